This is an optimization exercise on Yosys and OpenROAD, whose aim is small area and a short achievable clock period, not a production implementation.
RTL that was checked went through simulation tests only; none was proved equivalent to the original.
Order is by start time. A run may have started before the one above it ended, and the first run may already hold edits.
The series may have gaps, and a smaller design here may also do less where the tests do not look.
The RTL of runs 1 to 6, 8, 12, 15, 16, 20 to 23, 28 and 35 was laid out without a check of its function.

==> design/flow/design.v <==
module FullAdder(A,B,C,sum, carry);
	input A,B,C;
	output sum,carry;
	assign sum = A^B^C;
	assign carry = (A&B) | (B&C) | (C&A);
endmodule
module	FA4(A,B,Cin, sum,carry);
	input [3:0] A,B;
	input Cin;
	output [3:0] sum;
	output carry;
	wire C1,C2,C3;
	FullAdder FA_0(A[0],B[0],Cin,sum[0],C1);
	FullAdder FA_1(A[1],B[1],C1, sum[1], C2);
	FullAdder FA_2(A[2],B[2],C2, sum[2], C3);
	FullAdder FA_3(A[3],B[3], C3, sum[3], carry);
endmodule
module FA8(A,B,Cin,Sum,Carry);
	input [7:0] A,B;
	input Cin;
	output [7:0] Sum;
	output Carry;
	wire C1;
	FA4 f1(A[3:0],B[3:0], Cin, Sum[3:0], C1);
	FA4 f2(A[7:4],B[7:4], C1, Sum[7:4], Carry);
endmodule
module FA16(A,B,Cin,Sum,Cout);
	input [15:0] A,B;
	input Cin;
	output [15:0] Sum;
	output Cout;
	wire C1;
	FA8 f1(A[7:0],B[7:0], Cin, Sum[7:0], C1);
	FA8 f2(A[15:8],B[15:8], C1, Sum[15:8], Cout);
endmodule
module FA36(A,B,Sum,Carry);
	input [35:0] A,B;
	output [35:0] Sum;
	output Carry;
	wire C0,C1;
	FA16 f1(A[15:0],B[15:0],1'b0,Sum[15:0],C0);
	FA16 f2(A[31:16],B[31:16],C0,Sum[31:16],C1);
	FA4 f3(A[35:32],B[35:32],C1,Sum[35:32],Carry);
endmodule
module FA(A,B,C,sum, carry);
	input A,B,C;
	output sum,carry;
	assign sum = A^B^C;
	assign carry = (A&B) | (B&C) | (C&A);
endmodule
module HA(A,B,sum, carry);
	input A,B;
	output sum,carry;
	assign sum = A^B;
	assign carry = A&B;
endmodule
module step1(A,B,P1,P2,P3,P4,P5,P6,P7,P8);
	input [7:0] A,B;
	output [7:0] P1,P2,P3,P4,P5,P6,P7,P8;
	assign P1[0] = A[0] & B[0];
	assign P1[1] = A[1] & B[0];
	assign P1[2] = A[2] & B[0];
	assign P1[3] = A[3] & B[0];
	assign P1[4] = A[4] & B[0];
	assign P1[5] = A[5] & B[0];
	assign P1[6] = A[6] & B[0];
	assign P1[7] = A[7] & B[0];
	assign P2[0] = A[0] & B[1];
	assign P2[1] = A[1] & B[1];
	assign P2[2] = A[2] & B[1];
	assign P2[3] = A[3] & B[1];
	assign P2[4] = A[4] & B[1];
	assign P2[5] = A[5] & B[1];
	assign P2[6] = A[6] & B[1];
	assign P2[7] = A[7] & B[1];
	assign P3[0] = A[0] & B[2];
	assign P3[1] = A[1] & B[2];
	assign P3[2] = A[2] & B[2];
	assign P3[3] = A[3] & B[2];
	assign P3[4] = A[4] & B[2];
	assign P3[5] = A[5] & B[2];
	assign P3[6] = A[6] & B[2];
	assign P3[7] = A[7] & B[2];
	assign P4[0] = A[0] & B[3];
	assign P4[1] = A[1] & B[3];
	assign P4[2] = A[2] & B[3];
	assign P4[3] = A[3] & B[3];
	assign P4[4] = A[4] & B[3];
	assign P4[5] = A[5] & B[3];
	assign P4[6] = A[6] & B[3];
	assign P4[7] = A[7] & B[3];
	assign P5[0] = A[0] & B[4];
	assign P5[1] = A[1] & B[4];
	assign P5[2] = A[2] & B[4];
	assign P5[3] = A[3] & B[4];
	assign P5[4] = A[4] & B[4];
	assign P5[5] = A[5] & B[4];
	assign P5[6] = A[6] & B[4];
	assign P5[7] = A[7] & B[4];
	assign P6[0] = A[0] & B[5];
	assign P6[1] = A[1] & B[5];
	assign P6[2] = A[2] & B[5];
	assign P6[3] = A[3] & B[5];
	assign P6[4] = A[4] & B[5];
	assign P6[5] = A[5] & B[5];
	assign P6[6] = A[6] & B[5];
	assign P6[7] = A[7] & B[5];
	assign P7[0] = A[0] & B[6];
	assign P7[1] = A[1] & B[6];
	assign P7[2] = A[2] & B[6];
	assign P7[3] = A[3] & B[6];
	assign P7[4] = A[4] & B[6];
	assign P7[5] = A[5] & B[6];
	assign P7[6] = A[6] & B[6];
	assign P7[7] = A[7] & B[6];
	assign P8[0] = A[0] & B[7];
	assign P8[1] = A[1] & B[7];
	assign P8[2] = A[2] & B[7];
	assign P8[3] = A[3] & B[7];
	assign P8[4] = A[4] & B[7];
	assign P8[5] = A[5] & B[7];
	assign P8[6] = A[6] & B[7];
	assign P8[7] = A[7] & B[7];
endmodule
module it(P1,P2,P3,P4,P5,P6,P7,P8,S,C);
	input [7:0] P1,P2,P3,P4,P5,P6,P7,P8;
	output [14:0] S;
	output [10:0] C;	 
	wire [9:0] S1,S2;	
	wire [7:0] C1,C2;	 
	assign S1[0] = P1[0];  
	HA h1(P1[1],P2[0],S1[1],C1[0]);
	FA f1(P1[2],P2[1],P3[0],S1[2],C1[1]);
	FA f2(P1[3],P2[2],P3[1],S1[3],C1[2]);
	FA f3(P1[4],P2[3],P3[2],S1[4],C1[3]);
	FA f4(P1[5],P2[4],P3[3],S1[5],C1[4]);
	FA f5(P1[6],P2[5],P3[4],S1[6],C1[5]);
	FA f6(P1[7],P2[6],P3[5],S1[7],C1[6]);
	HA h2(P2[7],P3[6],S1[8],C1[7]);
	assign S1[9] = P3[7];
	assign S2[0] = P4[0];  
	HA i1h1(P4[1],P5[0],S2[1],C2[0]);
	FA i1f1(P4[2],P5[1],P6[0],S2[2],C2[1]);
	FA i1f2(P4[3],P5[2],P6[1],S2[3],C2[2]);
	FA i1f3(P4[4],P5[3],P6[2],S2[4],C2[3]);
	FA i1f4(P4[5],P5[4],P6[3],S2[5],C2[4]);
	FA i1f5(P4[6],P5[5],P6[4],S2[6],C2[5]);
	FA i1f6(P4[7],P5[6],P6[5],S2[7],C2[6]);
	HA i1h2(P5[7],P6[6],S2[8],C2[7]);
	assign S2[9] = P6[7];
	wire [10:0] S3;
	wire [9:0] C3;
	assign S3[0] = S1[0];
	assign S3[1] = S1[1];
	HA i2h1(S1[2],C1[0],S3[2],C3[0]);
	FA i2f1(S1[3],C1[1],S2[0],S3[3],C3[1]);
	FA i2f2(S1[4],C1[2],S2[1],S3[4],C3[2]);
	FA i2f3(S1[5],C1[3],S2[2],S3[5],C3[3]);
	FA i2f4(S1[6],C1[4],S2[3],S3[6],C3[4]);
	FA i2f5(S1[7],C1[5],S2[4],S3[7],C3[5]);
	FA i2f6(S1[8],C1[6],S2[5],S3[8],C3[6]);
	FA i2f7(S1[9],C1[7],S2[6],S3[9],C3[7]);
	assign S3[10] = S2[7];
	assign C3[8] = S2[8];
	assign C3[9] = S2[9];
	wire [9:0] S4;
	wire [7:0] C4;
	assign S4[0] = C2[0];  
	HA it2h1(C2[1],P7[0],S4[1],C4[0]);
	FA it2f1(C2[2],P7[1],P8[0],S4[2],C4[1]);
	FA it2f2(C2[3],P7[2],P8[1],S4[3],C4[2]);
	FA it2f3(C2[4],P7[3],P8[2],S4[4],C4[3]);
	FA it2f4(C2[5],P7[4],P8[3],S4[5],C4[4]);
	FA it2f5(C2[6],P7[5],P8[4],S4[6],C4[5]);
	FA it2f6(C2[7],P7[6],P8[5],S4[7],C4[6]);
	HA it2h2(P7[7],P8[6],S4[8],C4[7]);
	assign S4[9] = P8[7];
	wire [13:0] S5;
	wire [10:0] C5;
	assign S5[0] = S3[0];
	assign S5[1] = S3[1];
	assign S5[2] = S3[2];
	HA i3h1(S3[3],C3[0],S5[3],C5[0]);
	HA i3h2(S3[4],C3[1],S5[4],C5[1]);
	FA i3f1(S3[5],C3[2],S4[0],S5[5],C5[2]);
	FA i3f2(S3[6],C3[3],S4[1],S5[6],C5[3]);
	FA i3f3(S3[7],C3[4],S4[2],S5[7],C5[4]);
	FA i3f4(S3[8],C3[5],S4[3],S5[8],C5[5]);
	FA i3f5(S3[9],C3[6],S4[4],S5[9],C5[6]);
	FA i3f6(S3[10],C3[7],S4[5],S5[10],C5[7]);
	HA i3h3(C3[8],S4[6],S5[11],C5[8]);
	HA i3h4(C3[9],S4[7],S5[12],C5[9]);
	assign S5[13] = S4[8];
	assign C5[10] = S4[9];
	assign S[0] = S5[0];
	assign S[1] = S5[1];
	assign S[2] = S5[2];
	assign S[3] = S5[3];
	HA i4h1(S5[4],C5[0],S[4],C[0]);
	HA i4h2(S5[5],C5[1],S[5],C[1]);
	HA i4h3(S5[6],C5[2],S[6],C[2]);
	FA i4f1(S5[7],C5[3],C4[0],S[7],C[3]);
	FA i4f2(S5[8],C5[4],C4[1],S[8],C[4]);
	FA i4f3(S5[9],C5[5],C4[2],S[9],C[5]);
	FA i4f4(S5[10],C5[6],C4[3],S[10],C[6]);
	FA i4f5(S5[11],C5[7],C4[4],S[11],C[7]);
	FA i4f6(S5[12],C5[8],C4[5],S[12],C[8]);
	FA i4f7(S5[13],C5[9],C4[6],S[13],C[9]);
	HA i4h4(C5[10],C4[7],S[14],C[10]);
endmodule
module wm(A,B,Sum,Cout);
input [7:0] A,B;	 
output [15:0] Sum;		 
output Cout;
wire [7:0] P1,P2,P3,P4,P5,P6,P7,P8;
step1 s(A,B,P1,P2,P3,P4,P5,P6,P7,P8);
wire [14:0] S;
wire [10:0] C;
it i(P1,P2,P3,P4,P5,P6,P7,P8,S,C);
wire [15:0] a,b;	 
assign a[14:0] = S[14:0];
assign a[15] = 1'b0;
assign b[4:0] = 5'b00000;
assign b[15:5] = C[10:0];
FA16 add(a,b,1'b0,Sum,Cout);
endmodule
module Wallace16bit(A,B,out);
	input [15:0] A,B;
	output [35:0] out;
	wire cout1,cout2,cout3,cout4;
	wire [15:0] pp1,pp2,pp3,pp4;
	wm w1(A[7:0],B[7:0],pp1,cout1); 
	wm w2(A[15:8],B[7:0],pp2,cout2);
	wm w3(A[7:0],B[15:8],pp3,cout3);
	wm w4(A[15:8],B[15:8],pp4,cout4);
	assign out[7:0] = pp1[7:0];
	wire c1,c2,c3,c4,c5;
	wire [7:0] t1,t2;
	FA8 a(pp1[15:8],pp2[7:0],1'b0,t1,c1);
	FA8 b(t1,pp3[7:0],1'b0,out[15:8],c2);
	FA8 c(pp2[15:8],pp3[15:8],c1,t2,c3);
	FA8 d(t2,pp4[7:0],c2,out[23:16],c4);
	wire [7:0] ca1;
	assign ca1[0] = c3;
	assign ca1[7:1] = 7'd0;
	FA8 e(pp4[15:8],ca1,c4,out[31:24],c5);
	assign out[35:32] = 4'd0;
endmodule
module dff(d,clk,reset,q);
	input [35:0] d;
	input clk, reset;
	output reg [35:0] q;
	always @(posedge clk or posedge reset)
	begin
		if(reset)
 			q <= 36'd0;
		else
			q <= d;
	end
endmodule
module MAC(A,B,out,clk,reset);
	input [15:0] A,B;
	input clk,reset;
	output [35:0] out;
	wire [35:0] out1,temp;
	Wallace16bit w(A,B,out1);
	dff d1 (out1,clk,reset,temp);
	wire [35:0] sumt,outff;
	wire c;
	FA36 fa (temp,outff,out,c);
	dff d2 (out,clk,reset,outff);
endmodule
==> design/flow/constraint.sdc <==
create_clock -name core_clock -period 19.0 [get_ports {clk}]
set_input_delay 3.8000 -clock core_clock [delete_from_list [all_inputs] [get_ports {clk}]]
set_output_delay 3.8000 -clock core_clock [all_outputs]
set_load 0.01 [all_outputs]
==> design/flow/run.sh <==
#!/bin/bash
# synth_recipe.tcl (not shown) runs the flow's synth.tcl, then flattens the netlist and writes it again
# the make line also repeats each setting of config.mk as NAME=value (left out here)
make -C /OpenROAD-flow-scripts/flow DESIGN_CONFIG=/design/flow/config.mk WORK_HOME=/design/flow/orfs CLKGATE_MAP_FILE= SYNTH_SCRIPT=/design/flow/synth_recipe.tcl finish
==> design/flow/config.mk <==
export PLATFORM = sky130hd
export DESIGN_NAME = MAC
export DESIGN_NICKNAME = MAC
export VERILOG_FILES = /design/flow/design.v
export SDC_FILE = /design/flow/constraint.sdc
export NUM_CORES = 4
export LEC_CHECK = 0
export CAP_MARGIN = 20
export CORE_MARGIN = 2
export CORE_UTILIZATION = 40
export SLEW_MARGIN = 20
==> results.txt, run 1 <==
status finished clean; die area 27740 um2; Yosys reg bits 68; Post-CTS Setup Inserts 0; CTS Sinks 68; Worst Hold Class reg2reg; IO Port Bufs 69; Final Cycle Share 0.9707; DRC 0; Worst setup SP type flip-flop; H-tree depth 3; area growth from synthesis to layout 8.774%; Initial Util 0.4067; skew final 0.01108 ns; worst-skew pair later-pin latency approximately 0.34 ns; Ports 70; antenna diode count 0; post-synthesis cell type count 11; Rel. slew slack 0.4341; vias post-DR 5929; most used cell, CP fa_2; DRT Pass-1 Iters 4; critical path class reg2out; Routed Antenna Nets 0; unrepaired setup endpoints after global routing false; fmax 54.22 MHz; RD Place Congestion 0.7485; minimum clock period approximately 18 ns; Die X 166.5 um; Finished Layout Cells 1310; CTS tree done; measured slew at the worst slew-check pin 0.8489 ns; CTS Root Buffer Type clkbuf_16; mapped cell area 10570 um2; final hold violation count 0; cts bufs inserted 9; pin count of the biggest net entering global routing 69; Final Max Tran Viols 0; CORE AREA 25980 um2; max_cap viols 0; average wire per cell in the routed design 14.70 um; # hold bufs at CTS 0; die height 166.5 um; Mapped Cells 955; final wirelength 19260 um; GRT Overall Usage 0.1516; synthesized area per cell 11.07 um2; CP endpoint kind output port; CP peak stage delay 0.46 ns; WHS approximately 0.46 ns; CP delay by family, top adder cells; initial antenna violation count 0; arrival time at the worst endpoint 14.64 ns; DP Cell Count 1294; via/cell ratio 4.526; sequential area share after synthesis 0.1610; layout cell share with drive strength beyond 1 0.05949; Clock Path Buffers 2; first-pass GRT wire length roughly 34000 um; Detailed Route Iter0 Violations about 190; Rows 59; DP HPWL 14920 um; crit-path max FO 2; slowest CP cell fa_1; total congestion overflow 0; Syn. warnings 1; vias in the first global route 6472; clock-pin transition on the worst setup and hold timing paths ~0.06 ns; WP data required 15.20 ns; final setup fails 0; Buf+Inv Stages, Crit Path 1; nets@finish 1330
-- cell usage in the layout (no fill, tap or decap) --
master,netlist,layout
nand2_1,89,89
clkinvlp_4,0,2
dlygate4sd2_1,0,1
inv_2,0,1
fa_1,250,222
xor3_1,1,1
clkbuf_1,0,1
fa_2,0,28
and2_1,157,157
inv_1,232,231
clkinv_4,0,1
dfrtp_1,68,68
ha_1,76,76
and2_2,10,10
clkinv_2,0,1
buf_4,47,3
clkdlybuf4s50_1,0,66
dlymetal6s2s_1,0,1
clkbuf_16,0,9
clkbuf_2,0,1
bufinv_16,0,2
xor2_1,4,4
-- Yosys cell counts --
master / count / area share
and2_1: 157 / 0.093
and2_2: 10 / 0.0071
buf_4: 47 / 0.033
buf_6: 21 / 0.022
dfrtp_1: 68 / 0.16
fa_1: 250 / 0.47
ha_1: 76 / 0.090
inv_1: 232 / 0.082
nand2_1: 89 / 0.032
xor2_1: 4 / 0.0033
xor3_1: 1 / 0.0022
-- layout make-up --
| cell class | count | area, um2 |
|---|---|---|
| Clock buffer | 10 | 229.0 |
| Inverter | 232 | 870.8 |
| Clock inverter | 6 | 88.84 |
| Multi-Input combinational cell | 587 | 7476 |
| Sequential cell | 68 | 1702 |
| Timing Repair Buffer | 72 | 709.4 |
| Fill cell | 2436 | 14490 |
| Tap cell | 335 | 419.2 |
-- worst reg2reg max path: cells and delay by family (launching register included) --
family | cells | cell delay [ns]
XOR/XNOR | 1 | 0.17
adder cells (fa/ha/maj) | 35 | 13.56
flip-flops | 1 | 0.36
-- per-layer routing --
metal | vias to the layer above | wire, um | GRT usage
met3 | 12 | 631 | 0.02186
met1 | 3143 | 9248 | 0.2242
met2 | 85 | 9206 | 0.2404
li1 | 2689 | - | -
met4 | 0 | 177 | 0.03036
met5 | - | 0 | 0
-- flip-flops by register name, summed over array words and instances, names as in the netlist --
register	cells
d2.q	36
d1.q	32
-- cells by family (layout without fill, tap and decap cells) --
family                   count (synthesis)  count (layout)  synth area share
buffers and inverters                  300             320            0.1382
XOR/XNOR                                 5               5          0.005564
AND/OR/NAND/NOR                        256             256            0.1317
flip-flops                              68              68            0.1610
adder cells (fa/ha/maj)                326             326            0.5636
-- what timing repair did --
action / 4_1_cts / 5_1_grt
hold endpoints to repair: 0 / 0
setup endpoints to repair: 6 / 4
resized for setup: 20 / 8
-- stage by stage --
stage	area (um2)	TNS, ns	utilization	setup slack (ns)
4_1_cts	11480	0	0.4419	0.04319
3_3_place_gp	11120	-2.551	0.4281	-0.8332
3_5_place_dp	11120	-2.970	0.4281	-0.9317
2_1_floorplan	10580	0	-	0.007246
6_report	11490	0	0.4424	0.5570
5_1_grt	11490	0	0.4424	0.04231
-- final timing paths --
check / from / end / slack [ns] / depth (start not counted)
max in group asynchronous: reset / d1.q[4]$_DFF_PP0_ / 14.41 / 3
worst max-delay path: d2.q[0]$_DFF_PP0_ / out[34] / 0.56 / 36
worst max register to register: d2.q[0]$_DFF_PP0_ / d2.q[35]$_DFF_PP0_ / 4.79 / 36
min in group asynchronous: reset / d2.q[20]$_DFF_PP0_ / 4.04 / 3
worst min register to register: d2.q[35]$_DFF_PP0_ / d2.q[35]$_DFF_PP0_ / 0.46 / 1
worst min-delay path: d2.q[35]$_DFF_PP0_ / d2.q[35]$_DFF_PP0_ / 0.46 / 1
Power of run 1 is not shown: the default activity estimate is doubtful for this run.
==> run 2: changes to the inputs <==
==> design/flow/design.v (replaced) <==
module MAC(A,B,out,clk,reset);
	input [15:0] A,B;
	input clk,reset;
	output [35:0] out;
	reg [35:0] acc;
	wire [35:0] nxt;
	always @(posedge clk or posedge reset)
	begin
		if(reset)
			acc <= 36'd0;
		else
			acc <= nxt;
	end
	assign out = acc;
	wire [255:0] pp;
	genvar gi;
	generate for (gi = 0; gi < 16; gi = gi + 1) begin : ppg
		assign pp[16*gi+15:16*gi] = A & {16{B[gi]}};
	end endgenerate
	wire hs1;
	wire hc2;
	wire fs3;
	wire fc4;
	wire hs5;
	wire hc6;
	wire fs7;
	wire fc8;
	wire fs9;
	wire fc10;
	wire hs11;
	wire hc12;
	wire fs13;
	wire fc14;
	wire fs15;
	wire fc16;
	wire fs17;
	wire fc18;
	wire hs19;
	wire hc20;
	wire fs21;
	wire fc22;
	wire fs23;
	wire fc24;
	wire fs25;
	wire fc26;
	wire fs27;
	wire fc28;
	wire hs29;
	wire hc30;
	wire fs31;
	wire fc32;
	wire fs33;
	wire fc34;
	wire fs35;
	wire fc36;
	wire fs37;
	wire fc38;
	wire fs39;
	wire fc40;
	wire hs41;
	wire hc42;
	wire fs43;
	wire fc44;
	wire fs45;
	wire fc46;
	wire fs47;
	wire fc48;
	wire fs49;
	wire fc50;
	wire fs51;
	wire fc52;
	wire fs53;
	wire fc54;
	wire hs55;
	wire hc56;
	wire fs57;
	wire fc58;
	wire fs59;
	wire fc60;
	wire fs61;
	wire fc62;
	wire fs63;
	wire fc64;
	wire fs65;
	wire fc66;
	wire fs67;
	wire fc68;
	wire fs69;
	wire fc70;
	wire hs71;
	wire hc72;
	wire fs73;
	wire fc74;
	wire fs75;
	wire fc76;
	wire fs77;
	wire fc78;
	wire fs79;
	wire fc80;
	wire fs81;
	wire fc82;
	wire fs83;
	wire fc84;
	wire fs85;
	wire fc86;
	wire fs87;
	wire fc88;
	wire hs89;
	wire hc90;
	wire fs91;
	wire fc92;
	wire fs93;
	wire fc94;
	wire fs95;
	wire fc96;
	wire fs97;
	wire fc98;
	wire fs99;
	wire fc100;
	wire fs101;
	wire fc102;
	wire fs103;
	wire fc104;
	wire fs105;
	wire fc106;
	wire fs107;
	wire fc108;
	wire hs109;
	wire hc110;
	wire fs111;
	wire fc112;
	wire fs113;
	wire fc114;
	wire fs115;
	wire fc116;
	wire fs117;
	wire fc118;
	wire fs119;
	wire fc120;
	wire fs121;
	wire fc122;
	wire fs123;
	wire fc124;
	wire fs125;
	wire fc126;
	wire fs127;
	wire fc128;
	wire fs129;
	wire fc130;
	wire hs131;
	wire hc132;
	wire fs133;
	wire fc134;
	wire fs135;
	wire fc136;
	wire fs137;
	wire fc138;
	wire fs139;
	wire fc140;
	wire fs141;
	wire fc142;
	wire fs143;
	wire fc144;
	wire fs145;
	wire fc146;
	wire fs147;
	wire fc148;
	wire fs149;
	wire fc150;
	wire fs151;
	wire fc152;
	wire fs153;
	wire fc154;
	wire hs155;
	wire hc156;
	wire fs157;
	wire fc158;
	wire fs159;
	wire fc160;
	wire fs161;
	wire fc162;
	wire fs163;
	wire fc164;
	wire fs165;
	wire fc166;
	wire fs167;
	wire fc168;
	wire fs169;
	wire fc170;
	wire fs171;
	wire fc172;
	wire fs173;
	wire fc174;
	wire fs175;
	wire fc176;
	wire fs177;
	wire fc178;
	wire fs179;
	wire fc180;
	wire hs181;
	wire hc182;
	wire fs183;
	wire fc184;
	wire fs185;
	wire fc186;
	wire fs187;
	wire fc188;
	wire fs189;
	wire fc190;
	wire fs191;
	wire fc192;
	wire fs193;
	wire fc194;
	wire fs195;
	wire fc196;
	wire fs197;
	wire fc198;
	wire fs199;
	wire fc200;
	wire fs201;
	wire fc202;
	wire fs203;
	wire fc204;
	wire fs205;
	wire fc206;
	wire fs207;
	wire fc208;
	wire hs209;
	wire hc210;
	wire fs211;
	wire fc212;
	wire fs213;
	wire fc214;
	wire fs215;
	wire fc216;
	wire fs217;
	wire fc218;
	wire fs219;
	wire fc220;
	wire fs221;
	wire fc222;
	wire fs223;
	wire fc224;
	wire fs225;
	wire fc226;
	wire fs227;
	wire fc228;
	wire fs229;
	wire fc230;
	wire fs231;
	wire fc232;
	wire fs233;
	wire fc234;
	wire fs235;
	wire fc236;
	wire fs237;
	wire fc238;
	wire hs239;
	wire hc240;
	wire fs241;
	wire fc242;
	wire fs243;
	wire fc244;
	wire fs245;
	wire fc246;
	wire fs247;
	wire fc248;
	wire fs249;
	wire fc250;
	wire fs251;
	wire fc252;
	wire fs253;
	wire fc254;
	wire fs255;
	wire fc256;
	wire fs257;
	wire fc258;
	wire fs259;
	wire fc260;
	wire fs261;
	wire fc262;
	wire fs263;
	wire fc264;
	wire fs265;
	wire fc266;
	wire fs267;
	wire fc268;
	wire hs269;
	wire hc270;
	wire fs271;
	wire fc272;
	wire fs273;
	wire fc274;
	wire fs275;
	wire fc276;
	wire fs277;
	wire fc278;
	wire fs279;
	wire fc280;
	wire fs281;
	wire fc282;
	wire fs283;
	wire fc284;
	wire fs285;
	wire fc286;
	wire fs287;
	wire fc288;
	wire fs289;
	wire fc290;
	wire fs291;
	wire fc292;
	wire fs293;
	wire fc294;
	wire fs295;
	wire fc296;
	wire fs297;
	wire fc298;
	wire fs299;
	wire fc300;
	wire fs301;
	wire fc302;
	wire fs303;
	wire fc304;
	wire fs305;
	wire fc306;
	wire fs307;
	wire fc308;
	wire fs309;
	wire fc310;
	wire fs311;
	wire fc312;
	wire fs313;
	wire fc314;
	wire fs315;
	wire fc316;
	wire fs317;
	wire fc318;
	wire fs319;
	wire fc320;
	wire fs321;
	wire fc322;
	wire fs323;
	wire fc324;
	wire fs325;
	wire fc326;
	wire fs327;
	wire fc328;
	wire fs329;
	wire fc330;
	wire fs331;
	wire fc332;
	wire fs333;
	wire fc334;
	wire fs335;
	wire fc336;
	wire fs337;
	wire fc338;
	wire fs339;
	wire fc340;
	wire fs341;
	wire fc342;
	wire fs343;
	wire fc344;
	wire fs345;
	wire fc346;
	wire fs347;
	wire fc348;
	wire fs349;
	wire fc350;
	wire fs351;
	wire fc352;
	wire fs353;
	wire fc354;
	wire fs355;
	wire fc356;
	wire fs357;
	wire fc358;
	wire fs359;
	wire fc360;
	wire fs361;
	wire fc362;
	wire fs363;
	wire fc364;
	wire fs365;
	wire fc366;
	wire fs367;
	wire fc368;
	wire fs369;
	wire fc370;
	wire fs371;
	wire fc372;
	wire fs373;
	wire fc374;
	wire fs375;
	wire fc376;
	wire fs377;
	wire fc378;
	wire fs379;
	wire fc380;
	wire fs381;
	wire fc382;
	wire fs383;
	wire fc384;
	wire fs385;
	wire fc386;
	wire fs387;
	wire fc388;
	wire fs389;
	wire fc390;
	wire fs391;
	wire fc392;
	wire fs393;
	wire fc394;
	wire fs395;
	wire fc396;
	wire fs397;
	wire fc398;
	wire fs399;
	wire fc400;
	wire fs401;
	wire fc402;
	wire fs403;
	wire fc404;
	wire fs405;
	wire fc406;
	wire fs407;
	wire fc408;
	wire fs409;
	wire fc410;
	wire fs411;
	wire fc412;
	wire fs413;
	wire fc414;
	wire fs415;
	wire fc416;
	wire fs417;
	wire fc418;
	wire fs419;
	wire fc420;
	wire fs421;
	wire fc422;
	wire fs423;
	wire fc424;
	wire fs425;
	wire fc426;
	wire fs427;
	wire fc428;
	wire fs429;
	wire fc430;
	wire fs431;
	wire fc432;
	wire fs433;
	wire fc434;
	wire fs435;
	wire fc436;
	wire fs437;
	wire fc438;
	wire fs439;
	wire fc440;
	wire fs441;
	wire fc442;
	wire fs443;
	wire fc444;
	wire fs445;
	wire fc446;
	wire fs447;
	wire fc448;
	wire fs449;
	wire fc450;
	wire fs451;
	wire fc452;
	wire fs453;
	wire fc454;
	wire fs455;
	wire fc456;
	wire fs457;
	wire fc458;
	wire fs459;
	wire fc460;
	wire fs461;
	wire fc462;
	wire fs463;
	wire fc464;
	wire fs465;
	wire fc466;
	wire fs467;
	wire fc468;
	wire fs469;
	wire fc470;
	wire fs471;
	wire fc472;
	wire fs473;
	wire fc474;
	wire fs475;
	wire fc476;
	wire fs477;
	wire fc478;
	wire fs479;
	wire fc480;
	wire g0_0;
	wire p0_0;
	wire g0_1;
	wire p0_1;
	wire g0_2;
	wire p0_2;
	wire g0_3;
	wire p0_3;
	wire g0_4;
	wire p0_4;
	wire g0_5;
	wire p0_5;
	wire g0_6;
	wire p0_6;
	wire g0_7;
	wire p0_7;
	wire g0_8;
	wire p0_8;
	wire g0_9;
	wire p0_9;
	wire g0_10;
	wire p0_10;
	wire g0_11;
	wire p0_11;
	wire g0_12;
	wire p0_12;
	wire g0_13;
	wire p0_13;
	wire g0_14;
	wire p0_14;
	wire g0_15;
	wire p0_15;
	wire g0_16;
	wire p0_16;
	wire g0_17;
	wire p0_17;
	wire g0_18;
	wire p0_18;
	wire g0_19;
	wire p0_19;
	wire g0_20;
	wire p0_20;
	wire g0_21;
	wire p0_21;
	wire g0_22;
	wire p0_22;
	wire g0_23;
	wire p0_23;
	wire g0_24;
	wire p0_24;
	wire g0_25;
	wire p0_25;
	wire g0_26;
	wire p0_26;
	wire g0_27;
	wire p0_27;
	wire g0_28;
	wire p0_28;
	wire g0_29;
	wire p0_29;
	wire g0_30;
	wire p0_30;
	wire g0_31;
	wire p0_31;
	wire g0_32;
	wire p0_32;
	wire g0_33;
	wire p0_33;
	wire g0_34;
	wire p0_34;
	wire g0_35;
	wire p0_35;
	wire pg481;
	wire pp_482;
	wire pg483;
	wire pp_484;
	wire pg485;
	wire pp_486;
	wire pg487;
	wire pp_488;
	wire pg489;
	wire pp_490;
	wire pg491;
	wire pp_492;
	wire pg493;
	wire pp_494;
	wire pg495;
	wire pp_496;
	wire pg497;
	wire pp_498;
	wire pg499;
	wire pp_500;
	wire pg501;
	wire pp_502;
	wire pg503;
	wire pp_504;
	wire pg505;
	wire pp_506;
	wire pg507;
	wire pp_508;
	wire pg509;
	wire pp_510;
	wire pg511;
	wire pp_512;
	wire pg513;
	wire pp_514;
	wire pg515;
	wire pp_516;
	wire pg517;
	wire pp_518;
	wire pg519;
	wire pp_520;
	wire pg521;
	wire pp_522;
	wire pg523;
	wire pp_524;
	wire pg525;
	wire pp_526;
	wire pg527;
	wire pp_528;
	wire pg529;
	wire pp_530;
	wire pg531;
	wire pp_532;
	wire pg533;
	wire pp_534;
	wire pg535;
	wire pp_536;
	wire pg537;
	wire pp_538;
	wire pg539;
	wire pp_540;
	wire pg541;
	wire pp_542;
	wire pg543;
	wire pp_544;
	wire pg545;
	wire pp_546;
	wire pg547;
	wire pp_548;
	wire pg549;
	wire pp_550;
	wire pg551;
	wire pp_552;
	wire pg553;
	wire pp_554;
	wire pg555;
	wire pp_556;
	wire pg557;
	wire pp_558;
	wire pg559;
	wire pp_560;
	wire pg561;
	wire pp_562;
	wire pg563;
	wire pp_564;
	wire pg565;
	wire pp_566;
	wire pg567;
	wire pp_568;
	wire pg569;
	wire pp_570;
	wire pg571;
	wire pp_572;
	wire pg573;
	wire pp_574;
	wire pg575;
	wire pp_576;
	wire pg577;
	wire pp_578;
	wire pg579;
	wire pp_580;
	wire pg581;
	wire pp_582;
	wire pg583;
	wire pp_584;
	wire pg585;
	wire pp_586;
	wire pg587;
	wire pp_588;
	wire pg589;
	wire pp_590;
	wire pg591;
	wire pp_592;
	wire pg593;
	wire pp_594;
	wire pg595;
	wire pp_596;
	wire pg597;
	wire pp_598;
	wire pg599;
	wire pp_600;
	wire pg601;
	wire pp_602;
	wire pg603;
	wire pp_604;
	wire pg605;
	wire pp_606;
	wire pg607;
	wire pp_608;
	wire pg609;
	wire pp_610;
	wire pg611;
	wire pp_612;
	wire pg613;
	wire pp_614;
	wire pg615;
	wire pp_616;
	wire pg617;
	wire pp_618;
	wire pg619;
	wire pp_620;
	wire pg621;
	wire pp_622;
	wire pg623;
	wire pp_624;
	wire pg625;
	wire pp_626;
	wire pg627;
	wire pp_628;
	wire pg629;
	wire pp_630;
	wire pg631;
	wire pp_632;
	wire pg633;
	wire pp_634;
	wire pg635;
	wire pp_636;
	wire pg637;
	wire pp_638;
	wire pg639;
	wire pp_640;
	wire pg641;
	wire pp_642;
	wire pg643;
	wire pp_644;
	wire pg645;
	wire pp_646;
	wire pg647;
	wire pp_648;
	wire pg649;
	wire pp_650;
	wire pg651;
	wire pp_652;
	wire pg653;
	wire pp_654;
	wire pg655;
	wire pp_656;
	wire [35:0] x, y;
	assign hs1 = acc[1] ^ pp[1];
	assign hc2 = acc[1] & pp[1];
	assign fs3 = acc[2] ^ pp[2] ^ pp[17];
	assign fc4 = (acc[2] & pp[2]) | (acc[2] & pp[17]) | (pp[2] & pp[17]);
	assign hs5 = pp[32] ^ hc2;
	assign hc6 = pp[32] & hc2;
	assign fs7 = acc[3] ^ pp[3] ^ pp[18];
	assign fc8 = (acc[3] & pp[3]) | (acc[3] & pp[18]) | (pp[3] & pp[18]);
	assign fs9 = pp[33] ^ pp[48] ^ fc4;
	assign fc10 = (pp[33] & pp[48]) | (pp[33] & fc4) | (pp[48] & fc4);
	assign hs11 = fs7 ^ hc6;
	assign hc12 = fs7 & hc6;
	assign fs13 = acc[4] ^ pp[4] ^ pp[19];
	assign fc14 = (acc[4] & pp[4]) | (acc[4] & pp[19]) | (pp[4] & pp[19]);
	assign fs15 = pp[34] ^ pp[49] ^ pp[64];
	assign fc16 = (pp[34] & pp[49]) | (pp[34] & pp[64]) | (pp[49] & pp[64]);
	assign fs17 = fc8 ^ fs15 ^ fs13;
	assign fc18 = (fc8 & fs15) | (fc8 & fs13) | (fs15 & fs13);
	assign hs19 = fc10 ^ hc12;
	assign hc20 = fc10 & hc12;
	assign fs21 = acc[5] ^ pp[5] ^ pp[20];
	assign fc22 = (acc[5] & pp[5]) | (acc[5] & pp[20]) | (pp[5] & pp[20]);
	assign fs23 = pp[35] ^ pp[50] ^ pp[65];
	assign fc24 = (pp[35] & pp[50]) | (pp[35] & pp[65]) | (pp[50] & pp[65]);
	assign fs25 = pp[80] ^ fc14 ^ fc16;
	assign fc26 = (pp[80] & fc14) | (pp[80] & fc16) | (fc14 & fc16);
	assign fs27 = fs23 ^ fs21 ^ fs25;
	assign fc28 = (fs23 & fs21) | (fs23 & fs25) | (fs21 & fs25);
	assign hs29 = fc18 ^ hc20;
	assign hc30 = fc18 & hc20;
	assign fs31 = acc[6] ^ pp[6] ^ pp[21];
	assign fc32 = (acc[6] & pp[6]) | (acc[6] & pp[21]) | (pp[6] & pp[21]);
	assign fs33 = pp[36] ^ pp[51] ^ pp[66];
	assign fc34 = (pp[36] & pp[51]) | (pp[36] & pp[66]) | (pp[51] & pp[66]);
	assign fs35 = pp[81] ^ pp[96] ^ fc22;
	assign fc36 = (pp[81] & pp[96]) | (pp[81] & fc22) | (pp[96] & fc22);
	assign fs37 = fc24 ^ fs33 ^ fs31;
	assign fc38 = (fc24 & fs33) | (fc24 & fs31) | (fs33 & fs31);
	assign fs39 = fc26 ^ fs35 ^ fs37;
	assign fc40 = (fc26 & fs35) | (fc26 & fs37) | (fs35 & fs37);
	assign hs41 = fc28 ^ fs39;
	assign hc42 = fc28 & fs39;
	assign fs43 = acc[7] ^ pp[7] ^ pp[22];
	assign fc44 = (acc[7] & pp[7]) | (acc[7] & pp[22]) | (pp[7] & pp[22]);
	assign fs45 = pp[37] ^ pp[52] ^ pp[67];
	assign fc46 = (pp[37] & pp[52]) | (pp[37] & pp[67]) | (pp[52] & pp[67]);
	assign fs47 = pp[82] ^ pp[97] ^ pp[112];
	assign fc48 = (pp[82] & pp[97]) | (pp[82] & pp[112]) | (pp[97] & pp[112]);
	assign fs49 = fc32 ^ fc34 ^ fs47;
	assign fc50 = (fc32 & fc34) | (fc32 & fs47) | (fc34 & fs47);
	assign fs51 = fs45 ^ fs43 ^ fc36;
	assign fc52 = (fs45 & fs43) | (fs45 & fc36) | (fs43 & fc36);
	assign fs53 = fc38 ^ fs49 ^ fs51;
	assign fc54 = (fc38 & fs49) | (fc38 & fs51) | (fs49 & fs51);
	assign hs55 = fc40 ^ hc42;
	assign hc56 = fc40 & hc42;
	assign fs57 = acc[8] ^ pp[8] ^ pp[23];
	assign fc58 = (acc[8] & pp[8]) | (acc[8] & pp[23]) | (pp[8] & pp[23]);
	assign fs59 = pp[38] ^ pp[53] ^ pp[68];
	assign fc60 = (pp[38] & pp[53]) | (pp[38] & pp[68]) | (pp[53] & pp[68]);
	assign fs61 = pp[83] ^ pp[98] ^ pp[113];
	assign fc62 = (pp[83] & pp[98]) | (pp[83] & pp[113]) | (pp[98] & pp[113]);
	assign fs63 = pp[128] ^ fc44 ^ fc46;
	assign fc64 = (pp[128] & fc44) | (pp[128] & fc46) | (fc44 & fc46);
	assign fs65 = fc48 ^ fs61 ^ fs59;
	assign fc66 = (fc48 & fs61) | (fc48 & fs59) | (fs61 & fs59);
	assign fs67 = fs57 ^ fs63 ^ fc50;
	assign fc68 = (fs57 & fs63) | (fs57 & fc50) | (fs63 & fc50);
	assign fs69 = fs65 ^ fc52 ^ fs67;
	assign fc70 = (fs65 & fc52) | (fs65 & fs67) | (fc52 & fs67);
	assign hs71 = fc54 ^ fs69;
	assign hc72 = fc54 & fs69;
	assign fs73 = acc[9] ^ pp[9] ^ pp[24];
	assign fc74 = (acc[9] & pp[9]) | (acc[9] & pp[24]) | (pp[9] & pp[24]);
	assign fs75 = pp[39] ^ pp[54] ^ pp[69];
	assign fc76 = (pp[39] & pp[54]) | (pp[39] & pp[69]) | (pp[54] & pp[69]);
	assign fs77 = pp[84] ^ pp[99] ^ pp[114];
	assign fc78 = (pp[84] & pp[99]) | (pp[84] & pp[114]) | (pp[99] & pp[114]);
	assign fs79 = pp[129] ^ pp[144] ^ fc58;
	assign fc80 = (pp[129] & pp[144]) | (pp[129] & fc58) | (pp[144] & fc58);
	assign fs81 = fc60 ^ fc62 ^ fs77;
	assign fc82 = (fc60 & fc62) | (fc60 & fs77) | (fc62 & fs77);
	assign fs83 = fs75 ^ fs73 ^ fc64;
	assign fc84 = (fs75 & fs73) | (fs75 & fc64) | (fs73 & fc64);
	assign fs85 = fs79 ^ fc66 ^ fs81;
	assign fc86 = (fs79 & fc66) | (fs79 & fs81) | (fc66 & fs81);
	assign fs87 = fs83 ^ fc68 ^ fs85;
	assign fc88 = (fs83 & fc68) | (fs83 & fs85) | (fc68 & fs85);
	assign hs89 = fc70 ^ fs87;
	assign hc90 = fc70 & fs87;
	assign fs91 = acc[10] ^ pp[10] ^ pp[25];
	assign fc92 = (acc[10] & pp[10]) | (acc[10] & pp[25]) | (pp[10] & pp[25]);
	assign fs93 = pp[40] ^ pp[55] ^ pp[70];
	assign fc94 = (pp[40] & pp[55]) | (pp[40] & pp[70]) | (pp[55] & pp[70]);
	assign fs95 = pp[85] ^ pp[100] ^ pp[115];
	assign fc96 = (pp[85] & pp[100]) | (pp[85] & pp[115]) | (pp[100] & pp[115]);
	assign fs97 = pp[130] ^ pp[145] ^ pp[160];
	assign fc98 = (pp[130] & pp[145]) | (pp[130] & pp[160]) | (pp[145] & pp[160]);
	assign fs99 = fc74 ^ fc76 ^ fc78;
	assign fc100 = (fc74 & fc76) | (fc74 & fc78) | (fc76 & fc78);
	assign fs101 = fs97 ^ fs95 ^ fs93;
	assign fc102 = (fs97 & fs95) | (fs97 & fs93) | (fs95 & fs93);
	assign fs103 = fs91 ^ fc80 ^ fs99;
	assign fc104 = (fs91 & fc80) | (fs91 & fs99) | (fc80 & fs99);
	assign fs105 = fc82 ^ fs101 ^ fc84;
	assign fc106 = (fc82 & fs101) | (fc82 & fc84) | (fs101 & fc84);
	assign fs107 = fs103 ^ fc86 ^ fs105;
	assign fc108 = (fs103 & fc86) | (fs103 & fs105) | (fc86 & fs105);
	assign hs109 = fc88 ^ hc90;
	assign hc110 = fc88 & hc90;
	assign fs111 = acc[11] ^ pp[11] ^ pp[26];
	assign fc112 = (acc[11] & pp[11]) | (acc[11] & pp[26]) | (pp[11] & pp[26]);
	assign fs113 = pp[41] ^ pp[56] ^ pp[71];
	assign fc114 = (pp[41] & pp[56]) | (pp[41] & pp[71]) | (pp[56] & pp[71]);
	assign fs115 = pp[86] ^ pp[101] ^ pp[116];
	assign fc116 = (pp[86] & pp[101]) | (pp[86] & pp[116]) | (pp[101] & pp[116]);
	assign fs117 = pp[131] ^ pp[146] ^ pp[161];
	assign fc118 = (pp[131] & pp[146]) | (pp[131] & pp[161]) | (pp[146] & pp[161]);
	assign fs119 = pp[176] ^ fc92 ^ fc94;
	assign fc120 = (pp[176] & fc92) | (pp[176] & fc94) | (fc92 & fc94);
	assign fs121 = fc96 ^ fc98 ^ fs117;
	assign fc122 = (fc96 & fc98) | (fc96 & fs117) | (fc98 & fs117);
	assign fs123 = fs115 ^ fs113 ^ fs111;
	assign fc124 = (fs115 & fs113) | (fs115 & fs111) | (fs113 & fs111);
	assign fs125 = fc100 ^ fs119 ^ fc102;
	assign fc126 = (fc100 & fs119) | (fc100 & fc102) | (fs119 & fc102);
	assign fs127 = fs123 ^ fs121 ^ fc104;
	assign fc128 = (fs123 & fs121) | (fs123 & fc104) | (fs121 & fc104);
	assign fs129 = fs125 ^ fc106 ^ fs127;
	assign fc130 = (fs125 & fc106) | (fs125 & fs127) | (fc106 & fs127);
	assign hs131 = fc108 ^ fs129;
	assign hc132 = fc108 & fs129;
	assign fs133 = acc[12] ^ pp[12] ^ pp[27];
	assign fc134 = (acc[12] & pp[12]) | (acc[12] & pp[27]) | (pp[12] & pp[27]);
	assign fs135 = pp[42] ^ pp[57] ^ pp[72];
	assign fc136 = (pp[42] & pp[57]) | (pp[42] & pp[72]) | (pp[57] & pp[72]);
	assign fs137 = pp[87] ^ pp[102] ^ pp[117];
	assign fc138 = (pp[87] & pp[102]) | (pp[87] & pp[117]) | (pp[102] & pp[117]);
	assign fs139 = pp[132] ^ pp[147] ^ pp[162];
	assign fc140 = (pp[132] & pp[147]) | (pp[132] & pp[162]) | (pp[147] & pp[162]);
	assign fs141 = pp[177] ^ pp[192] ^ fc112;
	assign fc142 = (pp[177] & pp[192]) | (pp[177] & fc112) | (pp[192] & fc112);
	assign fs143 = fc114 ^ fc116 ^ fc118;
	assign fc144 = (fc114 & fc116) | (fc114 & fc118) | (fc116 & fc118);
	assign fs145 = fs139 ^ fs137 ^ fs135;
	assign fc146 = (fs139 & fs137) | (fs139 & fs135) | (fs137 & fs135);
	assign fs147 = fs133 ^ fc120 ^ fs143;
	assign fc148 = (fs133 & fc120) | (fs133 & fs143) | (fc120 & fs143);
	assign fs149 = fs141 ^ fc122 ^ fc124;
	assign fc150 = (fs141 & fc122) | (fs141 & fc124) | (fc122 & fc124);
	assign fs151 = fs145 ^ fc126 ^ fs149;
	assign fc152 = (fs145 & fc126) | (fs145 & fs149) | (fc126 & fs149);
	assign fs153 = fs147 ^ fc128 ^ fs151;
	assign fc154 = (fs147 & fc128) | (fs147 & fs151) | (fc128 & fs151);
	assign hs155 = fc130 ^ fs153;
	assign hc156 = fc130 & fs153;
	assign fs157 = acc[13] ^ pp[13] ^ pp[28];
	assign fc158 = (acc[13] & pp[13]) | (acc[13] & pp[28]) | (pp[13] & pp[28]);
	assign fs159 = pp[43] ^ pp[58] ^ pp[73];
	assign fc160 = (pp[43] & pp[58]) | (pp[43] & pp[73]) | (pp[58] & pp[73]);
	assign fs161 = pp[88] ^ pp[103] ^ pp[118];
	assign fc162 = (pp[88] & pp[103]) | (pp[88] & pp[118]) | (pp[103] & pp[118]);
	assign fs163 = pp[133] ^ pp[148] ^ pp[163];
	assign fc164 = (pp[133] & pp[148]) | (pp[133] & pp[163]) | (pp[148] & pp[163]);
	assign fs165 = pp[178] ^ pp[193] ^ pp[208];
	assign fc166 = (pp[178] & pp[193]) | (pp[178] & pp[208]) | (pp[193] & pp[208]);
	assign fs167 = fc134 ^ fc136 ^ fc138;
	assign fc168 = (fc134 & fc136) | (fc134 & fc138) | (fc136 & fc138);
	assign fs169 = fc140 ^ fs165 ^ fs163;
	assign fc170 = (fc140 & fs165) | (fc140 & fs163) | (fs165 & fs163);
	assign fs171 = fs161 ^ fs159 ^ fs157;
	assign fc172 = (fs161 & fs159) | (fs161 & fs157) | (fs159 & fs157);
	assign fs173 = fc142 ^ fc144 ^ fs167;
	assign fc174 = (fc142 & fc144) | (fc142 & fs167) | (fc144 & fs167);
	assign fs175 = fc146 ^ fs171 ^ fs169;
	assign fc176 = (fc146 & fs171) | (fc146 & fs169) | (fs171 & fs169);
	assign fs177 = fc148 ^ fc150 ^ fs173;
	assign fc178 = (fc148 & fc150) | (fc148 & fs173) | (fc150 & fs173);
	assign fs179 = fs175 ^ fc152 ^ fs177;
	assign fc180 = (fs175 & fc152) | (fs175 & fs177) | (fc152 & fs177);
	assign hs181 = fc154 ^ fs179;
	assign hc182 = fc154 & fs179;
	assign fs183 = acc[14] ^ pp[14] ^ pp[29];
	assign fc184 = (acc[14] & pp[14]) | (acc[14] & pp[29]) | (pp[14] & pp[29]);
	assign fs185 = pp[44] ^ pp[59] ^ pp[74];
	assign fc186 = (pp[44] & pp[59]) | (pp[44] & pp[74]) | (pp[59] & pp[74]);
	assign fs187 = pp[89] ^ pp[104] ^ pp[119];
	assign fc188 = (pp[89] & pp[104]) | (pp[89] & pp[119]) | (pp[104] & pp[119]);
	assign fs189 = pp[134] ^ pp[149] ^ pp[164];
	assign fc190 = (pp[134] & pp[149]) | (pp[134] & pp[164]) | (pp[149] & pp[164]);
	assign fs191 = pp[179] ^ pp[194] ^ pp[209];
	assign fc192 = (pp[179] & pp[194]) | (pp[179] & pp[209]) | (pp[194] & pp[209]);
	assign fs193 = pp[224] ^ fc158 ^ fc160;
	assign fc194 = (pp[224] & fc158) | (pp[224] & fc160) | (fc158 & fc160);
	assign fs195 = fc162 ^ fc164 ^ fc166;
	assign fc196 = (fc162 & fc164) | (fc162 & fc166) | (fc164 & fc166);
	assign fs197 = fs191 ^ fs189 ^ fs187;
	assign fc198 = (fs191 & fs189) | (fs191 & fs187) | (fs189 & fs187);
	assign fs199 = fs185 ^ fs183 ^ fc168;
	assign fc200 = (fs185 & fs183) | (fs185 & fc168) | (fs183 & fc168);
	assign fs201 = fs195 ^ fs193 ^ fc170;
	assign fc202 = (fs195 & fs193) | (fs195 & fc170) | (fs193 & fc170);
	assign fs203 = fc172 ^ fs197 ^ fs199;
	assign fc204 = (fc172 & fs197) | (fc172 & fs199) | (fs197 & fs199);
	assign fs205 = fc174 ^ fs201 ^ fc176;
	assign fc206 = (fc174 & fs201) | (fc174 & fc176) | (fs201 & fc176);
	assign fs207 = fs203 ^ fc178 ^ fs205;
	assign fc208 = (fs203 & fc178) | (fs203 & fs205) | (fc178 & fs205);
	assign hs209 = fc180 ^ fs207;
	assign hc210 = fc180 & fs207;
	assign fs211 = acc[15] ^ pp[15] ^ pp[30];
	assign fc212 = (acc[15] & pp[15]) | (acc[15] & pp[30]) | (pp[15] & pp[30]);
	assign fs213 = pp[45] ^ pp[60] ^ pp[75];
	assign fc214 = (pp[45] & pp[60]) | (pp[45] & pp[75]) | (pp[60] & pp[75]);
	assign fs215 = pp[90] ^ pp[105] ^ pp[120];
	assign fc216 = (pp[90] & pp[105]) | (pp[90] & pp[120]) | (pp[105] & pp[120]);
	assign fs217 = pp[135] ^ pp[150] ^ pp[165];
	assign fc218 = (pp[135] & pp[150]) | (pp[135] & pp[165]) | (pp[150] & pp[165]);
	assign fs219 = pp[180] ^ pp[195] ^ pp[210];
	assign fc220 = (pp[180] & pp[195]) | (pp[180] & pp[210]) | (pp[195] & pp[210]);
	assign fs221 = pp[225] ^ pp[240] ^ fc184;
	assign fc222 = (pp[225] & pp[240]) | (pp[225] & fc184) | (pp[240] & fc184);
	assign fs223 = fc186 ^ fc188 ^ fc190;
	assign fc224 = (fc186 & fc188) | (fc186 & fc190) | (fc188 & fc190);
	assign fs225 = fc192 ^ fs219 ^ fs217;
	assign fc226 = (fc192 & fs219) | (fc192 & fs217) | (fs219 & fs217);
	assign fs227 = fs215 ^ fs213 ^ fs211;
	assign fc228 = (fs215 & fs213) | (fs215 & fs211) | (fs213 & fs211);
	assign fs229 = fc194 ^ fc196 ^ fs223;
	assign fc230 = (fc194 & fc196) | (fc194 & fs223) | (fc196 & fs223);
	assign fs231 = fs221 ^ fc198 ^ fs227;
	assign fc232 = (fs221 & fc198) | (fs221 & fs227) | (fc198 & fs227);
	assign fs233 = fs225 ^ fc200 ^ fc202;
	assign fc234 = (fs225 & fc200) | (fs225 & fc202) | (fc200 & fc202);
	assign fs235 = fs229 ^ fs231 ^ fc204;
	assign fc236 = (fs229 & fs231) | (fs229 & fc204) | (fs231 & fc204);
	assign fs237 = fs233 ^ fc206 ^ fs235;
	assign fc238 = (fs233 & fc206) | (fs233 & fs235) | (fc206 & fs235);
	assign hs239 = fc208 ^ hc210;
	assign hc240 = fc208 & hc210;
	assign fs241 = acc[16] ^ pp[31] ^ pp[46];
	assign fc242 = (acc[16] & pp[31]) | (acc[16] & pp[46]) | (pp[31] & pp[46]);
	assign fs243 = pp[61] ^ pp[76] ^ pp[91];
	assign fc244 = (pp[61] & pp[76]) | (pp[61] & pp[91]) | (pp[76] & pp[91]);
	assign fs245 = pp[106] ^ pp[121] ^ pp[136];
	assign fc246 = (pp[106] & pp[121]) | (pp[106] & pp[136]) | (pp[121] & pp[136]);
	assign fs247 = pp[151] ^ pp[166] ^ pp[181];
	assign fc248 = (pp[151] & pp[166]) | (pp[151] & pp[181]) | (pp[166] & pp[181]);
	assign fs249 = pp[196] ^ pp[211] ^ pp[226];
	assign fc250 = (pp[196] & pp[211]) | (pp[196] & pp[226]) | (pp[211] & pp[226]);
	assign fs251 = pp[241] ^ fc212 ^ fc214;
	assign fc252 = (pp[241] & fc212) | (pp[241] & fc214) | (fc212 & fc214);
	assign fs253 = fc216 ^ fc218 ^ fc220;
	assign fc254 = (fc216 & fc218) | (fc216 & fc220) | (fc218 & fc220);
	assign fs255 = fs249 ^ fs247 ^ fs245;
	assign fc256 = (fs249 & fs247) | (fs249 & fs245) | (fs247 & fs245);
	assign fs257 = fs243 ^ fs241 ^ fc222;
	assign fc258 = (fs243 & fs241) | (fs243 & fc222) | (fs241 & fc222);
	assign fs259 = fc224 ^ fs253 ^ fs251;
	assign fc260 = (fc224 & fs253) | (fc224 & fs251) | (fs253 & fs251);
	assign fs261 = fc226 ^ fc228 ^ fs255;
	assign fc262 = (fc226 & fc228) | (fc226 & fs255) | (fc228 & fs255);
	assign fs263 = fs257 ^ fc230 ^ fs259;
	assign fc264 = (fs257 & fc230) | (fs257 & fs259) | (fc230 & fs259);
	assign fs265 = fc232 ^ fs261 ^ fc234;
	assign fc266 = (fc232 & fs261) | (fc232 & fc234) | (fs261 & fc234);
	assign fs267 = fs263 ^ fc236 ^ fs265;
	assign fc268 = (fs263 & fc236) | (fs263 & fs265) | (fc236 & fs265);
	assign hs269 = fc238 ^ fs267;
	assign hc270 = fc238 & fs267;
	assign fs271 = acc[17] ^ pp[47] ^ pp[62];
	assign fc272 = (acc[17] & pp[47]) | (acc[17] & pp[62]) | (pp[47] & pp[62]);
	assign fs273 = pp[77] ^ pp[92] ^ pp[107];
	assign fc274 = (pp[77] & pp[92]) | (pp[77] & pp[107]) | (pp[92] & pp[107]);
	assign fs275 = pp[122] ^ pp[137] ^ pp[152];
	assign fc276 = (pp[122] & pp[137]) | (pp[122] & pp[152]) | (pp[137] & pp[152]);
	assign fs277 = pp[167] ^ pp[182] ^ pp[197];
	assign fc278 = (pp[167] & pp[182]) | (pp[167] & pp[197]) | (pp[182] & pp[197]);
	assign fs279 = pp[212] ^ pp[227] ^ pp[242];
	assign fc280 = (pp[212] & pp[227]) | (pp[212] & pp[242]) | (pp[227] & pp[242]);
	assign fs281 = fc242 ^ fc244 ^ fc246;
	assign fc282 = (fc242 & fc244) | (fc242 & fc246) | (fc244 & fc246);
	assign fs283 = fc248 ^ fc250 ^ fs279;
	assign fc284 = (fc248 & fc250) | (fc248 & fs279) | (fc250 & fs279);
	assign fs285 = fs277 ^ fs275 ^ fs273;
	assign fc286 = (fs277 & fs275) | (fs277 & fs273) | (fs275 & fs273);
	assign fs287 = fs271 ^ fc252 ^ fc254;
	assign fc288 = (fs271 & fc252) | (fs271 & fc254) | (fc252 & fc254);
	assign fs289 = fs281 ^ fc256 ^ fs285;
	assign fc290 = (fs281 & fc256) | (fs281 & fs285) | (fc256 & fs285);
	assign fs291 = fs283 ^ fc258 ^ fs287;
	assign fc292 = (fs283 & fc258) | (fs283 & fs287) | (fc258 & fs287);
	assign fs293 = fc260 ^ fc262 ^ fs289;
	assign fc294 = (fc260 & fc262) | (fc260 & fs289) | (fc262 & fs289);
	assign fs295 = fs291 ^ fc264 ^ fs293;
	assign fc296 = (fs291 & fc264) | (fs291 & fs293) | (fc264 & fs293);
	assign fs297 = fc266 ^ fs295 ^ fc268;
	assign fc298 = (fc266 & fs295) | (fc266 & fc268) | (fs295 & fc268);
	assign fs299 = acc[18] ^ pp[63] ^ pp[78];
	assign fc300 = (acc[18] & pp[63]) | (acc[18] & pp[78]) | (pp[63] & pp[78]);
	assign fs301 = pp[93] ^ pp[108] ^ pp[123];
	assign fc302 = (pp[93] & pp[108]) | (pp[93] & pp[123]) | (pp[108] & pp[123]);
	assign fs303 = pp[138] ^ pp[153] ^ pp[168];
	assign fc304 = (pp[138] & pp[153]) | (pp[138] & pp[168]) | (pp[153] & pp[168]);
	assign fs305 = pp[183] ^ pp[198] ^ pp[213];
	assign fc306 = (pp[183] & pp[198]) | (pp[183] & pp[213]) | (pp[198] & pp[213]);
	assign fs307 = pp[228] ^ pp[243] ^ fc272;
	assign fc308 = (pp[228] & pp[243]) | (pp[228] & fc272) | (pp[243] & fc272);
	assign fs309 = fc274 ^ fc276 ^ fc278;
	assign fc310 = (fc274 & fc276) | (fc274 & fc278) | (fc276 & fc278);
	assign fs311 = fc280 ^ fs305 ^ fs303;
	assign fc312 = (fc280 & fs305) | (fc280 & fs303) | (fs305 & fs303);
	assign fs313 = fs301 ^ fs299 ^ fc282;
	assign fc314 = (fs301 & fs299) | (fs301 & fc282) | (fs299 & fc282);
	assign fs315 = fs309 ^ fs307 ^ fc284;
	assign fc316 = (fs309 & fs307) | (fs309 & fc284) | (fs307 & fc284);
	assign fs317 = fc286 ^ fs311 ^ fc288;
	assign fc318 = (fc286 & fs311) | (fc286 & fc288) | (fs311 & fc288);
	assign fs319 = fs313 ^ fs315 ^ fc290;
	assign fc320 = (fs313 & fs315) | (fs313 & fc290) | (fs315 & fc290);
	assign fs321 = fc292 ^ fs317 ^ fs319;
	assign fc322 = (fc292 & fs317) | (fc292 & fs319) | (fs317 & fs319);
	assign fs323 = fc294 ^ fs321 ^ fc296;
	assign fc324 = (fc294 & fs321) | (fc294 & fc296) | (fs321 & fc296);
	assign fs325 = acc[19] ^ pp[79] ^ pp[94];
	assign fc326 = (acc[19] & pp[79]) | (acc[19] & pp[94]) | (pp[79] & pp[94]);
	assign fs327 = pp[109] ^ pp[124] ^ pp[139];
	assign fc328 = (pp[109] & pp[124]) | (pp[109] & pp[139]) | (pp[124] & pp[139]);
	assign fs329 = pp[154] ^ pp[169] ^ pp[184];
	assign fc330 = (pp[154] & pp[169]) | (pp[154] & pp[184]) | (pp[169] & pp[184]);
	assign fs331 = pp[199] ^ pp[214] ^ pp[229];
	assign fc332 = (pp[199] & pp[214]) | (pp[199] & pp[229]) | (pp[214] & pp[229]);
	assign fs333 = pp[244] ^ fc300 ^ fc302;
	assign fc334 = (pp[244] & fc300) | (pp[244] & fc302) | (fc300 & fc302);
	assign fs335 = fc304 ^ fc306 ^ fs331;
	assign fc336 = (fc304 & fc306) | (fc304 & fs331) | (fc306 & fs331);
	assign fs337 = fs329 ^ fs327 ^ fs325;
	assign fc338 = (fs329 & fs327) | (fs329 & fs325) | (fs327 & fs325);
	assign fs339 = fc308 ^ fc310 ^ fs333;
	assign fc340 = (fc308 & fc310) | (fc308 & fs333) | (fc310 & fs333);
	assign fs341 = fc312 ^ fs337 ^ fs335;
	assign fc342 = (fc312 & fs337) | (fc312 & fs335) | (fs337 & fs335);
	assign fs343 = fc314 ^ fc316 ^ fs339;
	assign fc344 = (fc314 & fc316) | (fc314 & fs339) | (fc316 & fs339);
	assign fs345 = fs341 ^ fc318 ^ fc320;
	assign fc346 = (fs341 & fc318) | (fs341 & fc320) | (fc318 & fc320);
	assign fs347 = fs343 ^ fs345 ^ fc322;
	assign fc348 = (fs343 & fs345) | (fs343 & fc322) | (fs345 & fc322);
	assign fs349 = acc[20] ^ pp[95] ^ pp[110];
	assign fc350 = (acc[20] & pp[95]) | (acc[20] & pp[110]) | (pp[95] & pp[110]);
	assign fs351 = pp[125] ^ pp[140] ^ pp[155];
	assign fc352 = (pp[125] & pp[140]) | (pp[125] & pp[155]) | (pp[140] & pp[155]);
	assign fs353 = pp[170] ^ pp[185] ^ pp[200];
	assign fc354 = (pp[170] & pp[185]) | (pp[170] & pp[200]) | (pp[185] & pp[200]);
	assign fs355 = pp[215] ^ pp[230] ^ pp[245];
	assign fc356 = (pp[215] & pp[230]) | (pp[215] & pp[245]) | (pp[230] & pp[245]);
	assign fs357 = fc326 ^ fc328 ^ fc330;
	assign fc358 = (fc326 & fc328) | (fc326 & fc330) | (fc328 & fc330);
	assign fs359 = fc332 ^ fs355 ^ fs353;
	assign fc360 = (fc332 & fs355) | (fc332 & fs353) | (fs355 & fs353);
	assign fs361 = fs351 ^ fs349 ^ fc334;
	assign fc362 = (fs351 & fs349) | (fs351 & fc334) | (fs349 & fc334);
	assign fs363 = fs357 ^ fc336 ^ fc338;
	assign fc364 = (fs357 & fc336) | (fs357 & fc338) | (fc336 & fc338);
	assign fs365 = fs359 ^ fs361 ^ fc340;
	assign fc366 = (fs359 & fs361) | (fs359 & fc340) | (fs361 & fc340);
	assign fs367 = fs363 ^ fc342 ^ fs365;
	assign fc368 = (fs363 & fc342) | (fs363 & fs365) | (fc342 & fs365);
	assign fs369 = fc344 ^ fc346 ^ fs367;
	assign fc370 = (fc344 & fc346) | (fc344 & fs367) | (fc346 & fs367);
	assign fs371 = acc[21] ^ pp[111] ^ pp[126];
	assign fc372 = (acc[21] & pp[111]) | (acc[21] & pp[126]) | (pp[111] & pp[126]);
	assign fs373 = pp[141] ^ pp[156] ^ pp[171];
	assign fc374 = (pp[141] & pp[156]) | (pp[141] & pp[171]) | (pp[156] & pp[171]);
	assign fs375 = pp[186] ^ pp[201] ^ pp[216];
	assign fc376 = (pp[186] & pp[201]) | (pp[186] & pp[216]) | (pp[201] & pp[216]);
	assign fs377 = pp[231] ^ pp[246] ^ fc350;
	assign fc378 = (pp[231] & pp[246]) | (pp[231] & fc350) | (pp[246] & fc350);
	assign fs379 = fc352 ^ fc354 ^ fc356;
	assign fc380 = (fc352 & fc354) | (fc352 & fc356) | (fc354 & fc356);
	assign fs381 = fs375 ^ fs373 ^ fs371;
	assign fc382 = (fs375 & fs373) | (fs375 & fs371) | (fs373 & fs371);
	assign fs383 = fc358 ^ fs379 ^ fs377;
	assign fc384 = (fc358 & fs379) | (fc358 & fs377) | (fs379 & fs377);
	assign fs385 = fc360 ^ fs381 ^ fc362;
	assign fc386 = (fc360 & fs381) | (fc360 & fc362) | (fs381 & fc362);
	assign fs387 = fc364 ^ fs383 ^ fc366;
	assign fc388 = (fc364 & fs383) | (fc364 & fc366) | (fs383 & fc366);
	assign fs389 = fs385 ^ fs387 ^ fc368;
	assign fc390 = (fs385 & fs387) | (fs385 & fc368) | (fs387 & fc368);
	assign fs391 = acc[22] ^ pp[127] ^ pp[142];
	assign fc392 = (acc[22] & pp[127]) | (acc[22] & pp[142]) | (pp[127] & pp[142]);
	assign fs393 = pp[157] ^ pp[172] ^ pp[187];
	assign fc394 = (pp[157] & pp[172]) | (pp[157] & pp[187]) | (pp[172] & pp[187]);
	assign fs395 = pp[202] ^ pp[217] ^ pp[232];
	assign fc396 = (pp[202] & pp[217]) | (pp[202] & pp[232]) | (pp[217] & pp[232]);
	assign fs397 = pp[247] ^ fc372 ^ fc374;
	assign fc398 = (pp[247] & fc372) | (pp[247] & fc374) | (fc372 & fc374);
	assign fs399 = fc376 ^ fs395 ^ fs393;
	assign fc400 = (fc376 & fs395) | (fc376 & fs393) | (fs395 & fs393);
	assign fs401 = fs391 ^ fc378 ^ fc380;
	assign fc402 = (fs391 & fc378) | (fs391 & fc380) | (fc378 & fc380);
	assign fs403 = fs397 ^ fc382 ^ fs399;
	assign fc404 = (fs397 & fc382) | (fs397 & fs399) | (fc382 & fs399);
	assign fs405 = fs401 ^ fc384 ^ fs403;
	assign fc406 = (fs401 & fc384) | (fs401 & fs403) | (fc384 & fs403);
	assign fs407 = fc386 ^ fs405 ^ fc388;
	assign fc408 = (fc386 & fs405) | (fc386 & fc388) | (fs405 & fc388);
	assign fs409 = acc[23] ^ pp[143] ^ pp[158];
	assign fc410 = (acc[23] & pp[143]) | (acc[23] & pp[158]) | (pp[143] & pp[158]);
	assign fs411 = pp[173] ^ pp[188] ^ pp[203];
	assign fc412 = (pp[173] & pp[188]) | (pp[173] & pp[203]) | (pp[188] & pp[203]);
	assign fs413 = pp[218] ^ pp[233] ^ pp[248];
	assign fc414 = (pp[218] & pp[233]) | (pp[218] & pp[248]) | (pp[233] & pp[248]);
	assign fs415 = fc392 ^ fc394 ^ fc396;
	assign fc416 = (fc392 & fc394) | (fc392 & fc396) | (fc394 & fc396);
	assign fs417 = fs413 ^ fs411 ^ fs409;
	assign fc418 = (fs413 & fs411) | (fs413 & fs409) | (fs411 & fs409);
	assign fs419 = fc398 ^ fs415 ^ fc400;
	assign fc420 = (fc398 & fs415) | (fc398 & fc400) | (fs415 & fc400);
	assign fs421 = fs417 ^ fc402 ^ fs419;
	assign fc422 = (fs417 & fc402) | (fs417 & fs419) | (fc402 & fs419);
	assign fs423 = fc404 ^ fs421 ^ fc406;
	assign fc424 = (fc404 & fs421) | (fc404 & fc406) | (fs421 & fc406);
	assign fs425 = acc[24] ^ pp[159] ^ pp[174];
	assign fc426 = (acc[24] & pp[159]) | (acc[24] & pp[174]) | (pp[159] & pp[174]);
	assign fs427 = pp[189] ^ pp[204] ^ pp[219];
	assign fc428 = (pp[189] & pp[204]) | (pp[189] & pp[219]) | (pp[204] & pp[219]);
	assign fs429 = pp[234] ^ pp[249] ^ fc410;
	assign fc430 = (pp[234] & pp[249]) | (pp[234] & fc410) | (pp[249] & fc410);
	assign fs431 = fc412 ^ fc414 ^ fs427;
	assign fc432 = (fc412 & fc414) | (fc412 & fs427) | (fc414 & fs427);
	assign fs433 = fs425 ^ fc416 ^ fs429;
	assign fc434 = (fs425 & fc416) | (fs425 & fs429) | (fc416 & fs429);
	assign fs435 = fc418 ^ fs431 ^ fc420;
	assign fc436 = (fc418 & fs431) | (fc418 & fc420) | (fs431 & fc420);
	assign fs437 = fs433 ^ fs435 ^ fc422;
	assign fc438 = (fs433 & fs435) | (fs433 & fc422) | (fs435 & fc422);
	assign fs439 = acc[25] ^ pp[175] ^ pp[190];
	assign fc440 = (acc[25] & pp[175]) | (acc[25] & pp[190]) | (pp[175] & pp[190]);
	assign fs441 = pp[205] ^ pp[220] ^ pp[235];
	assign fc442 = (pp[205] & pp[220]) | (pp[205] & pp[235]) | (pp[220] & pp[235]);
	assign fs443 = pp[250] ^ fc426 ^ fc428;
	assign fc444 = (pp[250] & fc426) | (pp[250] & fc428) | (fc426 & fc428);
	assign fs445 = fs441 ^ fs439 ^ fc430;
	assign fc446 = (fs441 & fs439) | (fs441 & fc430) | (fs439 & fc430);
	assign fs447 = fs443 ^ fc432 ^ fs445;
	assign fc448 = (fs443 & fc432) | (fs443 & fs445) | (fc432 & fs445);
	assign fs449 = fc434 ^ fc436 ^ fs447;
	assign fc450 = (fc434 & fc436) | (fc434 & fs447) | (fc436 & fs447);
	assign fs451 = acc[26] ^ pp[191] ^ pp[206];
	assign fc452 = (acc[26] & pp[191]) | (acc[26] & pp[206]) | (pp[191] & pp[206]);
	assign fs453 = pp[221] ^ pp[236] ^ pp[251];
	assign fc454 = (pp[221] & pp[236]) | (pp[221] & pp[251]) | (pp[236] & pp[251]);
	assign fs455 = fc440 ^ fc442 ^ fs453;
	assign fc456 = (fc440 & fc442) | (fc440 & fs453) | (fc442 & fs453);
	assign fs457 = fs451 ^ fc444 ^ fs455;
	assign fc458 = (fs451 & fc444) | (fs451 & fs455) | (fc444 & fs455);
	assign fs459 = fc446 ^ fs457 ^ fc448;
	assign fc460 = (fc446 & fs457) | (fc446 & fc448) | (fs457 & fc448);
	assign fs461 = acc[27] ^ pp[207] ^ pp[222];
	assign fc462 = (acc[27] & pp[207]) | (acc[27] & pp[222]) | (pp[207] & pp[222]);
	assign fs463 = pp[237] ^ pp[252] ^ fc452;
	assign fc464 = (pp[237] & pp[252]) | (pp[237] & fc452) | (pp[252] & fc452);
	assign fs465 = fc454 ^ fs461 ^ fs463;
	assign fc466 = (fc454 & fs461) | (fc454 & fs463) | (fs461 & fs463);
	assign fs467 = fc456 ^ fs465 ^ fc458;
	assign fc468 = (fc456 & fs465) | (fc456 & fc458) | (fs465 & fc458);
	assign fs469 = acc[28] ^ pp[223] ^ pp[238];
	assign fc470 = (acc[28] & pp[223]) | (acc[28] & pp[238]) | (pp[223] & pp[238]);
	assign fs471 = pp[253] ^ fc462 ^ fs469;
	assign fc472 = (pp[253] & fc462) | (pp[253] & fs469) | (fc462 & fs469);
	assign fs473 = fc464 ^ fs471 ^ fc466;
	assign fc474 = (fc464 & fs471) | (fc464 & fc466) | (fs471 & fc466);
	assign fs475 = acc[29] ^ pp[239] ^ pp[254];
	assign fc476 = (acc[29] & pp[239]) | (acc[29] & pp[254]) | (pp[239] & pp[254]);
	assign fs477 = fc470 ^ fs475 ^ fc472;
	assign fc478 = (fc470 & fs475) | (fc470 & fc472) | (fs475 & fc472);
	assign fs479 = acc[30] ^ pp[255] ^ fc476;
	assign fc480 = (acc[30] & pp[255]) | (acc[30] & fc476) | (pp[255] & fc476);
	assign x[0] = acc[0];
	assign y[0] = pp[0];
	assign x[1] = pp[16];
	assign y[1] = hs1;
	assign x[2] = fs3;
	assign y[2] = hs5;
	assign x[3] = fs9;
	assign y[3] = hs11;
	assign x[4] = fs17;
	assign y[4] = hs19;
	assign x[5] = fs27;
	assign y[5] = hs29;
	assign x[6] = hc30;
	assign y[6] = hs41;
	assign x[7] = fs53;
	assign y[7] = hs55;
	assign x[8] = hc56;
	assign y[8] = hs71;
	assign x[9] = hc72;
	assign y[9] = hs89;
	assign x[10] = fs107;
	assign y[10] = hs109;
	assign x[11] = hc110;
	assign y[11] = hs131;
	assign x[12] = hc132;
	assign y[12] = hs155;
	assign x[13] = hc156;
	assign y[13] = hs181;
	assign x[14] = hc182;
	assign y[14] = hs209;
	assign x[15] = fs237;
	assign y[15] = hs239;
	assign x[16] = hc240;
	assign y[16] = hs269;
	assign x[17] = hc270;
	assign y[17] = fs297;
	assign x[18] = fs323;
	assign y[18] = fc298;
	assign x[19] = fs347;
	assign y[19] = fc324;
	assign x[20] = fc348;
	assign y[20] = fs369;
	assign x[21] = fs389;
	assign y[21] = fc370;
	assign x[22] = fs407;
	assign y[22] = fc390;
	assign x[23] = fs423;
	assign y[23] = fc408;
	assign x[24] = fs437;
	assign y[24] = fc424;
	assign x[25] = fc438;
	assign y[25] = fs449;
	assign x[26] = fs459;
	assign y[26] = fc450;
	assign x[27] = fs467;
	assign y[27] = fc460;
	assign x[28] = fs473;
	assign y[28] = fc468;
	assign x[29] = fs477;
	assign y[29] = fc474;
	assign x[30] = fs479;
	assign y[30] = fc478;
	assign x[31] = acc[31];
	assign y[31] = fc480;
	assign x[32] = acc[32];
	assign y[32] = 1'b0;
	assign x[33] = acc[33];
	assign y[33] = 1'b0;
	assign x[34] = acc[34];
	assign y[34] = 1'b0;
	assign x[35] = acc[35];
	assign y[35] = 1'b0;
	assign g0_0 = x[0] & y[0];
	assign p0_0 = x[0] ^ y[0];
	assign g0_1 = x[1] & y[1];
	assign p0_1 = x[1] ^ y[1];
	assign g0_2 = x[2] & y[2];
	assign p0_2 = x[2] ^ y[2];
	assign g0_3 = x[3] & y[3];
	assign p0_3 = x[3] ^ y[3];
	assign g0_4 = x[4] & y[4];
	assign p0_4 = x[4] ^ y[4];
	assign g0_5 = x[5] & y[5];
	assign p0_5 = x[5] ^ y[5];
	assign g0_6 = x[6] & y[6];
	assign p0_6 = x[6] ^ y[6];
	assign g0_7 = x[7] & y[7];
	assign p0_7 = x[7] ^ y[7];
	assign g0_8 = x[8] & y[8];
	assign p0_8 = x[8] ^ y[8];
	assign g0_9 = x[9] & y[9];
	assign p0_9 = x[9] ^ y[9];
	assign g0_10 = x[10] & y[10];
	assign p0_10 = x[10] ^ y[10];
	assign g0_11 = x[11] & y[11];
	assign p0_11 = x[11] ^ y[11];
	assign g0_12 = x[12] & y[12];
	assign p0_12 = x[12] ^ y[12];
	assign g0_13 = x[13] & y[13];
	assign p0_13 = x[13] ^ y[13];
	assign g0_14 = x[14] & y[14];
	assign p0_14 = x[14] ^ y[14];
	assign g0_15 = x[15] & y[15];
	assign p0_15 = x[15] ^ y[15];
	assign g0_16 = x[16] & y[16];
	assign p0_16 = x[16] ^ y[16];
	assign g0_17 = x[17] & y[17];
	assign p0_17 = x[17] ^ y[17];
	assign g0_18 = x[18] & y[18];
	assign p0_18 = x[18] ^ y[18];
	assign g0_19 = x[19] & y[19];
	assign p0_19 = x[19] ^ y[19];
	assign g0_20 = x[20] & y[20];
	assign p0_20 = x[20] ^ y[20];
	assign g0_21 = x[21] & y[21];
	assign p0_21 = x[21] ^ y[21];
	assign g0_22 = x[22] & y[22];
	assign p0_22 = x[22] ^ y[22];
	assign g0_23 = x[23] & y[23];
	assign p0_23 = x[23] ^ y[23];
	assign g0_24 = x[24] & y[24];
	assign p0_24 = x[24] ^ y[24];
	assign g0_25 = x[25] & y[25];
	assign p0_25 = x[25] ^ y[25];
	assign g0_26 = x[26] & y[26];
	assign p0_26 = x[26] ^ y[26];
	assign g0_27 = x[27] & y[27];
	assign p0_27 = x[27] ^ y[27];
	assign g0_28 = x[28] & y[28];
	assign p0_28 = x[28] ^ y[28];
	assign g0_29 = x[29] & y[29];
	assign p0_29 = x[29] ^ y[29];
	assign g0_30 = x[30] & y[30];
	assign p0_30 = x[30] ^ y[30];
	assign g0_31 = x[31] & y[31];
	assign p0_31 = x[31] ^ y[31];
	assign g0_32 = x[32] & y[32];
	assign p0_32 = x[32] ^ y[32];
	assign g0_33 = x[33] & y[33];
	assign p0_33 = x[33] ^ y[33];
	assign g0_34 = x[34] & y[34];
	assign p0_34 = x[34] ^ y[34];
	assign g0_35 = x[35] & y[35];
	assign p0_35 = x[35] ^ y[35];
	assign pg481 = g0_1 | (p0_1 & g0_0);
	assign pp_482 = p0_1 & p0_0;
	assign pg483 = g0_3 | (p0_3 & g0_2);
	assign pp_484 = p0_3 & p0_2;
	assign pg485 = g0_5 | (p0_5 & g0_4);
	assign pp_486 = p0_5 & p0_4;
	assign pg487 = g0_7 | (p0_7 & g0_6);
	assign pp_488 = p0_7 & p0_6;
	assign pg489 = g0_9 | (p0_9 & g0_8);
	assign pp_490 = p0_9 & p0_8;
	assign pg491 = g0_11 | (p0_11 & g0_10);
	assign pp_492 = p0_11 & p0_10;
	assign pg493 = g0_13 | (p0_13 & g0_12);
	assign pp_494 = p0_13 & p0_12;
	assign pg495 = g0_15 | (p0_15 & g0_14);
	assign pp_496 = p0_15 & p0_14;
	assign pg497 = g0_17 | (p0_17 & g0_16);
	assign pp_498 = p0_17 & p0_16;
	assign pg499 = g0_19 | (p0_19 & g0_18);
	assign pp_500 = p0_19 & p0_18;
	assign pg501 = g0_21 | (p0_21 & g0_20);
	assign pp_502 = p0_21 & p0_20;
	assign pg503 = g0_23 | (p0_23 & g0_22);
	assign pp_504 = p0_23 & p0_22;
	assign pg505 = g0_25 | (p0_25 & g0_24);
	assign pp_506 = p0_25 & p0_24;
	assign pg507 = g0_27 | (p0_27 & g0_26);
	assign pp_508 = p0_27 & p0_26;
	assign pg509 = g0_29 | (p0_29 & g0_28);
	assign pp_510 = p0_29 & p0_28;
	assign pg511 = g0_31 | (p0_31 & g0_30);
	assign pp_512 = p0_31 & p0_30;
	assign pg513 = g0_33 | (p0_33 & g0_32);
	assign pp_514 = p0_33 & p0_32;
	assign pg515 = g0_35 | (p0_35 & g0_34);
	assign pp_516 = p0_35 & p0_34;
	assign pg517 = g0_2 | (p0_2 & pg481);
	assign pp_518 = p0_2 & pp_482;
	assign pg519 = pg483 | (pp_484 & pg481);
	assign pp_520 = pp_484 & pp_482;
	assign pg521 = g0_6 | (p0_6 & pg485);
	assign pp_522 = p0_6 & pp_486;
	assign pg523 = pg487 | (pp_488 & pg485);
	assign pp_524 = pp_488 & pp_486;
	assign pg525 = g0_10 | (p0_10 & pg489);
	assign pp_526 = p0_10 & pp_490;
	assign pg527 = pg491 | (pp_492 & pg489);
	assign pp_528 = pp_492 & pp_490;
	assign pg529 = g0_14 | (p0_14 & pg493);
	assign pp_530 = p0_14 & pp_494;
	assign pg531 = pg495 | (pp_496 & pg493);
	assign pp_532 = pp_496 & pp_494;
	assign pg533 = g0_18 | (p0_18 & pg497);
	assign pp_534 = p0_18 & pp_498;
	assign pg535 = pg499 | (pp_500 & pg497);
	assign pp_536 = pp_500 & pp_498;
	assign pg537 = g0_22 | (p0_22 & pg501);
	assign pp_538 = p0_22 & pp_502;
	assign pg539 = pg503 | (pp_504 & pg501);
	assign pp_540 = pp_504 & pp_502;
	assign pg541 = g0_26 | (p0_26 & pg505);
	assign pp_542 = p0_26 & pp_506;
	assign pg543 = pg507 | (pp_508 & pg505);
	assign pp_544 = pp_508 & pp_506;
	assign pg545 = g0_30 | (p0_30 & pg509);
	assign pp_546 = p0_30 & pp_510;
	assign pg547 = pg511 | (pp_512 & pg509);
	assign pp_548 = pp_512 & pp_510;
	assign pg549 = g0_34 | (p0_34 & pg513);
	assign pp_550 = p0_34 & pp_514;
	assign pg551 = pg515 | (pp_516 & pg513);
	assign pp_552 = pp_516 & pp_514;
	assign pg553 = g0_4 | (p0_4 & pg519);
	assign pp_554 = p0_4 & pp_520;
	assign pg555 = pg485 | (pp_486 & pg519);
	assign pp_556 = pp_486 & pp_520;
	assign pg557 = pg521 | (pp_522 & pg519);
	assign pp_558 = pp_522 & pp_520;
	assign pg559 = pg523 | (pp_524 & pg519);
	assign pp_560 = pp_524 & pp_520;
	assign pg561 = g0_12 | (p0_12 & pg527);
	assign pp_562 = p0_12 & pp_528;
	assign pg563 = pg493 | (pp_494 & pg527);
	assign pp_564 = pp_494 & pp_528;
	assign pg565 = pg529 | (pp_530 & pg527);
	assign pp_566 = pp_530 & pp_528;
	assign pg567 = pg531 | (pp_532 & pg527);
	assign pp_568 = pp_532 & pp_528;
	assign pg569 = g0_20 | (p0_20 & pg535);
	assign pp_570 = p0_20 & pp_536;
	assign pg571 = pg501 | (pp_502 & pg535);
	assign pp_572 = pp_502 & pp_536;
	assign pg573 = pg537 | (pp_538 & pg535);
	assign pp_574 = pp_538 & pp_536;
	assign pg575 = pg539 | (pp_540 & pg535);
	assign pp_576 = pp_540 & pp_536;
	assign pg577 = g0_28 | (p0_28 & pg543);
	assign pp_578 = p0_28 & pp_544;
	assign pg579 = pg509 | (pp_510 & pg543);
	assign pp_580 = pp_510 & pp_544;
	assign pg581 = pg545 | (pp_546 & pg543);
	assign pp_582 = pp_546 & pp_544;
	assign pg583 = pg547 | (pp_548 & pg543);
	assign pp_584 = pp_548 & pp_544;
	assign pg585 = g0_8 | (p0_8 & pg559);
	assign pp_586 = p0_8 & pp_560;
	assign pg587 = pg489 | (pp_490 & pg559);
	assign pp_588 = pp_490 & pp_560;
	assign pg589 = pg525 | (pp_526 & pg559);
	assign pp_590 = pp_526 & pp_560;
	assign pg591 = pg527 | (pp_528 & pg559);
	assign pp_592 = pp_528 & pp_560;
	assign pg593 = pg561 | (pp_562 & pg559);
	assign pp_594 = pp_562 & pp_560;
	assign pg595 = pg563 | (pp_564 & pg559);
	assign pp_596 = pp_564 & pp_560;
	assign pg597 = pg565 | (pp_566 & pg559);
	assign pp_598 = pp_566 & pp_560;
	assign pg599 = pg567 | (pp_568 & pg559);
	assign pp_600 = pp_568 & pp_560;
	assign pg601 = g0_24 | (p0_24 & pg575);
	assign pp_602 = p0_24 & pp_576;
	assign pg603 = pg505 | (pp_506 & pg575);
	assign pp_604 = pp_506 & pp_576;
	assign pg605 = pg541 | (pp_542 & pg575);
	assign pp_606 = pp_542 & pp_576;
	assign pg607 = pg543 | (pp_544 & pg575);
	assign pp_608 = pp_544 & pp_576;
	assign pg609 = pg577 | (pp_578 & pg575);
	assign pp_610 = pp_578 & pp_576;
	assign pg611 = pg579 | (pp_580 & pg575);
	assign pp_612 = pp_580 & pp_576;
	assign pg613 = pg581 | (pp_582 & pg575);
	assign pp_614 = pp_582 & pp_576;
	assign pg615 = pg583 | (pp_584 & pg575);
	assign pp_616 = pp_584 & pp_576;
	assign pg617 = g0_16 | (p0_16 & pg599);
	assign pp_618 = p0_16 & pp_600;
	assign pg619 = pg497 | (pp_498 & pg599);
	assign pp_620 = pp_498 & pp_600;
	assign pg621 = pg533 | (pp_534 & pg599);
	assign pp_622 = pp_534 & pp_600;
	assign pg623 = pg535 | (pp_536 & pg599);
	assign pp_624 = pp_536 & pp_600;
	assign pg625 = pg569 | (pp_570 & pg599);
	assign pp_626 = pp_570 & pp_600;
	assign pg627 = pg571 | (pp_572 & pg599);
	assign pp_628 = pp_572 & pp_600;
	assign pg629 = pg573 | (pp_574 & pg599);
	assign pp_630 = pp_574 & pp_600;
	assign pg631 = pg575 | (pp_576 & pg599);
	assign pp_632 = pp_576 & pp_600;
	assign pg633 = pg601 | (pp_602 & pg599);
	assign pp_634 = pp_602 & pp_600;
	assign pg635 = pg603 | (pp_604 & pg599);
	assign pp_636 = pp_604 & pp_600;
	assign pg637 = pg605 | (pp_606 & pg599);
	assign pp_638 = pp_606 & pp_600;
	assign pg639 = pg607 | (pp_608 & pg599);
	assign pp_640 = pp_608 & pp_600;
	assign pg641 = pg609 | (pp_610 & pg599);
	assign pp_642 = pp_610 & pp_600;
	assign pg643 = pg611 | (pp_612 & pg599);
	assign pp_644 = pp_612 & pp_600;
	assign pg645 = pg613 | (pp_614 & pg599);
	assign pp_646 = pp_614 & pp_600;
	assign pg647 = pg615 | (pp_616 & pg599);
	assign pp_648 = pp_616 & pp_600;
	assign pg649 = g0_32 | (p0_32 & pg647);
	assign pp_650 = p0_32 & pp_648;
	assign pg651 = pg513 | (pp_514 & pg647);
	assign pp_652 = pp_514 & pp_648;
	assign pg653 = pg549 | (pp_550 & pg647);
	assign pp_654 = pp_550 & pp_648;
	assign pg655 = pg551 | (pp_552 & pg647);
	assign pp_656 = pp_552 & pp_648;
	assign nxt[0] = p0_0;
	assign nxt[1] = p0_1 ^ g0_0;
	assign nxt[2] = p0_2 ^ pg481;
	assign nxt[3] = p0_3 ^ pg517;
	assign nxt[4] = p0_4 ^ pg519;
	assign nxt[5] = p0_5 ^ pg553;
	assign nxt[6] = p0_6 ^ pg555;
	assign nxt[7] = p0_7 ^ pg557;
	assign nxt[8] = p0_8 ^ pg559;
	assign nxt[9] = p0_9 ^ pg585;
	assign nxt[10] = p0_10 ^ pg587;
	assign nxt[11] = p0_11 ^ pg589;
	assign nxt[12] = p0_12 ^ pg591;
	assign nxt[13] = p0_13 ^ pg593;
	assign nxt[14] = p0_14 ^ pg595;
	assign nxt[15] = p0_15 ^ pg597;
	assign nxt[16] = p0_16 ^ pg599;
	assign nxt[17] = p0_17 ^ pg617;
	assign nxt[18] = p0_18 ^ pg619;
	assign nxt[19] = p0_19 ^ pg621;
	assign nxt[20] = p0_20 ^ pg623;
	assign nxt[21] = p0_21 ^ pg625;
	assign nxt[22] = p0_22 ^ pg627;
	assign nxt[23] = p0_23 ^ pg629;
	assign nxt[24] = p0_24 ^ pg631;
	assign nxt[25] = p0_25 ^ pg633;
	assign nxt[26] = p0_26 ^ pg635;
	assign nxt[27] = p0_27 ^ pg637;
	assign nxt[28] = p0_28 ^ pg639;
	assign nxt[29] = p0_29 ^ pg641;
	assign nxt[30] = p0_30 ^ pg643;
	assign nxt[31] = p0_31 ^ pg645;
	assign nxt[32] = p0_32 ^ pg647;
	assign nxt[33] = p0_33 ^ pg649;
	assign nxt[34] = p0_34 ^ pg651;
	assign nxt[35] = p0_35 ^ pg653;
endmodule
==> results.txt, run 2 <==
status finished clean; average wire per cell in the routed design 16.83 um (+14%); Initial Util 0.4060 (-0.0006345); DRT Pass-1 Iters 5 (+1); Core Util, Final 0.4529 (+0.01050); nets@finish 1356 (+2.0%); max FFs per register 36 (unchanged); DRC 0 (unchanged); final setup fails 0 (unchanged); antenna diode count 0 (unchanged); Commonest cells post-synth 253 x inv_1, 229 x fa_1, 151 x and2_1; CTS tree done; final worst slack 8.490 ns (+7.933 ns); Final Max Tran Viols 0 (unchanged); measured slew at the worst slew-check pin 0.7624 ns (-0.08644 ns); top post-synthesis cells by area fa_1 48%, inv_1 10%, and2_1 10%; clock-pin transition on the worst setup and hold timing paths 0.07 ns (about the same); Synth Flop Type dfrtp_1; top cell type's share of synthesized area 0.4839 (+0.01029); Final Cycle Share 0.5532 (-0.4175); minimum clock period 10.51 ns (-7.933 ns); Mapped Cells 1005 (+5.2%); fillers 2278 (-6.5%); arrival time at the worst endpoint 10.71 ns (-3.93 ns); total congestion overflow 0 (unchanged); Yosys reg bits 36 (-47%); unrepaired setup endpoints after global routing false; Detailed Route Iter0 Violations 358 (+92%); critical path class in2reg; post-synthesis cell type count 49 (+38); Routed Antenna Nets 0 (unchanged); CP endpoint kind flip-flop; DP HPWL 19250 um (+29%); max_cap viols 0 (unchanged); die height 157.9 um (-5.2%); GRT Overall Usage 0.2066 (+0.05504); CTS Sinks 36 (-47%); vias in the first global route 7314 (+13%); synthesized area per cell 9.427 um2 (-15%); skew final 0.01542 ns (+0.004340 ns); Syn. warnings 1 (unchanged); Rows 56 (-5.1%); most frequent cells in the layout 252 x inv_1, 229 x fa_1, 151 x and2_1, 126 x nand2_1, 69 x clkdlybuf4s50_1; die area 24930 um2 (-10%); # hold bufs at CTS 0 (unchanged); Clock Path Buffers 2 (unchanged); final hold violation count 0 (unchanged); layout cell share with drive strength beyond 1 0.01530 (-0.04419); Finished Layout Cells 1365 (+4.2%); WP data required 19.19 ns (+3.99 ns); pre-CTS WS 8.159 ns (+9.091 ns); Worst Hold Class reg2reg; sequential area share after synthesis 0.09509 (-0.06594); initial antenna violation count 1 (+1); top flop regs acc (36); cts bufs inserted 5 (-4); post-synthesis async set-or-reset flop share 1.000 (unchanged); most numerous cell in the Yosys netlist inv_1; Post-synth EDFFs 0 (unchanged); commonest non-fill, non-tap cell in the layout inv_1; Die X 157.9 um (-5.2%); crit-path max FO 16 (+14); pin count of the biggest net entering global routing 37 (-46%); via/cell ratio 4.829 (+6.7%); FF+latch area 900.9 um2 (-47%); most flop-heavy register acc; first-pass GRT wire length 39120 um (+17%); total negative slack 0 ns (unchanged); cell taking the most area after synthesis fa_1; H-tree depth 2 (-1); mapped cell area 9474 um2 (-10%); Post-CTS Setup Inserts 0 (unchanged); IO Port Bufs 69 (unchanged); DP Cell Count 1357 (+4.9%); CTS Root Buffer Type clkbuf_16; Worst setup SP type primary input; final wirelength 22970 um (+19%); fmax 95.14 MHz (+75%); footprint of the multi-input gates 7470 um2 (about the same); worst-skew pair later-pin latency 0.31 ns (-0.03 ns); PostCTS Resize Cnt 0 (-100%); RD Place Congestion 0.8760 (+17%); Ports 70 (unchanged); CORE AREA 23330 um2 (-10%); area growth from synthesis to layout 11.53%; vias post-DR 6591 (+11%); Rel. slew slack 0.4901 (+0.05603)
[run 2: cell families after synthesis]
group | after synthesis | share of synthesized area
AO/OA/AOI/OAI | 65 | 0.04688
adder cells (fa/ha/maj) | 277 | 0.5473
XOR/XNOR | 23 | 0.02126
flip-flops | 36 | 0.09509
buffers and inverters | 290 | 0.1165
multiplexers | 1 | 0.001189
AND/OR/NAND/NOR | 313 | 0.1718
[run 2: worst paths after layout]
kind,start,end,slack [ns],cells past startpoint
setup / recovery,A[12],acc[33]$_DFF_PP0_,8.49,19
hold / removal,acc[34]$_DFF_PP0_,acc[34]$_DFF_PP0_,0.51,1
setup reg to reg,acc[13]$_DFF_PP0_,acc[33]$_DFF_PP0_,12.67,18
hold reg to reg,acc[34]$_DFF_PP0_,acc[34]$_DFF_PP0_,0.51,1
max in group asynchronous,reset,acc[18]$_DFF_PP0_,14.70,3
min in group asynchronous,reset,acc[2]$_DFF_PP0_,3.92,3
[run 2: final cells by class]
| cell class | instances | area share |
|---|---|---|
| clock buffers | 5 | 0.01184 |
| flip-flops and latches | 36 | 0.08526 |
| well taps | 319 | 0.03777 |
| clock inverters | 3 | 0.002250 |
| repair buffers | 70 | 0.06607 |
| inverters | 253 | 0.08988 |
| multi-input cells | 679 | 0.7069 |
[run 2: per-stage QoR]
stage	area (um2)	hold slack, ns
6_report	10570	0.5065
5_1_grt	10570	0.5259
4_1_cts	10570	0.5089
3_5_place_dp	10420	0.4989
3_3_place_gp	10420	0.4880
2_1_floorplan	9474	0.4572
[run 2: layer usage]
layer / vias to the layer above / GRT usage / wire [um]
met1: 3411 / 0.2896 / 10130
li1: 2998 / - / -
met3: 22 / 0.02436 / 1137
met5: - / 0 / 0
met2: 160 / 0.3449 / 11290
met4: 0 / 0.04805 / 414
[run 2: critical path, cell delays in order]
cell and delay, ns:
clkdlybuf4s50_1 0.94, nand2_1 0.17, fa_1 0.47, fa_1 0.50, fa_1 0.46, fa_1 0.48, fa_1 0.52, fa_1 0.46
fa_1 0.55, inv_1 0.04, ha_1 0.35, a21o_1 0.20, a221o_1 0.40, a211o_2 0.43, a221oi_2 0.34, and2_1 0.20
nor2_1 0.05, ha_1 0.18, xor2_1 0.15
Power of run 2 is not shown: default switching activity piles up to over one toggle a cycle in this logic, so the estimate is an artifact.
--- run 3: outline of the changes from run 2 ---
design/flow/design.v: 1585 -> 1357 lines; modules unchanged: 0
  FA: new, 6 lines
  HA: new, 6 lines
  MAC: edited, 1585 -> 1345 lines, shown in part
==> module FA as of run 3 <==
module FA(A,B,C,sum, carry);
	input A,B,C;
	output sum,carry;
	assign sum = A^B^C;
	assign carry = (A&B) | (B&C) | (C&A);
endmodule
==> module HA as of run 3 <==
module HA(A,B,sum, carry);
	input A,B;
	output sum,carry;
	assign sum = A^B;
	assign carry = A&B;
endmodule
==> module MAC as of run 3, first 135 of 1345 lines <==
module MAC(A,B,out,clk,reset);
	input [15:0] A,B;
	input clk,reset;
	output [35:0] out;
	reg [35:0] acc;
	wire [35:0] nxt;
	always @(posedge clk or posedge reset)
	begin
		if(reset)
			acc <= 36'd0;
		else
			acc <= nxt;
	end
	assign out = acc;
	wire [255:0] pp;
	genvar gi;
	generate for (gi = 0; gi < 16; gi = gi + 1) begin : ppg
		assign pp[16*gi+15:16*gi] = A & {16{B[gi]}};
	end endgenerate
	wire hs1;
	wire hc2;
	wire fs3;
	wire fc4;
	wire hs5;
	wire hc6;
	wire fs7;
	wire fc8;
	wire fs9;
	wire fc10;
	wire hs11;
	wire hc12;
	wire fs13;
	wire fc14;
	wire fs15;
	wire fc16;
	wire fs17;
	wire fc18;
	wire hs19;
	wire hc20;
	wire fs21;
	wire fc22;
	wire fs23;
	wire fc24;
	wire fs25;
	wire fc26;
	wire fs27;
	wire fc28;
	wire hs29;
	wire hc30;
	wire fs31;
	wire fc32;
	wire fs33;
	wire fc34;
	wire fs35;
	wire fc36;
	wire fs37;
	wire fc38;
	wire fs39;
	wire fc40;
	wire hs41;
	wire hc42;
	wire fs43;
	wire fc44;
	wire fs45;
	wire fc46;
	wire fs47;
	wire fc48;
	wire fs49;
	wire fc50;
	wire fs51;
	wire fc52;
	wire fs53;
	wire fc54;
	wire hs55;
	wire hc56;
	wire fs57;
	wire fc58;
	wire fs59;
	wire fc60;
	wire fs61;
	wire fc62;
	wire fs63;
	wire fc64;
	wire fs65;
	wire fc66;
	wire fs67;
	wire fc68;
	wire fs69;
	wire fc70;
	wire hs71;
	wire hc72;
	wire fs73;
	wire fc74;
	wire fs75;
	wire fc76;
	wire fs77;
	wire fc78;
	wire fs79;
	wire fc80;
	wire fs81;
	wire fc82;
	wire fs83;
	wire fc84;
	wire fs85;
	wire fc86;
	wire fs87;
	wire fc88;
	wire hs89;
	wire hc90;
	wire fs91;
	wire fc92;
	wire fs93;
	wire fc94;
	wire fs95;
	wire fc96;
	wire fs97;
	wire fc98;
	wire fs99;
	wire fc100;
	wire fs101;
	wire fc102;
	wire fs103;
	wire fc104;
	wire fs105;
	wire fc106;
	wire fs107;
	wire fc108;
	wire hs109;
	wire hc110;
	wire fs111;
	wire fc112;
	wire fs113;
	wire fc114;
	wire fs115;
	wire fc116;
--- a/design/flow/config.mk
+++ b/design/flow/config.mk
@@ -10,2 +10,4 @@
 export CORE_UTILIZATION = 40
 export SLEW_MARGIN = 20
+export SYNTH_HIERARCHICAL = 1
+export SYNTH_MINIMUM_KEEP_SIZE = 0
==> results.txt, run 3 <==
worst-skew pair later-pin latency 0.29 ns (-0.02 ns); vias in the first global route 6650 (-9.1%); post-synthesis async set-or-reset flop share 1.000 (unchanged); final hold violation count 0 (unchanged); met2 Usage GRT 0.3732 (+0.02830); most used cell, CP fa_1; CTS Root Buffer Type clkbuf_16; RD Place Congestion 0.8001 (-8.7%); H-tree depth 2 (unchanged); die height 152.5 um (-3.4%); area growth from synthesis to layout 12.67%; post-route design area 9938 um2 (-5.9%); average wire per cell in the routed design 21.34 um (+27%); CP endpoint kind flip-flop; sequential area share after synthesis 0.1021 (+0.007040); commonest non-fill, non-tap cell in the layout and2_1; worst path cell trace clkdlybuf4s50_1, and2_1, fa_1, fa_1, fa_1, fa_1, fa_1, fa_1, fa_1, ha_1, a21o_1, a21o_1, a21oi_1, nor2_1, o21bai_1, nand2_1, a21oi_1, o21bai_1, ha_1, xor2_1; cell taking the most area after synthesis fa_1; Routed Antenna Nets 0 (unchanged); die area 23260 um2 (-6.7%); total negative slack 0 ns (unchanged); max_cap viols 0 (unchanged); synthesized area per cell 11.58 um2 (+23%); post-synthesis cell type count 43 (-12%); mapped cell area 8821 um2 (-6.9%); DP HPWL 18010 um (-6.5%); layout cell share with drive strength beyond 1 0.03329 (+0.01800); Detailed Route Iter0 Violations 198 (-45%); met1 GRT Util 0.2975 (+0.007958); DRC 0 (unchanged); final wirelength 23300 um (+1.4%); top cell type's share of synthesized area 0.5197 (+0.03583); Post-synth EDFFs 0 (unchanged); Clock Path Buffers 2 (unchanged); Worst setup SP type primary input; Core Util, Final 0.4568 (+0.003945); Rel. slew slack 0.4780 (-0.01208); Rows 54 (-3.6%); Ports 70 (unchanged); via/cell ratio 5.212 (+8.0%); top post-synthesis cells by area fa_1 52%, and2_1 18%, dfrtp_1 10%; met3 global-route usage 0.02474 (+0.0003805); most numerous cell in the Yosys netlist and2_1; critical path class in2reg; WP data required 19.16 ns (-0.03 ns); measured slew at the worst slew-check pin 0.7805 ns (+0.01807 ns); most flop-heavy register acc; PostCTS Resize Cnt 0 (unchanged); slowest CP cell clkdlybuf4s50_1; CORE AREA 21760 um2 (-6.8%); nets@finish 1121 (-17%); Syn. warnings 7 (+6); status finished clean; initial antenna violation count 0 (-1); Worst Hold Class reg2reg; Post-CTS Setup Inserts 0 (unchanged); # hold bufs at CTS 0 (unchanged); pin count of the biggest net entering global routing 37 (unchanged); Final Max Tran Viols 0 (unchanged); cts bufs inserted 5 (unchanged); fmax 100.1 MHz (+5.2%); unrepaired setup endpoints after global routing false; most frequent cells in the layout 257 x and2_1, 229 x fa_1, 69 x clkdlybuf4s50_1, 48 x ha_1, 36 x dfrtp_1; CTS tree done; final setup fails 0 (unchanged); total congestion overflow 0 (unchanged); Synth Flop Type dfrtp_1; busiest grt layer met2; Die X 152.5 um (-3.4%); crit-path max FO 16 (unchanged); arrival time at the worst endpoint 10.16 ns (-0.55 ns); Mapped Cells 762 (-24%); top flop regs acc (36); DRT Pass-1 Iters 6 (+1); GRT Overall Usage 0.2152 (+0.008563); Commonest cells post-synth 257 x and2_1, 229 x fa_1, 48 x ha_1; fillers 2014 (-12%); minimum clock period 9.995 ns (-0.5155 ns); CTS Sinks 36 (unchanged); IO Port Bufs 69 (unchanged); Final Cycle Share 0.5260 (-0.02713); skew final 0.006813 ns (-0.008604 ns); Initial Util 0.4055 (-0.0005969); clock-pin transition on the worst setup and hold timing paths 0.06 ns (about the same); vias post-DR 5692 (-14%); max FFs per register 36 (unchanged); CP peak stage delay 0.81 ns (-0.13 ns); Area after DPL 9772 um2 (-6.2%); first-pass GRT wire length 38280 um (-2.1%); Yosys reg bits 36 (unchanged)
-- run 3: cells by family after synthesis --
logic type	Yosys count	synth area share
xor+xnor	22	0.02184
flops	36	0.1021
compound gates	57	0.04851
buf+inv	56	0.02553
fa+ha+maj	277	0.5878
simple gates	314	0.2142
-- run 3: final cells by class --
cell class | count | area, um2 | share of cell area
flip-flops and latches | 36 | 900.9 | 0.09065
clock buffers | 6 | 128.9 | 0.01297
repair buffers | 77 | 750.7 | 0.07554
well taps | 280 | 350.3 | 0.03525
multi-input cells | 670 | 7695 | 0.7743
diodes | 1 | 2.502 | 0.0002518
clock inverters | 2 | 35.03 | 0.003525
inverters | 20 | 75.07 | 0.007554
-- run 3: per-module statistics from Yosys (local to each module, per instance) --
module	flip-flops and latches	cell area [um2]	copies in the design
FA	0	20.02	224
HA	0	12.51	16
MAC	36	4136	1
-- run 3: per-layer routing --
| layer | vias up | wire length [um] |
|---|---|---|
| met5 | - | 0 |
| met4 | 0 | 329 |
| met3 | 23 | 882 |
| met2 | 128 | 11920 |
| met1 | 3052 | 10170 |
| li1 | 2489 | - |
-- run 3: critical path, delay by kind of cell --
family / cells / cell delay (ns)
fa+ha+maj: 9 / 3.64
simple gates: 3 / 0.60
buf+inv: 1 / 0.81
xor+xnor: 1 / 0.15
compound gates: 6 / 1.15
-- run 3: worst paths after layout --
check,slack [ns],startpoint,endpoint,cells past startpoint
max,9.01,B[8],acc[33]$_DFF_PP0_,20
min,0.47,acc[35]$_DFF_PP0_,acc[35]$_DFF_PP0_,1
max reg2reg,13.31,acc[13]$_DFF_PP0_,acc[33]$_DFF_PP0_,18
min reg2reg,0.47,acc[35]$_DFF_PP0_,acc[35]$_DFF_PP0_,1
max in group asynchronous,14.68,reset,acc[12]$_DFF_PP0_,3
min in group asynchronous,3.97,reset,acc[5]$_DFF_PP0_,3
-- run 3: through the flow --
step | hold slack, ns | worst slack, ns | std cells
6_report | 0.4731 | 9.005 | 1092
5_1_grt | 0.5125 | 8.702 | 1091
4_1_cts | 0.4788 | 8.997 | 1091
3_5_place_dp | 0.4715 | 8.696 | 1083
3_3_place_gp | 0.4632 | 8.801 | 1083
2_1_floorplan | 0.4477 | 9.906 | 762
Power of run 3 is left out for the same reason.
==> run 4: changes to the inputs <==
==> design/flow/flow/run.sh (new file) <==
#!/bin/bash
# The standard layout (standard synthesis, floorplan, place, CTS, route), with repair_timing
# asked for a larger setup slack than 0 so that it keeps shortening the critical path.
# Each tool's full output is also kept by ORFS under orfs/logs/.
set -euo pipefail
MARGIN=$(cat flow/setup_margin.txt)
bash standard.sh SETUP_SLACK_MARGIN=$MARGIN finish > make_finish.log 2>&1
==> design/flow/flow/setup_margin.txt (new file) <==
10
==> design/flow/standard.sh (new file) <==
#!/bin/bash
# synth_recipe.tcl (not shown) runs the flow's synth.tcl, then flattens the netlist and writes it again
# the make line also repeats each setting of config.mk as NAME=value (left out here)
make -C /OpenROAD-flow-scripts/flow DESIGN_CONFIG=/design/flow/config.mk WORK_HOME=/design/flow/orfs CLKGATE_MAP_FILE= SYNTH_SCRIPT=/design/flow/synth_recipe.tcl "${@:-finish}"
removed: design/flow/run.sh
==> results.txt, run 4 <==
arrival time at the worst endpoint 9.10 ns (-1.06 ns); most frequent cells in the layout 255 x and2_1, 213 x fa_1, 46 x ha_1, 37 x clkdlybuf4s50_1, 36 x dfrtp_1; CTS Root Buffer Type clkbuf_16; Mapped Cells 762 (unchanged); Routed Antenna Nets 0 (unchanged); Post-synth EDFFs 0 (unchanged); GRT Overall Usage 0.2142 (-0.0009707); Worst setup SP type primary input; measured slew at the worst slew-check pin 0.5369 ns (-0.2437 ns); crit-path max FO 16 (unchanged); Yosys reg bits 36 (unchanged); Ports 70 (unchanged); die height 152.5 um (unchanged); H-tree depth 2 (unchanged); vias post-DR 5679 (-0.23%); CP endpoint kind flip-flop; vias in the first global route 6645 (-0.075%); Clock Path Buffers 2 (unchanged); slowest CP cell fa_1; RD Place Congestion 0.8129 (+1.6%); DRT Pass-1 Iters 4 (-2); first-pass GRT wire length 38240 um (-0.11%); skew final 0.01373 ns (+0.006915 ns); Rows 54 (unchanged); CP delay by family, top adder cells; clock-pin transition on the worst setup and hold timing paths 0.08 ns (+0.02 ns); fmax 112.5 MHz (+12%); die area 23260 um2 (unchanged); IO Port Bufs 69 (unchanged); sequential area share after synthesis 0.1021 (unchanged); minimum clock period 8.890 ns (-1.105 ns); top flop regs acc (36); top cell type's share of synthesized area 0.5197 (unchanged); post-synthesis async set-or-reset flop share 1.000 (unchanged); final setup fails 0 (unchanged); worst r2r dst acc[29]$_DFF_PP0_; Reg-to-Reg Start acc[12]$_DFF_PP0_; mapped cell area 8821 um2 (unchanged); CP peak stage delay 0.59 ns (-0.22 ns); Final Max Tran Viols 0 (unchanged); layout cell share with drive strength beyond 1 0.1146 (+0.08134); # hold bufs at CTS 0 (unchanged); CTS Sinks 36 (unchanged); WP data required 19.21 ns (+0.05 ns); final hold violation count 0 (unchanged); critical path class in2reg; Initial Util 0.4055 (unchanged); Syn. warnings 7 (unchanged); Critical path destination acc[29]$_DFF_PP0_; DRC 0 (unchanged); nets@finish 1130 (+0.80%); worst r2r path cells 17 (-1); Detailed Route Iter0 Violations 204 (+3.0%); most used cell, CP fa_1; DP Cell Count 1079 (-0.37%); initial antenna violation count 0 (unchanged); most numerous cell in the Yosys netlist and2_1; DP HPWL 17930 um (-0.41%); Final Cycle Share 0.4679 (-0.05815); total negative slack 0 ns (unchanged); most flop-heavy register acc; synthesized area per cell 11.58 um2 (unchanged); final wirelength 23150 um (-0.68%); CTS tree done; via/cell ratio 5.163 (-0.95%); origin of the worst setup path B[7]; worst path cell trace clkbuf_4, and2_1, fa_1, fa_1, fa_1, fa_1, fa_1, fa_1, ha_4, a21o_1, a21o_1, a21oi_4, nor2_1, o21bai_2, buf_4, a21boi_2, or4_1, o311ai_2; CORE AREA 21760 um2 (unchanged); top post-synthesis cells by area fa_1 52%, and2_1 18%, dfrtp_1 10%; unrepaired setup endpoints after global routing true; Die X 152.5 um (unchanged); post-synthesis cell type count 43 (unchanged); average wire per cell in the routed design 21.04 um (-1.4%); Synth Flop Type dfrtp_1; max FFs per register 36 (unchanged); Worst Hold Class reg2reg; area growth from synthesis to layout 13.83%; Finished Layout Cells 1100 (+0.73%); status finished clean; Commonest cells post-synth 257 x and2_1, 229 x fa_1, 48 x ha_1; r2r setup slk 13.62 ns (+0.31 ns); Rel. slew slack 0.6421 (+0.1641); total congestion overflow 0 (unchanged); WP depth 18 (-10%); pin count of the biggest net entering global routing 37 (unchanged); Buf+Inv Stages, Crit Path 2 (+1); antenna diode count 0 (-1); worst-skew pair later-pin latency 0.31 ns (+0.02 ns); commonest non-fill, non-tap cell in the layout and2_1; cts bufs inserted 5 (unchanged); max_cap viols 0 (unchanged); cell taking the most area after synthesis fa_1
==> run 4: cell count changes in the layout (fill, tap and decap cells not counted), sizes merged <==
cell           change
bufinv             -1
buf               +21
clkinvlp           +2
clkdlybuf4s50     -32
clkbuf            +16
diode              -1
dlygate4sd2        +3
==> run 4: stage by stage <==
| step | hold slack [ns] | instance area, um2 | setup WS [ns] | utilization |
|---|---|---|---|---|
| floorplan | 0.4477 | 8841 | 10.00 | - |
| global placement | 0.4643 | 9762 | 8.654 | 0.4487 |
| detailed placement | 0.4744 | 9762 | 8.642 | 0.4487 |
| CTS | 0.4838 | 9945 | 10.01 | 0.4571 |
| global route | 0.5129 | 10040 | 9.975 | 0.4615 |
| finish | 0.4794 | 10040 | 10.11 | 0.4615 |
==> run 4: what timing repair did <==
action	in CTS	in global routing
gates cloned	1	0
pin swaps	13	7
resized for setup	153	44
endpoints found under the setup margin	21	14
setup buffers	9	3
==> run 4: Yosys stat by module, one instance, submodules excluded <==
module / cell area (um2) / times used / cells inside / flops+latches
HA: 12.51 / 16 / 1 / 0
FA: 20.02 / 224 / 1 / 0
MAC: 4136 / 1 / 522 / 36
==> run 4: area by class of cell <==
| cell class | count | area, um2 |
|---|---|---|
| multi-input combinational | 670 | 7833 |
| clock buffer | 5 | 125.1 |
| tap | 280 | 350.3 |
| inverter | 20 | 75.07 |
| fill | 2078 | 11720 |
| sequential | 36 | 900.9 |
| timing repair buffer | 86 | 733.2 |
| clock inverter | 3 | 23.77 |
==> run 4: worst min-delay path by stage <==
stage / start / end / depth (start not counted)
floorplan: acc[35]$_DFF_PP0_ / acc[35]$_DFF_PP0_ / 1
global placement: acc[35]$_DFF_PP0_ / acc[35]$_DFF_PP0_ / 1
detailed placement: acc[35]$_DFF_PP0_ / acc[35]$_DFF_PP0_ / 1
CTS: acc[35]$_DFF_PP0_ / acc[35]$_DFF_PP0_ / 1
global route: acc[35]$_DFF_PP0_ / acc[35]$_DFF_PP0_ / 1
finish: acc[35]$_DFF_PP0_ / acc[35]$_DFF_PP0_ / 1
==> run 4: cell families (layout without fill, tap and decap cells) <==
family / count (synthesis) / after routing / synth area share
buf+inv: 56 / 114 / 0.02553
simple gates: 314 / 314 / 0.2142
xor+xnor: 22 / 22 / 0.02184
fa+ha+maj: 277 / 277 / 0.5878
flops: 36 / 36 / 0.1021
compound gates: 57 / 57 / 0.04851
==> run 4: metal layers <==
layer	global-route usage	vias to the layer above	part of all wire
li1	-	2503	-
met2	0.3522	142	0.49
met1	0.3010	3004	0.44
met4	0.05247	0	0.025
met5	0	-	0
met3	0.03356	30	0.050
Power of run 4 is left out for the same reason.
==> run 5: changes to the inputs <==
==> design/flow/flow/setup_margin.txt (replaced) <==
12
==> results.txt, run 5 <==
clock-pin transition on the worst setup and hold timing paths 0.07 ns (about the same); die height 152.5 um (unchanged); critical path class in2reg; worst-skew pair later-pin latency 0.31 ns (about the same); Routed Antenna Nets 0 (unchanged); area growth from synthesis to layout 26.99%; Synth Flop Type dfrtp_1; Hold Crit Depth 1 (unchanged); vias post-DR 6075 (+7.0%); Die X 152.5 um (unchanged); Rows 54 (unchanged); synthesized area per cell 11.58 um2 (unchanged); most used cell, CP fa_2; CTS tree done; top flop regs acc (36); final hold violation count 0 (unchanged); GRT Overall Usage 0.2268 (+0.01255); mapped cell area 8821 um2 (unchanged); most flop-heavy register acc; post-synthesis async set-or-reset flop share 1.000 (unchanged); top cell type's share of synthesized area 0.5197 (unchanged); DRT Pass-1 Iters 5 (+1); CORE AREA 21760 um2 (unchanged); arrival time at the worst endpoint 8.98 ns (-0.12 ns); total negative slack 0 ns (unchanged); die area 23260 um2 (unchanged); sequential area share after synthesis 0.1021 (unchanged); max_cap viols 0 (unchanged); max FFs per register 36 (unchanged); pin count of the biggest net entering global routing 37 (unchanged); WP data required 19.21 ns (about the same); cell taking the most area after synthesis fa_1; DP HPWL 19140 um (+6.7%); minimum clock period 8.777 ns (-0.1126 ns); pre-CTS WS 8.724 ns (+0.08182 ns); worst r2r path cells 17 (unchanged); end of the worst hold path acc[35]$_DFF_PP0_; most frequent cells in the layout 226 x and2_1, 178 x fa_1, 51 x fa_2, 39 x buf_6, 37 x clkdlybuf4s50_1; measured slew at the worst slew-check pin 0.5548 ns (+0.01798 ns); commonest non-fill, non-tap cell in the layout and2_1; CP peak stage delay 0.55 ns (-0.04 ns); Worst Hold Class reg2reg; hold_sp acc[35]$_DFF_PP0_; via/cell ratio 5.367 (+3.9%); Initial Util 0.4055 (unchanged); Yosys reg bits 36 (unchanged); CP delay by family, top adder cells; IO Port Bufs 69 (unchanged); Rel. slew slack 0.6301 (-0.01199); fmax 113.9 MHz (+1.3%); Final Max Tran Viols 0 (unchanged); skew final 0.007158 ns (-0.006571 ns); nets@finish 1162 (+2.8%); worst path cell trace buf_6, buf_6, and2_4, fa_2, fa_1, fa_2, fa_2, fa_1, fa_2, fa_1, ha_4, a21o_1, a21o_1, a21oi_4, buf_4, nand2b_1, a22o_4, a21o_4, and2_4, o311ai_2; total congestion overflow 0 (unchanged); Syn. warnings 7 (unchanged); final worst slack 10.22 ns (+0.1126 ns); cts bufs inserted 5 (unchanged); average wire per cell in the routed design 22.36 um (+6.3%); first-pass GRT wire length 40630 um (+6.2%); antenna diode count 0 (unchanged); Reg-to-Reg Start acc[13]$_DFF_PP0_; Worst setup SP type primary input; most numerous cell in the Yosys netlist and2_1; CP endpoint kind flip-flop; top post-synthesis cells by area fa_1 52%, and2_1 18%, dfrtp_1 10%; layout cell share with drive strength beyond 1 0.2876 (+0.1729); CTS Sinks 36 (unchanged); Mapped Cells 762 (unchanged); final wirelength 25310 um (+9.3%); Post-synth EDFFs 0 (unchanged); CTS Root Buffer Type clkbuf_16; Clock Path Buffers 2 (unchanged); DRC 0 (unchanged); H-tree depth 2 (unchanged); r2r setup slk 13.61 ns (about the same); Detailed Route Iter0 Violations 395 (+94%); vias in the first global route 6979 (+5.0%); Buf+Inv Stages, Crit Path 3 (+1); status finished clean; Final Cycle Share 0.4620 (-0.005926); slowest CP cell fa_1; final setup fails 0 (unchanged); Commonest cells post-synth 257 x and2_1, 229 x fa_1, 48 x ha_1; crit-path max FO 4 (-12); worst r2r dst acc[26]$_DFF_PP0_; RD Place Congestion 0.8272 (+1.8%); Core Util, Final 0.5149 (+0.05337); initial antenna violation count 0 (unchanged); post-synthesis cell type count 43 (unchanged); Ports 70 (unchanged); # hold bufs at CTS 0 (unchanged); unrepaired setup endpoints after global routing true
[run 5: cells by family (layout without fill, tap and decap cells)]
logic type / count (synthesis) / in the layout / synth area share
flip-flops: 36 / 36 / 0.1021
adder cells (fa/ha/maj): 277 / 277 / 0.5878
AO/OA/AOI/OAI: 57 / 57 / 0.04851
AND/OR/NAND/NOR: 314 / 314 / 0.2142
XOR/XNOR: 22 / 22 / 0.02184
buffers and inverters: 56 / 146 / 0.02553
[run 5: metrics by stage]
stage	instances	hold slack [ns]	area, um2
finish	1132	0.4701	11200
global route	1132	0.4987	11200
CTS	1123	0.4758	10910
detailed placement	1077	0.4703	10090
global placement	1077	0.4655	10090
floorplan	762	0.4477	9268
[run 5: Yosys stat by module (local to each module, per instance)]
module / cells / flops+latches / area (um2) / copies in the design
MAC: 522 / 36 / 4136 / 1
FA: 1 / 0 / 20.02 / 224
HA: 1 / 0 / 12.51 / 16
[run 5: final cells by class]
cell class | count | area [um2]
Clock buffer | 5 | 125.1
Timing Repair Buffer | 118 | 1262
Inverter | 20 | 75.07
Tap cell | 280 | 350.3
Multi-Input combinational cell | 670 | 8464
Fill cell | 1885 | 10550
Clock inverter | 3 | 23.77
Sequential cell | 36 | 900.9
[run 5: routing by layer]
layer	global-route usage	wire [um]
met2	0.3820	12920
met3	0.03299	1132
met1	0.3104	10610
met4	0.05996	645
met5	0	0
[run 5: timing repair]
action | in CTS | in global routing
setup endpoints to repair | 30 | 27
cloned | 0 | 1
resized for setup | 305 | 46
setup buffers | 38 | 8
pin swaps | 65 | 30
[run 5: how the worst max path moves through the flow]
stage | from | endpoint | slack (ns) | cells past startpoint
after floorplan | B[3] | acc[33]$_DFF_PP0_ | 10.17 | 20
after global placement | B[10] | acc[33]$_DFF_PP0_ | 8.79 | 20
after detailed placement | B[10] | acc[33]$_DFF_PP0_ | 8.72 | 20
after CTS | B[10] | acc[33]$_DFF_PP0_ | 10.25 | 20
after global routing | A[0] | acc[30]$_DFF_PP0_ | 10.12 | 22
final | A[0] | acc[26]$_DFF_PP0_ | 10.22 | 20
Power of run 5 is left out for the same reason.
==> run 6: changes to the inputs <==
--- a/design/flow/design.v
+++ b/design/flow/design.v
@@ -30,4 +30,6 @@
 		assign pp[16*gi+15:16*gi] = A & {16{B[gi]}};
 	end endgenerate
+	wire [255:0] ppn = ~pp;
+	wire [35:0] accn = ~acc;
 	wire hs1;
 	wire hc2;
@@ -582,4 +584,5 @@
 	wire g0_35;
 	wire p0_35;
+	wire g0c;
 	wire pg481;
 	wire pp_482;
@@ -759,53 +762,53 @@
 	wire pp_656;
 	wire [35:0] x, y;
-	HA h2(acc[1], pp[1], hs1, hc2);
-	FA f4(acc[2], pp[2], pp[17], fs3, fc4);
-	HA h6(pp[32], hc2, hs5, hc6);
-	FA f8(acc[3], pp[3], pp[18], fs7, fc8);
-	FA f10(pp[33], pp[48], fc4, fs9, fc10);
-	HA h12(fs7, hc6, hs11, hc12);
-	FA f14(acc[4], pp[4], pp[19], fs13, fc14);
-	FA f16(pp[34], pp[49], pp[64], fs15, fc16);
+	FA h2(accn[1], ppn[1], 1'b1, hs1, hc2);
+	FA f4(accn[2], ppn[2], ppn[17], fs3, fc4);
+	FA h6(ppn[32], hc2, 1'b1, hs5, hc6);
+	FA f8(accn[3], ppn[3], ppn[18], fs7, fc8);
+	FA f10(ppn[33], ppn[48], fc4, fs9, fc10);
+	FA h12(fs7, hc6, 1'b1, hs11, hc12);
+	FA f14(accn[4], ppn[4], ppn[19], fs13, fc14);
+	FA f16(ppn[34], ppn[49], ppn[64], fs15, fc16);
 	FA f18(fc8, fs15, fs13, fs17, fc18);
-	HA h20(fc10, hc12, hs19, hc20);
-	FA f22(acc[5], pp[5], pp[20], fs21, fc22);
-	FA f24(pp[35], pp[50], pp[65], fs23, fc24);
-	FA f26(pp[80], fc14, fc16, fs25, fc26);
+	FA h20(fc10, hc12, 1'b1, hs19, hc20);
+	FA f22(accn[5], ppn[5], ppn[20], fs21, fc22);
+	FA f24(ppn[35], ppn[50], ppn[65], fs23, fc24);
+	FA f26(ppn[80], fc14, fc16, fs25, fc26);
 	FA f28(fs23, fs21, fs25, fs27, fc28);
-	HA h30(fc18, hc20, hs29, hc30);
-	FA f32(acc[6], pp[6], pp[21], fs31, fc32);
-	FA f34(pp[36], pp[51], pp[66], fs33, fc34);
-	FA f36(pp[81], pp[96], fc22, fs35, fc36);
+	FA h30(fc18, hc20, 1'b1, hs29, hc30);
+	FA f32(accn[6], ppn[6], ppn[21], fs31, fc32);
+	FA f34(ppn[36], ppn[51], ppn[66], fs33, fc34);
+	FA f36(ppn[81], ppn[96], fc22, fs35, fc36);
 	FA f38(fc24, fs33, fs31, fs37, fc38);
 	FA f40(fc26, fs35, fs37, fs39, fc40);
-	HA h42(fc28, fs39, hs41, hc42);
-	FA f44(acc[7], pp[7], pp[22], fs43, fc44);
-	FA f46(pp[37], pp[52], pp[67], fs45, fc46);
-	FA f48(pp[82], pp[97], pp[112], fs47, fc48);
+	FA h42(fc28, hc30, 1'b1, hs41, hc42);
+	FA f44(accn[7], ppn[7], ppn[22], fs43, fc44);
+	FA f46(ppn[37], ppn[52], ppn[67], fs45, fc46);
+	FA f48(ppn[82], ppn[97], ppn[112], fs47, fc48);
 	FA f50(fc32, fc34, fs47, fs49, fc50);
 	FA f52(fs45, fs43, fc36, fs51, fc52);
 	FA f54(fc38, fs49, fs51, fs53, fc54);
-	HA h56(fc40, hc42, hs55, hc56);
-	FA f58(acc[8], pp[8], pp[23], fs57, fc58);
-	FA f60(pp[38], pp[53], pp[68], fs59, fc60);
-	FA f62(pp[83], pp[98], pp[113], fs61, fc62);
-	FA f64(pp[128], fc44, fc46, fs63, fc64);
+	FA h56(fc40, hc42, 1'b1, hs55, hc56);
+	FA f58(accn[8], ppn[8], ppn[23], fs57, fc58);
+	FA f60(ppn[38], ppn[53], ppn[68], fs59, fc60);
+	FA f62(ppn[83], ppn[98], ppn[113], fs61, fc62);
+	FA f64(ppn[128], fc44, fc46, fs63, fc64);
 	FA f66(fc48, fs61, fs59, fs65, fc66);
 	FA f68(fs57, fs63, fc50, fs67, fc68);
 	FA f70(fs65, fc52, fs67, fs69, fc70);
-	HA h72(fc54, fs69, hs71, hc72);
-	FA f74(acc[9], pp[9], pp[24], fs73, fc74);
-	FA f76(pp[39], pp[54], pp[69], fs75, fc76);
-	FA f78(pp[84], pp[99], pp[114], fs77, fc78);
-	FA f80(pp[129], pp[144], fc58, fs79, fc80);
+	FA h72(fc54, fs69, 1'b1, hs71, hc72);
+	FA f74(accn[9], ppn[9], ppn[24], fs73, fc74);
+	FA f76(ppn[39], ppn[54], ppn[69], fs75, fc76);
+	FA f78(ppn[84], ppn[99], ppn[114], fs77, fc78);
+	FA f80(ppn[129], ppn[144], fc58, fs79, fc80);
 	FA f82(fc60, fc62, fs77, fs81, fc82);
 	FA f84(fs75, fs73, fc64, fs83, fc84);
 	FA f86(fs79, fc66, fs81, fs85, fc86);
 	FA f88(fs83, fc68, fs85, fs87, fc88);
-	HA h90(fc70, fs87, hs89, hc90);
-	FA f92(acc[10], pp[10], pp[25], fs91, fc92);
-	FA f94(pp[40], pp[55], pp[70], fs93, fc94);
-	FA f96(pp[85], pp[100], pp[115], fs95, fc96);
-	FA f98(pp[130], pp[145], pp[160], fs97, fc98);
+	FA h90(fc70, fs87, 1'b1, hs89, hc90);
+	FA f92(accn[10], ppn[10], ppn[25], fs91, fc92);
+	FA f94(ppn[40], ppn[55], ppn[70], fs93, fc94);
+	FA f96(ppn[85], ppn[100], ppn[115], fs95, fc96);
+	FA f98(ppn[130], ppn[145], ppn[160], fs97, fc98);
 	FA f100(fc74, fc76, fc78, fs99, fc100);
 	FA f102(fs97, fs95, fs93, fs101, fc102);
@@ -813,10 +816,10 @@
 	FA f106(fc82, fs101, fc84, fs105, fc106);
 	FA f108(fs103, fc86, fs105, fs107, fc108);
-	HA h110(fc88, hc90, hs109, hc110);
-	FA f112(acc[11], pp[11], pp[26], fs111, fc112);
-	FA f114(pp[41], pp[56], pp[71], fs113, fc114);
-	FA f116(pp[86], pp[101], pp[116], fs115, fc116);
-	FA f118(pp[131], pp[146], pp[161], fs117, fc118);
-	FA f120(pp[176], fc92, fc94, fs119, fc120);
+	FA h110(fc88, fs107, 1'b1, hs109, hc110);
+	FA f112(accn[11], ppn[11], ppn[26], fs111, fc112);
+	FA f114(ppn[41], ppn[56], ppn[71], fs113, fc114);
+	FA f116(ppn[86], ppn[101], ppn[116], fs115, fc116);
+	FA f118(ppn[131], ppn[146], ppn[161], fs117, fc118);
+	FA f120(ppn[176], fc92, fc94, fs119, fc120);
 	FA f122(fc96, fc98, fs117, fs121, fc122);
 	FA f124(fs115, fs113, fs111, fs123, fc124);
@@ -824,10 +827,10 @@
 	FA f128(fs123, fs121, fc104, fs127, fc128);
 	FA f130(fs125, fc106, fs127, fs129, fc130);
-	HA h132(fc108, fs129, hs131, hc132);
-	FA f134(acc[12], pp[12], pp[27], fs133, fc134);
-	FA f136(pp[42], pp[57], pp[72], fs135, fc136);
-	FA f138(pp[87], pp[102], pp[117], fs137, fc138);
-	FA f140(pp[132], pp[147], pp[162], fs139, fc140);
-	FA f142(pp[177], pp[192], fc112, fs141, fc142);
+	FA h132(fc108, fs129, 1'b1, hs131, hc132);
+	FA f134(accn[12], ppn[12], ppn[27], fs133, fc134);
+	FA f136(ppn[42], ppn[57], ppn[72], fs135, fc136);
+	FA f138(ppn[87], ppn[102], ppn[117], fs137, fc138);
+	FA f140(ppn[132], ppn[147], ppn[162], fs139, fc140);
+	FA f142(ppn[177], ppn[192], fc112, fs141, fc142);
 	FA f144(fc114, fc116, fc118, fs143, fc144);
 	FA f146(fs139, fs137, fs135, fs145, fc146);
@@ -836,10 +839,10 @@
 	FA f152(fs145, fc126, fs149, fs151, fc152);
 	FA f154(fs147, fc128, fs151, fs153, fc154);
-	HA h156(fc130, fs153, hs155, hc156);
-	FA f158(acc[13], pp[13], pp[28], fs157, fc158);
-	FA f160(pp[43], pp[58], pp[73], fs159, fc160);
-	FA f162(pp[88], pp[103], pp[118], fs161, fc162);
-	FA f164(pp[133], pp[148], pp[163], fs163, fc164);
-	FA f166(pp[178], pp[193], pp[208], fs165, fc166);
+	FA h156(fc130, fs153, 1'b1, hs155, hc156);
+	FA f158(accn[13], ppn[13], ppn[28], fs157, fc158);
+	FA f160(ppn[43], ppn[58], ppn[73], fs159, fc160);
+	FA f162(ppn[88], ppn[103], ppn[118], fs161, fc162);
+	FA f164(ppn[133], ppn[148], ppn[163], fs163, fc164);
+	FA f166(ppn[178], ppn[193], ppn[208], fs165, fc166);
 	FA f168(fc134, fc136, fc138, fs167, fc168);
 	FA f170(fc140, fs165, fs163, fs169, fc170);
@@ -849,11 +852,11 @@
 	FA f178(fc148, fc150, fs173, fs177, fc178);
 	FA f180(fs175, fc152, fs177, fs179, fc180);
-	HA h182(fc154, fs179, hs181, hc182);
-	FA f184(acc[14], pp[14], pp[29], fs183, fc184);
-	FA f186(pp[44], pp[59], pp[74], fs185, fc186);
-	FA f188(pp[89], pp[104], pp[119], fs187, fc188);
-	FA f190(pp[134], pp[149], pp[164], fs189, fc190);
-	FA f192(pp[179], pp[194], pp[209], fs191, fc192);
-	FA f194(pp[224], fc158, fc160, fs193, fc194);
+	FA h182(fc154, fs179, 1'b1, hs181, hc182);
+	FA f184(accn[14], ppn[14], ppn[29], fs183, fc184);
+	FA f186(ppn[44], ppn[59], ppn[74], fs185, fc186);
+	FA f188(ppn[89], ppn[104], ppn[119], fs187, fc188);
+	FA f190(ppn[134], ppn[149], ppn[164], fs189, fc190);
+	FA f192(ppn[179], ppn[194], ppn[209], fs191, fc192);
+	FA f194(ppn[224], fc158, fc160, fs193, fc194);
 	FA f196(fc162, fc164, fc166, fs195, fc196);
 	FA f198(fs191, fs189, fs187, fs197, fc198);
@@ -862,12 +865,12 @@
 	FA f204(fc172, fs197, fs199, fs203, fc204);
 	FA f206(fc174, fs201, fc176, fs205, fc206);
-	FA f208(fs203, fc178, fs205, fs207, fc208);
-	HA h210(fc180, fs207, hs209, hc210);
-	FA f212(acc[15], pp[15], pp[30], fs211, fc212);
-	FA f214(pp[45], pp[60], pp[75], fs213, fc214);
-	FA f216(pp[90], pp[105], pp[120], fs215, fc216);
-	FA f218(pp[135], pp[150], pp[165], fs217, fc218);
-	FA f220(pp[180], pp[195], pp[210], fs219, fc220);
-	FA f222(pp[225], pp[240], fc184, fs221, fc222);
+	FA f208(fc178, fs203, fs205, fs207, fc208);
+	FA h210(fc180, fs207, 1'b1, hs209, hc210);
+	FA f212(accn[15], ppn[15], ppn[30], fs211, fc212);
+	FA f214(ppn[45], ppn[60], ppn[75], fs213, fc214);
+	FA f216(ppn[90], ppn[105], ppn[120], fs215, fc216);
+	FA f218(ppn[135], ppn[150], ppn[165], fs217, fc218);
+	FA f220(ppn[180], ppn[195], ppn[210], fs219, fc220);
+	FA f222(ppn[225], ppn[240], fc184, fs221, fc222);
 	FA f224(fc186, fc188, fc190, fs223, fc224);
 	FA f226(fc192, fs219, fs217, fs225, fc226);
@@ -877,12 +880,12 @@
 	FA f234(fs225, fc200, fc202, fs233, fc234);
 	FA f236(fs229, fs231, fc204, fs235, fc236);
-	FA f238(fs233, fc206, fs235, fs237, fc238);
-	HA h240(fc208, hc210, hs239, hc240);
-	FA f242(acc[16], pp[31], pp[46], fs241, fc242);
-	FA f244(pp[61], pp[76], pp[91], fs243, fc244);
-	FA f246(pp[106], pp[121], pp[136], fs245, fc246);
-	FA f248(pp[151], pp[166], pp[181], fs247, fc248);
-	FA f250(pp[196], pp[211], pp[226], fs249, fc250);
-	FA f252(pp[241], fc212, fc214, fs251, fc252);
+	FA f238(fc206, fs233, fs235, fs237, fc238);
+	FA h240(fc208, hc210, 1'b1, hs239, hc240);
+	FA f242(accn[16], ppn[31], ppn[46], fs241, fc242);
+	FA f244(ppn[61], ppn[76], ppn[91], fs243, fc244);
+	FA f246(ppn[106], ppn[121], ppn[136], fs245, fc246);
+	FA f248(ppn[151], ppn[166], ppn[181], fs247, fc248);
+	FA f250(ppn[196], ppn[211], ppn[226], fs249, fc250);
+	FA f252(ppn[241], fc212, fc214, fs251, fc252);
 	FA f254(fc216, fc218, fc220, fs253, fc254);
 	FA f256(fs249, fs247, fs245, fs255, fc256);
@@ -893,10 +896,10 @@
 	FA f266(fc232, fs261, fc234, fs265, fc266);
 	FA f268(fs263, fc236, fs265, fs267, fc268);
-	HA h270(fc238, fs267, hs269, hc270);
-	FA f272(acc[17], pp[47], pp[62], fs271, fc272);
-	FA f274(pp[77], pp[92], pp[107], fs273, fc274);
-	FA f276(pp[122], pp[137], pp[152], fs275, fc276);
-	FA f278(pp[167], pp[182], pp[197], fs277, fc278);
-	FA f280(pp[212], pp[227], pp[242], fs279, fc280);
+	FA h270(fc238, fs267, 1'b1, hs269, hc270);
+	FA f272(accn[17], ppn[47], ppn[62], fs271, fc272);
+	FA f274(ppn[77], ppn[92], ppn[107], fs273, fc274);
+	FA f276(ppn[122], ppn[137], ppn[152], fs275, fc276);
+	FA f278(ppn[167], ppn[182], ppn[197], fs277, fc278);
+	FA f280(ppn[212], ppn[227], ppn[242], fs279, fc280);
 	FA f282(fc242, fc244, fc246, fs281, fc282);
 	FA f284(fc248, fc250, fs279, fs283, fc284);
@@ -906,11 +909,11 @@
 	FA f292(fs283, fc258, fs287, fs291, fc292);
 	FA f294(fc260, fc262, fs289, fs293, fc294);
-	FA f296(fs291, fc264, fs293, fs295, fc296);
+	FA f296(fc264, fs291, fs293, fs295, fc296);
 	FA f298(fc266, fs295, fc268, fs297, fc298);
-	FA f300(acc[18], pp[63], pp[78], fs299, fc300);
-	FA f302(pp[93], pp[108], pp[123], fs301, fc302);
-	FA f304(pp[138], pp[153], pp[168], fs303, fc304);
-	FA f306(pp[183], pp[198], pp[213], fs305, fc306);
-	FA f308(pp[228], pp[243], fc272, fs307, fc308);
+	FA f300(accn[18], ppn[63], ppn[78], fs299, fc300);
+	FA f302(ppn[93], ppn[108], ppn[123], fs301, fc302);
+	FA f304(ppn[138], ppn[153], ppn[168], fs303, fc304);
+	FA f306(ppn[183], ppn[198], ppn[213], fs305, fc306);
+	FA f308(ppn[228], ppn[243], fc272, fs307, fc308);
 	FA f310(fc274, fc276, fc278, fs309, fc310);
 	FA f312(fc280, fs305, fs303, fs311, fc312);
@@ -919,11 +922,11 @@
 	FA f318(fc286, fs311, fc288, fs317, fc318);
 	FA f320(fs313, fs315, fc290, fs319, fc320);
-	FA f322(fc292, fs317, fs319, fs321, fc322);
+	FA f322(fs317, fc292, fs319, fs321, fc322);
 	FA f324(fc294, fs321, fc296, fs323, fc324);
-	FA f326(acc[19], pp[79], pp[94], fs325, fc326);
-	FA f328(pp[109], pp[124], pp[139], fs327, fc328);
-	FA f330(pp[154], pp[169], pp[184], fs329, fc330);
-	FA f332(pp[199], pp[214], pp[229], fs331, fc332);
-	FA f334(pp[244], fc300, fc302, fs333, fc334);
+	FA f326(accn[19], ppn[79], ppn[94], fs325, fc326);
+	FA f328(ppn[109], ppn[124], ppn[139], fs327, fc328);
+	FA f330(ppn[154], ppn[169], ppn[184], fs329, fc330);
+	FA f332(ppn[199], ppn[214], ppn[229], fs331, fc332);
+	FA f334(ppn[244], fc300, fc302, fs333, fc334);
 	FA f336(fc304, fc306, fs331, fs335, fc336);
 	FA f338(fs329, fs327, fs325, fs337, fc338);
@@ -933,8 +936,8 @@
 	FA f346(fs341, fc318, fc320, fs345, fc346);
 	FA f348(fs343, fs345, fc322, fs347, fc348);
-	FA f350(acc[20], pp[95], pp[110], fs349, fc350);
-	FA f352(pp[125], pp[140], pp[155], fs351, fc352);
-	FA f354(pp[170], pp[185], pp[200], fs353, fc354);
-	FA f356(pp[215], pp[230], pp[245], fs355, fc356);
+	FA f350(accn[20], ppn[95], ppn[110], fs349, fc350);
+	FA f352(ppn[125], ppn[140], ppn[155], fs351, fc352);
+	FA f354(ppn[170], ppn[185], ppn[200], fs353, fc354);
+	FA f356(ppn[215], ppn[230], ppn[245], fs355, fc356);
 	FA f358(fc326, fc328, fc330, fs357, fc358);
 	FA f360(fc332, fs355, fs353, fs359, fc360);
@@ -942,20 +945,20 @@
 	FA f364(fs357, fc336, fc338, fs363, fc364);
 	FA f366(fs359, fs361, fc340, fs365, fc366);
-	FA f368(fs363, fc342, fs365, fs367, fc368);
-	FA f370(fc344, fc346, fs367, fs369, fc370);
-	FA f372(acc[21], pp[111], pp[126], fs371, fc372);
-	FA f374(pp[141], pp[156], pp[171], fs373, fc374);
-	FA f376(pp[186], pp[201], pp[216], fs375, fc376);
-	FA f378(pp[231], pp[246], fc350, fs377, fc378);
+	FA f368(fs363, fc342, fc344, fs367, fc368);
+	FA f370(fs365, fc346, fs367, fs369, fc370);
+	FA f372(accn[21], ppn[111], ppn[126], fs371, fc372);
+	FA f374(ppn[141], ppn[156], ppn[171], fs373, fc374);
+	FA f376(ppn[186], ppn[201], ppn[216], fs375, fc376);
+	FA f378(ppn[231], ppn[246], fc350, fs377, fc378);
 	FA f380(fc352, fc354, fc356, fs379, fc380);
 	FA f382(fs375, fs373, fs371, fs381, fc382);
 	FA f384(fc358, fs379, fs377, fs383, fc384);
 	FA f386(fc360, fs381, fc362, fs385, fc386);
-	FA f388(fc364, fs383, fc366, fs387, fc388);
-	FA f390(fs385, fs387, fc368, fs389, fc390);
-	FA f392(acc[22], pp[127], pp[142], fs391, fc392);
-	FA f394(pp[157], pp[172], pp[187], fs393, fc394);
-	FA f396(pp[202], pp[217], pp[232], fs395, fc396);
-	FA f398(pp[247], fc372, fc374, fs397, fc398);
+	FA f388(fc364, fs383, fs385, fs387, fc388);
+	FA f390(fc366, fc368, fs387, fs389, fc390);
+	FA f392(accn[22], ppn[127], ppn[142], fs391, fc392);
+	FA f394(ppn[157], ppn[172], ppn[187], fs393, fc394);
+	FA f396(ppn[202], ppn[217], ppn[232], fs395, fc396);
+	FA f398(ppn[247], fc372, fc374, fs397, fc398);
 	FA f400(fc376, fs395, fs393, fs399, fc400);
 	FA f402(fs391, fc378, fc380, fs401, fc402);
@@ -963,7 +966,7 @@
 	FA f406(fs401, fc384, fs403, fs405, fc406);
 	FA f408(fc386, fs405, fc388, fs407, fc408);
-	FA f410(acc[23], pp[143], pp[158], fs409, fc410);
-	FA f412(pp[173], pp[188], pp[203], fs411, fc412);
-	FA f414(pp[218], pp[233], pp[248], fs413, fc414);
+	FA f410(accn[23], ppn[143], ppn[158], fs409, fc410);
+	FA f412(ppn[173], ppn[188], ppn[203], fs411, fc412);
+	FA f414(ppn[218], ppn[233], ppn[248], fs413, fc414);
 	FA f416(fc392, fc394, fc396, fs415, fc416);
 	FA f418(fs413, fs411, fs409, fs417, fc418);
@@ -971,35 +974,35 @@
 	FA f422(fs417, fc402, fs419, fs421, fc422);
 	FA f424(fc404, fs421, fc406, fs423, fc424);
-	FA f426(acc[24], pp[159], pp[174], fs425, fc426);
-	FA f428(pp[189], pp[204], pp[219], fs427, fc428);
-	FA f430(pp[234], pp[249], fc410, fs429, fc430);
+	FA f426(accn[24], ppn[159], ppn[174], fs425, fc426);
+	FA f428(ppn[189], ppn[204], ppn[219], fs427, fc428);
+	FA f430(ppn[234], ppn[249], fc410, fs429, fc430);
 	FA f432(fc412, fc414, fs427, fs431, fc432);
 	FA f434(fs425, fc416, fs429, fs433, fc434);
 	FA f436(fc418, fs431, fc420, fs435, fc436);
-	FA f438(fs433, fs435, fc422, fs437, fc438);
-	FA f440(acc[25], pp[175], pp[190], fs439, fc440);
-	FA f442(pp[205], pp[220], pp[235], fs441, fc442);
-	FA f444(pp[250], fc426, fc428, fs443, fc444);
+	FA f438(fs433, fc422, fs435, fs437, fc438);
+	FA f440(accn[25], ppn[175], ppn[190], fs439, fc440);
+	FA f442(ppn[205], ppn[220], ppn[235], fs441, fc442);
+	FA f444(ppn[250], fc426, fc428, fs443, fc444);
 	FA f446(fs441, fs439, fc430, fs445, fc446);
 	FA f448(fs443, fc432, fs445, fs447, fc448);
 	FA f450(fc434, fc436, fs447, fs449, fc450);
-	FA f452(acc[26], pp[191], pp[206], fs451, fc452);
-	FA f454(pp[221], pp[236], pp[251], fs453, fc454);
+	FA f452(accn[26], ppn[191], ppn[206], fs451, fc452);
+	FA f454(ppn[221], ppn[236], ppn[251], fs453, fc454);
 	FA f456(fc440, fc442, fs453, fs455, fc456);
 	FA f458(fs451, fc444, fs455, fs457, fc458);
 	FA f460(fc446, fs457, fc448, fs459, fc460);
-	FA f462(acc[27], pp[207], pp[222], fs461, fc462);
-	FA f464(pp[237], pp[252], fc452, fs463, fc464);
+	FA f462(accn[27], ppn[207], ppn[222], fs461, fc462);
+	FA f464(ppn[237], ppn[252], fc452, fs463, fc464);
 	FA f466(fc454, fs461, fs463, fs465, fc466);
 	FA f468(fc456, fs465, fc458, fs467, fc468);
-	FA f470(acc[28], pp[223], pp[238], fs469, fc470);
-	FA f472(pp[253], fc462, fs469, fs471, fc472);
+	FA f470(accn[28], ppn[223], ppn[238], fs469, fc470);
+	FA f472(ppn[253], fc462, fs469, fs471, fc472);
 	FA f474(fc464, fs471, fc466, fs473, fc474);
-	FA f476(acc[29], pp[239], pp[254], fs475, fc476);
+	FA f476(accn[29], ppn[239], ppn[254], fs475, fc476);
 	FA f478(fc470, fs475, fc472, fs477, fc478);
-	FA f480(acc[30], pp[255], fc476, fs479, fc480);
-	assign x[0] = acc[0];
-	assign y[0] = pp[0];
-	assign x[1] = pp[16];
+	FA f480(accn[30], ppn[255], fc476, fs479, fc480);
+	assign x[0] = accn[0];
+	assign y[0] = ppn[0];
+	assign x[1] = ppn[16];
 	assign y[1] = hs1;
 	assign x[2] = fs3;
@@ -1011,5 +1014,5 @@
 	assign x[5] = fs27;
 	assign y[5] = hs29;
-	assign x[6] = hc30;
+	assign x[6] = fs39;
 	assign y[6] = hs41;
 	assign x[7] = fs53;
@@ -1019,5 +1022,5 @@
 	assign x[9] = hc72;
 	assign y[9] = hs89;
-	assign x[10] = fs107;
+	assign x[10] = hc90;
 	assign y[10] = hs109;
 	assign x[11] = hc110;
@@ -1041,6 +1044,6 @@
 	assign x[20] = fc348;
 	assign y[20] = fs369;
-	assign x[21] = fs389;
-	assign y[21] = fc370;
+	assign x[21] = fc370;
+	assign y[21] = fs389;
 	assign x[22] = fs407;
 	assign y[22] = fc390;
@@ -1055,20 +1058,20 @@
 	assign x[27] = fs467;
 	assign y[27] = fc460;
-	assign x[28] = fs473;
-	assign y[28] = fc468;
+	assign x[28] = fc468;
+	assign y[28] = fs473;
 	assign x[29] = fs477;
 	assign y[29] = fc474;
 	assign x[30] = fs479;
 	assign y[30] = fc478;
-	assign x[31] = acc[31];
+	assign x[31] = accn[31];
 	assign y[31] = fc480;
-	assign x[32] = acc[32];
-	assign y[32] = 1'b0;
-	assign x[33] = acc[33];
-	assign y[33] = 1'b0;
-	assign x[34] = acc[34];
-	assign y[34] = 1'b0;
-	assign x[35] = acc[35];
-	assign y[35] = 1'b0;
+	assign x[32] = accn[32];
+	assign y[32] = 1'b1;
+	assign x[33] = accn[33];
+	assign y[33] = 1'b1;
+	assign x[34] = accn[34];
+	assign y[34] = 1'b1;
+	assign x[35] = accn[35];
+	assign y[35] = 1'b1;
 	assign g0_0 = x[0] & y[0];
 	assign p0_0 = x[0] ^ y[0];
@@ -1143,5 +1146,6 @@
 	assign g0_35 = x[35] & y[35];
 	assign p0_35 = x[35] ^ y[35];
-	assign pg481 = g0_1 | (p0_1 & g0_0);
+	assign g0c = g0_0 | p0_0;
+	assign pg481 = g0_1 | (p0_1 & g0c);
 	assign pp_482 = p0_1 & p0_0;
 	assign pg483 = g0_3 | (p0_3 & g0_2);
@@ -1320,38 +1324,38 @@
 	assign pp_656 = pp_552 & pp_648;
 	assign nxt[0] = p0_0;
-	assign nxt[1] = p0_1 ^ g0_0;
-	assign nxt[2] = p0_2 ^ pg481;
-	assign nxt[3] = p0_3 ^ pg517;
-	assign nxt[4] = p0_4 ^ pg519;
-	assign nxt[5] = p0_5 ^ pg553;
-	assign nxt[6] = p0_6 ^ pg555;
-	assign nxt[7] = p0_7 ^ pg557;
-	assign nxt[8] = p0_8 ^ pg559;
-	assign nxt[9] = p0_9 ^ pg585;
-	assign nxt[10] = p0_10 ^ pg587;
-	assign nxt[11] = p0_11 ^ pg589;
-	assign nxt[12] = p0_12 ^ pg591;
-	assign nxt[13] = p0_13 ^ pg593;
-	assign nxt[14] = p0_14 ^ pg595;
-	assign nxt[15] = p0_15 ^ pg597;
-	assign nxt[16] = p0_16 ^ pg599;
-	assign nxt[17] = p0_17 ^ pg617;
-	assign nxt[18] = p0_18 ^ pg619;
-	assign nxt[19] = p0_19 ^ pg621;
-	assign nxt[20] = p0_20 ^ pg623;
-	assign nxt[21] = p0_21 ^ pg625;
-	assign nxt[22] = p0_22 ^ pg627;
-	assign nxt[23] = p0_23 ^ pg629;
-	assign nxt[24] = p0_24 ^ pg631;
-	assign nxt[25] = p0_25 ^ pg633;
-	assign nxt[26] = p0_26 ^ pg635;
-	assign nxt[27] = p0_27 ^ pg637;
-	assign nxt[28] = p0_28 ^ pg639;
-	assign nxt[29] = p0_29 ^ pg641;
-	assign nxt[30] = p0_30 ^ pg643;
-	assign nxt[31] = p0_31 ^ pg645;
-	assign nxt[32] = p0_32 ^ pg647;
-	assign nxt[33] = p0_33 ^ pg649;
-	assign nxt[34] = p0_34 ^ pg651;
-	assign nxt[35] = p0_35 ^ pg653;
+	assign nxt[1] = ~(p0_1 ^ g0c);
+	assign nxt[2] = ~(p0_2 ^ pg481);
+	assign nxt[3] = ~(p0_3 ^ pg517);
+	assign nxt[4] = ~(p0_4 ^ pg519);
+	assign nxt[5] = ~(p0_5 ^ pg553);
+	assign nxt[6] = ~(p0_6 ^ pg555);
+	assign nxt[7] = ~(p0_7 ^ pg557);
+	assign nxt[8] = ~(p0_8 ^ pg559);
+	assign nxt[9] = ~(p0_9 ^ pg585);
+	assign nxt[10] = ~(p0_10 ^ pg587);
+	assign nxt[11] = ~(p0_11 ^ pg589);
+	assign nxt[12] = ~(p0_12 ^ pg591);
+	assign nxt[13] = ~(p0_13 ^ pg593);
+	assign nxt[14] = ~(p0_14 ^ pg595);
+	assign nxt[15] = ~(p0_15 ^ pg597);
+	assign nxt[16] = ~(p0_16 ^ pg599);
+	assign nxt[17] = ~(p0_17 ^ pg617);
+	assign nxt[18] = ~(p0_18 ^ pg619);
+	assign nxt[19] = ~(p0_19 ^ pg621);
+	assign nxt[20] = ~(p0_20 ^ pg623);
+	assign nxt[21] = ~(p0_21 ^ pg625);
+	assign nxt[22] = ~(p0_22 ^ pg627);
+	assign nxt[23] = ~(p0_23 ^ pg629);
+	assign nxt[24] = ~(p0_24 ^ pg631);
+	assign nxt[25] = ~(p0_25 ^ pg633);
+	assign nxt[26] = ~(p0_26 ^ pg635);
+	assign nxt[27] = ~(p0_27 ^ pg637);
+	assign nxt[28] = ~(p0_28 ^ pg639);
+	assign nxt[29] = ~(p0_29 ^ pg641);
+	assign nxt[30] = ~(p0_30 ^ pg643);
+	assign nxt[31] = ~(p0_31 ^ pg645);
+	assign nxt[32] = ~(p0_32 ^ pg647);
+	assign nxt[33] = ~(p0_33 ^ pg649);
+	assign nxt[34] = ~(p0_34 ^ pg651);
+	assign nxt[35] = ~(p0_35 ^ pg653);
 endmodule
==> design/flow/flow/setup_margin.txt (replaced) <==
10
==> results.txt, run 6 <==
status finished clean; Rows 52 (-3.7%); r2r setup slk 13.05 ns (-0.56 ns); busiest grt layer met2; DRT Pass-1 Iters 7 (+2); total negative slack 0 ns (unchanged); skew final 0.01039 ns (+0.003229 ns); H-tree depth 2 (unchanged); Final Cycle Share 0.4893 (+0.02737); most flop-heavy register acc; fmax 107.6 MHz (-5.6%); Worst Hold Class reg2reg; CTS tree done; most frequent cells in the layout 250 x nand2_1, 198 x fa_1, 47 x fa_2, 43 x inv_1, 37 x clkdlybuf4s50_1; nets@finish 1172 (+0.86%); crit-path max FO 4 (unchanged); post-synthesis cell type count 35 (-19%); most used cell, CP fa_2; Detailed Route Iter0 Violations 377 (-4.6%); minimum clock period 9.297 ns (+0.5200 ns); slowest CP cell fa_1; Commonest cells post-synth 264 x nand2_1, 245 x fa_1, 61 x clkbuf_1; Post-synth EDFFs 0 (unchanged); cell taking the most area after synthesis fa_1; met1 GRT Util 0.2742 (-0.03624); IO Port Bufs 69 (unchanged); vias post-DR 5889 (-3.1%); sequential area share after synthesis 0.1076 (+0.005480); worst r2r dst acc[30]$_DFF_PP0_; Rel. slew slack 0.6530 (+0.02290); CTS Root Buffer Type clkbuf_16; worst path cell trace buf_6, buf_8, nand2_4, fa_2, fa_1, fa_2, fa_1, fa_1, fa_2, fa_2, ha_4, and3_4, a221oi_4, o211ai_1, a221o_2, buf_6, a31o_4, a31oi_4, xor2_1; Routed Antenna Nets 0 (unchanged); initial antenna violation count 0 (unchanged); worst r2r path cells 17 (unchanged); antenna diode count 0 (unchanged); GRT Overall Usage 0.2232 (-0.003565); Hold Crit Depth 1 (unchanged); Worst setup SP type primary input; most numerous cell in the Yosys netlist nand2_1; average wire per cell in the routed design 20.44 um (-8.6%); WP data required 19.21 ns (about the same); measured slew at the worst slew-check pin 0.5205 ns (-0.03435 ns); cts bufs inserted 5 (unchanged); RD Place Congestion 0.8404 (+1.6%); total congestion overflow 0 (unchanged); worst-skew pair later-pin latency 0.30 ns (about the same); Die X 148.7 um (-2.5%); die height 148.7 um (-2.5%); mapped cell area 8372 um2 (-5.1%); Final Max Tran Viols 0 (unchanged); CTS Sinks 36 (unchanged); clock-pin transition on the worst setup and hold timing paths 0.06 ns (about the same); origin of the worst setup path A[1]; met3 global-route usage 0.03037 (-0.002624); final hold violation count 0 (unchanged); met2 Usage GRT 0.4042 (+0.02214); Initial Util 0.4111 (+0.005644); unrepaired setup endpoints after global routing true; first-pass GRT wire length 36920 um (-9.1%); Clock Path Buffers 2 (unchanged); pin count of the biggest net entering global routing 37 (unchanged); Synth Flop Type dfrtp_1; final wirelength 23130 um (-8.6%); vias in the first global route 6822 (-2.2%); end of the worst hold path acc[0]$_DFF_PP0_; Mapped Cells 788 (+3.4%); max_cap viols 0 (unchanged); CP endpoint kind flip-flop; die area 22100 um2 (-5.0%); top flop regs acc (36); Ports 70 (unchanged); Syn. warnings 7 (unchanged); CORE AREA 20360 um2 (-6.4%); max FFs per register 36 (unchanged); # hold bufs at CTS 0 (unchanged); DRC 0 (unchanged); final setup fails 0 (unchanged); CP peak stage delay 0.57 ns (+0.02 ns); critical path class in2reg; via/cell ratio 5.202 (-3.1%); arrival time at the worst endpoint 9.51 ns (+0.53 ns); Yosys reg bits 36 (unchanged); layout cell share with drive strength beyond 1 0.1972 (-0.09034); hold_sp acc[0]$_DFF_PP0_; commonest non-fill, non-tap cell in the layout nand2_1; top cell type's share of synthesized area 0.5859 (+0.06615); top post-synthesis cells by area fa_1 59%, nand2_1 12%, dfrtp_1 11%; post-synthesis async set-or-reset flop share 1.000 (unchanged); DP HPWL 17120 um (-11%); area growth from synthesis to layout 22.76%; Reg-to-Reg Start acc[13]$_DFF_PP0_; synthesized area per cell 10.62 um2 (-8.2%)
run 6: cell types whose count changed after synthesis, sizes merged, moves of 16 or more:
cell / change
clkbuf: +29
ha: -16
and2: -253
fa: +16
inv: +23
nand2: +255
run 6: final cells by class:
| cell class | instances | area (um2) |
|---|---|---|
| clock buffers | 5 | 125.1 |
| fillers | 1867 | 10090 |
| clock inverters | 3 | 42.54 |
| inverters | 43 | 161.4 |
| repair buffers | 116 | 1282 |
| well taps | 270 | 337.8 |
| multi-input cells | 659 | 7427 |
| flip-flops and latches | 36 | 900.9 |
run 6: routing by layer:
layer	share of wire	wire length [um]
met1	0.38	8748
met2	0.53	12320
met3	0.050	1166
met4	0.039	903
met5	0	0
run 6: repair_timing:
action                                  4_1_cts  5_1_grt
pin swaps                                    31       38
cloned                                        1        0
endpoints found under the setup margin       28       14
gates resized for setup                     264       34
setup buffers                                32        4
run 6: logic make-up (layout without fill, tap and decap cells):
| logic type | count (synthesis) | after routing | synth area share |
|---|---|---|---|
| adder cells (fa/ha/maj) | 277 | 277 | 0.6337 |
| AO/OA/AOI/OAI | 45 | 45 | 0.04020 |
| other | 1 | 16 | 0.0004479 |
| AND/OR/NAND/NOR | 293 | 293 | 0.1385 |
| buffers and inverters | 108 | 167 | 0.05022 |
| flip-flops | 36 | 36 | 0.1076 |
| XOR/XNOR | 28 | 28 | 0.02929 |
run 6: how the worst max path moves through the flow:
stage	endpoint	slack, ns	depth (start not counted)
floorplan	acc[33]$_DFF_PP0_	9.92	20
global placement	acc[33]$_DFF_PP0_	8.31	19
detailed placement	acc[33]$_DFF_PP0_	8.19	19
CTS	acc[32]$_DFF_PP0_	9.68	19
global route	acc[30]$_DFF_PP0_	9.61	19
finish	acc[30]$_DFF_PP0_	9.70	19
run 6: modules after synthesis, one instance, submodules excluded:
module	cells inside	copies in the design
FA	1	240
MAC	548	1
run 6: per-stage QoR:
step | worst slack, ns | utilization | instance area, um2 | hold slack (ns) | std cells
2_1_floorplan | 9.919 | - | 9010 | 0.4477 | 803
3_3_place_gp | 8.307 | 0.4626 | 9422 | 0.4927 | 1087
3_5_place_dp | 8.185 | 0.4626 | 9422 | 0.4968 | 1087
4_1_cts | 9.682 | 0.4976 | 10130 | 0.5113 | 1128
5_1_grt | 9.610 | 0.5047 | 10280 | 0.5449 | 1132
6_report | 9.703 | 0.5047 | 10280 | 0.5083 | 1132
run 6: worst max-delay path, delay by kind of cell:
kind	cells	cell delay, ns
adder cells (fa/ha/maj)	8	3.53
AO/OA/AOI/OAI	5	1.48
buffers and inverters	3	0.32
AND/OR/NAND/NOR	2	0.20
XOR/XNOR	1	0.17
Power of run 6 is left out for the same reason.
## Run 7: large edit since run 6, in outline
design/flow/design.v: 1361 -> 1301 lines; modules unchanged: 2
  MAC: edited, 1349 -> 1289 lines, shown in part
==> module MAC as of run 7, first 135 of 1289 lines <==
module MAC(A,B,out,clk,reset);
	input [15:0] A,B;
	input clk,reset;
	output [35:0] out;
	reg [35:0] acc;
	wire [35:0] nxt;
	always @(posedge clk or posedge reset)
	begin
		if(reset)
			acc <= 36'd0;
		else
			acc <= nxt;
	end
	assign out = acc;
	wire [255:0] pp;
	genvar gi;
	generate for (gi = 0; gi < 16; gi = gi + 1) begin : ppg
		assign pp[16*gi+15:16*gi] = A & {16{B[gi]}};
	end endgenerate
	wire hs1;
	wire hc2;
	wire fs3;
	wire fc4;
	wire hs5;
	wire hc6;
	wire fs7;
	wire fc8;
	wire fs9;
	wire fc10;
	wire hs11;
	wire hc12;
	wire fs13;
	wire fc14;
	wire fs15;
	wire fc16;
	wire fs17;
	wire fc18;
	wire hs19;
	wire hc20;
	wire fs21;
	wire fc22;
	wire fs23;
	wire fc24;
	wire fs25;
	wire fc26;
	wire fs27;
	wire fc28;
	wire hs29;
	wire hc30;
	wire fs31;
	wire fc32;
	wire fs33;
	wire fc34;
	wire fs35;
	wire fc36;
	wire fs37;
	wire fc38;
	wire fs39;
	wire fc40;
	wire hs41;
	wire hc42;
	wire fs43;
	wire fc44;
	wire fs45;
	wire fc46;
	wire fs47;
	wire fc48;
	wire fs49;
	wire fc50;
	wire fs51;
	wire fc52;
	wire fs53;
	wire fc54;
	wire hs55;
	wire hc56;
	wire fs57;
	wire fc58;
	wire fs59;
	wire fc60;
	wire fs61;
	wire fc62;
	wire fs63;
	wire fc64;
	wire fs65;
	wire fc66;
	wire fs67;
	wire fc68;
	wire fs69;
	wire fc70;
	wire hs71;
	wire hc72;
	wire fs73;
	wire fc74;
	wire fs75;
	wire fc76;
	wire fs77;
	wire fc78;
	wire fs79;
	wire fc80;
	wire fs81;
	wire fc82;
	wire fs83;
	wire fc84;
	wire fs85;
	wire fc86;
	wire fs87;
	wire fc88;
	wire hs89;
	wire hc90;
	wire fs91;
	wire fc92;
	wire fs93;
	wire fc94;
	wire fs95;
	wire fc96;
	wire fs97;
	wire fc98;
	wire fs99;
	wire fc100;
	wire fs101;
	wire fc102;
	wire fs103;
	wire fc104;
	wire fs105;
	wire fc106;
	wire fs107;
	wire fc108;
	wire hs109;
	wire hc110;
	wire fs111;
	wire fc112;
	wire fs113;
	wire fc114;
	wire fs115;
	wire fc116;
==> results.txt, run 7 <==
status finished clean; CTS tree done; vias post-DR 5601 (-4.9%); Rel. slew slack 0.5504 (-0.1026); mapped cell area 8636 um2 (+3.2%); post-synthesis async set-or-reset flop share 1.000 (unchanged); FF+latch area 900.9 um2 (unchanged); Initial Util 0.4095 (-0.001579); most frequent cells in the layout 255 x and2_1, 235 x fa_1, 37 x ha_1, 37 x clkdlybuf4s50_1, 36 x dfrtp_1; Worst setup SP type primary input; H-tree depth 2 (unchanged); CTS Root Buffer Type clkbuf_16; RD Place Congestion 0.9100 (+8.3%); pre-CTS WS 9.010 ns (+0.8248 ns); layout cell share with drive strength beyond 1 0.08258 (-0.1146); GRT Overall Usage 0.2258 (+0.002588); average wire per cell in the routed design 22.55 um (+10%); arrival time at the worst endpoint 9.05 ns (-0.46 ns); cell taking the most area after synthesis fa_1; critical path class in2reg; worst-skew pair later-pin latency 0.30 ns (about the same); commonest non-fill, non-tap cell in the layout and2_1; top cell type's share of synthesized area 0.5471 (-0.03877); skew final 0.006134 ns (-0.004253 ns); met3 global-route usage 0.03404 (+0.003668); Final Max Tran Viols 0 (unchanged); top flop regs acc (36); via/cell ratio 5.334 (+2.5%); Mapped Cells 726 (-7.9%); Hold Crit Depth 1 (unchanged); final wirelength 23680 um (+2.3%); Yosys reg bits 36 (unchanged); DP HPWL 18240 um (+6.6%); worst r2r dst acc[24]$_DFF_PP0_; busiest grt layer met2; antenna diode count 0 (unchanged); total congestion overflow 0 (unchanged); Ports 70 (unchanged); DRC 0 (unchanged); cts bufs inserted 5 (unchanged); r2r setup slk 13.70 ns (+0.65 ns); footprint of the multi-input gates 7572 um2 (+2.0%); end of the worst hold path acc[35]$_DFF_PP0_; CTS Sinks 36 (unchanged); measured slew at the worst slew-check pin 0.6743 ns (+0.1539 ns); Reg-to-Reg Start acc[13]$_DFF_PP0_; max FFs per register 36 (unchanged); top post-synthesis cells by area fa_1 55%, and2_1 18%, dfrtp_1 10%; Worst Hold Class reg2reg; Final Cycle Share 0.4664 (-0.02293); # hold bufs at CTS 0 (unchanged); most flop-heavy register acc; Commonest cells post-synth 255 x and2_1, 236 x fa_1, 40 x ha_1; nets@finish 1084 (-7.5%); die height 150.9 um (+1.5%); fmax 112.8 MHz (+4.9%); worst r2r path cells 15 (-2); fillers 1934 (+3.6%); Syn. warnings 7 (unchanged); pin count of the biggest net entering global routing 37 (unchanged); post-synthesis cell type count 37 (+5.7%); WP data required 19.19 ns (-0.02 ns); Routed Antenna Nets 0 (unchanged); CP endpoint kind flip-flop; crit-path max FO 16 (+12); IO Port Bufs 69 (unchanged); DRT Pass-1 Iters 5 (-2); Clock Path Buffers 2 (unchanged); Die X 150.9 um (+1.5%); final worst slack 10.14 ns (+0.4358 ns); Rows 53 (+1.9%); Detailed Route Iter0 Violations 284 (-25%); clock-pin transition on the worst setup and hold timing paths 0.07 ns (about the same); minimum clock period 8.862 ns (-0.4358 ns); final hold violation count 0 (unchanged); total negative slack 0 ns (unchanged); area growth from synthesis to layout 12.47%; unrepaired setup endpoints after global routing true; Synth Flop Type dfrtp_1; most numerous cell in the Yosys netlist and2_1; CORE AREA 21090 um2 (+3.6%); met1 GRT Util 0.3061 (+0.03191); Post-synth EDFFs 0 (unchanged); first-pass GRT wire length 37870 um (+2.6%); hold_sp acc[35]$_DFF_PP0_; initial antenna violation count 0 (unchanged); max_cap viols 0 (unchanged); synthesized area per cell 11.90 um2 (+12%); sequential area share after synthesis 0.1043 (-0.003290); met2 Usage GRT 0.3811 (-0.02303); die area 22780 um2 (+3.1%); final setup fails 0 (unchanged); vias in the first global route 6563 (-3.8%)
run 7: logic make-up (layout without fill, tap and decap cells):
kind of cell / count (synthesis) / count (layout) / synth area share
flip-flops: 36 / 36 / 0.1043
AO/OA/AOI/OAI: 42 / 42 / 0.03535
adder cells (fa/ha/maj): 276 / 276 / 0.6050
XOR/XNOR: 22 / 22 / 0.02231
buffers and inverters: 58 / 107 / 0.02695
AND/OR/NAND/NOR: 292 / 292 / 0.2060
run 7: how the worst max path moves through the flow:
stage / depth (start not counted) / to / startpoint
2_1_floorplan: 17 / acc[24]$_DFF_PP0_ / B[5]
3_3_place_gp: 18 / acc[15]$_DFF_PP0_ / B[1]
3_5_place_dp: 18 / acc[15]$_DFF_PP0_ / B[1]
4_1_cts: 17 / acc[24]$_DFF_PP0_ / A[8]
5_1_grt: 17 / acc[23]$_DFF_PP0_ / B[6]
6_report: 17 / acc[24]$_DFF_PP0_ / B[6]
run 7: per-stage QoR:
step	hold slack, ns	area, um2	util	instances
global placement	0.4696	9535	0.4522	1036
floorplan	0.4463	8636	-	726
global route	0.5176	9713	0.4606	1050
finish	0.4786	9713	0.4606	1050
CTS	0.4840	9728	0.4613	1044
detailed placement	0.4748	9535	0.4522	1036
run 7: per-module statistics from Yosys (local to each module, per instance):
module	cell area [um2]	flip-flops and latches	cells	times used
MAC	3951	36	486	1
FA	20.02	0	1	224
HA	12.51	0	1	16
run 7: layer usage:
layer  routed length, um  up-vias
li1                    -     2332
met1                9657     3033
met2               12060      200
met3                1422       36
met4                 540        0
met5                   0        -
run 7: final cells by class:
type,instances,area share
repair buffers,77,0.06608
inverters,22,0.008502
clock buffers,5,0.01288
clock inverters,3,0.004766
flip-flops and latches,36,0.09275
well taps,275,0.03542
multi-input cells,632,0.7796
run 7: what timing repair did:
action	in CTS	in global routing
cloned	0	1
setup endpoints to repair	22	13
pin swaps	0	5
resized for setup	99	60
setup buffers	0	5
run 7: worst max-delay path, cell delays in order:
cell      delay (ns)
buf_2           0.34
and2_1          0.21
fa_1            0.45
fa_1            0.47
fa_1            0.42
fa_1            0.40
fa_1            0.46
fa_1            0.40
fa_1            0.52
ha_4            0.31
and4_1          0.21
o21ai_2         0.08
a21o_1          0.20
a21boi_2        0.18
nor2_1          0.08
fa_1            0.39
xnor2_1         0.13
Power of run 7 is left out for the same reason.
==> run 8: too many edits to list; what changed since run 7 <==
design/flow/design.v: 1301 -> 1408 lines; modules unchanged: 2
  MAC: edited, 1289 -> 1396 lines, shown in part
==> module MAC, changes in run 8, first 133 of 1928 lines <==
@@ -18,34 +18,35 @@
 		assign pp[16*gi+15:16*gi] = A & {16{B[gi]}};
 	end endgenerate
-	wire hs1;
-	wire hc2;
-	wire fs3;
-	wire fc4;
-	wire hs5;
-	wire hc6;
-	wire fs7;
-	wire fc8;
-	wire fs9;
-	wire fc10;
-	wire hs11;
-	wire hc12;
+	wire [255:0] ppn = ~pp;
+	wire i1;
+	wire hs2;
+	wire hc3;
+	wire i4;
+	wire fs5;
+	wire fc6;
+	wire i7;
+	wire hs8;
+	wire hc9;
+	wire i10;
+	wire fs11;
+	wire fc12;
 	wire fs13;
 	wire fc14;
-	wire fs15;
-	wire fc16;
-	wire fs17;
-	wire fc18;
-	wire hs19;
-	wire hc20;
+	wire i15;
+	wire hs16;
+	wire hc17;
+	wire i18;
+	wire fs19;
+	wire fc20;
 	wire fs21;
 	wire fc22;
 	wire fs23;
 	wire fc24;
-	wire fs25;
-	wire fc26;
-	wire fs27;
-	wire fc28;
-	wire hs29;
-	wire hc30;
+	wire i25;
+	wire hs26;
+	wire hc27;
+	wire i28;
+	wire fs29;
+	wire fc30;
 	wire fs31;
 	wire fc32;
@@ -54,10 +55,10 @@
 	wire fs35;
 	wire fc36;
-	wire fs37;
-	wire fc38;
-	wire fs39;
-	wire fc40;
-	wire hs41;
-	wire hc42;
+	wire i37;
+	wire hs38;
+	wire hc39;
+	wire i40;
+	wire fs41;
+	wire fc42;
 	wire fs43;
 	wire fc44;
@@ -68,10 +69,10 @@
 	wire fs49;
 	wire fc50;
-	wire fs51;
-	wire fc52;
-	wire fs53;
-	wire fc54;
-	wire hs55;
-	wire hc56;
+	wire i51;
+	wire hs52;
+	wire hc53;
+	wire i54;
+	wire fs55;
+	wire fc56;
 	wire fs57;
 	wire fc58;
@@ -84,10 +85,10 @@
 	wire fs65;
 	wire fc66;
-	wire fs67;
-	wire fc68;
-	wire fs69;
-	wire fc70;
-	wire hs71;
-	wire hc72;
+	wire i67;
+	wire hs68;
+	wire hc69;
+	wire i70;
+	wire fs71;
+	wire fc72;
 	wire fs73;
 	wire fc74;
@@ -102,10 +103,10 @@
 	wire fs83;
 	wire fc84;
-	wire fs85;
-	wire fc86;
-	wire fs87;
-	wire fc88;
-	wire hs89;
-	wire hc90;
+	wire i85;
+	wire hs86;
+	wire hc87;
+	wire i88;
+	wire fs89;
+	wire fc90;
 	wire fs91;
 	wire fc92;
@@ -122,32 +123,32 @@
 	wire fs103;
 	wire fc104;
-	wire fs105;
-	wire fc106;
==> results.txt, run 8 <==
post-synthesis cell type count 47 (+27%); Rel. slew slack 0.6338 (+0.08341); origin of the worst setup path A[10]; H-tree depth 2 (unchanged); antenna diode count 0 (unchanged); IO Port Bufs 69 (unchanged); top cell type's share of synthesized area 0.5766 (+0.02949); worst-skew pair later-pin latency 0.31 ns (about the same); Commonest cells post-synth 262 x nand2_1, 244 x fa_1, 67 x inv_1; layout cell share with drive strength beyond 1 0.1132 (+0.03060); post-synthesis async set-or-reset flop share 1.000 (unchanged); Worst Hold Class reg2reg; measured slew at the worst slew-check pin 0.5492 ns (-0.1251 ns); status finished clean; most used cell, CP fa_1; critical path class in2reg; Rows 53 (unchanged); Final Max Tran Viols 0 (unchanged); pin count of the biggest net entering global routing 37 (unchanged); top post-synthesis cells by area fa_1 58%, nand2_1 12%, dfrtp_1 11%; fmax 112.8 MHz (about the same); cts bufs inserted 5 (unchanged); vias post-DR 5948 (+6.2%); Mapped Cells 815 (+12%); initial antenna violation count 0 (unchanged); Reg-to-Reg Start acc[13]$_DFF_PP0_; Initial Util 0.4056 (-0.003946); final wirelength 22760 um (-3.9%); nets@finish 1166 (+7.6%); Clock Path Buffers 2 (unchanged); Hold Crit Depth 1 (unchanged); total negative slack 0 ns (unchanged); Worst setup SP type primary input; first-pass GRT wire length 36000 um (-4.9%); cell taking the most area after synthesis fa_1; Syn. warnings 7 (unchanged); Routed Antenna Nets 0 (unchanged); max FFs per register 36 (unchanged); max_cap viols 0 (unchanged); WP data required 19.19 ns (about the same); average wire per cell in the routed design 20.10 um (-11%); Yosys reg bits 36 (unchanged); Ports 70 (unchanged); most flop-heavy register acc; final hold violation count 0 (unchanged); DRC 0 (unchanged); Final Cycle Share 0.4666 (about the same); slowest CP cell fa_2; clock-pin transition on the worst setup and hold timing paths 0.08 ns (about the same); sequential area share after synthesis 0.1063 (+0.002018); DP HPWL 17580 um (-3.6%); CORE AREA 20890 um2 (-0.94%); synthesized area per cell 10.39 um2 (-13%); Post-synth EDFFs 0 (unchanged); unrepaired setup endpoints after global routing false; CP endpoint kind flip-flop; GRT Overall Usage 0.2155 (-0.01037); CTS tree done; die height 149.5 um (-0.93%); commonest non-fill, non-tap cell in the layout nand2_1; worst r2r path cells 15 (unchanged); CTS Sinks 36 (unchanged); Detailed Route Iter0 Violations 458 (+61%); area growth from synthesis to layout 15.63%; mapped cell area 8472 um2 (-1.9%); # hold bufs at CTS 0 (unchanged); most numerous cell in the Yosys netlist nand2_1; via/cell ratio 5.254 (-1.5%); final setup fails 0 (unchanged); arrival time at the worst endpoint 9.06 ns (about the same); Synth Flop Type dfrtp_1; DRT Pass-1 Iters 5 (unchanged); RD Place Congestion 0.8584 (-5.7%); vias in the first global route 6588 (+0.38%); minimum clock period 8.865 ns (+0.003400 ns); hold_sp acc[35]$_DFF_PP0_; skew final 0.01477 ns (+0.008634 ns); CTS Root Buffer Type clkbuf_16; die area 22360 um2 (-1.9%); Die X 149.5 um (-0.93%); crit-path max FO 16 (unchanged); worst path cell trace clkbuf_4, nand2_1, fa_1, fa_1, fa_1, fa_1, fa_1, fa_2, fa_1, ha_4, nand2_2, a2111oi_4, o21ai_4, and2_2, fa_1, xor2_1; total congestion overflow 0 (unchanged); CP peak stage delay 0.54 ns (+0.02 ns); top flop regs acc (36); most frequent cells in the layout 259 x nand2_1, 236 x fa_1, 66 x inv_1, 38 x clkdlybuf4s50_1, 36 x dfrtp_1
-- run 8: worst max-delay path: cells and delay by family --
family / cells / cell delay (ns)
fa+ha+maj: 9 / 3.88
simple gates: 3 / 0.45
compound gates: 2 / 0.51
xor+xnor: 1 / 0.17
buf+inv: 1 / 0.24
-- run 8: logic make-up (layout without fill, tap and decap cells) --
group                      after synthesis  in the layout  share of synthesized area
AOI/OAI and AO/OA                       44             44                    0.03988
xor gates and xnor gates                19             19                    0.01964
adders and majority gates              276            276                     0.6238
buffers and inverters                  131            166                    0.05981
DFF                                     36             36                     0.1063
muxes                                    2              2                   0.002363
other                                    1              8                  0.0004426
and+or+nand+nor                        306            306                     0.1477
-- run 8: area by class of cell --
type                       instances  area, um2
multi-input combinational        655       7283
sequential                        36      900.9
clock inverter                     3      42.54
clock buffer                       5      125.1
timing repair buffer              91      848.3
fill                            1989      11090
inverter                          67      251.5
tap                              275      344.1
-- run 8: through the flow --
stage	cells	cell area, um2	setup WS, ns	utilization	hold WS [ns]
final	1132	9796	10.14	0.4689	0.4834
after global routing	1132	9796	9.997	0.4689	0.5004
after CTS	1129	9718	9.995	0.4652	0.4822
after detailed placement	1107	9344	8.863	0.4473	0.4615
after global placement	1107	9344	8.914	0.4473	0.4739
after floorplan	822	8662	10.04	-	0.4428
-- run 8: repair_timing --
| action | CTS | global route |
|---|---|---|
| endpoints found under the setup margin | 22 | 20 |
| gates cloned | 0 | 1 |
| buffers inserted | 14 | 2 |
| pin swaps | 7 | 10 |
| resized for setup | 126 | 85 |
-- run 8: per-module statistics from Yosys (local to each module, per instance) --
module,cells inside,cell area (um2),flops+latches
FA,1,20.02,0
MAC,575,3727,36
HA,1,12.51,0
-- run 8: routing by layer --
metal,part of all wire,GRT usage,vias up
met1,0.40,0.2902,3159
met3,0.062,0.03384,45
met5,0,0,-
met2,0.51,0.3583,224
met4,0.032,0.07143,0
li1,-,-,2520
-- run 8: final timing paths --
path / endpoint / slack, ns
worst max-delay path: acc[24]$_DFF_PP0_ / 10.14
min in group asynchronous: acc[30]$_DFF_PP0_ / 3.93
worst min register to register: acc[35]$_DFF_PP0_ / 0.48
max in group asynchronous: acc[5]$_DFF_PP0_ / 14.69
worst max register to register: acc[24]$_DFF_PP0_ / 13.57
worst min-delay path: acc[35]$_DFF_PP0_ / 0.48
Power of run 8 is left out for the same reason.
==> run 9: changes to the inputs <==
==> design/flow/design.v: back to that of run 7 <==
--- a/design/flow/config.mk
+++ b/design/flow/config.mk
@@ -12,2 +12,3 @@
 export SYNTH_HIERARCHICAL = 1
 export SYNTH_MINIMUM_KEEP_SIZE = 0
+export TNS_END_PERCENT = 0
==> results.txt, run 9 <==
pin count of the biggest net entering global routing 37 (unchanged); most used cell, CP fa_1; Routed Antenna Nets 0 (unchanged); top post-synthesis cells by area fa_1 55%, and2_1 18%, dfrtp_1 10%; DRT Pass-1 Iters 5 (unchanged); Post-synth EDFFs 0 (unchanged); Ports 70 (unchanged); die area 22780 um2 (+1.9%); post-synthesis cell type count 37 (-21%); DP HPWL 18240 um (+3.8%); CTS Root Buffer Type clkbuf_16; unrepaired setup endpoints after global routing true; top cell type's share of synthesized area 0.5471 (-0.02949); Buf+Inv Stages, Crit Path 1 (unchanged); Die X 150.9 um (+0.94%); CTS tree done; synthesized area per cell 11.90 um2 (+14%); Mapped Cells 726 (-11%); clock-pin transition on the worst setup and hold timing paths 0.07 ns (about the same); die height 150.9 um (+0.94%); crit-path max FO 16 (unchanged); area growth from synthesis to layout 12.47%; CP delay by family, top adder cells; nets@finish 1084 (-7.0%); final setup fails 0 (unchanged); most frequent cells in the layout 255 x and2_1, 235 x fa_1, 37 x ha_1, 37 x clkdlybuf4s50_1, 36 x dfrtp_1; measured slew at the worst slew-check pin 0.6743 ns (+0.1251 ns); final hold violation count 0 (unchanged); CP peak stage delay 0.52 ns (-0.02 ns); WP data required 19.19 ns (about the same); worst path cell trace buf_2, and2_1, fa_1, fa_1, fa_1, fa_1, fa_1, fa_1, fa_1, ha_4, and4_1, o21ai_2, a21o_1, a21boi_2, nor2_1, fa_1, xnor2_1; Detailed Route Iter0 Violations 284 (-38%); critical path class in2reg; most numerous cell in the Yosys netlist and2_1; post-synthesis async set-or-reset flop share 1.000 (unchanged); # hold bufs at CTS 0 (unchanged); Commonest cells post-synth 255 x and2_1, 236 x fa_1, 40 x ha_1; Initial Util 0.4095 (+0.003946); fmax 112.8 MHz (about the same); CORE AREA 21090 um2 (+0.95%); DRC 0 (unchanged); worst-skew pair later-pin latency 0.30 ns (about the same); average wire per cell in the routed design 22.55 um (+12%); total congestion overflow 0 (unchanged); mapped cell area 8636 um2 (+1.9%); Yosys reg bits 36 (unchanged); vias post-DR 5601 (-5.8%); most flop-heavy register acc; Synth Flop Type dfrtp_1; Worst setup SP type primary input; first-pass GRT wire length 37870 um (+5.2%); Rows 53 (unchanged); layout cell share with drive strength beyond 1 0.08258 (-0.03060); status finished clean; vias in the first global route 6563 (-0.38%); sequential area share after synthesis 0.1043 (-0.002018); minimum clock period 8.862 ns (-0.003500 ns); max_cap viols 0 (unchanged); RD Place Congestion 0.9100 (+6.0%); max FFs per register 36 (unchanged); skew final 0.006134 ns (-0.008634 ns); Syn. warnings 7 (unchanged); CP endpoint kind flip-flop; via/cell ratio 5.334 (+1.5%); initial antenna violation count 0 (unchanged); final wirelength 23680 um (+4.0%); Clock Path Buffers 2 (unchanged); arrival time at the worst endpoint 9.05 ns (about the same); slowest CP cell fa_1; top flop regs acc (36); cts bufs inserted 5 (unchanged); IO Port Bufs 69 (unchanged); total negative slack 0 ns (unchanged); Final Max Tran Viols 0 (unchanged); Final Cycle Share 0.4664 (about the same); antenna diode count 0 (unchanged); cell taking the most area after synthesis fa_1; Rel. slew slack 0.5504 (-0.08341); H-tree depth 2 (unchanged); CTS Sinks 36 (unchanged); Worst Hold Class reg2reg; GRT Overall Usage 0.2258 (+0.01037); commonest non-fill, non-tap cell in the layout and2_1
==> run 9: cell types whose count changed after synthesis, sizes merged, moves of 8 or more <==
cell    change
ha          +8
fa          -8
clkbuf     -21
and2      +248
nand2     -248
inv        -45
==> run 9: timing repair <==
| item | 4_1_cts | 5_1_grt |
|---|---|---|
| endpoints found under the setup margin | 22 | 13 |
| gates cloned | 0 | 1 |
| pin swaps | 0 | 5 |
| resized for setup | 97 | 62 |
| buffers inserted | 0 | 5 |
==> run 9: worst reg2reg max path: cells and delay by family (launching register included) <==
kind	cells	cell delay [ns]
adders and majority gates	9	3.90
xor gates and xnor gates	1	0.13
DFF	1	0.41
AOI/OAI and AO/OA	3	0.46
and+or+nand+nor	2	0.29
==> run 9: final timing paths <==
path	startpoint	to	slack (ns)	cells after the start
hold reg to reg	acc[35]$_DFF_PP0_	acc[35]$_DFF_PP0_	0.48	1
hold / removal	acc[35]$_DFF_PP0_	acc[35]$_DFF_PP0_	0.48	1
setup reg to reg	acc[13]$_DFF_PP0_	acc[24]$_DFF_PP0_	13.70	15
setup / recovery	B[6]	acc[24]$_DFF_PP0_	10.14	17
max in group asynchronous	reset	acc[1]$_DFF_PP0_	14.67	3
min in group asynchronous	reset	acc[18]$_DFF_PP0_	3.94	3
==> run 9: logic make-up after synthesis <==
group,Yosys count,share of synthesized area
flops,36,0.1043
xor+xnor,22,0.02231
buf+inv,58,0.02695
fa+ha+maj,276,0.6050
simple gates,292,0.2060
compound gates,42,0.03535
==> run 9: metal layers <==
layer  track usage  up-vias  share of wire
met5             0        -              0
met4       0.06168        0          0.023
met3       0.03404       36          0.060
met2        0.3811      200           0.51
met1        0.3061     3033           0.41
li1              -     2332              -
==> run 9: layout make-up <==
type	instances	area [um2]
fill	1937	11370
multi-input combinational	632	7572
sequential	36	900.9
timing repair buffer	77	641.9
tap	275	344.1
clock buffer	5	125.1
inverter	22	82.58
clock inverter	3	46.29
==> run 9: per-stage QoR <==
step	instances	instance area, um2	hold WS, ns	utilization	setup slack, ns
final	1050	9713	0.4786	0.4606	10.14
after detailed placement	1036	9535	0.4748	0.4522	9.010
after CTS	1044	9734	0.4840	0.4616	9.997
after floorplan	726	8636	0.4463	-	10.29
after global placement	1036	9535	0.4696	0.4522	9.134
after global routing	1050	9713	0.5176	0.4606	9.955
==> run 9: modules after synthesis (local to each module, per instance) <==
module	copies in the design	cell area (um2)	flip-flops and latches
HA	16	12.51	0
MAC	1	3951	36
FA	224	20.02	0
Power of run 9 is left out for the same reason.
==> run 10: changes to the inputs <==
--- a/design/flow/config.mk
+++ b/design/flow/config.mk
@@ -8,5 +8,5 @@
 export CAP_MARGIN = 20
 export CORE_MARGIN = 2
-export CORE_UTILIZATION = 40
+export CORE_UTILIZATION = 65
 export SLEW_MARGIN = 20
 export SYNTH_HIERARCHICAL = 1
==> results.txt, run 10 <==
vias in the first global route 6810 (+3.8%); CP endpoint kind flip-flop; Synth Flop Type dfrtp_1; post-synthesis xor/xnor area fraction 0.02231 (unchanged); via/cell ratio 6.006 (+13%); Commonest cells post-synth 255 x and2_1, 236 x fa_1, 40 x ha_1; CTS Sinks 36 (unchanged); fmax 113.3 MHz (+0.39%); most frequent cells in the layout 255 x and2_1, 236 x fa_1, 39 x ha_1, 37 x clkdlybuf4s50_1, 36 x dfrtp_1; Post-CTS Setup Inserts 0 (unchanged); clock-pin transition on the worst setup and hold timing paths 0.06 ns (about the same); most used cell, CP fa_1; average wire per cell in the routed design 23.71 um (+5.2%); Post-Synth Adder-Cell Area 0.6050 (unchanged); worst path cell trace buf_2, and2_1, fa_1, fa_1, fa_1, fa_1, fa_1, fa_1, ha_1, ha_1, a21oi_1, o21a_1, o2bb2ai_2, nor2_1, nand3_1, a31oi_1, xnor2_1; Buf+Inv Stages, Crit Path 1 (unchanged); first-pass GRT wire length 36470 um (-3.7%); cell taking the most area after synthesis fa_1; worst-skew pair later-pin latency 0.30 ns (about the same); DRC 0 (unchanged); total congestion overflow 0 (unchanged); Ports 70 (unchanged); Routed Antenna Nets 0 (unchanged); vias post-DR 5670 (+1.2%); die height 119.3 um (-21%); skew final 0.008013 ns (+0.001880 ns); top flop regs acc (36); CP delay by family, top adder cells; commonest non-fill, non-tap cell in the layout and2_1; sequential area share after synthesis 0.1043 (unchanged); WP data required 19.22 ns (+0.03 ns); final hold violation count 0 (unchanged); CTS Root Buffer Type clkbuf_16; crit-path max FO 16 (unchanged); antenna diode count 0 (unchanged); post-synthesis cell type count 37 (unchanged); initial antenna violation count 0 (unchanged); Final Cycle Share 0.4646 (-0.001816); Die X 119.3 um (-21%); CP peak stage delay 0.52 ns (about the same); RD Place Congestion 0.9197 (+1.1%); die area 14220 um2 (-38%); largest family of logic cells by synthesized area adder cells; mapped cell area 8636 um2 (unchanged); Synth Area in Compound Gates 0.03535 (unchanged); CORE AREA 13090 um2 (-38%); mux cell area share after synthesis 0 (unchanged); Final Max Tran Viols 0 (unchanged); DP HPWL 17270 um (-5.3%); Rel. slew slack 0.6048 (+0.05436); Yosys reg bits 36 (unchanged); minimum clock period 8.827 ns (-0.03450 ns); nets@finish 1077 (-0.65%); measured slew at the worst slew-check pin 0.5918 ns (-0.08251 ns); arrival time at the worst endpoint 9.05 ns (about the same); synthesized area per cell 11.90 um2 (unchanged); GRT Overall Usage 0.3493 (+0.1235); final wirelength 22380 um (-5.5%); most numerous cell in the Yosys netlist and2_1; final setup fails 0 (unchanged); Clock Path Buffers 2 (unchanged); CTS tree done; IO Port Bufs 69 (unchanged); area growth from synthesis to layout 9.823%; Simple-Gate Fraction of Synth Area 0.2060 (unchanged); Syn. warnings 7 (unchanged); cts bufs inserted 5 (unchanged); Post-synth EDFFs 0 (unchanged); status finished clean; Worst Hold Class reg2reg; max_cap viols 0 (unchanged); most flop-heavy register acc; pin count of the biggest net entering global routing 37 (unchanged); layout cell share with drive strength beyond 1 0.06771 (-0.01487); H-tree depth 2 (unchanged); Mapped Cells 726 (unchanged); Detailed Route Iter0 Violations 368 (+30%); post-synthesis async set-or-reset flop share 1.000 (unchanged); max FFs per register 36 (unchanged); critical path class in2reg; Initial Util 0.6600 (+0.2505); Worst setup SP type primary input; DRT Pass-1 Iters 7 (+2); Rows 42 (-21%); total negative slack 0 ns (unchanged); top cell type's share of synthesized area 0.5471 (unchanged); slowest CP cell fa_1; unrepaired setup endpoints after global routing false; top post-synthesis cells by area fa_1 55%, and2_1 18%, dfrtp_1 10%
-- run 10: cell counts after synthesis --
No cell type changed its count.
-- run 10: per-layer routing --
layer	routed length [um]	up-vias	track usage
met1	8285	3016	0.4432
met4	1156	0	0.1644
met5	0	-	0
li1	-	2329	-
met3	1373	78	0.05603
met2	11570	247	0.5927
-- run 10: area by class of cell --
type	count	area (um2)
Multi-Input combinational cell	632	7527
Timing Repair Buffer	70	570.5
Clock inverter	1	30.03
Inverter	22	82.58
Fill cell	944	3601
Sequential cell	36	900.9
Tap cell	176	220.2
Clock buffer	7	152.6
-- run 10: path summary, 6_finish.rpt --
path	from	slack, ns	endpoint	cells after the start
setup reg to reg	acc[16]$_DFF_PP0_	13.69	acc[23]$_DFF_PP0_	14
max in group asynchronous	reset	14.69	acc[4]$_DFF_PP0_	3
hold reg to reg	acc[35]$_DFF_PP0_	0.48	acc[35]$_DFF_PP0_	1
hold / removal	acc[35]$_DFF_PP0_	0.48	acc[35]$_DFF_PP0_	1
setup / recovery	B[5]	10.17	acc[30]$_DFF_PP0_	17
min in group asynchronous	reset	3.95	acc[16]$_DFF_PP0_	3
-- run 10: cells by family (layout without fill, tap and decap cells) --
logic type,after synthesis,in the layout
compound gates,42,42
xor+xnor,22,22
buf+inv,58,100
flops,36,36
fa+ha+maj,276,276
simple gates,292,292
-- run 10: metrics by stage --
step	hold slack, ns	setup slack, ns	utilization	cells	cell area [um2]
final	0.4762	10.17	0.7248	944	9484
after global routing	0.4955	10.02	0.7248	944	9484
after detailed placement	0.4742	9.103	0.7187	936	9404
after CTS	0.4820	9.922	0.7349	944	9617
after floorplan	0.4463	10.29	-	726	8636
after global placement	0.4594	9.164	0.7187	936	9404
-- run 10: repair_timing --
action	CTS	global route
resized for setup	93	74
setup endpoints to repair	22	16
hold buffers	0	0
-- run 10: Yosys stat by module (local to each module, per instance) --
module / flip-flops and latches / copies in the design
HA: 0 / 16
MAC: 36 / 1
FA: 0 / 224
Power of run 10 is left out for the same reason.
==> run 11: changes to the inputs <==
==> design/flow/flow/run.sh (replaced) <==
#!/bin/bash
# The standard layout (standard synthesis, floorplan, place, CTS, route) with two changes:
# repair_timing is asked for a larger setup slack than 0 (flow/setup_margin.txt) so that it
# keeps shortening the critical path, and the port buffers that every input and output gets
# are sky130_fd_sc_hd__buf_1 (flow/port_buffer.txt) instead of the delay cell buffer_ports
# picks by default; repair_timing then sizes the ones on critical paths.
# Make's full output goes to make_finish.log; each tool's own log is under orfs/logs/.
set -euo pipefail
MARGIN=$(cat flow/setup_margin.txt)
PBUF=$(cat flow/port_buffer.txt)
bash standard.sh SETUP_SLACK_MARGIN=$MARGIN "BUFFER_PORTS_ARGS=-buffer_cell $PBUF" finish > make_finish.log 2>&1
==> design/flow/flow/port_buffer.txt (new file) <==
sky130_fd_sc_hd__buf_1
--- a/design/flow/config.mk
+++ b/design/flow/config.mk
@@ -8,7 +8,6 @@
 export CAP_MARGIN = 20
 export CORE_MARGIN = 2
-export CORE_UTILIZATION = 65
+export CORE_UTILIZATION = 40
 export SLEW_MARGIN = 20
 export SYNTH_HIERARCHICAL = 1
 export SYNTH_MINIMUM_KEEP_SIZE = 0
-export TNS_END_PERCENT = 0
==> results.txt, run 11 <==
status finished clean; unrepaired setup endpoints after global routing false; final hold violation count 0 (unchanged); fmax 113.3 MHz (about the same); skew final 0.004927 ns (-0.003086 ns); initial antenna violation count 0 (unchanged); Worst setup SP type primary input; CP endpoint kind flip-flop; total congestion overflow 0 (unchanged); Post-CTS Setup Inserts 0 (unchanged); CTS Sinks 36 (unchanged); first-pass GRT wire length 36270 um (-0.57%); Initial Util 0.4095 (-0.2505); worst path cell trace buf_2, and2_1, fa_1, fa_1, fa_1, fa_1, fa_1, fa_1, fa_1, ha_1, and4_1, o21ai_1, a21o_1, a21boi_1, nor2_1, fa_1, xnor2_1; total negative slack 0 ns (unchanged); Post-Synth Adder-Cell Area 0.6050 (unchanged); measured slew at the worst slew-check pin 0.9388 ns (+0.3470 ns); DRT Pass-1 Iters 4 (-3); Commonest cells post-synth 255 x and2_1, 236 x fa_1, 40 x ha_1; crit-path max FO 16 (unchanged); layout cell share with drive strength beyond 1 0.06468 (-0.003025); Clock Path Buffers 2 (unchanged); most numerous cell in the Yosys netlist and2_1; final wirelength 22280 um (-0.46%); commonest non-fill, non-tap cell in the layout and2_1; Synth Flop Type dfrtp_1; most flop-heavy register acc; CP peak stage delay 0.45 ns (-0.07 ns); post-synthesis xor/xnor area fraction 0.02231 (unchanged); H-tree depth 2 (unchanged); Final Max Tran Viols 0 (unchanged); vias in the first global route 6244 (-8.3%); final setup fails 0 (unchanged); Detailed Route Iter0 Violations 194 (-47%); most frequent cells in the layout 255 x and2_1, 236 x fa_1, 44 x buf_1, 40 x ha_1, 36 x dfrtp_1; top flop regs acc (36); clock-pin transition on the worst setup and hold timing paths 0.07 ns (about the same); synthesized area per cell 11.90 um2 (unchanged); CORE AREA 21090 um2 (+61%); nets@finish 1082 (+0.46%); sequential area share after synthesis 0.1043 (unchanged); cts bufs inserted 5 (unchanged); Yosys reg bits 36 (unchanged); CTS Root Buffer Type clkbuf_16; Worst Hold Class reg2reg; average wire per cell in the routed design 21.26 um (-10%); IO Port Bufs 69 (unchanged); Simple-Gate Fraction of Synth Area 0.2060 (unchanged); max FFs per register 36 (unchanged); r2r setup slk 13.72 ns (+0.03 ns); CP delay by family, top adder cells; Final Cycle Share 0.4644 (about the same); Die X 150.9 um (+27%); DP HPWL 17900 um (+3.7%); DRC 0 (unchanged); critical path class in2reg; Synth Area in Compound Gates 0.03535 (unchanged); post-synthesis cell type count 37 (unchanged); Syn. warnings 7 (unchanged); WHS 0.4808 ns (+0.004558 ns); Rel. slew slack 0.3732 (-0.2316); Ports 70 (unchanged); largest family of logic cells by synthesized area adder cells; cell taking the most area after synthesis fa_1; max_cap viols 0 (unchanged); Rows 53 (+26%); worst-skew pair later-pin latency 0.30 ns (about the same); DP Cell Count 1040 (+11%); via/cell ratio 5.148 (-14%); vias post-DR 5395 (-4.9%); RD Place Congestion 0.8417 (-8.5%); Buf+Inv Stages, Crit Path 1 (unchanged); most used cell, CP fa_1; WP data required 19.19 ns (-0.03 ns); GRT Overall Usage 0.2168 (-0.1325); arrival time at the worst endpoint 9.01 ns (-0.04 ns); mapped cell area 8636 um2 (unchanged); final worst slack 10.18 ns (+0.004200 ns); die height 150.9 um (+27%); top cell type's share of synthesized area 0.5471 (unchanged); post-synthesis async set-or-reset flop share 1.000 (unchanged); die area 22780 um2 (+60%); Mapped Cells 726 (unchanged); Finished Layout Cells 1048 (+11%); pin count of the biggest net entering global routing 37 (unchanged); pre-CTS WS 9.413 ns (+0.3102 ns); minimum clock period 8.823 ns (-0.004200 ns); area growth from synthesis to layout 8.244%; slowest CP cell fa_1; Routed Antenna Nets 0 (unchanged); top post-synthesis cells by area fa_1 55%, and2_1 18%, dfrtp_1 10%; # hold bufs at CTS 0 (unchanged); antenna diode count 0 (unchanged); mux cell area share after synthesis 0 (unchanged); Post-synth EDFFs 0 (unchanged); CTS tree done
[run 11: final timing paths]
| kind | end | cells past startpoint | startpoint |
|---|---|---|---|
| hold / removal | acc[35]$_DFF_PP0_ | 1 | acc[35]$_DFF_PP0_ |
| max in group asynchronous | acc[1]$_DFF_PP0_ | 2 | reset |
| setup reg to reg | acc[24]$_DFF_PP0_ | 15 | acc[13]$_DFF_PP0_ |
| setup / recovery | acc[24]$_DFF_PP0_ | 17 | B[1] |
| min in group asynchronous | acc[34]$_DFF_PP0_ | 2 | reset |
| hold reg to reg | acc[35]$_DFF_PP0_ | 1 | acc[35]$_DFF_PP0_ |
[run 11: Yosys stat by module, one instance, submodules excluded]
| module | flip-flops and latches | cell area (um2) | cells inside | copies in the design |
|---|---|---|---|---|
| MAC | 36 | 3951 | 486 | 1 |
| FA | 0 | 20.02 | 1 | 224 |
| HA | 0 | 12.51 | 1 | 16 |
[run 11: area by class of cell]
| cell class | instances | area (um2) |
|---|---|---|
| fillers | 2005 | 11740 |
| multi-input cells | 632 | 7511 |
| flip-flops and latches | 36 | 900.9 |
| well taps | 275 | 344.1 |
| repair buffers | 75 | 337.8 |
| clock buffers | 5 | 125.1 |
| inverters | 22 | 82.58 |
| clock inverters | 3 | 46.29 |
[run 11: what timing repair did]
action | 4_1_cts | 5_1_grt
resized for setup | 29 | 5
endpoints found under the setup margin | 16 | 9
pin swaps | 0 | 0
[run 11: logic make-up after synthesis]
kind of cell               after synthesis
buffers and inverters                   58
AOI/OAI and AO/OA                       42
DFF                                     36
xor gates and xnor gates                22
and+or+nand+nor                        292
adders and majority gates              276
[run 11: worst register-to-register path: stages, from the launching register on]
cell and delay [ns]:
dfrtp_1 0.41, fa_1 0.53, fa_1 0.44, fa_1 0.44, fa_1 0.39, fa_1 0.45
fa_1 0.39, fa_1 0.45, ha_1 0.35, and4_1 0.19, o21ai_1 0.09, a21o_1 0.21
a21boi_1 0.21, nor2_1 0.08, fa_1 0.39, xnor2_1 0.13
[run 11: per-stage QoR]
step / utilization / instance area, um2
finish: 0.4433 / 9348
global route: 0.4433 / 9348
CTS: 0.4434 / 9350
detailed placement: 0.4331 / 9134
global placement: 0.4331 / 9134
floorplan: - / 8636
[run 11: layer usage]
layer  vias to the layer above  wire length, um  track usage
li1                       2327                -            -
met2                       152            11090       0.3570
met1                      2887             9453       0.3000
met3                        29             1273      0.03675
met4                         0              461      0.05701
met5                         -                0            0
Power of run 11 is left out for the same reason.
==> run 12: changes to the inputs <==
==> design/flow/design.v: back to that of run 8 <==
--- a/design/flow/config.mk
+++ b/design/flow/config.mk
@@ -8,5 +8,5 @@
 export CAP_MARGIN = 20
 export CORE_MARGIN = 2
-export CORE_UTILIZATION = 40
+export CORE_UTILIZATION = 65
 export SLEW_MARGIN = 20
 export SYNTH_HIERARCHICAL = 1
==> results.txt, run 12 <==
DP HPWL 17660 um (-1.4%); IO Port Bufs 69 (unchanged); top flop regs acc (36); unrepaired setup endpoints after global routing true; sequential area share after synthesis 0.1063 (+0.002018); first-pass GRT wire length 37020 um (+2.1%); fillers 980 (-51%); fmax 111.2 MHz (-1.9%); CP delay by family, top adder cells; most frequent cells in the layout 262 x nand2_1, 240 x fa_1, 67 x inv_1, 40 x buf_1, 36 x dfrtp_1; WHS 0.4764 ns (-0.004341 ns); Commonest cells post-synth 262 x nand2_1, 244 x fa_1, 67 x inv_1; hold_sp acc[35]$_DFF_PP0_; clock-pin transition on the worst setup and hold timing paths 0.06 ns (about the same); Detailed Route Iter0 Violations 644 (+230%); FF+latch area 900.9 um2 (unchanged); Clock Path Buffers 2 (unchanged); max_cap viols 0 (unchanged); final wirelength 21970 um (-1.4%); Rows 41 (-23%); CP peak stage delay 0.52 ns (+0.07 ns); area growth from synthesis to layout 7.990%; most numerous cell in the Yosys netlist nand2_1; final setup fails 0 (unchanged); GRT Overall Usage 0.3513 (+0.1345); RD Place Congestion 0.9355 (+11%); total negative slack 0 ns (unchanged); synthesized area per cell 10.39 um2 (-13%); DRT Pass-1 Iters 6 (+2); Worst setup SP type primary input; H-tree depth 2 (unchanged); cts bufs inserted 5 (unchanged); vias post-DR 6025 (+12%); Routed Antenna Nets 0 (unchanged); CORE AREA 12670 um2 (-40%); DRC 0 (unchanged); Mapped Cells 815 (+12%); status finished clean; max FFs per register 36 (unchanged); Final Max Tran Viols 0 (unchanged); WP data required 19.17 ns (-0.02 ns); Worst Hold Class reg2reg; Rel. slew slack 0.6394 (+0.2662); top post-synthesis cells by area fa_1 58%, nand2_1 12%, dfrtp_1 11%; antenna diode count 0 (unchanged); most flop-heavy register acc; Syn. warnings 7 (unchanged); nets@finish 1151 (+6.4%); DP Cell Count 1003 (-3.6%); initial antenna violation count 0 (unchanged); die area 13960 um2 (-39%); CTS Root Buffer Type clkbuf_16; CTS tree done; worst path cell trace buf_4, nand2_1, fa_1, fa_1, fa_1, fa_1, fa_1, fa_1, fa_2, ha_4, nand2_1, a2111oi_4, o21ai_2, and2_2, fa_1, xor2_1; final hold violation count 0 (unchanged); footprint of the multi-input gates 7153 um2 (-4.8%); minimum clock period 8.996 ns (+0.1731 ns); Yosys reg bits 36 (unchanged); top cell type's share of synthesized area 0.5766 (+0.02949); pin count of the biggest net entering global routing 37 (unchanged); critical path class in2reg; average wire per cell in the routed design 21.69 um (+2.0%); via/cell ratio 5.948 (+16%); CTS Sinks 36 (unchanged); Initial Util 0.6686 (+0.2591); origin of the worst setup path A[7]; post-synthesis cell type count 47 (+27%); Reg-to-Reg Start acc[13]$_DFF_PP0_; Die X 118.2 um (-22%); Ports 70 (unchanged); Finished Layout Cells 1013 (-3.3%); crit-path max FO 16 (unchanged); total congestion overflow 0 (unchanged); CP endpoint kind flip-flop; skew final 0.008425 ns (+0.003498 ns); Post-synth EDFFs 0 (unchanged); Synth Flop Type dfrtp_1; worst-skew pair later-pin latency 0.30 ns (about the same); mapped cell area 8472 um2 (-1.9%); die height 118.2 um (-22%); layout cell share with drive strength beyond 1 0.07491 (+0.01023); commonest non-fill, non-tap cell in the layout nand2_1; vias in the first global route 6897 (+10%); Buf+Inv Stages, Crit Path 1 (unchanged); most used cell, CP fa_1; measured slew at the worst slew-check pin 0.5409 ns (-0.3979 ns); slowest CP cell fa_1; post-synthesis async set-or-reset flop share 1.000 (unchanged); arrival time at the worst endpoint 9.17 ns (+0.16 ns); Final Cycle Share 0.4735 (+0.009111); cell taking the most area after synthesis fa_1
run 12: cells by family (layout without fill, tap and decap cells):
logic type / Yosys count / after routing / synth area share
AOI/OAI and AO/OA: 44 / 44 / 0.03988
xor gates and xnor gates: 19 / 19 / 0.01964
adders and majority gates: 276 / 276 / 0.6238
buffers and inverters: 131 / 150 / 0.05981
DFF: 36 / 36 / 0.1063
muxes: 2 / 2 / 0.002363
other: 1 / 8 / 0.0004426
and+or+nand+nor: 306 / 306 / 0.1477
run 12: per-layer routing:
metal	track usage	routed length (um)
met5	0	0
met4	0.1145	576
met3	0.07963	2016
met2	0.5813	11310
met1	0.4668	8067
run 12: area by class of cell:
| cell class | instances | area share |
|---|---|---|
| multi-input combinational | 655 | 0.7819 |
| sequential | 36 | 0.09847 |
| tap | 172 | 0.02352 |
| inverter | 67 | 0.02749 |
| timing repair buffer | 76 | 0.05197 |
| clock buffer | 7 | 0.01668 |
run 12: through the flow:
stage	setup slack [ns]	utilization	cell area (um2)
finish	10.00	0.7220	9149
global route	9.894	0.7220	9149
floorplan	10.04	-	8662
detailed placement	9.032	0.6926	8776
CTS	10.02	0.7181	9099
global placement	9.132	0.6926	8776
run 12: worst reg2reg max path, stage by stage, from the launching register on:
cell and delay (ns):
dfrtp_1 0.34, inv_1 0.06, fa_1 0.50, fa_1 0.45, fa_1 0.44, fa_1 0.40, fa_1 0.48, fa_1 0.52
fa_2 0.46, ha_4 0.31, nand2_1 0.13, a2111oi_4 0.42, o21ai_2 0.17, and2_2 0.24, fa_1 0.37, xor2_1 0.17
run 12: worst paths after layout:
path                                      to  slack (ns)  cells past startpoint
setup reg to reg           acc[24]$_DFF_PP0_       13.41                     15
min in group asynchronous  acc[17]$_DFF_PP0_        3.58                      3
max in group asynchronous  acc[10]$_DFF_PP0_       15.02                      3
setup / recovery           acc[24]$_DFF_PP0_       10.00                     16
hold / removal             acc[35]$_DFF_PP0_        0.48                      1
hold reg to reg            acc[35]$_DFF_PP0_        0.48                      1
run 12: per-module statistics from Yosys (local to each module, per instance):
| module | flip-flops and latches | area (um2) | cells inside | copies in the design |
|---|---|---|---|---|
| FA | 0 | 20.02 | 1 | 232 |
| MAC | 36 | 3727 | 575 | 1 |
| HA | 0 | 12.51 | 1 | 8 |
run 12: repair_timing:
action / in CTS / in global routing
endpoints found under the setup margin: 21 / 16
gates resized for setup: 109 / 16
buffers inserted: 2 / 1
hold buffers: 0 / 0
pin swaps: 1 / 2
Power of run 12 is left out for the same reason.
==> run 13: changes to the inputs <==
==> design/flow/design.v: back to that of run 7 <==
==> results.txt, run 13 <==
status finished clean; Rel. slew slack 0.4445 (-0.1949); WHS 0.4726 ns (-0.003799 ns); worst path cell trace buf_1, and2_1, fa_1, fa_1, fa_1, fa_1, fa_1, fa_1, ha_1, and4_1, o21ai_1, a21o_1, a21boi_2, nor2_1, fa_1, inv_1; slowest CP cell fa_1; top cell type's share of synthesized area 0.5471 (-0.02949); Worst Hold Class reg2reg; top post-synthesis cells by area fa_1 55%, and2_1 18%, dfrtp_1 10%; cts bufs inserted 5 (unchanged); Rows 42 (+2.4%); DRT Pass-1 Iters 5 (-1); worst r2r dst acc[23]$_DFF_PP0_; nets@finish 1077 (-6.4%); max_cap viols 0 (unchanged); Routed Antenna Nets 0 (unchanged); Reg-to-Reg Start acc[13]$_DFF_PP0_; crit-path max FO 16 (unchanged); die height 119.3 um (+0.93%); Ports 70 (unchanged); antenna diode count 0 (unchanged); worst-skew pair later-pin latency 0.30 ns (about the same); RD Place Congestion 0.8813 (-5.8%); total negative slack 0 ns (unchanged); final setup fails 0 (unchanged); Core Util, Final 0.7035 (-0.01855); CTS Root Buffer Type clkbuf_16; pin count of the biggest net entering global routing 37 (unchanged); CP peak stage delay 0.57 ns (+0.05 ns); fillers 975 (-0.51%); final hold violation count 0 (unchanged); Commonest cells post-synth 255 x and2_1, 236 x fa_1, 40 x ha_1; via/cell ratio 5.941 (-0.12%); CP endpoint kind flip-flop; arrival time at the worst endpoint 9.01 ns (-0.16 ns); Post-CTS Setup Inserts 0 (-2); # hold bufs at CTS 0 (unchanged); r2r setup slk 13.73 ns (+0.32 ns); skew final 0.009119 ns (+0.0006942 ns); Yosys reg bits 36 (unchanged); cell taking the most area after synthesis fa_1; initial antenna violation count 0 (unchanged); CTS Sinks 36 (unchanged); CORE AREA 13090 um2 (+3.3%); GRT Overall Usage 0.3500 (-0.001347); Final Max Tran Viols 0 (unchanged); most flop-heavy register acc; fmax 113.5 MHz (+2.1%); Mapped Cells 726 (-11%); Die X 119.3 um (+0.93%); post-synthesis async set-or-reset flop share 1.000 (unchanged); minimum clock period 8.812 ns (-0.1835 ns); sequential area share after synthesis 0.1043 (-0.002018); clock-pin transition on the worst setup and hold timing paths 0.06 ns (about the same); Worst setup SP type primary input; most frequent cells in the layout 255 x and2_1, 236 x fa_1, 40 x ha_1, 39 x buf_1, 36 x dfrtp_1; H-tree depth 2 (unchanged); Critical path destination acc[23]$_DFF_PP0_; vias in the first global route 6647 (-3.6%); IO Port Bufs 69 (unchanged); DP HPWL 17050 um (-3.4%); Clock Path Buffers 2 (unchanged); area growth from synthesis to layout 6.592%; Syn. warnings 7 (unchanged); top flop regs acc (36); commonest non-fill, non-tap cell in the layout and2_1; total congestion overflow 0 (unchanged); WP data required 19.19 ns (+0.02 ns); CTS tree done; Post-synth EDFFs 0 (unchanged); most used cell, CP fa_1; Synth Flop Type dfrtp_1; DP Cell Count 936 (-6.7%); Final Cycle Share 0.4638 (-0.009658); vias post-DR 5608 (-6.9%); first-pass GRT wire length 36630 um (-1.0%); unrepaired setup endpoints after global routing false; final wirelength 21960 um (about the same); max FFs per register 36 (unchanged); worst r2r path cells 15 (unchanged); die area 14220 um2 (+1.9%); critical path class in2reg; origin of the worst setup path B[14]; Initial Util 0.6600 (-0.008635); measured slew at the worst slew-check pin 0.8332 ns (+0.2923 ns); synthesized area per cell 11.90 um2 (+14%); Finished Layout Cells 944 (-6.8%); average wire per cell in the routed design 23.27 um (+7.3%); most numerous cell in the Yosys netlist and2_1; post-synthesis cell type count 37 (-21%); Detailed Route Iter0 Violations 361 (-44%); layout cell share with drive strength beyond 1 0.06510 (-0.009807); mapped cell area 8636 um2 (+1.9%); DRC 0 (unchanged)
==> run 13: kinds of logic (layout without fill, tap and decap cells) <==
family / Yosys count / in the layout / synth area share
xor+xnor: 22 / 22 / 0.02231
simple gates: 292 / 292 / 0.2060
buf+inv: 58 / 100 / 0.02695
fa+ha+maj: 276 / 276 / 0.6050
compound gates: 42 / 42 / 0.03535
flops: 36 / 36 / 0.1043
==> run 13: worst max-delay path, delay by kind of cell <==
| kind | cells | cell delay, ns |
|---|---|---|
| compound gates | 3 | 0.51 |
| fa+ha+maj | 8 | 3.72 |
| buf+inv | 2 | 0.39 |
| simple gates | 3 | 0.59 |
==> run 13: routing by layer <==
layer / global-route usage / up-vias / share of wire
li1: - / 2328 / -
met1: 0.4667 / 2995 / 0.38
met2: 0.5981 / 238 / 0.52
met3: 0.05843 / 47 / 0.069
met4: 0.1027 / 0 / 0.032
met5: 0 / - / 0
==> run 13: worst min-delay path by stage <==
stage	start	end	slack, ns	cells after the start
4_1_cts	acc[35]$_DFF_PP0_	acc[35]$_DFF_PP0_	0.47	1
6_report	acc[35]$_DFF_PP0_	acc[35]$_DFF_PP0_	0.47	1
3_5_place_dp	acc[35]$_DFF_PP0_	acc[35]$_DFF_PP0_	0.47	1
3_3_place_gp	acc[35]$_DFF_PP0_	acc[35]$_DFF_PP0_	0.46	1
5_1_grt	acc[0]$_DFF_PP0_	acc[0]$_DFF_PP0_	0.51	1
2_1_floorplan	acc[35]$_DFF_PP0_	acc[35]$_DFF_PP0_	0.45	1
==> run 13: per-module statistics from Yosys (local to each module, per instance) <==
module  cell area, um2  times used
FA               20.02         224
HA               12.51          16
MAC               3951           1
==> run 13: final cells by class <==
cell class | count | area [um2] | share of cell area
Inverter | 22 | 82.58 | 0.008971
Multi-Input combinational cell | 632 | 7515 | 0.8164
Clock buffer | 5 | 125.1 | 0.01359
Clock inverter | 3 | 42.54 | 0.004621
Timing Repair Buffer | 70 | 319.1 | 0.03466
Sequential cell | 36 | 900.9 | 0.09787
Tap cell | 176 | 220.2 | 0.02392
==> run 13: stage by stage <==
stage	worst slack (ns)	cell area [um2]
global placement	9.563	8972
floorplan	10.29	8636
detailed placement	9.475	8972
global route	10.03	9205
finish	10.19	9205
CTS	10.06	9176
==> run 13: repair_timing <==
action / in CTS / in global routing
setup endpoints to repair: 14 / 16
resized for setup: 32 / 9
endpoints found under the hold margin: 0 / 0
Power of run 13 is left out for the same reason.
==> run 14: changes to the inputs <==
==> design/flow/flow/setup_margin.txt (replaced) <==
9
==> results.txt, run 14 <==
post-synthesis xor/xnor area fraction 0.02231 (unchanged); Detailed Route Iter0 Violations 395 (+9.4%); CP endpoint kind flip-flop; worst path cell trace buf_1, and2_1, fa_1, fa_1, fa_1, fa_1, fa_1, fa_1, fa_1, ha_1, and4_1, o21ai_1, a21o_1, a21boi_1, nor2_1, fa_1, inv_1; cts bufs inserted 5 (unchanged); post-synthesis async set-or-reset flop share 1.000 (unchanged); PostCTS Resize Cnt 0 (-100%); antenna diode count 0 (unchanged); top flop regs acc (36); worst r2r dst acc[15]$_DFF_PP0_; Synth Flop Type dfrtp_1; crit-path max FO 16 (unchanged); slowest CP cell buf_1; area growth from synthesis to layout 5.839%; Post-Synth Adder-Cell Area 0.6050 (unchanged); origin of the worst setup path B[8]; Rel. slew slack 0.3582 (-0.08639); Syn. warnings 7 (unchanged); critical path class in2reg; layout cell share with drive strength beyond 1 0.02474 (-0.04036); arrival time at the worst endpoint 9.44 ns (+0.43 ns); Mapped Cells 726 (unchanged); CP delay by family, top adder cells; sequential area share after synthesis 0.1043 (unchanged); clock-pin transition on the worst setup and hold timing paths 0.06 ns (about the same); DRC 0 (unchanged); Ports 70 (unchanged); mux cell area share after synthesis 0 (unchanged); Final Cycle Share 0.4867 (+0.02287); Worst setup SP type primary input; WP depth 17 (+1); status finished clean; max FFs per register 36 (unchanged); vias post-DR 5592 (-0.29%); CTS Root Buffer Type clkbuf_16; top post-synthesis cells by area fa_1 55%, and2_1 18%, dfrtp_1 10%; via/cell ratio 5.924 (-0.29%); H-tree depth 2 (unchanged); Worst Hold Class reg2reg; Yosys reg bits 36 (unchanged); IO Port Bufs 69 (unchanged); initial antenna violation count 0 (unchanged); total congestion overflow 0 (unchanged); GRT Overall Usage 0.3498 (about the same); most frequent cells in the layout 255 x and2_1, 236 x fa_1, 69 x buf_1, 40 x ha_1, 36 x dfrtp_1; Clock Path Buffers 2 (unchanged); die height 119.3 um (unchanged); final setup fails 0 (unchanged); WHS 0.4733 ns (+0.0007270 ns); fillers 985 (+1.0%); Final Max Tran Viols 0 (unchanged); die area 14220 um2 (unchanged); largest family of logic cells by synthesized area adder cells; commonest non-fill, non-tap cell in the layout and2_1; Buf+Inv Stages, Crit Path 2 (unchanged); average wire per cell in the routed design 23.28 um (about the same); most numerous cell in the Yosys netlist and2_1; Simple-Gate Fraction of Synth Area 0.2060 (unchanged); final wirelength 21980 um (about the same); Die X 119.3 um (unchanged); top cell type's share of synthesized area 0.5471 (unchanged); cell taking the most area after synthesis fa_1; nets@finish 1077 (unchanged); CTS tree done; Commonest cells post-synth 255 x and2_1, 236 x fa_1, 40 x ha_1; measured slew at the worst slew-check pin 0.9628 ns (+0.1296 ns); Post-CTS Setup Inserts 0 (unchanged); DRT Pass-1 Iters 4 (-1); Routed Antenna Nets 0 (unchanged); skew final 0.009177 ns (+0.00005773 ns); most used cell, CP fa_1; synthesized area per cell 11.90 um2 (unchanged); RD Place Congestion 0.8813 (unchanged); Reg-to-Reg Start acc[2]$_DFF_PP0_; CORE AREA 13090 um2 (unchanged); Rows 42 (unchanged); r2r setup slk 13.64 ns (-0.09 ns); fmax 108.1 MHz (-4.7%); pin count of the biggest net entering global routing 37 (unchanged); minimum clock period 9.247 ns (+0.4345 ns); Synth Area in Compound Gates 0.03535 (unchanged); first-pass GRT wire length 36620 um (about the same); DP HPWL 17050 um (unchanged); unrepaired setup endpoints after global routing false; worst r2r path cells 16 (+1); Initial Util 0.6600 (unchanged); vias in the first global route 6641 (-0.090%); mapped cell area 8636 um2 (unchanged); worst-skew pair later-pin latency 0.30 ns (about the same); most flop-heavy register acc; WP data required 19.19 ns (about the same); CTS Sinks 36 (unchanged); post-synthesis cell type count 37 (unchanged); # hold bufs at CTS 0 (unchanged); final hold violation count 0 (unchanged); max_cap viols 0 (unchanged); total negative slack 0 ns (unchanged); Critical path destination acc[23]$_DFF_PP0_; CP peak stage delay 0.69 ns (+0.12 ns); Post-synth EDFFs 0 (unchanged)
[run 14: cell count changes in the layout (fill, tap and decap cells not counted)]
cell | before | now
buf_1 | 39 | 69
buf_2 | 23 | 0
clkbuf_2 | 1 | 0
clkbuf_4 | 6 | 0
o31ai_4 | 1 | 0
a21boi_1 | 0 | 1
o31ai_2 | 0 | 1
a21boi_2 | 1 | 0
[run 14: worst reg2reg max path, delay by kind of cell (launching register included)]
family	cells	cell delay (ns)
compound gates	3	0.82
fa+ha+maj	9	3.62
buf+inv	2	0.14
flops	1	0.42
simple gates	2	0.30
[run 14: per-layer routing]
metal | share of wire | global-route usage
met2 | 0.52 | 0.5977
met3 | 0.073 | 0.05843
met5 | 0 | 0
met4 | 0.031 | 0.1027
met1 | 0.38 | 0.4667
[run 14: logic make-up (layout without fill, tap and decap cells)]
logic type	after synthesis	in the layout
compound gates	42	42
xor+xnor	22	22
fa+ha+maj	276	276
buf+inv	58	100
flops	36	36
simple gates	292	292
[run 14: worst min path at each step]
stage                            startpoint           endpoint  slack (ns)  cells after the start
after floorplan           acc[35]$_DFF_PP0_  acc[35]$_DFF_PP0_        0.45                      1
after global placement    acc[35]$_DFF_PP0_  acc[35]$_DFF_PP0_        0.46                      1
after detailed placement  acc[35]$_DFF_PP0_  acc[35]$_DFF_PP0_        0.47                      1
after CTS                 acc[35]$_DFF_PP0_  acc[35]$_DFF_PP0_        0.47                      1
after global routing       acc[0]$_DFF_PP0_   acc[0]$_DFF_PP0_        0.51                      1
final                     acc[35]$_DFF_PP0_  acc[35]$_DFF_PP0_        0.47                      1
[run 14: modules after synthesis (local to each module, per instance)]
| module | flip-flops and latches | cells inside | times used |
|---|---|---|---|
| MAC | 36 | 486 | 1 |
| FA | 0 | 1 | 224 |
| HA | 0 | 1 | 16 |
[run 14: area by class of cell]
class | instances | area (um2) | area share
Clock buffer | 5 | 125.1 | 0.01369
Clock inverter | 3 | 42.54 | 0.004654
Inverter | 22 | 82.58 | 0.009035
Multi-Input combinational cell | 632 | 7502 | 0.8208
Sequential cell | 36 | 900.9 | 0.09856
Tap cell | 176 | 220.2 | 0.02409
Timing Repair Buffer | 70 | 266.5 | 0.02916
[run 14: stage by stage]
step                      utilization  worst slack, ns  cell area, um2  cells
after detailed placement       0.6857            9.475            8972    936
after floorplan                     -            10.29            8636    726
final                          0.6985            9.753            9140    944
after CTS                      0.6985            9.776            9140    944
after global routing           0.6985            9.543            9140    944
after global placement         0.6857            9.563            8972    936
Power of run 14 is left out for the same reason.
## Run 15: large edit since run 14, in outline
design/flow/design.v: 1301 -> 1400 lines; modules unchanged: 2
  MAC: edited, 1289 -> 1388 lines, shown in part
==> module MAC, changes in run 15, first 133 of 2144 lines <==
@@ -18,34 +18,35 @@
 		assign pp[16*gi+15:16*gi] = A & {16{B[gi]}};
 	end endgenerate
-	wire hs1;
-	wire hc2;
-	wire fs3;
-	wire fc4;
-	wire hs5;
-	wire hc6;
-	wire fs7;
-	wire fc8;
-	wire fs9;
-	wire fc10;
-	wire hs11;
-	wire hc12;
+	wire [255:0] ppn = ~pp;
+	wire i1;
+	wire hs2;
+	wire hc3;
+	wire i4;
+	wire fs5;
+	wire fc6;
+	wire i7;
+	wire hs8;
+	wire hc9;
+	wire i10;
+	wire fs11;
+	wire fc12;
 	wire fs13;
 	wire fc14;
-	wire fs15;
-	wire fc16;
-	wire fs17;
-	wire fc18;
-	wire hs19;
-	wire hc20;
+	wire i15;
+	wire hs16;
+	wire hc17;
+	wire i18;
+	wire fs19;
+	wire fc20;
 	wire fs21;
 	wire fc22;
 	wire fs23;
 	wire fc24;
-	wire fs25;
-	wire fc26;
-	wire fs27;
-	wire fc28;
-	wire hs29;
-	wire hc30;
+	wire i25;
+	wire hs26;
+	wire hc27;
+	wire i28;
+	wire fs29;
+	wire fc30;
 	wire fs31;
 	wire fc32;
@@ -54,10 +55,10 @@
 	wire fs35;
 	wire fc36;
-	wire fs37;
-	wire fc38;
-	wire fs39;
-	wire fc40;
-	wire hs41;
-	wire hc42;
+	wire i37;
+	wire hs38;
+	wire hc39;
+	wire i40;
+	wire fs41;
+	wire fc42;
 	wire fs43;
 	wire fc44;
@@ -68,10 +69,10 @@
 	wire fs49;
 	wire fc50;
-	wire fs51;
-	wire fc52;
-	wire fs53;
-	wire fc54;
-	wire hs55;
-	wire hc56;
+	wire i51;
+	wire hs52;
+	wire hc53;
+	wire i54;
+	wire fs55;
+	wire fc56;
 	wire fs57;
 	wire fc58;
@@ -84,10 +85,10 @@
 	wire fs65;
 	wire fc66;
-	wire fs67;
-	wire fc68;
-	wire fs69;
-	wire fc70;
-	wire hs71;
-	wire hc72;
+	wire i67;
+	wire hs68;
+	wire hc69;
+	wire i70;
+	wire fs71;
+	wire fc72;
 	wire fs73;
 	wire fc74;
@@ -102,10 +103,10 @@
 	wire fs83;
 	wire fc84;
-	wire fs85;
-	wire fc86;
-	wire fs87;
-	wire fc88;
-	wire hs89;
-	wire hc90;
+	wire i85;
+	wire hs86;
+	wire hc87;
+	wire i88;
+	wire fs89;
+	wire fc90;
 	wire fs91;
 	wire fc92;
@@ -122,32 +123,32 @@
 	wire fs103;
 	wire fc104;
-	wire fs105;
-	wire fc106;
==> design/flow/flow/setup_margin.txt (replaced) <==
10
==> results.txt, run 15 <==
commonest non-fill, non-tap cell in the layout nand2_1; Commonest cells post-synth 262 x nand2_1, 232 x fa_1, 96 x inv_1; # hold bufs at CTS 0 (unchanged); Rows 41 (-2.4%); top post-synthesis cells by area fa_1 55%, nand2_1 12%, dfrtp_1 11%; Mapped Cells 828 (+14%); die area 13850 um2 (-2.6%); synthesized area per cell 10.14 um2 (-15%); minimum clock period 8.893 ns (-0.3542 ns); Yosys reg bits 36 (unchanged); vias post-DR 6058 (+8.3%); Final Max Tran Viols 0 (unchanged); IO Port Bufs 69 (unchanged); max_cap viols 0 (unchanged); CTS Sinks 36 (unchanged); Detailed Route Iter0 Violations 543 (+37%); Die X 117.7 um (-1.3%); RD Place Congestion 0.9042 (+2.6%); via/cell ratio 5.825 (-1.7%); die height 117.7 um (-1.3%); top cell type's share of synthesized area 0.5530 (+0.005869); Worst setup SP type primary input; status finished clean; post-synthesis async set-or-reset flop share 1.000 (unchanged); Synth Flop Type dfrtp_1; DRT Pass-1 Iters 6 (+2); DRC 0 (unchanged); first-pass GRT wire length 35340 um (-3.5%); measured slew at the worst slew-check pin 0.5382 ns (-0.4246 ns); CTS Root Buffer Type clkbuf_16; total congestion overflow 0 (unchanged); most flop-heavy register acc; top flop regs acc (36); WP data required 19.22 ns (+0.03 ns); final wirelength 21240 um (-3.4%); cts bufs inserted 5 (unchanged); post-synthesis cell type count 39 (+5.4%); Rel. slew slack 0.6412 (+0.2831); fmax 112.5 MHz (+4.0%); critical path class in2reg; most numerous cell in the Yosys netlist nand2_1; H-tree depth 2 (unchanged); vias in the first global route 6784 (+2.2%); max FFs per register 36 (unchanged); total negative slack 0 ns (unchanged); skew final 0.005900 ns (-0.003277 ns); worst-skew pair later-pin latency 0.30 ns (about the same); cell taking the most area after synthesis fa_1; arrival time at the worst endpoint 9.11 ns (-0.33 ns); Worst Hold Class reg2reg; GRT Overall Usage 0.3351 (-0.01473); CTS tree done; final hold violation count 0 (unchanged); most frequent cells in the layout 261 x nand2_1, 224 x fa_1, 96 x inv_1, 46 x ha_1, 40 x buf_1; antenna diode count 0 (unchanged); pin count of the biggest net entering global routing 37 (unchanged); mapped cell area 8399 um2 (-2.7%); sequential area share after synthesis 0.1073 (+0.002937); Post-synth EDFFs 0 (unchanged); CORE AREA 12620 um2 (-3.6%); area growth from synthesis to layout 10.17%; Final Cycle Share 0.4680 (-0.01864); Syn. warnings 7 (unchanged); unrepaired setup endpoints after global routing true; nets@finish 1183 (+9.8%); Core Util, Final 0.7333 (+0.03479); initial antenna violation count 1 (+1); average wire per cell in the routed design 20.42 um (-12%); layout cell share with drive strength beyond 1 0.09677 (+0.07203); Routed Antenna Nets 0 (unchanged); Initial Util 0.6656 (+0.005603); crit-path max FO 16 (unchanged); DP HPWL 16560 um (-2.9%); Ports 70 (unchanged); final setup fails 0 (unchanged); clock-pin transition on the worst setup and hold timing paths 0.06 ns (about the same); Clock Path Buffers 2 (unchanged); CP endpoint kind flip-flop
run 15: Yosys stat by module (local to each module, per instance):
module	area, um2	flops+latches	times used	cells
FA	20.02	0	232	1
HA	12.51	0	44	1
MAC	3204	36	1	552
run 15: final timing paths:
check,depth (start not counted),to,start,slack [ns]
min,3,acc[0]$_DFF_PP0_,acc[0]$_DFF_PP0_,0.72
min in group asynchronous,3,acc[17]$_DFF_PP0_,reset,3.60
max reg2reg,19,acc[25]$_DFF_PP0_,acc[0]$_DFF_PP0_,13.47
max,20,acc[25]$_DFF_PP0_,B[0],10.11
min reg2reg,3,acc[0]$_DFF_PP0_,acc[0]$_DFF_PP0_,0.72
max in group asynchronous,3,acc[32]$_DFF_PP0_,reset,15.01
run 15: kinds of logic (layout without fill, tap and decap cells):
kind of cell	count (synthesis)	count (layout)	share of synthesized area
simple gates	288	288	0.1332
fa+ha+maj	281	281	0.6259
buf+inv	156	192	0.06972
compound gates	43	43	0.03948
flops	36	36	0.1073
xor+xnor	23	23	0.02398
other cells	1	5	0.0004465
run 15: layer usage:
layer  global-route usage  routed length [um]  share of wire
met2               0.5491               10750           0.51
met4               0.1212                 784          0.037
met5                    0                  13        0.00061
met3              0.07171                1990          0.094
met1               0.4480                7704           0.36
run 15: final cells by class:
class	instances	area, um2
Clock buffer	6	128.9
Clock inverter	1	5.005
Fill cell	937	3366
Inverter	96	360.3
Multi-Input combinational cell	640	7044
Sequential cell	36	900.9
Tap cell	172	215.2
Timing Repair Buffer	89	599.3
run 15: through the flow:
step,instance area [um2],cells,hold WS (ns),setup WS (ns)
floorplan,8432,832,0.7070,10.00
global placement,8701,1018,0.7016,9.159
detailed placement,8701,1018,0.7089,9.013
CTS,9002,1029,0.7295,10.00
global route,9254,1040,0.7725,9.948
finish,9254,1040,0.7248,10.11
run 15: critical path, stage by stage:
cell,delay (ns)
buf_6,0.16
nand2_1,0.12
fa_1,0.43
fa_1,0.42
fa_2,0.38
fa_1,0.40
fa_2,0.35
fa_1,0.38
fa_1,0.39
fa_1,0.38
ha_1,0.24
o211ai_2,0.27
a21oi_2,0.13
o21ai_4,0.21
o41ai_4,0.13
a21oi_2,0.29
inv_1,0.11
a21o_1,0.18
a21oi_1,0.17
xor2_1,0.16
run 15: what timing repair did:
action	4_1_cts	5_1_grt
buffers inserted	4	11
gates resized for setup	100	58
endpoints found under the setup margin	20	13
pin swaps	4	15
Power of run 15 is left out for the same reason.
==> run 16: too many edits to list; what changed since run 15 <==
design/flow/design.v: 1400 -> 1235 lines; modules unchanged: 2
  MAC: edited, 1388 -> 1223 lines, shown in part
==> module MAC, changes in run 16, first 133 of 1988 lines <==
@@ -18,35 +18,34 @@
 		assign pp[16*gi+15:16*gi] = A & {16{B[gi]}};
 	end endgenerate
-	wire [255:0] ppn = ~pp;
-	wire i1;
-	wire hs2;
-	wire hc3;
-	wire i4;
-	wire fs5;
-	wire fc6;
-	wire i7;
-	wire hs8;
-	wire hc9;
-	wire i10;
-	wire fs11;
-	wire fc12;
+	wire hs1;
+	wire hc2;
+	wire fs3;
+	wire fc4;
+	wire hs5;
+	wire hc6;
+	wire fs7;
+	wire fc8;
+	wire fs9;
+	wire fc10;
+	wire hs11;
+	wire hc12;
 	wire fs13;
 	wire fc14;
-	wire i15;
-	wire hs16;
-	wire hc17;
-	wire i18;
-	wire fs19;
-	wire fc20;
+	wire fs15;
+	wire fc16;
+	wire fs17;
+	wire fc18;
+	wire hs19;
+	wire hc20;
 	wire fs21;
 	wire fc22;
 	wire fs23;
 	wire fc24;
-	wire i25;
-	wire hs26;
-	wire hc27;
-	wire i28;
-	wire fs29;
-	wire fc30;
+	wire fs25;
+	wire fc26;
+	wire fs27;
+	wire fc28;
+	wire hs29;
+	wire hc30;
 	wire fs31;
 	wire fc32;
@@ -55,10 +54,10 @@
 	wire fs35;
 	wire fc36;
-	wire i37;
-	wire hs38;
-	wire hc39;
-	wire i40;
-	wire fs41;
-	wire fc42;
+	wire fs37;
+	wire fc38;
+	wire fs39;
+	wire fc40;
+	wire hs41;
+	wire hc42;
 	wire fs43;
 	wire fc44;
@@ -69,10 +68,10 @@
 	wire fs49;
 	wire fc50;
-	wire i51;
-	wire hs52;
-	wire hc53;
-	wire i54;
-	wire fs55;
-	wire fc56;
+	wire fs51;
+	wire fc52;
+	wire fs53;
+	wire fc54;
+	wire hs55;
+	wire hc56;
 	wire fs57;
 	wire fc58;
@@ -85,10 +84,10 @@
 	wire fs65;
 	wire fc66;
-	wire i67;
-	wire hs68;
-	wire hc69;
-	wire i70;
-	wire fs71;
-	wire fc72;
+	wire fs67;
+	wire fc68;
+	wire fs69;
+	wire fc70;
+	wire hs71;
+	wire hc72;
 	wire fs73;
 	wire fc74;
@@ -103,10 +102,10 @@
 	wire fs83;
 	wire fc84;
-	wire i85;
-	wire hs86;
-	wire hc87;
-	wire i88;
-	wire fs89;
-	wire fc90;
+	wire fs85;
+	wire fc86;
+	wire fs87;
+	wire fc88;
+	wire hs89;
+	wire hc90;
 	wire fs91;
 	wire fc92;
@@ -123,32 +122,32 @@
 	wire fs103;
 	wire fc104;
-	wire i105;
-	wire i106;
==> results.txt, run 16 <==
status finished clean; # hold bufs at CTS 0 (unchanged); skew final 0.008778 ns (+0.002879 ns); Mapped Cells 746 (-9.9%); mapped cell area 8807 um2 (+4.9%); top post-synthesis cells by area fa_1 53%, and2_1 18%, dfrtp_1 10%; Worst Hold Class reg2reg; Worst setup SP type primary input; Yosys reg bits 36 (unchanged); commonest non-fill, non-tap cell in the layout and2_1; most numerous cell in the Yosys netlist and2_1; average wire per cell in the routed design 23.21 um (+14%); post-synthesis async set-or-reset flop share 1.000 (unchanged); final hold violation count 0 (unchanged); synthesized area per cell 11.81 um2 (+16%); initial antenna violation count 0 (-1); Commonest cells post-synth 258 x and2_1, 232 x fa_1, 49 x ha_1; Clock Path Buffers 2 (unchanged); Final Max Tran Viols 0 (unchanged); top flop regs acc (36); antenna diode count 0 (unchanged); Ports 70 (unchanged); max_cap viols 0 (unchanged); total congestion overflow 0 (unchanged); CTS Root Buffer Type clkbuf_16; end of the worst hold path acc[0]$_DFF_PP0_; DP HPWL 17900 um (+8.1%); RD Place Congestion 0.9615 (+6.3%); die height 120.4 um (+2.3%); cell taking the most area after synthesis fa_1; pre-CTS WS 9.234 ns (+0.2212 ns); area growth from synthesis to layout 7.387%; Synth Flop Type dfrtp_1; top cell type's share of synthesized area 0.5273 (-0.02561); Rows 42 (+2.4%); fillers 992 (+5.9%); crit-path max FO 16 (unchanged); total negative slack 0 ns (unchanged); hold_sp acc[0]$_DFF_PP0_; unrepaired setup endpoints after global routing false; post-synthesis cell type count 51 (+31%); DRC 0 (unchanged); first-pass GRT wire length 37250 um (+5.4%); final worst slack 10.13 ns (+0.02310 ns); CTS Sinks 36 (unchanged); most frequent cells in the layout 258 x and2_1, 226 x fa_1, 48 x ha_1, 39 x buf_1, 36 x dfrtp_1; Detailed Route Iter0 Violations 352 (-35%); CP endpoint kind flip-flop; vias in the first global route 6869 (+1.3%); Post-synth EDFFs 0 (unchanged); worst-skew pair later-pin latency 0.30 ns (about the same); vias post-DR 5871 (-3.1%); Routed Antenna Nets 0 (unchanged); final wirelength 22650 um (+6.7%); minimum clock period 8.870 ns (-0.02310 ns); cts bufs inserted 5 (unchanged); critical path class in2reg; final setup fails 0 (unchanged); WP data required 19.20 ns (-0.02 ns); Final Cycle Share 0.4668 (-0.001216); measured slew at the worst slew-check pin 0.7550 ns (+0.2168 ns); clock-pin transition on the worst setup and hold timing paths 0.07 ns (about the same); footprint of the multi-input gates 7795 um2 (+11%); FF+latch area 900.9 um2 (unchanged); worst r2r path cells 14 (-5); pin count of the biggest net entering global routing 37 (unchanged); die area 14500 um2 (+4.7%); H-tree depth 2 (unchanged); DRT Pass-1 Iters 5 (-1); arrival time at the worst endpoint 9.07 ns (-0.04 ns); GRT Overall Usage 0.3448 (+0.009678); layout cell share with drive strength beyond 1 0.07750 (-0.01927); r2r setup slk 13.59 ns (+0.12 ns); fmax 112.7 MHz (+0.26%); CORE AREA 13240 um2 (+4.9%); sequential area share after synthesis 0.1023 (-0.004967); CTS tree done; Syn. warnings 7 (unchanged); Die X 120.4 um (+2.3%); Rel. slew slack 0.4967 (-0.1445); Reg-to-Reg Start acc[16]$_DFF_PP0_; max FFs per register 36 (unchanged); most flop-heavy register acc; IO Port Bufs 69 (unchanged); Initial Util 0.6651 (about the same); worst r2r dst acc[32]$_DFF_PP0_; nets@finish 1114 (-5.8%); via/cell ratio 6.015 (+3.3%); Hold Crit Depth 1 (-2)
[run 16: changes by cell type after synthesis, moves of 4 or more]
cell,previous run,this run
inv_1,96,8
o21ai_0,7,3
xor2_1,14,1
buf_1,9,0
clkbuf_1,51,32
or4_1,0,4
nand2_1,262,9
nor2_1,10,18
nand3_1,3,11
and2_1,3,258
xnor2_1,9,14
[run 16: cell type report]
type	instances	area share
tap	176	0.02328
multi-input combinational	673	0.8242
sequential	36	0.09525
clock buffer	7	0.01508
timing repair buffer	75	0.03823
clock inverter	1	0.0007938
inverter	8	0.003175
[run 16: metrics by stage]
step	area (um2)	hold slack, ns	utilization	cells
after detailed placement	9185	0.5721	0.6936	964
after global placement	9185	0.5628	0.6936	964
after CTS	9412	0.6105	0.7107	976
after global routing	9458	0.6230	0.7142	976
after floorplan	8822	0.6037	-	750
final	9458	0.6027	0.7142	976
[run 16: Yosys stat by module, one instance, submodules excluded]
module / area [um2] / flops+latches
MAC: 3612 / 36
HA: 12.51 / 0
FA: 20.02 / 0
[run 16: logic make-up (layout without fill, tap and decap cells)]
group                      after synthesis  after routing  synth area share
AOI/OAI and AO/OA                       54             54           0.04873
xor gates and xnor gates                15             15           0.01492
adders and majority gates              281            281            0.5970
buffers and inverters                   41             91           0.01833
muxes                                    2              2          0.002273
DFF                                     36             36            0.1023
other                                    1              5         0.0004258
and+or+nand+nor                        316            316            0.2161
[run 16: worst max-delay path by stage]
stage	to	depth (start not counted)	startpoint	slack [ns]
after global routing	acc[22]$_DFF_PP0_	17	B[0]	10.01
after global placement	acc[34]$_DFF_PP0_	17	B[0]	9.26
final	acc[32]$_DFF_PP0_	16	A[15]	10.13
after detailed placement	acc[34]$_DFF_PP0_	17	B[0]	9.23
after CTS	acc[22]$_DFF_PP0_	17	B[0]	10.04
after floorplan	acc[34]$_DFF_PP0_	16	B[5]	10.22
[run 16: worst max-delay path, cell delays in order]
cell,delay (ns)
buf_2,0.29
and2_1,0.20
fa_1,0.44
fa_1,0.47
fa_1,0.58
fa_1,0.45
fa_1,0.40
fa_1,0.45
ha_1,0.42
nand4_1,0.24
nor2_1,0.12
a2111oi_4,0.42
buf_4,0.19
a21oi_2,0.06
or4_1,0.41
o311ai_1,0.10
[run 16: metal layers]
layer	global-route usage	vias up	part of all wire
met5	0	-	0
met2	0.5911	221	0.53
met4	0.1192	0	0.036
met1	0.4560	3121	0.39
met3	0.04764	53	0.053
li1	-	2476	-
[run 16: repair_timing]
| item | in CTS | in global routing |
|---|---|---|
| gates cloned | 0 | 0 |
| setup buffers | 4 | 0 |
| endpoints found under the setup margin | 18 | 13 |
| resized for setup | 39 | 14 |
| pin swaps | 5 | 4 |
Power of run 16 is left out for the same reason.
==> run 17: changes to the inputs <==
==> design/flow/design.v: back to that of run 7 <==
--- a/design/flow/config.mk
+++ b/design/flow/config.mk
@@ -9,4 +9,5 @@
 export CORE_MARGIN = 2
 export CORE_UTILIZATION = 65
+export CTS_BUF_LIST = sky130_fd_sc_hd__clkbuf_2 sky130_fd_sc_hd__clkbuf_4 sky130_fd_sc_hd__clkbuf_8
 export SLEW_MARGIN = 20
 export SYNTH_HIERARCHICAL = 1
==> results.txt, run 17 <==
top cell type's share of synthesized area 0.5471 (+0.01974); status finished clean; first-pass GRT wire length 36550 um (-1.9%); Syn. warnings 7 (unchanged); DRT Pass-1 Iters 5 (unchanged); CORE AREA 13090 um2 (-1.2%); Clock Path Buffers 2 (unchanged); Final Cycle Share 0.4641 (-0.002721); top post-synthesis cells by area fa_1 55%, and2_1 18%, dfrtp_1 10%; Worst setup SP type primary input; Initial Util 0.6600 (-0.005087); most used cell, CP fa_1; measured slew at the worst slew-check pin 0.8043 ns (+0.04932 ns); fillers 976 (-1.6%); nets@finish 1077 (-3.3%); crit-path max FO 16 (unchanged); CP peak stage delay 0.49 ns (-0.09 ns); Routed Antenna Nets 0 (unchanged); skew final 0.01724 ns (+0.008462 ns); critical path class in2reg; Mapped Cells 726 (-2.7%); Ports 70 (unchanged); worst path cell trace buf_2, and2_1, fa_1, fa_1, fa_1, fa_1, fa_1, fa_1, fa_1, ha_1, and4_1, o21ai_1, a21o_1, a21boi_1, nor2_1, fa_1, inv_1; DP HPWL 17050 um (-4.8%); post-synthesis cell type count 37 (-27%); minimum clock period 8.818 ns (-0.05170 ns); mux cell area share after synthesis 0 (-0.002273); CP endpoint kind flip-flop; RD Place Congestion 0.8813 (-8.3%); antenna diode count 0 (unchanged); H-tree depth 2 (unchanged); slowest CP cell fa_1; most frequent cells in the layout 255 x and2_1, 236 x fa_1, 40 x ha_1, 39 x buf_1, 36 x dfrtp_1; arrival time at the worst endpoint 9.04 ns (-0.03 ns); post-synthesis xor/xnor area fraction 0.02231 (+0.007395); worst-skew pair later-pin latency 0.33 ns (+0.03 ns); GRT Overall Usage 0.3495 (+0.004728); mapped cell area 8636 um2 (-1.9%); average wire per cell in the routed design 23.16 um (-0.22%); WP data required 19.22 ns (+0.02 ns); cts bufs inserted 5 (unchanged); post-route design area 9133 um2 (-3.4%); CTS Root Buffer Type clkbuf_8; Synth Area in Compound Gates 0.03535 (-0.01338); total negative slack 0 ns (unchanged); Simple-Gate Fraction of Synth Area 0.2060 (-0.01005); total congestion overflow 0 (unchanged); largest family of logic cells by synthesized area adder cells; final hold violation count 0 (unchanged); CTS Sinks 36 (unchanged); clock-pin transition on the worst setup and hold timing paths 0.08 ns (about the same); fmax 113.4 MHz (+0.59%); top flop regs acc (36); Finished Layout Cells 944 (-3.3%); Post-Synth Adder-Cell Area 0.6050 (+0.008082); via/cell ratio 5.948 (-1.1%); footprint of the multi-input gates 7511 um2 (-3.6%); unrepaired setup endpoints after global routing false; initial antenna violation count 0 (unchanged); Synth Flop Type dfrtp_1; most numerous cell in the Yosys netlist and2_1; cell taking the most area after synthesis fa_1; max FFs per register 36 (unchanged); DP Cell Count 936 (-2.9%); final worst slack 10.18 ns (+0.05170 ns); sequential area share after synthesis 0.1043 (+0.002030); Post-CTS Setup Inserts 0 (-4); pre-CTS WS 9.475 ns (+0.2405 ns); area growth from synthesis to layout 5.752%; max_cap viols 0 (unchanged); Rel. slew slack 0.4638 (-0.03288); Yosys reg bits 36 (unchanged); post-synthesis async set-or-reset flop share 1.000 (unchanged); DRC 0 (unchanged); Final Max Tran Viols 0 (unchanged); Worst Hold Class reg2reg; vias post-DR 5615 (-4.4%); die height 119.3 um (-0.94%); commonest non-fill, non-tap cell in the layout and2_1; most flop-heavy register acc; Die X 119.3 um (-0.94%); Detailed Route Iter0 Violations 295 (-16%); pin count of the biggest net entering global routing 37 (unchanged); Post-synth EDFFs 0 (unchanged); final wirelength 21860 um (-3.5%); synthesized area per cell 11.90 um2 (+0.75%); die area 14220 um2 (-1.9%); Area after DPL 8972 um2 (-2.3%); IO Port Bufs 69 (unchanged); CTS tree done; vias in the first global route 6697 (-2.5%); Rows 42 (unchanged); final setup fails 0 (unchanged); Commonest cells post-synth 255 x and2_1, 236 x fa_1, 40 x ha_1; FF+latch area 900.9 um2 (unchanged); layout cell share with drive strength beyond 1 0.06380 (-0.01370)
run 17: changes by cell type after synthesis, sizes merged, moves of 4 or more:
cell	change
xor2	+9
nand2	+5
nor2	-8
o21ai	+5
ha	-9
fa	+4
inv	+14
or4	-4
nand3	-8
run 17: critical path: cells and delay by family:
kind,cells,cell delay (ns)
buffers and inverters,2,0.35
AND/OR/NAND/NOR,3,0.49
adder cells (fa/ha/maj),9,3.87
AO/OA/AOI/OAI,3,0.54
run 17: worst paths after layout:
check | startpoint | endpoint | slack [ns] | depth (start not counted)
min in group asynchronous | reset | acc[14]$_DFF_PP0_ | 3.57 | 3
max reg2reg | acc[13]$_DFF_PP0_ | acc[23]$_DFF_PP0_ | 13.69 | 15
min reg2reg | acc[35]$_DFF_PP0_ | acc[35]$_DFF_PP0_ | 0.48 | 1
max | A[13] | acc[23]$_DFF_PP0_ | 10.18 | 17
max in group asynchronous | reset | acc[23]$_DFF_PP0_ | 15.03 | 3
min | acc[35]$_DFF_PP0_ | acc[35]$_DFF_PP0_ | 0.48 | 1
run 17: cells by family (layout without fill, tap and decap cells):
kind of cell             count (synthesis)  after routing
flip-flops                              36             36
XOR/XNOR                                22             22
AO/OA/AOI/OAI                           42             42
buffers and inverters                   58            100
adder cells (fa/ha/maj)                276            276
AND/OR/NAND/NOR                        292            292
run 17: area by class of cell:
type                       instances  share of cell area
inverter                          22            0.009042
sequential                        36             0.09864
tap                              176             0.02411
multi-input combinational        632              0.8224
clock buffer                       5            0.007535
clock inverter                     3            0.004658
timing repair buffer              70             0.03357
run 17: modules after synthesis (local to each module, per instance):
module / flops+latches / cells
HA: 0 / 1
FA: 0 / 1
MAC: 36 / 486
run 17: per-stage QoR:
stage                     utilization  hold WS, ns
after floorplan                     -       0.4463
after global placement         0.6857       0.4591
after detailed placement       0.6857       0.4655
after CTS                      0.6971       0.4779
after global routing           0.6979       0.5151
final                          0.6979       0.4758
run 17: metal layers:
metal | part of all wire | global-route usage
met1 | 0.39 | 0.4561
met5 | 0 | 0
met3 | 0.067 | 0.07232
met2 | 0.51 | 0.5823
met4 | 0.040 | 0.1339
run 17: what timing repair did:
item                                    CTS  global route
hold buffers                              0             0
resized for setup                        26            10
endpoints found under the setup margin   10            16
Power of run 17 is left out for the same reason.
==> run 18: changes to the inputs <==
==> design/flow/flow/setup_margin.txt (replaced) <==
11
--- a/design/flow/config.mk
+++ b/design/flow/config.mk
@@ -9,5 +9,4 @@
 export CORE_MARGIN = 2
 export CORE_UTILIZATION = 65
-export CTS_BUF_LIST = sky130_fd_sc_hd__clkbuf_2 sky130_fd_sc_hd__clkbuf_4 sky130_fd_sc_hd__clkbuf_8
 export SLEW_MARGIN = 20
 export SYNTH_HIERARCHICAL = 1
==> results.txt, run 18 <==
unrepaired setup endpoints after global routing true; top cell type's share of synthesized area 0.5471 (unchanged); vias in the first global route 7119 (+6.3%); DRC 0 (unchanged); Yosys reg bits 36 (unchanged); CTS Sinks 36 (unchanged); total congestion overflow 0 (unchanged); status finished clean; mapped cell area 8636 um2 (unchanged); Final Cycle Share 0.4431 (-0.02095); Ports 70 (unchanged); Post-synth EDFFs 0 (unchanged); Initial Util 0.6600 (unchanged); most frequent cells in the layout 243 x and2_1, 191 x fa_1, 45 x fa_2, 37 x buf_1, 36 x dfrtp_1; antenna diode count 0 (unchanged); arrival time at the worst endpoint 8.61 ns (-0.43 ns); worst path cell trace buf_6, and2_4, fa_1, fa_2, fa_1, fa_1, fa_2, fa_1, ha_4, and4_1, o21ai_2, a21o_4, a21boi_4, nor2_2, fa_1, inv_1; layout cell share with drive strength beyond 1 0.2208 (+0.1570); final hold violation count 0 (unchanged); Syn. warnings 7 (unchanged); Core Util, Final 0.7782 (+0.08022); Detailed Route Iter0 Violations 447 (+52%); origin of the worst setup path B[1]; CORE AREA 13090 um2 (unchanged); most flop-heavy register acc; crit-path max FO 16 (unchanged); most numerous cell in the Yosys netlist and2_1; slowest CP cell fa_1; Reg-to-Reg Start acc[17]$_DFF_PP0_; Routed Antenna Nets 0 (unchanged); vias post-DR 5966 (+6.3%); max FFs per register 36 (unchanged); post-synthesis cell type count 37 (unchanged); first-pass GRT wire length 38800 um (+6.2%); commonest non-fill, non-tap cell in the layout and2_1; fmax 118.8 MHz (+4.7%); Commonest cells post-synth 255 x and2_1, 236 x fa_1, 40 x ha_1; Clock Path Buffers 2 (unchanged); area growth from synthesis to layout 17.91%; Critical path destination acc[23]$_DFF_PP0_; CTS Root Buffer Type clkbuf_16; cts bufs inserted 5 (unchanged); synthesized area per cell 11.90 um2 (unchanged); die height 119.3 um (unchanged); CP endpoint kind flip-flop; Synth Flop Type dfrtp_1; post-synthesis async set-or-reset flop share 1.000 (unchanged); Mapped Cells 726 (unchanged); final setup fails 0 (unchanged); H-tree depth 2 (unchanged); IO Port Bufs 69 (unchanged); Worst Hold Class reg2reg; top post-synthesis cells by area fa_1 55%, and2_1 18%, dfrtp_1 10%; cell taking the most area after synthesis fa_1; critical path class in2reg; skew final 0.01837 ns (+0.001126 ns); average wire per cell in the routed design 25.33 um (+9.4%); DP HPWL 17220 um (+1.0%); minimum clock period 8.420 ns (-0.3981 ns); Final Max Tran Viols 0 (unchanged); top flop regs acc (36); worst r2r path cells 14 (-1); CP peak stage delay 0.56 ns (+0.07 ns); die area 14220 um2 (unchanged); sequential area share after synthesis 0.1043 (unchanged); measured slew at the worst slew-check pin 0.5423 ns (-0.2620 ns); Rows 42 (unchanged); fillers 837 (-14%); GRT Overall Usage 0.3727 (+0.02321); RD Place Congestion 0.9169 (+4.0%); total negative slack 0 ns (unchanged); Rel. slew slack 0.6385 (+0.1747); CTS tree done; initial antenna violation count 0 (unchanged); max_cap viols 0 (unchanged); most used cell, CP fa_1; WP depth 16 (-1); pin count of the biggest net entering global routing 37 (unchanged); # hold bufs at CTS 0 (unchanged); DRT Pass-1 Iters 4 (-1); r2r setup slk 13.85 ns (+0.16 ns); Worst setup SP type primary input; CP delay by family, top adder cells; Buf+Inv Stages, Crit Path 2 (unchanged); worst r2r dst acc[23]$_DFF_PP0_; via/cell ratio 6.132 (+3.1%); clock-pin transition on the worst setup and hold timing paths 0.06 ns (-0.02 ns); nets@finish 1106 (+2.7%); Die X 119.3 um (unchanged); final wirelength 24650 um (+13%); WP data required 19.19 ns (-0.03 ns); worst-skew pair later-pin latency 0.31 ns (-0.02 ns)
run 18: changes by cell type in the layout (fill, tap and decap cells not counted), moves of 10 or more:
cell	before	now
and2_4	0	12
fa_2	0	45
buf_4	1	23
and2_1	255	243
fa_1	236	191
buf_6	0	20
buf_12	0	10
buf_2	24	1
run 18: cell families after synthesis:
kind of cell	count (synthesis)	synth area share
AND/OR/NAND/NOR	292	0.2060
adder cells (fa/ha/maj)	276	0.6050
buffers and inverters	58	0.02695
AO/OA/AOI/OAI	42	0.03535
flip-flops	36	0.1043
XOR/XNOR	22	0.02231
run 18: worst min-delay path by stage:
stage,startpoint,slack [ns],endpoint,cells after the start
6_report,acc[35]$_DFF_PP0_,0.48,acc[35]$_DFF_PP0_,1
5_1_grt,acc[35]$_DFF_PP0_,0.52,acc[35]$_DFF_PP0_,1
4_1_cts,acc[35]$_DFF_PP0_,0.49,acc[35]$_DFF_PP0_,1
3_5_place_dp,acc[35]$_DFF_PP0_,0.47,acc[35]$_DFF_PP0_,1
3_3_place_gp,acc[35]$_DFF_PP0_,0.46,acc[35]$_DFF_PP0_,1
2_1_floorplan,acc[35]$_DFF_PP0_,0.45,acc[35]$_DFF_PP0_,1
run 18: area by class of cell:
class	instances	area, um2	share of cell area
clock inverters	2	15.01	0.001475
multi-input cells	632	7915	0.7773
repair buffers	99	909.6	0.08933
inverters	22	82.58	0.008110
flip-flops and latches	36	900.9	0.08847
well taps	176	220.2	0.02163
clock buffers	6	138.9	0.01364
run 18: layer usage:
metal	wire length (um)	GRT usage	up-vias	share of wire
li1	-	-	2379	-
met1	8834	0.4681	3150	0.36
met2	12480	0.6189	342	0.51
met3	2041	0.08764	95	0.083
met4	1296	0.1711	0	0.053
met5	0	0	-	0
run 18: what timing repair did:
action                     in CTS  in global routing
gates resized for setup       175                 22
setup endpoints to repair      25                 22
pin swaps                      30                 13
cloned                          1                  3
buffers inserted               17                  8
run 18: modules after synthesis (local to each module, per instance):
| module | copies in the design | flip-flops and latches | cells inside |
|---|---|---|---|
| MAC | 1 | 36 | 486 |
| FA | 224 | 0 | 1 |
| HA | 16 | 0 | 1 |
run 18: worst register-to-register path: stages, from the launching register on:
cell and delay [ns]:
dfrtp_1 0.45, fa_1 0.58, fa_1 0.46, fa_1 0.53, fa_1 0.44, fa_2 0.56, fa_1 0.46, ha_4 0.30
and4_1 0.20, o21ai_2 0.07, a21o_4 0.22, a21boi_4 0.15, nor2_2 0.06, fa_1 0.50, inv_1 0.04
run 18: per-stage QoR:
step | instances | hold slack, ns | cell area (um2) | setup slack (ns)
detailed placement | 936 | 0.4738 | 9071 | 9.599
global route | 973 | 0.5211 | 10180 | 10.45
finish | 973 | 0.4798 | 10180 | 10.58
floorplan | 726 | 0.4464 | 8761 | 10.47
CTS | 962 | 0.4857 | 9935 | 10.62
global placement | 936 | 0.4593 | 9071 | 9.672
Power of run 18 is left out for the same reason.
==> run 19: changes to the inputs <==
==> design/flow/flow/setup_margin.txt (replaced) <==
10
--- a/design/flow/config.mk
+++ b/design/flow/config.mk
@@ -9,4 +9,6 @@
 export CORE_MARGIN = 2
 export CORE_UTILIZATION = 65
+export CTS_BUF_LIST = sky130_fd_sc_hd__clkbuf_2 sky130_fd_sc_hd__clkbuf_4 sky130_fd_sc_hd__clkbuf_8
+export GPL_TIMING_DRIVEN = 1
 export SLEW_MARGIN = 20
 export SYNTH_HIERARCHICAL = 1
==> results.txt, run 19 <==
status finished clean; worst path cell trace buf_2, and2_1, fa_1, fa_1, fa_1, fa_1, fa_1, fa_1, fa_1, ha_1, and4_1, o21ai_1, a21o_1, a21boi_1, nor2_1, fa_1, inv_1; Final Max Tran Viols 0 (unchanged); post-route design area 9133 um2 (-10%); Clock Path Buffers 2 (unchanged); post-synthesis cell type count 37 (unchanged); DRT Pass-1 Iters 5 (+1); Worst setup SP type primary input; fmax 113.4 MHz (-4.5%); synthesized area per cell 11.90 um2 (unchanged); critical path class in2reg; cell taking the most area after synthesis fa_1; final setup fails 0 (unchanged); Synth Flop Type dfrtp_1; pin count of the biggest net entering global routing 37 (unchanged); Final Cycle Share 0.4641 (+0.02095); met2 Usage GRT 0.5823 (-0.03664); sequential area share after synthesis 0.1043 (unchanged); most numerous cell in the Yosys netlist and2_1; CP endpoint kind flip-flop; via/cell ratio 5.948 (-3.0%); footprint of the multi-input gates 7511 um2 (-5.1%); commonest non-fill, non-tap cell in the layout and2_1; post-synthesis xor/xnor area fraction 0.02231 (unchanged); Worst Hold Class reg2reg; CTS Root Buffer Type clkbuf_8; Post-Synth Adder-Cell Area 0.6050 (unchanged); Detailed Route Iter0 Violations 295 (-34%); # hold bufs at CTS 0 (unchanged); Syn. warnings 7 (unchanged); final worst slack 10.18 ns (-0.3981 ns); first-pass GRT wire length 36550 um (-5.8%); layout cell share with drive strength beyond 1 0.06380 (-0.1570); top cell type's share of synthesized area 0.5471 (unchanged); Simple-Gate Fraction of Synth Area 0.2060 (unchanged); FF+latch area 900.9 um2 (unchanged); skew final 0.01724 ns (-0.001126 ns); top flop regs acc (36); post-synthesis async set-or-reset flop share 1.000 (unchanged); GRT Overall Usage 0.3495 (-0.02321); initial antenna violation count 0 (unchanged); unrepaired setup endpoints after global routing false; Synth Area in Compound Gates 0.03535 (unchanged); CTS Sinks 36 (unchanged); DP HPWL 17050 um (-0.99%); vias in the first global route 6697 (-5.9%); Initial Util 0.6600 (unchanged); most used cell, CP fa_1; total congestion overflow 0 (unchanged); pre-CTS WS 9.475 ns (-0.1245 ns); DRC 0 (unchanged); Commonest cells post-synth 255 x and2_1, 236 x fa_1, 40 x ha_1; mux cell area share after synthesis 0 (unchanged); Post-CTS Setup Inserts 0 (-17); max_cap viols 0 (unchanged); busiest grt layer met2; Die X 119.3 um (unchanged); worst-skew pair later-pin latency 0.33 ns (+0.02 ns); max FFs per register 36 (unchanged); most frequent cells in the layout 255 x and2_1, 236 x fa_1, 40 x ha_1, 39 x buf_1, 36 x dfrtp_1; met1 GRT Util 0.4561 (-0.01197); largest family of logic cells by synthesized area adder cells; slowest CP cell fa_1; crit-path max FO 16 (unchanged); top post-synthesis cells by area fa_1 55%, and2_1 18%, dfrtp_1 10%; Post-synth EDFFs 0 (unchanged); Ports 70 (unchanged); Routed Antenna Nets 0 (unchanged); die area 14220 um2 (unchanged); Mapped Cells 726 (unchanged); cts bufs inserted 5 (unchanged); die height 119.3 um (unchanged); minimum clock period 8.818 ns (+0.3981 ns); Rows 42 (unchanged); Yosys reg bits 36 (unchanged); measured slew at the worst slew-check pin 0.8043 ns (+0.2620 ns); antenna diode count 0 (unchanged); H-tree depth 2 (unchanged); IO Port Bufs 69 (unchanged); clock-pin transition on the worst setup and hold timing paths 0.08 ns (+0.02 ns); area growth from synthesis to layout 5.752%; total negative slack 0 ns (unchanged); nets@finish 1077 (-2.6%); average wire per cell in the routed design 23.16 um (-8.6%); final hold violation count 0 (unchanged); vias post-DR 5615 (-5.9%); arrival time at the worst endpoint 9.04 ns (+0.43 ns); mapped cell area 8636 um2 (unchanged); CP peak stage delay 0.49 ns (-0.07 ns); WHS 0.4758 ns (-0.004019 ns); CORE AREA 13090 um2 (unchanged); final wirelength 21860 um (-11%); WP data required 19.22 ns (+0.03 ns); Rel. slew slack 0.4638 (-0.1747); RD Place Congestion 0.8813 (-3.9%); most flop-heavy register acc; Area after DPL 8972 um2 (-1.1%); fillers 976 (+17%); met3 global-route usage 0.07232 (-0.01533); CTS tree done
[run 19: worst paths after layout]
kind                                   startpoint           endpoint  slack, ns  cells past startpoint
worst max-delay path                        A[13]  acc[23]$_DFF_PP0_      10.18                     17
worst min-delay path            acc[35]$_DFF_PP0_  acc[35]$_DFF_PP0_       0.48                      1
worst max register to register  acc[13]$_DFF_PP0_  acc[23]$_DFF_PP0_      13.69                     15
worst min register to register  acc[35]$_DFF_PP0_  acc[35]$_DFF_PP0_       0.48                      1
max in group asynchronous                   reset  acc[23]$_DFF_PP0_      15.03                      3
min in group asynchronous                   reset  acc[14]$_DFF_PP0_       3.57                      3
[run 19: Yosys stat by module, one instance, submodules excluded]
module | flip-flops and latches | times used | area, um2
MAC | 36 | 1 | 3951
FA | 0 | 224 | 20.02
HA | 0 | 16 | 12.51
[run 19: timing repair]
action	CTS	global route
cloned	0	0
pin swaps	0	0
resized for setup	26	10
endpoints found under the setup margin	10	16
[run 19: logic make-up after synthesis]
family,Yosys count
AO/OA/AOI/OAI,42
flip-flops,36
adder cells (fa/ha/maj),276
buffers and inverters,58
AND/OR/NAND/NOR,292
XOR/XNOR,22
[run 19: metal layers]
metal	share of wire	vias to the layer above
li1	-	2323
met1	0.39	2987
met2	0.51	246
met3	0.067	59
met4	0.040	0
met5	0	-
[run 19: area by class of cell]
| type | count | area share |
|---|---|---|
| Clock buffer | 5 | 0.007535 |
| Timing Repair Buffer | 70 | 0.03357 |
| Sequential cell | 36 | 0.09864 |
| Clock inverter | 3 | 0.004658 |
| Inverter | 22 | 0.009042 |
| Tap cell | 176 | 0.02411 |
| Multi-Input combinational cell | 632 | 0.8224 |
[run 19: stage by stage]
stage,cells,utilization
global placement,936,0.6857
detailed placement,936,0.6857
global route,944,0.6979
CTS,944,0.6971
finish,944,0.6979
floorplan,726,-
[run 19: worst max-delay path: cells and delay by family]
kind                       cells  cell delay (ns)
buffers and inverters          2             0.35
adders and majority gates      9             3.87
and+or+nand+nor                3             0.49
AOI/OAI and AO/OA              3             0.54
Power of run 19 is left out for the same reason.
==> run 20: changes to the inputs <==
--- a/design/flow/design.v
+++ b/design/flow/design.v
@@ -1,2 +1,20 @@
+module FX(A, B, C, S, CO);
+	input A, B, C;
+	output S, CO;
+	wire t;
+	X2 x1(A, B, t);
+	X2 x2(t, C, S);
+	MJ m(A, B, C, CO);
+endmodule
+module X2(a, b, y);
+	input a, b;
+	output y;
+	assign y = a ^ b;
+endmodule
+module MJ(a, b, c, y);
+	input a, b, c;
+	output y;
+	assign y = (a & b) | (a & c) | (b & c);
+endmodule
 module FA(A,B,C,sum, carry);
 	input A,B,C;
@@ -796,11 +814,11 @@
 	FA f130(fs125, fc106, fs127, fs129, fc130);
 	HA h132(fc108, fs129, hs131, hc132);
-	FA f134(acc[12], pp[12], pp[27], fs133, fc134);
-	FA f136(pp[42], pp[57], pp[72], fs135, fc136);
-	FA f138(pp[87], pp[102], pp[117], fs137, fc138);
-	FA f140(pp[132], pp[147], pp[162], fs139, fc140);
+	FX x134(acc[12], pp[12], pp[27], fs133, fc134);
+	FX x136(pp[42], pp[57], pp[72], fs135, fc136);
+	FX x138(pp[87], pp[102], pp[117], fs137, fc138);
+	FX x140(pp[132], pp[147], pp[162], fs139, fc140);
 	FA f142(pp[177], pp[192], fc112, fs141, fc142);
 	FA f144(fc114, fc116, fc118, fs143, fc144);
-	FA f146(fs133, fs135, fs137, fs145, fc146);
+	FX x146(fs133, fs135, fs137, fs145, fc146);
 	FA f148(fs139, fc120, fc122, fs147, fc148);
 	FA f150(fc124, fs141, fs143, fs149, fc150);
@@ -808,13 +826,13 @@
 	FA f154(fs149, fc128, fs151, fs153, fc154);
 	HA h156(fc130, fs153, hs155, hc156);
-	FA f158(acc[13], pp[13], pp[28], fs157, fc158);
-	FA f160(pp[43], pp[58], pp[73], fs159, fc160);
-	FA f162(pp[88], pp[103], pp[118], fs161, fc162);
-	FA f164(pp[133], pp[148], pp[163], fs163, fc164);
-	FA f166(pp[178], pp[193], pp[208], fs165, fc166);
-	FA f168(fc134, fc136, fc138, fs167, fc168);
-	FA f170(fc140, fs157, fs159, fs169, fc170);
-	FA f172(fs161, fs163, fs165, fs171, fc172);
-	FA f174(fc142, fc144, fc146, fs173, fc174);
+	FX x158(acc[13], pp[13], pp[28], fs157, fc158);
+	FX x160(pp[43], pp[58], pp[73], fs159, fc160);
+	FX x162(pp[88], pp[103], pp[118], fs161, fc162);
+	FX x164(pp[133], pp[148], pp[163], fs163, fc164);
+	FX x166(pp[178], pp[193], pp[208], fs165, fc166);
+	FX x168(fc134, fc136, fc138, fs167, fc168);
+	FX x170(fc140, fs157, fs159, fs169, fc170);
+	FX x172(fs161, fs163, fs165, fs171, fc172);
+	FX x174(fc142, fc144, fc146, fs173, fc174);
 	FA f176(fs167, fs169, fs171, fs175, fc176);
 	FA f178(fc148, fc150, fs173, fs177, fc178);
@@ -826,10 +844,10 @@
 	FA f190(pp[134], pp[149], pp[164], fs189, fc190);
 	FA f192(pp[179], pp[194], pp[209], fs191, fc192);
-	FA f194(pp[224], fc158, fc160, fs193, fc194);
+	FX x194(pp[224], fc158, fc160, fs193, fc194);
 	FA f196(fc162, fc164, fc166, fs195, fc196);
 	FA f198(fs183, fs185, fs187, fs197, fc198);
-	FA f200(fs189, fs191, fc168, fs199, fc200);
-	FA f202(fc170, fc172, fs193, fs201, fc202);
-	FA f204(fs195, fs197, fc174, fs203, fc204);
+	FX x200(fs189, fs191, fc168, fs199, fc200);
+	FX x202(fc170, fc172, fs193, fs201, fc202);
+	FX x204(fs195, fs197, fc174, fs203, fc204);
 	FA f206(fs199, fc176, fs201, fs205, fc206);
 	FA f208(fc178, fs203, fs205, fs207, fc208);
@@ -846,6 +864,6 @@
 	FA f230(fc194, fc196, fc198, fs229, fc230);
 	FA f232(fs221, fs223, fs225, fs231, fc232);
-	FA f234(fs227, fc200, fc202, fs233, fc234);
-	FA f236(fs229, fs231, fc204, fs235, fc236);
+	FX x234(fs227, fc200, fc202, fs233, fc234);
+	FX x236(fs229, fs231, fc204, fs235, fc236);
 	FA f238(fc206, fs233, fs235, fs237, fc238);
 	HA h240(fc208, hc210, hs239, hc240);
@@ -862,21 +880,21 @@
 	FA f262(fs251, fs253, fs255, fs261, fc262);
 	FA f264(fc230, fs257, fc232, fs263, fc264);
-	FA f266(fs259, fs261, fc234, fs265, fc266);
-	FA f268(fs263, fc236, fs265, fs267, fc268);
+	FX x266(fs259, fs261, fc234, fs265, fc266);
+	FX x268(fs263, fc236, fs265, fs267, fc268);
 	HA h270(fc238, fs267, hs269, hc270);
-	FA f272(acc[17], pp[47], pp[62], fs271, fc272);
-	FA f274(pp[77], pp[92], pp[107], fs273, fc274);
-	FA f276(pp[122], pp[137], pp[152], fs275, fc276);
+	FX x272(acc[17], pp[47], pp[62], fs271, fc272);
+	FX x274(pp[77], pp[92], pp[107], fs273, fc274);
+	FX x276(pp[122], pp[137], pp[152], fs275, fc276);
 	FA f278(pp[167], pp[182], pp[197], fs277, fc278);
 	FA f280(pp[212], pp[227], pp[242], fs279, fc280);
 	FA f282(fc242, fc244, fc246, fs281, fc282);
-	FA f284(fc248, fc250, fs271, fs283, fc284);
+	FX x284(fc248, fc250, fs271, fs283, fc284);
 	FA f286(fs273, fs275, fs277, fs285, fc286);
 	FA f288(fs279, fc252, fc254, fs287, fc288);
-	FA f290(fc256, fs281, fs283, fs289, fc290);
+	FX x290(fc256, fs281, fs283, fs289, fc290);
 	FA f292(fs285, fc258, fc260, fs291, fc292);
-	FA f294(fs287, fc262, fs289, fs293, fc294);
-	FA f296(fc264, fs291, fs293, fs295, fc296);
-	FA f298(fc266, fs295, fc268, fs297, fc298);
+	FX x294(fs287, fc262, fs289, fs293, fc294);
+	FX x296(fc264, fs291, fs293, fs295, fc296);
+	FX x298(fc266, fs295, fc268, fs297, fc298);
 	FA f300(acc[18], pp[63], pp[78], fs299, fc300);
 	FA f302(pp[93], pp[108], pp[123], fs301, fc302);
@@ -997,16 +1015,16 @@
 	assign r0[12] = hc132;
 	assign r1[12] = hs155;
-	assign r0[13] = hc156;
-	assign r1[13] = hs181;
-	assign r0[14] = hc182;
-	assign r1[14] = hs209;
+	assign r0[13] = hs181;
+	assign r1[13] = hc156;
+	assign r0[14] = hs209;
+	assign r1[14] = hc182;
 	assign r0[15] = fs237;
 	assign r1[15] = hs239;
 	assign r0[16] = hc240;
 	assign r1[16] = hs269;
-	assign r0[17] = hc270;
-	assign r1[17] = fs297;
-	assign r0[18] = fs323;
-	assign r1[18] = fc298;
+	assign r0[17] = fs297;
+	assign r1[17] = hc270;
+	assign r0[18] = fc298;
+	assign r1[18] = fs323;
 	assign r0[19] = fc324;
 	assign r1[19] = fs347;
--- a/design/flow/config.mk
+++ b/design/flow/config.mk
@@ -10,5 +10,4 @@
 export CORE_UTILIZATION = 65
 export CTS_BUF_LIST = sky130_fd_sc_hd__clkbuf_2 sky130_fd_sc_hd__clkbuf_4 sky130_fd_sc_hd__clkbuf_8
-export GPL_TIMING_DRIVEN = 1
 export SLEW_MARGIN = 20
 export SYNTH_HIERARCHICAL = 1
==> results.txt, run 20 <==
status finished clean; max FFs per register 36 (unchanged); worst r2r dst acc[34]$_DFF_PP0_; final hold violation count 0 (unchanged); Post-CTS Setup Inserts 0 (unchanged); vias post-DR 5991 (+6.7%); IO Port Bufs 69 (unchanged); # hold bufs at CTS 0 (unchanged); Commonest cells post-synth 255 x and2_1, 206 x fa_1, 67 x xor2_1; top post-synthesis cells by area fa_1 46%, and2_1 18%, dfrtp_1 10%; nets@finish 1109 (+3.0%); Worst Hold Class reg2reg; Routed Antenna Nets 0 (unchanged); WHS 0.4814 ns (+0.005627 ns); antenna diode count 0 (unchanged); worst-skew pair later-pin latency 0.34 ns (about the same); DP HPWL 18020 um (+5.7%); crit-path max FO 16 (unchanged); H-tree depth 2 (unchanged); cell taking the most area after synthesis fa_1; area growth from synthesis to layout 5.301%; pin count of the biggest net entering global routing 37 (unchanged); Area after DPL 9235 um2 (+2.9%); total congestion overflow 0 (unchanged); top flop regs acc (36); RD Place Congestion 0.8860 (+0.53%); top cell type's share of synthesized area 0.4634 (-0.08365); Die X 121.0 um (+1.5%); skew final 0.01574 ns (-0.001495 ns); average wire per cell in the routed design 22.96 um (-0.85%); commonest non-fill, non-tap cell in the layout and2_1; first-pass GRT wire length 37980 um (+3.9%); Final Max Tran Viols 0 (unchanged); most flop-heavy register acc; sequential area share after synthesis 0.1012 (-0.003080); worst r2r path cells 14 (-1); Reg-to-Reg Start acc[15]$_DFF_PP0_; Final Cycle Share 0.4648 (+0.0007316); r2r setup slk 13.67 ns (-0.02 ns); mapped cell area 8899 um2 (+3.0%); critical path class in2reg; CORE AREA 13300 um2 (+1.6%); CTS Sinks 36 (unchanged); measured slew at the worst slew-check pin 0.8619 ns (+0.05764 ns); CP peak stage delay 0.54 ns (+0.05 ns); vias in the first global route 7017 (+4.8%); post-route design area 9370 um2 (+2.6%); final wirelength 23100 um (+5.7%); Syn. warnings 7 (unchanged); synthesized area per cell 11.29 um2 (-5.1%); Critical path destination acc[34]$_DFF_PP0_; die height 121.0 um (+1.5%); most frequent cells in the layout 255 x and2_1, 206 x fa_1, 67 x xor2_1, 40 x ha_1, 40 x buf_1; most numerous cell in the Yosys netlist and2_1; layout cell share with drive strength beyond 1 0.09398 (+0.03017); Finished Layout Cells 1006 (+6.6%); Post-synth EDFFs 0 (unchanged); Clock Path Buffers 2 (unchanged); Yosys reg bits 36 (unchanged); unrepaired setup endpoints after global routing false; origin of the worst setup path B[5]; slowest CP cell fa_1; fmax 113.2 MHz (-0.16%); cts bufs inserted 5 (unchanged); die area 14640 um2 (+2.9%); Worst setup SP type primary input; Rows 42 (unchanged); CP endpoint kind flip-flop; Ports 70 (unchanged); via/cell ratio 5.955 (+0.12%); post-synthesis async set-or-reset flop share 1.000 (unchanged); arrival time at the worst endpoint 9.06 ns (+0.02 ns); DP Cell Count 998 (+6.6%); max_cap viols 0 (unchanged); clock-pin transition on the worst setup and hold timing paths 0.09 ns (about the same); Initial Util 0.6693 (+0.009329); DRT Pass-1 Iters 8 (+3); CTS tree done; Mapped Cells 788 (+8.5%); Synth Flop Type dfrtp_1; WP data required 19.23 ns (about the same); initial antenna violation count 0 (unchanged); worst path cell trace clkbuf_2, and2_1, fa_1, fa_1, fa_1, fa_1, fa_1, fa_1, ha_1, and4_1, o21ai_0, a31o_2, o21ba_4, o31ai_4, nand2_1, xnor2_1; post-synthesis cell type count 37 (unchanged); minimum clock period 8.832 ns (+0.01390 ns); Rel. slew slack 0.4254 (-0.03842); CTS Root Buffer Type clkbuf_8; total negative slack 0 ns (unchanged); Detailed Route Iter0 Violations 340 (+15%); most used cell, CP fa_1; final setup fails 0 (unchanged); GRT Overall Usage 0.3534 (+0.003902); DRC 0 (unchanged)
==> run 20: logic make-up after synthesis <==
kind of cell,share of synthesized area
XOR/XNOR,0.08071
adder cells (fa/ha/maj),0.5576
AND/OR/NAND/NOR,0.2008
buffers and inverters,0.02742
AO/OA/AOI/OAI,0.03220
flip-flops,0.1012
==> run 20: what timing repair did <==
item | 4_1_cts | 5_1_grt
setup endpoints to repair | 5 | 14
pin swaps | 0 | 0
resized for setup | 14 | 36
==> run 20: worst min path at each step <==
stage | from | endpoint | cells after the start
2_1_floorplan | acc[35]$_DFF_PP0_ | acc[35]$_DFF_PP0_ | 1
3_3_place_gp | acc[35]$_DFF_PP0_ | acc[35]$_DFF_PP0_ | 1
3_5_place_dp | acc[35]$_DFF_PP0_ | acc[35]$_DFF_PP0_ | 1
4_1_cts | acc[35]$_DFF_PP0_ | acc[35]$_DFF_PP0_ | 1
5_1_grt | acc[35]$_DFF_PP0_ | acc[35]$_DFF_PP0_ | 1
6_report | acc[35]$_DFF_PP0_ | acc[35]$_DFF_PP0_ | 1
==> run 20: metrics by stage <==
stage,util,setup slack [ns]
CTS,0.7044,10.00
finish,0.7048,10.17
floorplan,-,10.48
global placement,0.6946,9.591
detailed placement,0.6946,9.568
global route,0.7048,9.986
==> run 20: layout make-up <==
| cell class | instances | area [um2] |
|---|---|---|
| well taps | 176 | 220.2 |
| clock inverters | 3 | 23.77 |
| clock buffers | 5 | 68.82 |
| flip-flops and latches | 36 | 900.9 |
| multi-input cells | 691 | 7760 |
| fillers | 1005 | 3925 |
| repair buffers | 70 | 302.8 |
| inverters | 25 | 93.84 |
==> run 20: critical path: cells and delay by family <==
family          cells  cell delay, ns
fa+ha+maj           7            3.16
xor+xnor            1            0.13
simple gates        3            0.59
compound gates      4            1.09
buf+inv             1            0.27
==> run 20: metal layers <==
metal,vias up,GRT usage,wire length [um]
met5,-,0,0
met4,0,0.1475,697
met3,57,0.09352,1911
met2,264,0.5811,11450
met1,3133,0.4456,9043
li1,2537,-,-
==> run 20: per-module statistics from Yosys, one instance, submodules excluded, excerpt <==
module  times used  flops+latches  area, um2  cells inside
FA             194              0      20.02             1
X2              60              0      8.758             1
MJ              30              0      11.26             1
MAC              1             36       3951           488
HA              16              0      12.51             1
Power of run 20 is left out for the same reason.
==> run 21: changes to the inputs <==
==> design/flow/flow/setup_margin.txt (replaced) <==
10.4
==> results.txt, run 21 <==
GRT Overall Usage 0.3537 (about the same); Final Cycle Share 0.4449 (-0.01992); area growth from synthesis to layout 8.296%; Detailed Route Iter0 Violations 362 (+6.5%); Worst Hold Class reg2reg; skew final 0.01589 ns (+0.0001422 ns); most frequent cells in the layout 253 x and2_1, 171 x fa_1, 67 x xor2_1, 37 x buf_1; Commonest cells post-synth 255 x and2_1, 206 x fa_1, 67 x xor2_1; status finished clean; CP endpoint kind flip-flop; Routed Antenna Nets 0 (unchanged); vias in the first global route 7010 (-0.10%); DRT Pass-1 Iters 5 (-3); CTS Root Buffer Type clkbuf_8; total congestion overflow 0 (unchanged); critical path class in2reg; die area 14640 um2 (unchanged); first-pass GRT wire length 38060 um (+0.22%); antenna diode count 0 (unchanged); DRC 0 (unchanged); H-tree depth 2 (unchanged); synthesized area per cell 11.29 um2 (unchanged); Mapped Cells 788 (unchanged); layout cell share with drive strength beyond 1 0.1561 (+0.06209); pin count of the biggest net entering global routing 37 (unchanged); vias post-DR 5996 (+0.083%); IO Port Bufs 69 (unchanged); commonest non-fill, non-tap cell in the layout and2_1; crit-path max FO 16 (unchanged); worst-skew pair later-pin latency 0.34 ns (about the same); DP HPWL 18020 um (unchanged); CTS Sinks 36 (unchanged); Core Util, Final 0.7248 (+0.02004); Die X 121.0 um (unchanged); CORE AREA 13300 um2 (unchanged); Worst setup SP type primary input; WP data required 19.23 ns (about the same); most numerous cell in the Yosys netlist and2_1; Rows 42 (unchanged); arrival time at the worst endpoint 8.68 ns (-0.38 ns); average wire per cell in the routed design 23.08 um (+0.49%); Final Max Tran Viols 0 (unchanged); Yosys reg bits 36 (unchanged); via/cell ratio 5.943 (-0.21%); worst path cell trace clkbuf_4, and2_1, fa_1, fa_1, fa_2, fa_2, fa_1, ha_1, ha_1, o211ai_1, a21o_1, a31o_2, o21ba_4, o31ai_4, nand2_1, xnor2_1; post-synthesis cell type count 37 (unchanged); post-synthesis async set-or-reset flop share 1.000 (unchanged); fmax 118.3 MHz (+4.5%); Buf+Inv Stages, Crit Path 1 (unchanged); RD Place Congestion 0.8860 (unchanged); cell taking the most area after synthesis fa_1; post-route design area 9637 um2 (+2.8%); Clock Path Buffers 2 (unchanged); slowest CP cell fa_2; Syn. warnings 7 (unchanged); unrepaired setup endpoints after global routing false; max_cap viols 0 (unchanged); sequential area share after synthesis 0.1012 (unchanged); mapped cell area 8899 um2 (unchanged); Initial Util 0.6693 (unchanged); Rel. slew slack 0.6445 (+0.2192); CTS tree done; CP peak stage delay 0.56 ns (+0.02 ns); initial antenna violation count 0 (unchanged); total negative slack 0 ns (unchanged); die height 121.0 um (unchanged); most used cell, CP fa_1; top post-synthesis cells by area fa_1 46%, and2_1 18%, dfrtp_1 10%; Synth Flop Type dfrtp_1; max FFs per register 36 (unchanged); minimum clock period 8.453 ns (-0.3784 ns); final wirelength 23280 um (+0.79%); pre-CTS WS 9.568 ns (unchanged); measured slew at the worst slew-check pin 0.5332 ns (-0.3287 ns); nets@finish 1112 (+0.27%); Post-synth EDFFs 0 (unchanged); top cell type's share of synthesized area 0.4634 (unchanged); most flop-heavy register acc; cts bufs inserted 5 (unchanged); Area after DPL 9235 um2 (unchanged); final worst slack 10.55 ns (+0.3784 ns); # hold bufs at CTS 0 (unchanged); final hold violation count 0 (unchanged); Ports 70 (unchanged); final setup fails 0 (unchanged); clock-pin transition on the worst setup and hold timing paths 0.09 ns (about the same); CP delay by family, top adder cells; top flop regs acc (36)
-- run 21: cell families (layout without fill, tap and decap cells) --
group	Yosys count	after routing	synth area share
buf+inv	61	106	0.02742
fa+ha+maj	276	276	0.5576
compound gates	41	41	0.03220
xor+xnor	82	82	0.08071
simple gates	292	292	0.2008
flops	36	36	0.1012
-- run 21: worst paths after layout --
| check | startpoint | endpoint | slack, ns | depth (start not counted) |
|---|---|---|---|---|
| hold / removal | acc[35]$_DFF_PP0_ | acc[35]$_DFF_PP0_ | 0.48 | 1 |
| hold reg to reg | acc[35]$_DFF_PP0_ | acc[35]$_DFF_PP0_ | 0.48 | 1 |
| setup / recovery | A[5] | acc[34]$_DFF_PP0_ | 10.55 | 16 |
| setup reg to reg | acc[18]$_DFF_PP0_ | acc[34]$_DFF_PP0_ | 13.90 | 14 |
| max in group asynchronous | reset | acc[19]$_DFF_PP0_ | 15.07 | 3 |
| min in group asynchronous | reset | acc[1]$_DFF_PP0_ | 3.56 | 3 |
-- run 21: final cells by class --
type	count	area, um2
fill	958	3659
clock buffer	5	68.82
tap	176	220.2
multi-input combinational	691	7924
inverter	25	93.84
timing repair buffer	73	405.4
sequential	36	900.9
clock inverter	3	23.77
-- run 21: metrics by stage --
stage,std cells,hold slack (ns)
detailed placement,998,0.4650
CTS,1007,0.4803
global placement,998,0.4593
floorplan,788,0.4459
global route,1009,0.4952
finish,1009,0.4763
-- run 21: metal layers --
metal	global-route usage	wire, um	vias up
met5	0	0	-
met4	0.1395	646	0
met3	0.08741	1843	51
met2	0.5874	11750	267
met1	0.4486	9047	3140
li1	-	-	2538
-- run 21: Yosys stat by module (local to each module, per instance), a selection --
module | flip-flops and latches | cell area (um2) | times used
FA | 0 | 20.02 | 194
HA | 0 | 12.51 | 16
MAC | 36 | 3951 | 1
MJ | 0 | 11.26 | 30
X2 | 0 | 8.758 | 60
-- run 21: repair_timing --
action	in CTS	in global routing
setup endpoints to repair	19	18
gates resized for setup	50	92
pin swaps	1	16
buffers inserted	1	2
Power of run 21 is left out for the same reason.
==> run 22: changes to the inputs <==
--- a/design/flow/design.v
+++ b/design/flow/design.v
@@ -1,19 +1,6 @@
-module FX(A, B, C, S, CO);
-	input A, B, C;
-	output S, CO;
-	wire t;
-	X2 x1(A, B, t);
-	X2 x2(t, C, S);
-	MJ m(A, B, C, CO);
-endmodule
-module X2(a, b, y);
-	input a, b;
-	output y;
-	assign y = a ^ b;
-endmodule
-module MJ(a, b, c, y);
-	input a, b, c;
-	output y;
-	assign y = (a & b) | (a & c) | (b & c);
+module NOT16(a, y);
+	input [15:0] a;
+	output [15:0] y;
+	assign y = ~a;
 endmodule
 module FA(A,B,C,sum, carry);
@@ -43,8 +30,11 @@
 	end
 	assign out = acc;
+	wire [15:0] An, Bn;
+	NOT16 ina(A, An);
+	NOT16 inb(B, Bn);
 	wire [255:0] pp;
 	genvar gi;
 	generate for (gi = 0; gi < 16; gi = gi + 1) begin : ppg
-		assign pp[16*gi+15:16*gi] = A & {16{B[gi]}};
+		assign pp[16*gi+15:16*gi] = ~(An | {16{Bn[gi]}});
 	end endgenerate
 	wire hs1;
@@ -814,11 +804,11 @@
 	FA f130(fs125, fc106, fs127, fs129, fc130);
 	HA h132(fc108, fs129, hs131, hc132);
-	FX x134(acc[12], pp[12], pp[27], fs133, fc134);
-	FX x136(pp[42], pp[57], pp[72], fs135, fc136);
-	FX x138(pp[87], pp[102], pp[117], fs137, fc138);
-	FX x140(pp[132], pp[147], pp[162], fs139, fc140);
+	FA f134(acc[12], pp[12], pp[27], fs133, fc134);
+	FA f136(pp[42], pp[57], pp[72], fs135, fc136);
+	FA f138(pp[87], pp[102], pp[117], fs137, fc138);
+	FA f140(pp[132], pp[147], pp[162], fs139, fc140);
 	FA f142(pp[177], pp[192], fc112, fs141, fc142);
 	FA f144(fc114, fc116, fc118, fs143, fc144);
-	FX x146(fs133, fs135, fs137, fs145, fc146);
+	FA f146(fs133, fs135, fs137, fs145, fc146);
 	FA f148(fs139, fc120, fc122, fs147, fc148);
 	FA f150(fc124, fs141, fs143, fs149, fc150);
@@ -826,13 +816,13 @@
 	FA f154(fs149, fc128, fs151, fs153, fc154);
 	HA h156(fc130, fs153, hs155, hc156);
-	FX x158(acc[13], pp[13], pp[28], fs157, fc158);
-	FX x160(pp[43], pp[58], pp[73], fs159, fc160);
-	FX x162(pp[88], pp[103], pp[118], fs161, fc162);
-	FX x164(pp[133], pp[148], pp[163], fs163, fc164);
-	FX x166(pp[178], pp[193], pp[208], fs165, fc166);
-	FX x168(fc134, fc136, fc138, fs167, fc168);
-	FX x170(fc140, fs157, fs159, fs169, fc170);
-	FX x172(fs161, fs163, fs165, fs171, fc172);
-	FX x174(fc142, fc144, fc146, fs173, fc174);
+	FA f158(acc[13], pp[13], pp[28], fs157, fc158);
+	FA f160(pp[43], pp[58], pp[73], fs159, fc160);
+	FA f162(pp[88], pp[103], pp[118], fs161, fc162);
+	FA f164(pp[133], pp[148], pp[163], fs163, fc164);
+	FA f166(pp[178], pp[193], pp[208], fs165, fc166);
+	FA f168(fc134, fc136, fc138, fs167, fc168);
+	FA f170(fc140, fs157, fs159, fs169, fc170);
+	FA f172(fs161, fs163, fs165, fs171, fc172);
+	FA f174(fc142, fc144, fc146, fs173, fc174);
 	FA f176(fs167, fs169, fs171, fs175, fc176);
 	FA f178(fc148, fc150, fs173, fs177, fc178);
@@ -844,10 +834,10 @@
 	FA f190(pp[134], pp[149], pp[164], fs189, fc190);
 	FA f192(pp[179], pp[194], pp[209], fs191, fc192);
-	FX x194(pp[224], fc158, fc160, fs193, fc194);
+	FA f194(pp[224], fc158, fc160, fs193, fc194);
 	FA f196(fc162, fc164, fc166, fs195, fc196);
 	FA f198(fs183, fs185, fs187, fs197, fc198);
-	FX x200(fs189, fs191, fc168, fs199, fc200);
-	FX x202(fc170, fc172, fs193, fs201, fc202);
-	FX x204(fs195, fs197, fc174, fs203, fc204);
+	FA f200(fs189, fs191, fc168, fs199, fc200);
+	FA f202(fc170, fc172, fs193, fs201, fc202);
+	FA f204(fs195, fs197, fc174, fs203, fc204);
 	FA f206(fs199, fc176, fs201, fs205, fc206);
 	FA f208(fc178, fs203, fs205, fs207, fc208);
@@ -864,6 +854,6 @@
 	FA f230(fc194, fc196, fc198, fs229, fc230);
 	FA f232(fs221, fs223, fs225, fs231, fc232);
-	FX x234(fs227, fc200, fc202, fs233, fc234);
-	FX x236(fs229, fs231, fc204, fs235, fc236);
+	FA f234(fs227, fc200, fc202, fs233, fc234);
+	FA f236(fs229, fs231, fc204, fs235, fc236);
 	FA f238(fc206, fs233, fs235, fs237, fc238);
 	HA h240(fc208, hc210, hs239, hc240);
@@ -880,21 +870,21 @@
 	FA f262(fs251, fs253, fs255, fs261, fc262);
 	FA f264(fc230, fs257, fc232, fs263, fc264);
-	FX x266(fs259, fs261, fc234, fs265, fc266);
-	FX x268(fs263, fc236, fs265, fs267, fc268);
+	FA f266(fs259, fs261, fc234, fs265, fc266);
+	FA f268(fs263, fc236, fs265, fs267, fc268);
 	HA h270(fc238, fs267, hs269, hc270);
-	FX x272(acc[17], pp[47], pp[62], fs271, fc272);
-	FX x274(pp[77], pp[92], pp[107], fs273, fc274);
-	FX x276(pp[122], pp[137], pp[152], fs275, fc276);
+	FA f272(acc[17], pp[47], pp[62], fs271, fc272);
+	FA f274(pp[77], pp[92], pp[107], fs273, fc274);
+	FA f276(pp[122], pp[137], pp[152], fs275, fc276);
 	FA f278(pp[167], pp[182], pp[197], fs277, fc278);
 	FA f280(pp[212], pp[227], pp[242], fs279, fc280);
 	FA f282(fc242, fc244, fc246, fs281, fc282);
-	FX x284(fc248, fc250, fs271, fs283, fc284);
+	FA f284(fc248, fc250, fs271, fs283, fc284);
 	FA f286(fs273, fs275, fs277, fs285, fc286);
 	FA f288(fs279, fc252, fc254, fs287, fc288);
-	FX x290(fc256, fs281, fs283, fs289, fc290);
+	FA f290(fc256, fs281, fs283, fs289, fc290);
 	FA f292(fs285, fc258, fc260, fs291, fc292);
-	FX x294(fs287, fc262, fs289, fs293, fc294);
-	FX x296(fc264, fs291, fs293, fs295, fc296);
-	FX x298(fc266, fs295, fc268, fs297, fc298);
+	FA f294(fs287, fc262, fs289, fs293, fc294);
+	FA f296(fc264, fs291, fs293, fs295, fc296);
+	FA f298(fc266, fs295, fc268, fs297, fc298);
 	FA f300(acc[18], pp[63], pp[78], fs299, fc300);
 	FA f302(pp[93], pp[108], pp[123], fs301, fc302);
@@ -1015,16 +1005,16 @@
 	assign r0[12] = hc132;
 	assign r1[12] = hs155;
-	assign r0[13] = hs181;
-	assign r1[13] = hc156;
-	assign r0[14] = hs209;
-	assign r1[14] = hc182;
+	assign r0[13] = hc156;
+	assign r1[13] = hs181;
+	assign r0[14] = hc182;
+	assign r1[14] = hs209;
 	assign r0[15] = fs237;
 	assign r1[15] = hs239;
 	assign r0[16] = hc240;
 	assign r1[16] = hs269;
-	assign r0[17] = fs297;
-	assign r1[17] = hc270;
-	assign r0[18] = fc298;
-	assign r1[18] = fs323;
+	assign r0[17] = hc270;
+	assign r1[17] = fs297;
+	assign r0[18] = fs323;
+	assign r1[18] = fc298;
 	assign r0[19] = fc324;
 	assign r1[19] = fs347;
==> design/flow/flow/setup_margin.txt (replaced) <==
10
==> results.txt, run 22 <==
CTS tree done; Initial Util 0.6577 (-0.01156); Ports 70 (unchanged); Rows 41 (-2.4%); H-tree depth 2 (unchanged); pin count of the biggest net entering global routing 37 (unchanged); most used cell, CP fa_1; Synth Flop Type dfrtp_1; cell taking the most area after synthesis fa_1; vias in the first global route 7183 (+2.5%); RD Place Congestion 0.9380 (+5.9%); Routed Antenna Nets 0 (unchanged); pre-CTS WS 9.425 ns (-0.1435 ns); worst-skew pair later-pin latency 0.34 ns (about the same); final worst slack 10.07 ns (-0.4725 ns); die area 13580 um2 (-7.2%); status finished clean; synthesized area per cell 10.42 um2 (-7.7%); DRT Pass-1 Iters 7 (+2); top flop regs acc (36); clock-pin transition on the worst setup and hold timing paths 0.09 ns (about the same); sequential area share after synthesis 0.1094 (+0.008185); CTS Root Buffer Type clkbuf_8; final setup fails 0 (unchanged); measured slew at the worst slew-check pin 0.6423 ns (+0.1091 ns); Yosys reg bits 36 (unchanged); Buf+Inv Stages, Crit Path 4 (+3); Final Max Tran Viols 0 (unchanged); WP data required 19.26 ns (+0.03 ns); CORE AREA 12520 um2 (-5.9%); worst r2r dst acc[33]$_DFF_PP0_; commonest non-fill, non-tap cell in the layout nor2_1; CTS Sinks 36 (unchanged); hold_sp acc[35]$_DFF_PP0_; Final Cycle Share 0.4698 (+0.02487); Worst Hold Class reg2reg; Syn. warnings 7 (unchanged); mapped cell area 8233 um2 (-7.5%); CP peak stage delay 0.57 ns (about the same); post-synthesis async set-or-reset flop share 1.000 (unchanged); cts bufs inserted 5 (unchanged); Mapped Cells 790 (+0.25%); critical path class in2reg; r2r setup slk 13.68 ns (-0.22 ns); Finished Layout Cells 1084 (+7.4%); unrepaired setup endpoints after global routing true; area growth from synthesis to layout 16.85%; average wire per cell in the routed design 23.00 um (-0.32%); final hold violation count 0 (unchanged); worst path cell trace buf_1, clkinvlp_4, buf_12, nor2_1, fa_1, fa_2, fa_1, fa_1, fa_1, fa_1, ha_4, and4_1, o21ai_0, a31o_2, o21ba_4, o31ai_4, buf_4, xor2_1; nets@finish 1221 (+9.8%); CP endpoint kind flip-flop; Worst setup SP type primary input; DP Cell Count 966 (-3.2%); arrival time at the worst endpoint 9.19 ns (+0.51 ns); Detailed Route Iter0 Violations 744 (+110%); Clock Path Buffers 2 (unchanged); Post-synth EDFFs 0 (unchanged); final wirelength 24940 um (+7.1%); slowest CP cell fa_2; total negative slack 0 ns (unchanged); die height 116.5 um (-3.7%); top post-synthesis cells by area fa_1 57%, nor2_1 12%, dfrtp_1 11%; Rel. slew slack 0.5713 (-0.07319); DP HPWL 16470 um (-8.6%); Commonest cells post-synth 263 x nor2_1, 236 x fa_1, 62 x clkbuf_1; DRC 0 (unchanged); total congestion overflow 0 (unchanged); CP delay by family, top adder cells; IO Port Bufs 69 (unchanged); Reg-to-Reg Start acc[13]$_DFF_PP0_; via/cell ratio 6.043 (+1.7%); antenna diode count 0 (unchanged); most flop-heavy register acc; first-pass GRT wire length 38270 um (+0.54%); # hold bufs at CTS 0 (unchanged); vias post-DR 6551 (+9.3%); Area after DPL 8452 um2 (-8.5%); post-route design area 9620 um2 (-0.17%); max_cap viols 0 (unchanged); layout cell share with drive strength beyond 1 0.1974 (+0.04131); worst r2r path cells 15 (+1); skew final 0.01659 ns (+0.0007050 ns); end of the worst hold path acc[35]$_DFF_PP0_; Hold Crit Depth 1 (unchanged); most frequent cells in the layout 253 x nor2_1, 232 x fa_1, 103 x buf_4, 67 x buf_1, 38 x ha_1; fmax 112.0 MHz (-5.3%); max FFs per register 36 (unchanged); top cell type's share of synthesized area 0.5739 (+0.1104); Die X 116.5 um (-3.7%); crit-path max FO 4 (-12); GRT Overall Usage 0.3921 (+0.03838); post-synthesis cell type count 35 (-5.4%); most numerous cell in the Yosys netlist nor2_1; minimum clock period 8.926 ns (+0.4725 ns); initial antenna violation count 0 (unchanged)
==> run 22: through the flow <==
stage | hold slack [ns] | utilization
2_1_floorplan | 0.4459 | -
3_3_place_gp | 0.4595 | 0.6752
3_5_place_dp | 0.4841 | 0.6752
4_1_cts | 0.4963 | 0.7537
5_1_grt | 0.5028 | 0.7686
6_report | 0.4903 | 0.7686
==> run 22: area by class of cell <==
cell class | instances | area (um2)
Multi-Input combinational cell | 631 | 6917
Fill cell | 854 | 2897
Timing Repair Buffer | 178 | 1137
Sequential cell | 36 | 900.9
Inverter | 57 | 326.6
Tap cell | 172 | 215.2
Clock buffer | 5 | 68.82
Clock inverter | 3 | 42.54
Timing Repair inverter | 2 | 12.51
==> run 22: per-layer routing <==
layer	wire length, um	vias up	global-route usage
met5	0	-	0
met3	2362	195	0.09964
met2	12200	490	0.6388
li1	-	2613	-
met1	8178	3253	0.4822
met4	2190	0	0.2235
==> run 22: worst max path at each step <==
stage	end	startpoint	slack [ns]	cells after the start
after floorplan	acc[35]$_DFF_PP0_	A[4]	10.00	19
after global placement	acc[34]$_DFF_PP0_	A[13]	9.57	17
after detailed placement	acc[34]$_DFF_PP0_	A[12]	9.42	18
after CTS	acc[35]$_DFF_PP0_	B[15]	10.01	17
after global routing	acc[15]$_DFF_PP0_	B[0]	9.91	23
final	acc[33]$_DFF_PP0_	A[13]	10.07	18
==> run 22: repair_timing <==
action	CTS	global route
setup endpoints to repair	12	16
gates resized for setup	30	25
buffers inserted	96	12
pin swaps	0	5
gates cloned	0	2
endpoints found under the hold margin	0	0
==> run 22: worst register-to-register path: stages, from the launching register on <==
cell and delay [ns]:
dfrtp_1 0.41, fa_1 0.52, fa_1 0.44, fa_1 0.45, fa_1 0.39, fa_1 0.46
fa_1 0.41, fa_1 0.50, ha_4 0.31, and4_1 0.19, o21ai_0 0.11, a31o_2 0.25
o21ba_4 0.25, o31ai_4 0.28, buf_4 0.17, xor2_1 0.13
==> run 22: cells by family after synthesis <==
kind of cell | synth area share
and+or+nand+nor | 0.1398
DFF | 0.1094
xor gates and xnor gates | 0.02340
AOI/OAI and AO/OA | 0.03480
adders and majority gates | 0.6347
buffers and inverters | 0.05790
==> run 22: Yosys stat by module (local to each module, per instance) <==
| module | times used | flops+latches |
|---|---|---|
| FA | 224 | 0 |
| MAC | 1 | 36 |
| HA | 16 | 0 |
| NOT16 | 2 | 0 |
Power of run 22 is left out for the same reason.
==> run 23: changes to the inputs <==
==> design/flow/flow/setup_margin.txt (replaced) <==
9.5
--- a/design/flow/config.mk
+++ b/design/flow/config.mk
@@ -8,6 +8,5 @@
 export CAP_MARGIN = 20
 export CORE_MARGIN = 2
-export CORE_UTILIZATION = 65
-export CTS_BUF_LIST = sky130_fd_sc_hd__clkbuf_2 sky130_fd_sc_hd__clkbuf_4 sky130_fd_sc_hd__clkbuf_8
+export CORE_UTILIZATION = 40
 export SLEW_MARGIN = 20
 export SYNTH_HIERARCHICAL = 1
==> results.txt, run 23 <==
Rel. slew slack 0.3986 (-0.1728); Post-CTS Setup Inserts 0 (-100%); total congestion overflow 0 (unchanged); top post-synthesis cells by area fa_1 57%, nor2_1 12%, dfrtp_1 11%; Commonest cells post-synth 263 x nor2_1, 236 x fa_1, 62 x clkbuf_1; clock-pin transition on the worst setup and hold timing paths 0.07 ns (-0.02 ns); post-synthesis async set-or-reset flop share 1.000 (unchanged); top flop regs acc (36); Synth Flop Type dfrtp_1; PostCTS Resize Cnt 0 (-100%); cell taking the most area after synthesis fa_1; worst r2r dst acc[34]$_DFF_PP0_; Die X 147.5 um (+27%); H-tree depth 2 (unchanged); max FFs per register 36 (unchanged); final hold violation count 0 (unchanged); commonest non-fill, non-tap cell in the layout nor2_1; crit-path max FO 16 (+12); CP endpoint kind flip-flop; unrepaired setup endpoints after global routing false; most frequent cells in the layout 263 x nor2_1, 236 x fa_1, 69 x buf_1, 56 x inv_1, 40 x ha_1; initial antenna violation count 0 (unchanged); most numerous cell in the Yosys netlist nor2_1; post-synthesis cell type count 35 (unchanged); Worst Hold Class reg2reg; footprint of the multi-input gates 6855 um2 (-0.89%); antenna diode count 0 (unchanged); Post-synth EDFFs 0 (unchanged); vias post-DR 5596 (-15%); synthesized area per cell 10.42 um2 (unchanged); Worst setup SP type primary input; skew final 0.006345 ns (-0.01025 ns); vias in the first global route 6334 (-12%); cts bufs inserted 5 (unchanged); end of the worst hold path acc[35]$_DFF_PP0_; nets@finish 1110 (-9.1%); first-pass GRT wire length 34340 um (-10%); Syn. warnings 7 (unchanged); # hold bufs at CTS 0 (unchanged); critical path class in2reg; arrival time at the worst endpoint 9.42 ns (+0.23 ns); Detailed Route Iter0 Violations 413 (-44%); Area after DPL 8567 um2 (+1.4%); sequential area share after synthesis 0.1094 (unchanged); measured slew at the worst slew-check pin 0.9008 ns (+0.2585 ns); post-route design area 8735 um2 (-9.2%); top cell type's share of synthesized area 0.5739 (unchanged); FF+latch area 900.9 um2 (unchanged); RD Place Congestion 0.8473 (-9.7%); most flop-heavy register acc; Initial Util 0.4069 (-0.2509); mapped cell area 8233 um2 (unchanged); worst r2r path cells 15 (unchanged); status finished clean; via/cell ratio 5.225 (-14%); final setup fails 0 (unchanged); Ports 70 (unchanged); Routed Antenna Nets 0 (unchanged); CORE AREA 20230 um2 (+62%); final wirelength 21290 um (-15%); layout cell share with drive strength beyond 1 0.02372 (-0.1736); fillers 1984 (+130%); average wire per cell in the routed design 19.87 um (-14%); Clock Path Buffers 2 (unchanged); CTS tree done; hold_sp acc[35]$_DFF_PP0_; max_cap viols 0 (unchanged); die area 21750 um2 (+60%); die height 147.5 um (+27%); pre-CTS WS 9.497 ns (+0.07184 ns); WP data required 19.19 ns (-0.07 ns); IO Port Bufs 69 (unchanged); fmax 108.4 MHz (-3.3%); Yosys reg bits 36 (unchanged); CTS Sinks 36 (unchanged); r2r setup slk 13.67 ns (about the same); CTS Root Buffer Type clkbuf_16; Mapped Cells 790 (unchanged); final worst slack 9.771 ns (-0.3028 ns); Hold Crit Depth 1 (unchanged); DP HPWL 16830 um (+2.2%); Rows 52 (+27%); Final Max Tran Viols 0 (unchanged); worst-skew pair later-pin latency 0.30 ns (-0.04 ns); Reg-to-Reg Start acc[13]$_DFF_PP0_; total negative slack 0 ns (unchanged); area growth from synthesis to layout 6.094%; pin count of the biggest net entering global routing 37 (unchanged); DRT Pass-1 Iters 5 (-2); minimum clock period 9.229 ns (+0.3028 ns); GRT Overall Usage 0.2091 (-0.1831); DRC 0 (unchanged); Final Cycle Share 0.4857 (+0.01594)
run 23: critical path, stage by stage:
cell	delay [ns]
buf_1	0.10
inv_1	0.55
nor2_1	0.15
fa_1	0.51
fa_1	0.43
fa_1	0.45
fa_1	0.41
fa_1	0.46
fa_1	0.38
fa_1	0.45
ha_1	0.35
and4_1	0.19
o21ai_0	0.11
a31o_2	0.25
o21ba_4	0.24
o31ai_4	0.33
nand2_1	0.11
xnor2_1	0.13
run 23: metrics by stage:
step,hold WS [ns],std cells,utilization
floorplan,0.4459,790,-
global placement,0.4651,1063,0.4234
detailed placement,0.4669,1063,0.4234
CTS,0.4759,1071,0.4317
global route,0.5021,1071,0.4317
finish,0.4761,1071,0.4317
run 23: how the worst max path moves through the flow:
stage | start | to | slack [ns] | cells after the start
finish | A[13] | acc[34]$_DFF_PP0_ | 9.77 | 18
global placement | A[13] | acc[35]$_DFF_PP0_ | 9.53 | 18
CTS | A[13] | acc[35]$_DFF_PP0_ | 9.81 | 18
floorplan | B[5] | acc[35]$_DFF_PP0_ | 9.87 | 19
detailed placement | A[13] | acc[35]$_DFF_PP0_ | 9.50 | 18
global route | A[12] | acc[34]$_DFF_PP0_ | 9.54 | 18
run 23: cell families after synthesis:
kind of cell / Yosys count / synth area share
simple gates: 292 / 0.1398
fa+ha+maj: 276 / 0.6347
buf+inv: 123 / 0.05790
compound gates: 41 / 0.03480
flops: 36 / 0.1094
xor+xnor: 22 / 0.02340
run 23: layout make-up:
type                            instances  share of cell area
Clock buffer                            5             0.01432
Clock inverter                          3            0.004870
Inverter                               57             0.02450
Multi-Input combinational cell        631              0.7848
Sequential cell                        36              0.1031
Tap cell                              270             0.03868
Timing Repair Buffer                   69             0.02965
run 23: Yosys stat by module, one instance, submodules excluded:
module	times used	area (um2)
MAC	1	3428
NOT16	2	60.06
FA	224	20.02
HA	16	12.51
run 23: metal layers:
layer  vias up  share of wire  GRT usage
li1       2387              -          -
met5         -              0          0
met3        43          0.053    0.02963
met4         0          0.039    0.08317
met2       201           0.50     0.3537
met1      2965           0.41     0.2740
Power of run 23 is left out for the same reason.
==> run 24: changes to the inputs <==
--- a/design/flow/design.v
+++ b/design/flow/design.v
@@ -30,11 +30,20 @@
 	end
 	assign out = acc;
-	wire [15:0] An, Bn;
-	NOT16 ina(A, An);
-	NOT16 inb(B, Bn);
 	wire [255:0] pp;
 	genvar gi;
+	wire [15:0] An0, Bn0;
+	NOT16 ina0(A, An0);
+	NOT16 inb0(B, Bn0);
+	wire [15:0] An1, Bn1;
+	NOT16 ina1(A, An1);
+	NOT16 inb1(B, Bn1);
+	genvar gj;
 	generate for (gi = 0; gi < 16; gi = gi + 1) begin : ppg
-		assign pp[16*gi+15:16*gi] = ~(An | {16{Bn[gi]}});
+		for (gj = 0; gj < 16; gj = gj + 1) begin : ppc
+			wire an, bn;
+			assign an = (gi * 2 / 16 == 0) ? An0[gj] : An1[gj];
+			assign bn = (gj * 2 / 16 == 0) ? Bn0[gi] : Bn1[gi];
+			assign pp[16*gi+gj] = ~(an | bn);
+		end
 	end endgenerate
 	wire hs1;
==> results.txt, run 24 <==
worst-skew pair later-pin latency 0.31 ns (about the same); Initial Util 0.4093 (+0.002438); WP data required 19.19 ns (about the same); Post-Synth Adder-Cell Area 0.6268 (-0.007812); vias post-DR 5605 (+0.16%); RD Place Congestion 0.8900 (+5.0%); post-synthesis async set-or-reset flop share 1.000 (unchanged); DRT Pass-1 Iters 4 (-1); mux cell area share after synthesis 0 (unchanged); post-synthesis cell type count 34 (-2.9%); Syn. warnings 7 (unchanged); Mapped Cells 826 (+4.6%); slowest CP cell fa_1; antenna diode count 0 (unchanged); commonest non-fill, non-tap cell in the layout nor2_1; DRC 0 (unchanged); critical path class in2reg; Post-synth EDFFs 0 (unchanged); CTS tree done; Ports 70 (unchanged); Final Max Tran Viols 0 (unchanged); CP endpoint kind flip-flop; arrival time at the worst endpoint 9.18 ns (-0.24 ns); most numerous cell in the Yosys netlist nor2_1; top post-synthesis cells by area fa_1 57%, nor2_1 12%, dfrtp_1 11%; DP HPWL 17630 um (+4.7%); mapped cell area 8335 um2 (+1.2%); minimum clock period 8.996 ns (-0.2330 ns); measured slew at the worst slew-check pin 0.5111 ns (-0.3897 ns); CTS Root Buffer Type clkbuf_16; Detailed Route Iter0 Violations 223 (-46%); skew final 0.01104 ns (+0.004692 ns); PostCTS Resize Cnt 0 (unchanged); Die X 148.4 um (+0.60%); Synth Flop Type dfrtp_1; Final Cycle Share 0.4735 (-0.01226); unrepaired setup endpoints after global routing false; Core Util, Final 0.4340 (+0.002280); Worst setup SP type primary input; H-tree depth 2 (unchanged); top cell type's share of synthesized area 0.5668 (-0.007063); die height 148.4 um (+0.60%); pre-CTS WS 9.718 ns (+0.2212 ns); Routed Antenna Nets 0 (unchanged); sequential area share after synthesis 0.1081 (-0.001347); worst path cell trace buf_1, inv_1, nor2_1, fa_1, fa_1, fa_1, fa_1, fa_1, fa_1, fa_1, ha_1, nand2_1, nor3_1, o21ai_2, o22ai_1, o21ai_1, o21ba_1, xnor2_1; max FFs per register 36 (unchanged); total congestion overflow 0 (unchanged); crit-path max FO 8 (-8); CP peak stage delay 0.46 ns (-0.09 ns); Yosys reg bits 36 (unchanged); first-pass GRT wire length 33370 um (-2.8%); vias in the first global route 6264 (-1.1%); total negative slack 0 ns (unchanged); final worst slack 10.00 ns (+0.2330 ns); CORE AREA 20360 um2 (+0.64%); Clock Path Buffers 2 (unchanged); CTS Sinks 36 (unchanged); most frequent cells in the layout 267 x nor2_1, 236 x fa_1, 88 x inv_1, 69 x buf_1, 40 x ha_1; WHS 0.4766 ns (+0.0005030 ns); final hold violation count 0 (unchanged); Rows 52 (unchanged); fmax 111.2 MHz (+2.6%); largest family of logic cells by synthesized area adder cells; Post-CTS Setup Inserts 0 (unchanged); average wire per cell in the routed design 18.52 um (-6.8%); clock-pin transition on the worst setup and hold timing paths 0.06 ns (about the same); die area 22010 um2 (+1.2%); area growth from synthesis to layout 6.019% (about the same); post-synthesis xor/xnor area fraction 0.02312 (-0.0002881); Simple-Gate Fraction of Synth Area 0.1391 (-0.0006702); status finished clean; cell taking the most area after synthesis fa_1; IO Port Bufs 69 (unchanged); synthesized area per cell 10.09 um2 (-3.2%); most flop-heavy register acc; Worst Hold Class reg2reg; # hold bufs at CTS 0 (unchanged); initial antenna violation count 0 (unchanged); top flop regs acc (36); final wirelength 20480 um (-3.8%); via/cell ratio 5.068 (-3.0%); layout cell share with drive strength beyond 1 0.02153 (-0.002189); Buf+Inv Stages, Crit Path 2 (unchanged); max_cap viols 0 (unchanged); most used cell, CP fa_1; Rel. slew slack 0.6592 (+0.2607); Commonest cells post-synth 267 x nor2_1, 236 x fa_1, 89 x inv_1; nets@finish 1145 (+3.2%); final setup fails 0 (unchanged); cts bufs inserted 5 (unchanged); Synth Area in Compound Gates 0.03032 (-0.004481); pin count of the biggest net entering global routing 37 (unchanged); CP delay by family, top adder cells; GRT Overall Usage 0.1991 (-0.01000)
==> run 24: path summary, 6_finish.rpt <==
kind | start | end | slack, ns | depth (start not counted)
max in group asynchronous | reset | acc[14]$_DFF_PP0_ | 15.07 | 3
setup / recovery | A[12] | acc[30]$_DFF_PP0_ | 10.00 | 18
hold / removal | acc[35]$_DFF_PP0_ | acc[35]$_DFF_PP0_ | 0.48 | 1
hold reg to reg | acc[35]$_DFF_PP0_ | acc[35]$_DFF_PP0_ | 0.48 | 1
setup reg to reg | acc[13]$_DFF_PP0_ | acc[30]$_DFF_PP0_ | 13.57 | 15
min in group asynchronous | reset | acc[27]$_DFF_PP0_ | 3.58 | 3
==> run 24: routing by layer <==
| metal | part of all wire | global-route usage |
|---|---|---|
| met5 | 0 | 0 |
| met3 | 0.054 | 0.03006 |
| met2 | 0.50 | 0.3285 |
| met1 | 0.42 | 0.2766 |
| met4 | 0.026 | 0.05571 |
==> run 24: metrics by stage <==
stage | cells | instance area, um2
floorplan | 826 | 8335
global placement | 1098 | 8670
detailed placement | 1098 | 8670
CTS | 1106 | 8837
global route | 1106 | 8837
finish | 1106 | 8837
==> run 24: final cells by class <==
class / instances / area (um2)
inverters: 89 / 334.1
repair buffers: 70 / 266.5
clock buffers: 5 / 125.1
clock inverters: 3 / 42.54
well taps: 270 / 337.8
multi-input cells: 633 / 6830
flip-flops and latches: 36 / 900.9
fillers: 1999 / 11530
==> run 24: logic make-up (layout without fill, tap and decap cells) <==
group	after synthesis	in the layout
fa+ha+maj	276	276
flops	36	36
xor+xnor	22	22
simple gates	295	295
buf+inv	157	167
compound gates	40	40
==> run 24: Yosys stat by module (local to each module, per instance) <==
module	cells inside	cell area [um2]	flops+latches
MAC	522	3411	36
NOT16	16	60.06	0
FA	1	20.02	0
HA	1	12.51	0
Power of run 24 is left out for the same reason.
==> run 25: changes to the inputs <==
==> design/flow/flow/setup_margin.txt (replaced) <==
10
==> results.txt, run 25 <==
status finished clean; die height 148.4 um (unchanged); average wire per cell in the routed design 18.48 um (-0.20%); Core Util, Final 0.4356 (+0.001659); Rows 52 (unchanged); Worst setup SP type primary input; layout cell share with drive strength beyond 1 0.03589 (+0.01435); max_cap viols 0 (unchanged); footprint of the multi-input gates 6864 um2 (+0.49%); cell taking the most area after synthesis fa_1; final hold violation count 0 (unchanged); top cell type's share of synthesized area 0.5668 (unchanged); Yosys reg bits 36 (unchanged); post-synthesis cell type count 34 (unchanged); vias in the first global route 6264 (unchanged); DP HPWL 17630 um (unchanged); commonest non-fill, non-tap cell in the layout nor2_1; FF+latch area 900.9 um2 (unchanged); first-pass GRT wire length 33370 um (unchanged); # hold bufs at CTS 0 (unchanged); WP data required 19.19 ns (about the same); most flop-heavy register acc; Routed Antenna Nets 0 (unchanged); Rel. slew slack 0.6598 (about the same); fillers 1990 (-0.45%); H-tree depth 2 (unchanged); vias post-DR 5588 (-0.30%); most numerous cell in the Yosys netlist nor2_1; Initial Util 0.4093 (unchanged); via/cell ratio 5.052 (-0.30%); pre-CTS WS 9.718 ns (unchanged); Final Cycle Share 0.4599 (-0.01352); IO Port Bufs 69 (unchanged); Area after DPL 8670 um2 (unchanged); critical path class in2reg; measured slew at the worst slew-check pin 0.5103 ns (-0.0008612 ns); most frequent cells in the layout 266 x nor2_1, 236 x fa_1, 83 x inv_1, 69 x buf_1, 40 x ha_1; CTS Sinks 36 (unchanged); CORE AREA 20360 um2 (unchanged); Ports 70 (unchanged); Die X 148.4 um (unchanged); PostCTS Resize Cnt 0 (unchanged); arrival time at the worst endpoint 8.93 ns (-0.25 ns); clock-pin transition on the worst setup and hold timing paths 0.06 ns (about the same); Syn. warnings 7 (unchanged); Clock Path Buffers 2 (unchanged); Commonest cells post-synth 267 x nor2_1, 236 x fa_1, 89 x inv_1; DRT Pass-1 Iters 5 (+1); Mapped Cells 826 (unchanged); synthesized area per cell 10.09 um2 (unchanged); Post-CTS Setup Inserts 0 (unchanged); Post-synth EDFFs 0 (unchanged); Synth Flop Type dfrtp_1; Final Max Tran Viols 0 (unchanged); crit-path max FO 8 (unchanged); top flop regs acc (36); Detailed Route Iter0 Violations 222 (-0.45%); sequential area share after synthesis 0.1081 (unchanged); cts bufs inserted 5 (unchanged); Worst Hold Class reg2reg; final worst slack 10.26 ns (+0.2569 ns); minimum clock period 8.739 ns (-0.2569 ns); CTS tree done; pin count of the biggest net entering global routing 37 (unchanged); top post-synthesis cells by area fa_1 57%, nor2_1 12%, dfrtp_1 11%; post-route design area 8871 um2 (+0.38%); CP endpoint kind flip-flop; CTS Root Buffer Type clkbuf_16; skew final 0.01177 ns (+0.0007344 ns); antenna diode count 0 (unchanged); final setup fails 0 (unchanged); post-synthesis async set-or-reset flop share 1.000 (unchanged); final wirelength 20440 um (-0.20%); RD Place Congestion 0.8900 (unchanged); initial antenna violation count 0 (unchanged); die area 22010 um2 (unchanged); mapped cell area 8335 um2 (unchanged); area growth from synthesis to layout 6.425%; nets@finish 1145 (unchanged); unrepaired setup endpoints after global routing false; total congestion overflow 0 (unchanged); max FFs per register 36 (unchanged); fmax 114.4 MHz (+2.9%); total negative slack 0 ns (unchanged); worst-skew pair later-pin latency 0.31 ns (about the same); DRC 0 (unchanged); GRT Overall Usage 0.1991 (unchanged)
[run 25: worst paths after layout]
check	startpoint	endpoint	slack, ns	cells after the start
setup / recovery	A[4]	acc[35]$_DFF_PP0_	10.26	18
hold / removal	acc[35]$_DFF_PP0_	acc[35]$_DFF_PP0_	0.48	1
setup reg to reg	acc[2]$_DFF_PP0_	acc[28]$_DFF_PP0_	13.79	16
hold reg to reg	acc[35]$_DFF_PP0_	acc[35]$_DFF_PP0_	0.48	1
max in group asynchronous	reset	acc[14]$_DFF_PP0_	15.07	3
min in group asynchronous	reset	acc[27]$_DFF_PP0_	3.58	3
[run 25: metrics by stage]
stage	cells	hold slack, ns
2_1_floorplan	826	0.4459
3_3_place_gp	1098	0.4575
3_5_place_dp	1098	0.4707
4_1_cts	1106	0.4796
5_1_grt	1106	0.5049
6_report	1106	0.4766
[run 25: final cells by class]
class	instances	area share
clock inverters	3	0.004795
clock buffers	5	0.01410
well taps	270	0.03808
multi-input cells	633	0.7738
flip-flops and latches	36	0.1016
inverters	89	0.03766
repair buffers	70	0.03004
[run 25: worst max-delay path, stage by stage]
cell and delay (ns):
buf_1 0.16, inv_1 0.18, nor2_1 0.18, fa_1 0.47, fa_1 0.46, fa_1 0.42
fa_1 0.39, fa_1 0.46, fa_1 0.39, fa_1 0.44, ha_1 0.33, nand2_1 0.11
o21ai_2 0.25, a21oi_1 0.14, o22a_2 0.30, o21ai_4 0.23, nand3_2 0.10, xnor2_1 0.12
[run 25: per-module statistics from Yosys (local to each module, per instance)]
module  cells  flip-flops and latches  copies in the design  cell area [um2]
FA          1                       0                   224            20.02
HA          1                       0                    16            12.51
NOT16      16                       0                     4            60.06
MAC       522                      36                     1             3411
[run 25: logic make-up after synthesis]
group / Yosys count / share of synthesized area
flip-flops: 36 / 0.1081
XOR/XNOR: 22 / 0.02312
AO/OA/AOI/OAI: 40 / 0.03032
adder cells (fa/ha/maj): 276 / 0.6268
AND/OR/NAND/NOR: 295 / 0.1391
buffers and inverters: 157 / 0.07250
[run 25: per-layer routing]
layer,share of wire,up-vias,track usage
li1,-,2447,-
met1,0.42,2939,0.2766
met2,0.50,175,0.3285
met3,0.049,27,0.03006
met4,0.026,0,0.05571
met5,0,-,0
Power of run 25 is left out for the same reason.
==> run 26: changes to the inputs <==
==> design/flow/flow/setup_margin.txt (replaced) <==
10.4
==> results.txt, run 26 <==
worst path cell trace clkbuf_2, clkinvlp_4, nor2_1, fa_1, fa_2, fa_1, fa_1, fa_1, ha_1, ha_4, o211ai_1, nor3_4, o21ai_4, a21o_1, fa_2, inv_1; via/cell ratio 5.169 (+2.3%); Final Cycle Share 0.4466 (-0.01336); # hold bufs at CTS 0 (unchanged); Core Util, Final 0.4574 (+0.02175); final wirelength 21610 um (+5.7%); total congestion overflow 0 (unchanged); CORE AREA 20360 um2 (unchanged); Rows 52 (unchanged); Post-synth EDFFs 0 (unchanged); IO Port Bufs 69 (unchanged); die height 148.4 um (unchanged); Worst setup SP type primary input; Ports 70 (unchanged); top post-synthesis cells by area fa_1 57%, nor2_1 12%, dfrtp_1 11%; worst r2r path cells 13 (-3); cts bufs inserted 5 (unchanged); r2r setup slk 13.92 ns (+0.13 ns); CTS tree done; Syn. warnings 7 (unchanged); vias post-DR 5826 (+4.3%); Die X 148.4 um (unchanged); Area after DPL 8670 um2 (unchanged); mux cell area share after synthesis 0 (unchanged); most used cell, CP fa_1; Simple-Gate Fraction of Synth Area 0.1391 (unchanged); Rel. slew slack 0.6313 (-0.02848); vias in the first global route 6408 (+2.3%); nets@finish 1166 (+1.8%); minimum clock period 8.485 ns (-0.2538 ns); Worst Hold Class reg2reg; worst-skew pair later-pin latency 0.31 ns (about the same); mapped cell area 8335 um2 (unchanged); post-route design area 9314 um2 (+5.0%); most numerous cell in the Yosys netlist nor2_1; H-tree depth 2 (unchanged); crit-path max FO 6 (-2); most flop-heavy register acc; area growth from synthesis to layout 11.74%; CTS Sinks 36 (unchanged); antenna diode count 0 (unchanged); Routed Antenna Nets 0 (unchanged); Synth Flop Type dfrtp_1; max FFs per register 36 (unchanged); post-synthesis async set-or-reset flop share 1.000 (unchanged); first-pass GRT wire length 34650 um (+3.8%); WP depth 16 (-2); critical path class in2reg; Commonest cells post-synth 267 x nor2_1, 236 x fa_1, 89 x inv_1; slowest CP cell fa_1; Yosys reg bits 36 (unchanged); top flop regs acc (36); pin count of the biggest net entering global routing 37 (unchanged); layout cell share with drive strength beyond 1 0.1832 (+0.1473); most frequent cells in the layout 244 x nor2_1, 218 x fa_1, 54 x buf_1, 45 x inv_1, 36 x dfrtp_1; measured slew at the worst slew-check pin 0.5488 ns (+0.03851 ns); synthesized area per cell 10.09 um2 (unchanged); Mapped Cells 826 (unchanged); sequential area share after synthesis 0.1081 (unchanged); max_cap viols 0 (unchanged); DRC 0 (unchanged); CP peak stage delay 0.56 ns (+0.09 ns); DRT Pass-1 Iters 4 (-1); Detailed Route Iter0 Violations 315 (+42%); Final Max Tran Viols 0 (unchanged); total negative slack 0 ns (unchanged); Post-Synth Adder-Cell Area 0.6268 (unchanged); Buf+Inv Stages, Crit Path 3 (+1); GRT Overall Usage 0.2064 (+0.007332); post-synthesis cell type count 34 (unchanged); final hold violation count 0 (unchanged); CP endpoint kind flip-flop; arrival time at the worst endpoint 8.69 ns (-0.24 ns); DP HPWL 18120 um (+2.8%); initial antenna violation count 0 (unchanged); fmax 117.9 MHz (+3.0%); Initial Util 0.4093 (unchanged); largest family of logic cells by synthesized area adder cells; post-synthesis xor/xnor area fraction 0.02312 (unchanged); CP delay by family, top adder cells; die area 22010 um2 (unchanged); commonest non-fill, non-tap cell in the layout nor2_1; Hold Crit Depth 1 (unchanged); WHS 0.4625 ns (-0.01410 ns); cell taking the most area after synthesis fa_1; WP data required 19.21 ns (+0.02 ns); average wire per cell in the routed design 19.18 um (+3.8%); final setup fails 0 (unchanged); clock-pin transition on the worst setup and hold timing paths 0.07 ns (about the same); RD Place Congestion 0.9291 (+4.4%); Synth Area in Compound Gates 0.03032 (unchanged); top cell type's share of synthesized area 0.5668 (unchanged); Clock Path Buffers 2 (unchanged); status finished clean; skew final 0.01178 ns (+0.00001100 ns); unrepaired setup endpoints after global routing false; CTS Root Buffer Type clkbuf_16
-- run 26: area by class of cell --
cell class / instances / area, um2
Timing Repair Buffer: 91 / 442.9
Clock inverter: 3 / 42.54
Tap cell: 270 / 337.8
Clock buffer: 5 / 125.1
Multi-Input combinational cell: 633 / 7088
Sequential cell: 36 / 900.9
Inverter: 89 / 376.6
Fill cell: 1963 / 11050
-- run 26: metal layers --
metal	share of wire	track usage	vias to the layer above
met5	0	0	-
met4	0.029	0.06143	0
met3	0.059	0.03282	35
met2	0.51	0.3431	215
met1	0.41	0.2819	3087
li1	-	-	2489
-- run 26: worst reg2reg max path: cells and delay by family, from the launching register on --
kind / cells / cell delay, ns
adder cells (fa/ha/maj): 8 / 3.69
AO/OA/AOI/OAI: 3 / 0.53
flip-flops: 1 / 0.46
AND/OR/NAND/NOR: 1 / 0.27
buffers and inverters: 1 / 0.04
-- run 26: final timing paths --
kind	start	end
setup / recovery	B[6]	acc[23]$_DFF_PP0_
hold / removal	acc[35]$_DFF_PP0_	acc[35]$_DFF_PP0_
setup reg to reg	acc[16]$_DFF_PP0_	acc[23]$_DFF_PP0_
hold reg to reg	acc[35]$_DFF_PP0_	acc[35]$_DFF_PP0_
max in group asynchronous	reset	acc[28]$_DFF_PP0_
min in group asynchronous	reset	acc[4]$_DFF_PP0_
-- run 26: Yosys stat by module (local to each module, per instance) --
module	flip-flops and latches	cell area [um2]	cells
MAC	36	3411	522
HA	0	12.51	1
FA	0	20.02	1
NOT16	0	60.06	16
-- run 26: metrics by stage --
| step | std cells | worst slack (ns) |
|---|---|---|
| 4_1_cts | 1106 | 10.37 |
| 6_report | 1127 | 10.52 |
| 3_3_place_gp | 1098 | 9.723 |
| 2_1_floorplan | 826 | 10.41 |
| 5_1_grt | 1127 | 10.36 |
| 3_5_place_dp | 1098 | 9.720 |
-- run 26: kinds of logic (layout without fill, tap and decap cells) --
| logic type | after synthesis | count (layout) |
|---|---|---|
| DFF | 36 | 36 |
| buffers and inverters | 157 | 188 |
| xor gates and xnor gates | 22 | 22 |
| and+or+nand+nor | 295 | 295 |
| adders and majority gates | 276 | 276 |
| AOI/OAI and AO/OA | 40 | 40 |
-- run 26: timing repair --
item / 4_1_cts / 5_1_grt
buffers inserted: 0 / 21
pin swaps: 4 / 9
endpoints found under the setup margin: 16 / 17
gates resized for setup: 41 / 98
Power of run 26 is left out for the same reason.
==> run 27: changes to the inputs <==
==> design/flow/flow/setup_margin.txt (replaced) <==
10
--- a/design/flow/config.mk
+++ b/design/flow/config.mk
@@ -8,5 +8,6 @@
 export CAP_MARGIN = 20
 export CORE_MARGIN = 2
-export CORE_UTILIZATION = 40
+export CORE_UTILIZATION = 65
+export CTS_BUF_LIST = sky130_fd_sc_hd__clkbuf_2 sky130_fd_sc_hd__clkbuf_4 sky130_fd_sc_hd__clkbuf_8
 export SLEW_MARGIN = 20
 export SYNTH_HIERARCHICAL = 1
==> results.txt, run 27 <==
initial antenna violation count 0 (unchanged); max_cap viols 0 (unchanged); Worst Hold Class reg2reg; CP peak stage delay 0.51 ns (-0.05 ns); first-pass GRT wire length 33840 um (-2.3%); WP data required 19.20 ns (about the same); most frequent cells in the layout 267 x nor2_1, 236 x fa_1, 88 x inv_1, 69 x buf_1, 40 x ha_1; Ports 70 (unchanged); RD Place Congestion 0.9713 (+4.5%); worst-skew pair later-pin latency 0.32 ns (about the same); PostCTS Resize Cnt 0 (-100%); worst r2r path cells 15 (+2); CORE AREA 12570 um2 (-38%); Post-synth EDFFs 0 (unchanged); critical path class in2reg; post-synthesis cell type count 34 (unchanged); r2r setup slk 13.69 ns (-0.23 ns); CTS Sinks 36 (unchanged); status finished clean; synthesized area per cell 10.09 um2 (unchanged); Post-CTS Setup Inserts 0 (unchanged); die area 13750 um2 (-38%); DP HPWL 18200 um (+0.43%); cts bufs inserted 5 (unchanged); Detailed Route Iter0 Violations 413 (+31%); measured slew at the worst slew-check pin 0.5386 ns (-0.01015 ns); Routed Antenna Nets 0 (unchanged); CTS Root Buffer Type clkbuf_8; total negative slack 0 ns (unchanged); GRT Overall Usage 0.3403 (+0.1339); Final Max Tran Viols 0 (unchanged); die height 117.2 um (-21%); post-synthesis async set-or-reset flop share 1.000 (unchanged); fillers 1014 (-48%); sequential area share after synthesis 0.1081 (unchanged); unrepaired setup endpoints after global routing true; worst path cell trace buf_1, inv_1, nor2_1, fa_1, fa_1, fa_1, fa_1, fa_1, fa_1, fa_1, ha_1, nand2_1, o21ai_2, a21oi_1, o22a_1, o21ai_2, nand3_2, xnor2_1; footprint of the multi-input gates 6847 um2 (-3.4%); most numerous cell in the Yosys netlist nor2_1; area growth from synthesis to layout 3.843%; # hold bufs at CTS 0 (unchanged); top flop regs acc (36); slowest CP cell fa_1; final wirelength 21610 um (about the same); Reg-to-Reg Start acc[13]$_DFF_PP0_; CP delay by family, top adder cells; commonest non-fill, non-tap cell in the layout nor2_1; Rows 41 (-21%); Critical path destination acc[35]$_DFF_PP0_; CTS tree done; clock-pin transition on the worst setup and hold timing paths 0.09 ns (+0.02 ns); minimum clock period 8.837 ns (+0.3524 ns); crit-path max FO 8 (+2); DRC 0 (unchanged); final setup fails 0 (unchanged); Initial Util 0.6632 (+0.2539); Final Cycle Share 0.4651 (+0.01855); H-tree depth 2 (unchanged); most used cell, CP fa_1; worst r2r dst acc[35]$_DFF_PP0_; layout cell share with drive strength beyond 1 0.02512 (-0.1581); Buf+Inv Stages, Crit Path 2 (-1); Syn. warnings 7 (unchanged); DRT Pass-1 Iters 5 (+1); arrival time at the worst endpoint 9.04 ns (+0.35 ns); FF+latch area 900.9 um2 (unchanged); top cell type's share of synthesized area 0.5668 (unchanged); most flop-heavy register acc; Yosys reg bits 36 (unchanged); final hold violation count 0 (unchanged); Mapped Cells 826 (unchanged); max FFs per register 36 (unchanged); pin count of the biggest net entering global routing 37 (unchanged); nets@finish 1145 (-1.8%); via/cell ratio 5.802 (+12%); cell taking the most area after synthesis fa_1; Commonest cells post-synth 267 x nor2_1, 236 x fa_1, 89 x inv_1; WP depth 18 (+2); vias post-DR 5848 (+0.38%); skew final 0.01339 ns (+0.001607 ns); total congestion overflow 0 (unchanged); Clock Path Buffers 2 (unchanged); fmax 113.2 MHz (-4.0%); antenna diode count 0 (unchanged); hold_sp acc[35]$_DFF_PP0_; origin of the worst setup path B[5]; mapped cell area 8335 um2 (unchanged); vias in the first global route 6441 (+0.51%); IO Port Bufs 69 (unchanged); Rel. slew slack 0.6409 (+0.009584); Worst setup SP type primary input; Synth Flop Type dfrtp_1; average wire per cell in the routed design 21.44 um (+12%); Die X 117.2 um (-21%); CP endpoint kind flip-flop; top post-synthesis cells by area fa_1 57%, nor2_1 12%, dfrtp_1 11%
run 27: cell counts after synthesis:
No cell type changed its count.
run 27: through the flow:
stage          setup WS [ns]  hold WS [ns]  instances    util  instance area (um2)
5_1_grt                9.994        0.4842       1008  0.6887                 8656
3_5_place_dp           9.715        0.4605       1000  0.6800                 8547
6_report               10.16        0.4706       1008  0.6887                 8656
2_1_floorplan          10.35        0.4459        826       -                 8335
4_1_cts                10.05        0.4779       1008  0.6874                 8640
3_3_place_gp           9.779        0.4587       1000  0.6800                 8547
run 27: cell type report:
| class | instances | area share |
|---|---|---|
| sequential | 36 | 0.1041 |
| inverter | 89 | 0.03859 |
| tap | 172 | 0.02486 |
| timing repair buffer | 70 | 0.03079 |
| clock buffer | 5 | 0.007950 |
| clock inverter | 3 | 0.002746 |
| multi-input combinational | 633 | 0.7910 |
run 27: kinds of logic after synthesis:
group	count (synthesis)	share of synthesized area
XOR/XNOR	22	0.02312
AO/OA/AOI/OAI	40	0.03032
buffers and inverters	157	0.07250
AND/OR/NAND/NOR	295	0.1391
adder cells (fa/ha/maj)	276	0.6268
flip-flops	36	0.1081
run 27: worst min-delay path by stage:
stage / end / cells past startpoint
global route: acc[35]$_DFF_PP0_ / 1
floorplan: acc[35]$_DFF_PP0_ / 1
finish: acc[35]$_DFF_PP0_ / 1
detailed placement: acc[35]$_DFF_PP0_ / 1
global placement: acc[35]$_DFF_PP0_ / 1
CTS: acc[35]$_DFF_PP0_ / 1
run 27: layer usage:
layer	global-route usage	up-vias	wire length, um
met3	0.05046	70	1322
met1	0.4358	3056	8057
li1	-	2439	-
met4	0.1710	0	974
met5	0	-	0
met2	0.5716	283	11260
run 27: Yosys stat by module (local to each module, per instance):
module	cell area, um2	flops+latches	copies in the design
NOT16	60.06	0	4
HA	12.51	0	16
FA	20.02	0	224
MAC	3411	36	1
Power of run 27 is left out for the same reason.
==> run 28: changes to the inputs <==
--- a/design/flow/design.v
+++ b/design/flow/design.v
@@ -38,10 +38,13 @@
 	NOT16 ina1(A, An1);
 	NOT16 inb1(B, Bn1);
+	wire [15:0] An2, Bn2;
+	NOT16 ina2(A, An2);
+	NOT16 inb2(B, Bn2);
 	genvar gj;
 	generate for (gi = 0; gi < 16; gi = gi + 1) begin : ppg
 		for (gj = 0; gj < 16; gj = gj + 1) begin : ppc
 			wire an, bn;
-			assign an = (gi * 2 / 16 == 0) ? An0[gj] : An1[gj];
-			assign bn = (gj * 2 / 16 == 0) ? Bn0[gi] : Bn1[gi];
+			assign an = (gi * 3 / 16 == 0) ? An0[gj] : (gi * 3 / 16 == 1) ? An1[gj] : An2[gj];
+			assign bn = (gj * 3 / 16 == 0) ? Bn0[gi] : (gj * 3 / 16 == 1) ? Bn1[gi] : Bn2[gi];
 			assign pp[16*gi+gj] = ~(an | bn);
 		end
--- a/design/flow/config.mk
+++ b/design/flow/config.mk
@@ -8,6 +8,5 @@
 export CAP_MARGIN = 20
 export CORE_MARGIN = 2
-export CORE_UTILIZATION = 65
-export CTS_BUF_LIST = sky130_fd_sc_hd__clkbuf_2 sky130_fd_sc_hd__clkbuf_4 sky130_fd_sc_hd__clkbuf_8
+export CORE_UTILIZATION = 40
 export SLEW_MARGIN = 20
 export SYNTH_HIERARCHICAL = 1
==> results.txt, run 28 <==
Mapped Cells 792 (-4.1%); top post-synthesis cells by area fa_1 57%, nor2_1 12%, dfrtp_1 11%; Worst Hold Class reg2reg; worst-skew pair later-pin latency 0.29 ns (-0.03 ns); post-synthesis async set-or-reset flop share 1.000 (unchanged); Die X 147.6 um (+26%); slowest CP cell fa_1; r2r setup slk 13.73 ns (+0.04 ns); Reg-to-Reg Start acc[13]$_DFF_PP0_; Post-CTS Setup Inserts 0 (unchanged); first-pass GRT wire length 35990 um (+6.3%); average wire per cell in the routed design 19.30 um (-10%); sequential area share after synthesis 0.1092 (+0.001081); DP HPWL 19590 um (+7.6%); WP data required 19.18 ns (-0.02 ns); DRC 0 (unchanged); die height 147.6 um (+26%); CORE AREA 20230 um2 (+61%); Initial Util 0.4079 (-0.2554); Clock Path Buffers 2 (unchanged); total negative slack 0 ns (unchanged); Post-synth EDFFs 0 (unchanged); Detailed Route Iter0 Violations 311 (-25%); post-synthesis cell type count 38 (+12%); measured slew at the worst slew-check pin 0.8363 ns (+0.2977 ns); layout cell share with drive strength beyond 1 0.02890 (+0.003782); skew final 0.009439 ns (-0.003950 ns); most used cell, CP fa_1; via/cell ratio 5.091 (-12%); initial antenna violation count 0 (unchanged); Synth Flop Type dfrtp_1; nets@finish 1174 (+2.5%); vias in the first global route 6752 (+4.8%); die area 21800 um2 (+59%); vias post-DR 5778 (-1.2%); synthesized area per cell 10.42 um2 (+3.3%); Final Cycle Share 0.4635 (-0.001637); Worst setup SP type primary input; Ports 70 (unchanged); max FFs per register 36 (unchanged); most frequent cells in the layout 260 x nor2_1, 236 x fa_1, 116 x inv_1, 69 x buf_1, 40 x ha_1; Hold Crit Depth 1 (unchanged); CP endpoint kind flip-flop; # hold bufs at CTS 0 (unchanged); critical path class in2reg; GRT Overall Usage 0.2168 (-0.1235); pin count of the biggest net entering global routing 37 (unchanged); most numerous cell in the Yosys netlist nor2_1; final worst slack 10.19 ns (+0.03110 ns); worst path cell trace buf_1, inv_1, nor2_1, fa_1, fa_1, fa_1, fa_1, fa_1, fa_1, fa_1, ha_1, and4_1, o21ai_0, a31oi_1, o21ai_0, fa_1, xnor2_1; max_cap viols 0 (unchanged); status finished clean; cell taking the most area after synthesis fa_1; final wirelength 21900 um (+1.4%); arrival time at the worst endpoint 8.98 ns (-0.06 ns); DRT Pass-1 Iters 4 (-1); worst r2r dst acc[24]$_DFF_PP0_; Rel. slew slack 0.4416 (-0.1993); RD Place Congestion 0.8665 (-11%); unrepaired setup endpoints after global routing false; hold_sp acc[35]$_DFF_PP0_; end of the worst hold path acc[35]$_DFF_PP0_; minimum clock period 8.806 ns (-0.03110 ns); crit-path max FO 6 (-2); Syn. warnings 7 (unchanged); area growth from synthesis to layout 8.778%; pre-CTS WS 9.823 ns (+0.1074 ns); worst r2r path cells 14 (-1); IO Port Bufs 69 (unchanged); CTS Root Buffer Type clkbuf_16; CTS Sinks 36 (unchanged); H-tree depth 2 (unchanged); antenna diode count 0 (unchanged); Rows 52 (+27%); Final Max Tran Viols 0 (unchanged); most flop-heavy register acc; cts bufs inserted 5 (unchanged); mapped cell area 8253 um2 (-0.99%); top cell type's share of synthesized area 0.5725 (+0.005671); final hold violation count 0 (unchanged); final setup fails 0 (unchanged); commonest non-fill, non-tap cell in the layout nor2_1; CTS tree done; Yosys reg bits 36 (unchanged); clock-pin transition on the worst setup and hold timing paths 0.06 ns (-0.03 ns); Routed Antenna Nets 0 (unchanged); total congestion overflow 0 (unchanged); Commonest cells post-synth 261 x nor2_1, 236 x fa_1, 120 x inv_1; top flop regs acc (36); fmax 113.6 MHz (+0.35%); CP peak stage delay 0.47 ns (-0.04 ns)
run 28: cells by family (layout without fill, tap and decap cells):
group                      count (synthesis)  after routing  share of synthesized area
AOI/OAI and AO/OA                         43             43                    0.03654
buffers and inverters                    124            197                    0.05822
and+or+nand+nor                          291            291                     0.1396
adders and majority gates                276            276                     0.6331
DFF                                       36             36                     0.1092
xor gates and xnor gates                  22             22                    0.02335
run 28: how the worst max path moves through the flow:
stage | startpoint | endpoint | cells after the start
2_1_floorplan | A[8] | acc[32]$_DFF_PP0_ | 17
3_3_place_gp | A[8] | acc[34]$_DFF_PP0_ | 18
3_5_place_dp | A[8] | acc[32]$_DFF_PP0_ | 18
4_1_cts | A[8] | acc[32]$_DFF_PP0_ | 18
5_1_grt | B[6] | acc[23]$_DFF_PP0_ | 17
6_report | A[13] | acc[24]$_DFF_PP0_ | 17
run 28: per-module statistics from Yosys (local to each module, per instance):
module	flip-flops and latches	area, um2
FA	0	20.02
HA	0	12.51
MAC	36	3208
NOT16	0	60.06
run 28: metal layers:
metal	track usage	share of wire	wire [um]	vias up
li1	-	-	-	2514
met1	0.3011	0.44	9599	3027
met2	0.3530	0.48	10560	195
met3	0.03426	0.052	1130	42
met4	0.06827	0.028	609	0
met5	0	0	0	-
run 28: final cells by class:
type / instances / area (um2)
Fill cell: 1939 / 11260
Multi-Input combinational cell: 632 / 6885
Sequential cell: 36 / 900.9
Inverter: 120 / 450.4
Tap cell: 270 / 337.8
Timing Repair Buffer: 69 / 259.0
Clock buffer: 5 / 125.1
Clock inverter: 3 / 18.77
run 28: what timing repair did:
item                       in CTS  in global routing
gates resized for setup         0                  6
setup endpoints to repair       0                  8
hold endpoints to repair        0                  0
run 28: per-stage QoR:
stage	hold slack, ns	cell area, um2	util	cells
3_5_place_dp	0.4948	8820	0.4359	1127
4_1_cts	0.5041	8964	0.4430	1135
3_3_place_gp	0.4955	8820	0.4359	1127
2_1_floorplan	0.4428	8253	-	792
5_1_grt	0.5293	8977	0.4437	1135
6_report	0.5050	8977	0.4437	1135
run 28: worst max-delay path, delay by kind of cell:
kind                       cells  cell delay (ns)
adders and majority gates      9             3.86
xor gates and xnor gates       1             0.13
buffers and inverters          2             0.35
AOI/OAI and AO/OA              3             0.44
and+or+nand+nor                2             0.40
Power of run 28 is left out for the same reason.
==> run 29: changes to the inputs <==
--- a/design/flow/design.v
+++ b/design/flow/design.v
@@ -38,13 +38,10 @@
 	NOT16 ina1(A, An1);
 	NOT16 inb1(B, Bn1);
-	wire [15:0] An2, Bn2;
-	NOT16 ina2(A, An2);
-	NOT16 inb2(B, Bn2);
 	genvar gj;
 	generate for (gi = 0; gi < 16; gi = gi + 1) begin : ppg
 		for (gj = 0; gj < 16; gj = gj + 1) begin : ppc
 			wire an, bn;
-			assign an = (gi * 3 / 16 == 0) ? An0[gj] : (gi * 3 / 16 == 1) ? An1[gj] : An2[gj];
-			assign bn = (gj * 3 / 16 == 0) ? Bn0[gi] : (gj * 3 / 16 == 1) ? Bn1[gi] : Bn2[gi];
+			assign an = (gi * 2 / 16 == 0) ? An0[gj] : An1[gj];
+			assign bn = (gj * 2 / 16 == 0) ? Bn0[gi] : Bn1[gi];
 			assign pp[16*gi+gj] = ~(an | bn);
 		end
==> design/flow/flow/setup_margin.txt (replaced) <==
9.8
==> results.txt, run 29 <==
status finished clean; CTS Root Buffer Type clkbuf_16; final worst slack 10.09 ns (-0.1033 ns); cell taking the most area after synthesis fa_1; Clock Path Buffers 2 (unchanged); Detailed Route Iter0 Violations 235 (-24%); WHS 0.4766 ns (-0.02841 ns); max FFs per register 36 (unchanged); vias post-DR 5611 (-2.9%); most flop-heavy register acc; Mapped Cells 826 (+4.3%); max_cap viols 0 (unchanged); Routed Antenna Nets 0 (unchanged); H-tree depth 2 (unchanged); post-synthesis async set-or-reset flop share 1.000 (unchanged); via/cell ratio 5.073 (-0.34%); initial antenna violation count 0 (unchanged); PostCTS Resize Cnt 0 (unchanged); post-synthesis cell type count 34 (-11%); DP HPWL 17630 um (-10%); Core Util, Final 0.4343 (-0.009409); synthesized area per cell 10.09 um2 (-3.2%); Final Max Tran Viols 0 (unchanged); clock-pin transition on the worst setup and hold timing paths 0.06 ns (about the same); CP endpoint kind flip-flop; Yosys reg bits 36 (unchanged); area growth from synthesis to layout 6.094%; fillers 1998 (+3.0%); antenna diode count 0 (unchanged); total negative slack 0 ns (unchanged); measured slew at the worst slew-check pin 0.5181 ns (-0.3183 ns); nets@finish 1145 (-2.5%); fmax 112.2 MHz (-1.2%); top cell type's share of synthesized area 0.5668 (-0.005671); Met3 Wirelength 1069 um (-5.4%); DRT Pass-1 Iters 5 (+1); RD Place Congestion 0.8900 (+2.7%); Post-synth EDFFs 0 (unchanged); crit-path max FO 8 (+2); layout cell share with drive strength beyond 1 0.02273 (-0.006174); Die X 148.4 um (+0.48%); Initial Util 0.4093 (+0.001449); mapped cell area 8335 um2 (+1.0%); WP data required 19.19 ns (about the same); CORE AREA 20360 um2 (+0.64%); # hold bufs at CTS 0 (unchanged); Post-CTS Setup Inserts 0 (unchanged); arrival time at the worst endpoint 9.10 ns (+0.12 ns); sequential area share after synthesis 0.1081 (-0.001081); die area 22010 um2 (+0.97%); Syn. warnings 7 (unchanged); commonest non-fill, non-tap cell in the layout nor2_1; IO Port Bufs 69 (unchanged); Post-Route M1 WL 8617 um (-10%); skew final 0.01130 ns (+0.001856 ns); Worst Hold Class reg2reg; pre-CTS WS 9.718 ns (-0.1047 ns); average wire per cell in the routed design 18.48 um (-4.2%); worst r2r path cells 15 (+1); final setup fails 0 (unchanged); CTS tree done; Met2 Wirelength 10210 um (-3.3%); cts bufs inserted 5 (unchanged); Ports 70 (unchanged); worst-skew pair later-pin latency 0.31 ns (+0.02 ns); Synth Flop Type dfrtp_1; Rows 52 (unchanged); Worst setup SP type primary input; final hold violation count 0 (unchanged); top post-synthesis cells by area fa_1 57%, nor2_1 12%, dfrtp_1 11%; vias in the first global route 6264 (-7.2%); die height 148.4 um (+0.48%); Commonest cells post-synth 267 x nor2_1, 236 x fa_1, 89 x inv_1; minimum clock period 8.910 ns (+0.1033 ns); top flop regs acc (36); Final Cycle Share 0.4689 (+0.005437); most numerous cell in the Yosys netlist nor2_1; DRC 0 (unchanged); most frequent cells in the layout 267 x nor2_1, 236 x fa_1, 88 x inv_1, 69 x buf_1, 40 x ha_1; total congestion overflow 0 (unchanged); Rel. slew slack 0.6546 (+0.2130); Hold Crit Depth 1 (unchanged); unrepaired setup endpoints after global routing true; critical path class in2reg; final wirelength 20440 um (-6.7%); CTS Sinks 36 (unchanged); pin count of the biggest net entering global routing 37 (unchanged); GRT Overall Usage 0.1991 (-0.01775); first-pass GRT wire length 33370 um (-7.3%); top sig layer met4
==> run 29: cell families (layout without fill, tap and decap cells) <==
family	count (synthesis)	in the layout	share of synthesized area
simple gates	295	295	0.1391
fa+ha+maj	276	276	0.6268
buf+inv	157	167	0.07250
compound gates	40	40	0.03032
flops	36	36	0.1081
xor+xnor	22	22	0.02312
==> run 29: Yosys stat by module (local to each module, per instance) <==
module  copies in the design  cells inside  cell area [um2]  flip-flops and latches
MAC                        1           522             3411                      36
NOT16                      4            16            60.06                       0
FA                       224             1            20.02                       0
HA                        16             1            12.51                       0
==> run 29: critical path, stage by stage <==
cell,delay [ns]
buf_1,0.11
inv_1,0.25
nor2_1,0.11
fa_1,0.50
fa_1,0.48
fa_1,0.42
fa_1,0.39
fa_1,0.46
fa_1,0.39
fa_1,0.44
ha_1,0.33
nand2_1,0.09
nor3_1,0.31
o21ai_2,0.19
o22a_1,0.29
o21ai_2,0.28
nand3_2,0.11
xnor2_1,0.12
==> run 29: final timing paths <==
path                       slack (ns)         startpoint                end
setup / recovery                10.09               A[7]  acc[35]$_DFF_PP0_
hold reg to reg                  0.48  acc[35]$_DFF_PP0_  acc[35]$_DFF_PP0_
min in group asynchronous        3.58              reset  acc[27]$_DFF_PP0_
hold / removal                   0.48  acc[35]$_DFF_PP0_  acc[35]$_DFF_PP0_
max in group asynchronous       15.06              reset  acc[14]$_DFF_PP0_
setup reg to reg                13.66  acc[13]$_DFF_PP0_  acc[35]$_DFF_PP0_
==> run 29: layout make-up <==
cell class | count | area, um2 | share of cell area
multi-input cells | 633 | 6837 | 0.7731
inverters | 89 | 334.1 | 0.03778
repair buffers | 70 | 266.5 | 0.03014
clock inverters | 3 | 42.54 | 0.004810
clock buffers | 5 | 125.1 | 0.01415
well taps | 270 | 337.8 | 0.03820
flip-flops and latches | 36 | 900.9 | 0.1019
==> run 29: metrics by stage <==
step | cell area (um2) | instances
2_1_floorplan | 8335 | 826
3_3_place_gp | 8670 | 1098
3_5_place_dp | 8670 | 1098
4_1_cts | 8837 | 1106
5_1_grt | 8843 | 1106
6_report | 8843 | 1106
==> run 29: routing by layer <==
| layer | vias up | GRT usage |
|---|---|---|
| met5 | - | 0 |
| met4 | 0 | 0.05571 |
| met3 | 27 | 0.03006 |
| met2 | 178 | 0.3285 |
| met1 | 2959 | 0.2766 |
| li1 | 2447 | - |
Power of run 29 is left out for the same reason.
==> run 30: changes to the inputs <==
==> design/flow/flow/setup_margin.txt (replaced) <==
10
--- a/design/flow/config.mk
+++ b/design/flow/config.mk
@@ -8,5 +8,5 @@
 export CAP_MARGIN = 20
 export CORE_MARGIN = 2
-export CORE_UTILIZATION = 40
+export CORE_UTILIZATION = 55
 export SLEW_MARGIN = 20
 export SYNTH_HIERARCHICAL = 1
==> results.txt, run 30 <==
status finished clean; Synth Flop Type dfrtp_1; origin of the worst setup path A[10]; unrepaired setup endpoints after global routing false; Post-synth EDFFs 0 (unchanged); max FFs per register 36 (unchanged); CORE AREA 14640 um2 (-28%); worst r2r path cells 14 (-1); average wire per cell in the routed design 21.79 um (+18%); H-tree depth 2 (unchanged); clock-pin transition on the worst setup and hold timing paths 0.07 ns (about the same); Mapped Cells 826 (unchanged); first-pass GRT wire length 36110 um (+8.2%); sequential area share after synthesis 0.1081 (unchanged); vias in the first global route 6681 (+6.7%); die area 16160 um2 (-27%); cell taking the most area after synthesis fa_1; Worst setup SP type primary input; Detailed Route Iter0 Violations 461 (+96%); top post-synthesis cells by area fa_1 57%, nor2_1 12%, dfrtp_1 11%; initial antenna violation count 0 (unchanged); Reg-to-Reg Start acc[13]$_DFF_PP0_; post-synthesis cell type count 34 (unchanged); synthesized area per cell 10.09 um2 (unchanged); Ports 70 (unchanged); Syn. warnings 7 (unchanged); Critical path destination acc[23]$_DFF_PP0_; post-synthesis async set-or-reset flop share 1.000 (unchanged); IO Port Bufs 69 (unchanged); minimum clock period 8.883 ns (-0.02630 ns); CTS tree done; Final Max Tran Viols 0 (unchanged); DRC 0 (unchanged); crit-path max FO 8 (unchanged); Final Cycle Share 0.4675 (-0.001384); via/cell ratio 5.656 (+11%); Commonest cells post-synth 267 x nor2_1, 236 x fa_1, 89 x inv_1; Rows 44 (-15%); most numerous cell in the Yosys netlist nor2_1; DRT Pass-1 Iters 5 (unchanged); CTS Sinks 36 (unchanged); Routed Antenna Nets 0 (unchanged); Worst Hold Class reg2reg; Rel. slew slack 0.6427 (-0.01194); final wirelength 22320 um (+9.2%); RD Place Congestion 0.9624 (+8.1%); pin count of the biggest net entering global routing 37 (unchanged); CP endpoint kind flip-flop; area growth from synthesis to layout 5.599%; total congestion overflow 0 (unchanged); skew final 0.006363 ns (-0.004932 ns); Yosys reg bits 36 (unchanged); most flop-heavy register acc; arrival time at the worst endpoint 9.08 ns (-0.02 ns); critical path class in2reg; antenna diode count 0 (unchanged); vias post-DR 5792 (+3.2%); WP data required 19.20 ns (about the same); max_cap viols 0 (unchanged); measured slew at the worst slew-check pin 0.5360 ns (+0.01791 ns); final hold violation count 0 (unchanged); GRT Overall Usage 0.2997 (+0.1006); final setup fails 0 (unchanged); Initial Util 0.5692 (+0.1599); total negative slack 0 ns (unchanged); Clock Path Buffers 2 (unchanged); top cell type's share of synthesized area 0.5668 (unchanged); cts bufs inserted 5 (unchanged); die height 127.1 um (-14%); worst-skew pair later-pin latency 0.30 ns (about the same); top flop regs acc (36); fmax 112.6 MHz (+0.29%); DP HPWL 18720 um (+6.2%); Die X 127.1 um (-14%); r2r setup slk 13.63 ns (-0.03 ns); commonest non-fill, non-tap cell in the layout nor2_1; most frequent cells in the layout 265 x nor2_1, 236 x fa_1, 72 x inv_1, 69 x buf_1, 40 x ha_1; layout cell share with drive strength beyond 1 0.05595 (+0.03323); worst r2r dst acc[23]$_DFF_PP0_; nets@finish 1149 (+0.35%); CTS Root Buffer Type clkbuf_16; mapped cell area 8335 um2 (unchanged)
## run 30: cell counts after synthesis
Identical to the previous run, type by type.
## run 30: layout make-up
class / count / area [um2]
well taps: 184 / 230.2
inverters: 89 / 337.8
repair buffers: 74 / 296.5
flip-flops and latches: 36 / 900.9
multi-input cells: 633 / 6865
clock buffers: 5 / 125.1
clock inverters: 3 / 46.29
fillers: 1267 / 5842
## run 30: how the worst min path moves through the flow
stage,end,cells after the start,from
global placement,acc[35]$_DFF_PP0_,1,acc[35]$_DFF_PP0_
detailed placement,acc[35]$_DFF_PP0_,1,acc[35]$_DFF_PP0_
finish,acc[35]$_DFF_PP0_,1,acc[35]$_DFF_PP0_
CTS,acc[35]$_DFF_PP0_,1,acc[35]$_DFF_PP0_
global route,acc[35]$_DFF_PP0_,1,acc[35]$_DFF_PP0_
floorplan,acc[35]$_DFF_PP0_,1,acc[35]$_DFF_PP0_
## run 30: Yosys stat by module, one instance, submodules excluded
module  flip-flops and latches  cell area [um2]
FA                           0            20.02
HA                           0            12.51
MAC                         36             3411
NOT16                        0            60.06
## run 30: stage by stage
step,setup WS (ns),area (um2),util,hold WS (ns),cells
floorplan,10.35,8335,-,0.4459,826
global placement,9.795,8562,0.5847,0.4560,1012
detailed placement,9.727,8562,0.5847,0.4655,1012
CTS,10.03,8733,0.5964,0.4753,1020
global route,9.937,8802,0.6011,0.5032,1024
finish,10.12,8802,0.6011,0.4694,1024
## run 30: repair_timing
item	4_1_cts	5_1_grt
gates resized for setup	0	26
hold endpoints to repair	0	0
setup buffers	0	4
endpoints found under the setup margin	0	15
hold buffers	0	0
## run 30: cell families (layout without fill, tap and decap cells)
kind of cell | Yosys count | count (layout) | synth area share
AND/OR/NAND/NOR | 295 | 295 | 0.1391
adder cells (fa/ha/maj) | 276 | 276 | 0.6268
buffers and inverters | 157 | 171 | 0.07250
AO/OA/AOI/OAI | 40 | 40 | 0.03032
flip-flops | 36 | 36 | 0.1081
XOR/XNOR | 22 | 22 | 0.02312
## run 30: metal layers
layer,global-route usage,vias to the layer above,share of wire
met3,0.04983,57,0.070
met2,0.4968,270,0.50
met5,0,-,0
met4,0.1183,0,0.038
met1,0.4013,3008,0.39
li1,-,2457,-
## run 30: worst max-delay path: stages
cell	delay [ns]
buf_1	0.14
inv_1	0.19
nor2_1	0.20
fa_1	0.46
fa_1	0.42
fa_1	0.46
fa_1	0.40
fa_1	0.46
fa_1	0.41
fa_1	0.46
ha_1	0.34
nand2_1	0.09
nor3_1	0.27
o21ai_2	0.19
a21o_1	0.25
fa_1	0.50
inv_1	0.04
Power of run 30 is left out for the same reason.
==> run 31: changes to the inputs <==
==> design/flow/flow/setup_margin.txt (replaced) <==
10.3
--- a/design/flow/config.mk
+++ b/design/flow/config.mk
@@ -8,5 +8,5 @@
 export CAP_MARGIN = 20
 export CORE_MARGIN = 2
-export CORE_UTILIZATION = 55
+export CORE_UTILIZATION = 65
 export SLEW_MARGIN = 20
 export SYNTH_HIERARCHICAL = 1
==> results.txt, run 31 <==
CTS Root Buffer Type clkbuf_16; initial antenna violation count 0 (unchanged); DRC 0 (unchanged); final setup fails 0 (unchanged); post-synthesis cell type count 34 (unchanged); CTS tree done; Syn. warnings 7 (unchanged); final hold violation count 0 (unchanged); skew final 0.009277 ns (+0.002913 ns); pre-CTS WS 9.715 ns (-0.01158 ns); Rows 41 (-6.8%); worst path cell trace buf_1, inv_2, buf_4, nor2_1, fa_1, fa_1, fa_1, fa_1, fa_1, fa_1, ha_4, nand2_2, nor3_4, o21ai_4, a21o_1, fa_1, inv_1; die height 117.2 um (-7.8%); Post-synth EDFFs 0 (unchanged); RD Place Congestion 0.9713 (+0.92%); Clock Path Buffers 2 (unchanged); Die X 117.2 um (-7.8%); Detailed Route Iter0 Violations 363 (-21%); via/cell ratio 5.847 (+3.4%); H-tree depth 2 (unchanged); Final Cycle Share 0.4531 (-0.01441); die area 13750 um2 (-15%); Ports 70 (unchanged); DP HPWL 18200 um (-2.8%); most used cell, CP fa_1; Synth Area in Compound Gates 0.03032 (unchanged); total congestion overflow 0 (unchanged); mapped cell area 8335 um2 (unchanged); nets@finish 1164 (+1.3%); top flop regs acc (36); Rel. slew slack 0.6274 (-0.01526); synthesized area per cell 10.09 um2 (unchanged); post-synthesis async set-or-reset flop share 1.000 (unchanged); max FFs per register 36 (unchanged); slowest CP cell fa_1; antenna diode count 0 (unchanged); Buf+Inv Stages, Crit Path 4 (+1); Mapped Cells 826 (unchanged); top cell type's share of synthesized area 0.5668 (unchanged); Synth Flop Type dfrtp_1; unrepaired setup endpoints after global routing true; CORE AREA 12570 um2 (-14%); CP endpoint kind flip-flop; sequential area share after synthesis 0.1081 (unchanged); most numerous cell in the Yosys netlist nor2_1; IO Port Bufs 69 (unchanged); status finished clean; CTS Sinks 36 (unchanged); Post-Synth Adder-Cell Area 0.6268 (unchanged); arrival time at the worst endpoint 8.80 ns (-0.28 ns); top post-synthesis cells by area fa_1 57%, nor2_1 12%, dfrtp_1 11%; CP peak stage delay 0.59 ns (+0.09 ns); WP data required 19.19 ns (about the same); layout cell share with drive strength beyond 1 0.1450 (+0.08908); DRT Pass-1 Iters 6 (+1); GRT Overall Usage 0.3387 (+0.03905); commonest non-fill, non-tap cell in the layout nor2_1; cell taking the most area after synthesis fa_1; Routed Antenna Nets 0 (unchanged); Commonest cells post-synth 267 x nor2_1, 236 x fa_1, 89 x inv_1; minimum clock period 8.610 ns (-0.2738 ns); first-pass GRT wire length 33600 um (-7.0%); cts bufs inserted 5 (unchanged); vias post-DR 6005 (+3.7%); average wire per cell in the routed design 21.30 um (-2.2%); post-synthesis xor/xnor area fraction 0.02312 (unchanged); CP delay by family, top adder cells; most frequent cells in the layout 251 x nor2_1, 230 x fa_1, 62 x buf_1, 47 x inv_1; largest family of logic cells by synthesized area adder cells; Simple-Gate Fraction of Synth Area 0.1391 (unchanged); worst-skew pair later-pin latency 0.30 ns (about the same); clock-pin transition on the worst setup and hold timing paths 0.07 ns (about the same); Final Max Tran Viols 0 (unchanged); vias in the first global route 6432 (-3.7%); critical path class in2reg; max_cap viols 0 (unchanged); pin count of the biggest net entering global routing 37 (unchanged); # hold bufs at CTS 0 (unchanged); final worst slack 10.39 ns (+0.2738 ns); fmax 116.2 MHz (+3.2%); Yosys reg bits 36 (unchanged); area growth from synthesis to layout 8.466%; most flop-heavy register acc; measured slew at the worst slew-check pin 0.5546 ns (+0.01863 ns); crit-path max FO 8 (unchanged); Worst setup SP type primary input; Initial Util 0.6632 (+0.09401); Worst Hold Class reg2reg; mux cell area share after synthesis 0 (unchanged); final wirelength 21880 um (-2.0%); total negative slack 0 ns (unchanged)
-- run 31: cell counts after synthesis --
Identical to the previous run, type by type.
-- run 31: final timing paths --
| kind | from | to | slack [ns] | cells after the start |
|---|---|---|---|---|
| max | A[9] | acc[23]$_DFF_PP0_ | 10.39 | 17 |
| min | acc[35]$_DFF_PP0_ | acc[35]$_DFF_PP0_ | 0.47 | 1 |
| max reg2reg | acc[13]$_DFF_PP0_ | acc[23]$_DFF_PP0_ | 13.87 | 14 |
| min reg2reg | acc[35]$_DFF_PP0_ | acc[35]$_DFF_PP0_ | 0.47 | 1 |
| max in group asynchronous | reset | acc[17]$_DFF_PP0_ | 15.03 | 3 |
| min in group asynchronous | reset | acc[25]$_DFF_PP0_ | 3.61 | 3 |
-- run 31: cells by family after synthesis --
family	count (synthesis)
AO/OA/AOI/OAI	40
XOR/XNOR	22
adder cells (fa/ha/maj)	276
buffers and inverters	157
flip-flops	36
AND/OR/NAND/NOR	295
-- run 31: stage by stage --
step,hold WS (ns),cell area [um2],std cells,utilization
after floorplan,0.4459,8335,826,-
after global placement,0.4587,8547,1000,0.6800
after detailed placement,0.4605,8547,1000,0.6800
after CTS,0.4740,8732,1008,0.6948
after global routing,0.4795,9041,1027,0.7194
final,0.4720,9041,1027,0.7194
-- run 31: final cells by class --
class,instances,area [um2]
timing repair buffer,89,417.9
clock buffer,5,125.1
inverter,89,352.8
tap,172,215.2
fill,971,3527
sequential,36,900.9
multi-input combinational,633,7005
clock inverter,3,23.77
-- run 31: Yosys stat by module (local to each module, per instance) --
module,times used,flip-flops and latches,cells
HA,16,0,1
NOT16,4,0,16
MAC,1,36,522
FA,224,0,1
-- run 31: what timing repair did --
action | CTS | global route
setup buffers | 0 | 19
pin swaps | 2 | 4
endpoints found under the setup margin | 16 | 19
gates resized for setup | 19 | 78
-- run 31: per-layer routing --
layer,share of wire,vias to the layer above,track usage,wire length [um]
li1,-,2482,-,-
met1,0.38,3160,0.4315,8291
met2,0.52,294,0.5674,11290
met3,0.055,69,0.05098,1197
met4,0.050,0,0.1773,1099
met5,0,-,0,0
Power of run 31 is left out for the same reason.
==> run 32: changes to the inputs <==
==> design/flow/flow/setup_margin.txt (replaced) <==
10.2
--- a/design/flow/config.mk
+++ b/design/flow/config.mk
@@ -8,5 +8,5 @@
 export CAP_MARGIN = 20
 export CORE_MARGIN = 2
-export CORE_UTILIZATION = 65
+export CORE_UTILIZATION = 40
 export SLEW_MARGIN = 20
 export SYNTH_HIERARCHICAL = 1
==> results.txt, run 32 <==
status finished clean; IO Port Bufs 69 (unchanged); Die X 148.4 um (+27%); Yosys reg bits 36 (unchanged); antenna diode count 0 (unchanged); layout cell share with drive strength beyond 1 0.07416 (-0.07087); worst-skew pair later-pin latency 0.31 ns (about the same); Syn. warnings 7 (unchanged); max FFs per register 36 (unchanged); H-tree depth 2 (unchanged); Post-CTS Setup Inserts 0 (unchanged); GRT Overall Usage 0.1990 (-0.1397); area growth from synthesis to layout 7.235%; top post-synthesis cells by area fa_1 57%, nor2_1 12%, dfrtp_1 11%; nets@finish 1145 (-1.6%); sequential area share after synthesis 0.1081 (unchanged); CORE AREA 20360 um2 (+62%); max_cap viols 0 (unchanged); total congestion overflow 0 (unchanged); average wire per cell in the routed design 18.49 um (-13%); skew final 0.01196 ns (+0.002687 ns); initial antenna violation count 0 (unchanged); most numerous cell in the Yosys netlist nor2_1; vias post-DR 5546 (-7.6%); Worst Hold Class reg2reg; Mapped Cells 826 (unchanged); met2 Usage GRT 0.3285 (-0.2390); final wirelength 20450 um (-6.5%); DRT Pass-1 Iters 5 (-1); arrival time at the worst endpoint 8.80 ns (about the same); Worst setup SP type primary input; met3 global-route usage 0.03006 (-0.02092); die height 148.4 um (+27%); first-pass GRT wire length 33360 um (-0.70%); die area 22010 um2 (+60%); pin count of the biggest net entering global routing 37 (unchanged); Rows 52 (+27%); CTS Sinks 36 (unchanged); most frequent cells in the layout 264 x nor2_1, 236 x fa_1, 69 x buf_1, 61 x inv_1, 39 x ha_1; DRC 0 (unchanged); fmax 116.1 MHz (about the same); unrepaired setup endpoints after global routing false; critical path class in2reg; worst path cell trace buf_1, inv_1, nor2_1, fa_1, fa_1, fa_1, fa_1, fa_1, fa_1, fa_1, ha_4, nand2_2, o21ai_4, a21oi_1, o22ai_2, o21ai_1, o21ba_1, xnor2_1; Initial Util 0.4093 (-0.2539); cell taking the most area after synthesis fa_1; met1 GRT Util 0.2764 (-0.1552); Clock Path Buffers 2 (unchanged); CP endpoint kind flip-flop; r2r setup slk 13.89 ns (+0.02 ns); RD Place Congestion 0.8900 (-8.4%); most used cell, CP fa_1; Post-synth EDFFs 0 (unchanged); total negative slack 0 ns (unchanged); commonest non-fill, non-tap cell in the layout nor2_1; Rel. slew slack 0.6508 (+0.02341); synthesized area per cell 10.09 um2 (unchanged); mapped cell area 8335 um2 (unchanged); Ports 70 (unchanged); DP HPWL 17630 um (-3.1%); # hold bufs at CTS 0 (unchanged); post-synthesis cell type count 34 (unchanged); busiest grt layer met2; top flop regs acc (36); vias in the first global route 6265 (-2.6%); measured slew at the worst slew-check pin 0.5238 ns (-0.03085 ns); CP peak stage delay 0.49 ns (-0.10 ns); final hold violation count 0 (unchanged); Final Cycle Share 0.4531 (about the same); pre-CTS WS 9.718 ns (+0.002700 ns); most flop-heavy register acc; Final Max Tran Viols 0 (unchanged); Synth Flop Type dfrtp_1; slowest CP cell fa_1; crit-path max FO 8 (unchanged); WP data required 19.19 ns (about the same); Commonest cells post-synth 267 x nor2_1, 236 x fa_1, 89 x inv_1; via/cell ratio 5.014 (-14%); final worst slack 10.39 ns (-0.0003000 ns); CTS tree done; post-synthesis async set-or-reset flop share 1.000 (unchanged); CTS Root Buffer Type clkbuf_16; clock-pin transition on the worst setup and hold timing paths 0.06 ns (about the same); final setup fails 0 (unchanged); minimum clock period 8.610 ns (+0.0003000 ns); cts bufs inserted 5 (unchanged); top cell type's share of synthesized area 0.5668 (unchanged); Detailed Route Iter0 Violations 197 (-46%); Routed Antenna Nets 0 (unchanged)
run 32: cell counts after synthesis:
No cell type changed its count.
run 32: cell families after synthesis:
family,Yosys count,share of synthesized area
AOI/OAI and AO/OA,40,0.03032
DFF,36,0.1081
and+or+nand+nor,295,0.1391
adders and majority gates,276,0.6268
buffers and inverters,157,0.07250
xor gates and xnor gates,22,0.02312
run 32: critical path: cells and delay by family:
family | cells | cell delay [ns]
adder cells (fa/ha/maj) | 8 | 3.39
AND/OR/NAND/NOR | 2 | 0.19
XOR/XNOR | 1 | 0.11
buffers and inverters | 2 | 0.33
AO/OA/AOI/OAI | 5 | 0.97
run 32: repair_timing:
| action | 4_1_cts | 5_1_grt |
|---|---|---|
| resized for setup | 10 | 38 |
| pin swaps | 0 | 6 |
| gates cloned | 0 | 0 |
| setup endpoints to repair | 8 | 18 |
run 32: path summary, 6_finish.rpt:
check	cells after the start	end	startpoint
max	18	acc[30]$_DFF_PP0_	A[3]
min reg2reg	1	acc[35]$_DFF_PP0_	acc[35]$_DFF_PP0_
min	1	acc[35]$_DFF_PP0_	acc[35]$_DFF_PP0_
max reg2reg	16	acc[15]$_DFF_PP0_	acc[2]$_DFF_PP0_
min in group asynchronous	3	acc[27]$_DFF_PP0_	reset
max in group asynchronous	3	acc[14]$_DFF_PP0_	reset
run 32: per-stage QoR:
step | std cells | hold slack, ns | instance area, um2 | util
after floorplan | 826 | 0.4459 | 8335 | -
after global placement | 1098 | 0.4575 | 8670 | 0.4257
after detailed placement | 1098 | 0.4707 | 8670 | 0.4257
after CTS | 1106 | 0.4796 | 8861 | 0.4351
after global routing | 1106 | 0.5049 | 8939 | 0.4389
final | 1106 | 0.4766 | 8939 | 0.4389
run 32: cell type report:
type,instances,area [um2]
inverters,89,334.1
clock inverters,3,42.54
flip-flops and latches,36,900.9
fillers,1982,11430
clock buffers,5,125.1
repair buffers,70,266.5
multi-input cells,633,6932
well taps,270,337.8
run 32: layer usage:
layer,vias to the layer above,wire (um)
met2,158,10240
met5,-,0
met1,2911,8723
met3,26,954
li1,2451,-
met4,0,529
run 32: Yosys stat by module (local to each module, per instance):
module | cells inside | flip-flops and latches | times used
FA | 1 | 0 | 224
HA | 1 | 0 | 16
MAC | 522 | 36 | 1
NOT16 | 16 | 0 | 4
Power of run 32 is left out for the same reason.
==> run 33: changes to the inputs <==
--- a/design/flow/config.mk
+++ b/design/flow/config.mk
@@ -9,4 +9,5 @@
 export CORE_MARGIN = 2
 export CORE_UTILIZATION = 40
+export CTS_BUF_LIST = sky130_fd_sc_hd__clkbuf_2 sky130_fd_sc_hd__clkbuf_4 sky130_fd_sc_hd__clkbuf_8
 export SLEW_MARGIN = 20
 export SYNTH_HIERARCHICAL = 1
==> results.txt, run 33 <==
status finished clean; Routed Antenna Nets 0 (unchanged); Buf+Inv Stages, Crit Path 2 (unchanged); max FFs per register 36 (unchanged); top flop regs acc (36); unrepaired setup endpoints after global routing false; area growth from synthesis to layout 6.244%; worst path cell trace buf_1, inv_1, nor2_1, fa_1, fa_1, fa_1, fa_1, fa_1, fa_1, fa_1, ha_1, nand2_2, o21ai_4, a21oi_1, o22a_2, o21ai_4, nand3_2, xnor2_1; Syn. warnings 7 (unchanged); cts bufs inserted 5 (unchanged); most used cell, CP fa_1; WP data required 19.23 ns (+0.04 ns); DRC 0 (unchanged); commonest non-fill, non-tap cell in the layout nor2_1; Clock Path Buffers 2 (unchanged); vias post-DR 5609 (+1.1%); WHS 0.4801 ns (+0.003581 ns); sequential area share after synthesis 0.1081 (unchanged); arrival time at the worst endpoint 8.89 ns (+0.09 ns); # hold bufs at CTS 0 (unchanged); worst r2r dst acc[35]$_DFF_PP0_; measured slew at the worst slew-check pin 0.5200 ns (-0.003809 ns); most frequent cells in the layout 265 x nor2_1, 236 x fa_1, 69 x buf_1, 65 x inv_1, 40 x ha_1; r2r setup slk 13.80 ns (-0.09 ns); clock-pin transition on the worst setup and hold timing paths 0.09 ns (+0.03 ns); CP delay by family, top adder cells; cell taking the most area after synthesis fa_1; post-synthesis cell type count 34 (unchanged); total negative slack 0 ns (unchanged); final setup fails 0 (unchanged); H-tree depth 2 (unchanged); initial antenna violation count 0 (unchanged); CTS Root Buffer Type clkbuf_8; Initial Util 0.4093 (unchanged); vias in the first global route 6270 (+0.080%); GRT Overall Usage 0.2004 (+0.001371); most numerous cell in the Yosys netlist nor2_1; Mapped Cells 826 (unchanged); post-synthesis async set-or-reset flop share 1.000 (unchanged); Detailed Route Iter0 Violations 248 (+26%); final worst slack 10.35 ns (-0.04360 ns); fillers 1988 (+0.30%); Final Max Tran Viols 0 (unchanged); Yosys reg bits 36 (unchanged); critical path class in2reg; nets@finish 1145 (unchanged); antenna diode count 0 (unchanged); Final Cycle Share 0.4554 (+0.002295); Reg-to-Reg Start acc[13]$_DFF_PP0_; Ports 70 (unchanged); Area after DPL 8670 um2 (unchanged); CORE AREA 20360 um2 (unchanged); CP peak stage delay 0.47 ns (-0.02 ns); most flop-heavy register acc; final wirelength 20580 um (+0.63%); IO Port Bufs 69 (unchanged); Synth Flop Type dfrtp_1; DP HPWL 17630 um (unchanged); slowest CP cell fa_1; CTS tree done; DRT Pass-1 Iters 5 (unchanged); Worst setup SP type primary input; average wire per cell in the routed design 18.60 um (+0.63%); top post-synthesis cells by area fa_1 57%, nor2_1 12%, dfrtp_1 11%; pre-CTS WS 9.718 ns (unchanged); crit-path max FO 8 (unchanged); CP endpoint kind flip-flop; final hold violation count 0 (unchanged); mapped cell area 8335 um2 (unchanged); Commonest cells post-synth 267 x nor2_1, 236 x fa_1, 89 x inv_1; RD Place Congestion 0.8900 (unchanged); worst r2r path cells 15 (-1); Rows 52 (unchanged); Worst Hold Class reg2reg; fmax 115.6 MHz (-0.50%); hold_sp acc[35]$_DFF_PP0_; max_cap viols 0 (unchanged); Hold Crit Depth 1 (unchanged); CTS Sinks 36 (unchanged); top cell type's share of synthesized area 0.5668 (unchanged); Post-CTS Setup Inserts 0 (unchanged); synthesized area per cell 10.09 um2 (unchanged); via/cell ratio 5.071 (+1.1%); worst-skew pair later-pin latency 0.35 ns (+0.04 ns); skew final 0.01349 ns (+0.001524 ns); die height 148.4 um (unchanged); end of the worst hold path acc[35]$_DFF_PP0_; pin count of the biggest net entering global routing 37 (unchanged); Die X 148.4 um (unchanged); die area 22010 um2 (unchanged); minimum clock period 8.653 ns (+0.04360 ns); Rel. slew slack 0.6534 (+0.002539); layout cell share with drive strength beyond 1 0.06459 (-0.009569); Post-synth EDFFs 0 (unchanged); total congestion overflow 0 (unchanged); first-pass GRT wire length 33450 um (+0.27%); post-route design area 8856 um2 (-0.92%)
## run 33: logic make-up (layout without fill, tap and decap cells)
kind of cell / Yosys count / after routing / synth area share
buffers and inverters: 157 / 167 / 0.07250
adders and majority gates: 276 / 276 / 0.6268
and+or+nand+nor: 295 / 295 / 0.1391
AOI/OAI and AO/OA: 40 / 40 / 0.03032
xor gates and xnor gates: 22 / 22 / 0.02312
DFF: 36 / 36 / 0.1081
## run 33: worst max-delay path by stage
stage                      from                end  slack, ns  cells past startpoint
after floorplan            A[8]  acc[24]$_DFF_PP0_      10.35                     17
after global placement     B[0]  acc[30]$_DFF_PP0_       9.68                     18
after detailed placement   A[7]  acc[30]$_DFF_PP0_       9.72                     18
after CTS                 A[13]  acc[35]$_DFF_PP0_      10.28                     18
after global routing      A[12]  acc[34]$_DFF_PP0_      10.21                     18
final                      A[3]  acc[35]$_DFF_PP0_      10.35                     18
## run 33: repair_timing
| item | in CTS | in global routing |
|---|---|---|
| pin swaps | 0 | 2 |
| resized for setup | 7 | 33 |
| endpoints found under the setup margin | 6 | 15 |
## run 33: layout make-up
cell class | instances | area [um2] | share of cell area
Tap cell | 270 | 337.8 | 0.03815
Multi-Input combinational cell | 633 | 6905 | 0.7797
Inverter | 89 | 334.1 | 0.03772
Timing Repair Buffer | 70 | 266.5 | 0.03009
Clock inverter | 3 | 42.54 | 0.004804
Clock buffer | 5 | 68.82 | 0.007771
Sequential cell | 36 | 900.9 | 0.1017
## run 33: stage by stage
step	util	cells
after floorplan	-	826
after global placement	0.4257	1098
after detailed placement	0.4257	1098
after CTS	0.4324	1106
after global routing	0.4349	1106
final	0.4349	1106
## run 33: per-layer routing
metal	vias to the layer above	global-route usage	wire, um
li1	2448	-	-
met1	2937	0.2787	8656
met2	200	0.3292	10280
met3	24	0.03528	1217
met4	0	0.05048	418
met5	-	0	0
## run 33: modules after synthesis, one instance, submodules excluded
module	cell area [um2]	times used	cells
NOT16	60.06	4	16
FA	20.02	224	1
MAC	3411	1	522
HA	12.51	16	1
Power of run 33 is left out for the same reason.
==> run 34: changes to the inputs <==
==> design/flow/flow/setup_margin.txt (replaced) <==
10.1
==> results.txt, run 34 <==
status finished clean; die area 22010 um2 (unchanged); critical path class in2reg; DRC 0 (unchanged); clock-pin transition on the worst setup and hold timing paths 0.09 ns (about the same); Final Max Tran Viols 0 (unchanged); Routed Antenna Nets 0 (unchanged); CP endpoint kind flip-flop; mapped cell area 8335 um2 (unchanged); CP peak stage delay 0.47 ns (about the same); Syn. warnings 7 (unchanged); arrival time at the worst endpoint 8.94 ns (+0.05 ns); top post-synthesis cells by area fa_1 57%, nor2_1 12%, dfrtp_1 11%; CTS Root Buffer Type clkbuf_8; CP delay by family, top adder cells; skew final 0.01354 ns (+0.00005230 ns); max FFs per register 36 (unchanged); Synth Flop Type dfrtp_1; total congestion overflow 0 (unchanged); CTS tree done; measured slew at the worst slew-check pin 0.5120 ns (-0.008012 ns); crit-path max FO 8 (unchanged); pin count of the biggest net entering global routing 37 (unchanged); WP data required 19.23 ns (about the same); cts bufs inserted 5 (unchanged); area growth from synthesis to layout 5.794%; Yosys reg bits 36 (unchanged); Post-synth EDFFs 0 (unchanged); total negative slack 0 ns (unchanged); Clock Path Buffers 2 (unchanged); Buf+Inv Stages, Crit Path 2 (unchanged); most numerous cell in the Yosys netlist nor2_1; Final Cycle Share 0.4583 (+0.002895); final setup fails 0 (unchanged); minimum clock period 8.708 ns (+0.05500 ns); average wire per cell in the routed design 18.49 um (-0.59%); Rel. slew slack 0.6587 (+0.005341); max_cap viols 0 (unchanged); worst-skew pair later-pin latency 0.35 ns (about the same); post-synthesis cell type count 34 (unchanged); top flop regs acc (36); post-synthesis async set-or-reset flop share 1.000 (unchanged); die height 148.4 um (unchanged); nets@finish 1145 (unchanged); layout cell share with drive strength beyond 1 0.04306 (-0.02153); commonest non-fill, non-tap cell in the layout nor2_1; initial antenna violation count 0 (unchanged); most used cell, CP fa_1; Finished Layout Cells 1106 (unchanged); unrepaired setup endpoints after global routing false; RD Place Congestion 0.8900 (unchanged); Worst Hold Class reg2reg; vias post-DR 5580 (-0.52%); Post-CTS Setup Inserts 0 (unchanged); Commonest cells post-synth 267 x nor2_1, 236 x fa_1, 89 x inv_1; fmax 114.8 MHz (-0.63%); sequential area share after synthesis 0.1081 (unchanged); CTS Sinks 36 (unchanged); DP Cell Count 1098 (unchanged); first-pass GRT wire length 33520 um (+0.21%); DRT Pass-1 Iters 4 (-1); Rows 52 (unchanged); antenna diode count 0 (unchanged); CORE AREA 20360 um2 (unchanged); GRT Overall Usage 0.2008 (+0.0003991); vias in the first global route 6270 (unchanged); DP HPWL 17630 um (unchanged); most frequent cells in the layout 266 x nor2_1, 236 x fa_1, 78 x inv_1, 69 x buf_1, 40 x ha_1; Ports 70 (unchanged); cell taking the most area after synthesis fa_1; IO Port Bufs 69 (unchanged); final wirelength 20450 um (-0.59%); final hold violation count 0 (unchanged); Detailed Route Iter0 Violations 223 (-10%); H-tree depth 2 (unchanged); Initial Util 0.4093 (unchanged); worst path cell trace buf_1, inv_1, nor2_1, fa_1, fa_1, fa_1, fa_1, fa_1, fa_1, fa_1, ha_1, nand2_1, o21ai_2, a21oi_1, o22a_2, o21ai_4, nand3_2, xnor2_1; via/cell ratio 5.045 (-0.52%); Die X 148.4 um (unchanged); most flop-heavy register acc; slowest CP cell fa_1; top cell type's share of synthesized area 0.5668 (unchanged); Mapped Cells 826 (unchanged); synthesized area per cell 10.09 um2 (unchanged); Worst setup SP type primary input
==> run 34: cell type report <==
class                      instances  area, um2
fill                            1993      11550
multi-input combinational        633       6868
clock inverter                     3      42.54
sequential                        36      900.9
inverter                          89      334.1
clock buffer                       5      68.82
tap                              270      337.8
timing repair buffer              70      266.5
==> run 34: path summary, 6_finish.rpt <==
check,startpoint,end,slack (ns),cells after the start
max,B[6],acc[35]$_DFF_PP0_,10.29,18
min,acc[35]$_DFF_PP0_,acc[35]$_DFF_PP0_,0.48,1
max reg2reg,acc[13]$_DFF_PP0_,acc[35]$_DFF_PP0_,13.77,15
min reg2reg,acc[35]$_DFF_PP0_,acc[35]$_DFF_PP0_,0.48,1
max in group asynchronous,reset,acc[17]$_DFF_PP0_,15.11,3
min in group asynchronous,reset,acc[27]$_DFF_PP0_,3.53,3
==> run 34: routing by layer <==
| metal | global-route usage | part of all wire |
|---|---|---|
| met4 | 0.04952 | 0.020 |
| met3 | 0.03466 | 0.052 |
| met5 | 0 | 0 |
| met1 | 0.2795 | 0.43 |
| met2 | 0.3306 | 0.50 |
==> run 34: what timing repair did <==
action	CTS	global route
pin swaps	0	1
hold buffers	0	0
endpoints found under the setup margin	2	13
resized for setup	1	18
==> run 34: metrics by stage <==
step	worst slack [ns]	area [um2]	hold WS [ns]	util
final	10.29	8818	0.4801	0.4330
after global routing	10.11	8818	0.5096	0.4330
after CTS	10.10	8787	0.4835	0.4315
after detailed placement	9.718	8670	0.4707	0.4257
after global placement	9.683	8670	0.4575	0.4257
after floorplan	10.35	8335	0.4459	-
==> run 34: cells by family (layout without fill, tap and decap cells) <==
group,after synthesis,count (layout),share of synthesized area
xor gates and xnor gates,22,22,0.02312
buffers and inverters,157,167,0.07250
and+or+nand+nor,295,295,0.1391
adders and majority gates,276,276,0.6268
AOI/OAI and AO/OA,40,40,0.03032
DFF,36,36,0.1081
==> run 34: worst reg2reg max path: cells and delay by family (launching register included) <==
family | cells | cell delay (ns)
compound gates | 4 | 0.92
xor+xnor | 1 | 0.12
fa+ha+maj | 8 | 3.45
flops | 1 | 0.42
simple gates | 2 | 0.21
==> run 34: modules after synthesis (local to each module, per instance) <==
module / flip-flops and latches / copies in the design / cells inside
NOT16: 0 / 4 / 16
MAC: 36 / 1 / 522
FA: 0 / 224 / 1
HA: 0 / 16 / 1
Power of run 34 is left out for the same reason.
==> run 35: changes to the inputs <==
--- a/design/flow/design.v
+++ b/design/flow/design.v
@@ -747,4 +747,16 @@
 	wire G554;
 	wire P554;
+	wire G555;
+	wire P555;
+	wire G556;
+	wire P556;
+	wire G557;
+	wire P557;
+	wire G558;
+	wire P558;
+	wire G559;
+	wire P559;
+	wire G560;
+	wire P560;
 	HA h2(acc[1], pp[1], hs1, hc2);
 	FA f4(acc[2], pp[2], pp[17], fs3, fc4);
@@ -1144,140 +1156,152 @@
 	assign G486 = g0_6 | (p0_6 & G485);
 	assign P486 = p0_6 & P485;
-	assign G487 = g0_7 | (p0_7 & G486);
-	assign P487 = p0_7 & P486;
-	assign G488 = g0_8 | (p0_8 & G487);
-	assign P488 = p0_8 & P487;
-	assign G489 = g0_10 | (p0_10 & g0_9);
-	assign P489 = p0_10 & p0_9;
-	assign G490 = g0_12 | (p0_12 & g0_11);
-	assign P490 = p0_12 & p0_11;
-	assign G491 = g0_14 | (p0_14 & g0_13);
-	assign P491 = p0_14 & p0_13;
-	assign G492 = g0_16 | (p0_16 & g0_15);
-	assign P492 = p0_16 & p0_15;
-	assign G493 = g0_18 | (p0_18 & g0_17);
-	assign P493 = p0_18 & p0_17;
-	assign G494 = g0_20 | (p0_20 & g0_19);
-	assign P494 = p0_20 & p0_19;
-	assign G495 = g0_22 | (p0_22 & g0_21);
-	assign P495 = p0_22 & p0_21;
-	assign G496 = g0_24 | (p0_24 & g0_23);
-	assign P496 = p0_24 & p0_23;
-	assign G497 = g0_26 | (p0_26 & g0_25);
-	assign P497 = p0_26 & p0_25;
-	assign G498 = g0_28 | (p0_28 & g0_27);
-	assign P498 = p0_28 & p0_27;
-	assign G499 = g0_30 | (p0_30 & g0_29);
-	assign P499 = p0_30 & p0_29;
-	assign G500 = g0_32 | (p0_32 & g0_31);
-	assign P500 = p0_32 & p0_31;
-	assign G501 = g0_34 | (p0_34 & g0_33);
-	assign P501 = p0_34 & p0_33;
-	assign G502 = g0_9 | (p0_9 & G488);
-	assign P502 = p0_9 & P488;
-	assign G503 = G489 | (P489 & G488);
-	assign P503 = P489 & P488;
-	assign G504 = g0_13 | (p0_13 & G490);
-	assign P504 = p0_13 & P490;
-	assign G505 = G491 | (P491 & G490);
-	assign P505 = P491 & P490;
-	assign G506 = g0_17 | (p0_17 & G492);
-	assign P506 = p0_17 & P492;
-	assign G507 = G493 | (P493 & G492);
-	assign P507 = P493 & P492;
-	assign G508 = g0_21 | (p0_21 & G494);
-	assign P508 = p0_21 & P494;
-	assign G509 = G495 | (P495 & G494);
-	assign P509 = P495 & P494;
-	assign G510 = g0_25 | (p0_25 & G496);
-	assign P510 = p0_25 & P496;
-	assign G511 = G497 | (P497 & G496);
-	assign P511 = P497 & P496;
-	assign G512 = g0_29 | (p0_29 & G498);
-	assign P512 = p0_29 & P498;
-	assign G513 = G499 | (P499 & G498);
-	assign P513 = P499 & P498;
-	assign G514 = g0_33 | (p0_33 & G500);
-	assign P514 = p0_33 & P500;
-	assign G515 = G501 | (P501 & G500);
-	assign P515 = P501 & P500;
-	assign G516 = g0_11 | (p0_11 & G503);
-	assign P516 = p0_11 & P503;
-	assign G517 = G490 | (P490 & G503);
-	assign P517 = P490 & P503;
-	assign G518 = G504 | (P504 & G503);
-	assign P518 = P504 & P503;
-	assign G519 = G505 | (P505 & G503);
-	assign P519 = P505 & P503;
-	assign G520 = g0_19 | (p0_19 & G507);
-	assign P520 = p0_19 & P507;
-	assign G521 = G494 | (P494 & G507);
-	assign P521 = P494 & P507;
-	assign G522 = G508 | (P508 & G507);
-	assign P522 = P508 & P507;
-	assign G523 = G509 | (P509 & G507);
-	assign P523 = P509 & P507;
-	assign G524 = g0_27 | (p0_27 & G511);
-	assign P524 = p0_27 & P511;
-	assign G525 = G498 | (P498 & G511);
-	assign P525 = P498 & P511;
-	assign G526 = G512 | (P512 & G511);
-	assign P526 = P512 & P511;
-	assign G527 = G513 | (P513 & G511);
-	assign P527 = P513 & P511;
-	assign G528 = g0_35 | (p0_35 & G515);
-	assign P528 = p0_35 & P515;
-	assign G529 = g0_15 | (p0_15 & G519);
-	assign P529 = p0_15 & P519;
-	assign G530 = G492 | (P492 & G519);
-	assign P530 = P492 & P519;
-	assign G531 = G506 | (P506 & G519);
-	assign P531 = P506 & P519;
-	assign G532 = G507 | (P507 & G519);
-	assign P532 = P507 & P519;
-	assign G533 = G520 | (P520 & G519);
-	assign P533 = P520 & P519;
-	assign G534 = G521 | (P521 & G519);
-	assign P534 = P521 & P519;
-	assign G535 = G522 | (P522 & G519);
-	assign P535 = P522 & P519;
-	assign G536 = G523 | (P523 & G519);
-	assign P536 = P523 & P519;
-	assign G537 = g0_31 | (p0_31 & G527);
-	assign P537 = p0_31 & P527;
-	assign G538 = G500 | (P500 & G527);
-	assign P538 = P500 & P527;
-	assign G539 = G514 | (P514 & G527);
-	assign P539 = P514 & P527;
-	assign G540 = G515 | (P515 & G527);
-	assign P540 = P515 & P527;
-	assign G541 = G528 | (P528 & G527);
-	assign P541 = P528 & P527;
-	assign G542 = g0_23 | (p0_23 & G536);
-	assign P542 = p0_23 & P536;
-	assign G543 = G496 | (P496 & G536);
-	assign P543 = P496 & P536;
-	assign G544 = G510 | (P510 & G536);
-	assign P544 = P510 & P536;
-	assign G545 = G511 | (P511 & G536);
-	assign P545 = P511 & P536;
-	assign G546 = G524 | (P524 & G536);
-	assign P546 = P524 & P536;
-	assign G547 = G525 | (P525 & G536);
-	assign P547 = P525 & P536;
-	assign G548 = G526 | (P526 & G536);
-	assign P548 = P526 & P536;
-	assign G549 = G527 | (P527 & G536);
-	assign P549 = P527 & P536;
-	assign G550 = G537 | (P537 & G536);
-	assign P550 = P537 & P536;
-	assign G551 = G538 | (P538 & G536);
-	assign P551 = P538 & P536;
-	assign G552 = G539 | (P539 & G536);
-	assign P552 = P539 & P536;
-	assign G553 = G540 | (P540 & G536);
-	assign P553 = P540 & P536;
-	assign G554 = G541 | (P541 & G536);
-	assign P554 = P541 & P536;
+	assign G487 = g0_8 | (p0_8 & g0_7);
+	assign P487 = p0_8 & p0_7;
+	assign G488 = g0_10 | (p0_10 & g0_9);
+	assign P488 = p0_10 & p0_9;
+	assign G489 = g0_12 | (p0_12 & g0_11);
+	assign P489 = p0_12 & p0_11;
+	assign G490 = g0_14 | (p0_14 & g0_13);
+	assign P490 = p0_14 & p0_13;
+	assign G491 = g0_16 | (p0_16 & g0_15);
+	assign P491 = p0_16 & p0_15;
+	assign G492 = g0_18 | (p0_18 & g0_17);
+	assign P492 = p0_18 & p0_17;
+	assign G493 = g0_20 | (p0_20 & g0_19);
+	assign P493 = p0_20 & p0_19;
+	assign G494 = g0_22 | (p0_22 & g0_21);
+	assign P494 = p0_22 & p0_21;
+	assign G495 = g0_24 | (p0_24 & g0_23);
+	assign P495 = p0_24 & p0_23;
+	assign G496 = g0_26 | (p0_26 & g0_25);
+	assign P496 = p0_26 & p0_25;
+	assign G497 = g0_28 | (p0_28 & g0_27);
+	assign P497 = p0_28 & p0_27;
+	assign G498 = g0_30 | (p0_30 & g0_29);
+	assign P498 = p0_30 & p0_29;
+	assign G499 = g0_32 | (p0_32 & g0_31);
+	assign P499 = p0_32 & p0_31;
+	assign G500 = g0_34 | (p0_34 & g0_33);
+	assign P500 = p0_34 & p0_33;
+	assign G501 = g0_7 | (p0_7 & G486);
+	assign P501 = p0_7 & P486;
+	assign G502 = G487 | (P487 & G486);
+	assign P502 = P487 & P486;
+	assign G503 = g0_11 | (p0_11 & G488);
+	assign P503 = p0_11 & P488;
+	assign G504 = G489 | (P489 & G488);
+	assign P504 = P489 & P488;
+	assign G505 = g0_15 | (p0_15 & G490);
+	assign P505 = p0_15 & P490;
+	assign G506 = G491 | (P491 & G490);
+	assign P506 = P491 & P490;
+	assign G507 = g0_19 | (p0_19 & G492);
+	assign P507 = p0_19 & P492;
+	assign G508 = G493 | (P493 & G492);
+	assign P508 = P493 & P492;
+	assign G509 = g0_23 | (p0_23 & G494);
+	assign P509 = p0_23 & P494;
+	assign G510 = G495 | (P495 & G494);
+	assign P510 = P495 & P494;
+	assign G511 = g0_27 | (p0_27 & G496);
+	assign P511 = p0_27 & P496;
+	assign G512 = G497 | (P497 & G496);
+	assign P512 = P497 & P496;
+	assign G513 = g0_31 | (p0_31 & G498);
+	assign P513 = p0_31 & P498;
+	assign G514 = G499 | (P499 & G498);
+	assign P514 = P499 & P498;
+	assign G515 = g0_35 | (p0_35 & G500);
+	assign P515 = p0_35 & P500;
+	assign G516 = g0_9 | (p0_9 & G502);
+	assign P516 = p0_9 & P502;
+	assign G517 = G488 | (P488 & G502);
+	assign P517 = P488 & P502;
+	assign G518 = G503 | (P503 & G502);
+	assign P518 = P503 & P502;
+	assign G519 = G504 | (P504 & G502);
+	assign P519 = P504 & P502;
+	assign G520 = g0_17 | (p0_17 & G506);
+	assign P520 = p0_17 & P506;
+	assign G521 = G492 | (P492 & G506);
+	assign P521 = P492 & P506;
+	assign G522 = G507 | (P507 & G506);
+	assign P522 = P507 & P506;
+	assign G523 = G508 | (P508 & G506);
+	assign P523 = P508 & P506;
+	assign G524 = g0_25 | (p0_25 & G510);
+	assign P524 = p0_25 & P510;
+	assign G525 = G496 | (P496 & G510);
+	assign P525 = P496 & P510;
+	assign G526 = G511 | (P511 & G510);
+	assign P526 = P511 & P510;
+	assign G527 = G512 | (P512 & G510);
+	assign P527 = P512 & P510;
+	assign G528 = g0_33 | (p0_33 & G514);
+	assign P528 = p0_33 & P514;
+	assign G529 = G500 | (P500 & G514);
+	assign P529 = P500 & P514;
+	assign G530 = G515 | (P515 & G514);
+	assign P530 = P515 & P514;
+	assign G531 = g0_13 | (p0_13 & G519);
+	assign P531 = p0_13 & P519;
+	assign G532 = G490 | (P490 & G519);
+	assign P532 = P490 & P519;
+	assign G533 = G505 | (P505 & G519);
+	assign P533 = P505 & P519;
+	assign G534 = G506 | (P506 & G519);
+	assign P534 = P506 & P519;
+	assign G535 = G520 | (P520 & G519);
+	assign P535 = P520 & P519;
+	assign G536 = G521 | (P521 & G519);
+	assign P536 = P521 & P519;
+	assign G537 = G522 | (P522 & G519);
+	assign P537 = P522 & P519;
+	assign G538 = G523 | (P523 & G519);
+	assign P538 = P523 & P519;
+	assign G539 = g0_29 | (p0_29 & G527);
+	assign P539 = p0_29 & P527;
+	assign G540 = G498 | (P498 & G527);
+	assign P540 = P498 & P527;
+	assign G541 = G513 | (P513 & G527);
+	assign P541 = P513 & P527;
+	assign G542 = G514 | (P514 & G527);
+	assign P542 = P514 & P527;
+	assign G543 = G528 | (P528 & G527);
+	assign P543 = P528 & P527;
+	assign G544 = G529 | (P529 & G527);
+	assign P544 = P529 & P527;
+	assign G545 = G530 | (P530 & G527);
+	assign P545 = P530 & P527;
+	assign G546 = g0_21 | (p0_21 & G538);
+	assign P546 = p0_21 & P538;
+	assign G547 = G494 | (P494 & G538);
+	assign P547 = P494 & P538;
+	assign G548 = G509 | (P509 & G538);
+	assign P548 = P509 & P538;
+	assign G549 = G510 | (P510 & G538);
+	assign P549 = P510 & P538;
+	assign G550 = G524 | (P524 & G538);
+	assign P550 = P524 & P538;
+	assign G551 = G525 | (P525 & G538);
+	assign P551 = P525 & P538;
+	assign G552 = G526 | (P526 & G538);
+	assign P552 = P526 & P538;
+	assign G553 = G527 | (P527 & G538);
+	assign P553 = P527 & P538;
+	assign G554 = G539 | (P539 & G538);
+	assign P554 = P539 & P538;
+	assign G555 = G540 | (P540 & G538);
+	assign P555 = P540 & P538;
+	assign G556 = G541 | (P541 & G538);
+	assign P556 = P541 & P538;
+	assign G557 = G542 | (P542 & G538);
+	assign P557 = P542 & P538;
+	assign G558 = G543 | (P543 & G538);
+	assign P558 = P543 & P538;
+	assign G559 = G544 | (P544 & G538);
+	assign P559 = P544 & P538;
+	assign G560 = G545 | (P545 & G538);
+	assign P560 = P545 & P538;
 	assign nxt[0] = p0_0;
 	assign nxt[1] = p0_1 ^ g0_0;
@@ -1288,31 +1312,31 @@
 	assign nxt[6] = p0_6 ^ G485;
 	assign nxt[7] = p0_7 ^ G486;
-	assign nxt[8] = p0_8 ^ G487;
-	assign nxt[9] = p0_9 ^ G488;
-	assign nxt[10] = p0_10 ^ G502;
-	assign nxt[11] = p0_11 ^ G503;
-	assign nxt[12] = p0_12 ^ G516;
-	assign nxt[13] = p0_13 ^ G517;
-	assign nxt[14] = p0_14 ^ G518;
-	assign nxt[15] = p0_15 ^ G519;
-	assign nxt[16] = p0_16 ^ G529;
-	assign nxt[17] = p0_17 ^ G530;
-	assign nxt[18] = p0_18 ^ G531;
-	assign nxt[19] = p0_19 ^ G532;
-	assign nxt[20] = p0_20 ^ G533;
-	assign nxt[21] = p0_21 ^ G534;
-	assign nxt[22] = p0_22 ^ G535;
-	assign nxt[23] = p0_23 ^ G536;
-	assign nxt[24] = p0_24 ^ G542;
-	assign nxt[25] = p0_25 ^ G543;
-	assign nxt[26] = p0_26 ^ G544;
-	assign nxt[27] = p0_27 ^ G545;
-	assign nxt[28] = p0_28 ^ G546;
-	assign nxt[29] = p0_29 ^ G547;
-	assign nxt[30] = p0_30 ^ G548;
-	assign nxt[31] = p0_31 ^ G549;
-	assign nxt[32] = p0_32 ^ G550;
-	assign nxt[33] = p0_33 ^ G551;
-	assign nxt[34] = p0_34 ^ G552;
-	assign nxt[35] = p0_35 ^ G553;
+	assign nxt[8] = p0_8 ^ G501;
+	assign nxt[9] = p0_9 ^ G502;
+	assign nxt[10] = p0_10 ^ G516;
+	assign nxt[11] = p0_11 ^ G517;
+	assign nxt[12] = p0_12 ^ G518;
+	assign nxt[13] = p0_13 ^ G519;
+	assign nxt[14] = p0_14 ^ G531;
+	assign nxt[15] = p0_15 ^ G532;
+	assign nxt[16] = p0_16 ^ G533;
+	assign nxt[17] = p0_17 ^ G534;
+	assign nxt[18] = p0_18 ^ G535;
+	assign nxt[19] = p0_19 ^ G536;
+	assign nxt[20] = p0_20 ^ G537;
+	assign nxt[21] = p0_21 ^ G538;
+	assign nxt[22] = p0_22 ^ G546;
+	assign nxt[23] = p0_23 ^ G547;
+	assign nxt[24] = p0_24 ^ G548;
+	assign nxt[25] = p0_25 ^ G549;
+	assign nxt[26] = p0_26 ^ G550;
+	assign nxt[27] = p0_27 ^ G551;
+	assign nxt[28] = p0_28 ^ G552;
+	assign nxt[29] = p0_29 ^ G553;
+	assign nxt[30] = p0_30 ^ G554;
+	assign nxt[31] = p0_31 ^ G555;
+	assign nxt[32] = p0_32 ^ G556;
+	assign nxt[33] = p0_33 ^ G557;
+	assign nxt[34] = p0_34 ^ G558;
+	assign nxt[35] = p0_35 ^ G559;
 endmodule
==> design/flow/flow/setup_margin.txt (replaced) <==
10.2
==> results.txt, run 35 <==
Yosys reg bits 36 (unchanged); commonest non-fill, non-tap cell in the layout nor2_1; layout cell share with drive strength beyond 1 0.1763 (+0.1333); Rows 53 (+1.9%); IO Port Bufs 69 (unchanged); CP delay by family, top adder cells; mapped cell area 8442 um2 (+1.3%); CP peak stage delay 0.58 ns (+0.11 ns); first-pass GRT wire length 35840 um (+6.9%); slowest CP cell or4b_4; critical path class in2reg; Worst setup SP type primary input; skew final 0.01726 ns (+0.003719 ns); pin count of the biggest net entering global routing 37 (unchanged); unrepaired setup endpoints after global routing false; WP depth 18 (unchanged); nets@finish 1188 (+3.8%); most used cell, CP fa_1; Ports 70 (unchanged); Final Cycle Share 0.4576 (-0.0007737); Worst Hold Class reg2reg; Detailed Route Iter0 Violations 331 (+48%); max_cap viols 0 (unchanged); crit-path max FO 6 (-2); worst-skew pair later-pin latency 0.32 ns (-0.03 ns); Syn. warnings 7 (unchanged); Post-synth EDFFs 0 (unchanged); Synth Flop Type dfrtp_1; antenna diode count 0 (unchanged); average wire per cell in the routed design 18.83 um (+1.8%); most numerous cell in the Yosys netlist nor2_1; DP Cell Count 1116 (+1.6%); Final Max Tran Viols 0 (unchanged); cts bufs inserted 5 (unchanged); FF+latch area 900.9 um2 (unchanged); WP data required 19.23 ns (about the same); most frequent cells in the layout 238 x nor2_1, 222 x fa_1, 52 x buf_1, 46 x inv_1, 37 x ha_1; cell taking the most area after synthesis fa_1; Rel. slew slack 0.4271 (-0.2316); sequential area share after synthesis 0.1067 (-0.001362); DRC 0 (unchanged); # hold bufs at CTS 0 (unchanged); Clock Path Buffers 2 (unchanged); hold_sp acc[35]$_DFF_PP0_; total negative slack 0 ns (unchanged); CTS Root Buffer Type clkbuf_8; fillers 2000 (+0.35%); Routed Antenna Nets 0 (unchanged); footprint of the multi-input gates 7098 um2 (+3.4%); Commonest cells post-synth 264 x nor2_1, 234 x fa_1, 91 x inv_1; measured slew at the worst slew-check pin 0.8582 ns (+0.3462 ns); r2r setup slk 13.64 ns (-0.13 ns); post-synthesis async set-or-reset flop share 1.000 (unchanged); die height 149.3 um (+0.62%); top cell type's share of synthesized area 0.5549 (-0.01188); worst r2r dst acc[26]$_DFF_PP0_; area growth from synthesis to layout 10.94%; CORE AREA 20890 um2 (+2.6%); CTS Sinks 36 (unchanged); fmax 115.0 MHz (+0.17%); arrival time at the worst endpoint 8.93 ns (about the same); Initial Util 0.4041 (-0.005181); Finished Layout Cells 1154 (+4.3%); initial antenna violation count 0 (unchanged); worst r2r path cells 14 (-1); top post-synthesis cells by area fa_1 55%, nor2_1 12%, dfrtp_1 11%; H-tree depth 2 (unchanged); status finished clean; CP endpoint kind flip-flop; final hold violation count 0 (unchanged); top flop regs acc (36); RD Place Congestion 0.8759 (-1.6%); Mapped Cells 840 (+1.7%); WHS 0.4842 ns (+0.004124 ns); die area 22280 um2 (+1.2%); Reg-to-Reg Start acc[17]$_DFF_PP0_; Core Util, Final 0.4483 (+0.01531); Die X 149.3 um (+0.62%); final wirelength 21730 um (+6.2%); DP HPWL 18290 um (+3.8%); worst path cell trace buf_1, inv_2, buf_6, nor2_1, fa_1, fa_1, fa_1, fa_1, fa_1, fa_2, ha_4, and3_1, nand4_1, a211oi_2, or4b_4, a21o_1, a21oi_2, xnor2_2; Hold Crit Depth 1 (unchanged); vias post-DR 5944 (+6.5%); vias in the first global route 6757 (+7.8%); Buf+Inv Stages, Crit Path 3 (+1); post-synthesis cell type count 43 (+26%); CTS tree done; end of the worst hold path acc[35]$_DFF_PP0_; DRT Pass-1 Iters 5 (+1); GRT Overall Usage 0.2111 (+0.01028); minimum clock period 8.694 ns (-0.01470 ns); clock-pin transition on the worst setup and hold timing paths 0.09 ns (about the same); final setup fails 0 (unchanged); synthesized area per cell 10.05 um2 (-0.41%); most flop-heavy register acc; via/cell ratio 5.151 (+2.1%); total congestion overflow 0 (unchanged); max FFs per register 36 (unchanged)
run 35: cell types whose count changed after synthesis, sizes merged, moves of 3 or more:
cell | previous run | this run
and3 | 1 | 8
nand2 | 13 | 7
nand2b | 6 | 2
a31oi | 0 | 3
nand3 | 1 | 4
nor2 | 267 | 264
run 35: area by class of cell:
cell class | count | area share
Sequential cell | 36 | 0.09619
Multi-Input combinational cell | 645 | 0.7579
Timing Repair Buffer | 99 | 0.05438
Tap cell | 275 | 0.03674
Clock inverter | 2 | 0.003741
Inverter | 91 | 0.04289
Clock buffer | 6 | 0.008150
run 35: stage by stage:
| step | worst slack [ns] | instance area [um2] |
|---|---|---|
| 2_1_floorplan | 10.22 | 8482 |
| 3_3_place_gp | 9.627 | 8787 |
| 3_5_place_dp | 9.465 | 8787 |
| 4_1_cts | 10.21 | 8960 |
| 5_1_grt | 10.19 | 9365 |
| 6_report | 10.31 | 9365 |
run 35: worst reg2reg max path, delay by kind of cell, from the launching register on:
family | cells | cell delay (ns)
and+or+nand+nor | 3 | 0.87
AOI/OAI and AO/OA | 3 | 0.44
adders and majority gates | 7 | 3.37
xor gates and xnor gates | 1 | 0.14
DFF | 1 | 0.47
run 35: kinds of logic after synthesis:
| logic type | Yosys count | share of synthesized area |
|---|---|---|
| and+or+nand+nor | 297 | 0.1408 |
| adders and majority gates | 276 | 0.6172 |
| buffers and inverters | 159 | 0.07248 |
| AOI/OAI and AO/OA | 50 | 0.03987 |
| DFF | 36 | 0.1067 |
| xor gates and xnor gates | 21 | 0.02179 |
| muxes | 1 | 0.001186 |
run 35: worst max path at each step:
stage / start / end / slack, ns
floorplan: B[0] / acc[26]$_DFF_PP0_ / 10.22
CTS: B[5] / acc[26]$_DFF_PP0_ / 10.21
global route: A[4] / acc[26]$_DFF_PP0_ / 10.19
global placement: B[5] / acc[34]$_DFF_PP0_ / 9.63
finish: A[4] / acc[26]$_DFF_PP0_ / 10.31
detailed placement: B[5] / acc[33]$_DFF_PP0_ / 9.47
run 35: repair_timing:
action,4_1_cts,5_1_grt
pin swaps,1,17
setup buffers,4,26
resized for setup,39,94
setup endpoints to repair,11,11
run 35: per-layer routing:
| metal | GRT usage | part of all wire |
|---|---|---|
| met3 | 0.05015 | 0.066 |
| met2 | 0.3364 | 0.48 |
| met1 | 0.2925 | 0.44 |
| met4 | 0.05524 | 0.014 |
| met5 | 0 | 0 |
run 35: Yosys stat by module (local to each module, per instance):
module  area [um2]  flip-flops and latches
HA           12.51                       0
NOT16        60.06                       0
MAC           3517                      36
FA           20.02                       0
Power of run 35 is left out for the same reason.
==> run 36: changes to the inputs <==
==> design/flow/design.v: back to that of run 24 <==
--- a/design/flow/config.mk
+++ b/design/flow/config.mk
@@ -8,5 +8,5 @@
 export CAP_MARGIN = 20
 export CORE_MARGIN = 2
-export CORE_UTILIZATION = 40
+export CORE_UTILIZATION = 65
 export CTS_BUF_LIST = sky130_fd_sc_hd__clkbuf_2 sky130_fd_sc_hd__clkbuf_4 sky130_fd_sc_hd__clkbuf_8
 export SLEW_MARGIN = 20
==> results.txt, run 36 <==
worst-skew pair later-pin latency 0.32 ns (about the same); die area 13750 um2 (-38%); Post-CTS Setup Inserts 0 (-4); max_cap viols 0 (unchanged); sequential area share after synthesis 0.1081 (+0.001362); Syn. warnings 7 (unchanged); CP delay by family, top adder cells; final hold violation count 0 (unchanged); cell taking the most area after synthesis fa_1; commonest non-fill, non-tap cell in the layout nor2_1; first-pass GRT wire length 33800 um (-5.7%); fmax 114.8 MHz (-0.21%); most flop-heavy register acc; WP depth 17 (-1); Ports 70 (unchanged); DRT Pass-1 Iters 5 (unchanged); Synth Flop Type dfrtp_1; pin count of the biggest net entering global routing 37 (unchanged); final setup fails 0 (unchanged); Final Max Tran Viols 0 (unchanged); measured slew at the worst slew-check pin 0.5355 ns (-0.3226 ns); CTS Root Buffer Type clkbuf_8; Worst Hold Class reg2reg; Final Cycle Share 0.4585 (+0.0009842); top cell type's share of synthesized area 0.5668 (+0.01188); slowest CP cell fa_1; most used cell, CP fa_1; # hold bufs at CTS 0 (unchanged); top flop regs acc (36); worst path cell trace buf_1, inv_1, nor2_1, fa_1, fa_1, fa_1, fa_1, fa_1, fa_1, fa_1, ha_1, nand2_2, nor3_4, o21ai_4, a21o_1, fa_1, inv_1; status finished clean; top post-synthesis cells by area fa_1 57%, nor2_1 12%, dfrtp_1 11%; Initial Util 0.6632 (+0.2591); Mapped Cells 826 (-1.7%); initial antenna violation count 0 (unchanged); IO Port Bufs 69 (unchanged); most numerous cell in the Yosys netlist nor2_1; vias in the first global route 6439 (-4.7%); via/cell ratio 5.875 (+14%); CTS tree done; Die X 117.2 um (-21%); nets@finish 1145 (-3.6%); final wirelength 21670 um (-0.25%); worst r2r path cells 14 (unchanged); minimum clock period 8.712 ns (+0.01870 ns); mapped cell area 8335 um2 (-1.3%); post-synthesis async set-or-reset flop share 1.000 (unchanged); Clock Path Buffers 2 (unchanged); crit-path max FO 8 (+2); max FFs per register 36 (unchanged); antenna diode count 0 (unchanged); layout cell share with drive strength beyond 1 0.05502 (-0.1213); fillers 1005 (-50%); CTS Sinks 36 (unchanged); Hold Crit Depth 1 (unchanged); die height 117.2 um (-21%); arrival time at the worst endpoint 8.94 ns (about the same); total negative slack 0 ns (unchanged); H-tree depth 2 (unchanged); Detailed Route Iter0 Violations 376 (+14%); GRT Overall Usage 0.3397 (+0.1287); average wire per cell in the routed design 21.50 um (+14%); RD Place Congestion 0.9713 (+11%); synthesized area per cell 10.09 um2 (+0.41%); total congestion overflow 0 (unchanged); CP endpoint kind flip-flop; Commonest cells post-synth 267 x nor2_1, 236 x fa_1, 89 x inv_1; Buf+Inv Stages, Crit Path 3 (unchanged); post-synthesis cell type count 34 (-21%); CORE AREA 12570 um2 (-40%); Routed Antenna Nets 0 (unchanged); clock-pin transition on the worst setup and hold timing paths 0.10 ns (about the same); cts bufs inserted 5 (unchanged); Yosys reg bits 36 (unchanged); WP data required 19.22 ns (about the same); critical path class in2reg; skew final 0.01391 ns (-0.003345 ns); CP peak stage delay 0.52 ns (-0.06 ns); Rel. slew slack 0.6430 (+0.2159); vias post-DR 5922 (-0.37%); unrepaired setup endpoints after global routing true; Worst setup SP type primary input; most frequent cells in the layout 265 x nor2_1, 236 x fa_1, 72 x inv_1, 69 x buf_1, 40 x ha_1; area growth from synthesis to layout 4.398%; Rows 41 (-23%); Post-synth EDFFs 0 (unchanged); DRC 0 (unchanged); DP HPWL 18200 um (-0.52%)
-- run 36: per-stage QoR --
step                      setup slack, ns    util  cells  cell area, um2  hold slack [ns]
final                               10.29  0.6924   1008            8702           0.4745
after global routing                10.13  0.6924   1008            8702           0.4842
after CTS                           10.22  0.6881   1008            8648           0.4779
after detailed placement            9.715  0.6800   1000            8547           0.4605
after global placement              9.779  0.6800   1000            8547           0.4587
after floorplan                     10.35       -    826            8335           0.4459
-- run 36: cell type report --
cell class | instances | area, um2 | area share
Clock buffer | 5 | 68.82 | 0.007908
Clock inverter | 3 | 23.77 | 0.002732
Inverter | 89 | 334.1 | 0.03839
Multi-Input combinational cell | 633 | 6893 | 0.7921
Sequential cell | 36 | 900.9 | 0.1035
Tap cell | 172 | 215.2 | 0.02473
Timing Repair Buffer | 70 | 266.5 | 0.03063
-- run 36: what timing repair did --
item,4_1_cts,5_1_grt
endpoints found under the setup margin,8,18
cloned,0,0
pin swaps,0,1
resized for setup,14,17
-- run 36: worst paths after layout --
| kind | from | endpoint | slack, ns |
|---|---|---|---|
| setup / recovery | A[2] | acc[23]$_DFF_PP0_ | 10.29 |
| hold / removal | acc[35]$_DFF_PP0_ | acc[35]$_DFF_PP0_ | 0.47 |
| setup reg to reg | acc[13]$_DFF_PP0_ | acc[23]$_DFF_PP0_ | 13.76 |
| hold reg to reg | acc[35]$_DFF_PP0_ | acc[35]$_DFF_PP0_ | 0.47 |
| max in group asynchronous | reset | acc[17]$_DFF_PP0_ | 15.05 |
| min in group asynchronous | reset | acc[5]$_DFF_PP0_ | 3.58 |
-- run 36: cells by family (layout without fill, tap and decap cells) --
kind of cell / after synthesis / in the layout / synth area share
buffers and inverters: 157 / 167 / 0.07250
xor gates and xnor gates: 22 / 22 / 0.02312
and+or+nand+nor: 295 / 295 / 0.1391
AOI/OAI and AO/OA: 40 / 40 / 0.03032
adders and majority gates: 276 / 276 / 0.6268
DFF: 36 / 36 / 0.1081
-- run 36: worst register-to-register path, delay by kind of cell, from the launching register on --
kind	cells	cell delay (ns)
fa+ha+maj	9	3.93
flops	1	0.45
compound gates	2	0.37
simple gates	2	0.36
buf+inv	1	0.04
-- run 36: Yosys stat by module, one instance, submodules excluded --
| module | area, um2 | times used | cells | flops+latches |
|---|---|---|---|---|
| FA | 20.02 | 224 | 1 | 0 |
| MAC | 3411 | 1 | 522 | 36 |
| NOT16 | 60.06 | 4 | 16 | 0 |
| HA | 12.51 | 16 | 1 | 0 |
-- run 36: metal layers --
metal	part of all wire	global-route usage	vias to the layer above
li1	-	-	2440
met1	0.37	0.4351	3087
met2	0.51	0.5713	318
met3	0.065	0.04995	77
met4	0.052	0.1702	0
met5	0	0	-
Power of run 36 is left out for the same reason.
==> run 37: changes to the inputs <==
--- a/design/flow/config.mk
+++ b/design/flow/config.mk
@@ -8,6 +8,7 @@
 export CAP_MARGIN = 20
 export CORE_MARGIN = 2
-export CORE_UTILIZATION = 65
+export CORE_UTILIZATION = 70
 export CTS_BUF_LIST = sky130_fd_sc_hd__clkbuf_2 sky130_fd_sc_hd__clkbuf_4 sky130_fd_sc_hd__clkbuf_8
+export PLACE_DENSITY = 0.85
 export SLEW_MARGIN = 20
 export SYNTH_HIERARCHICAL = 1
==> results.txt, run 37 <==
status finished clean; CTS Root Buffer Type clkbuf_8; DP HPWL 18470 um (+1.5%); Routed Antenna Nets 0 (unchanged); CP endpoint kind flip-flop; Commonest cells post-synth 267 x nor2_1, 236 x fa_1, 89 x inv_1; worst path cell trace buf_1, inv_1, nor2_1, fa_1, fa_1, fa_1, fa_1, fa_1, fa_1, ha_1, ha_4, o211ai_1, nor3_2, o21ai_2, a21o_1, fa_1, xnor2_1; synthesized area per cell 10.09 um2 (unchanged); clock-pin transition on the worst setup and hold timing paths 0.09 ns (about the same); Die X 113.1 um (-3.5%); cell taking the most area after synthesis fa_1; pin count of the biggest net entering global routing 37 (unchanged); Syn. warnings 7 (unchanged); Post-synth EDFFs 0 (unchanged); die height 113.1 um (-3.5%); top cell type's share of synthesized area 0.5668 (unchanged); worst-skew pair later-pin latency 0.33 ns (about the same); total negative slack 0 ns (unchanged); most frequent cells in the layout 262 x nor2_1, 234 x fa_1, 65 x buf_1, 55 x inv_1, 38 x ha_1; max_cap viols 0 (unchanged); unrepaired setup endpoints after global routing false; max FFs per register 36 (unchanged); minimum clock period 8.685 ns (-0.02710 ns); fmax 115.1 MHz (+0.31%); DRT Pass-1 Iters 16 (+11); GRT Overall Usage 0.3790 (+0.03933); post-route design area 8730 um2 (+0.32%); vias post-DR 6045 (+2.1%); most flop-heavy register acc; via/cell ratio 6.156 (+4.8%); CTS Sinks 36 (unchanged); Worst Hold Class reg2reg; DP Cell Count 971 (-2.9%); Rel. slew slack 0.6545 (+0.01154); commonest non-fill, non-tap cell in the layout nor2_1; area growth from synthesis to layout 4.728%; antenna diode count 0 (unchanged); mapped cell area 8335 um2 (unchanged); Worst setup SP type primary input; Synth Flop Type dfrtp_1; Ports 70 (unchanged); Finished Layout Cells 982 (-2.6%); sequential area share after synthesis 0.1081 (unchanged); total congestion overflow 0 (unchanged); first-pass GRT wire length 35760 um (+5.8%); H-tree depth 2 (unchanged); CP delay by family, top adder cells; Buf+Inv Stages, Crit Path 2 (-1); final hold violation count 0 (unchanged); skew final 0.02472 ns (+0.01081 ns); top flop regs acc (36); # hold bufs at CTS 0 (unchanged); vias in the first global route 6903 (+7.2%); CP peak stage delay 0.50 ns (-0.02 ns); nets@finish 1148 (+0.26%); measured slew at the worst slew-check pin 0.5143 ns (-0.02127 ns); average wire per cell in the routed design 22.83 um (+6.2%); Detailed Route Iter0 Violations 592 (+57%); Rows 39 (-4.9%); cts bufs inserted 5 (unchanged); final setup fails 0 (unchanged); IO Port Bufs 69 (unchanged); Initial Util 0.7238 (+0.06060); WP data required 19.20 ns (-0.02 ns); Final Max Tran Viols 0 (unchanged); most used cell, CP fa_1; Mapped Cells 826 (unchanged); final wirelength 22420 um (+3.4%); layout cell share with drive strength beyond 1 0.09178 (+0.03675); Final Cycle Share 0.4571 (-0.001426); initial antenna violation count 0 (unchanged); CTS tree done; top post-synthesis cells by area fa_1 57%, nor2_1 12%, dfrtp_1 11%; arrival time at the worst endpoint 8.89 ns (-0.05 ns); most numerous cell in the Yosys netlist nor2_1; DRC 0 (unchanged); Yosys reg bits 36 (unchanged); Clock Path Buffers 2 (unchanged); die area 12800 um2 (-6.9%); CORE AREA 11520 um2 (-8.4%); post-synthesis async set-or-reset flop share 1.000 (unchanged); crit-path max FO 8 (unchanged); post-synthesis cell type count 34 (unchanged); slowest CP cell fa_1; RD Place Congestion 0.9911 (+2.0%); Area after DPL 8511 um2 (-0.42%); critical path class in2reg
-- run 37: final timing paths --
path / end / slack (ns) / from / depth (start not counted)
worst max-delay path: acc[24]$_DFF_PP0_ / 10.31 / B[4] / 17
worst min-delay path: acc[35]$_DFF_PP0_ / 0.48 / acc[35]$_DFF_PP0_ / 1
worst max register to register: acc[24]$_DFF_PP0_ / 13.73 / acc[13]$_DFF_PP0_ / 14
worst min register to register: acc[35]$_DFF_PP0_ / 0.48 / acc[35]$_DFF_PP0_ / 1
max in group asynchronous: acc[14]$_DFF_PP0_ / 15.06 / reset / 3
min in group asynchronous: acc[5]$_DFF_PP0_ / 3.56 / reset / 3
-- run 37: area by class of cell --
class | count | area (um2)
fillers | 795 | 2786
well taps | 143 | 178.9
flip-flops and latches | 36 | 900.9
repair buffers | 73 | 294.0
clock buffers | 5 | 68.82
inverters | 89 | 347.8
multi-input cells | 633 | 6918
clock inverters | 3 | 21.27
-- run 37: per-layer routing --
metal	global-route usage	routed length, um	vias to the layer above
met5	0	0	-
met4	0.1894	1127	0
met3	0.07820	2286	96
met2	0.6140	10970	437
met1	0.4958	8035	3062
li1	-	-	2450
-- run 37: Yosys stat by module, one instance, submodules excluded --
module  flops+latches  cells  times used  cell area (um2)
FA                  0      1         224            20.02
MAC                36    522           1             3411
HA                  0      1          16            12.51
NOT16               0     16           4            60.06
-- run 37: cells by family after synthesis --
logic type               Yosys count  synth area share
AND/OR/NAND/NOR                  295            0.1391
adder cells (fa/ha/maj)          276            0.6268
buffers and inverters            157           0.07250
AO/OA/AOI/OAI                     40           0.03032
flip-flops                        36            0.1081
XOR/XNOR                          22           0.02312
-- run 37: metrics by stage --
stage          hold slack (ns)  utilization  setup WS [ns]
2_1_floorplan           0.4459            -          10.35
3_3_place_gp            0.4577       0.7390          9.877
3_5_place_dp            0.4632       0.7390          9.732
4_1_cts                 0.4767       0.7468          10.20
5_1_grt                 0.5019       0.7580          10.16
6_report                0.4752       0.7580          10.31
-- run 37: what timing repair did --
action,in CTS,in global routing
pin swaps,0,3
endpoints found under the setup margin,11,18
buffers inserted,0,3
gates cloned,0,0
resized for setup,6,55
Power of run 37 is left out for the same reason.
==> run 38: changes to the inputs <==
--- a/design/flow/config.mk
+++ b/design/flow/config.mk
@@ -8,7 +8,7 @@
 export CAP_MARGIN = 20
 export CORE_MARGIN = 2
-export CORE_UTILIZATION = 70
+export CORE_UTILIZATION = 40
 export CTS_BUF_LIST = sky130_fd_sc_hd__clkbuf_2 sky130_fd_sc_hd__clkbuf_4 sky130_fd_sc_hd__clkbuf_8
-export PLACE_DENSITY = 0.85
+export PLACE_DENSITY = 0.8
 export SLEW_MARGIN = 20
 export SYNTH_HIERARCHICAL = 1
==> results.txt, run 38 <==
Worst Hold Class reg2reg; Routed Antenna Nets 0 (unchanged); Rel. slew slack 0.6436 (-0.01088); total congestion overflow 0 (unchanged); Syn. warnings 7 (unchanged); CP delay by family, top adder cells; layout cell share with drive strength beyond 1 0.06100 (-0.03077); most numerous cell in the Yosys netlist nor2_1; DRC 0 (unchanged); synthesized area per cell 10.09 um2 (unchanged); Post-CTS Setup Inserts 0 (unchanged); CORE AREA 20360 um2 (+77%); cell taking the most area after synthesis fa_1; CTS Sinks 36 (unchanged); CP endpoint kind flip-flop; WP data required 19.20 ns (about the same); nets@finish 1145 (-0.26%); fmax 115.6 MHz (+0.39%); DP HPWL 18300 um (-0.91%); most used cell, CP fa_1; FF+latch area 900.9 um2 (unchanged); area growth from synthesis to layout 5.839%; most frequent cells in the layout 264 x nor2_1, 236 x fa_1, 68 x inv_1, 68 x buf_1, 40 x ha_1; status finished clean; top cell type's share of synthesized area 0.5668 (unchanged); IO Port Bufs 69 (unchanged); measured slew at the worst slew-check pin 0.5345 ns (+0.02028 ns); worst-skew pair later-pin latency 0.31 ns (-0.02 ns); footprint of the multi-input gates 6884 um2 (-0.49%); die height 148.4 um (+31%); final setup fails 0 (unchanged); GRT Overall Usage 0.2050 (-0.1741); Hold Crit Depth 1 (unchanged); CTS tree done; most flop-heavy register acc; Die X 148.4 um (+31%); crit-path max FO 8 (unchanged); first-pass GRT wire length 34530 um (-3.5%); hold_sp acc[35]$_DFF_PP0_; final wirelength 21390 um (-4.6%); Worst setup SP type primary input; Commonest cells post-synth 267 x nor2_1, 236 x fa_1, 89 x inv_1; vias post-DR 6001 (-0.73%); Final Cycle Share 0.4553 (-0.001789); minimum clock period 8.651 ns (-0.03400 ns); max FFs per register 36 (unchanged); fillers 1908 (+140%); CTS Root Buffer Type clkbuf_8; DRT Pass-1 Iters 6 (-10); vias in the first global route 6816 (-1.3%); initial antenna violation count 0 (unchanged); worst r2r path cells 14 (unchanged); Reg-to-Reg Start acc[13]$_DFF_PP0_; top post-synthesis cells by area fa_1 57%, nor2_1 12%, dfrtp_1 11%; total negative slack 0 ns (unchanged); max_cap viols 0 (unchanged); H-tree depth 2 (unchanged); via/cell ratio 5.426 (-12%); die area 22010 um2 (+72%); worst path cell trace buf_1, inv_1, nor2_2, fa_1, fa_1, fa_1, fa_1, fa_1, fa_1, fa_1, ha_1, nand2_1, nor3_2, o21ai_2, a21o_1, fa_1, xnor2_1; cts bufs inserted 5 (unchanged); Final Max Tran Viols 0 (unchanged); sequential area share after synthesis 0.1081 (unchanged); pin count of the biggest net entering global routing 37 (unchanged); Detailed Route Iter0 Violations 500 (-16%); Rows 52 (+33%); post-synthesis async set-or-reset flop share 1.000 (unchanged); antenna diode count 0 (unchanged); CP peak stage delay 0.50 ns (about the same); clock-pin transition on the worst setup and hold timing paths 0.08 ns (about the same); slowest CP cell fa_1; Buf+Inv Stages, Crit Path 2 (unchanged); post-synthesis cell type count 34 (unchanged); arrival time at the worst endpoint 8.85 ns (-0.04 ns); Initial Util 0.4093 (-0.3145); critical path class in2reg; top flop regs acc (36); Synth Flop Type dfrtp_1; worst r2r dst acc[24]$_DFF_PP0_; r2r setup slk 13.81 ns (+0.08 ns); Mapped Cells 826 (unchanged); end of the worst hold path acc[35]$_DFF_PP0_; Ports 70 (unchanged); final hold violation count 0 (unchanged); Clock Path Buffers 2 (unchanged); skew final 0.003957 ns (-0.02076 ns); RD Place Congestion 0.9655 (-2.6%); Post-synth EDFFs 0 (unchanged); unrepaired setup endpoints after global routing true; Yosys reg bits 36 (unchanged); mapped cell area 8335 um2 (unchanged); commonest non-fill, non-tap cell in the layout nor2_1; average wire per cell in the routed design 19.34 um (-15%)
[run 38: kinds of logic after synthesis]
logic type | Yosys count | share of synthesized area
compound gates | 40 | 0.03032
xor+xnor | 22 | 0.02312
fa+ha+maj | 276 | 0.6268
buf+inv | 157 | 0.07250
flops | 36 | 0.1081
simple gates | 295 | 0.1391
[run 38: layout make-up]
type	count	share of cell area
Multi-Input combinational cell	633	0.7803
Tap cell	270	0.03829
Sequential cell	36	0.1021
Clock buffer	8	0.01106
Inverter	89	0.03787
Timing Repair Buffer	70	0.03035
[run 38: what timing repair did]
action / 4_1_cts / 5_1_grt
setup endpoints to repair: 1 / 16
cloned: 0 / 0
hold buffers: 0 / 0
pin swaps: 0 / 2
gates resized for setup: 1 / 33
[run 38: layer usage]
| metal | routed length [um] | share of wire | GRT usage | vias to the layer above |
|---|---|---|---|---|
| met5 | 0 | 0 | 0 | - |
| met4 | 1516 | 0.071 | 0.1252 | 0 |
| met3 | 1813 | 0.085 | 0.04325 | 101 |
| met2 | 10630 | 0.50 | 0.3373 | 373 |
| met1 | 7428 | 0.35 | 0.2484 | 3083 |
| li1 | - | - | - | 2444 |
[run 38: worst max path at each step]
| stage | from | to | slack (ns) | cells after the start |
|---|---|---|---|---|
| 2_1_floorplan | A[8] | acc[24]$_DFF_PP0_ | 10.35 | 17 |
| 3_3_place_gp | B[5] | acc[30]$_DFF_PP0_ | 9.96 | 18 |
| 3_5_place_dp | B[5] | acc[30]$_DFF_PP0_ | 9.87 | 18 |
| 4_1_cts | B[5] | acc[35]$_DFF_PP0_ | 10.23 | 18 |
| 5_1_grt | A[4] | acc[34]$_DFF_PP0_ | 10.16 | 18 |
| 6_report | A[5] | acc[24]$_DFF_PP0_ | 10.35 | 17 |
[run 38: per-stage QoR]
step / instance area, um2 / std cells / hold WS (ns) / util / setup slack [ns]
2_1_floorplan: 8335 / 826 / 0.4459 / - / 10.35
3_3_place_gp: 8670 / 1098 / 0.4603 / 0.4257 / 9.962
3_5_place_dp: 8670 / 1098 / 0.4664 / 0.4257 / 9.873
4_1_cts: 8773 / 1106 / 0.4783 / 0.4308 / 10.23
5_1_grt: 8822 / 1106 / 0.4950 / 0.4332 / 10.16
6_report: 8822 / 1106 / 0.4712 / 0.4332 / 10.35
[run 38: per-module statistics from Yosys, one instance, submodules excluded]
| module | times used | cells | cell area (um2) |
|---|---|---|---|
| NOT16 | 4 | 16 | 60.06 |
| MAC | 1 | 522 | 3411 |
| FA | 224 | 1 | 20.02 |
| HA | 16 | 1 | 12.51 |
Power of run 38 is left out for the same reason.

## port drivers added, routing unchanged
The flow's constraints put no driver on any port. The routed layouts listed below were extracted and timed again, unchanged, in two steps. Step 1: set_driving_cell puts a clkbuf_16 on clk and a buf_2 on each other input, an assumption about the parent block. Step 2 times the ports against the registers' clock, not the clock port: input delays grow and output delays shrink by t, the midpoint of the rising clock arrivals with the driver on. Three values: no drivers, after step 1, after step 2; two values: the first two.
| run | t, ns | setup slack, ns | hold WS [ns] |
|---|---|---|---|
| run 1 | 0.381 | 0.557 / 0.510 / 0.890 | 0.458 / 0.458 / 0.458 |
| run 2 | 0.352 | 8.490 / 8.505 / 8.153 | 0.506 / 0.506 / 0.506 |
| run 3 | 0.330 | 9.005 / 9.020 / 8.691 | 0.473 / 0.473 / 0.473 |
| run 4 | 0.344 | 10.110 / 10.126 / 9.782 | 0.479 / 0.479 / 0.479 |
| run 5 | 0.342 | 10.223 / 10.216 / 9.874 | 0.470 / 0.470 / 0.470 |
| run 6 | 0.336 | 9.703 / 9.701 / 9.365 | 0.508 / 0.508 / 0.508 |
| run 7 | 0.345 | 10.138 / 10.158 / 9.813 | 0.479 / 0.479 / 0.479 |
| run 8 | 0.347 | 10.135 / 10.147 / 9.800 | 0.483 / 0.483 / 0.483 |
| run 9 | 0.345 | 10.138 / 10.159 / 9.814 | 0.479 / 0.479 / 0.479 |
| run 10 | 0.337 | 10.173 / 10.195 / 9.858 | 0.476 / 0.476 / 0.476 |
| run 11 | 0.346 | 10.177 / 10.199 / 9.853 | 0.481 / 0.481 / 0.481 |
| run 12 | 0.341 | 10.004 / 10.003 / 9.662 | 0.476 / 0.476 / 0.476 |
| run 13 | 0.339 | 10.188 / 10.195 / 9.857 | 0.473 / 0.473 / 0.473 |
| run 14 | 0.341 | 9.753 / 9.767 / 9.426 | 0.473 / 0.473 / 0.473 |
| run 15 | 0.342 | 10.107 / 10.111 / 9.769 | 0.725 / 0.725 / 0.725 |
| run 16 | 0.340 | 10.130 / 10.151 / 9.811 | 0.603 / 0.603 / 0.603 |
| run 17 | 0.362 | 10.182 / 10.187 / 9.825 | 0.476 / 0.476 / 0.476 |
| run 18 | 0.342 | 10.580 / 10.548 / 10.206 | 0.480 / 0.480 / 0.480 |
| run 19 | 0.362 | 10.182 / 10.187 / 9.825 | 0.476 / 0.476 / 0.476 |
| run 20 | 0.377 | 10.168 / 10.181 / 9.805 | 0.481 / 0.481 / 0.481 |
| run 21 | 0.375 | 10.547 / 10.555 / 10.180 | 0.476 / 0.476 / 0.476 |
| run 22 | 0.370 | 10.074 / 10.071 / 9.701 | 0.490 / 0.490 / 0.490 |
| run 23 | 0.349 | 9.771 / 9.792 / 9.443 | 0.476 / 0.476 / 0.476 |
| run 24 | 0.346 | 10.004 / 10.023 / 9.678 | 0.477 / 0.477 / 0.477 |
| run 25 | 0.346 | 10.261 / 10.277 / 9.931 | 0.477 / 0.477 / 0.477 |
| run 26 | 0.342 | 10.515 / 10.531 / 10.189 | 0.463 / 0.463 / 0.463 |
| run 27 | 0.352 | 10.163 / 10.181 / 9.829 | 0.471 / 0.471 / 0.471 |
| run 28 | 0.338 | 10.194 / 10.216 / 9.879 | 0.505 / 0.505 / 0.505 |
| run 29 | 0.346 | 10.090 / 10.110 / 9.764 | 0.477 / 0.477 / 0.477 |
| run 30 | 0.344 | 10.117 / 10.135 / 9.791 | 0.469 / 0.469 / 0.469 |
| run 31 | 0.334 | 10.391 / 10.399 / 10.066 | 0.472 / 0.472 / 0.472 |
| run 32 | 0.345 | 10.390 / 10.399 / 10.054 | 0.477 / 0.477 / 0.477 |
| run 33 | 0.381 | 10.347 / 10.364 / 9.983 | 0.480 / 0.480 / 0.480 |
| run 34 | 0.380 | 10.292 / 10.305 / 9.925 | 0.480 / 0.480 / 0.480 |
| run 35 | 0.340 | 10.306 / 10.311 / 9.972 | 0.484 / 0.484 / 0.484 |
| run 36 | 0.352 | 10.288 / 10.305 / 9.953 | 0.474 / 0.474 / 0.474 |
| run 37 | 0.354 | 10.315 / 10.327 / 9.973 | 0.475 / 0.475 / 0.475 |
| run 38 | 0.347 | 10.349 / 10.356 / 10.009 | 0.471 / 0.471 / 0.471 |
After both steps setup and hold are still met in every run listed. For run 18, which loses most, drivers alone change the setup slack by -0.032 ns; drivers and shift together by -0.374 ns.
